From an optimization exercise on the open Yosys and OpenROAD flow, aimed at small area and a short achievable clock period; shortcuts taken in it are not production practice. RTL that was checked went through simulation tests only; none was proved equivalent to the original. Order is by start time. A run may have started before the one above it ended, and the first run may already hold edits. The series may have gaps, and a smaller design here may also do less where the tests do not look. Only the layout flow was run in runs 6, 7 and 9; the RTL was not checked for function there. The clock cells of runs 9 to 15 come from the design's own scripts or RTL, not from TritonCTS. No driver is modelled on the clock port, so clock power and skew are understated where the tree is cut down; a real chip needs a root buffer or a tree. Power and IR drop assume default switching activity.

**flow/run.sh**
```bash
#!/bin/bash
# synth_recipe.tcl (not shown) runs the flow's synth.tcl, then flattens the netlist and writes it again
# the make line also repeats each setting of config.mk as NAME=value (left out here)
make -C /OpenROAD-flow-scripts/flow DESIGN_CONFIG=/design/flow/config.mk WORK_HOME=/design/flow/orfs CLKGATE_MAP_FILE= SYNTH_SCRIPT=/design/flow/synth_recipe.tcl finish
```
**flow/config.mk**
```make
export PLATFORM = sky130hd
export DESIGN_NAME = mips_exu
export DESIGN_NICKNAME = mips_exu
export VERILOG_FILES = /design/flow/design.v
export SDC_FILE = /design/flow/constraint.sdc
export NUM_CORES = 4
export LEC_CHECK = 0
export CAP_MARGIN = 20
export CORE_MARGIN = 2
export CORE_UTILIZATION = 40
export SLEW_MARGIN = 20
```
**flow/constraint.sdc**
```tcl
create_clock -name core_clock -period 14.0 [get_ports {clk}]
set_input_delay 2.8000 -clock core_clock [delete_from_list [all_inputs] [get_ports {clk}]]
set_output_delay 2.8000 -clock core_clock [all_outputs]
set_load 0.01 [all_outputs]
```
**flow/design.v**
```verilog
module mips_exu (
    input  logic        clk,
    input  logic [31:0] a,
    input  logic [31:0] b,
    input  logic [4:0]  sa,
    input  logic [3:0]  af,
    input  logic        i,
    input  logic [1:0]  sf,
    input  logic [3:0]  bf,
    output logic [31:0] alures,
    output logic        ovfalu,
    output logic [31:0] sures,
    output logic        bcres
);
logic [31:0] a_q, b_q;
logic [4:0]  sa_q;
logic [3:0]  af_q, bf_q;
logic        i_q;
logic [1:0]  sf_q;
always_ff @(posedge clk) begin
    a_q  <= a;
    b_q  <= b;
    sa_q <= sa;
    af_q <= af;
    i_q  <= i;
    sf_q <= sf;
    bf_q <= bf;
end
logic [31:0] alures_d, sures_d;
logic        ovfalu_d, bcres_d;
exu_core #(.N(32)) core (
    .alures(alures_d),
    .ovfalu(ovfalu_d),
    .sures(sures_d),
    .bcres(bcres_d),
    .a(a_q),
    .b(b_q),
    .sa(sa_q),
    .af(af_q),
    .i(i_q),
    .sf(sf_q),
    .bf(bf_q)
);
always_ff @(posedge clk) begin
    alures <= alures_d;
    ovfalu <= ovfalu_d;
    sures  <= sures_d;
    bcres  <= bcres_d;
end
endmodule

module full_adder(
    output logic cout,s,
    input logic a,b,cin
);
assign s = ((a ^ b) ^ cin);
assign cout = (a & b) | (a & cin) | (b & cin);
endmodule
module mux21(
    output logic z,
    input logic a,b,s
);
assign z = (a & ~s) | (b & s);
endmodule
module nmux21 #(parameter N = 32)(
    output logic [N-1:0] z,
    input logic [N-1:0] a,b,
    input logic s
);
genvar i;
generate
  for (i = 0; i < N; i++) begin
    mux21 mux_i(
      .a(a[i]),
      .b(b[i]),
      .s(s),
      .z(z[i])
    );
  end
endgenerate
endmodule
module zero_check #(parameter N = 32)(
    output logic zero, nzero,
    input logic [N-1:0] a
);
assign nzero = |a;
assign zero = ~nzero;
endmodule
module equality_check #(parameter N = 32)(
    output logic eq, neq,
    input logic [N-1:0] a,b
);
logic [N-1:0] tmp;
assign tmp = (a ^ b);
zero_check #(
    .N(N)
)check_xor(
    .a(tmp),
    .zero(eq),
    .nzero(neq)
);
endmodule
module nadder #(parameter N = 32)(
    output logic [N-1:0] s,
    output logic cout,
    input logic [N-1:0] a,b,
    input logic cin
);
logic [N-1:0] carry_internal;
full_adder base_case(
    .a(a[0]),
    .b(b[0]),
    .cin(cin),
    .s(s[0]),
    .cout(carry_internal[0])
);
genvar i;
generate
    for (i = 1; i < N; i++) begin
        full_adder inductive_step(
            .a(a[i]),
            .b(b[i]),
            .cin(carry_internal[i-1]),
            .s(s[i]),
            .cout(carry_internal[i])
        );
    end
endgenerate
assign cout = carry_internal[N-1];
endmodule
module nincrementer #(parameter N=32) (
    output logic [N-1:0] s,
    output logic cout,
    input logic [N-1:0] a,
    input logic cin
);
nadder #(
    .N(N)
) add_inc (
    .a(a),
    .b('0),
    .cin(cin),
    .s(s),
    .cout(cout)
);
endmodule
module au #(parameter N=32) (
    output logic [N-1:0] s,
    output logic ovf, neg,
    input logic [N-1:0] a,b,
    input logic u, sub
);
logic [N-1:0] b_checked;
logic cout;
assign b_checked = (b ^ {N{sub}});
nadder #(
    .N(N)
) add_sub (
    .a(a),
    .b(b_checked),
    .cin(sub),
    .s(s),
    .cout(cout)
);
assign neg = (~u & (a[N-1] ^ b_checked[N-1] ^ cout)) | (u & sub & ~cout);
assign ovf = (~u & ((s[N-1] ^ a[N-1]) & ~(a[N-1] ^ b_checked[N-1])));
endmodule
module logical_unit #(parameter N=32) (
    output logic [N-1:0] res,
    input logic [N-1:0] a,b,
    input logic [1:0] af,
    input logic i
);
logic [N-1:0] a_and_b, a_or_b, a_xor_b, a_nor_b, b_lsbs;
assign a_and_b = (a & b);
assign a_or_b = (a | b);
assign a_xor_b = (a ^ b);
assign a_nor_b = ~a_or_b;
assign b_lsbs = { b[N/2-1:0], { (N/2){1'b0} } };
logic [N-1:0] sel_and_or, sel_nor_lsbs, sel_nor_lsbs_xor;
nmux21 #(.N(N)) g1 (
    .z(sel_and_or),
    .a(a_and_b),
    .b(a_or_b),
    .s(af[0])
);
nmux21 #(.N(N)) g2 (
    .z(sel_nor_lsbs),
    .a(a_nor_b),
    .b(b_lsbs),
    .s(i)
);
nmux21 #(.N(N)) g3 (
    .z(sel_nor_lsbs_xor),
    .a(a_xor_b),
    .b(sel_nor_lsbs),
    .s(af[0])
);
nmux21 #(.N(N)) g4 (
    .z(res),
    .a(sel_and_or),
    .b(sel_nor_lsbs_xor),
    .s(af[1])
);
endmodule
module alu #(parameter N=32) (
    output logic [N-1:0] alures,
    output logic ovfalu,
    input logic [N-1:0] a,b,
    input logic[3:0] af,
    input logic i
);
logic [N-1:0] arith_out;
logic ovf,neg,u,sub;
assign u = af[0];
assign sub = af[1];
au #(.N(N)) arith_ops(
    .s(arith_out),
    .ovf(ovf),
    .neg(neg),
    .a(a),
    .b(b),
    .u(u),
    .sub(sub)
);
logic [N-1:0] logic_out;
logical_unit #(.N(N)) logic_ops(
    .res(logic_out),
    .a(a),
    .b(b),
    .af(af[1:0]),
    .i(i)
);
logic [N-1:0] sel_arith_logic;
nmux21 #(.N(N)) g1 (
    .z(sel_arith_logic),
    .a(arith_out),
    .b(logic_out),
    .s(af[2])
);
logic cmp;
logic [N-1:0] cmp_res;
assign cmp = neg;
assign cmp_res = { {(N-1){1'b0}}, cmp };
nmux21 #(.N(N)) g2 (
    .z(alures),
    .a(sel_arith_logic),
    .b(cmp_res),
    .s(af[3])
);
assign ovfalu = (ovf & (~af[3]) & (~af[2]));
endmodule
module bslc #(
    parameter N=32,
    parameter b=1
    ) (
    output logic [N-1:0] z,
    input logic [N-1:0] a,
    input logic s
);
logic [N-1:0] with_shift;
logic [b-1: 0] a_suf;
logic [N-b-1:0] a_pref;
assign a_pref =  a[N-b-1:0];
assign a_suf = a[N-1:N-b];
assign with_shift = {a_pref, a_suf};
nmux21 #(.N(N)) g1 (
    .z(z),
    .a(a),  
    .b(with_shift),
    .s(s)
);
endmodule
module slc #(parameter N=32) (
    output logic [N-1:0] r,
    input logic [N-1:0] a,
    input logic [$clog2(N)-1:0] b
);
localparam int K = $clog2(N);
logic [N-1:0] shift_res [0:K-1];
bslc #(
    .N(N),
    .b(1)
) shift_0 (
    .z(shift_res[0]),
    .a(a),
    .s(b[0])
);
genvar i;
generate
    for(i=1; i<K; i++) begin
        bslc #(
            .N(N),
            .b(2**i)
        ) shift_i (
            .z(shift_res[i]),
            .a(shift_res[i-1]),
            .s(b[i])
        );
    end
endgenerate
assign r = shift_res[K-1];
endmodule
module srlc #(parameter N=32) (
    output logic [N-1:0] r,
    input logic [N-1:0] a,
    input logic[$clog2(N)-1:0] b,
    input logic f
);
localparam K = $clog2(N);
logic [K-1:0] not_b, neg_b, shift_dist;
assign not_b = ~b;
nincrementer #(
    .N(K)
) convert_to_neg (
    .s(neg_b),
    .cout(),
    .a(not_b),
    .cin('1)
);
nmux21 #(
    .N(K)
) select_b(
    .z(shift_dist),
    .a(b),
    .b(neg_b),
    .s(f)
);
slc #(
    .N(N)
) perform_shift (
    .r(r),
    .a(a),
    .b(shift_dist)
);
endmodule
module su #(parameter N=32) (
    output logic [N-1:0] sures,
    input logic [N-1:0] a,
    input logic [$clog2(N)-1:0] b,
    input logic [1:0] sf
);
localparam K = $clog2(N);
logic [N-1:0] srlc_out;
srlc #(
    .N(N)
) logic_shifts (
    .r(srlc_out),
    .a(a),
    .b(b),
    .f(sf[1])
);
logic [N-1:0] sra_out;
assign sra_out = $signed(a) >>> b;
nmux21 #(
    .N(N)
) select_srlc_sra(
    .z(sures),
    .a(srlc_out),
    .b(sra_out),
    .s(sf[1]&sf[0])
);
endmodule
module bce #(parameter N=32) (
    output logic bcres,
    input logic [N-1:0] a,b,
    input logic [3:0] bf
);
logic [N-1:0] b_or_zero;
logic eq,neq,a_lt_zero,a_lte_zero;
assign a_lt_zero = a[N-1];
assign a_lte_zero = (eq | a_lt_zero);
assign b_or_zero = b & {N{bf[3] & (~bf[2])}};
equality_check #(.N(N)) compare_ab (
    .eq(eq),
    .neq(neq),
    .a(a),
    .b(b_or_zero)
);
assign bcres = (~bf[3] & ~bf[2] & bf[1] & ~bf[0] & a_lt_zero) | (~bf[3] & ~bf[2] & bf[1] & bf[0] & ~a_lt_zero)
    | (bf[3] & ~bf[2] & ~bf[1] & eq) | (bf[3] & ~bf[2] & bf[1] & neq) | (bf[3] & bf[2] & ~bf[1] & a_lte_zero) | (bf[3] & bf[2] & bf[1] & ~a_lte_zero);
endmodule
module exu_core #(parameter N=32) (
    output logic [N-1:0] alures,
    output logic ovfalu,
    output logic [N-1:0] sures,
    output logic bcres,
    input logic [N-1:0] a, b,
    input logic [$clog2(N)-1:0] sa,
    input logic [3:0] af,
    input logic i,
    input logic [1:0] sf,
    input logic [3:0] bf
);
alu #(.N(N)) alu_i (
    .alures(alures),
    .ovfalu(ovfalu),
    .a(a),
    .b(b),
    .af(af),
    .i(i)
);
su #(.N(N)) su_i (
    .sures(sures),
    .a(a),
    .b(sa),
    .sf(sf)
);
bce #(.N(N)) bce_i (
    .bcres(bcres),
    .a(a),
    .b(b),
    .bf(bf)
);
endmodule
```
==> notes.md, run 1 <==
Critical path:
- The capturing element type of the critical path is a register.
- The critical path launch point type is a register.
- The sum of buffers and inverters on the critical path is 2.
- The cell seen most often among critical-path stages is fa_1.
- The critical setup path kind is reg2reg.
- Along the worst path, the maximum fanout reaches 5.
- The category of cells accounting for the largest share of critical-path delay is adder cells.
- The peak per-stage delay on the critical path is 470 ps.
- The endpoint required time on the critical path is 14370 ps.
- For the worst setup path, the data arrival time is 13860 ps.
- The largest individual stage delay along the critical path comes from the cell fa_1.

Route:
- After detailed routing, the number of remaining DRC violations is 0.
- Before antenna repair, the detailed router went through 5 iterations.
- The via count normalized by instance count is 5.55.
- In this run the remaining antenna-violating nets after routing total 0.
- The routed layout has 9194 vias.
- The detailed router's first-iteration violation count is 803.
- For this block, wires on met1 add up to 14300 um.
- The routed length per instance is 21.0 um.
- The routed design has 34800 um of wire.
- The highest metal layer carrying signal wires in the routed design is met4.
- In the detailed route, the total length drawn on met3 is 2160 um.
- The routed design uses 16900 um of met2 wire.

GRT:
- The total overflow left after global routing is 0.
- The pin count of the biggest net entering global routing is 66.
- The number of global-route vias before repair is 9046.
- The number of antenna violations at the first check in global routing was 0.
- The global-route wire length before repair is 52900 um.
- The global routing usage summed across all routing layers is 24.1%.

Die:
- After floorplanning, the core was sized to cover 27700 um^2.
- For this configuration, the core starts out at a cell density of 40.4%.
- The number of I/O pins is 147.
- The number of placement rows is 61.
- Measured along the x axis, the die boundary spans 171 um.
- The die boundary height is 171 um.
- The area of the die is 29400 um^2.

Yosys:
- The number of nets in the synthesized netlist is 1377.
- Summing the sequential cell areas from Yosys gives 26.1% of the chip area.
- Summing every instance area after synthesis gives 11200 um^2.
- The synthesized netlist cell count is 1196.
- The most used flip-flop cell after synthesis is dfxtp_1.
- In the post-synthesis netlist, the biggest area contributors are dfxtp_1, mux2i_1, mux4_2.
- In the synthesized netlist the async set-or-reset flop fraction comes to 0%.
- The count of flip-flops with a built-in enable after synthesis is 0.
- Counting distinct cell types in the post-synthesis netlist gives 58.
- The mean cell area of the mapped netlist is 9.37 um^2.
- The top cell type by area accounts for 26.1% of the synthesized area.
- Yosys printed 3 warnings.
- Of all cell types, the one taking the most synthesized area is dfxtp_1.
- Counting flops and latches in the post-synthesis netlist gives 146.

Placed design:
- Including well taps, the total number of placed cells is 1624.
- Input and output buffers added on the ports amount to 146.
- The instance area at placement is 12800 um^2.
- The placed wire-length estimate after detailed placement is 25800 um.
- The routability-driven placement congestion ratio is 0.887.

Flow run:
- The number of maximum-capacitance violations is 0.

CTS:
- CTS placed an instance of clkbuf_16 at the clock tree root.
- The maximum level of the CTS H-tree is 4.
- The maximum number of buffers from clock root to sink is 2.
- For this design, the sink count on the clock tree is 146.
- Clock-pin slew was measured on the worst setup and hold paths at 70 ps.
- The clock latency on the worst-skew pair is 440 ps.
- The number of setup buffers added after CTS is 0.
- TritonCTS built the clock tree.
- The number of buffers inserted during clock tree synthesis is 17.

Timing:
- For the final routed database, the setup TNS stands at 0 ps.
- Clock skew on the completed layout was measured at 16.9 ps.
- Setup repair after global routing left no endpoint under its margin.
- The share of the cycle needed by the critical path after routing is 96.4%.
- At the pin with the least slew margin, the transition time is 1080 ps.
- The number of pins with negative max-slew slack in the final report is 0.
- The maximum clock rate is 74.1 MHz.
- The final period demand of the worst path is 13490 ps.
- Hold timing on the final database bottoms out at a slack of 707 ps.
- Setup violations remaining at the end of the flow were counted as 0.
- The number of endpoints with negative hold slack in the final report is 0.
- The worst pin sits at a relative slew slack of 28.0%.

Power and ir drop:
- The static power due to leakage is 5.81 nW.
- The part of the total power dissipated in combinational logic is 30.7%.
- The switching power total is 477 uW.
- The clock network burns 34.5% of the power.
- The internal power contribution is 986 uW.
- The peak supply drop is 63.9 uV.
- The design draws 1.46 mW.
- In this run the power density over the cells is 108 nW/um^2.
- Of the total power, registers draw 34.8%.
- The net switching fraction of the power is 32.6%.

Finish:
- From synthesis to final layout, the design area changed by 20.5%.
- Cells with a size suffix above 1 make up 10.9% of the layout.
- Once layout is complete, the cells apart from fillers number 1657.
- Once layout is done, the placed cells without fillers occupy 13500 um^2.
- The diode insertion count for antenna repair is 0.
- For this run, the post-layout net count is 1447.

Worst hold path:
- The kind of path behind the tightest hold check is reg2reg.

Outcome:
- The run finished with no timing, DRC or antenna violations.
## placed cells by master, fill, tap and decap left out, drive strengths merged, types with 4 or more instances in the layout
| master | count |
|---|---|
| mux2i | 166 |
| clkdlybuf4s50 | 146 |
| dfxtp | 146 |
| nand2 | 121 |
| inv | 95 |
| nor2 | 86 |
| ha | 68 |
| mux4 | 53 |
| a21oi | 43 |
| xor2 | 39 |
| fa | 32 |
| o21ai | 32 |
| a211oi | 27 |
| a31oi | 25 |
| buf | 20 |
| clkbuf | 19 |
| nor2b | 17 |
| o211ai | 16 |
| nand4 | 12 |
| mux2 | 12 |
| o21a | 10 |
| xnor2 | 10 |
| a32oi | 9 |
| nand2b | 8 |
| or4b | 7 |
| and3 | 6 |
| o32a | 5 |
| nor3 | 4 |
| clkinv | 4 |
## kinds of logic after synthesis
| logic type | synth area share (%) |
|---|---|
| AND/OR/NAND/NOR | 11.0 |
| multiplexers | 26.7 |
| flip-flops | 26.1 |
| buffers and inverters | 7.67 |
| adder cells (fa/ha/maj) | 13.3 |
| AO/OA/AOI/OAI | 11.4 |
| XOR/XNOR | 3.83 |
## area by class of cell
cell class | instances | area (um^2)
tap | 378 | 473
timing repair buffer | 166 | 1630
clock inverter | 13 | 169
clock buffer | 19 | 464
fill | 2629 | 14200
multi-input combinational | 845 | 7490
inverter | 90 | 338
sequential | 146 | 2940
## flip-flops by register name, indices dropped and copies added (netlist names)
signal	flops
a_q	32
alures	32
b_q	32
sures	32
sa_q	5
af_q	4
bf_q	4
sf_q	2
bcres	1
i_q	1
ovfalu	1
## worst register-to-register path, delay by kind of cell, from the launching register on
kind | cells | cell delay [ps]
xor+xnor | 1 | 180
fa+ha+maj | 31 | 12400
buf+inv | 2 | 140
flops | 1 | 380
mux | 1 | 230
simple gates | 1 | 120
## cells in the mapped netlist (5+ instances only)
cell,n
o21a_1,10
a31oi_1,25
buf_1,12
mux2_2,10
nand2_1,121
o211ai_1,16
nand2b_1,8
dfxtp_1,146
buf_4,5
inv_1,86
and3_1,6
buf_2,17
a21oi_1,43
clkbuf_1,73
nor2b_1,17
a211oi_1,27
xor2_1,39
o21ai_1,9
o21ai_0,22
xnor2_1,10
or4b_1,7
mux4_2,53
a32oi_1,9
fa_1,32
nand4_1,12
ha_1,68
o32a_1,5
nor2_1,86
mux2i_1,166
buf_6,6
## power groups by stage
| stage | Clock, mW | Combinational (mW) | Sequential (mW) |
|---|---|---|---|
| 3_3_place_gp | 0 | 0.438 | 0.520 |
| 2_1_floorplan | 0 | 0.272 | 0.512 |
| 6_report | 0.504 | 0.449 | 0.509 |
| 3_5_place_dp | 0 | 0.442 | 0.521 |
| 4_1_cts | 0.513 | 0.445 | 0.512 |
| 5_1_grt | 0.530 | 0.493 | 0.514 |
## path summary, 6_finish.rpt
path,start,endpoint,depth (start not counted),slack [ps]
worst min register to register,af_q[3],alures[27],2,710
worst min-delay path,af_q[3],alures[27],2,710
worst max register to register,b_q[0],ovfalu,36,510
worst max-delay path,b_q[0],ovfalu,36,510
## through the flow
| stage | utilization [%] | setup WS, ps |
|---|---|---|
| 2_1_floorplan | - | 36.8 |
| 3_3_place_gp | 46.2 | 188 |
| 3_5_place_dp | 46.2 | 29.0 |
| 4_1_cts | 48.5 | 13.4 |
| 5_1_grt | 48.7 | 58.3 |
| 6_report | 48.7 | 507 |
## metal layers
metal | vias up | GRT usage (%)
li1 | 4318 | -
met1 | 4448 | 29.3
met2 | 354 | 41.2
met3 | 74 | 4.46
met4 | 0 | 11.2
met5 | - | 0
## repair_timing
item,4_1_cts,5_1_grt
resized for setup,1,11
hold buffers,0,0
pin swaps,0,1
setup endpoints to repair,2,3
==> run 2, diff against run 1 <==
--- a/flow/design.v
+++ b/flow/design.v
@@ -380,6 +380,148 @@
 assign bcres = (~bf[3] & ~bf[2] & bf[1] & ~bf[0] & a_lt_zero) | (~bf[3] & ~bf[2] & bf[1] & bf[0] & ~a_lt_zero)
     | (bf[3] & ~bf[2] & ~bf[1] & eq) | (bf[3] & ~bf[2] & bf[1] & neq) | (bf[3] & bf[2] & ~bf[1] & a_lte_zero) | (bf[3] & bf[2] & bf[1] & ~a_lte_zero);
 endmodule
+module exu_g_a21o (output logic y, input logic a1, a2, b1);
+assign y = (a1 & a2) | b1;
+endmodule
+module exu_g_a21oi (output logic y, input logic a1, a2, b1);
+assign y = ~((a1 & a2) | b1);
+endmodule
+module exu_g_a222oi (output logic y, input logic a1, a2, b1, b2, c1, c2);
+assign y = ~((a1 & a2) | (b1 & b2) | (c1 & c2));
+endmodule
+module exu_g_a22o (output logic y, input logic a1, a2, b1, b2);
+assign y = (a1 & a2) | (b1 & b2);
+endmodule
+module exu_g_inv (output logic y, input logic a);
+assign y = ~a;
+endmodule
+module exu_g_mux2i (output logic y, input logic a0, a1, s);
+assign y = ~(s ? a1 : a0);
+endmodule
+module exu_g_nand2 (output logic y, input logic a, b);
+assign y = ~(a & b);
+endmodule
+module exu_g_nand3 (output logic y, input logic a, b, c);
+assign y = ~(a & b & c);
+endmodule
+module exu_g_nor2 (output logic y, input logic a, b);
+assign y = ~(a | b);
+endmodule
+module exu_g_o21a (output logic y, input logic a1, a2, b1);
+assign y = (a1 | a2) & b1;
+endmodule
+module exu_g_o21ai (output logic y, input logic a1, a2, b1);
+assign y = ~((a1 | a2) & b1);
+endmodule
+module exu_g_o22ai (output logic y, input logic a1, a2, b1, b2);
+assign y = ~((a1 | a2) & (b1 | b2));
+endmodule
+module exu_g_or4 (output logic y, input logic a, b, c, d);
+assign y = a | b | c | d;
+endmodule
+module exu_g_xnor2 (output logic y, input logic a, b);
+assign y = ~(a ^ b);
+endmodule
+module exu_g_xor2 (output logic y, input logic a, b);
+assign y = a ^ b;
+endmodule
+module exu_alu_ctl (
+    input  logic [3:0] af,
+    input  logic i,
+    output logic T0, T3, U1n, lm, cin, cinn, enn, en, lui
+);
+logic sub, U1;
+assign sub = af[1];
+assign lm  = af[2] & ~af[3];
+always_comb begin
+    if (!lm) begin
+        T0 = sub; T3 = sub; U1 = ~sub;
+    end else begin
+        case (af[1:0])
+            2'b00:   begin T0 = 1'b0; T3 = 1'b1; U1 = 1'b0; end
+            2'b01:   begin T0 = 1'b0; T3 = 1'b1; U1 = 1'b1; end
+            2'b10:   begin T0 = 1'b0; T3 = 1'b0; U1 = 1'b1; end
+            default: begin T0 = ~i;   T3 = 1'b0; U1 = 1'b0; end
+        endcase
+    end
+end
+assign U1n  = ~U1;
+assign cin  = sub & ~lm;
+assign cinn = ~cin;
+assign en   = ~af[3];
+assign enn  = af[3];
+assign lui  = lm & af[1] & af[0] & i;
+endmodule
+module exu_alu_flags (
+    input  logic [3:0] af,
+    input  logic coutn, zn31, a31, c31n,
+    output logic negn, sltn, ovfalu
+);
+logic cout, p31, s31, neg, ovf;
+assign cout = ~coutn;
+assign p31  = ~zn31;
+assign s31  = p31 ^ ~c31n;
+assign neg  = af[0] ? (af[1] & ~cout) : (p31 ^ cout);
+assign ovf  = ~af[0] & (s31 ^ a31) & ~p31;
+assign negn = ~neg;
+assign sltn = ~af[3];
+assign ovfalu = ovf & ~af[3] & ~af[2];
+endmodule
+module exu_bce (
+    input  logic [3:0] bf,
+    input  logic eq, az, a31,
+    output logic bcres
+);
+logic a_lez;
+assign a_lez = az | a31;
+always_comb begin
+    casez (bf)
+        4'b0010: bcres = a31;
+        4'b0011: bcres = ~a31;
+        4'b100?: bcres = eq;
+        4'b101?: bcres = ~eq;
+        4'b110?: bcres = a_lez;
+        4'b111?: bcres = ~a_lez;
+        default: bcres = 1'b0;
+    endcase
+end
+endmodule
+module exu_sh_ctl (
+    input  logic [4:0] sa,
+    input  logic [1:0] sf,
+    input  logic sign,
+    output logic sA0, sA1, sA2, sA3, sAr1, sAr2, sAr3, Fn1, Fn2, Fn3,
+    output logic sB0, sB1, sB2, sC0, sC1, sC2, nar, fs, fsn
+);
+logic arith;
+logic [4:0] r;
+logic [3:0] qa;
+assign arith = sf[1] & sf[0];
+assign r = sf[1] ? sa : (5'd0 - sa);
+assign qa = 4'b0001 << r[4:3];
+assign {sA3, sA2, sA1, sA0} = qa;
+always_comb begin
+    case (r[2:0])
+        3'd0: {sB2, sB1, sB0, sC2, sC1, sC0} = 6'b001_001;
+        3'd1: {sB2, sB1, sB0, sC2, sC1, sC0} = 6'b001_010;
+        3'd2: {sB2, sB1, sB0, sC2, sC1, sC0} = 6'b001_100;
+        3'd3: {sB2, sB1, sB0, sC2, sC1, sC0} = 6'b010_001;
+        3'd4: {sB2, sB1, sB0, sC2, sC1, sC0} = 6'b010_010;
+        3'd5: {sB2, sB1, sB0, sC2, sC1, sC0} = 6'b010_100;
+        3'd6: {sB2, sB1, sB0, sC2, sC1, sC0} = 6'b100_001;
+        default: {sB2, sB1, sB0, sC2, sC1, sC0} = 6'b100_010;
+    endcase
+end
+assign sAr1 = qa[1] & ~arith;
+assign sAr2 = qa[2] & ~arith;
+assign sAr3 = qa[3] & ~arith;
+assign Fn1 = ~(arith & sign & (qa[1] | qa[2] | qa[3]));
+assign Fn2 = ~(arith & sign & (qa[2] | qa[3]));
+assign Fn3 = ~(arith & sign & qa[3]);
+assign nar = ~arith;
+assign fs  = arith & sign;
+assign fsn = arith & ~sign;
+endmodule
 module exu_core #(parameter N=32) (
     output logic [N-1:0] alures,
     output logic ovfalu,
@@ -392,24 +534,941 @@
     input logic [1:0] sf,
     input logic [3:0] bf
 );
-alu #(.N(N)) alu_i (
-    .alures(alures),
-    .ovfalu(ovfalu),
-    .a(a),
-    .b(b),
-    .af(af),
-    .i(i)
-);
-su #(.N(N)) su_i (
-    .sures(sures),
-    .a(a),
-    .b(sa),
-    .sf(sf)
-);
-bce #(.N(N)) bce_i (
-    .bcres(bcres),
-    .a(a),
-    .b(b),
-    .bf(bf)
-);
+logic [31:0] x;
+logic T01;
+logic T32;
+logic U1n3;
+logic lm4;
+logic cin5;
+logic cinn6;
+logic enn7;
+logic en8;
+logic lui9;
+logic n11;
+logic n13;
+logic n15;
+logic n17;
+logic n19;
+logic n21;
+logic n23;
+logic n25;
+logic n27;
+logic n29;
+logic n31;
+logic n33;
+logic n35;
+logic n37;
+logic n39;
+logic n41;
+logic n44;
+logic n46;
+logic n48;
+logic n50;
+logic n53;
+logic n55;
+logic n57;
+logic n60;
+logic n62;
+logic n64;
+logic n67;
+logic n69;
+logic n71;
+logic n74;
+logic n76;
+logic n78;
+logic n81;
+logic n83;
+logic n85;
+logic n88;
+logic n90;
+logic n92;
+logic n95;
+logic n97;
+logic n99;
+logic n102;
+logic n104;
+logic n106;
+logic n109;
+logic n111;
+logic n113;
+logic n116;
+logic n118;
+logic n120;
+logic n123;
+logic n125;
+logic n127;
+logic n130;
+logic n132;
+logic n134;
+logic n137;
+logic n139;
+logic n141;
+logic n144;
+logic n146;
+logic n148;
+logic n151;
+logic n153;
+logic n155;
+logic n158;
+logic n160;
+logic n162;
+logic n165;
+logic n167;
+logic n169;
+logic n172;
+logic n174;
+logic n176;
+logic n179;
+logic n181;
+logic n183;
+logic n186;
+logic n188;
+logic n190;
+logic n193;
+logic n195;
+logic n197;
+logic n200;
+logic n202;
+logic n204;
+logic n207;
+logic n209;
+logic n211;
+logic n214;
+logic n216;
+logic n218;
+logic n221;
+logic n223;
+logic n225;
+logic n228;
+logic n230;
+logic n232;
+logic n235;
+logic n237;
+logic n239;
+logic n242;
+logic n244;
+logic n246;
+logic n249;
+logic n251;
+logic n253;
+logic n256;
+logic n258;
+logic n260;
+logic n263;
+logic n265;
+logic n267;
+logic n269;
+logic n271;
+logic n273;
+logic n275;
+logic n277;
+logic n279;
+logic n281;
+logic n283;
+logic n285;
+logic n287;
+logic n289;
+logic n291;
+logic n293;
+logic n295;
+logic n297;
+logic n299;
+logic n301;
+logic n303;
+logic n305;
+logic n307;
+logic n309;
+logic n311;
+logic n313;
+logic n315;
+logic n317;
+logic n319;
+logic n321;
+logic n323;
+logic n325;
+logic n327;
+logic n329;
+logic n331;
+logic n333;
+logic n335;
+logic n337;
+logic n339;
+logic n341;
+logic n343;
+logic n345;
+logic n347;
+logic n349;
+logic n351;
+logic n353;
+logic n355;
+logic n357;
+logic n359;
+logic n361;
+logic n363;
+logic n365;
+logic n367;
+logic n369;
+logic n371;
+logic n373;
+logic n375;
+logic n377;
+logic n379;
+logic n381;
+logic n383;
+logic n385;
+logic n387;
+logic n389;
+logic n391;
+logic n393;
+logic n395;
+logic n397;
+logic n399;
+logic n401;
+logic n403;
+logic n405;
+logic n407;
+logic n409;
+logic n411;
+logic n413;
+logic n415;
+logic n417;
+logic n419;
+logic n421;
+logic n423;
+logic n425;
+logic n427;
+logic n429;
+logic n431;
+logic n433;
+logic n435;
+logic n437;
+logic n439;
+logic n441;
+logic n443;
+logic n445;
+logic n447;
+logic n449;
+logic n451;
+logic n453;
+logic n455;
+logic n457;
+logic lui_n459;
+logic n461;
+logic n463;
+logic n465;
+logic n467;
+logic n470;
+logic n473;
+logic n476;
+logic n479;
+logic n482;
+logic n485;
+logic n488;
+logic n491;
+logic n494;
+logic n497;
+logic n500;
+logic n503;
+logic n506;
+logic n509;
+logic n512;
+logic n515;
+logic n518;
+logic n521;
+logic n524;
+logic n527;
+logic n530;
+logic n533;
+logic n536;
+logic n539;
+logic n542;
+logic n545;
+logic n548;
+logic n551;
+logic n554;
+logic n557;
+logic negn560;
+logic sltn561;
+logic n562;
+logic n564;
+logic n568;
+logic n570;
+logic n572;
+logic n574;
+logic n576;
+logic n578;
+logic n580;
+logic n582;
+logic n584;
+logic n586;
+logic n588;
+logic n590;
+logic n592;
+logic n594;
+logic n596;
+logic n598;
+logic n600;
+logic n602;
+logic n604;
+logic n606;
+logic n608;
+logic n610;
+logic sA0613;
+logic sA1614;
+logic sA2615;
+logic sA3616;
+logic sAr1617;
+logic sAr2618;
+logic sAr3619;
+logic Fn1620;
+logic Fn2621;
+logic Fn3622;
+logic sB0623;
+logic sB1624;
+logic sB2625;
+logic sC0626;
+logic sC1627;
+logic sC2628;
+logic nar629;
+logic fs630;
+logic fsn631;
+logic n633;
+logic n635;
+logic n637;
+logic n639;
+logic n641;
+logic n643;
+logic n645;
+logic n647;
+logic n649;
+logic n651;
+logic n653;
+logic n655;
+logic n657;
+logic n659;
+logic n661;
+logic n663;
+logic n665;
+logic n667;
+logic n669;
+logic n671;
+logic n673;
+logic n675;
+logic n677;
+logic n679;
+logic n681;
+logic n683;
+logic n685;
+logic n687;
+logic n689;
+logic n691;
+logic n693;
+logic n695;
+logic n697;
+logic n699;
+logic n701;
+logic n703;
+logic n705;
+logic n707;
+logic n709;
+logic n711;
+logic n713;
+logic n715;
+logic n717;
+logic n719;
+logic n721;
+logic n723;
+logic n725;
+logic n727;
+logic n729;
+logic n731;
+logic n733;
+logic n735;
+logic n737;
+logic n739;
+logic n741;
+logic n743;
+logic n745;
+logic n747;
+logic n749;
+logic n751;
+logic n753;
+logic n755;
+logic n757;
+logic n759;
+logic n761;
+logic n763;
+logic n765;
+logic n767;
+logic n769;
+logic n771;
+logic n773;
+logic n775;
+logic n777;
+logic n779;
+logic n781;
+logic n783;
+logic n785;
+logic n787;
+logic n789;
+logic n791;
+logic n793;
+logic n795;
+logic n797;
+logic n799;
+logic n801;
+logic n803;
+logic n805;
+logic n807;
+logic n809;
+logic n811;
+logic n813;
+logic n815;
+logic n817;
+logic n819;
+logic n821;
+logic n823;
+logic n825;
+logic n827;
+logic n829;
+logic n831;
+logic n833;
+logic n835;
+logic n837;
+logic n839;
+logic n841;
+logic n843;
+logic n845;
+logic n847;
+logic n849;
+logic n851;
+logic n853;
+logic n855;
+logic n857;
+logic n859;
+logic n861;
+logic n863;
+logic n865;
+logic n867;
+logic n869;
+logic n871;
+logic n873;
+logic n875;
+logic n877;
+logic n879;
+logic n881;
+logic n883;
+logic n885;
+logic n887;
+logic n889;
+logic n891;
+logic n893;
+logic n895;
+logic n897;
+logic n899;
+logic n901;
+logic n903;
+exu_alu_ctl u10 (.af(af), .i(i), .T0(T01), .T3(T32), .U1n(U1n3), .lm(lm4), .cin(cin5), .cinn(cinn6), .enn(enn7), .en(en8), .lui(lui9));
+exu_g_inv u12 (.y(n11), .a(T01));
+exu_g_inv u14 (.y(n13), .a(T01));
+exu_g_inv u16 (.y(n15), .a(T01));
+exu_g_inv u18 (.y(n17), .a(T01));
+exu_g_inv u20 (.y(n19), .a(T32));
+exu_g_inv u22 (.y(n21), .a(T32));
+exu_g_inv u24 (.y(n23), .a(T32));
+exu_g_inv u26 (.y(n25), .a(T32));
+exu_g_inv u28 (.y(n27), .a(U1n3));
+exu_g_inv u30 (.y(n29), .a(U1n3));
+exu_g_inv u32 (.y(n31), .a(U1n3));
+exu_g_inv u34 (.y(n33), .a(U1n3));
+exu_g_inv u36 (.y(n35), .a(lm4));
+exu_g_inv u38 (.y(n37), .a(lm4));
+exu_g_inv u40 (.y(n39), .a(lm4));
+exu_g_inv u42 (.y(n41), .a(lm4));
+exu_g_xor2 u43 (.y(x[0]), .a(a[0]), .b(b[0]));
+exu_g_mux2i u45 (.y(n44), .a0(n11), .a1(n19), .s(a[0]));
+exu_g_mux2i u47 (.y(n46), .a0(n44), .a1(n27), .s(x[0]));
+exu_g_nand3 u49 (.y(n48), .a(a[0]), .b(n46), .c(n35));
+exu_g_o21a u51 (.y(n50), .a1(n46), .a2(cinn6), .b1(n48));
+exu_g_xor2 u52 (.y(x[1]), .a(a[1]), .b(b[1]));
+exu_g_mux2i u54 (.y(n53), .a0(n11), .a1(n19), .s(a[1]));
+exu_g_mux2i u56 (.y(n55), .a0(n53), .a1(n27), .s(x[1]));
+exu_g_nand3 u58 (.y(n57), .a(a[1]), .b(n55), .c(n35));
+exu_g_xor2 u59 (.y(x[2]), .a(a[2]), .b(b[2]));
+exu_g_mux2i u61 (.y(n60), .a0(n11), .a1(n19), .s(a[2]));
+exu_g_mux2i u63 (.y(n62), .a0(n60), .a1(n27), .s(x[2]));
+exu_g_nand3 u65 (.y(n64), .a(a[2]), .b(n62), .c(n35));
+exu_g_xor2 u66 (.y(x[3]), .a(a[3]), .b(b[3]));
+exu_g_mux2i u68 (.y(n67), .a0(n11), .a1(n19), .s(a[3]));
+exu_g_mux2i u70 (.y(n69), .a0(n67), .a1(n27), .s(x[3]));
+exu_g_nand3 u72 (.y(n71), .a(a[3]), .b(n69), .c(n35));
+exu_g_xor2 u73 (.y(x[4]), .a(a[4]), .b(b[4]));
+exu_g_mux2i u75 (.y(n74), .a0(n11), .a1(n19), .s(a[4]));
+exu_g_mux2i u77 (.y(n76), .a0(n74), .a1(n27), .s(x[4]));
+exu_g_nand3 u79 (.y(n78), .a(a[4]), .b(n76), .c(n35));
+exu_g_xor2 u80 (.y(x[5]), .a(a[5]), .b(b[5]));
+exu_g_mux2i u82 (.y(n81), .a0(n11), .a1(n19), .s(a[5]));
+exu_g_mux2i u84 (.y(n83), .a0(n81), .a1(n27), .s(x[5]));
+exu_g_nand3 u86 (.y(n85), .a(a[5]), .b(n83), .c(n35));
+exu_g_xor2 u87 (.y(x[6]), .a(a[6]), .b(b[6]));
+exu_g_mux2i u89 (.y(n88), .a0(n11), .a1(n19), .s(a[6]));
+exu_g_mux2i u91 (.y(n90), .a0(n88), .a1(n27), .s(x[6]));
+exu_g_nand3 u93 (.y(n92), .a(a[6]), .b(n90), .c(n35));
+exu_g_xor2 u94 (.y(x[7]), .a(a[7]), .b(b[7]));
+exu_g_mux2i u96 (.y(n95), .a0(n11), .a1(n19), .s(a[7]));
+exu_g_mux2i u98 (.y(n97), .a0(n95), .a1(n27), .s(x[7]));
+exu_g_nand3 u100 (.y(n99), .a(a[7]), .b(n97), .c(n35));
+exu_g_xor2 u101 (.y(x[8]), .a(a[8]), .b(b[8]));
+exu_g_mux2i u103 (.y(n102), .a0(n13), .a1(n21), .s(a[8]));
+exu_g_mux2i u105 (.y(n104), .a0(n102), .a1(n29), .s(x[8]));
+exu_g_nand3 u107 (.y(n106), .a(a[8]), .b(n104), .c(n37));
+exu_g_xor2 u108 (.y(x[9]), .a(a[9]), .b(b[9]));
+exu_g_mux2i u110 (.y(n109), .a0(n13), .a1(n21), .s(a[9]));
+exu_g_mux2i u112 (.y(n111), .a0(n109), .a1(n29), .s(x[9]));
+exu_g_nand3 u114 (.y(n113), .a(a[9]), .b(n111), .c(n37));
+exu_g_xor2 u115 (.y(x[10]), .a(a[10]), .b(b[10]));
+exu_g_mux2i u117 (.y(n116), .a0(n13), .a1(n21), .s(a[10]));
+exu_g_mux2i u119 (.y(n118), .a0(n116), .a1(n29), .s(x[10]));
+exu_g_nand3 u121 (.y(n120), .a(a[10]), .b(n118), .c(n37));
+exu_g_xor2 u122 (.y(x[11]), .a(a[11]), .b(b[11]));
+exu_g_mux2i u124 (.y(n123), .a0(n13), .a1(n21), .s(a[11]));
+exu_g_mux2i u126 (.y(n125), .a0(n123), .a1(n29), .s(x[11]));
+exu_g_nand3 u128 (.y(n127), .a(a[11]), .b(n125), .c(n37));
+exu_g_xor2 u129 (.y(x[12]), .a(a[12]), .b(b[12]));
+exu_g_mux2i u131 (.y(n130), .a0(n13), .a1(n21), .s(a[12]));
+exu_g_mux2i u133 (.y(n132), .a0(n130), .a1(n29), .s(x[12]));
+exu_g_nand3 u135 (.y(n134), .a(a[12]), .b(n132), .c(n37));
+exu_g_xor2 u136 (.y(x[13]), .a(a[13]), .b(b[13]));
+exu_g_mux2i u138 (.y(n137), .a0(n13), .a1(n21), .s(a[13]));
+exu_g_mux2i u140 (.y(n139), .a0(n137), .a1(n29), .s(x[13]));
+exu_g_nand3 u142 (.y(n141), .a(a[13]), .b(n139), .c(n37));
+exu_g_xor2 u143 (.y(x[14]), .a(a[14]), .b(b[14]));
+exu_g_mux2i u145 (.y(n144), .a0(n13), .a1(n21), .s(a[14]));
+exu_g_mux2i u147 (.y(n146), .a0(n144), .a1(n29), .s(x[14]));
+exu_g_nand3 u149 (.y(n148), .a(a[14]), .b(n146), .c(n37));
+exu_g_xor2 u150 (.y(x[15]), .a(a[15]), .b(b[15]));
+exu_g_mux2i u152 (.y(n151), .a0(n13), .a1(n21), .s(a[15]));
+exu_g_mux2i u154 (.y(n153), .a0(n151), .a1(n29), .s(x[15]));
+exu_g_nand3 u156 (.y(n155), .a(a[15]), .b(n153), .c(n37));
+exu_g_xor2 u157 (.y(x[16]), .a(a[16]), .b(b[16]));
+exu_g_mux2i u159 (.y(n158), .a0(n15), .a1(n23), .s(a[16]));
+exu_g_mux2i u161 (.y(n160), .a0(n158), .a1(n31), .s(x[16]));
+exu_g_nand3 u163 (.y(n162), .a(a[16]), .b(n160), .c(n39));
+exu_g_xor2 u164 (.y(x[17]), .a(a[17]), .b(b[17]));
+exu_g_mux2i u166 (.y(n165), .a0(n15), .a1(n23), .s(a[17]));
+exu_g_mux2i u168 (.y(n167), .a0(n165), .a1(n31), .s(x[17]));
+exu_g_nand3 u170 (.y(n169), .a(a[17]), .b(n167), .c(n39));
+exu_g_xor2 u171 (.y(x[18]), .a(a[18]), .b(b[18]));
+exu_g_mux2i u173 (.y(n172), .a0(n15), .a1(n23), .s(a[18]));
+exu_g_mux2i u175 (.y(n174), .a0(n172), .a1(n31), .s(x[18]));
+exu_g_nand3 u177 (.y(n176), .a(a[18]), .b(n174), .c(n39));
+exu_g_xor2 u178 (.y(x[19]), .a(a[19]), .b(b[19]));
+exu_g_mux2i u180 (.y(n179), .a0(n15), .a1(n23), .s(a[19]));
+exu_g_mux2i u182 (.y(n181), .a0(n179), .a1(n31), .s(x[19]));
+exu_g_nand3 u184 (.y(n183), .a(a[19]), .b(n181), .c(n39));
+exu_g_xor2 u185 (.y(x[20]), .a(a[20]), .b(b[20]));
+exu_g_mux2i u187 (.y(n186), .a0(n15), .a1(n23), .s(a[20]));
+exu_g_mux2i u189 (.y(n188), .a0(n186), .a1(n31), .s(x[20]));
+exu_g_nand3 u191 (.y(n190), .a(a[20]), .b(n188), .c(n39));
+exu_g_xor2 u192 (.y(x[21]), .a(a[21]), .b(b[21]));
+exu_g_mux2i u194 (.y(n193), .a0(n15), .a1(n23), .s(a[21]));
+exu_g_mux2i u196 (.y(n195), .a0(n193), .a1(n31), .s(x[21]));
+exu_g_nand3 u198 (.y(n197), .a(a[21]), .b(n195), .c(n39));
+exu_g_xor2 u199 (.y(x[22]), .a(a[22]), .b(b[22]));
+exu_g_mux2i u201 (.y(n200), .a0(n15), .a1(n23), .s(a[22]));
+exu_g_mux2i u203 (.y(n202), .a0(n200), .a1(n31), .s(x[22]));
+exu_g_nand3 u205 (.y(n204), .a(a[22]), .b(n202), .c(n39));
+exu_g_xor2 u206 (.y(x[23]), .a(a[23]), .b(b[23]));
+exu_g_mux2i u208 (.y(n207), .a0(n15), .a1(n23), .s(a[23]));
+exu_g_mux2i u210 (.y(n209), .a0(n207), .a1(n31), .s(x[23]));
+exu_g_nand3 u212 (.y(n211), .a(a[23]), .b(n209), .c(n39));
+exu_g_xor2 u213 (.y(x[24]), .a(a[24]), .b(b[24]));
+exu_g_mux2i u215 (.y(n214), .a0(n17), .a1(n25), .s(a[24]));
+exu_g_mux2i u217 (.y(n216), .a0(n214), .a1(n33), .s(x[24]));
+exu_g_nand3 u219 (.y(n218), .a(a[24]), .b(n216), .c(n41));
+exu_g_xor2 u220 (.y(x[25]), .a(a[25]), .b(b[25]));
+exu_g_mux2i u222 (.y(n221), .a0(n17), .a1(n25), .s(a[25]));
+exu_g_mux2i u224 (.y(n223), .a0(n221), .a1(n33), .s(x[25]));
+exu_g_nand3 u226 (.y(n225), .a(a[25]), .b(n223), .c(n41));
+exu_g_xor2 u227 (.y(x[26]), .a(a[26]), .b(b[26]));
+exu_g_mux2i u229 (.y(n228), .a0(n17), .a1(n25), .s(a[26]));
+exu_g_mux2i u231 (.y(n230), .a0(n228), .a1(n33), .s(x[26]));
+exu_g_nand3 u233 (.y(n232), .a(a[26]), .b(n230), .c(n41));
+exu_g_xor2 u234 (.y(x[27]), .a(a[27]), .b(b[27]));
+exu_g_mux2i u236 (.y(n235), .a0(n17), .a1(n25), .s(a[27]));
+exu_g_mux2i u238 (.y(n237), .a0(n235), .a1(n33), .s(x[27]));
+exu_g_nand3 u240 (.y(n239), .a(a[27]), .b(n237), .c(n41));
+exu_g_xor2 u241 (.y(x[28]), .a(a[28]), .b(b[28]));
+exu_g_mux2i u243 (.y(n242), .a0(n17), .a1(n25), .s(a[28]));
+exu_g_mux2i u245 (.y(n244), .a0(n242), .a1(n33), .s(x[28]));
+exu_g_nand3 u247 (.y(n246), .a(a[28]), .b(n244), .c(n41));
+exu_g_xor2 u248 (.y(x[29]), .a(a[29]), .b(b[29]));
+exu_g_mux2i u250 (.y(n249), .a0(n17), .a1(n25), .s(a[29]));
+exu_g_mux2i u252 (.y(n251), .a0(n249), .a1(n33), .s(x[29]));
+exu_g_nand3 u254 (.y(n253), .a(a[29]), .b(n251), .c(n41));
+exu_g_xor2 u255 (.y(x[30]), .a(a[30]), .b(b[30]));
+exu_g_mux2i u257 (.y(n256), .a0(n17), .a1(n25), .s(a[30]));
+exu_g_mux2i u259 (.y(n258), .a0(n256), .a1(n33), .s(x[30]));
+exu_g_nand3 u261 (.y(n260), .a(a[30]), .b(n258), .c(n41));
+exu_g_xor2 u262 (.y(x[31]), .a(a[31]), .b(b[31]));
+exu_g_mux2i u264 (.y(n263), .a0(n17), .a1(n25), .s(a[31]));
+exu_g_mux2i u266 (.y(n265), .a0(n263), .a1(n33), .s(x[31]));
+exu_g_nand3 u268 (.y(n267), .a(a[31]), .b(n265), .c(n41));
+exu_g_o21ai u270 (.y(n269), .a1(n55), .a2(n50), .b1(n57));
+exu_g_o21ai u272 (.y(n271), .a1(n69), .a2(n64), .b1(n71));
+exu_g_nor2 u274 (.y(n273), .a(n69), .b(n62));
+exu_g_o21ai u276 (.y(n275), .a1(n83), .a2(n78), .b1(n85));
+exu_g_nor2 u278 (.y(n277), .a(n83), .b(n76));
+exu_g_o21ai u280 (.y(n279), .a1(n97), .a2(n92), .b1(n99));
+exu_g_nor2 u282 (.y(n281), .a(n97), .b(n90));
+exu_g_o21ai u284 (.y(n283), .a1(n111), .a2(n106), .b1(n113));
+exu_g_nor2 u286 (.y(n285), .a(n111), .b(n104));
+exu_g_o21ai u288 (.y(n287), .a1(n125), .a2(n120), .b1(n127));
+exu_g_nor2 u290 (.y(n289), .a(n125), .b(n118));
+exu_g_o21ai u292 (.y(n291), .a1(n139), .a2(n134), .b1(n141));
+exu_g_nor2 u294 (.y(n293), .a(n139), .b(n132));
+exu_g_o21ai u296 (.y(n295), .a1(n153), .a2(n148), .b1(n155));
+exu_g_nor2 u298 (.y(n297), .a(n153), .b(n146));
+exu_g_o21ai u300 (.y(n299), .a1(n167), .a2(n162), .b1(n169));
+exu_g_nor2 u302 (.y(n301), .a(n167), .b(n160));
+exu_g_o21ai u304 (.y(n303), .a1(n181), .a2(n176), .b1(n183));
+exu_g_nor2 u306 (.y(n305), .a(n181), .b(n174));
+exu_g_o21ai u308 (.y(n307), .a1(n195), .a2(n190), .b1(n197));
+exu_g_nor2 u310 (.y(n309), .a(n195), .b(n188));
+exu_g_o21ai u312 (.y(n311), .a1(n209), .a2(n204), .b1(n211));
+exu_g_nor2 u314 (.y(n313), .a(n209), .b(n202));
+exu_g_o21ai u316 (.y(n315), .a1(n223), .a2(n218), .b1(n225));
+exu_g_nor2 u318 (.y(n317), .a(n223), .b(n216));
+exu_g_o21ai u320 (.y(n319), .a1(n237), .a2(n232), .b1(n239));
+exu_g_nor2 u322 (.y(n321), .a(n237), .b(n230));
+exu_g_o21ai u324 (.y(n323), .a1(n251), .a2(n246), .b1(n253));
+exu_g_nor2 u326 (.y(n325), .a(n251), .b(n244));
+exu_g_o21ai u328 (.y(n327), .a1(n265), .a2(n260), .b1(n267));
+exu_g_nor2 u330 (.y(n329), .a(n265), .b(n258));
+exu_g_a21oi u332 (.y(n331), .a1(n273), .a2(n269), .b1(n271));
+exu_g_a21oi u334 (.y(n333), .a1(n281), .a2(n275), .b1(n279));
+exu_g_nand2 u336 (.y(n335), .a(n281), .b(n277));
+exu_g_a21oi u338 (.y(n337), .a1(n289), .a2(n283), .b1(n287));
+exu_g_nand2 u340 (.y(n339), .a(n289), .b(n285));
+exu_g_a21oi u342 (.y(n341), .a1(n297), .a2(n291), .b1(n295));
+exu_g_nand2 u344 (.y(n343), .a(n297), .b(n293));
+exu_g_a21oi u346 (.y(n345), .a1(n305), .a2(n299), .b1(n303));
+exu_g_nand2 u348 (.y(n347), .a(n305), .b(n301));
+exu_g_a21oi u350 (.y(n349), .a1(n313), .a2(n307), .b1(n311));
+exu_g_nand2 u352 (.y(n351), .a(n313), .b(n309));
+exu_g_a21oi u354 (.y(n353), .a1(n321), .a2(n315), .b1(n319));
+exu_g_nand2 u356 (.y(n355), .a(n321), .b(n317));
+exu_g_a21oi u358 (.y(n357), .a1(n329), .a2(n323), .b1(n327));
+exu_g_nand2 u360 (.y(n359), .a(n329), .b(n325));
+exu_g_o21ai u362 (.y(n361), .a1(n335), .a2(n331), .b1(n333));
+exu_g_o21ai u364 (.y(n363), .a1(n343), .a2(n337), .b1(n341));
+exu_g_nor2 u366 (.y(n365), .a(n343), .b(n339));
+exu_g_o21ai u368 (.y(n367), .a1(n351), .a2(n345), .b1(n349));
+exu_g_nor2 u370 (.y(n369), .a(n351), .b(n347));
+exu_g_o21ai u372 (.y(n371), .a1(n359), .a2(n353), .b1(n357));
+exu_g_nor2 u374 (.y(n373), .a(n359), .b(n355));
+exu_g_a21oi u376 (.y(n375), .a1(n365), .a2(n361), .b1(n363));
+exu_g_a21oi u378 (.y(n377), .a1(n373), .a2(n367), .b1(n371));
+exu_g_nand2 u380 (.y(n379), .a(n373), .b(n369));
+exu_g_o21ai u382 (.y(n381), .a1(n379), .a2(n375), .b1(n377));
+exu_g_inv u384 (.y(n383), .a(n375));
+exu_g_a21oi u386 (.y(n385), .a1(n369), .a2(n383), .b1(n367));
+exu_g_inv u388 (.y(n387), .a(n361));
+exu_g_o21ai u390 (.y(n389), .a1(n339), .a2(n387), .b1(n337));
+exu_g_o21ai u392 (.y(n391), .a1(n347), .a2(n375), .b1(n345));
+exu_g_o21ai u394 (.y(n393), .a1(n355), .a2(n385), .b1(n353));
+exu_g_inv u396 (.y(n395), .a(n331));
+exu_g_a21oi u398 (.y(n397), .a1(n277), .a2(n395), .b1(n275));
+exu_g_a21oi u400 (.y(n399), .a1(n285), .a2(n361), .b1(n283));
+exu_g_a21oi u402 (.y(n401), .a1(n293), .a2(n389), .b1(n291));
+exu_g_a21oi u404 (.y(n403), .a1(n301), .a2(n383), .b1(n299));
+exu_g_a21oi u406 (.y(n405), .a1(n309), .a2(n391), .b1(n307));
+exu_g_inv u408 (.y(n407), .a(n385));
+exu_g_a21oi u410 (.y(n409), .a1(n317), .a2(n407), .b1(n315));
+exu_g_a21oi u412 (.y(n411), .a1(n325), .a2(n393), .b1(n323));
+exu_g_inv u414 (.y(n413), .a(n269));
+exu_g_o21ai u416 (.y(n415), .a1(n62), .a2(n413), .b1(n64));
+exu_g_o21ai u418 (.y(n417), .a1(n76), .a2(n331), .b1(n78));
+exu_g_o21ai u420 (.y(n419), .a1(n90), .a2(n397), .b1(n92));
+exu_g_o21ai u422 (.y(n421), .a1(n104), .a2(n387), .b1(n106));
+exu_g_o21ai u424 (.y(n423), .a1(n118), .a2(n399), .b1(n120));
+exu_g_inv u426 (.y(n425), .a(n389));
+exu_g_o21ai u428 (.y(n427), .a1(n132), .a2(n425), .b1(n134));
+exu_g_o21ai u430 (.y(n429), .a1(n146), .a2(n401), .b1(n148));
+exu_g_o21ai u432 (.y(n431), .a1(n160), .a2(n375), .b1(n162));
+exu_g_o21ai u434 (.y(n433), .a1(n174), .a2(n403), .b1(n176));
+exu_g_inv u436 (.y(n435), .a(n391));
+exu_g_o21ai u438 (.y(n437), .a1(n188), .a2(n435), .b1(n190));
+exu_g_o21ai u440 (.y(n439), .a1(n202), .a2(n405), .b1(n204));
+exu_g_o21ai u442 (.y(n441), .a1(n216), .a2(n385), .b1(n218));
+exu_g_o21ai u444 (.y(n443), .a1(n230), .a2(n409), .b1(n232));
+exu_g_inv u446 (.y(n445), .a(n393));
+exu_g_o21ai u448 (.y(n447), .a1(n244), .a2(n445), .b1(n246));
+exu_g_o21ai u450 (.y(n449), .a1(n258), .a2(n411), .b1(n260));
+exu_g_inv u452 (.y(n451), .a(enn7));
+exu_g_inv u454 (.y(n453), .a(enn7));
+exu_g_inv u456 (.y(n455), .a(en8));
+exu_g_inv u458 (.y(n457), .a(en8));
+exu_g_inv u460 (.y(lui_n459), .a(lui9));
+exu_g_inv u462 (.y(n461), .a(lui_n459));
+exu_g_inv u464 (.y(n463), .a(lui_n459));
+exu_g_xor2 u466 (.y(n465), .a(n46), .b(cin5));
+exu_g_xnor2 u468 (.y(n467), .a(n55), .b(n50));
+exu_g_nor2 u469 (.y(alures[1]), .a(n467), .b(n455));
+exu_g_xor2 u471 (.y(n470), .a(n62), .b(n269));
+exu_g_nor2 u472 (.y(alures[2]), .a(n470), .b(n455));
+exu_g_xor2 u474 (.y(n473), .a(n69), .b(n415));
+exu_g_nor2 u475 (.y(alures[3]), .a(n473), .b(n455));
+exu_g_xnor2 u477 (.y(n476), .a(n76), .b(n331));
+exu_g_nor2 u478 (.y(alures[4]), .a(n476), .b(n455));
+exu_g_xor2 u480 (.y(n479), .a(n83), .b(n417));
+exu_g_nor2 u481 (.y(alures[5]), .a(n479), .b(n455));
+exu_g_xnor2 u483 (.y(n482), .a(n90), .b(n397));
+exu_g_nor2 u484 (.y(alures[6]), .a(n482), .b(n455));
+exu_g_xor2 u486 (.y(n485), .a(n97), .b(n419));
+exu_g_nor2 u487 (.y(alures[7]), .a(n485), .b(n455));
+exu_g_xor2 u489 (.y(n488), .a(n104), .b(n361));
+exu_g_nor2 u490 (.y(alures[8]), .a(n488), .b(n457));
+exu_g_xor2 u492 (.y(n491), .a(n111), .b(n421));
+exu_g_nor2 u493 (.y(alures[9]), .a(n491), .b(n457));
+exu_g_xnor2 u495 (.y(n494), .a(n118), .b(n399));
+exu_g_nor2 u496 (.y(alures[10]), .a(n494), .b(n457));
+exu_g_xor2 u498 (.y(n497), .a(n125), .b(n423));
+exu_g_nor2 u499 (.y(alures[11]), .a(n497), .b(n457));
+exu_g_xor2 u501 (.y(n500), .a(n132), .b(n389));
+exu_g_nor2 u502 (.y(alures[12]), .a(n500), .b(n457));
+exu_g_xor2 u504 (.y(n503), .a(n139), .b(n427));
+exu_g_nor2 u505 (.y(alures[13]), .a(n503), .b(n457));
+exu_g_xnor2 u507 (.y(n506), .a(n146), .b(n401));
+exu_g_nor2 u508 (.y(alures[14]), .a(n506), .b(n457));
+exu_g_xor2 u510 (.y(n509), .a(n153), .b(n429));
+exu_g_nor2 u511 (.y(alures[15]), .a(n509), .b(n457));
+exu_g_xor2 u513 (.y(n512), .a(n160), .b(n375));
+exu_g_a22o u514 (.y(alures[16]), .a1(n512), .a2(n451), .b1(n461), .b2(b[0]));
+exu_g_xnor2 u516 (.y(n515), .a(n167), .b(n431));
+exu_g_a22o u517 (.y(alures[17]), .a1(n515), .a2(n451), .b1(n461), .b2(b[1]));
+exu_g_xor2 u519 (.y(n518), .a(n174), .b(n403));
+exu_g_a22o u520 (.y(alures[18]), .a1(n518), .a2(n451), .b1(n461), .b2(b[2]));
+exu_g_xnor2 u522 (.y(n521), .a(n181), .b(n433));
+exu_g_a22o u523 (.y(alures[19]), .a1(n521), .a2(n451), .b1(n461), .b2(b[3]));
+exu_g_xnor2 u525 (.y(n524), .a(n188), .b(n391));
+exu_g_a22o u526 (.y(alures[20]), .a1(n524), .a2(n451), .b1(n461), .b2(b[4]));
+exu_g_xnor2 u528 (.y(n527), .a(n195), .b(n437));
+exu_g_a22o u529 (.y(alures[21]), .a1(n527), .a2(n451), .b1(n461), .b2(b[5]));
+exu_g_xor2 u531 (.y(n530), .a(n202), .b(n405));
+exu_g_a22o u532 (.y(alures[22]), .a1(n530), .a2(n451), .b1(n461), .b2(b[6]));
+exu_g_xnor2 u534 (.y(n533), .a(n209), .b(n439));
+exu_g_a22o u535 (.y(alures[23]), .a1(n533), .a2(n451), .b1(n461), .b2(b[7]));
+exu_g_xor2 u537 (.y(n536), .a(n216), .b(n385));
+exu_g_a22o u538 (.y(alures[24]), .a1(n536), .a2(n453), .b1(n463), .b2(b[8]));
+exu_g_xnor2 u540 (.y(n539), .a(n223), .b(n441));
+exu_g_a22o u541 (.y(alures[25]), .a1(n539), .a2(n453), .b1(n463), .b2(b[9]));
+exu_g_xor2 u543 (.y(n542), .a(n230), .b(n409));
+exu_g_a22o u544 (.y(alures[26]), .a1(n542), .a2(n453), .b1(n463), .b2(b[10]));
+exu_g_xnor2 u546 (.y(n545), .a(n237), .b(n443));
+exu_g_a22o u547 (.y(alures[27]), .a1(n545), .a2(n453), .b1(n463), .b2(b[11]));
+exu_g_xnor2 u549 (.y(n548), .a(n244), .b(n393));
+exu_g_a22o u550 (.y(alures[28]), .a1(n548), .a2(n453), .b1(n463), .b2(b[12]));
+exu_g_xnor2 u552 (.y(n551), .a(n251), .b(n447));
+exu_g_a22o u553 (.y(alures[29]), .a1(n551), .a2(n453), .b1(n463), .b2(b[13]));
+exu_g_xor2 u555 (.y(n554), .a(n258), .b(n411));
+exu_g_a22o u556 (.y(alures[30]), .a1(n554), .a2(n453), .b1(n463), .b2(b[14]));
+exu_g_xnor2 u558 (.y(n557), .a(n265), .b(n449));
+exu_g_a22o u559 (.y(alures[31]), .a1(n557), .a2(n453), .b1(n463), .b2(b[15]));
+exu_g_inv u563 (.y(n562), .a(n381));
+exu_g_inv u565 (.y(n564), .a(n449));
+exu_alu_flags u566 (.af(af), .coutn(n562), .zn31(n265), .a31(a[31]), .c31n(n564), .negn(negn560), .sltn(sltn561), .ovfalu(ovfalu));
+exu_g_o22ai u567 (.y(alures[0]), .a1(n465), .a2(n455), .b1(negn560), .b2(sltn561));
+exu_g_or4 u569 (.y(n568), .a(x[0]), .b(x[1]), .c(x[2]), .d(x[3]));
+exu_g_or4 u571 (.y(n570), .a(x[4]), .b(x[5]), .c(x[6]), .d(x[7]));
+exu_g_or4 u573 (.y(n572), .a(x[8]), .b(x[9]), .c(x[10]), .d(x[11]));
+exu_g_or4 u575 (.y(n574), .a(x[12]), .b(x[13]), .c(x[14]), .d(x[15]));
+exu_g_or4 u577 (.y(n576), .a(x[16]), .b(x[17]), .c(x[18]), .d(x[19]));
+exu_g_or4 u579 (.y(n578), .a(x[20]), .b(x[21]), .c(x[22]), .d(x[23]));
+exu_g_or4 u581 (.y(n580), .a(x[24]), .b(x[25]), .c(x[26]), .d(x[27]));
+exu_g_or4 u583 (.y(n582), .a(x[28]), .b(x[29]), .c(x[30]), .d(x[31]));
+exu_g_or4 u585 (.y(n584), .a(n568), .b(n570), .c(n572), .d(n574));
+exu_g_or4 u587 (.y(n586), .a(n576), .b(n578), .c(n580), .d(n582));
+exu_g_nor2 u589 (.y(n588), .a(n584), .b(n586));
+exu_g_or4 u591 (.y(n590), .a(a[0]), .b(a[1]), .c(a[2]), .d(a[3]));
+exu_g_or4 u593 (.y(n592), .a(a[4]), .b(a[5]), .c(a[6]), .d(a[7]));
+exu_g_or4 u595 (.y(n594), .a(a[8]), .b(a[9]), .c(a[10]), .d(a[11]));
+exu_g_or4 u597 (.y(n596), .a(a[12]), .b(a[13]), .c(a[14]), .d(a[15]));
+exu_g_or4 u599 (.y(n598), .a(a[16]), .b(a[17]), .c(a[18]), .d(a[19]));
+exu_g_or4 u601 (.y(n600), .a(a[20]), .b(a[21]), .c(a[22]), .d(a[23]));
+exu_g_or4 u603 (.y(n602), .a(a[24]), .b(a[25]), .c(a[26]), .d(a[27]));
+exu_g_or4 u605 (.y(n604), .a(a[28]), .b(a[29]), .c(a[30]), .d(a[31]));
+exu_g_or4 u607 (.y(n606), .a(n590), .b(n592), .c(n594), .d(n596));
+exu_g_or4 u609 (.y(n608), .a(n598), .b(n600), .c(n602), .d(n604));
+exu_g_nor2 u611 (.y(n610), .a(n606), .b(n608));
+exu_bce u612 (.bf(bf), .eq(n588), .az(n610), .a31(a[31]), .bcres(bcres));
+exu_sh_ctl u632 (.sa(sa), .sf(sf), .sign(a[31]), .sA0(sA0613), .sA1(sA1614), .sA2(sA2615), .sA3(sA3616), .sAr1(sAr1617), .sAr2(sAr2618), .sAr3(sAr3619), .Fn1(Fn1620), .Fn2(Fn2621), .Fn3(Fn3622), .sB0(sB0623), .sB1(sB1624), .sB2(sB2625), .sC0(sC0626), .sC1(sC1627), .sC2(sC2628), .nar(nar629), .fs(fs630), .fsn(fsn631));
+exu_g_a222oi u634 (.y(n633), .a1(sA0613), .a2(a[0]), .b1(sA1614), .b2(a[8]), .c1(sA2615), .c2(a[16]));
+exu_g_nand2 u636 (.y(n635), .a(sA3616), .b(a[24]));
+exu_g_nand2 u638 (.y(n637), .a(n633), .b(n635));
+exu_g_a222oi u640 (.y(n639), .a1(sA0613), .a2(a[1]), .b1(sA1614), .b2(a[9]), .c1(sA2615), .c2(a[17]));
+exu_g_nand2 u642 (.y(n641), .a(sA3616), .b(a[25]));
+exu_g_nand2 u644 (.y(n643), .a(n639), .b(n641));
+exu_g_a222oi u646 (.y(n645), .a1(sA0613), .a2(a[2]), .b1(sA1614), .b2(a[10]), .c1(sA2615), .c2(a[18]));
+exu_g_nand2 u648 (.y(n647), .a(sA3616), .b(a[26]));
+exu_g_nand2 u650 (.y(n649), .a(n645), .b(n647));
+exu_g_a222oi u652 (.y(n651), .a1(sA0613), .a2(a[3]), .b1(sA1614), .b2(a[11]), .c1(sA2615), .c2(a[19]));
+exu_g_nand2 u654 (.y(n653), .a(sA3616), .b(a[27]));
+exu_g_nand2 u656 (.y(n655), .a(n651), .b(n653));
+exu_g_a222oi u658 (.y(n657), .a1(sA0613), .a2(a[4]), .b1(sA1614), .b2(a[12]), .c1(sA2615), .c2(a[20]));
+exu_g_nand2 u660 (.y(n659), .a(sA3616), .b(a[28]));
+exu_g_nand2 u662 (.y(n661), .a(n657), .b(n659));
+exu_g_a222oi u664 (.y(n663), .a1(sA0613), .a2(a[5]), .b1(sA1614), .b2(a[13]), .c1(sA2615), .c2(a[21]));
+exu_g_nand2 u666 (.y(n665), .a(sA3616), .b(a[29]));
+exu_g_nand2 u668 (.y(n667), .a(n663), .b(n665));
+exu_g_a222oi u670 (.y(n669), .a1(sA0613), .a2(a[6]), .b1(sA1614), .b2(a[14]), .c1(sA2615), .c2(a[22]));
+exu_g_nand2 u672 (.y(n671), .a(sA3616), .b(a[30]));
+exu_g_nand2 u674 (.y(n673), .a(n669), .b(n671));
+exu_g_a222oi u676 (.y(n675), .a1(sA0613), .a2(a[7]), .b1(sA1614), .b2(a[15]), .c1(sA2615), .c2(a[23]));
+exu_g_nand2 u678 (.y(n677), .a(sA3616), .b(a[31]));
+exu_g_nand2 u680 (.y(n679), .a(n675), .b(n677));
+exu_g_a222oi u682 (.y(n681), .a1(sA0613), .a2(a[8]), .b1(sA1614), .b2(a[16]), .c1(sA2615), .c2(a[24]));
+exu_g_nand2 u684 (.y(n683), .a(sAr3619), .b(a[0]));
+exu_g_nand3 u686 (.y(n685), .a(n681), .b(n683), .c(Fn3622));
+exu_g_a222oi u688 (.y(n687), .a1(sA0613), .a2(a[9]), .b1(sA1614), .b2(a[17]), .c1(sA2615), .c2(a[25]));
+exu_g_nand2 u690 (.y(n689), .a(sAr3619), .b(a[1]));
+exu_g_nand3 u692 (.y(n691), .a(n687), .b(n689), .c(Fn3622));
+exu_g_a222oi u694 (.y(n693), .a1(sA0613), .a2(a[10]), .b1(sA1614), .b2(a[18]), .c1(sA2615), .c2(a[26]));
+exu_g_nand2 u696 (.y(n695), .a(sAr3619), .b(a[2]));
+exu_g_nand3 u698 (.y(n697), .a(n693), .b(n695), .c(Fn3622));
+exu_g_a222oi u700 (.y(n699), .a1(sA0613), .a2(a[11]), .b1(sA1614), .b2(a[19]), .c1(sA2615), .c2(a[27]));
+exu_g_nand2 u702 (.y(n701), .a(sAr3619), .b(a[3]));
+exu_g_nand3 u704 (.y(n703), .a(n699), .b(n701), .c(Fn3622));
+exu_g_a222oi u706 (.y(n705), .a1(sA0613), .a2(a[12]), .b1(sA1614), .b2(a[20]), .c1(sA2615), .c2(a[28]));
+exu_g_nand2 u708 (.y(n707), .a(sAr3619), .b(a[4]));
+exu_g_nand3 u710 (.y(n709), .a(n705), .b(n707), .c(Fn3622));
+exu_g_a222oi u712 (.y(n711), .a1(sA0613), .a2(a[13]), .b1(sA1614), .b2(a[21]), .c1(sA2615), .c2(a[29]));
+exu_g_nand2 u714 (.y(n713), .a(sAr3619), .b(a[5]));
+exu_g_nand3 u716 (.y(n715), .a(n711), .b(n713), .c(Fn3622));
+exu_g_a222oi u718 (.y(n717), .a1(sA0613), .a2(a[14]), .b1(sA1614), .b2(a[22]), .c1(sA2615), .c2(a[30]));
+exu_g_nand2 u720 (.y(n719), .a(sAr3619), .b(a[6]));
+exu_g_nand3 u722 (.y(n721), .a(n717), .b(n719), .c(Fn3622));
+exu_g_a222oi u724 (.y(n723), .a1(sA0613), .a2(a[15]), .b1(sA1614), .b2(a[23]), .c1(sA2615), .c2(a[31]));
+exu_g_nand2 u726 (.y(n725), .a(sAr3619), .b(a[7]));
+exu_g_nand3 u728 (.y(n727), .a(n723), .b(n725), .c(Fn3622));
+exu_g_a222oi u730 (.y(n729), .a1(sA0613), .a2(a[16]), .b1(sA1614), .b2(a[24]), .c1(sAr2618), .c2(a[0]));
+exu_g_nand2 u732 (.y(n731), .a(sAr3619), .b(a[8]));
+exu_g_nand3 u734 (.y(n733), .a(n729), .b(n731), .c(Fn2621));
+exu_g_a222oi u736 (.y(n735), .a1(sA0613), .a2(a[17]), .b1(sA1614), .b2(a[25]), .c1(sAr2618), .c2(a[1]));
+exu_g_nand2 u738 (.y(n737), .a(sAr3619), .b(a[9]));
+exu_g_nand3 u740 (.y(n739), .a(n735), .b(n737), .c(Fn2621));
+exu_g_a222oi u742 (.y(n741), .a1(sA0613), .a2(a[18]), .b1(sA1614), .b2(a[26]), .c1(sAr2618), .c2(a[2]));
+exu_g_nand2 u744 (.y(n743), .a(sAr3619), .b(a[10]));
+exu_g_nand3 u746 (.y(n745), .a(n741), .b(n743), .c(Fn2621));
+exu_g_a222oi u748 (.y(n747), .a1(sA0613), .a2(a[19]), .b1(sA1614), .b2(a[27]), .c1(sAr2618), .c2(a[3]));
+exu_g_nand2 u750 (.y(n749), .a(sAr3619), .b(a[11]));
+exu_g_nand3 u752 (.y(n751), .a(n747), .b(n749), .c(Fn2621));
+exu_g_a222oi u754 (.y(n753), .a1(sA0613), .a2(a[20]), .b1(sA1614), .b2(a[28]), .c1(sAr2618), .c2(a[4]));
+exu_g_nand2 u756 (.y(n755), .a(sAr3619), .b(a[12]));
+exu_g_nand3 u758 (.y(n757), .a(n753), .b(n755), .c(Fn2621));
+exu_g_a222oi u760 (.y(n759), .a1(sA0613), .a2(a[21]), .b1(sA1614), .b2(a[29]), .c1(sAr2618), .c2(a[5]));
+exu_g_nand2 u762 (.y(n761), .a(sAr3619), .b(a[13]));
+exu_g_nand3 u764 (.y(n763), .a(n759), .b(n761), .c(Fn2621));
+exu_g_a222oi u766 (.y(n765), .a1(sA0613), .a2(a[22]), .b1(sA1614), .b2(a[30]), .c1(sAr2618), .c2(a[6]));
+exu_g_nand2 u768 (.y(n767), .a(sAr3619), .b(a[14]));
+exu_g_nand3 u770 (.y(n769), .a(n765), .b(n767), .c(Fn2621));
+exu_g_a222oi u772 (.y(n771), .a1(sA0613), .a2(a[23]), .b1(sA1614), .b2(a[31]), .c1(sAr2618), .c2(a[7]));
+exu_g_nand2 u774 (.y(n773), .a(sAr3619), .b(a[15]));
+exu_g_nand3 u776 (.y(n775), .a(n771), .b(n773), .c(Fn2621));
+exu_g_a222oi u778 (.y(n777), .a1(sA0613), .a2(a[24]), .b1(sAr1617), .b2(a[0]), .c1(sAr2618), .c2(a[8]));
+exu_g_nand2 u780 (.y(n779), .a(sAr3619), .b(a[16]));
+exu_g_nand3 u782 (.y(n781), .a(n777), .b(n779), .c(Fn1620));
+exu_g_a222oi u784 (.y(n783), .a1(sA0613), .a2(a[25]), .b1(sAr1617), .b2(a[1]), .c1(sAr2618), .c2(a[9]));
+exu_g_nand2 u786 (.y(n785), .a(sAr3619), .b(a[17]));
+exu_g_nand3 u788 (.y(n787), .a(n783), .b(n785), .c(Fn1620));
+exu_g_a222oi u790 (.y(n789), .a1(sA0613), .a2(a[26]), .b1(sAr1617), .b2(a[2]), .c1(sAr2618), .c2(a[10]));
+exu_g_nand2 u792 (.y(n791), .a(sAr3619), .b(a[18]));
+exu_g_nand3 u794 (.y(n793), .a(n789), .b(n791), .c(Fn1620));
+exu_g_a222oi u796 (.y(n795), .a1(sA0613), .a2(a[27]), .b1(sAr1617), .b2(a[3]), .c1(sAr2618), .c2(a[11]));
+exu_g_nand2 u798 (.y(n797), .a(sAr3619), .b(a[19]));
+exu_g_nand3 u800 (.y(n799), .a(n795), .b(n797), .c(Fn1620));
+exu_g_a222oi u802 (.y(n801), .a1(sA0613), .a2(a[28]), .b1(sAr1617), .b2(a[4]), .c1(sAr2618), .c2(a[12]));
+exu_g_nand2 u804 (.y(n803), .a(sAr3619), .b(a[20]));
+exu_g_nand3 u806 (.y(n805), .a(n801), .b(n803), .c(Fn1620));
+exu_g_a222oi u808 (.y(n807), .a1(sA0613), .a2(a[29]), .b1(sAr1617), .b2(a[5]), .c1(sAr2618), .c2(a[13]));
+exu_g_nand2 u810 (.y(n809), .a(sAr3619), .b(a[21]));
+exu_g_nand3 u812 (.y(n811), .a(n807), .b(n809), .c(Fn1620));
+exu_g_a222oi u814 (.y(n813), .a1(sA0613), .a2(a[30]), .b1(sAr1617), .b2(a[6]), .c1(sAr2618), .c2(a[14]));
+exu_g_nand2 u816 (.y(n815), .a(sAr3619), .b(a[22]));
+exu_g_nand3 u818 (.y(n817), .a(n813), .b(n815), .c(Fn1620));
+exu_g_a222oi u820 (.y(n819), .a1(sA0613), .a2(a[31]), .b1(sAr1617), .b2(a[7]), .c1(sAr2618), .c2(a[15]));
+exu_g_nand2 u822 (.y(n821), .a(sAr3619), .b(a[23]));
+exu_g_nand3 u824 (.y(n823), .a(n819), .b(n821), .c(Fn1620));
+exu_g_a21o u826 (.y(n825), .a1(n637), .a2(nar629), .b1(fs630));
+exu_g_a21o u828 (.y(n827), .a1(n643), .a2(nar629), .b1(fs630));
+exu_g_a21o u830 (.y(n829), .a1(n649), .a2(nar629), .b1(fs630));
+exu_g_a21o u832 (.y(n831), .a1(n655), .a2(nar629), .b1(fs630));
+exu_g_a21o u834 (.y(n833), .a1(n661), .a2(nar629), .b1(fs630));
+exu_g_a21o u836 (.y(n835), .a1(n667), .a2(nar629), .b1(fs630));
+exu_g_a222oi u838 (.y(n837), .a1(sB0623), .a2(n637), .b1(sB1624), .b2(n655), .c1(sB2625), .c2(n673));
+exu_g_a222oi u840 (.y(n839), .a1(sB0623), .a2(n643), .b1(sB1624), .b2(n661), .c1(sB2625), .c2(n679));
+exu_g_a222oi u842 (.y(n841), .a1(sB0623), .a2(n649), .b1(sB1624), .b2(n667), .c1(sB2625), .c2(n685));
+exu_g_a222oi u844 (.y(n843), .a1(sB0623), .a2(n655), .b1(sB1624), .b2(n673), .c1(sB2625), .c2(n691));
+exu_g_a222oi u846 (.y(n845), .a1(sB0623), .a2(n661), .b1(sB1624), .b2(n679), .c1(sB2625), .c2(n697));
+exu_g_a222oi u848 (.y(n847), .a1(sB0623), .a2(n667), .b1(sB1624), .b2(n685), .c1(sB2625), .c2(n703));
+exu_g_a222oi u850 (.y(n849), .a1(sB0623), .a2(n673), .b1(sB1624), .b2(n691), .c1(sB2625), .c2(n709));
+exu_g_a222oi u852 (.y(n851), .a1(sB0623), .a2(n679), .b1(sB1624), .b2(n697), .c1(sB2625), .c2(n715));
+exu_g_a222oi u854 (.y(n853), .a1(sB0623), .a2(n685), .b1(sB1624), .b2(n703), .c1(sB2625), .c2(n721));
+exu_g_a222oi u856 (.y(n855), .a1(sB0623), .a2(n691), .b1(sB1624), .b2(n709), .c1(sB2625), .c2(n727));
+exu_g_a222oi u858 (.y(n857), .a1(sB0623), .a2(n697), .b1(sB1624), .b2(n715), .c1(sB2625), .c2(n733));
+exu_g_a222oi u860 (.y(n859), .a1(sB0623), .a2(n703), .b1(sB1624), .b2(n721), .c1(sB2625), .c2(n739));
+exu_g_a222oi u862 (.y(n861), .a1(sB0623), .a2(n709), .b1(sB1624), .b2(n727), .c1(sB2625), .c2(n745));
+exu_g_a222oi u864 (.y(n863), .a1(sB0623), .a2(n715), .b1(sB1624), .b2(n733), .c1(sB2625), .c2(n751));
+exu_g_a222oi u866 (.y(n865), .a1(sB0623), .a2(n721), .b1(sB1624), .b2(n739), .c1(sB2625), .c2(n757));
+exu_g_a222oi u868 (.y(n867), .a1(sB0623), .a2(n727), .b1(sB1624), .b2(n745), .c1(sB2625), .c2(n763));
+exu_g_a222oi u870 (.y(n869), .a1(sB0623), .a2(n733), .b1(sB1624), .b2(n751), .c1(sB2625), .c2(n769));
+exu_g_a222oi u872 (.y(n871), .a1(sB0623), .a2(n739), .b1(sB1624), .b2(n757), .c1(sB2625), .c2(n775));
+exu_g_a222oi u874 (.y(n873), .a1(sB0623), .a2(n745), .b1(sB1624), .b2(n763), .c1(sB2625), .c2(n781));
+exu_g_a222oi u876 (.y(n875), .a1(sB0623), .a2(n751), .b1(sB1624), .b2(n769), .c1(sB2625), .c2(n787));
+exu_g_a222oi u878 (.y(n877), .a1(sB0623), .a2(n757), .b1(sB1624), .b2(n775), .c1(sB2625), .c2(n793));
+exu_g_a222oi u880 (.y(n879), .a1(sB0623), .a2(n763), .b1(sB1624), .b2(n781), .c1(sB2625), .c2(n799));
+exu_g_a222oi u882 (.y(n881), .a1(sB0623), .a2(n769), .b1(sB1624), .b2(n787), .c1(sB2625), .c2(n805));
+exu_g_a222oi u884 (.y(n883), .a1(sB0623), .a2(n775), .b1(sB1624), .b2(n793), .c1(sB2625), .c2(n811));
+exu_g_a222oi u886 (.y(n885), .a1(sB0623), .a2(n781), .b1(sB1624), .b2(n799), .c1(sB2625), .c2(n817));
+exu_g_a222oi u888 (.y(n887), .a1(sB0623), .a2(n787), .b1(sB1624), .b2(n805), .c1(sB2625), .c2(n823));
+exu_g_a222oi u890 (.y(n889), .a1(sB0623), .a2(n793), .b1(sB1624), .b2(n811), .c1(sB2625), .c2(n825));
+exu_g_a222oi u892 (.y(n891), .a1(sB0623), .a2(n799), .b1(sB1624), .b2(n817), .c1(sB2625), .c2(n827));
+exu_g_a222oi u894 (.y(n893), .a1(sB0623), .a2(n805), .b1(sB1624), .b2(n823), .c1(sB2625), .c2(n829));
+exu_g_a222oi u896 (.y(n895), .a1(sB0623), .a2(n811), .b1(sB1624), .b2(n825), .c1(sB2625), .c2(n831));
+exu_g_a222oi u898 (.y(n897), .a1(sB0623), .a2(n817), .b1(sB1624), .b2(n827), .c1(sB2625), .c2(n833));
+exu_g_a222oi u900 (.y(n899), .a1(sB0623), .a2(n823), .b1(sB1624), .b2(n829), .c1(sB2625), .c2(n835));
+exu_g_a21o u902 (.y(n901), .a1(n837), .a2(nar629), .b1(fsn631));
+exu_g_a21o u904 (.y(n903), .a1(n839), .a2(nar629), .b1(fsn631));
+exu_g_a222oi u905 (.y(sures[0]), .a1(sC0626), .a2(n837), .b1(sC1627), .b2(n839), .c1(sC2628), .c2(n841));
+exu_g_a222oi u906 (.y(sures[1]), .a1(sC0626), .a2(n839), .b1(sC1627), .b2(n841), .c1(sC2628), .c2(n843));
+exu_g_a222oi u907 (.y(sures[2]), .a1(sC0626), .a2(n841), .b1(sC1627), .b2(n843), .c1(sC2628), .c2(n845));
+exu_g_a222oi u908 (.y(sures[3]), .a1(sC0626), .a2(n843), .b1(sC1627), .b2(n845), .c1(sC2628), .c2(n847));
+exu_g_a222oi u909 (.y(sures[4]), .a1(sC0626), .a2(n845), .b1(sC1627), .b2(n847), .c1(sC2628), .c2(n849));
+exu_g_a222oi u910 (.y(sures[5]), .a1(sC0626), .a2(n847), .b1(sC1627), .b2(n849), .c1(sC2628), .c2(n851));
+exu_g_a222oi u911 (.y(sures[6]), .a1(sC0626), .a2(n849), .b1(sC1627), .b2(n851), .c1(sC2628), .c2(n853));
+exu_g_a222oi u912 (.y(sures[7]), .a1(sC0626), .a2(n851), .b1(sC1627), .b2(n853), .c1(sC2628), .c2(n855));
+exu_g_a222oi u913 (.y(sures[8]), .a1(sC0626), .a2(n853), .b1(sC1627), .b2(n855), .c1(sC2628), .c2(n857));
+exu_g_a222oi u914 (.y(sures[9]), .a1(sC0626), .a2(n855), .b1(sC1627), .b2(n857), .c1(sC2628), .c2(n859));
+exu_g_a222oi u915 (.y(sures[10]), .a1(sC0626), .a2(n857), .b1(sC1627), .b2(n859), .c1(sC2628), .c2(n861));
+exu_g_a222oi u916 (.y(sures[11]), .a1(sC0626), .a2(n859), .b1(sC1627), .b2(n861), .c1(sC2628), .c2(n863));
+exu_g_a222oi u917 (.y(sures[12]), .a1(sC0626), .a2(n861), .b1(sC1627), .b2(n863), .c1(sC2628), .c2(n865));
+exu_g_a222oi u918 (.y(sures[13]), .a1(sC0626), .a2(n863), .b1(sC1627), .b2(n865), .c1(sC2628), .c2(n867));
+exu_g_a222oi u919 (.y(sures[14]), .a1(sC0626), .a2(n865), .b1(sC1627), .b2(n867), .c1(sC2628), .c2(n869));
+exu_g_a222oi u920 (.y(sures[15]), .a1(sC0626), .a2(n867), .b1(sC1627), .b2(n869), .c1(sC2628), .c2(n871));
+exu_g_a222oi u921 (.y(sures[16]), .a1(sC0626), .a2(n869), .b1(sC1627), .b2(n871), .c1(sC2628), .c2(n873));
+exu_g_a222oi u922 (.y(sures[17]), .a1(sC0626), .a2(n871), .b1(sC1627), .b2(n873), .c1(sC2628), .c2(n875));
+exu_g_a222oi u923 (.y(sures[18]), .a1(sC0626), .a2(n873), .b1(sC1627), .b2(n875), .c1(sC2628), .c2(n877));
+exu_g_a222oi u924 (.y(sures[19]), .a1(sC0626), .a2(n875), .b1(sC1627), .b2(n877), .c1(sC2628), .c2(n879));
+exu_g_a222oi u925 (.y(sures[20]), .a1(sC0626), .a2(n877), .b1(sC1627), .b2(n879), .c1(sC2628), .c2(n881));
+exu_g_a222oi u926 (.y(sures[21]), .a1(sC0626), .a2(n879), .b1(sC1627), .b2(n881), .c1(sC2628), .c2(n883));
+exu_g_a222oi u927 (.y(sures[22]), .a1(sC0626), .a2(n881), .b1(sC1627), .b2(n883), .c1(sC2628), .c2(n885));
+exu_g_a222oi u928 (.y(sures[23]), .a1(sC0626), .a2(n883), .b1(sC1627), .b2(n885), .c1(sC2628), .c2(n887));
+exu_g_a222oi u929 (.y(sures[24]), .a1(sC0626), .a2(n885), .b1(sC1627), .b2(n887), .c1(sC2628), .c2(n889));
+exu_g_a222oi u930 (.y(sures[25]), .a1(sC0626), .a2(n887), .b1(sC1627), .b2(n889), .c1(sC2628), .c2(n891));
+exu_g_a222oi u931 (.y(sures[26]), .a1(sC0626), .a2(n889), .b1(sC1627), .b2(n891), .c1(sC2628), .c2(n893));
+exu_g_a222oi u932 (.y(sures[27]), .a1(sC0626), .a2(n891), .b1(sC1627), .b2(n893), .c1(sC2628), .c2(n895));
+exu_g_a222oi u933 (.y(sures[28]), .a1(sC0626), .a2(n893), .b1(sC1627), .b2(n895), .c1(sC2628), .c2(n897));
+exu_g_a222oi u934 (.y(sures[29]), .a1(sC0626), .a2(n895), .b1(sC1627), .b2(n897), .c1(sC2628), .c2(n899));
+exu_g_a222oi u935 (.y(sures[30]), .a1(sC0626), .a2(n897), .b1(sC1627), .b2(n899), .c1(sC2628), .c2(n901));
+exu_g_a222oi u936 (.y(sures[31]), .a1(sC0626), .a2(n899), .b1(sC1627), .b2(n901), .c1(sC2628), .c2(n903));
 endmodule
--- a/flow/config.mk
+++ b/flow/config.mk
@@ -9,3 +9,4 @@
 export CORE_MARGIN = 2
 export CORE_UTILIZATION = 40
 export SLEW_MARGIN = 20
+export SYNTH_HIERARCHICAL = 1
==> notes.md, run 2 <==
Die:
- The area of the die is 18800 um^2 (-36%).
- The initial standard-cell utilization of the core is 41.0% (+0.53 points).
- The placeable core region is 17300 um^2 (-38%).
- The number of placement rows was 48 (-21%).
- The number of I/O pins came to 147 (unchanged).
- The die width is 137 um (-20%).
- The die boundary height came to 137 um (-20%).

Critical path:
- The arrival time of the worst setup path is 4890 ps (-8970 ps).
- The capturing element type of the critical path is a register.
- The endpoint required time on the critical path was 14340 ps (-30 ps).
- The source of the critical timing path is af_q[2].
- The endpoint identified for the worst register-to-register timing path is ovfalu.
- The reg2reg setup slack is 9450 ps (+8950 ps).
- Walking the worst path, the cells encountered are nor2b_2 > mux2i_1 > inv_1 > mux2i_1 > nand3_1 > o21a_1 > o21ai_1 > a21oi_2 > o21ai_1 > a21oi_2 > inv_1 > a21oi_2 > o21ai_1 > a21oi_2 > o21ai_1 > inv_1 > xor2_1 > nor4_2.
- The path length in cells of the critical path was 18 (-50%).
- The critical setup path kind is reg2reg.
- The reg-to-reg startpoint is af_q[2].
- The category of cells accounting for the largest share of critical-path delay is compound AO/OA/AOI/OAI gates.
- The largest driver fanout on the critical path was 10 (+5).
- The cell count of the worst reg-to-reg path is 18 (-50%).
- Among all stages on the critical path, the largest delay is contributed by mux2i_1.
- The sum of buffers and inverters on the critical path was 3 (+1).
- The peak per-stage delay on the critical path is 430 ps (-40 ps).
- In this run the worst setup path terminates at ovfalu.
- The critical path launch point type is a register.

Yosys:
- The warning count from the yosys run is 10 (+7).
- The synthesized netlist cell count is 723 (-40%).
- The count of flip-flops with a built-in enable after synthesis was 0 (unchanged).
- The number of storage elements in the synthesis netlist is 146 (unchanged).
- The number of distinct library cell variants in the gate-level netlist after synthesis is 42 (-28%).
- The number of nets produced by synthesis is 808 (-41%).
- The mapped cell area is 7090 um^2 (-37%).
- The most common cell in the synthesized netlist is dfxtp_1.
- The mean cell area of the mapped netlist was 9.80 um^2 (+4.6%).
- By area the synthesized netlist is led by dfxtp_1, a222oi_1, mux2i_1.
- dfxtp_1 takes more of the synthesized area than any other cell.
- The part of the Yosys area used for sequential elements is 41.3% (+15 points).
- Among all flip-flop cells after synthesis, the most frequent one is dfxtp_1.
- The share of Yosys cell area claimed by the top area cell type is 41.3% (+15 points).
- The proportion of synthesized flip-flops having asynchronous set or reset is 0% (unchanged).
- Ranked by instance count, the synthesized netlist is headed by dfxtp_1, a222oi_1, mux2i_1, nand3_1, nand2_1.

Worst hold path:
- The hold path startpoint is bf_q[1].
- The path class of the tightest hold or removal check is reg2reg.

CTS:
- The number of resized instances in the post-cts repair step is 0 (-1).
- The clock tree root driver cell is clkbuf_16.
- The number of hold buffers added after cts was 0 (unchanged).
- The clock latency on the worst-skew pair is 420 ps (-20 ps).
- The number of buffers inserted during clock tree synthesis is 17 (unchanged).
- The number of setup buffers added after CTS was 0 (unchanged).
- The maximum number of buffers from clock root to sink came to 2 (unchanged).
- The clock-pin slew on the worst setup and hold paths is 60 ps (about the same).
- The clock sink count was 146 (unchanged).
- The maximum level of the CTS H-tree is 4 (unchanged).
- TritonCTS built the clock tree.

GRT:
- The global-route met1 utilization came to 38.1% (+8.7 points).
- The number of global-route vias before repair came to 6369 (-30%).
- The global-route wire length before repair is 36600 um (-31%).
- The layer carrying the most global-route usage is met1.
- The number of antenna violations at the first check in global routing is 0 (unchanged).
- The global routing met3 resource utilization is 5.37% (+0.91 points).
- The met2 usage was 37.6% (-3.6 points).
- The global routing usage summed across all routing layers is 25.7% (+1.6 points).
- The pin count of the biggest net entering global routing is 33 (-50%).
- The overall overflow remaining after global route was 0 (unchanged).

Timing:
- The share of the cycle needed by the critical path after routing is 32.5% (-64 points).
- The number of pins with negative max-slew slack in the final report was 0 (unchanged).
- The relative max-transition margin is 30.2% (+2.2 points).
- The maximum clock rate is 220 MHz (+200%).
- The final period demand of the worst path is 4550 ps (-8950 ps).
- The worst clock skew is 9.39 ps (-7.54 ps).
- The worst hold slack after final layout was 477 ps (-230 ps).
- Setup repair after global routing left no endpoint under its margin.
- The final setup violation count was 0 (unchanged).
- The final setup TNS is 0 ps (unchanged).
- The slew at the pin with the worst max-slew slack is 1050 ps (-30.5 ps).
- The number of endpoints with negative hold slack in the final report is 0 (unchanged).

Finish:
- Relative to the synthesized area, the layout overhead comes to 33.1%.
- The net count of the finished layout is 973 (-33%).
- The diode insertion count for antenna repair is 0 (unchanged).
- The top cell types in the final layout, fill and taps aside, are dfxtp_1, clkdlybuf4s50_1, a222oi_1, mux2i_1, nand3_1.
- The fraction of layout cells with a size suffix above 1 was 7.89% (-3.0 points).

Placed design:
- The number of input and output port buffers inserted came to 146 (unchanged).
- The routability-driven placement congestion ratio is 0.934 (+5.3%).
- The placed wire-length estimate after detailed placement is 17700 um (-31%).

Route:
- The via count came to 6842 (-26%).
- The routed length per instance is 21.4 um (+1.9%).
- The detailed router's first-iteration violation count was 1379 (+72%).
- The post-detailed-route count of antenna-violating nets is 0 (unchanged).
- The iteration count of the initial detailed-routing pass is 14 (+9).
- The count of unresolved DRC violations after routing was 0 (unchanged).
- The sum of routed wire length over all layers is 24100 um (-31%).
- The via count normalized by instance count is 6.08 (+9.6%).

Power and ir drop:
- The internal power contribution is 944 uW (-4.2%).
- The net switching fraction of the power is 32.0% (-0.57 points).
- The part of the total power dissipated in combinational logic is 31.7% (+1.0 points).
- The peak supply drop is 109 uV (+71%).
- The static power due to leakage is 3.82 nW (-34%).
- The power density over the cells is 147 nW/um^2 (+36%).
- The switching power total came to 445 uW (-6.7%).
- The relative contribution of sequential cells to total power is 37.1% (+2.3 points).
- The clock power share is 31.1% (-3.4 points).

Outcome:
- The flow ran to the end and the layout has no timing, DRC or antenna violations.

Flow run:
- The number of maximum-capacitance violations is 0 (unchanged).
run 2: cell count changes after synthesis, moves of 31 or more:
cell	change
inv_1	-45
nor2_1	-45
ha_1	-64
fa_1	-32
nand2_1	-68
a222oi_1	+94
mux4_2	-53
a21oi_1	-40
o21ai_1	+31
nand3_1	+57
mux2i_1	-98
clkbuf_1	-73
run 2: how the worst min path moves through the flow:
stage | endpoint | slack (ps) | depth (start not counted)
floorplan | ovfalu | 430 | 1
global placement | ovfalu | 440 | 1
detailed placement | ovfalu | 470 | 1
CTS | ovfalu | 480 | 1
global route | ovfalu | 500 | 1
finish | bcres | 480 | 2
run 2: Yosys stat by module (local to each module, per instance), a selection:
module         area (um^2)  times used
exu_g_nand3           5.00          56
exu_g_or4             7.51          20
exu_g_a21oi           8.76          18
exu_g_a222oi          10.0          96
exu_g_a22o            8.76          16
exu_g_xor2            8.76          49
exu_alu_ctl            135           1
exu_g_o21ai           5.00          39
exu_g_o21a            7.51           1
exu_g_nor2            3.75          35
exu_alu_flags         56.3           1
exu_g_inv             3.75          33
exu_sh_ctl             324           1
run 2: layout make-up:
| cell class | count | area (um^2) |
|---|---|---|
| Sequential cell | 146 | 2920 |
| Multi-Input combinational cell | 532 | 4020 |
| Inverter | 41 | 154 |
| Clock buffer | 20 | 457 |
| Fill cell | 1502 | 7870 |
| Clock inverter | 11 | 105 |
| Tap cell | 225 | 282 |
| Timing Repair Buffer | 150 | 1490 |
run 2: metrics by stage:
stage	worst slack (ps)	util, %	cells	area (um^2)	total power [mW]
after floorplan	10190	-	723	7090	0.760
after global placement	9830	51.1	1094	8840	0.953
after detailed placement	9570	51.1	1094	8850	0.955
after CTS	9520	54.4	1125	9410	1.39
after global routing	9040	54.5	1125	9430	1.45
final	9450	54.5	1125	9430	1.39
run 2: per-layer routing:
metal,vias up,part of all wire (%)
met1,3227,46
li1,3181,-
met3,27,9.2
met2,407,43
met4,0,1.4
met5,-,0
run 2: tightest hold or removal path: cells and delay by family (launching register included):
kind | cells | cell delay (ps)
AO/OA/AOI/OAI | 2 | 120
flip-flops | 1 | 310
run 2: cell families after synthesis:
| logic type | Yosys count | synth area share (%) |
|---|---|---|
| flops | 146 | 41.3 |
| xor+xnor | 67 | 8.48 |
| fa+ha+maj | 4 | 0.706 |
| simple gates | 197 | 14.1 |
| buf+inv | 45 | 2.67 |
| compound gates | 195 | 23.0 |
| mux | 69 | 9.77 |
run 2: power by group through the flow:
stage | registers, mW | clock network (mW) | logic [mW]
4_1_cts | 0.516 | 0.442 | 0.433
5_1_grt | 0.522 | 0.456 | 0.474
6_report | 0.516 | 0.432 | 0.441
2_1_floorplan | 0.538 | 0 | 0.222
3_3_place_gp | 0.523 | 0 | 0.430
3_5_place_dp | 0.524 | 0 | 0.431
## Run 3: large edit since run 2, in outline
flow/design.v: 1474 -> 1650 lines; modules unchanged: 34
  exu_bit0: new, 11 lines
  exu_core: edited, 950 -> 1118 lines, shown in part
  removed: exu_g_o21a
==> module exu_bit0 as of run 3 <==
module exu_bit0 (
    input  logic a0, b0,
    input  logic [3:0] af,
    output logic G0n
);
logic sub, lm, bx0;
assign sub = af[1];
assign lm  = af[2] & ~af[3];
assign bx0 = b0 ^ sub;
assign G0n = ~(~lm & ((a0 & bx0) | ((a0 ^ bx0) & sub)));
endmodule
==> module exu_core, changes in run 3, first 140 of 1586 lines <==
@@ -36,134 +36,134 @@
 logic n37;
 logic n39;
 logic n41;
-logic n44;
-logic n46;
-logic n48;
-logic n50;
-logic n53;
-logic n55;
-logic n57;
-logic n60;
-logic n62;
-logic n64;
+logic n43;
+logic n45;
+logic n47;
+logic n49;
+logic n51;
+logic n54;
+logic n56;
+logic G0n58;
+logic n61;
+logic n63;
+logic n65;
 logic n67;
-logic n69;
-logic n71;
+logic n70;
+logic n72;
 logic n74;
 logic n76;
-logic n78;
+logic n79;
 logic n81;
 logic n83;
 logic n85;
 logic n88;
 logic n90;
 logic n92;
-logic n95;
+logic n94;
 logic n97;
 logic n99;
-logic n102;
-logic n104;
+logic n101;
+logic n103;
 logic n106;
-logic n109;
-logic n111;
-logic n113;
-logic n116;
-logic n118;
-logic n120;
-logic n123;
-logic n125;
-logic n127;
+logic n108;
+logic n110;
+logic n112;
+logic n115;
+logic n117;
+logic n119;
+logic n121;
+logic n124;
+logic n126;
+logic n128;
 logic n130;
-logic n132;
-logic n134;
+logic n133;
+logic n135;
 logic n137;
 logic n139;
-logic n141;
+logic n142;
 logic n144;
 logic n146;
 logic n148;
 logic n151;
 logic n153;
 logic n155;
-logic n158;
+logic n157;
 logic n160;
 logic n162;
-logic n165;
-logic n167;
+logic n164;
+logic n166;
 logic n169;
-logic n172;
-logic n174;
-logic n176;
-logic n179;
-logic n181;
-logic n183;
-logic n186;
-logic n188;
-logic n190;
+logic n171;
+logic n173;
+logic n175;
+logic n178;
+logic n180;
+logic n182;
+logic n184;
+logic n187;
+logic n189;
+logic n191;
 logic n193;
-logic n195;
-logic n197;
+logic n196;
+logic n198;
 logic n200;
 logic n202;
-logic n204;
+logic n205;
 logic n207;
 logic n209;
 logic n211;
 logic n214;
 logic n216;
 logic n218;
-logic n221;
+logic n220;
 logic n223;
 logic n225;
-logic n228;
-logic n230;
+logic n227;
+logic n229;
 logic n232;
-logic n235;
-logic n237;
-logic n239;
-logic n242;
-logic n244;
--- a/flow/config.mk
+++ b/flow/config.mk
@@ -7,6 +7,6 @@
 export LEC_CHECK = 0
 export CAP_MARGIN = 20
 export CORE_MARGIN = 2
-export CORE_UTILIZATION = 40
+export CORE_UTILIZATION = 35
 export SLEW_MARGIN = 20
 export SYNTH_HIERARCHICAL = 1
==> notes.md, run 3 <==
Outcome:
- The flow ran to the end and the layout has no timing, DRC or antenna violations.

Critical path:
- The sum of buffers and inverters on the critical path came to 1 (-2).
- The capturing element type of the critical path is an output pin.
- The worst setup path is of the reg2out kind.
- The arrival time of the worst setup path was 1330 ps (-3560 ps).
- Among all stages on the critical path, the largest delay is contributed by clkdlybuf4s50_1.
- Walking the worst path, the cells encountered are clkdlybuf4s50_1.
- The critical path launch point type is a register.
- The largest driver fanout on the critical path was 1 (-9).
- The category of cells accounting for the largest share of critical-path delay is buffers and inverters.
- The endpoint required time on the critical path is 11200 ps (-3140 ps).
- The peak per-stage delay on the critical path is 550 ps (+120 ps).

Finish:
- The net count of the finished layout is 1055 (+8.4%).
- The synthesis-to-finish area growth is 31.4%.
- The area used by sequential logic in the layout is 2920 um^2 (unchanged).
- In the layout the commonest cells are dfxtp_1, clkdlybuf4s50_1, a222oi_1, inv_1, xor2_1.
- The combined area of the multi-input logic cells is 4260 um^2 (+6.1%).
- The number of filler instances in the final layout is 2055 (+37%).
- The final design area excluding fillers is 9940 um^2 (+5.4%).
- The fraction of layout cells with a size suffix above 1 is 6.31% (-1.6 points).
- The diode insertion count for antenna repair is 0 (unchanged).

Placed design:
- The number of input and output port buffers inserted is 146 (unchanged).
- The routability-driven placement congestion ratio was 0.914 (-2.2%).
- The placed wire-length estimate after detailed placement is 18000 um (+1.6%).
- The instance area at placement is 9340 um^2 (+5.6%).

GRT:
- The global-route wire length before repair is 37300 um (+1.8%).
- The pin count of the biggest net entering global routing is 17 (-48%).
- The number of global-route vias before repair came to 6753 (+6.0%).
- The global routing usage summed across all routing layers is 21.3% (-4.4 points).
- The overall overflow remaining after global route came to 0 (unchanged).
- The number of antenna violations at the first check in global routing is 0 (unchanged).

Timing:
- The maximum clock rate came to 242 MHz (+10%).
- The number of pins with negative max-slew slack in the final report is 0 (unchanged).
- The final period demand of the worst path is 4130 ps (-419 ps).
- The final setup violation count came to 0 (unchanged).
- The worst clock skew is 9.85 ps (+0.457 ps).
- The number of endpoints with negative hold slack in the final report is 0 (unchanged).
- The share of the cycle needed by the critical path after routing is 29.5% (-3.0 points).
- Setup repair after global routing left no endpoint under its margin.
- The final setup TNS is 0 ps (unchanged).
- The relative max-transition margin was 46.3% (+16 points).
- The slew at the pin with the worst max-slew slack is 797 ps (-250 ps).

Power and ir drop:
- The power density over the cells is 144 nW/um^2 (-2.3%).
- The static power due to leakage is 4.30 nW (+13%).
- The peak supply drop was 69.2 uV (-37%).
- The total power of the final layout is 1.43 mW (+3.0%).

Worst hold path:
- The kind of path behind the tightest hold check is reg2reg.

CTS:
- The maximum level of the CTS H-tree is 4 (unchanged).
- The TritonCTS clock tree is yes.
- The number of setup buffers added after CTS is 0 (unchanged).
- The clock-pin slew on the worst setup and hold paths is 60 ps (about the same).
- The number of hold buffers added after cts is 0 (unchanged).
- The clock latency on the worst-skew pair came to 420 ps (about the same).
- The tree is rooted in a clkbuf_16.
- The number of resized instances in the post-cts repair step is 0 (unchanged).
- The number of buffers inserted during clock tree synthesis came to 17 (unchanged).
- The maximum number of buffers from clock root to sink was 2 (unchanged).
- The clock sink count was 146 (unchanged).

Die:
- The placeable core region is 21100 um^2 (+22%).
- The area of the die is 22800 um^2 (+21%).
- The number of placement rows is 53 (+10%).
- The die width is 151 um (+10%).
- The die boundary height is 151 um (+10%).
- The number of I/O pins is 147 (unchanged).
- The initial standard-cell utilization of the core is 35.9% (-5.1 points).

Route:
- The post-detailed-route count of antenna-violating nets came to 0 (unchanged).
- The via count is 7120 (+4.1%).
- The iteration count of the initial detailed-routing pass is 12 (-2).
- The via count normalized by instance count came to 5.66 (-6.9%).
- The routed length per instance is 19.3 um (-9.7%).
- The sum of routed wire length over all layers is 24300 um (+0.85%).
- The count of unresolved DRC violations after routing is 0 (unchanged).
- The detailed router's first-iteration violation count was 1237 (-10%).

Yosys:
- The mapped cell area is 7570 um^2 (+6.8%).
- The number of nets produced by synthesis is 893 (+11%).
- The mean cell area of the mapped netlist came to 9.36 um^2 (-4.5%).
- The warning count from the yosys run is 10 (unchanged).
- The synthesized netlist cell count came to 808 (+12%).

Flow run:
- The number of maximum-capacitance violations came to 0 (unchanged).
-- run 3: cell count changes in the layout (fill, tap and decap cells not counted), sizes merged, moves of 2 or more --
cell      previous run  this run
clkinvlp             4         2
nand2               53        57
xor2                51        82
buf                  4         1
clkinv               3         5
inv                 44        92
bufinv               1         3
-- run 3: layout make-up --
class / count / share of cell area (%)
tap: 275 / 3.46
clock buffer: 21 / 4.63
multi-input combinational: 566 / 42.9
sequential: 146 / 29.4
inverter: 92 / 3.47
clock inverter: 10 / 1.35
timing repair buffer: 147 / 14.8
-- run 3: layer usage --
metal	share of wire [%]	vias up	global-route usage, %
met2	44	389	32.4
met1	44	3318	29.3
met4	2.3	0	8.13
li1	-	3376	-
met5	0	-	0
met3	9.3	37	5.09
-- run 3: report_power, final --
| part | total [mW] | internal [mW] | switching (mW) | leakage, nW |
|---|---|---|---|---|
| combinational | 0.454 | 0.219 | 0.235 | 2.78 |
| sequential | 0.516 | 0.478 | 0.0381 | 1.23 |
| clock | 0.460 | 0.287 | 0.172 | 0.289 |
-- run 3: through the flow --
| stage | hold slack, ps | setup WS [ps] | utilization (%) | cells |
|---|---|---|---|---|
| 5_1_grt | 507 | 9820 | 47.1 | 1257 |
| 3_3_place_gp | 479 | 10300 | 44.3 | 1226 |
| 4_1_cts | 489 | 9850 | 47.1 | 1257 |
| 2_1_floorplan | 450 | 10870 | - | 808 |
| 3_5_place_dp | 477 | 10300 | 44.3 | 1226 |
| 6_report | 492 | 9870 | 47.1 | 1257 |
-- run 3: worst paths after layout --
path	startpoint	slack, ps	depth (start not counted)	endpoint
min reg2reg	b_q[15]	490	1	alures[31]
min	b_q[15]	490	1	alures[31]
max reg2reg	sa_q[0]	10450	12	sures[31]
max	ovfalu	9870	1	ovfalu
==> run 4, diff against run 3 <==
==> flow/flow/run.sh (new file) <==
#!/bin/bash
# The standard layout, except that the port buffers are plain buffers
# (sky130_fd_sc_hd__buf_1) instead of the delay cells buffer_ports picks
# by default. Every port still gets its own buffer.
set -euo pipefail
cd "$(dirname "$0")/.."
export BUFFER_PORTS_ARGS="-buffer_cell sky130_fd_sc_hd__buf_1"
bash standard.sh BUFFER_PORTS_ARGS="$BUFFER_PORTS_ARGS" finish > standard_flow.log 2>&1
==> flow/standard.sh (new file) <==
#!/bin/bash
# synth_recipe.tcl (not shown) runs the flow's synth.tcl, then flattens the netlist and writes it again
# the make line also repeats each setting of config.mk as NAME=value (left out here)
make -C /OpenROAD-flow-scripts/flow DESIGN_CONFIG=/design/flow/config.mk WORK_HOME=/design/flow/orfs CLKGATE_MAP_FILE= SYNTH_SCRIPT=/design/flow/synth_recipe.tcl "${@:-finish}"
removed: flow/run.sh
==> notes.md, run 4 <==
Outcome:
- The run finished with no timing, DRC or antenna violations.

Critical path:
- The worst setup path is captured at an output pin.
- The critical path goes through buf_1.
- The category of cells accounting for the largest share of critical-path delay is flip-flops.
- The largest driver fanout on the critical path was 1 (unchanged).
- The peak per-stage delay on the critical path is 310 ps (-240 ps).
- The arrival time of the worst setup path is 940 ps (-390 ps).
- The endpoint required time on the critical path is 11200 ps (about the same).
- On the critical path, the stage with the largest delay is an instance of dfxtp_1.
- The sum of buffers and inverters on the critical path was 1 (unchanged).
- The critical setup path kind is reg2out.
- The critical path launch point type is a register.

Die:
- The die boundary height is 151 um (unchanged).
- The initial standard-cell utilization of the core is 35.9% (unchanged).
- The area of the die is 22800 um^2 (unchanged).
- The number of placement rows was 53 (unchanged).
- The die width came to 151 um (unchanged).
- The placeable core region is 21100 um^2 (unchanged).
- The number of I/O pins is 147 (unchanged).

Finish:
- The net count of the finished layout came to 1055 (unchanged).
- Leaving out fill and tap cells, the most frequent cells in the layout are dfxtp_1, buf_1, a222oi_1, inv_1, xor2_1.
- The fraction of layout cells with a size suffix above 1 is 6.31% (unchanged).
- Compared with the post-synthesis result, the final layout area differs by 19.6%.
- The final design area excluding fillers is 9050 um^2 (-9.0%).
- The diode insertion count for antenna repair came to 0 (unchanged).

Yosys:
- The synthesized netlist cell count is 808 (unchanged).
- The mapped cell area was 7570 um^2 (unchanged).
- The mean cell area of the mapped netlist was 9.36 um^2 (unchanged).
- The number of nets produced by synthesis is 893 (unchanged).
- The warning count from the yosys run was 10 (unchanged).

Route:
- The routed length per instance is 19.2 um (-0.48%).
- The iteration count of the initial detailed-routing pass is 13 (+1).
- The detailed router's first-iteration violation count is 1574 (+27%).
- The count of unresolved DRC violations after routing is 0 (unchanged).
- The post-detailed-route count of antenna-violating nets is 0 (unchanged).
- The via count normalized by instance count is 5.66 (-0.15%).
- The via count is 7109 (-0.15%).
- The sum of routed wire length over all layers is 24200 um (-0.48%).

CTS:
- The TritonCTS clock tree is yes.
- The number of buffers inserted during clock tree synthesis is 17 (unchanged).
- The clock-pin slew on the worst setup and hold paths is 60 ps (about the same).
- The clock latency on the worst-skew pair is 420 ps (about the same).
- The number of resized instances in the post-cts repair step is 0 (unchanged).
- The maximum level of the CTS H-tree is 4 (unchanged).
- In this run the clock root is driven by a clkbuf_16.
- The clock sink count is 146 (unchanged).
- The number of setup buffers added after CTS is 0 (unchanged).
- The number of hold buffers added after cts is 0 (unchanged).
- The maximum number of buffers from clock root to sink is 2 (unchanged).

Timing:
- The share of the cycle needed by the critical path after routing came to 26.7% (-2.8 points).
- The maximum clock rate is 268 MHz (+10%).
- The worst clock skew is 10.4 ps (+0.518 ps).
- The slew at the pin with the worst max-slew slack was 813 ps (+16.3 ps).
- The final setup TNS is 0 ps (unchanged).
- The number of endpoints with negative hold slack in the final report is 0 (unchanged).
- Setup repair after global routing left no endpoint under its margin.
- The number of pins with negative max-slew slack in the final report came to 0 (unchanged).
- The final setup violation count was 0 (unchanged).
- The final period demand of the worst path is 3740 ps (-391 ps).
- The relative max-transition margin is 45.2% (-1.1 points).

Worst hold path:
- The tightest min-delay check is of the reg2reg type.

GRT:
- The number of antenna violations at the first check in global routing is 0 (unchanged).
- The pin count of the biggest net entering global routing is 17 (unchanged).
- The global routing usage summed across all routing layers was 21.1% (-0.23 points).
- The number of global-route vias before repair came to 6626 (-1.9%).
- The global-route wire length before repair is 36600 um (-1.8%).
- The overall overflow remaining after global route was 0 (unchanged).

Placed design:
- The routability-driven placement congestion ratio is 0.955 (+4.4%).
- The number of input and output port buffers inserted is 146 (unchanged).
- The instance area at placement is 8430 um^2 (-9.8%).
- The placed wire-length estimate after detailed placement is 17700 um (-1.7%).

Power and ir drop:
- The power density over the cells is 152 nW/um^2 (+5.4%).
- The peak supply drop is 75.7 uV (+9.5%).
- The static power due to leakage came to 3.91 nW (-9.0%).

Flow run:
- The number of maximum-capacitance violations is 0 (unchanged).
run 4: metal layers:
| layer | vias up | routed length [um] | global-route usage, % |
|---|---|---|---|
| li1 | 3379 | - | - |
| met1 | 3258 | 10700 | 29.2 |
| met2 | 420 | 10600 | 32.1 |
| met3 | 52 | 2240 | 5.27 |
| met4 | 0 | 620 | 7.06 |
| met5 | - | 0 | 0 |
run 4: where the power goes:
part           internal, mW  leakage (nW)  switching, mW
Clock                 0.298         0.290          0.179
Sequential            0.478          1.23         0.0379
Combinational         0.144          2.39          0.234
Total                 0.921          3.91          0.451
run 4: area by class of cell:
class / instances / area [um^2]
clock inverters: 12 / 183
well taps: 275 / 344
multi-input cells: 566 / 4260
flip-flops and latches: 146 / 2920
fillers: 2145 / 12000
clock buffers: 19 / 433
repair buffers: 147 / 556
inverters: 92 / 345
run 4: worst paths after layout:
path,startpoint,to,slack (ps),depth (start not counted)
max,ovfalu,ovfalu,10260,1
min,b_q[12],alures[28],500,1
min reg2reg,b_q[12],alures[28],500,1
max reg2reg,a_q[2],ovfalu,10480,15
run 4: metrics by stage:
stage	hold WS, ps	util (%)	instances	worst slack (ps)	power [mW]
global route	524	42.9	1257	10230	1.44
global placement	481	40.0	1226	10580	0.894
floorplan	450	-	808	10870	0.779
finish	502	42.9	1257	10260	1.37
CTS	505	42.9	1257	10250	1.38
detailed placement	486	40.0	1226	10550	0.897
==> run 5, diff against run 4 <==
==> flow/design.v (replaced) <==
module mips_exu (
    input  logic        clk,
    input  logic [31:0] a,
    input  logic [31:0] b,
    input  logic [4:0]  sa,
    input  logic [3:0]  af,
    input  logic        i,
    input  logic [1:0]  sf,
    input  logic [3:0]  bf,
    output logic [31:0] alures,
    output logic        ovfalu,
    output logic [31:0] sures,
    output logic        bcres
);
logic [31:0] a_q, b_q;
logic [4:0]  sa_q;
logic [3:0]  af_q, bf_q;
logic        i_q;
logic [1:0]  sf_q;
always_ff @(posedge clk) begin
    a_q  <= a;
    b_q  <= b;
    sa_q <= sa;
    af_q <= af;
    i_q  <= i;
    sf_q <= sf;
    bf_q <= bf;
end
logic [31:0] alures_d, sures_d;
logic        ovfalu_d, bcres_d;
exu_core #(.N(32)) core (
    .alures(alures_d),
    .ovfalu(ovfalu_d),
    .sures(sures_d),
    .bcres(bcres_d),
    .a(a_q),
    .b(b_q),
    .sa(sa_q),
    .af(af_q),
    .i(i_q),
    .sf(sf_q),
    .bf(bf_q)
);
always_ff @(posedge clk) begin
    alures <= alures_d;
    ovfalu <= ovfalu_d;
    sures  <= sures_d;
    bcres  <= bcres_d;
end
endmodule

module full_adder(
    output logic cout,s,
    input logic a,b,cin
);
assign s = ((a ^ b) ^ cin);
assign cout = (a & b) | (a & cin) | (b & cin);
endmodule
module mux21(
    output logic z,
    input logic a,b,s
);
assign z = (a & ~s) | (b & s);
endmodule
module nmux21 #(parameter N = 32)(
    output logic [N-1:0] z,
    input logic [N-1:0] a,b,
    input logic s
);
genvar i;
generate
  for (i = 0; i < N; i++) begin
    mux21 mux_i(
      .a(a[i]),
      .b(b[i]),
      .s(s),
      .z(z[i])
    );
  end
endgenerate
endmodule
module zero_check #(parameter N = 32)(
    output logic zero, nzero,
    input logic [N-1:0] a
);
assign nzero = |a;
assign zero = ~nzero;
endmodule
module equality_check #(parameter N = 32)(
    output logic eq, neq,
    input logic [N-1:0] a,b
);
logic [N-1:0] tmp;
assign tmp = (a ^ b);
zero_check #(
    .N(N)
)check_xor(
    .a(tmp),
    .zero(eq),
    .nzero(neq)
);
endmodule
module nadder #(parameter N = 32)(
    output logic [N-1:0] s,
    output logic cout,
    input logic [N-1:0] a,b,
    input logic cin
);
logic [N-1:0] carry_internal;
full_adder base_case(
    .a(a[0]),
    .b(b[0]),
    .cin(cin),
    .s(s[0]),
    .cout(carry_internal[0])
);
genvar i;
generate
    for (i = 1; i < N; i++) begin
        full_adder inductive_step(
            .a(a[i]),
            .b(b[i]),
            .cin(carry_internal[i-1]),
            .s(s[i]),
            .cout(carry_internal[i])
        );
    end
endgenerate
assign cout = carry_internal[N-1];
endmodule
module nincrementer #(parameter N=32) (
    output logic [N-1:0] s,
    output logic cout,
    input logic [N-1:0] a,
    input logic cin
);
nadder #(
    .N(N)
) add_inc (
    .a(a),
    .b('0),
    .cin(cin),
    .s(s),
    .cout(cout)
);
endmodule
module au #(parameter N=32) (
    output logic [N-1:0] s,
    output logic ovf, neg,
    input logic [N-1:0] a,b,
    input logic u, sub
);
logic [N-1:0] b_checked;
logic cout;
assign b_checked = (b ^ {N{sub}});
nadder #(
    .N(N)
) add_sub (
    .a(a),
    .b(b_checked),
    .cin(sub),
    .s(s),
    .cout(cout)
);
assign neg = (~u & (a[N-1] ^ b_checked[N-1] ^ cout)) | (u & sub & ~cout);
assign ovf = (~u & ((s[N-1] ^ a[N-1]) & ~(a[N-1] ^ b_checked[N-1])));
endmodule
module logical_unit #(parameter N=32) (
    output logic [N-1:0] res,
    input logic [N-1:0] a,b,
    input logic [1:0] af,
    input logic i
);
logic [N-1:0] a_and_b, a_or_b, a_xor_b, a_nor_b, b_lsbs;
assign a_and_b = (a & b);
assign a_or_b = (a | b);
assign a_xor_b = (a ^ b);
assign a_nor_b = ~a_or_b;
assign b_lsbs = { b[N/2-1:0], { (N/2){1'b0} } };
logic [N-1:0] sel_and_or, sel_nor_lsbs, sel_nor_lsbs_xor;
nmux21 #(.N(N)) g1 (
    .z(sel_and_or),
    .a(a_and_b),
    .b(a_or_b),
    .s(af[0])
);
nmux21 #(.N(N)) g2 (
    .z(sel_nor_lsbs),
    .a(a_nor_b),
    .b(b_lsbs),
    .s(i)
);
nmux21 #(.N(N)) g3 (
    .z(sel_nor_lsbs_xor),
    .a(a_xor_b),
    .b(sel_nor_lsbs),
    .s(af[0])
);
nmux21 #(.N(N)) g4 (
    .z(res),
    .a(sel_and_or),
    .b(sel_nor_lsbs_xor),
    .s(af[1])
);
endmodule
module alu #(parameter N=32) (
    output logic [N-1:0] alures,
    output logic ovfalu,
    input logic [N-1:0] a,b,
    input logic[3:0] af,
    input logic i
);
logic [N-1:0] arith_out;
logic ovf,neg,u,sub;
assign u = af[0];
assign sub = af[1];
au #(.N(N)) arith_ops(
    .s(arith_out),
    .ovf(ovf),
    .neg(neg),
    .a(a),
    .b(b),
    .u(u),
    .sub(sub)
);
logic [N-1:0] logic_out;
logical_unit #(.N(N)) logic_ops(
    .res(logic_out),
    .a(a),
    .b(b),
    .af(af[1:0]),
    .i(i)
);
logic [N-1:0] sel_arith_logic;
nmux21 #(.N(N)) g1 (
    .z(sel_arith_logic),
    .a(arith_out),
    .b(logic_out),
    .s(af[2])
);
logic cmp;
logic [N-1:0] cmp_res;
assign cmp = neg;
assign cmp_res = { {(N-1){1'b0}}, cmp };
nmux21 #(.N(N)) g2 (
    .z(alures),
    .a(sel_arith_logic),
    .b(cmp_res),
    .s(af[3])
);
assign ovfalu = (ovf & (~af[3]) & (~af[2]));
endmodule
module bslc #(
    parameter N=32,
    parameter b=1
    ) (
    output logic [N-1:0] z,
    input logic [N-1:0] a,
    input logic s
);
logic [N-1:0] with_shift;
logic [b-1: 0] a_suf;
logic [N-b-1:0] a_pref;
assign a_pref =  a[N-b-1:0];
assign a_suf = a[N-1:N-b];
assign with_shift = {a_pref, a_suf};
nmux21 #(.N(N)) g1 (
    .z(z),
    .a(a),  
    .b(with_shift),
    .s(s)
);
endmodule
module slc #(parameter N=32) (
    output logic [N-1:0] r,
    input logic [N-1:0] a,
    input logic [$clog2(N)-1:0] b
);
localparam int K = $clog2(N);
logic [N-1:0] shift_res [0:K-1];
bslc #(
    .N(N),
    .b(1)
) shift_0 (
    .z(shift_res[0]),
    .a(a),
    .s(b[0])
);
genvar i;
generate
    for(i=1; i<K; i++) begin
        bslc #(
            .N(N),
            .b(2**i)
        ) shift_i (
            .z(shift_res[i]),
            .a(shift_res[i-1]),
            .s(b[i])
        );
    end
endgenerate
assign r = shift_res[K-1];
endmodule
module srlc #(parameter N=32) (
    output logic [N-1:0] r,
    input logic [N-1:0] a,
    input logic[$clog2(N)-1:0] b,
    input logic f
);
localparam K = $clog2(N);
logic [K-1:0] not_b, neg_b, shift_dist;
assign not_b = ~b;
nincrementer #(
    .N(K)
) convert_to_neg (
    .s(neg_b),
    .cout(),
    .a(not_b),
    .cin('1)
);
nmux21 #(
    .N(K)
) select_b(
    .z(shift_dist),
    .a(b),
    .b(neg_b),
    .s(f)
);
slc #(
    .N(N)
) perform_shift (
    .r(r),
    .a(a),
    .b(shift_dist)
);
endmodule
module su #(parameter N=32) (
    output logic [N-1:0] sures,
    input logic [N-1:0] a,
    input logic [$clog2(N)-1:0] b,
    input logic [1:0] sf
);
localparam K = $clog2(N);
logic [N-1:0] srlc_out;
srlc #(
    .N(N)
) logic_shifts (
    .r(srlc_out),
    .a(a),
    .b(b),
    .f(sf[1])
);
logic [N-1:0] sra_out;
assign sra_out = $signed(a) >>> b;
nmux21 #(
    .N(N)
) select_srlc_sra(
    .z(sures),
    .a(srlc_out),
    .b(sra_out),
    .s(sf[1]&sf[0])
);
endmodule
module bce #(parameter N=32) (
    output logic bcres,
    input logic [N-1:0] a,b,
    input logic [3:0] bf
);
logic [N-1:0] b_or_zero;
logic eq,neq,a_lt_zero,a_lte_zero;
assign a_lt_zero = a[N-1];
assign a_lte_zero = (eq | a_lt_zero);
assign b_or_zero = b & {N{bf[3] & (~bf[2])}};
equality_check #(.N(N)) compare_ab (
    .eq(eq),
    .neq(neq),
    .a(a),
    .b(b_or_zero)
);
assign bcres = (~bf[3] & ~bf[2] & bf[1] & ~bf[0] & a_lt_zero) | (~bf[3] & ~bf[2] & bf[1] & bf[0] & ~a_lt_zero)
    | (bf[3] & ~bf[2] & ~bf[1] & eq) | (bf[3] & ~bf[2] & bf[1] & neq) | (bf[3] & bf[2] & ~bf[1] & a_lte_zero) | (bf[3] & bf[2] & bf[1] & ~a_lte_zero);
endmodule
module exu_g_a21o (output logic y, input logic a1, a2, b1);
assign y = (a1 & a2) | b1;
endmodule
module exu_g_a21oi (output logic y, input logic a1, a2, b1);
assign y = ~((a1 & a2) | b1);
endmodule
module exu_g_a222oi (output logic y, input logic a1, a2, b1, b2, c1, c2);
assign y = ~((a1 & a2) | (b1 & b2) | (c1 & c2));
endmodule
module exu_g_a22o (output logic y, input logic a1, a2, b1, b2);
assign y = (a1 & a2) | (b1 & b2);
endmodule
module exu_g_inv (output logic y, input logic a);
assign y = ~a;
endmodule
module exu_g_mux2i (output logic y, input logic a0, a1, s);
assign y = ~(s ? a1 : a0);
endmodule
module exu_g_nand2 (output logic y, input logic a, b);
assign y = ~(a & b);
endmodule
module exu_g_nand3 (output logic y, input logic a, b, c);
assign y = ~(a & b & c);
endmodule
module exu_g_nor2 (output logic y, input logic a, b);
assign y = ~(a | b);
endmodule
module exu_g_o21ai (output logic y, input logic a1, a2, b1);
assign y = ~((a1 | a2) & b1);
endmodule
module exu_g_o22ai (output logic y, input logic a1, a2, b1, b2);
assign y = ~((a1 | a2) & (b1 | b2));
endmodule
module exu_g_or4 (output logic y, input logic a, b, c, d);
assign y = a | b | c | d;
endmodule
module exu_g_xnor2 (output logic y, input logic a, b);
assign y = ~(a ^ b);
endmodule
module exu_g_xor2 (output logic y, input logic a, b);
assign y = a ^ b;
endmodule
module exu_alu_ctl (
    input  logic [3:0] af,
    input  logic i,
    output logic T0, T3, U1n, lm, cin, cinn, enn, en, lui
);
logic sub, U1;
assign sub = af[1];
assign lm  = af[2] & ~af[3];
always_comb begin
    if (!lm) begin
        T0 = sub; T3 = sub; U1 = ~sub;
    end else begin
        case (af[1:0])
            2'b00:   begin T0 = 1'b0; T3 = 1'b1; U1 = 1'b0; end
            2'b01:   begin T0 = 1'b0; T3 = 1'b1; U1 = 1'b1; end
            2'b10:   begin T0 = 1'b0; T3 = 1'b0; U1 = 1'b1; end
            default: begin T0 = ~i;   T3 = 1'b0; U1 = 1'b0; end
        endcase
    end
end
assign U1n  = ~U1;
assign cin  = sub & ~lm;
assign cinn = ~cin;
assign en   = ~af[3];
assign enn  = af[3];
assign lui  = lm & af[1] & af[0] & i;
endmodule
module exu_bit0 (
    input  logic a0, b0,
    input  logic [3:0] af,
    output logic G0n
);
logic sub, lm, bx0;
assign sub = af[1];
assign lm  = af[2] & ~af[3];
assign bx0 = b0 ^ sub;
assign G0n = ~(~lm & ((a0 & bx0) | ((a0 ^ bx0) & sub)));
endmodule
module exu_alu_flags (
    input  logic [3:0] af,
    input  logic coutn, zn31, a31, c31n,
    output logic negn, sltn, ovfalu
);
logic cout, p31, s31, neg, ovf;
assign cout = ~coutn;
assign p31  = ~zn31;
assign s31  = p31 ^ ~c31n;
assign neg  = af[0] ? (af[1] & ~cout) : (p31 ^ cout);
assign ovf  = ~af[0] & (s31 ^ a31) & ~p31;
assign negn = ~neg;
assign sltn = ~af[3];
assign ovfalu = ovf & ~af[3] & ~af[2];
endmodule
module exu_bce (
    input  logic [3:0] bf,
    input  logic eq, az, a31,
    output logic bcres
);
logic a_lez;
assign a_lez = az | a31;
always_comb begin
    casez (bf)
        4'b0010: bcres = a31;
        4'b0011: bcres = ~a31;
        4'b100?: bcres = eq;
        4'b101?: bcres = ~eq;
        4'b110?: bcres = a_lez;
        4'b111?: bcres = ~a_lez;
        default: bcres = 1'b0;
    endcase
end
endmodule
module exu_sh_ctl (
    input  logic [4:0] sa,
    input  logic [1:0] sf,
    input  logic sign,
    output logic sA0, sA1, sA2, sA3, sAr1, sAr2, sAr3, Fn1, Fn2, Fn3,
    output logic sB0, sB1, sB2, sC0, sC1, sC2, nar, fs, fsn
);
logic arith;
logic [4:0] r;
logic [3:0] qa;
assign arith = sf[1] & sf[0];
assign r = sf[1] ? sa : (5'd0 - sa);
assign qa = 4'b0001 << r[4:3];
assign {sA3, sA2, sA1, sA0} = qa;
always_comb begin
    case (r[2:0])
        3'd0: {sB2, sB1, sB0, sC2, sC1, sC0} = 6'b001_001;
        3'd1: {sB2, sB1, sB0, sC2, sC1, sC0} = 6'b001_010;
        3'd2: {sB2, sB1, sB0, sC2, sC1, sC0} = 6'b001_100;
        3'd3: {sB2, sB1, sB0, sC2, sC1, sC0} = 6'b010_001;
        3'd4: {sB2, sB1, sB0, sC2, sC1, sC0} = 6'b010_010;
        3'd5: {sB2, sB1, sB0, sC2, sC1, sC0} = 6'b010_100;
        3'd6: {sB2, sB1, sB0, sC2, sC1, sC0} = 6'b100_001;
        default: {sB2, sB1, sB0, sC2, sC1, sC0} = 6'b100_010;
    endcase
end
assign sAr1 = qa[1] & ~arith;
assign sAr2 = qa[2] & ~arith;
assign sAr3 = qa[3] & ~arith;
assign Fn1 = ~(arith & sign & (qa[1] | qa[2] | qa[3]));
assign Fn2 = ~(arith & sign & (qa[2] | qa[3]));
assign Fn3 = ~(arith & sign & qa[3]);
assign nar = ~arith;
assign fs  = arith & sign;
assign fsn = arith & ~sign;
endmodule
module exu_core #(parameter N=32) (
    output logic [N-1:0] alures,
    output logic ovfalu,
    output logic [N-1:0] sures,
    output logic bcres,
    input logic [N-1:0] a, b,
    input logic [$clog2(N)-1:0] sa,
    input logic [3:0] af,
    input logic i,
    input logic [1:0] sf,
    input logic [3:0] bf
);
logic [31:0] x;
logic T01;
logic T32;
logic U1n3;
logic lm4;
logic cin5;
logic cinn6;
logic enn7;
logic en8;
logic lui9;
logic n11;
logic n13;
logic n15;
logic n17;
logic n19;
logic n21;
logic n23;
logic n25;
logic n27;
logic n29;
logic n31;
logic n33;
logic n35;
logic n37;
logic n39;
logic n42;
logic n44;
logic G0n46;
logic n49;
logic n51;
logic n53;
logic n55;
logic n58;
logic n60;
logic n62;
logic n64;
logic n67;
logic n69;
logic n71;
logic n73;
logic n76;
logic n78;
logic n80;
logic n82;
logic n85;
logic n87;
logic n89;
logic n91;
logic n94;
logic n96;
logic n98;
logic n100;
logic n103;
logic n105;
logic n107;
logic n109;
logic n112;
logic n114;
logic n116;
logic n118;
logic n121;
logic n123;
logic n125;
logic n127;
logic n130;
logic n132;
logic n134;
logic n136;
logic n139;
logic n141;
logic n143;
logic n145;
logic n148;
logic n150;
logic n152;
logic n154;
logic n157;
logic n159;
logic n161;
logic n163;
logic n166;
logic n168;
logic n170;
logic n172;
logic n175;
logic n177;
logic n179;
logic n181;
logic n184;
logic n186;
logic n188;
logic n190;
logic n193;
logic n195;
logic n197;
logic n199;
logic n202;
logic n204;
logic n206;
logic n208;
logic n211;
logic n213;
logic n215;
logic n217;
logic n220;
logic n222;
logic n224;
logic n226;
logic n229;
logic n231;
logic n233;
logic n235;
logic n238;
logic n240;
logic n242;
logic n244;
logic n247;
logic n249;
logic n251;
logic n253;
logic n256;
logic n258;
logic n260;
logic n262;
logic n265;
logic n267;
logic n269;
logic n271;
logic n274;
logic n276;
logic n278;
logic n280;
logic n283;
logic n285;
logic n287;
logic n289;
logic n292;
logic n294;
logic n296;
logic n298;
logic n301;
logic n303;
logic n305;
logic n307;
logic n310;
logic n312;
logic n314;
logic n316;
logic n319;
logic n321;
logic n323;
logic n325;
logic n327;
logic n329;
logic n331;
logic n333;
logic n335;
logic n337;
logic n339;
logic n341;
logic n343;
logic n345;
logic n347;
logic n349;
logic n351;
logic n353;
logic n355;
logic n357;
logic n359;
logic n361;
logic n363;
logic n365;
logic n367;
logic n369;
logic n371;
logic n373;
logic n375;
logic n377;
logic n379;
logic n381;
logic n383;
logic n385;
logic n387;
logic n389;
logic n391;
logic n393;
logic n395;
logic n397;
logic n399;
logic n401;
logic n403;
logic n405;
logic n407;
logic n409;
logic n411;
logic n413;
logic n415;
logic n417;
logic n419;
logic n421;
logic n423;
logic n425;
logic n427;
logic n429;
logic n431;
logic n433;
logic n435;
logic n437;
logic n439;
logic n441;
logic n443;
logic n445;
logic n447;
logic n449;
logic n451;
logic n453;
logic n455;
logic n457;
logic n459;
logic n461;
logic n463;
logic n465;
logic n467;
logic n469;
logic n471;
logic n473;
logic n475;
logic n477;
logic n479;
logic n481;
logic n483;
logic n485;
logic n487;
logic n489;
logic n491;
logic n493;
logic n495;
logic n497;
logic n499;
logic n501;
logic n503;
logic n505;
logic n507;
logic n509;
logic n511;
logic n514;
logic n517;
logic n520;
logic n523;
logic n526;
logic n529;
logic n532;
logic n535;
logic n538;
logic n541;
logic n544;
logic n547;
logic n550;
logic n553;
logic n556;
logic n559;
logic n562;
logic n565;
logic n568;
logic n571;
logic n574;
logic n577;
logic n580;
logic n583;
logic n586;
logic n589;
logic n592;
logic n595;
logic n598;
logic n601;
logic negn604;
logic sltn605;
logic n606;
logic n608;
logic n612;
logic n614;
logic n616;
logic n618;
logic n620;
logic n622;
logic n624;
logic n626;
logic n628;
logic n630;
logic n632;
logic n634;
logic n636;
logic n638;
logic n640;
logic n642;
logic n644;
logic n646;
logic n648;
logic n650;
logic n652;
logic n654;
logic sA0657;
logic sA1658;
logic sA2659;
logic sA3660;
logic sAr1661;
logic sAr2662;
logic sAr3663;
logic Fn1664;
logic Fn2665;
logic Fn3666;
logic sB0667;
logic sB1668;
logic sB2669;
logic sC0670;
logic sC1671;
logic sC2672;
logic nar673;
logic fs674;
logic fsn675;
logic n677;
logic n679;
logic n681;
logic n683;
logic n685;
logic n687;
logic n689;
logic n691;
logic n693;
logic n695;
logic n697;
logic n699;
logic n701;
logic n703;
logic n705;
logic n707;
logic n709;
logic n711;
logic n713;
logic n715;
logic n717;
logic n719;
logic n721;
logic n723;
logic n725;
logic n727;
logic n729;
logic n731;
logic n733;
logic n735;
logic n737;
logic n739;
logic n741;
logic n743;
logic n745;
logic n747;
logic n749;
logic n751;
logic n753;
logic n755;
logic n757;
logic n759;
logic n761;
logic n763;
logic n765;
logic n767;
logic n769;
logic n771;
logic n773;
logic n775;
logic n777;
logic n779;
logic n781;
logic n783;
logic n785;
logic n787;
logic n789;
logic n791;
logic n793;
logic n795;
logic n797;
logic n799;
logic n801;
logic n803;
logic n805;
logic n807;
logic n809;
logic n811;
logic n813;
logic n815;
logic n817;
logic n819;
logic n821;
logic n823;
logic n825;
logic n827;
logic n829;
logic n831;
logic n833;
logic n835;
logic n837;
logic n839;
logic n841;
logic n843;
logic n845;
logic n847;
logic n849;
logic n851;
logic n853;
logic n855;
logic n857;
logic n859;
logic n861;
logic n863;
logic n865;
logic n867;
logic n869;
logic n871;
logic n873;
logic n875;
logic n877;
logic n879;
logic n881;
logic n883;
logic n885;
logic n887;
logic n889;
logic n891;
logic n893;
logic n895;
logic n897;
logic n899;
logic n901;
logic n903;
logic n905;
logic n907;
logic n909;
logic n911;
logic n913;
logic n915;
logic n917;
logic n919;
logic n921;
logic n923;
logic n925;
logic n927;
logic n929;
logic n931;
logic n933;
logic n935;
logic n937;
logic n939;
logic n941;
logic n943;
logic n945;
logic n947;
logic n949;
logic n951;
logic n953;
logic n955;
logic n957;
logic n959;
logic n961;
logic n963;
logic n965;
logic n967;
logic n969;
logic n971;
logic n973;
logic n975;
logic n977;
logic n979;
logic n981;
logic n983;
logic n985;
logic n987;
logic n989;
logic n991;
logic n993;
logic n995;
logic n997;
logic n999;
logic n1001;
logic n1003;
logic n1005;
logic n1007;
logic n1009;
exu_alu_ctl u10 (.af(af), .i(i), .T0(T01), .T3(T32), .U1n(U1n3), .lm(lm4), .cin(cin5), .cinn(cinn6), .enn(enn7), .en(en8), .lui(lui9));
exu_g_inv u12 (.y(n11), .a(T01));
exu_g_inv u14 (.y(n13), .a(T01));
exu_g_inv u16 (.y(n15), .a(T32));
exu_g_inv u18 (.y(n17), .a(T32));
exu_g_inv u20 (.y(n19), .a(U1n3));
exu_g_inv u22 (.y(n21), .a(U1n3));
exu_g_inv u24 (.y(n23), .a(af[1]));
exu_g_inv u26 (.y(n25), .a(af[1]));
exu_g_inv u28 (.y(n27), .a(af[1]));
exu_g_inv u30 (.y(n29), .a(af[1]));
exu_g_inv u32 (.y(n31), .a(af[3]));
exu_g_nand2 u34 (.y(n33), .a(af[2]), .b(n31));
exu_g_nand2 u36 (.y(n35), .a(af[2]), .b(n31));
exu_g_nand2 u38 (.y(n37), .a(af[2]), .b(n31));
exu_g_nand2 u40 (.y(n39), .a(af[2]), .b(n31));
exu_g_xor2 u41 (.y(x[0]), .a(a[0]), .b(b[0]));
exu_g_mux2i u43 (.y(n42), .a0(n11), .a1(n15), .s(a[0]));
exu_g_mux2i u45 (.y(n44), .a0(n42), .a1(n19), .s(x[0]));
exu_bit0 u47 (.a0(a[0]), .b0(b[0]), .af(af), .G0n(G0n46));
exu_g_xor2 u48 (.y(x[1]), .a(a[1]), .b(b[1]));
exu_g_mux2i u50 (.y(n49), .a0(n11), .a1(n15), .s(a[1]));
exu_g_mux2i u52 (.y(n51), .a0(n49), .a1(n19), .s(x[1]));
exu_g_xor2 u54 (.y(n53), .a(x[1]), .b(n23));
exu_g_nand3 u56 (.y(n55), .a(a[1]), .b(n53), .c(n33));
exu_g_xor2 u57 (.y(x[2]), .a(a[2]), .b(b[2]));
exu_g_mux2i u59 (.y(n58), .a0(n11), .a1(n15), .s(a[2]));
exu_g_mux2i u61 (.y(n60), .a0(n58), .a1(n19), .s(x[2]));
exu_g_xor2 u63 (.y(n62), .a(x[2]), .b(n23));
exu_g_nand3 u65 (.y(n64), .a(a[2]), .b(n62), .c(n33));
exu_g_xor2 u66 (.y(x[3]), .a(a[3]), .b(b[3]));
exu_g_mux2i u68 (.y(n67), .a0(n11), .a1(n15), .s(a[3]));
exu_g_mux2i u70 (.y(n69), .a0(n67), .a1(n19), .s(x[3]));
exu_g_xor2 u72 (.y(n71), .a(x[3]), .b(n23));
exu_g_nand3 u74 (.y(n73), .a(a[3]), .b(n71), .c(n33));
exu_g_xor2 u75 (.y(x[4]), .a(a[4]), .b(b[4]));
exu_g_mux2i u77 (.y(n76), .a0(n11), .a1(n15), .s(a[4]));
exu_g_mux2i u79 (.y(n78), .a0(n76), .a1(n19), .s(x[4]));
exu_g_xor2 u81 (.y(n80), .a(x[4]), .b(n23));
exu_g_nand3 u83 (.y(n82), .a(a[4]), .b(n80), .c(n33));
exu_g_xor2 u84 (.y(x[5]), .a(a[5]), .b(b[5]));
exu_g_mux2i u86 (.y(n85), .a0(n11), .a1(n15), .s(a[5]));
exu_g_mux2i u88 (.y(n87), .a0(n85), .a1(n19), .s(x[5]));
exu_g_xor2 u90 (.y(n89), .a(x[5]), .b(n23));
exu_g_nand3 u92 (.y(n91), .a(a[5]), .b(n89), .c(n33));
exu_g_xor2 u93 (.y(x[6]), .a(a[6]), .b(b[6]));
exu_g_mux2i u95 (.y(n94), .a0(n11), .a1(n15), .s(a[6]));
exu_g_mux2i u97 (.y(n96), .a0(n94), .a1(n19), .s(x[6]));
exu_g_xor2 u99 (.y(n98), .a(x[6]), .b(n23));
exu_g_nand3 u101 (.y(n100), .a(a[6]), .b(n98), .c(n33));
exu_g_xor2 u102 (.y(x[7]), .a(a[7]), .b(b[7]));
exu_g_mux2i u104 (.y(n103), .a0(n11), .a1(n15), .s(a[7]));
exu_g_mux2i u106 (.y(n105), .a0(n103), .a1(n19), .s(x[7]));
exu_g_xor2 u108 (.y(n107), .a(x[7]), .b(n23));
exu_g_nand3 u110 (.y(n109), .a(a[7]), .b(n107), .c(n33));
exu_g_xor2 u111 (.y(x[8]), .a(a[8]), .b(b[8]));
exu_g_mux2i u113 (.y(n112), .a0(n11), .a1(n15), .s(a[8]));
exu_g_mux2i u115 (.y(n114), .a0(n112), .a1(n19), .s(x[8]));
exu_g_xor2 u117 (.y(n116), .a(x[8]), .b(n23));
exu_g_nand3 u119 (.y(n118), .a(a[8]), .b(n116), .c(n33));
exu_g_xor2 u120 (.y(x[9]), .a(a[9]), .b(b[9]));
exu_g_mux2i u122 (.y(n121), .a0(n11), .a1(n15), .s(a[9]));
exu_g_mux2i u124 (.y(n123), .a0(n121), .a1(n19), .s(x[9]));
exu_g_xor2 u126 (.y(n125), .a(x[9]), .b(n25));
exu_g_nand3 u128 (.y(n127), .a(a[9]), .b(n125), .c(n35));
exu_g_xor2 u129 (.y(x[10]), .a(a[10]), .b(b[10]));
exu_g_mux2i u131 (.y(n130), .a0(n11), .a1(n15), .s(a[10]));
exu_g_mux2i u133 (.y(n132), .a0(n130), .a1(n19), .s(x[10]));
exu_g_xor2 u135 (.y(n134), .a(x[10]), .b(n25));
exu_g_nand3 u137 (.y(n136), .a(a[10]), .b(n134), .c(n35));
exu_g_xor2 u138 (.y(x[11]), .a(a[11]), .b(b[11]));
exu_g_mux2i u140 (.y(n139), .a0(n11), .a1(n15), .s(a[11]));
exu_g_mux2i u142 (.y(n141), .a0(n139), .a1(n19), .s(x[11]));
exu_g_xor2 u144 (.y(n143), .a(x[11]), .b(n25));
exu_g_nand3 u146 (.y(n145), .a(a[11]), .b(n143), .c(n35));
exu_g_xor2 u147 (.y(x[12]), .a(a[12]), .b(b[12]));
exu_g_mux2i u149 (.y(n148), .a0(n11), .a1(n15), .s(a[12]));
exu_g_mux2i u151 (.y(n150), .a0(n148), .a1(n19), .s(x[12]));
exu_g_xor2 u153 (.y(n152), .a(x[12]), .b(n25));
exu_g_nand3 u155 (.y(n154), .a(a[12]), .b(n152), .c(n35));
exu_g_xor2 u156 (.y(x[13]), .a(a[13]), .b(b[13]));
exu_g_mux2i u158 (.y(n157), .a0(n11), .a1(n15), .s(a[13]));
exu_g_mux2i u160 (.y(n159), .a0(n157), .a1(n19), .s(x[13]));
exu_g_xor2 u162 (.y(n161), .a(x[13]), .b(n25));
exu_g_nand3 u164 (.y(n163), .a(a[13]), .b(n161), .c(n35));
exu_g_xor2 u165 (.y(x[14]), .a(a[14]), .b(b[14]));
exu_g_mux2i u167 (.y(n166), .a0(n11), .a1(n15), .s(a[14]));
exu_g_mux2i u169 (.y(n168), .a0(n166), .a1(n19), .s(x[14]));
exu_g_xor2 u171 (.y(n170), .a(x[14]), .b(n25));
exu_g_nand3 u173 (.y(n172), .a(a[14]), .b(n170), .c(n35));
exu_g_xor2 u174 (.y(x[15]), .a(a[15]), .b(b[15]));
exu_g_mux2i u176 (.y(n175), .a0(n11), .a1(n15), .s(a[15]));
exu_g_mux2i u178 (.y(n177), .a0(n175), .a1(n19), .s(x[15]));
exu_g_xor2 u180 (.y(n179), .a(x[15]), .b(n25));
exu_g_nand3 u182 (.y(n181), .a(a[15]), .b(n179), .c(n35));
exu_g_xor2 u183 (.y(x[16]), .a(a[16]), .b(b[16]));
exu_g_mux2i u185 (.y(n184), .a0(n13), .a1(n17), .s(a[16]));
exu_g_mux2i u187 (.y(n186), .a0(n184), .a1(n21), .s(x[16]));
exu_g_xor2 u189 (.y(n188), .a(x[16]), .b(n25));
exu_g_nand3 u191 (.y(n190), .a(a[16]), .b(n188), .c(n35));
exu_g_xor2 u192 (.y(x[17]), .a(a[17]), .b(b[17]));
exu_g_mux2i u194 (.y(n193), .a0(n13), .a1(n17), .s(a[17]));
exu_g_mux2i u196 (.y(n195), .a0(n193), .a1(n21), .s(x[17]));
exu_g_xor2 u198 (.y(n197), .a(x[17]), .b(n27));
exu_g_nand3 u200 (.y(n199), .a(a[17]), .b(n197), .c(n37));
exu_g_xor2 u201 (.y(x[18]), .a(a[18]), .b(b[18]));
exu_g_mux2i u203 (.y(n202), .a0(n13), .a1(n17), .s(a[18]));
exu_g_mux2i u205 (.y(n204), .a0(n202), .a1(n21), .s(x[18]));
exu_g_xor2 u207 (.y(n206), .a(x[18]), .b(n27));
exu_g_nand3 u209 (.y(n208), .a(a[18]), .b(n206), .c(n37));
exu_g_xor2 u210 (.y(x[19]), .a(a[19]), .b(b[19]));
exu_g_mux2i u212 (.y(n211), .a0(n13), .a1(n17), .s(a[19]));
exu_g_mux2i u214 (.y(n213), .a0(n211), .a1(n21), .s(x[19]));
exu_g_xor2 u216 (.y(n215), .a(x[19]), .b(n27));
exu_g_nand3 u218 (.y(n217), .a(a[19]), .b(n215), .c(n37));
exu_g_xor2 u219 (.y(x[20]), .a(a[20]), .b(b[20]));
exu_g_mux2i u221 (.y(n220), .a0(n13), .a1(n17), .s(a[20]));
exu_g_mux2i u223 (.y(n222), .a0(n220), .a1(n21), .s(x[20]));
exu_g_xor2 u225 (.y(n224), .a(x[20]), .b(n27));
exu_g_nand3 u227 (.y(n226), .a(a[20]), .b(n224), .c(n37));
exu_g_xor2 u228 (.y(x[21]), .a(a[21]), .b(b[21]));
exu_g_mux2i u230 (.y(n229), .a0(n13), .a1(n17), .s(a[21]));
exu_g_mux2i u232 (.y(n231), .a0(n229), .a1(n21), .s(x[21]));
exu_g_xor2 u234 (.y(n233), .a(x[21]), .b(n27));
exu_g_nand3 u236 (.y(n235), .a(a[21]), .b(n233), .c(n37));
exu_g_xor2 u237 (.y(x[22]), .a(a[22]), .b(b[22]));
exu_g_mux2i u239 (.y(n238), .a0(n13), .a1(n17), .s(a[22]));
exu_g_mux2i u241 (.y(n240), .a0(n238), .a1(n21), .s(x[22]));
exu_g_xor2 u243 (.y(n242), .a(x[22]), .b(n27));
exu_g_nand3 u245 (.y(n244), .a(a[22]), .b(n242), .c(n37));
exu_g_xor2 u246 (.y(x[23]), .a(a[23]), .b(b[23]));
exu_g_mux2i u248 (.y(n247), .a0(n13), .a1(n17), .s(a[23]));
exu_g_mux2i u250 (.y(n249), .a0(n247), .a1(n21), .s(x[23]));
exu_g_xor2 u252 (.y(n251), .a(x[23]), .b(n27));
exu_g_nand3 u254 (.y(n253), .a(a[23]), .b(n251), .c(n37));
exu_g_xor2 u255 (.y(x[24]), .a(a[24]), .b(b[24]));
exu_g_mux2i u257 (.y(n256), .a0(n13), .a1(n17), .s(a[24]));
exu_g_mux2i u259 (.y(n258), .a0(n256), .a1(n21), .s(x[24]));
exu_g_xor2 u261 (.y(n260), .a(x[24]), .b(n27));
exu_g_nand3 u263 (.y(n262), .a(a[24]), .b(n260), .c(n37));
exu_g_xor2 u264 (.y(x[25]), .a(a[25]), .b(b[25]));
exu_g_mux2i u266 (.y(n265), .a0(n13), .a1(n17), .s(a[25]));
exu_g_mux2i u268 (.y(n267), .a0(n265), .a1(n21), .s(x[25]));
exu_g_xor2 u270 (.y(n269), .a(x[25]), .b(n29));
exu_g_nand3 u272 (.y(n271), .a(a[25]), .b(n269), .c(n39));
exu_g_xor2 u273 (.y(x[26]), .a(a[26]), .b(b[26]));
exu_g_mux2i u275 (.y(n274), .a0(n13), .a1(n17), .s(a[26]));
exu_g_mux2i u277 (.y(n276), .a0(n274), .a1(n21), .s(x[26]));
exu_g_xor2 u279 (.y(n278), .a(x[26]), .b(n29));
exu_g_nand3 u281 (.y(n280), .a(a[26]), .b(n278), .c(n39));
exu_g_xor2 u282 (.y(x[27]), .a(a[27]), .b(b[27]));
exu_g_mux2i u284 (.y(n283), .a0(n13), .a1(n17), .s(a[27]));
exu_g_mux2i u286 (.y(n285), .a0(n283), .a1(n21), .s(x[27]));
exu_g_xor2 u288 (.y(n287), .a(x[27]), .b(n29));
exu_g_nand3 u290 (.y(n289), .a(a[27]), .b(n287), .c(n39));
exu_g_xor2 u291 (.y(x[28]), .a(a[28]), .b(b[28]));
exu_g_mux2i u293 (.y(n292), .a0(n13), .a1(n17), .s(a[28]));
exu_g_mux2i u295 (.y(n294), .a0(n292), .a1(n21), .s(x[28]));
exu_g_xor2 u297 (.y(n296), .a(x[28]), .b(n29));
exu_g_nand3 u299 (.y(n298), .a(a[28]), .b(n296), .c(n39));
exu_g_xor2 u300 (.y(x[29]), .a(a[29]), .b(b[29]));
exu_g_mux2i u302 (.y(n301), .a0(n13), .a1(n17), .s(a[29]));
exu_g_mux2i u304 (.y(n303), .a0(n301), .a1(n21), .s(x[29]));
exu_g_xor2 u306 (.y(n305), .a(x[29]), .b(n29));
exu_g_nand3 u308 (.y(n307), .a(a[29]), .b(n305), .c(n39));
exu_g_xor2 u309 (.y(x[30]), .a(a[30]), .b(b[30]));
exu_g_mux2i u311 (.y(n310), .a0(n13), .a1(n17), .s(a[30]));
exu_g_mux2i u313 (.y(n312), .a0(n310), .a1(n21), .s(x[30]));
exu_g_xor2 u315 (.y(n314), .a(x[30]), .b(n29));
exu_g_nand3 u317 (.y(n316), .a(a[30]), .b(n314), .c(n39));
exu_g_xor2 u318 (.y(x[31]), .a(a[31]), .b(b[31]));
exu_g_mux2i u320 (.y(n319), .a0(n13), .a1(n17), .s(a[31]));
exu_g_mux2i u322 (.y(n321), .a0(n319), .a1(n21), .s(x[31]));
exu_g_xor2 u324 (.y(n323), .a(x[31]), .b(n29));
exu_g_nand3 u326 (.y(n325), .a(a[31]), .b(n323), .c(n39));
exu_g_o21ai u328 (.y(n327), .a1(n53), .a2(G0n46), .b1(n55));
exu_g_o21ai u330 (.y(n329), .a1(n71), .a2(n64), .b1(n73));
exu_g_nor2 u332 (.y(n331), .a(n71), .b(n62));
exu_g_o21ai u334 (.y(n333), .a1(n89), .a2(n82), .b1(n91));
exu_g_nor2 u336 (.y(n335), .a(n89), .b(n80));
exu_g_o21ai u338 (.y(n337), .a1(n107), .a2(n100), .b1(n109));
exu_g_nor2 u340 (.y(n339), .a(n107), .b(n98));
exu_g_o21ai u342 (.y(n341), .a1(n125), .a2(n118), .b1(n127));
exu_g_nor2 u344 (.y(n343), .a(n125), .b(n116));
exu_g_o21ai u346 (.y(n345), .a1(n143), .a2(n136), .b1(n145));
exu_g_nor2 u348 (.y(n347), .a(n143), .b(n134));
exu_g_o21ai u350 (.y(n349), .a1(n161), .a2(n154), .b1(n163));
exu_g_nor2 u352 (.y(n351), .a(n161), .b(n152));
exu_g_o21ai u354 (.y(n353), .a1(n179), .a2(n172), .b1(n181));
exu_g_nor2 u356 (.y(n355), .a(n179), .b(n170));
exu_g_o21ai u358 (.y(n357), .a1(n197), .a2(n190), .b1(n199));
exu_g_nor2 u360 (.y(n359), .a(n197), .b(n188));
exu_g_o21ai u362 (.y(n361), .a1(n215), .a2(n208), .b1(n217));
exu_g_nor2 u364 (.y(n363), .a(n215), .b(n206));
exu_g_o21ai u366 (.y(n365), .a1(n233), .a2(n226), .b1(n235));
exu_g_nor2 u368 (.y(n367), .a(n233), .b(n224));
exu_g_o21ai u370 (.y(n369), .a1(n251), .a2(n244), .b1(n253));
exu_g_nor2 u372 (.y(n371), .a(n251), .b(n242));
exu_g_o21ai u374 (.y(n373), .a1(n269), .a2(n262), .b1(n271));
exu_g_nor2 u376 (.y(n375), .a(n269), .b(n260));
exu_g_o21ai u378 (.y(n377), .a1(n287), .a2(n280), .b1(n289));
exu_g_nor2 u380 (.y(n379), .a(n287), .b(n278));
exu_g_o21ai u382 (.y(n381), .a1(n305), .a2(n298), .b1(n307));
exu_g_nor2 u384 (.y(n383), .a(n305), .b(n296));
exu_g_o21ai u386 (.y(n385), .a1(n323), .a2(n316), .b1(n325));
exu_g_nor2 u388 (.y(n387), .a(n323), .b(n314));
exu_g_a21oi u390 (.y(n389), .a1(n331), .a2(n327), .b1(n329));
exu_g_a21oi u392 (.y(n391), .a1(n339), .a2(n333), .b1(n337));
exu_g_nand2 u394 (.y(n393), .a(n339), .b(n335));
exu_g_a21oi u396 (.y(n395), .a1(n347), .a2(n341), .b1(n345));
exu_g_nand2 u398 (.y(n397), .a(n347), .b(n343));
exu_g_a21oi u400 (.y(n399), .a1(n355), .a2(n349), .b1(n353));
exu_g_nand2 u402 (.y(n401), .a(n355), .b(n351));
exu_g_a21oi u404 (.y(n403), .a1(n363), .a2(n357), .b1(n361));
exu_g_nand2 u406 (.y(n405), .a(n363), .b(n359));
exu_g_a21oi u408 (.y(n407), .a1(n371), .a2(n365), .b1(n369));
exu_g_nand2 u410 (.y(n409), .a(n371), .b(n367));
exu_g_a21oi u412 (.y(n411), .a1(n379), .a2(n373), .b1(n377));
exu_g_nand2 u414 (.y(n413), .a(n379), .b(n375));
exu_g_a21oi u416 (.y(n415), .a1(n387), .a2(n381), .b1(n385));
exu_g_nand2 u418 (.y(n417), .a(n387), .b(n383));
exu_g_o21ai u420 (.y(n419), .a1(n393), .a2(n389), .b1(n391));
exu_g_o21ai u422 (.y(n421), .a1(n401), .a2(n395), .b1(n399));
exu_g_nor2 u424 (.y(n423), .a(n401), .b(n397));
exu_g_o21ai u426 (.y(n425), .a1(n409), .a2(n403), .b1(n407));
exu_g_nor2 u428 (.y(n427), .a(n409), .b(n405));
exu_g_o21ai u430 (.y(n429), .a1(n417), .a2(n411), .b1(n415));
exu_g_nor2 u432 (.y(n431), .a(n417), .b(n413));
exu_g_a21oi u434 (.y(n433), .a1(n423), .a2(n419), .b1(n421));
exu_g_a21oi u436 (.y(n435), .a1(n431), .a2(n425), .b1(n429));
exu_g_nand2 u438 (.y(n437), .a(n431), .b(n427));
exu_g_o21ai u440 (.y(n439), .a1(n437), .a2(n433), .b1(n435));
exu_g_inv u442 (.y(n441), .a(n433));
exu_g_a21oi u444 (.y(n443), .a1(n427), .a2(n441), .b1(n425));
exu_g_inv u446 (.y(n445), .a(n419));
exu_g_o21ai u448 (.y(n447), .a1(n397), .a2(n445), .b1(n395));
exu_g_o21ai u450 (.y(n449), .a1(n405), .a2(n433), .b1(n403));
exu_g_o21ai u452 (.y(n451), .a1(n413), .a2(n443), .b1(n411));
exu_g_inv u454 (.y(n453), .a(n389));
exu_g_a21oi u456 (.y(n455), .a1(n335), .a2(n453), .b1(n333));
exu_g_a21oi u458 (.y(n457), .a1(n343), .a2(n419), .b1(n341));
exu_g_a21oi u460 (.y(n459), .a1(n351), .a2(n447), .b1(n349));
exu_g_a21oi u462 (.y(n461), .a1(n359), .a2(n441), .b1(n357));
exu_g_a21oi u464 (.y(n463), .a1(n367), .a2(n449), .b1(n365));
exu_g_inv u466 (.y(n465), .a(n443));
exu_g_a21oi u468 (.y(n467), .a1(n375), .a2(n465), .b1(n373));
exu_g_a21oi u470 (.y(n469), .a1(n383), .a2(n451), .b1(n381));
exu_g_inv u472 (.y(n471), .a(n327));
exu_g_o21ai u474 (.y(n473), .a1(n62), .a2(n471), .b1(n64));
exu_g_o21ai u476 (.y(n475), .a1(n80), .a2(n389), .b1(n82));
exu_g_o21ai u478 (.y(n477), .a1(n98), .a2(n455), .b1(n100));
exu_g_o21ai u480 (.y(n479), .a1(n116), .a2(n445), .b1(n118));
exu_g_o21ai u482 (.y(n481), .a1(n134), .a2(n457), .b1(n136));
exu_g_inv u484 (.y(n483), .a(n447));
exu_g_o21ai u486 (.y(n485), .a1(n152), .a2(n483), .b1(n154));
exu_g_o21ai u488 (.y(n487), .a1(n170), .a2(n459), .b1(n172));
exu_g_o21ai u490 (.y(n489), .a1(n188), .a2(n433), .b1(n190));
exu_g_o21ai u492 (.y(n491), .a1(n206), .a2(n461), .b1(n208));
exu_g_inv u494 (.y(n493), .a(n449));
exu_g_o21ai u496 (.y(n495), .a1(n224), .a2(n493), .b1(n226));
exu_g_o21ai u498 (.y(n497), .a1(n242), .a2(n463), .b1(n244));
exu_g_o21ai u500 (.y(n499), .a1(n260), .a2(n443), .b1(n262));
exu_g_o21ai u502 (.y(n501), .a1(n278), .a2(n467), .b1(n280));
exu_g_inv u504 (.y(n503), .a(n451));
exu_g_o21ai u506 (.y(n505), .a1(n296), .a2(n503), .b1(n298));
exu_g_o21ai u508 (.y(n507), .a1(n314), .a2(n469), .b1(n316));
exu_g_xor2 u510 (.y(n509), .a(n44), .b(cin5));
exu_g_xnor2 u512 (.y(n511), .a(n51), .b(G0n46));
exu_g_nor2 u513 (.y(alures[1]), .a(n511), .b(enn7));
exu_g_xor2 u515 (.y(n514), .a(n60), .b(n327));
exu_g_nor2 u516 (.y(alures[2]), .a(n514), .b(enn7));
exu_g_xor2 u518 (.y(n517), .a(n69), .b(n473));
exu_g_nor2 u519 (.y(alures[3]), .a(n517), .b(enn7));
exu_g_xnor2 u521 (.y(n520), .a(n78), .b(n389));
exu_g_nor2 u522 (.y(alures[4]), .a(n520), .b(enn7));
exu_g_xor2 u524 (.y(n523), .a(n87), .b(n475));
exu_g_nor2 u525 (.y(alures[5]), .a(n523), .b(enn7));
exu_g_xnor2 u527 (.y(n526), .a(n96), .b(n455));
exu_g_nor2 u528 (.y(alures[6]), .a(n526), .b(enn7));
exu_g_xor2 u530 (.y(n529), .a(n105), .b(n477));
exu_g_nor2 u531 (.y(alures[7]), .a(n529), .b(enn7));
exu_g_xor2 u533 (.y(n532), .a(n114), .b(n419));
exu_g_nor2 u534 (.y(alures[8]), .a(n532), .b(enn7));
exu_g_xor2 u536 (.y(n535), .a(n123), .b(n479));
exu_g_nor2 u537 (.y(alures[9]), .a(n535), .b(enn7));
exu_g_xnor2 u539 (.y(n538), .a(n132), .b(n457));
exu_g_nor2 u540 (.y(alures[10]), .a(n538), .b(enn7));
exu_g_xor2 u542 (.y(n541), .a(n141), .b(n481));
exu_g_nor2 u543 (.y(alures[11]), .a(n541), .b(enn7));
exu_g_xor2 u545 (.y(n544), .a(n150), .b(n447));
exu_g_nor2 u546 (.y(alures[12]), .a(n544), .b(enn7));
exu_g_xor2 u548 (.y(n547), .a(n159), .b(n485));
exu_g_nor2 u549 (.y(alures[13]), .a(n547), .b(enn7));
exu_g_xnor2 u551 (.y(n550), .a(n168), .b(n459));
exu_g_nor2 u552 (.y(alures[14]), .a(n550), .b(enn7));
exu_g_xor2 u554 (.y(n553), .a(n177), .b(n487));
exu_g_nor2 u555 (.y(alures[15]), .a(n553), .b(enn7));
exu_g_xor2 u557 (.y(n556), .a(n186), .b(n433));
exu_g_a22o u558 (.y(alures[16]), .a1(n556), .a2(en8), .b1(lui9), .b2(b[0]));
exu_g_xnor2 u560 (.y(n559), .a(n195), .b(n489));
exu_g_a22o u561 (.y(alures[17]), .a1(n559), .a2(en8), .b1(lui9), .b2(b[1]));
exu_g_xor2 u563 (.y(n562), .a(n204), .b(n461));
exu_g_a22o u564 (.y(alures[18]), .a1(n562), .a2(en8), .b1(lui9), .b2(b[2]));
exu_g_xnor2 u566 (.y(n565), .a(n213), .b(n491));
exu_g_a22o u567 (.y(alures[19]), .a1(n565), .a2(en8), .b1(lui9), .b2(b[3]));
exu_g_xnor2 u569 (.y(n568), .a(n222), .b(n449));
exu_g_a22o u570 (.y(alures[20]), .a1(n568), .a2(en8), .b1(lui9), .b2(b[4]));
exu_g_xnor2 u572 (.y(n571), .a(n231), .b(n495));
exu_g_a22o u573 (.y(alures[21]), .a1(n571), .a2(en8), .b1(lui9), .b2(b[5]));
exu_g_xor2 u575 (.y(n574), .a(n240), .b(n463));
exu_g_a22o u576 (.y(alures[22]), .a1(n574), .a2(en8), .b1(lui9), .b2(b[6]));
exu_g_xnor2 u578 (.y(n577), .a(n249), .b(n497));
exu_g_a22o u579 (.y(alures[23]), .a1(n577), .a2(en8), .b1(lui9), .b2(b[7]));
exu_g_xor2 u581 (.y(n580), .a(n258), .b(n443));
exu_g_a22o u582 (.y(alures[24]), .a1(n580), .a2(en8), .b1(lui9), .b2(b[8]));
exu_g_xnor2 u584 (.y(n583), .a(n267), .b(n499));
exu_g_a22o u585 (.y(alures[25]), .a1(n583), .a2(en8), .b1(lui9), .b2(b[9]));
exu_g_xor2 u587 (.y(n586), .a(n276), .b(n467));
exu_g_a22o u588 (.y(alures[26]), .a1(n586), .a2(en8), .b1(lui9), .b2(b[10]));
exu_g_xnor2 u590 (.y(n589), .a(n285), .b(n501));
exu_g_a22o u591 (.y(alures[27]), .a1(n589), .a2(en8), .b1(lui9), .b2(b[11]));
exu_g_xnor2 u593 (.y(n592), .a(n294), .b(n451));
exu_g_a22o u594 (.y(alures[28]), .a1(n592), .a2(en8), .b1(lui9), .b2(b[12]));
exu_g_xnor2 u596 (.y(n595), .a(n303), .b(n505));
exu_g_a22o u597 (.y(alures[29]), .a1(n595), .a2(en8), .b1(lui9), .b2(b[13]));
exu_g_xor2 u599 (.y(n598), .a(n312), .b(n469));
exu_g_a22o u600 (.y(alures[30]), .a1(n598), .a2(en8), .b1(lui9), .b2(b[14]));
exu_g_xnor2 u602 (.y(n601), .a(n321), .b(n507));
exu_g_a22o u603 (.y(alures[31]), .a1(n601), .a2(en8), .b1(lui9), .b2(b[15]));
exu_g_inv u607 (.y(n606), .a(n439));
exu_g_inv u609 (.y(n608), .a(n507));
exu_alu_flags u610 (.af(af), .coutn(n606), .zn31(n323), .a31(a[31]), .c31n(n608), .negn(negn604), .sltn(sltn605), .ovfalu(ovfalu));
exu_g_o22ai u611 (.y(alures[0]), .a1(n509), .a2(enn7), .b1(negn604), .b2(sltn605));
exu_g_or4 u613 (.y(n612), .a(x[0]), .b(x[1]), .c(x[2]), .d(x[3]));
exu_g_or4 u615 (.y(n614), .a(x[4]), .b(x[5]), .c(x[6]), .d(x[7]));
exu_g_or4 u617 (.y(n616), .a(x[8]), .b(x[9]), .c(x[10]), .d(x[11]));
exu_g_or4 u619 (.y(n618), .a(x[12]), .b(x[13]), .c(x[14]), .d(x[15]));
exu_g_or4 u621 (.y(n620), .a(x[16]), .b(x[17]), .c(x[18]), .d(x[19]));
exu_g_or4 u623 (.y(n622), .a(x[20]), .b(x[21]), .c(x[22]), .d(x[23]));
exu_g_or4 u625 (.y(n624), .a(x[24]), .b(x[25]), .c(x[26]), .d(x[27]));
exu_g_or4 u627 (.y(n626), .a(x[28]), .b(x[29]), .c(x[30]), .d(x[31]));
exu_g_or4 u629 (.y(n628), .a(n612), .b(n614), .c(n616), .d(n618));
exu_g_or4 u631 (.y(n630), .a(n620), .b(n622), .c(n624), .d(n626));
exu_g_nor2 u633 (.y(n632), .a(n628), .b(n630));
exu_g_or4 u635 (.y(n634), .a(a[0]), .b(a[1]), .c(a[2]), .d(a[3]));
exu_g_or4 u637 (.y(n636), .a(a[4]), .b(a[5]), .c(a[6]), .d(a[7]));
exu_g_or4 u639 (.y(n638), .a(a[8]), .b(a[9]), .c(a[10]), .d(a[11]));
exu_g_or4 u641 (.y(n640), .a(a[12]), .b(a[13]), .c(a[14]), .d(a[15]));
exu_g_or4 u643 (.y(n642), .a(a[16]), .b(a[17]), .c(a[18]), .d(a[19]));
exu_g_or4 u645 (.y(n644), .a(a[20]), .b(a[21]), .c(a[22]), .d(a[23]));
exu_g_or4 u647 (.y(n646), .a(a[24]), .b(a[25]), .c(a[26]), .d(a[27]));
exu_g_or4 u649 (.y(n648), .a(a[28]), .b(a[29]), .c(a[30]), .d(a[31]));
exu_g_or4 u651 (.y(n650), .a(n634), .b(n636), .c(n638), .d(n640));
exu_g_or4 u653 (.y(n652), .a(n642), .b(n644), .c(n646), .d(n648));
exu_g_nor2 u655 (.y(n654), .a(n650), .b(n652));
exu_bce u656 (.bf(bf), .eq(n632), .az(n654), .a31(a[31]), .bcres(bcres));
exu_sh_ctl u676 (.sa(sa), .sf(sf), .sign(a[31]), .sA0(sA0657), .sA1(sA1658), .sA2(sA2659), .sA3(sA3660), .sAr1(sAr1661), .sAr2(sAr2662), .sAr3(sAr3663), .Fn1(Fn1664), .Fn2(Fn2665), .Fn3(Fn3666), .sB0(sB0667), .sB1(sB1668), .sB2(sB2669), .sC0(sC0670), .sC1(sC1671), .sC2(sC2672), .nar(nar673), .fs(fs674), .fsn(fsn675));
exu_g_inv u678 (.y(n677), .a(sA0657));
exu_g_inv u680 (.y(n679), .a(n677));
exu_g_inv u682 (.y(n681), .a(n677));
exu_g_inv u684 (.y(n683), .a(sA1658));
exu_g_inv u686 (.y(n685), .a(n683));
exu_g_inv u688 (.y(n687), .a(n683));
exu_g_inv u690 (.y(n689), .a(sA2659));
exu_g_inv u692 (.y(n691), .a(n689));
exu_g_inv u694 (.y(n693), .a(sB0667));
exu_g_inv u696 (.y(n695), .a(n693));
exu_g_inv u698 (.y(n697), .a(n693));
exu_g_inv u700 (.y(n699), .a(sC0670));
exu_g_inv u702 (.y(n701), .a(n699));
exu_g_inv u704 (.y(n703), .a(n699));
exu_g_inv u706 (.y(n705), .a(sB1668));
exu_g_inv u708 (.y(n707), .a(n705));
exu_g_inv u710 (.y(n709), .a(n705));
exu_g_inv u712 (.y(n711), .a(sC1671));
exu_g_inv u714 (.y(n713), .a(n711));
exu_g_inv u716 (.y(n715), .a(n711));
exu_g_inv u718 (.y(n717), .a(sB2669));
exu_g_inv u720 (.y(n719), .a(n717));
exu_g_inv u722 (.y(n721), .a(n717));
exu_g_inv u724 (.y(n723), .a(sC2672));
exu_g_inv u726 (.y(n725), .a(n723));
exu_g_inv u728 (.y(n727), .a(n723));
exu_g_inv u730 (.y(n729), .a(sAr3663));
exu_g_inv u732 (.y(n731), .a(n729));
exu_g_inv u734 (.y(n733), .a(n729));
exu_g_inv u736 (.y(n735), .a(sAr2662));
exu_g_inv u738 (.y(n737), .a(n735));
exu_g_a222oi u740 (.y(n739), .a1(n679), .a2(a[0]), .b1(n685), .b2(a[8]), .c1(n691), .c2(a[16]));
exu_g_nand2 u742 (.y(n741), .a(sA3660), .b(a[24]));
exu_g_nand2 u744 (.y(n743), .a(n739), .b(n741));
exu_g_a222oi u746 (.y(n745), .a1(n679), .a2(a[1]), .b1(n685), .b2(a[9]), .c1(n691), .c2(a[17]));
exu_g_nand2 u748 (.y(n747), .a(sA3660), .b(a[25]));
exu_g_nand2 u750 (.y(n749), .a(n745), .b(n747));
exu_g_a222oi u752 (.y(n751), .a1(n679), .a2(a[2]), .b1(n685), .b2(a[10]), .c1(n691), .c2(a[18]));
exu_g_nand2 u754 (.y(n753), .a(sA3660), .b(a[26]));
exu_g_nand2 u756 (.y(n755), .a(n751), .b(n753));
exu_g_a222oi u758 (.y(n757), .a1(n679), .a2(a[3]), .b1(n685), .b2(a[11]), .c1(n691), .c2(a[19]));
exu_g_nand2 u760 (.y(n759), .a(sA3660), .b(a[27]));
exu_g_nand2 u762 (.y(n761), .a(n757), .b(n759));
exu_g_a222oi u764 (.y(n763), .a1(n679), .a2(a[4]), .b1(n685), .b2(a[12]), .c1(n691), .c2(a[20]));
exu_g_nand2 u766 (.y(n765), .a(sA3660), .b(a[28]));
exu_g_nand2 u768 (.y(n767), .a(n763), .b(n765));
exu_g_a222oi u770 (.y(n769), .a1(n679), .a2(a[5]), .b1(n685), .b2(a[13]), .c1(n691), .c2(a[21]));
exu_g_nand2 u772 (.y(n771), .a(sA3660), .b(a[29]));
exu_g_nand2 u774 (.y(n773), .a(n769), .b(n771));
exu_g_a222oi u776 (.y(n775), .a1(n679), .a2(a[6]), .b1(n685), .b2(a[14]), .c1(n691), .c2(a[22]));
exu_g_nand2 u778 (.y(n777), .a(sA3660), .b(a[30]));
exu_g_nand2 u780 (.y(n779), .a(n775), .b(n777));
exu_g_a222oi u782 (.y(n781), .a1(n679), .a2(a[7]), .b1(n685), .b2(a[15]), .c1(n691), .c2(a[23]));
exu_g_nand2 u784 (.y(n783), .a(sA3660), .b(a[31]));
exu_g_nand2 u786 (.y(n785), .a(n781), .b(n783));
exu_g_a222oi u788 (.y(n787), .a1(n679), .a2(a[8]), .b1(n685), .b2(a[16]), .c1(n691), .c2(a[24]));
exu_g_nand2 u790 (.y(n789), .a(n731), .b(a[0]));
exu_g_nand3 u792 (.y(n791), .a(n787), .b(n789), .c(Fn3666));
exu_g_a222oi u794 (.y(n793), .a1(n679), .a2(a[9]), .b1(n685), .b2(a[17]), .c1(n691), .c2(a[25]));
exu_g_nand2 u796 (.y(n795), .a(n731), .b(a[1]));
exu_g_nand3 u798 (.y(n797), .a(n793), .b(n795), .c(Fn3666));
exu_g_a222oi u800 (.y(n799), .a1(n679), .a2(a[10]), .b1(n685), .b2(a[18]), .c1(n691), .c2(a[26]));
exu_g_nand2 u802 (.y(n801), .a(n731), .b(a[2]));
exu_g_nand3 u804 (.y(n803), .a(n799), .b(n801), .c(Fn3666));
exu_g_a222oi u806 (.y(n805), .a1(n679), .a2(a[11]), .b1(n685), .b2(a[19]), .c1(n691), .c2(a[27]));
exu_g_nand2 u808 (.y(n807), .a(n731), .b(a[3]));
exu_g_nand3 u810 (.y(n809), .a(n805), .b(n807), .c(Fn3666));
exu_g_a222oi u812 (.y(n811), .a1(n679), .a2(a[12]), .b1(n687), .b2(a[20]), .c1(n691), .c2(a[28]));
exu_g_nand2 u814 (.y(n813), .a(n731), .b(a[4]));
exu_g_nand3 u816 (.y(n815), .a(n811), .b(n813), .c(Fn3666));
exu_g_a222oi u818 (.y(n817), .a1(n679), .a2(a[13]), .b1(n687), .b2(a[21]), .c1(n691), .c2(a[29]));
exu_g_nand2 u820 (.y(n819), .a(n731), .b(a[5]));
exu_g_nand3 u822 (.y(n821), .a(n817), .b(n819), .c(Fn3666));
exu_g_a222oi u824 (.y(n823), .a1(n679), .a2(a[14]), .b1(n687), .b2(a[22]), .c1(n691), .c2(a[30]));
exu_g_nand2 u826 (.y(n825), .a(n731), .b(a[6]));
exu_g_nand3 u828 (.y(n827), .a(n823), .b(n825), .c(Fn3666));
exu_g_a222oi u830 (.y(n829), .a1(n679), .a2(a[15]), .b1(n687), .b2(a[23]), .c1(n691), .c2(a[31]));
exu_g_nand2 u832 (.y(n831), .a(n731), .b(a[7]));
exu_g_nand3 u834 (.y(n833), .a(n829), .b(n831), .c(Fn3666));
exu_g_a222oi u836 (.y(n835), .a1(n681), .a2(a[16]), .b1(n687), .b2(a[24]), .c1(n737), .c2(a[0]));
exu_g_nand2 u838 (.y(n837), .a(n731), .b(a[8]));
exu_g_nand3 u840 (.y(n839), .a(n835), .b(n837), .c(Fn2665));
exu_g_a222oi u842 (.y(n841), .a1(n681), .a2(a[17]), .b1(n687), .b2(a[25]), .c1(n737), .c2(a[1]));
exu_g_nand2 u844 (.y(n843), .a(n731), .b(a[9]));
exu_g_nand3 u846 (.y(n845), .a(n841), .b(n843), .c(Fn2665));
exu_g_a222oi u848 (.y(n847), .a1(n681), .a2(a[18]), .b1(n687), .b2(a[26]), .c1(n737), .c2(a[2]));
exu_g_nand2 u850 (.y(n849), .a(n731), .b(a[10]));
exu_g_nand3 u852 (.y(n851), .a(n847), .b(n849), .c(Fn2665));
exu_g_a222oi u854 (.y(n853), .a1(n681), .a2(a[19]), .b1(n687), .b2(a[27]), .c1(n737), .c2(a[3]));
exu_g_nand2 u856 (.y(n855), .a(n731), .b(a[11]));
exu_g_nand3 u858 (.y(n857), .a(n853), .b(n855), .c(Fn2665));
exu_g_a222oi u860 (.y(n859), .a1(n681), .a2(a[20]), .b1(n687), .b2(a[28]), .c1(n737), .c2(a[4]));
exu_g_nand2 u862 (.y(n861), .a(n733), .b(a[12]));
exu_g_nand3 u864 (.y(n863), .a(n859), .b(n861), .c(Fn2665));
exu_g_a222oi u866 (.y(n865), .a1(n681), .a2(a[21]), .b1(n687), .b2(a[29]), .c1(n737), .c2(a[5]));
exu_g_nand2 u868 (.y(n867), .a(n733), .b(a[13]));
exu_g_nand3 u870 (.y(n869), .a(n865), .b(n867), .c(Fn2665));
exu_g_a222oi u872 (.y(n871), .a1(n681), .a2(a[22]), .b1(n687), .b2(a[30]), .c1(n737), .c2(a[6]));
exu_g_nand2 u874 (.y(n873), .a(n733), .b(a[14]));
exu_g_nand3 u876 (.y(n875), .a(n871), .b(n873), .c(Fn2665));
exu_g_a222oi u878 (.y(n877), .a1(n681), .a2(a[23]), .b1(n687), .b2(a[31]), .c1(n737), .c2(a[7]));
exu_g_nand2 u880 (.y(n879), .a(n733), .b(a[15]));
exu_g_nand3 u882 (.y(n881), .a(n877), .b(n879), .c(Fn2665));
exu_g_a222oi u884 (.y(n883), .a1(n681), .a2(a[24]), .b1(sAr1661), .b2(a[0]), .c1(n737), .c2(a[8]));
exu_g_nand2 u886 (.y(n885), .a(n733), .b(a[16]));
exu_g_nand3 u888 (.y(n887), .a(n883), .b(n885), .c(Fn1664));
exu_g_a222oi u890 (.y(n889), .a1(n681), .a2(a[25]), .b1(sAr1661), .b2(a[1]), .c1(n737), .c2(a[9]));
exu_g_nand2 u892 (.y(n891), .a(n733), .b(a[17]));
exu_g_nand3 u894 (.y(n893), .a(n889), .b(n891), .c(Fn1664));
exu_g_a222oi u896 (.y(n895), .a1(n681), .a2(a[26]), .b1(sAr1661), .b2(a[2]), .c1(n737), .c2(a[10]));
exu_g_nand2 u898 (.y(n897), .a(n733), .b(a[18]));
exu_g_nand3 u900 (.y(n899), .a(n895), .b(n897), .c(Fn1664));
exu_g_a222oi u902 (.y(n901), .a1(n681), .a2(a[27]), .b1(sAr1661), .b2(a[3]), .c1(n737), .c2(a[11]));
exu_g_nand2 u904 (.y(n903), .a(n733), .b(a[19]));
exu_g_nand3 u906 (.y(n905), .a(n901), .b(n903), .c(Fn1664));
exu_g_a222oi u908 (.y(n907), .a1(n681), .a2(a[28]), .b1(sAr1661), .b2(a[4]), .c1(n737), .c2(a[12]));
exu_g_nand2 u910 (.y(n909), .a(n733), .b(a[20]));
exu_g_nand3 u912 (.y(n911), .a(n907), .b(n909), .c(Fn1664));
exu_g_a222oi u914 (.y(n913), .a1(n681), .a2(a[29]), .b1(sAr1661), .b2(a[5]), .c1(n737), .c2(a[13]));
exu_g_nand2 u916 (.y(n915), .a(n733), .b(a[21]));
exu_g_nand3 u918 (.y(n917), .a(n913), .b(n915), .c(Fn1664));
exu_g_a222oi u920 (.y(n919), .a1(n681), .a2(a[30]), .b1(sAr1661), .b2(a[6]), .c1(n737), .c2(a[14]));
exu_g_nand2 u922 (.y(n921), .a(n733), .b(a[22]));
exu_g_nand3 u924 (.y(n923), .a(n919), .b(n921), .c(Fn1664));
exu_g_a222oi u926 (.y(n925), .a1(n681), .a2(a[31]), .b1(sAr1661), .b2(a[7]), .c1(n737), .c2(a[15]));
exu_g_nand2 u928 (.y(n927), .a(n733), .b(a[23]));
exu_g_nand3 u930 (.y(n929), .a(n925), .b(n927), .c(Fn1664));
exu_g_a21o u932 (.y(n931), .a1(n743), .a2(nar673), .b1(fs674));
exu_g_a21o u934 (.y(n933), .a1(n749), .a2(nar673), .b1(fs674));
exu_g_a21o u936 (.y(n935), .a1(n755), .a2(nar673), .b1(fs674));
exu_g_a21o u938 (.y(n937), .a1(n761), .a2(nar673), .b1(fs674));
exu_g_a21o u940 (.y(n939), .a1(n767), .a2(nar673), .b1(fs674));
exu_g_a21o u942 (.y(n941), .a1(n773), .a2(nar673), .b1(fs674));
exu_g_a222oi u944 (.y(n943), .a1(n695), .a2(n743), .b1(n707), .b2(n761), .c1(n719), .c2(n779));
exu_g_a222oi u946 (.y(n945), .a1(n695), .a2(n749), .b1(n707), .b2(n767), .c1(n719), .c2(n785));
exu_g_a222oi u948 (.y(n947), .a1(n695), .a2(n755), .b1(n707), .b2(n773), .c1(n719), .c2(n791));
exu_g_a222oi u950 (.y(n949), .a1(n695), .a2(n761), .b1(n707), .b2(n779), .c1(n719), .c2(n797));
exu_g_a222oi u952 (.y(n951), .a1(n695), .a2(n767), .b1(n707), .b2(n785), .c1(n719), .c2(n803));
exu_g_a222oi u954 (.y(n953), .a1(n695), .a2(n773), .b1(n707), .b2(n791), .c1(n719), .c2(n809));
exu_g_a222oi u956 (.y(n955), .a1(n695), .a2(n779), .b1(n707), .b2(n797), .c1(n719), .c2(n815));
exu_g_a222oi u958 (.y(n957), .a1(n695), .a2(n785), .b1(n707), .b2(n803), .c1(n719), .c2(n821));
exu_g_a222oi u960 (.y(n959), .a1(n695), .a2(n791), .b1(n707), .b2(n809), .c1(n719), .c2(n827));
exu_g_a222oi u962 (.y(n961), .a1(n695), .a2(n797), .b1(n707), .b2(n815), .c1(n719), .c2(n833));
exu_g_a222oi u964 (.y(n963), .a1(n695), .a2(n803), .b1(n707), .b2(n821), .c1(n719), .c2(n839));
exu_g_a222oi u966 (.y(n965), .a1(n695), .a2(n809), .b1(n707), .b2(n827), .c1(n719), .c2(n845));
exu_g_a222oi u968 (.y(n967), .a1(n695), .a2(n815), .b1(n707), .b2(n833), .c1(n719), .c2(n851));
exu_g_a222oi u970 (.y(n969), .a1(n695), .a2(n821), .b1(n707), .b2(n839), .c1(n719), .c2(n857));
exu_g_a222oi u972 (.y(n971), .a1(n695), .a2(n827), .b1(n707), .b2(n845), .c1(n719), .c2(n863));
exu_g_a222oi u974 (.y(n973), .a1(n695), .a2(n833), .b1(n707), .b2(n851), .c1(n719), .c2(n869));
exu_g_a222oi u976 (.y(n975), .a1(n697), .a2(n839), .b1(n709), .b2(n857), .c1(n721), .c2(n875));
exu_g_a222oi u978 (.y(n977), .a1(n697), .a2(n845), .b1(n709), .b2(n863), .c1(n721), .c2(n881));
exu_g_a222oi u980 (.y(n979), .a1(n697), .a2(n851), .b1(n709), .b2(n869), .c1(n721), .c2(n887));
exu_g_a222oi u982 (.y(n981), .a1(n697), .a2(n857), .b1(n709), .b2(n875), .c1(n721), .c2(n893));
exu_g_a222oi u984 (.y(n983), .a1(n697), .a2(n863), .b1(n709), .b2(n881), .c1(n721), .c2(n899));
exu_g_a222oi u986 (.y(n985), .a1(n697), .a2(n869), .b1(n709), .b2(n887), .c1(n721), .c2(n905));
exu_g_a222oi u988 (.y(n987), .a1(n697), .a2(n875), .b1(n709), .b2(n893), .c1(n721), .c2(n911));
exu_g_a222oi u990 (.y(n989), .a1(n697), .a2(n881), .b1(n709), .b2(n899), .c1(n721), .c2(n917));
exu_g_a222oi u992 (.y(n991), .a1(n697), .a2(n887), .b1(n709), .b2(n905), .c1(n721), .c2(n923));
exu_g_a222oi u994 (.y(n993), .a1(n697), .a2(n893), .b1(n709), .b2(n911), .c1(n721), .c2(n929));
exu_g_a222oi u996 (.y(n995), .a1(n697), .a2(n899), .b1(n709), .b2(n917), .c1(n721), .c2(n931));
exu_g_a222oi u998 (.y(n997), .a1(n697), .a2(n905), .b1(n709), .b2(n923), .c1(n721), .c2(n933));
exu_g_a222oi u1000 (.y(n999), .a1(n697), .a2(n911), .b1(n709), .b2(n929), .c1(n721), .c2(n935));
exu_g_a222oi u1002 (.y(n1001), .a1(n697), .a2(n917), .b1(n709), .b2(n931), .c1(n721), .c2(n937));
exu_g_a222oi u1004 (.y(n1003), .a1(n697), .a2(n923), .b1(n709), .b2(n933), .c1(n721), .c2(n939));
exu_g_a222oi u1006 (.y(n1005), .a1(n697), .a2(n929), .b1(n709), .b2(n935), .c1(n721), .c2(n941));
exu_g_a21o u1008 (.y(n1007), .a1(n943), .a2(nar673), .b1(fsn675));
exu_g_a21o u1010 (.y(n1009), .a1(n945), .a2(nar673), .b1(fsn675));
exu_g_a222oi u1011 (.y(sures[0]), .a1(n701), .a2(n943), .b1(n713), .b2(n945), .c1(n725), .c2(n947));
exu_g_a222oi u1012 (.y(sures[1]), .a1(n701), .a2(n945), .b1(n713), .b2(n947), .c1(n725), .c2(n949));
exu_g_a222oi u1013 (.y(sures[2]), .a1(n701), .a2(n947), .b1(n713), .b2(n949), .c1(n725), .c2(n951));
exu_g_a222oi u1014 (.y(sures[3]), .a1(n701), .a2(n949), .b1(n713), .b2(n951), .c1(n725), .c2(n953));
exu_g_a222oi u1015 (.y(sures[4]), .a1(n701), .a2(n951), .b1(n713), .b2(n953), .c1(n725), .c2(n955));
exu_g_a222oi u1016 (.y(sures[5]), .a1(n701), .a2(n953), .b1(n713), .b2(n955), .c1(n725), .c2(n957));
exu_g_a222oi u1017 (.y(sures[6]), .a1(n701), .a2(n955), .b1(n713), .b2(n957), .c1(n725), .c2(n959));
exu_g_a222oi u1018 (.y(sures[7]), .a1(n701), .a2(n957), .b1(n713), .b2(n959), .c1(n725), .c2(n961));
exu_g_a222oi u1019 (.y(sures[8]), .a1(n701), .a2(n959), .b1(n713), .b2(n961), .c1(n725), .c2(n963));
exu_g_a222oi u1020 (.y(sures[9]), .a1(n701), .a2(n961), .b1(n713), .b2(n963), .c1(n725), .c2(n965));
exu_g_a222oi u1021 (.y(sures[10]), .a1(n701), .a2(n963), .b1(n713), .b2(n965), .c1(n725), .c2(n967));
exu_g_a222oi u1022 (.y(sures[11]), .a1(n701), .a2(n965), .b1(n713), .b2(n967), .c1(n725), .c2(n969));
exu_g_a222oi u1023 (.y(sures[12]), .a1(n701), .a2(n967), .b1(n713), .b2(n969), .c1(n725), .c2(n971));
exu_g_a222oi u1024 (.y(sures[13]), .a1(n701), .a2(n969), .b1(n713), .b2(n971), .c1(n725), .c2(n973));
exu_g_a222oi u1025 (.y(sures[14]), .a1(n701), .a2(n971), .b1(n713), .b2(n973), .c1(n725), .c2(n975));
exu_g_a222oi u1026 (.y(sures[15]), .a1(n701), .a2(n973), .b1(n713), .b2(n975), .c1(n725), .c2(n977));
exu_g_a222oi u1027 (.y(sures[16]), .a1(n703), .a2(n975), .b1(n715), .b2(n977), .c1(n727), .c2(n979));
exu_g_a222oi u1028 (.y(sures[17]), .a1(n703), .a2(n977), .b1(n715), .b2(n979), .c1(n727), .c2(n981));
exu_g_a222oi u1029 (.y(sures[18]), .a1(n703), .a2(n979), .b1(n715), .b2(n981), .c1(n727), .c2(n983));
exu_g_a222oi u1030 (.y(sures[19]), .a1(n703), .a2(n981), .b1(n715), .b2(n983), .c1(n727), .c2(n985));
exu_g_a222oi u1031 (.y(sures[20]), .a1(n703), .a2(n983), .b1(n715), .b2(n985), .c1(n727), .c2(n987));
exu_g_a222oi u1032 (.y(sures[21]), .a1(n703), .a2(n985), .b1(n715), .b2(n987), .c1(n727), .c2(n989));
exu_g_a222oi u1033 (.y(sures[22]), .a1(n703), .a2(n987), .b1(n715), .b2(n989), .c1(n727), .c2(n991));
exu_g_a222oi u1034 (.y(sures[23]), .a1(n703), .a2(n989), .b1(n715), .b2(n991), .c1(n727), .c2(n993));
exu_g_a222oi u1035 (.y(sures[24]), .a1(n703), .a2(n991), .b1(n715), .b2(n993), .c1(n727), .c2(n995));
exu_g_a222oi u1036 (.y(sures[25]), .a1(n703), .a2(n993), .b1(n715), .b2(n995), .c1(n727), .c2(n997));
exu_g_a222oi u1037 (.y(sures[26]), .a1(n703), .a2(n995), .b1(n715), .b2(n997), .c1(n727), .c2(n999));
exu_g_a222oi u1038 (.y(sures[27]), .a1(n703), .a2(n997), .b1(n715), .b2(n999), .c1(n727), .c2(n1001));
exu_g_a222oi u1039 (.y(sures[28]), .a1(n703), .a2(n999), .b1(n715), .b2(n1001), .c1(n727), .c2(n1003));
exu_g_a222oi u1040 (.y(sures[29]), .a1(n703), .a2(n1001), .b1(n715), .b2(n1003), .c1(n727), .c2(n1005));
exu_g_a222oi u1041 (.y(sures[30]), .a1(n703), .a2(n1003), .b1(n715), .b2(n1005), .c1(n727), .c2(n1007));
exu_g_a222oi u1042 (.y(sures[31]), .a1(n703), .a2(n1005), .b1(n715), .b2(n1007), .c1(n727), .c2(n1009));
endmodule
==> notes.md, run 5 <==
Worst hold path:
- In this run the most critical hold path is launched from bf_q[1].
- The path class of the tightest hold or removal check is reg2reg.
- The worst hold path terminates at bcres.
- The number of instances on the worst hold path is 2 (+1).

GRT:
- The number of antenna violations at the first check in global routing is 0 (unchanged).
- The global-route wire length before repair came to 35200 um (-3.8%).
- The overall overflow remaining after global route is 0 (unchanged).
- The global routing usage summed across all routing layers is 20.6% (-0.55 points).
- The number of global-route vias before repair is 6235 (-5.9%).
- The pin count of the biggest net entering global routing is 24 (+7).

Finish:
- The fraction of layout cells with a size suffix above 1 is 6.62% (+0.31 points).
- The net count of the finished layout is 1023 (-3.0%).
- The library cells used most frequently in the layout, excluding fill and tap cells, are dfxtp_1, buf_1, a222oi_1, xor2_1, mux2i_1.
- The synthesis-to-finish area growth is 19.5% (about the same).
- The final cell utilization of the core was 42.5% (-0.43 points).
- The diode insertion count for antenna repair came to 0 (unchanged).

Die:
- The area of the die is 22500 um^2 (-1.5%).
- The placeable core region is 21000 um^2 (-0.63%).
- The number of I/O pins came to 147 (unchanged).
- The number of placement rows is 53 (unchanged).
- The initial standard-cell utilization of the core was 35.6% (-0.33 points).
- The die width is 150 um (-0.75%).
- The die boundary height is 150 um (-0.75%).

CTS:
- The maximum number of buffers from clock root to sink is 2 (unchanged).
- The TritonCTS clock tree is yes.
- The number of buffers inserted during clock tree synthesis came to 17 (unchanged).
- The clock latency on the worst-skew pair is 420 ps (about the same).
- The clock sink count is 146 (unchanged).
- The number of setup buffers added after CTS is 0 (unchanged).
- The clock tree root driver cell is clkbuf_16.
- The number of resized instances in the post-cts repair step was 0 (unchanged).
- The maximum level of the CTS H-tree is 4 (unchanged).
- The number of hold buffers added after cts came to 0 (unchanged).
- The clock-pin slew on the worst setup and hold paths is 60 ps (about the same).

Critical path:
- The reg2reg setup slack was 10230 ps (-250 ps).
- The cell count of the worst reg-to-reg path is 15 (unchanged).
- The capturing element type of the critical path is a register.
- The endpoint required time on the critical path was 14340 ps (+3140 ps).
- The worst setup path is launched from a register.
- The largest driver fanout on the critical path came to 23 (+22).
- The arrival time of the worst setup path is 4110 ps (+3170 ps).
- The startpoint identified for the worst register-to-register timing path is af_q[3].
- The critical path in this run is classified as reg2reg.
- The endpoint of the lowest-slack register-to-register path is ovfalu.

Timing:
- The final setup violation count is 0 (unchanged).
- The number of endpoints with negative hold slack in the final report is 0 (unchanged).
- Setup repair after global routing left no endpoint under its margin.
- The number of pins with negative max-slew slack in the final report is 0 (unchanged).
- The slew at the pin with the worst max-slew slack is 876 ps (+63.4 ps).
- The relative max-transition margin came to 41.5% (-3.7 points).
- The worst clock skew came to 11.1 ps (+0.733 ps).
- The final setup TNS is 0 ps (unchanged).
- The final period demand of the worst path is 3770 ps (+31.1 ps).
- The share of the cycle needed by the critical path after routing is 26.9% (+0.22 points).
- The maximum clock rate came to 265 MHz (-0.82%).

Power and ir drop:
- The total power of the final layout is 1.35 mW (-1.9%).
- The power density over the cells is 151 nW/um^2 (-0.26%).
- The peak supply drop is 76.4 uV (+0.88%).
- The static power due to leakage was 3.70 nW (-5.4%).

Yosys:
- The mapped cell area came to 7450 um^2 (-1.5%).
- The warning count from the yosys run came to 10 (unchanged).
- The number of nets produced by synthesis is 862 (-3.5%).
- The synthesized netlist cell count is 777 (-3.8%).
- The mean cell area of the mapped netlist was 9.59 um^2 (+2.4%).

Route:
- The routed length per instance is 19.0 um (-0.90%).
- The via count came to 6923 (-2.6%).
- The detailed router's first-iteration violation count is 1307 (-17%).
- The iteration count of the initial detailed-routing pass came to 12 (-1).
- The via count normalized by instance count is 5.65 (-0.15%).
- The count of unresolved DRC violations after routing came to 0 (unchanged).
- The sum of routed wire length over all layers came to 23400 um (-3.3%).
- The post-detailed-route count of antenna-violating nets is 0 (unchanged).

Placed design:
- The number of input and output port buffers inserted is 146 (unchanged).
- The placed wire-length estimate after detailed placement is 17200 um (-2.4%).
- The routability-driven placement congestion ratio was 0.955 (unchanged).

Outcome:
- The run finished with no timing, DRC or antenna violations.

Flow run:
- The number of maximum-capacitance violations is 0 (unchanged).
run 5: cell types whose count changed in the layout (fill, tap and decap cells not counted), moves of 2 or more:
| cell | previous run | this run |
|---|---|---|
| clkinvlp_4 | 3 | 1 |
| clkinv_4 | 2 | 4 |
| inv_1 | 92 | 61 |
| bufinv_16 | 4 | 2 |
run 5: metal layers:
metal  track usage [%]  routed length, um  vias up
met1              28.9              10500     3175
met3              4.21               2070       36
li1                  -                  -     3323
met2              31.2              10400      389
met5                 0                  0        -
met4              7.41                438        0
run 5: cell type report:
cell class                 instances  area (um^2)
clock buffer                      19          443
clock inverter                    13          150
fill                            2115        12100
inverter                          61          229
multi-input combinational        566         4260
sequential                       146         2920
tap                              275          344
timing repair buffer             146          548
run 5: metrics by stage:
stage / instances / area (um^2) / worst slack [ps] / hold WS (ps)
after floorplan: 777 / 7450 / 10870 / 450
after global placement: 1194 / 8310 / 10450 / 475
after detailed placement: 1194 / 8310 / 10340 / 477
after CTS: 1226 / 8900 / 10250 / 485
after global routing: 1226 / 8900 / 9890 / 499
final: 1226 / 8900 / 10230 / 484
run 5: worst max-delay path by stage:
stage	from	endpoint	slack, ps	depth (start not counted)
floorplan	alures[0]	alures[0]	10870	0
global placement	af_q[3]	ovfalu	10450	15
detailed placement	af_q[3]	ovfalu	10340	15
CTS	ovfalu	ovfalu	10250	1
global route	af_q[3]	ovfalu	9890	15
finish	af_q[3]	ovfalu	10230	15
run 5: critical path, cell delays in order (launching register included):
cell and delay (ps):
dfxtp_1 890, inv_1 200, nand2_1 270, nand3_1 110, o21ai_1 180, a21oi_2 140
o21ai_1 410, a21oi_2 180, inv_1 140, a21oi_2 90, o21ai_1 310, a21oi_2 110
o21ai_1 230, inv_1 80, xor2_1 170, nor4_2 160
run 5: power breakdown:
| group | switching [mW] | internal, mW |
|---|---|---|
| Clock | 0.185 | 0.270 |
| Sequential | 0.0385 | 0.478 |
| Combinational | 0.231 | 0.143 |
| Total | 0.455 | 0.891 |
## Run 6: large edit since run 5, in outline
flow/design.v: 1588 -> 1602 lines; modules unchanged: 33
  exu_g_or3: new, 3 lines
  exu_alu_t0: new, 3 lines
  exu_alu_u1n: new, 3 lines
  exu_alu_lui: new, 3 lines
  exu_sh_dec3: new, 17 lines
  exu_sh_deca: new, 21 lines
  exu_core: edited, 1056 -> 1083 lines, shown in part
  removed: exu_alu_ctl, exu_sh_ctl
==> module exu_g_or3 as of run 6 <==
module exu_g_or3 (output logic y, input logic a, b, c);
assign y = a | b | c;
endmodule
==> module exu_alu_t0 as of run 6 <==
module exu_alu_t0 (input logic lm, input logic [1:0] af, input logic i, output logic y);
assign y = lm ? (af[1] & af[0] & ~i) : af[1];
endmodule
==> module exu_alu_u1n as of run 6 <==
module exu_alu_u1n (input logic lm, input logic [1:0] af, output logic y);
assign y = lm ? ~(af[1] ^ af[0]) : af[1];
endmodule
==> module exu_alu_lui as of run 6 <==
module exu_alu_lui (input logic lm, input logic [1:0] af, input logic i, output logic y);
assign y = lm & af[1] & af[0] & i;
endmodule
==> module exu_sh_dec3 as of run 6 <==
module exu_sh_dec3 (
    input  logic [2:0] r,
    output logic sB0, sB1, sB2, sC0, sC1, sC2
);
always_comb begin
    case (r)
        3'd0: {sB2, sB1, sB0, sC2, sC1, sC0} = 6'b001_001;
        3'd1: {sB2, sB1, sB0, sC2, sC1, sC0} = 6'b001_010;
        3'd2: {sB2, sB1, sB0, sC2, sC1, sC0} = 6'b001_100;
        3'd3: {sB2, sB1, sB0, sC2, sC1, sC0} = 6'b010_001;
        3'd4: {sB2, sB1, sB0, sC2, sC1, sC0} = 6'b010_010;
        3'd5: {sB2, sB1, sB0, sC2, sC1, sC0} = 6'b010_100;
        3'd6: {sB2, sB1, sB0, sC2, sC1, sC0} = 6'b100_001;
        default: {sB2, sB1, sB0, sC2, sC1, sC0} = 6'b100_010;
    endcase
end
endmodule
==> module exu_sh_deca as of run 6 <==
module exu_sh_deca (
    input  logic [1:0] r43,
    input  logic [1:0] sf,
    input  logic sign,
    output logic sA0, sA1, sA2, sA3, sAr1, sAr2, sAr3, Fn1, Fn2, Fn3, nar, fs, fsn
);
logic arith;
logic [3:0] qa;
assign arith = sf[1] & sf[0];
assign qa = 4'b0001 << r43;
assign {sA3, sA2, sA1, sA0} = qa;
assign sAr1 = qa[1] & ~arith;
assign sAr2 = qa[2] & ~arith;
assign sAr3 = qa[3] & ~arith;
assign Fn1 = ~(arith & sign & (qa[1] | qa[2] | qa[3]));
assign Fn2 = ~(arith & sign & (qa[2] | qa[3]));
assign Fn3 = ~(arith & sign & qa[3]);
assign nar = ~arith;
assign fs  = arith & sign;
assign fsn = arith & ~sign;
endmodule
==> module exu_core, changes in run 6, first 142 of 1503 lines <==
@@ -11,156 +11,152 @@
     input logic [3:0] bf
 );
 logic [31:0] x;
-logic T01;
-logic T32;
-logic U1n3;
-logic lm4;
-logic cin5;
-logic cinn6;
-logic enn7;
-logic en8;
-logic lui9;
+logic n1;
+logic n3;
+logic n5;
+logic n7;
+logic n9;
 logic n11;
 logic n13;
 logic n15;
 logic n17;
 logic n19;
 logic n21;
-logic n23;
-logic n25;
-logic n27;
+logic T023;
+logic U1n24;
+logic lui25;
 logic n29;
 logic n31;
 logic n33;
 logic n35;
 logic n37;
 logic n39;
-logic n42;
-logic n44;
-logic G0n46;
-logic n49;
-logic n51;
-logic n53;
+logic n41;
+logic n43;
+logic n45;
+logic n48;
+logic n50;
+logic G0n52;
 logic n55;
-logic n58;
-logic n60;
-logic n62;
+logic n57;
+logic n59;
+logic n61;
 logic n64;
-logic n67;
-logic n69;
-logic n71;
+logic n66;
+logic n68;
+logic n70;
 logic n73;
-logic n76;
-logic n78;
-logic n80;
+logic n75;
+logic n77;
+logic n79;
 logic n82;
-logic n85;
-logic n87;
-logic n89;
+logic n84;
+logic n86;
+logic n88;
 logic n91;
-logic n94;
-logic n96;
-logic n98;
+logic n93;
+logic n95;
+logic n97;
 logic n100;
-logic n103;
-logic n105;
-logic n107;
+logic n102;
+logic n104;
+logic n106;
 logic n109;
-logic n112;
-logic n114;
-logic n116;
+logic n111;
+logic n113;
+logic n115;
 logic n118;
-logic n121;
-logic n123;
-logic n125;
+logic n120;
+logic n122;
+logic n124;
 logic n127;
-logic n130;
-logic n132;
-logic n134;
+logic n129;
+logic n131;
+logic n133;
 logic n136;
-logic n139;
-logic n141;
-logic n143;
+logic n138;
+logic n140;
+logic n142;
 logic n145;
-logic n148;
-logic n150;
-logic n152;
+logic n147;
+logic n149;
+logic n151;
 logic n154;
-logic n157;
-logic n159;
-logic n161;
+logic n156;
+logic n158;
+logic n160;
 logic n163;
-logic n166;
-logic n168;
-logic n170;
+logic n165;
+logic n167;
+logic n169;
 logic n172;
-logic n175;
-logic n177;
--- a/flow/config.mk
+++ b/flow/config.mk
@@ -8,5 +8,6 @@
 export CAP_MARGIN = 20
 export CORE_MARGIN = 2
 export CORE_UTILIZATION = 35
+export PLACE_DENSITY = 0.5
 export SLEW_MARGIN = 20
 export SYNTH_HIERARCHICAL = 1
==> notes.md, run 6 <==
Critical path:
- The largest driver fanout on the critical path is 1 (-96%).
- The library cell contributing the largest single delay on the critical path is dfxtp_1.
- The critical path goes through buf_1.
- The peak per-stage delay on the critical path was 330 ps (-560 ps).
- The capturing element type of the critical path is an output pin.
- The sum of buffers and inverters on the critical path is 1 (-2).
- The critical setup path kind is reg2out.
- The arrival time of the worst setup path was 900 ps (-3210 ps).
- The endpoint required time on the critical path is 11200 ps (-3140 ps).
- Grouping stages by cell kind, the critical path spends the most delay in flip-flops.
- The critical path launch point type is a register.

CTS:
- The clock latency on the worst-skew pair is 420 ps (about the same).
- The number of setup buffers added after CTS is 0 (unchanged).
- The number of hold buffers added after cts is 0 (unchanged).
- The clock tree root driver cell is clkbuf_16.
- The clock-pin slew on the worst setup and hold paths is 60 ps (about the same).
- The number of buffers inserted during clock tree synthesis is 17 (unchanged).
- The clock sink count is 146 (unchanged).
- The number of resized instances in the post-cts repair step is 0 (unchanged).
- The maximum level of the CTS H-tree came to 4 (unchanged).
- The maximum number of buffers from clock root to sink was 2 (unchanged).
- TritonCTS built the clock tree.

Timing:
- The worst clock skew came to 7.20 ps (-3.90 ps).
- Setup repair after global routing left no endpoint under its margin.
- The final setup TNS is 0 ps (unchanged).
- The worst hold slack after final layout is 492 ps (+7.23 ps).
- The final worst slack is 10300 ps (+63.7 ps).
- The final period demand of the worst path is 3700 ps (-63.7 ps).
- The slew at the pin with the worst max-slew slack is 807 ps (-69.6 ps).
- The number of pins with negative max-slew slack in the final report was 0 (unchanged).
- The final setup violation count is 0 (unchanged).
- The relative max-transition margin came to 45.7% (+4.2 points).
- The maximum clock rate was 270 MHz (+1.7%).
- The number of endpoints with negative hold slack in the final report came to 0 (unchanged).
- The share of the cycle needed by the critical path after routing came to 26.5% (-0.45 points).

Die:
- The die width is 148 um (-0.98%).
- The number of I/O pins came to 147 (unchanged).
- The number of placement rows came to 52 (-1.9%).
- The placeable core region is 20400 um^2 (-2.8%).
- The die boundary height is 148 um (-0.98%).
- The initial standard-cell utilization of the core is 35.9% (+0.30 points).
- The area of the die is 22000 um^2 (-1.9%).

Route:
- The iteration count of the initial detailed-routing pass came to 10 (-2).
- The via count normalized by instance count came to 5.67 (+0.49%).
- The detailed router's first-iteration violation count was 1160 (-11%).
- The via count is 6855 (-0.98%).
- The count of unresolved DRC violations after routing came to 0 (unchanged).
- The routed length per instance came to 20.3 um (+6.5%).
- The sum of routed wire length over all layers is 24500 um (+4.9%).
- The post-detailed-route count of antenna-violating nets came to 0 (unchanged).

Finish:
- The area growth from synthesis to layout is 20.9%.
- The diode insertion count for antenna repair is 0 (unchanged).
- The number of standard cells in the layout, taps in and fillers out is 1208 (-1.5%).
- The final cell utilization of the core was 43.3% (+0.86 points).
- The fraction of layout cells with a size suffix above 1 is 6.08% (-0.55 points).
- The final design area excluding fillers is 8820 um^2 (-0.86%).
- The library cells used most frequently in the layout, excluding fill and tap cells, are dfxtp_1, buf_1, a222oi_1, xor2_1, mux2i_1.
- The net count of the finished layout came to 1008 (-1.5%).

Yosys:
- The number of distinct library cell variants in the gate-level netlist after synthesis is 38.
- The mean cell area of the mapped netlist was 9.58 um^2 (about the same).
- The warning count from the yosys run is 9 (-1).
- The commonest register cell after synthesis is dfxtp_1.
- Yosys attributes the largest share of cell area to dfxtp_1, a222oi_1, xor2_1.
- The number of nets produced by synthesis is 843 (-2.2%).
- Ranked by instance count, the synthesized netlist is headed by dfxtp_1, a222oi_1, xor2_1, mux2i_1, inv_1.
- The synthesized design devotes to its leading area cell type 40.0% of total area.
- In the synthesized netlist the async set-or-reset flop fraction comes to 0%.
- The most instantiated library cell after synthesis is dfxtp_1.
- The mapped cell area is 7300 um^2 (-2.0%).
- The synthesized netlist cell count is 762 (-1.9%).
- The count of flip-flops with a built-in enable after synthesis is 0.
- The number of storage elements in the synthesis netlist is 146.
- dfxtp_1 takes more of the synthesized area than any other cell.
- The part of the Yosys area used for sequential elements is 40.0%.

GRT:
- The pin count of the biggest net entering global routing was 18 (-25%).
- The global-route wire length before repair is 36700 um (+4.2%).
- The number of global-route vias before repair was 6423 (+3.0%).
- The global routing usage summed across all routing layers came to 21.8% (+1.2 points).
- The number of antenna violations at the first check in global routing came to 0 (unchanged).
- The overall overflow remaining after global route is 0 (unchanged).

Power and ir drop:
- The static power due to leakage is 3.68 nW (-0.43%).
- The peak supply drop is 77.4 uV (+1.3%).
- The total power of the final layout came to 1.41 mW (+5.1%).
- The power density over the cells is 160 nW/um^2 (+6.0%).

Placed design:
- The routability-driven placement congestion ratio is 0.882 (-7.7%).
- The instance area at placement came to 8190 um^2 (-1.4%).
- The placed instance count is 1178 (-1.3%).
- The worst slack at placement came to 10460 ps (+123 ps).
- The placed wire-length estimate after detailed placement is 17800 um (+3.2%).
- The number of input and output port buffers inserted is 146 (unchanged).

Outcome:
- The run finished with no timing, DRC or antenna violations.

Worst hold path:
- The worst hold path belongs to the class reg2reg.

Flow run:
- The number of maximum-capacitance violations came to 0 (unchanged).
## run 6: report_power, final
group / total [mW] / switching (mW) / internal (mW)
clock network: 0.488 / 0.172 / 0.316
registers: 0.519 / 0.0378 / 0.482
logic: 0.407 / 0.256 / 0.151
total: 1.41 / 0.466 / 0.949
## run 6: kinds of logic (layout without fill, tap and decap cells)
group | after synthesis | count (layout) | share of synthesized area (%)
compound gates | 190 | 190 | 21.9
mux | 67 | 67 | 9.19
xor+xnor | 104 | 104 | 12.6
simple gates | 194 | 194 | 13.2
buf+inv | 61 | 237 | 3.15
flops | 146 | 146 | 40.0
## run 6: Yosys stat by module (local to each module, per instance), excerpt
| module | flops+latches | area (um^2) | cells inside |
|---|---|---|---|
| mips_exu | 146 | 2920 | 146 |
| exu_alu_flags | 0 | 56.3 | 8 |
| exu_bit0 | 0 | 25.0 | 3 |
| exu_alu_t0 | 0 | 13.8 | 2 |
| exu_g_a22o | 0 | 8.76 | 1 |
| exu_g_o22ai | 0 | 6.26 | 1 |
| exu_g_nor2 | 0 | 3.75 | 1 |
| exu_g_nand2 | 0 | 3.75 | 1 |
## run 6: per-layer routing
| layer | track usage [%] | vias to the layer above | part of all wire (%) |
|---|---|---|---|
| met2 | 33.5 | 341 | 44 |
| met3 | 3.99 | 49 | 7.5 |
| met1 | 30.6 | 3212 | 46 |
| met4 | 8.00 | 0 | 2.5 |
| met5 | 0 | - | 0 |
| li1 | - | 3253 | - |
## run 6: final timing paths
kind	slack [ps]	cells past startpoint	startpoint	endpoint
worst max-delay path	10300	1	alures[29]	alures[29]
worst min-delay path	490	2	bf_q[1]	bcres
worst max register to register	10460	14	af_q[1]	alures[31]
worst min register to register	490	2	bf_q[1]	bcres
## run 6: layout make-up
cell class / instances / area [um^2]
Timing Repair Buffer: 147 / 556
Sequential cell: 146 / 2920
Multi-Input combinational cell: 555 / 4150
Inverter: 60 / 225
Clock inverter: 8 / 150
Tap cell: 270 / 338
Clock buffer: 22 / 484
Fill cell: 2062 / 11500
## run 6: tightest hold or removal path, stage by stage, from the launching register on
cell	delay, ps
dfxtp_1	310
o21ai_0	70
o21bai_1	70
==> run 7, diff against run 6 <==
--- a/flow/config.mk
+++ b/flow/config.mk
@@ -8,6 +8,6 @@
 export CAP_MARGIN = 20
 export CORE_MARGIN = 2
 export CORE_UTILIZATION = 35
-export PLACE_DENSITY = 0.5
+export CTS_BUF_LIST = sky130_fd_sc_hd__clkbuf_8
 export SLEW_MARGIN = 20
 export SYNTH_HIERARCHICAL = 1
==> notes.md, run 7 <==
Power and ir drop:
- The peak supply drop is 62.5 uV (-19%).
- The power density over the cells is 144 nW/um^2 (-10%).
- The static power due to leakage is 3.55 nW (-3.5%).

Worst hold path:
- The kind of path behind the tightest hold check is reg2reg.

Yosys:
- The most instantiated library cell after synthesis is dfxtp_1.
- The proportion of synthesized flip-flops having asynchronous set or reset was 0% (unchanged).
- The number of nets produced by synthesis is 843 (unchanged).
- The mapped cell area is 7300 um^2 (unchanged).
- The mean cell area of the mapped netlist is 9.58 um^2 (unchanged).
- The share of Yosys cell area claimed by the top area cell type is 40.0% (unchanged).
- The synthesized netlist cell count came to 762 (unchanged).
- The warning count from the yosys run was 9 (unchanged).
- The synthesized design spends more area on one cell type than any other, namely dfxtp_1.
- The number of distinct library cell variants in the gate-level netlist after synthesis is 38 (unchanged).
- The count of flip-flops with a built-in enable after synthesis is 0 (unchanged).
- The commonest register cell after synthesis is dfxtp_1.
- The part of the Yosys area used for sequential elements is 40.0% (unchanged).
- Sorting the synthesized cells by how often they occur yields dfxtp_1, a222oi_1, xor2_1, mux2i_1, inv_1.
- By area the synthesized netlist is led by dfxtp_1, a222oi_1, xor2_1.
- The number of storage elements in the synthesis netlist was 146 (unchanged).

Placed design:
- The placed instance count is 1178 (unchanged).
- The instance area at placement is 8190 um^2 (unchanged).
- The number of input and output port buffers inserted is 146 (unchanged).
- The placed wire-length estimate after detailed placement is 16900 um (-4.8%).
- The routability-driven placement congestion ratio was 0.929 (+5.4%).
- The worst slack at placement is 10540 ps (+79.9 ps).

Route:
- The sum of routed wire length over all layers is 23000 um (-6.0%).
- The routed length per instance is 19.0 um (-6.2%).
- The via count normalized by instance count was 5.68 (about the same).
- The count of unresolved DRC violations after routing is 0 (unchanged).
- The iteration count of the initial detailed-routing pass came to 14 (+4).
- The via count came to 6872 (+0.25%).
- The detailed router's first-iteration violation count is 1391 (+20%).
- The post-detailed-route count of antenna-violating nets is 0 (unchanged).

Finish:
- The fraction of layout cells with a size suffix above 1 is 6.06% (-0.013 points).
- The number of standard cells in the layout, taps in and fillers out is 1210 (+0.17%).
- The diode insertion count for antenna repair is 0 (unchanged).
- The synthesis-to-finish area growth is 17.3%.
- The final design area excluding fillers is 8560 um^2 (-2.9%).
- The library cells used most frequently in the layout, excluding fill and tap cells, are dfxtp_1, buf_1, a222oi_1, xor2_1, mux2i_1.
- The net count of the finished layout was 1008 (unchanged).

Critical path:
- The critical setup path kind is reg2out.
- The endpoint required time on the critical path is 11200 ps (about the same).
- The peak per-stage delay on the critical path is 360 ps (+30 ps).
- The arrival time of the worst setup path is 960 ps (+60 ps).
- The sum of buffers and inverters on the critical path is 1 (unchanged).
- The capturing element type of the critical path is an output pin.
- The critical path launch point type is a register.
- The library cell contributing the largest single delay on the critical path is dfxtp_1.
- The largest driver fanout on the critical path is 1 (unchanged).
- The critical path goes through buf_1.
- Among cell families on the critical path, the largest total delay comes from flip-flops.

CTS:
- The number of buffers inserted during clock tree synthesis came to 17 (unchanged).
- The maximum number of buffers from clock root to sink is 2 (unchanged).
- TritonCTS built the clock tree.
- The maximum level of the CTS H-tree was 4 (unchanged).
- The cell sitting at the root of the clock tree is a clkbuf_8.
- The number of hold buffers added after cts came to 0 (unchanged).
- The clock sink count is 146 (unchanged).
- The clock latency on the worst-skew pair is 450 ps (+30 ps).
- The number of setup buffers added after CTS came to 0 (unchanged).
- The number of resized instances in the post-cts repair step is 0 (unchanged).
- The clock-pin slew on the worst setup and hold paths is 90 ps (+30 ps).

Timing:
- The worst hold slack after final layout is 500 ps (+7.82 ps).
- The final setup violation count is 0 (unchanged).
- The worst clock skew is 16.7 ps (+9.52 ps).
- The slew at the pin with the worst max-slew slack came to 848 ps (+40.9 ps).
- The relative max-transition margin came to 42.9% (-2.8 points).
- The share of the cycle needed by the critical path after routing was 26.9% (+0.42 points).
- The final worst slack came to 10240 ps (-59.0 ps).
- The number of pins with negative max-slew slack in the final report is 0 (unchanged).
- The final setup TNS is 0 ps (unchanged).
- The final period demand of the worst path is 3760 ps (+59.0 ps).
- Setup repair after global routing left no endpoint under its margin.
- The number of endpoints with negative hold slack in the final report was 0 (unchanged).
- The maximum clock rate came to 266 MHz (-1.6%).

GRT:
- The overall overflow remaining after global route is 0 (unchanged).
- The number of global-route vias before repair is 6359 (-1.0%).
- The global routing usage summed across all routing layers is 20.4% (-1.4 points).
- The pin count of the biggest net entering global routing is 18 (unchanged).
- The number of antenna violations at the first check in global routing is 0 (unchanged).
- The global-route wire length before repair came to 35000 um (-4.6%).

Die:
- The die width came to 148 um (unchanged).
- The die boundary height is 148 um (unchanged).
- The area of the die is 22000 um^2 (unchanged).
- The initial standard-cell utilization of the core is 35.9% (unchanged).
- The number of I/O pins was 147 (unchanged).
- The number of placement rows is 52 (unchanged).
- The placeable core region came to 20400 um^2 (unchanged).

Outcome:
- The run finished with no timing, DRC or antenna violations.

Flow run:
- The number of maximum-capacitance violations came to 0 (unchanged).
[run 7: cell counts after synthesis]
Identical to the previous run, type by type.
[run 7: power by group]
part           leakage, nW  internal (mW)  switching [mW]
clock network        0.181          0.149           0.166
registers             1.23          0.481          0.0374
logic                 2.15          0.151           0.252
total                 3.55          0.781           0.455
[run 7: cells by family (layout without fill, tap and decap cells)]
family	after synthesis	after routing	share of synthesized area, %
compound gates	190	190	21.9
xor+xnor	104	104	12.6
flops	146	146	40.0
simple gates	194	194	13.2
mux	67	67	9.19
buf+inv	61	239	3.15
[run 7: path summary, 6_finish.rpt]
kind | start | endpoint | slack, ps | cells after the start
worst max-delay path | alures[29] | alures[29] | 10240 | 1
worst min-delay path | b_q[14] | alures[30] | 500 | 1
worst max register to register | af_q[1] | ovfalu | 10480 | 15
worst min register to register | b_q[14] | alures[30] | 500 | 1
[run 7: worst reg2reg max path, stage by stage (launching register included)]
cell     delay [ps]
dfxtp_1         590
inv_1           330
xor2_1          330
nand3_1         150
o21ai_1         180
a21oi_2          80
o21ai_1         370
a21oi_2         180
inv_1           140
a21oi_2          90
o21ai_1         280
a21oi_2         110
o21ai_1         210
inv_1            80
xor2_1          170
nor4_2          150
[run 7: metal layers]
layer	vias up	wire length, um	global-route usage [%]
met2	411	9980	30.6
li1	3258	-	-
met1	3166	10300	28.8
met5	-	0	0
met3	37	2220	4.79
met4	0	494	7.14
[run 7: cell type report]
class	instances	area, um^2
inverters	60	225
repair buffers	147	556
clock buffers	19	262
flip-flops and latches	146	2920
fillers	2036	11800
well taps	270	338
multi-input cells	555	4150
clock inverters	13	113
[run 7: stage by stage]
| step | power (mW) | utilization, % |
|---|---|---|
| 5_1_grt | 1.30 | 42.0 |
| 3_5_place_dp | 0.920 | 40.2 |
| 2_1_floorplan | 0.797 | - |
| 6_report | 1.24 | 42.0 |
| 4_1_cts | 1.24 | 42.0 |
| 3_3_place_gp | 0.920 | 40.2 |
[run 7: Yosys stat by module, one instance, submodules excluded, excerpt]
module / area [um^2] / flops+latches / times used
exu_g_a21oi: 8.76 / 0 / 18
exu_g_mux2i: 10.0 / 0 / 64
exu_g_o22ai: 6.26 / 0 / 1
exu_alu_lui: 8.76 / 0 / 1
exu_bce: 52.6 / 0 / 1
exu_g_or3: 6.26 / 0 / 1
exu_g_nand3: 5.00 / 0 / 55
exu_g_a21o: 7.51 / 0 / 8
exu_bit0: 25.0 / 0 / 1
==> run 8, diff against run 7 <==
--- a/flow/design.v
+++ b/flow/design.v
@@ -1047,161 +1047,161 @@
 exu_g_inv u44 (.y(n43), .a(U1n24));
 exu_g_inv u46 (.y(n45), .a(U1n24));
 exu_g_xor2 u47 (.y(x[0]), .a(a[0]), .b(b[0]));
-exu_g_mux2i u49 (.y(n48), .a0(n35), .a1(n39), .s(a[0]));
+exu_g_mux2i u49 (.y(n48), .a0(n35), .a1(n39), .s(b[0]));
 exu_g_mux2i u51 (.y(n50), .a0(n48), .a1(n43), .s(x[0]));
 exu_bit0 u53 (.a0(a[0]), .b0(b[0]), .af(af), .G0n(G0n52));
 exu_g_xor2 u54 (.y(x[1]), .a(a[1]), .b(b[1]));
-exu_g_mux2i u56 (.y(n55), .a0(n35), .a1(n39), .s(a[1]));
+exu_g_mux2i u56 (.y(n55), .a0(n35), .a1(n39), .s(b[1]));
 exu_g_mux2i u58 (.y(n57), .a0(n55), .a1(n43), .s(x[1]));
 exu_g_xor2 u60 (.y(n59), .a(x[1]), .b(n1));
 exu_g_nand3 u62 (.y(n61), .a(a[1]), .b(n59), .c(n11));
 exu_g_xor2 u63 (.y(x[2]), .a(a[2]), .b(b[2]));
-exu_g_mux2i u65 (.y(n64), .a0(n35), .a1(n39), .s(a[2]));
+exu_g_mux2i u65 (.y(n64), .a0(n35), .a1(n39), .s(b[2]));
 exu_g_mux2i u67 (.y(n66), .a0(n64), .a1(n43), .s(x[2]));
 exu_g_xor2 u69 (.y(n68), .a(x[2]), .b(n1));
 exu_g_nand3 u71 (.y(n70), .a(a[2]), .b(n68), .c(n11));
 exu_g_xor2 u72 (.y(x[3]), .a(a[3]), .b(b[3]));
-exu_g_mux2i u74 (.y(n73), .a0(n35), .a1(n39), .s(a[3]));
+exu_g_mux2i u74 (.y(n73), .a0(n35), .a1(n39), .s(b[3]));
 exu_g_mux2i u76 (.y(n75), .a0(n73), .a1(n43), .s(x[3]));
 exu_g_xor2 u78 (.y(n77), .a(x[3]), .b(n1));
 exu_g_nand3 u80 (.y(n79), .a(a[3]), .b(n77), .c(n11));
 exu_g_xor2 u81 (.y(x[4]), .a(a[4]), .b(b[4]));
-exu_g_mux2i u83 (.y(n82), .a0(n35), .a1(n39), .s(a[4]));
+exu_g_mux2i u83 (.y(n82), .a0(n35), .a1(n39), .s(b[4]));
 exu_g_mux2i u85 (.y(n84), .a0(n82), .a1(n43), .s(x[4]));
 exu_g_xor2 u87 (.y(n86), .a(x[4]), .b(n1));
 exu_g_nand3 u89 (.y(n88), .a(a[4]), .b(n86), .c(n11));
 exu_g_xor2 u90 (.y(x[5]), .a(a[5]), .b(b[5]));
-exu_g_mux2i u92 (.y(n91), .a0(n35), .a1(n39), .s(a[5]));
+exu_g_mux2i u92 (.y(n91), .a0(n35), .a1(n39), .s(b[5]));
 exu_g_mux2i u94 (.y(n93), .a0(n91), .a1(n43), .s(x[5]));
 exu_g_xor2 u96 (.y(n95), .a(x[5]), .b(n1));
 exu_g_nand3 u98 (.y(n97), .a(a[5]), .b(n95), .c(n11));
 exu_g_xor2 u99 (.y(x[6]), .a(a[6]), .b(b[6]));
-exu_g_mux2i u101 (.y(n100), .a0(n35), .a1(n39), .s(a[6]));
+exu_g_mux2i u101 (.y(n100), .a0(n35), .a1(n39), .s(b[6]));
 exu_g_mux2i u103 (.y(n102), .a0(n100), .a1(n43), .s(x[6]));
 exu_g_xor2 u105 (.y(n104), .a(x[6]), .b(n1));
 exu_g_nand3 u107 (.y(n106), .a(a[6]), .b(n104), .c(n11));
 exu_g_xor2 u108 (.y(x[7]), .a(a[7]), .b(b[7]));
-exu_g_mux2i u110 (.y(n109), .a0(n35), .a1(n39), .s(a[7]));
+exu_g_mux2i u110 (.y(n109), .a0(n35), .a1(n39), .s(b[7]));
 exu_g_mux2i u112 (.y(n111), .a0(n109), .a1(n43), .s(x[7]));
 exu_g_xor2 u114 (.y(n113), .a(x[7]), .b(n1));
 exu_g_nand3 u116 (.y(n115), .a(a[7]), .b(n113), .c(n11));
 exu_g_xor2 u117 (.y(x[8]), .a(a[8]), .b(b[8]));
-exu_g_mux2i u119 (.y(n118), .a0(n35), .a1(n39), .s(a[8]));
+exu_g_mux2i u119 (.y(n118), .a0(n35), .a1(n39), .s(b[8]));
 exu_g_mux2i u121 (.y(n120), .a0(n118), .a1(n43), .s(x[8]));
 exu_g_xor2 u123 (.y(n122), .a(x[8]), .b(n1));
 exu_g_nand3 u125 (.y(n124), .a(a[8]), .b(n122), .c(n11));
 exu_g_xor2 u126 (.y(x[9]), .a(a[9]), .b(b[9]));
-exu_g_mux2i u128 (.y(n127), .a0(n35), .a1(n39), .s(a[9]));
+exu_g_mux2i u128 (.y(n127), .a0(n35), .a1(n39), .s(b[9]));
 exu_g_mux2i u130 (.y(n129), .a0(n127), .a1(n43), .s(x[9]));
 exu_g_xor2 u132 (.y(n131), .a(x[9]), .b(n3));
 exu_g_nand3 u134 (.y(n133), .a(a[9]), .b(n131), .c(n13));
 exu_g_xor2 u135 (.y(x[10]), .a(a[10]), .b(b[10]));
-exu_g_mux2i u137 (.y(n136), .a0(n35), .a1(n39), .s(a[10]));
+exu_g_mux2i u137 (.y(n136), .a0(n35), .a1(n39), .s(b[10]));
 exu_g_mux2i u139 (.y(n138), .a0(n136), .a1(n43), .s(x[10]));
 exu_g_xor2 u141 (.y(n140), .a(x[10]), .b(n3));
 exu_g_nand3 u143 (.y(n142), .a(a[10]), .b(n140), .c(n13));
 exu_g_xor2 u144 (.y(x[11]), .a(a[11]), .b(b[11]));
-exu_g_mux2i u146 (.y(n145), .a0(n35), .a1(n39), .s(a[11]));
+exu_g_mux2i u146 (.y(n145), .a0(n35), .a1(n39), .s(b[11]));
 exu_g_mux2i u148 (.y(n147), .a0(n145), .a1(n43), .s(x[11]));
 exu_g_xor2 u150 (.y(n149), .a(x[11]), .b(n3));
 exu_g_nand3 u152 (.y(n151), .a(a[11]), .b(n149), .c(n13));
 exu_g_xor2 u153 (.y(x[12]), .a(a[12]), .b(b[12]));
-exu_g_mux2i u155 (.y(n154), .a0(n35), .a1(n39), .s(a[12]));
+exu_g_mux2i u155 (.y(n154), .a0(n35), .a1(n39), .s(b[12]));
 exu_g_mux2i u157 (.y(n156), .a0(n154), .a1(n43), .s(x[12]));
 exu_g_xor2 u159 (.y(n158), .a(x[12]), .b(n3));
 exu_g_nand3 u161 (.y(n160), .a(a[12]), .b(n158), .c(n13));
 exu_g_xor2 u162 (.y(x[13]), .a(a[13]), .b(b[13]));
-exu_g_mux2i u164 (.y(n163), .a0(n35), .a1(n39), .s(a[13]));
+exu_g_mux2i u164 (.y(n163), .a0(n35), .a1(n39), .s(b[13]));
 exu_g_mux2i u166 (.y(n165), .a0(n163), .a1(n43), .s(x[13]));
 exu_g_xor2 u168 (.y(n167), .a(x[13]), .b(n3));
 exu_g_nand3 u170 (.y(n169), .a(a[13]), .b(n167), .c(n13));
 exu_g_xor2 u171 (.y(x[14]), .a(a[14]), .b(b[14]));
-exu_g_mux2i u173 (.y(n172), .a0(n35), .a1(n39), .s(a[14]));
+exu_g_mux2i u173 (.y(n172), .a0(n35), .a1(n39), .s(b[14]));
 exu_g_mux2i u175 (.y(n174), .a0(n172), .a1(n43), .s(x[14]));
 exu_g_xor2 u177 (.y(n176), .a(x[14]), .b(n3));
 exu_g_nand3 u179 (.y(n178), .a(a[14]), .b(n176), .c(n13));
 exu_g_xor2 u180 (.y(x[15]), .a(a[15]), .b(b[15]));
-exu_g_mux2i u182 (.y(n181), .a0(n35), .a1(n39), .s(a[15]));
+exu_g_mux2i u182 (.y(n181), .a0(n35), .a1(n39), .s(b[15]));
 exu_g_mux2i u184 (.y(n183), .a0(n181), .a1(n43), .s(x[15]));
 exu_g_xor2 u186 (.y(n185), .a(x[15]), .b(n3));
 exu_g_nand3 u188 (.y(n187), .a(a[15]), .b(n185), .c(n13));
 exu_g_xor2 u189 (.y(x[16]), .a(a[16]), .b(b[16]));
-exu_g_mux2i u191 (.y(n190), .a0(n37), .a1(n41), .s(a[16]));
+exu_g_mux2i u191 (.y(n190), .a0(n37), .a1(n41), .s(b[16]));
 exu_g_mux2i u193 (.y(n192), .a0(n190), .a1(n45), .s(x[16]));
 exu_g_xor2 u195 (.y(n194), .a(x[16]), .b(n3));
 exu_g_nand3 u197 (.y(n196), .a(a[16]), .b(n194), .c(n13));
 exu_g_xor2 u198 (.y(x[17]), .a(a[17]), .b(b[17]));
-exu_g_mux2i u200 (.y(n199), .a0(n37), .a1(n41), .s(a[17]));
+exu_g_mux2i u200 (.y(n199), .a0(n37), .a1(n41), .s(b[17]));
 exu_g_mux2i u202 (.y(n201), .a0(n199), .a1(n45), .s(x[17]));
 exu_g_xor2 u204 (.y(n203), .a(x[17]), .b(n5));
 exu_g_nand3 u206 (.y(n205), .a(a[17]), .b(n203), .c(n15));
 exu_g_xor2 u207 (.y(x[18]), .a(a[18]), .b(b[18]));
-exu_g_mux2i u209 (.y(n208), .a0(n37), .a1(n41), .s(a[18]));
+exu_g_mux2i u209 (.y(n208), .a0(n37), .a1(n41), .s(b[18]));
 exu_g_mux2i u211 (.y(n210), .a0(n208), .a1(n45), .s(x[18]));
 exu_g_xor2 u213 (.y(n212), .a(x[18]), .b(n5));
 exu_g_nand3 u215 (.y(n214), .a(a[18]), .b(n212), .c(n15));
 exu_g_xor2 u216 (.y(x[19]), .a(a[19]), .b(b[19]));
-exu_g_mux2i u218 (.y(n217), .a0(n37), .a1(n41), .s(a[19]));
+exu_g_mux2i u218 (.y(n217), .a0(n37), .a1(n41), .s(b[19]));
 exu_g_mux2i u220 (.y(n219), .a0(n217), .a1(n45), .s(x[19]));
 exu_g_xor2 u222 (.y(n221), .a(x[19]), .b(n5));
 exu_g_nand3 u224 (.y(n223), .a(a[19]), .b(n221), .c(n15));
 exu_g_xor2 u225 (.y(x[20]), .a(a[20]), .b(b[20]));
-exu_g_mux2i u227 (.y(n226), .a0(n37), .a1(n41), .s(a[20]));
+exu_g_mux2i u227 (.y(n226), .a0(n37), .a1(n41), .s(b[20]));
 exu_g_mux2i u229 (.y(n228), .a0(n226), .a1(n45), .s(x[20]));
 exu_g_xor2 u231 (.y(n230), .a(x[20]), .b(n5));
 exu_g_nand3 u233 (.y(n232), .a(a[20]), .b(n230), .c(n15));
 exu_g_xor2 u234 (.y(x[21]), .a(a[21]), .b(b[21]));
-exu_g_mux2i u236 (.y(n235), .a0(n37), .a1(n41), .s(a[21]));
+exu_g_mux2i u236 (.y(n235), .a0(n37), .a1(n41), .s(b[21]));
 exu_g_mux2i u238 (.y(n237), .a0(n235), .a1(n45), .s(x[21]));
 exu_g_xor2 u240 (.y(n239), .a(x[21]), .b(n5));
 exu_g_nand3 u242 (.y(n241), .a(a[21]), .b(n239), .c(n15));
 exu_g_xor2 u243 (.y(x[22]), .a(a[22]), .b(b[22]));
-exu_g_mux2i u245 (.y(n244), .a0(n37), .a1(n41), .s(a[22]));
+exu_g_mux2i u245 (.y(n244), .a0(n37), .a1(n41), .s(b[22]));
 exu_g_mux2i u247 (.y(n246), .a0(n244), .a1(n45), .s(x[22]));
 exu_g_xor2 u249 (.y(n248), .a(x[22]), .b(n5));
 exu_g_nand3 u251 (.y(n250), .a(a[22]), .b(n248), .c(n15));
 exu_g_xor2 u252 (.y(x[23]), .a(a[23]), .b(b[23]));
-exu_g_mux2i u254 (.y(n253), .a0(n37), .a1(n41), .s(a[23]));
+exu_g_mux2i u254 (.y(n253), .a0(n37), .a1(n41), .s(b[23]));
 exu_g_mux2i u256 (.y(n255), .a0(n253), .a1(n45), .s(x[23]));
 exu_g_xor2 u258 (.y(n257), .a(x[23]), .b(n5));
 exu_g_nand3 u260 (.y(n259), .a(a[23]), .b(n257), .c(n15));
 exu_g_xor2 u261 (.y(x[24]), .a(a[24]), .b(b[24]));
-exu_g_mux2i u263 (.y(n262), .a0(n37), .a1(n41), .s(a[24]));
+exu_g_mux2i u263 (.y(n262), .a0(n37), .a1(n41), .s(b[24]));
 exu_g_mux2i u265 (.y(n264), .a0(n262), .a1(n45), .s(x[24]));
 exu_g_xor2 u267 (.y(n266), .a(x[24]), .b(n5));
 exu_g_nand3 u269 (.y(n268), .a(a[24]), .b(n266), .c(n15));
 exu_g_xor2 u270 (.y(x[25]), .a(a[25]), .b(b[25]));
-exu_g_mux2i u272 (.y(n271), .a0(n37), .a1(n41), .s(a[25]));
+exu_g_mux2i u272 (.y(n271), .a0(n37), .a1(n41), .s(b[25]));
 exu_g_mux2i u274 (.y(n273), .a0(n271), .a1(n45), .s(x[25]));
 exu_g_xor2 u276 (.y(n275), .a(x[25]), .b(n7));
 exu_g_nand3 u278 (.y(n277), .a(a[25]), .b(n275), .c(n17));
 exu_g_xor2 u279 (.y(x[26]), .a(a[26]), .b(b[26]));
-exu_g_mux2i u281 (.y(n280), .a0(n37), .a1(n41), .s(a[26]));
+exu_g_mux2i u281 (.y(n280), .a0(n37), .a1(n41), .s(b[26]));
 exu_g_mux2i u283 (.y(n282), .a0(n280), .a1(n45), .s(x[26]));
 exu_g_xor2 u285 (.y(n284), .a(x[26]), .b(n7));
 exu_g_nand3 u287 (.y(n286), .a(a[26]), .b(n284), .c(n17));
 exu_g_xor2 u288 (.y(x[27]), .a(a[27]), .b(b[27]));
-exu_g_mux2i u290 (.y(n289), .a0(n37), .a1(n41), .s(a[27]));
+exu_g_mux2i u290 (.y(n289), .a0(n37), .a1(n41), .s(b[27]));
 exu_g_mux2i u292 (.y(n291), .a0(n289), .a1(n45), .s(x[27]));
 exu_g_xor2 u294 (.y(n293), .a(x[27]), .b(n7));
 exu_g_nand3 u296 (.y(n295), .a(a[27]), .b(n293), .c(n17));
 exu_g_xor2 u297 (.y(x[28]), .a(a[28]), .b(b[28]));
-exu_g_mux2i u299 (.y(n298), .a0(n37), .a1(n41), .s(a[28]));
+exu_g_mux2i u299 (.y(n298), .a0(n37), .a1(n41), .s(b[28]));
 exu_g_mux2i u301 (.y(n300), .a0(n298), .a1(n45), .s(x[28]));
 exu_g_xor2 u303 (.y(n302), .a(x[28]), .b(n7));
 exu_g_nand3 u305 (.y(n304), .a(a[28]), .b(n302), .c(n17));
 exu_g_xor2 u306 (.y(x[29]), .a(a[29]), .b(b[29]));
-exu_g_mux2i u308 (.y(n307), .a0(n37), .a1(n41), .s(a[29]));
+exu_g_mux2i u308 (.y(n307), .a0(n37), .a1(n41), .s(b[29]));
 exu_g_mux2i u310 (.y(n309), .a0(n307), .a1(n45), .s(x[29]));
 exu_g_xor2 u312 (.y(n311), .a(x[29]), .b(n7));
 exu_g_nand3 u314 (.y(n313), .a(a[29]), .b(n311), .c(n17));
 exu_g_xor2 u315 (.y(x[30]), .a(a[30]), .b(b[30]));
-exu_g_mux2i u317 (.y(n316), .a0(n37), .a1(n41), .s(a[30]));
+exu_g_mux2i u317 (.y(n316), .a0(n37), .a1(n41), .s(b[30]));
 exu_g_mux2i u319 (.y(n318), .a0(n316), .a1(n45), .s(x[30]));
 exu_g_xor2 u321 (.y(n320), .a(x[30]), .b(n7));
 exu_g_nand3 u323 (.y(n322), .a(a[30]), .b(n320), .c(n17));
 exu_g_xor2 u324 (.y(x[31]), .a(a[31]), .b(b[31]));
-exu_g_mux2i u326 (.y(n325), .a0(n37), .a1(n41), .s(a[31]));
+exu_g_mux2i u326 (.y(n325), .a0(n37), .a1(n41), .s(b[31]));
 exu_g_mux2i u328 (.y(n327), .a0(n325), .a1(n45), .s(x[31]));
 exu_g_xor2 u330 (.y(n329), .a(x[31]), .b(n7));
 exu_g_nand3 u332 (.y(n331), .a(a[31]), .b(n329), .c(n17));
==> flow/flow/run.sh (replaced) <==
#!/bin/bash
# The standard layout (standard.sh), except that
# - the port buffers are plain buffers (sky130_fd_sc_hd__buf_1) instead of the
#   delay cells buffer_ports picks by default; every port still gets its own
#   buffer;
# - the clock tree uses clkbuf_8 below a clkbuf_16 root, without dummy loads.
# Its output goes to standard_flow.log here, and ORFS's per-step logs to
# orfs/logs/.
set -euo pipefail
cd "$(dirname "$0")/.."
BUF="-buffer_cell sky130_fd_sc_hd__buf_1"
CTS="-sink_clustering_enable -repair_clock_nets -buf_list sky130_fd_sc_hd__clkbuf_8 -root_buf sky130_fd_sc_hd__clkbuf_16 -dont_use_dummy_load"
export BUFFER_PORTS_ARGS="$BUF" CTS_ARGS="$CTS"
bash standard.sh BUFFER_PORTS_ARGS="$BUF" CTS_ARGS="$CTS" finish > standard_flow.log 2>&1
--- a/flow/config.mk
+++ b/flow/config.mk
@@ -6,8 +6,8 @@
 export NUM_CORES = 4
 export LEC_CHECK = 0
 export CAP_MARGIN = 20
+export CELL_PAD_IN_SITES_DETAIL_PLACEMENT = 1
 export CORE_MARGIN = 2
 export CORE_UTILIZATION = 35
-export CTS_BUF_LIST = sky130_fd_sc_hd__clkbuf_8
 export SLEW_MARGIN = 20
 export SYNTH_HIERARCHICAL = 1
==> notes.md, run 8 <==
Route:
- The routed length per instance came to 20.4 um (+7.3%).
- The post-detailed-route count of antenna-violating nets is 0 (unchanged).
- The count of unresolved DRC violations after routing is 0 (unchanged).
- The iteration count of the initial detailed-routing pass is 11 (-3).
- The sum of routed wire length over all layers is 24400 um (+5.9%).
- The via count came to 6934 (+0.90%).
- The via count normalized by instance count is 5.80 (+2.2%).
- The detailed router's first-iteration violation count came to 1104 (-21%).

Flow run:
- The number of maximum-capacitance violations came to 0 (unchanged).

Critical path:
- The worst register-to-register path ends at ovfalu.
- Following the worst setup path forward leads to its endpoint at alures[27].
- The critical path launch point type is a register.
- The reg2reg setup slack is 10450 ps (-30 ps).
- The cell count of the worst reg-to-reg path is 15 (unchanged).
- The largest driver fanout on the critical path was 1 (unchanged).
- The source of the critical timing path is alures[27].
- The arrival time of the worst setup path was 880 ps (-80 ps).
- Among all stages on the critical path, the largest delay is contributed by dfxtp_1.
- The reg-to-reg startpoint is af_q[1].
- The path length in cells of the critical path is 1 (unchanged).
- Walking the worst path, the cells encountered are buf_1.
- By startpoint and endpoint, the worst setup path is classified as reg2out.
- In this design, the largest share of critical-path delay is due to flip-flops.
- The sum of buffers and inverters on the critical path is 1 (unchanged).
- The peak per-stage delay on the critical path is 340 ps (-20 ps).
- The endpoint required time on the critical path is 11200 ps (about the same).
- STA classifies the critical path endpoint as an output pin.

Timing:
- The slew at the pin with the worst max-slew slack is 785 ps (-62.0 ps).
- The relative max-transition margin is 47.1% (+4.2 points).
- The final setup violation count is 0 (unchanged).
- The final worst slack is 10320 ps (+84.4 ps).
- The share of the cycle needed by the critical path after routing is 26.3% (-0.60 points).
- The final setup TNS is 0 ps (unchanged).
- The number of endpoints with negative hold slack in the final report came to 0 (unchanged).
- The worst clock skew is 27.5 ps (+10.8 ps).
- The maximum clock rate is 272 MHz (+2.3%).
- The final period demand of the worst path is 3680 ps (-84.4 ps).
- Setup repair after global routing left no endpoint under its margin.
- The number of pins with negative max-slew slack in the final report is 0 (unchanged).

Yosys:
- In the post-synthesis netlist, the biggest area contributors are dfxtp_1, a222oi_1, xor2_1.
- The share of Yosys cell area claimed by the top area cell type is 40.0% (unchanged).
- Among all flip-flop cells after synthesis, the most frequent one is dfxtp_1.
- The synthesized netlist cell count is 762 (unchanged).
- The warning count from the yosys run is 9 (unchanged).
- The mapped cell area came to 7300 um^2 (unchanged).
- The most area-hungry cell type in the Yosys netlist is dfxtp_1.
- The number of distinct library cell variants in the gate-level netlist after synthesis is 38 (unchanged).
- The count of flip-flops with a built-in enable after synthesis is 0 (unchanged).
- The mean cell area of the mapped netlist is 9.58 um^2 (unchanged).
- The part of the Yosys area used for sequential elements is 40.0% (unchanged).
- After synthesis, the most frequently instantiated cells are dfxtp_1, a222oi_1, xor2_1, mux2i_1, inv_1.
- The number of nets produced by synthesis came to 843 (unchanged).
- The most instantiated library cell after synthesis is dfxtp_1.
- The proportion of synthesized flip-flops having asynchronous set or reset is 0% (unchanged).
- The number of storage elements in the synthesis netlist is 146 (unchanged).

CTS:
- The number of hold buffers added after cts came to 0 (unchanged).
- The clock sink count is 146 (unchanged).
- The maximum level of the CTS H-tree was 4 (unchanged).
- TritonCTS built the clock tree.
- The maximum number of buffers from clock root to sink is 2 (unchanged).
- The number of buffers inserted during clock tree synthesis was 17 (unchanged).
- The clock-pin slew on the worst setup and hold paths is 80 ps (about the same).
- The tree is rooted in a clkbuf_16.
- The number of setup buffers added after CTS is 0 (unchanged).
- The clock latency on the worst-skew pair was 380 ps (-70 ps).
- The number of resized instances in the post-cts repair step was 0 (unchanged).

Power and ir drop:
- The peak supply drop is 67.2 uV (+7.6%).
- The power density over the cells is 140 nW/um^2 (-3.3%).
- The static power due to leakage came to 3.50 nW (-1.5%).

GRT:
- The number of antenna violations at the first check in global routing was 0 (unchanged).
- The global-route wire length before repair came to 37600 um (+7.3%).
- The number of global-route vias before repair came to 6865 (+8.0%).
- The global routing usage summed across all routing layers is 21.9% (+1.5 points).
- The overall overflow remaining after global route is 0 (unchanged).
- The pin count of the biggest net entering global routing came to 18 (unchanged).

Worst hold path:
- The kind of path behind the tightest hold check is reg2reg.

Die:
- The die width is 148 um (unchanged).
- The initial standard-cell utilization of the core is 35.9% (unchanged).
- The die boundary height was 148 um (unchanged).
- The number of placement rows is 52 (unchanged).
- The area of the die is 22000 um^2 (unchanged).
- The placeable core region is 20400 um^2 (unchanged).
- The number of I/O pins is 147 (unchanged).

Finish:
- The synthesis-to-finish area growth is 15.5%.
- The final design area excluding fillers is 8430 um^2 (-1.5%).
- The diode insertion count for antenna repair is 0 (unchanged).
- The fraction of layout cells with a size suffix above 1 was 4.86% (-1.2 points).
- The net count of the finished layout is 1008 (unchanged).
- In the layout the commonest cells are dfxtp_1, buf_1, a222oi_1, xor2_1, mux2i_1.

Placed design:
- The placed wire-length estimate after detailed placement was 18400 um (+8.7%).
- The routability-driven placement congestion ratio is 0.936 (+0.76%).
- The worst slack at placement came to 10510 ps (-31.4 ps).
- The instance area at placement was 8190 um^2 (unchanged).
- The number of input and output port buffers inserted came to 146 (unchanged).

Outcome:
- The flow ran to the end and the layout has no timing, DRC or antenna violations.
-- run 8: cell counts after synthesis --
Identical to the previous run, type by type.
-- run 8: worst min path at each step --
stage	startpoint	end	slack, ps	depth (start not counted)
final	bf_q[1]	bcres	520	2
after global routing	bf_q[1]	bcres	560	2
after CTS	bf_q[1]	bcres	520	2
after detailed placement	bf_q[1]	bcres	480	2
after global placement	bf_q[1]	bcres	480	2
after floorplan	bf_q[1]	bcres	450	2
-- run 8: stage by stage --
stage | power [mW] | instances | hold WS [ps] | util [%]
after floorplan | 0.797 | 762 | 450 | -
after global placement | 0.919 | 1178 | 477 | 40.2
after detailed placement | 0.927 | 1178 | 484 | 40.2
after CTS | 1.18 | 1195 | 521 | 41.4
after global routing | 1.24 | 1195 | 560 | 41.4
final | 1.18 | 1195 | 522 | 41.4
-- run 8: layout make-up --
cell class,count,area [um^2]
Multi-Input combinational cell,555,4150
Fill cell,2427,11900
Clock buffer,17,245
Sequential cell,146,2920
Inverter,60,225
Timing Repair Buffer,147,556
Tap cell,270,338
-- run 8: per-layer routing --
metal	part of all wire, %	track usage, %	wire [um]
met4	2.6	7.76	640
met1	44	29.7	10900
met2	46	34.6	11100
met3	7.3	4.66	1790
met5	0	0	0
-- run 8: worst min-delay path: stages (launching register included) --
cell and delay (ps):
dfxtp_1 320, o21ai_0 70, o21bai_1 60
-- run 8: modules after synthesis, one instance, submodules excluded, a selection --
module,cells inside,flip-flops and latches,copies in the design,cell area (um^2)
exu_sh_deca,13,0,1,76.3
exu_g_xor2,1,0,81,8.76
mips_exu,146,146,1,2920
exu_g_a21o,1,0,8,7.51
exu_g_xnor2,1,0,19,8.76
exu_g_a222oi,1,0,96,10.0
exu_g_nor2,1,0,36,3.75
exu_alu_flags,8,0,1,56.3
exu_alu_lui,1,0,1,8.76
exu_alu_u1n,2,0,1,30.0
exu_alu_t0,2,0,1,13.8
-- run 8: kinds of logic (layout without fill, tap and decap cells) --
group	after synthesis	count (layout)	share of synthesized area (%)
AO/OA/AOI/OAI	190	190	21.9
XOR/XNOR	104	104	12.6
buffers and inverters	61	224	3.15
flip-flops	146	146	40.0
multiplexers	67	67	9.19
AND/OR/NAND/NOR	194	194	13.2
-- run 8: power by group --
group          switching (mW)  total, mW  leakage [nW]  internal (mW)
clock                   0.136      0.250         0.127          0.114
combinational           0.257      0.408          2.15          0.151
sequential             0.0370      0.518          1.23          0.481
## Run 9: large edit since run 8, in outline
flow/design.v: 1602 -> 1609 lines; modules unchanged: 38
  exu_alu_flags: edited, 15 -> 15 lines
  exu_core: edited, 1083 -> 1090 lines, shown in part
==> module exu_alu_flags as of run 9 <==
module exu_alu_flags (
    input  logic [3:0] af,
    input  logic coutn, zn31, a31,
    output logic negn, sltn, k0n, k1n
);
logic cout, p31, neg, ok;
assign cout = ~coutn;
assign p31  = ~zn31;
assign neg  = af[0] ? (af[1] & ~cout) : (p31 ^ cout);
assign negn = ~neg;
assign sltn = ~af[3];
assign ok   = ~af[0] & ~p31 & ~af[3] & ~af[2];
assign k0n  = ~(ok & a31);
assign k1n  = ~(ok & ~a31);
endmodule
==> module exu_core, changes in run 9, first 139 of 1875 lines <==
@@ -11,6 +11,7 @@
     input logic [3:0] bf
 );
 logic [31:0] x;
+logic [3:0] afs;
 logic n1;
 logic n3;
 logic n5;
@@ -22,11 +23,11 @@
 logic n17;
 logic n19;
 logic n21;
-logic T023;
-logic U1n24;
-logic lui25;
-logic n29;
-logic n31;
+logic n23;
+logic n25;
+logic T027;
+logic U1n28;
+logic lui29;
 logic n33;
 logic n35;
 logic n37;
@@ -34,131 +35,131 @@
 logic n41;
 logic n43;
 logic n45;
-logic n48;
-logic n50;
-logic G0n52;
-logic n55;
-logic n57;
+logic n47;
+logic n49;
+logic n52;
+logic n54;
+logic G0n56;
 logic n59;
 logic n61;
-logic n64;
-logic n66;
+logic n63;
+logic n65;
 logic n68;
 logic n70;
-logic n73;
-logic n75;
+logic n72;
+logic n74;
 logic n77;
 logic n79;
-logic n82;
-logic n84;
+logic n81;
+logic n83;
 logic n86;
 logic n88;
-logic n91;
-logic n93;
+logic n90;
+logic n92;
 logic n95;
 logic n97;
-logic n100;
-logic n102;
+logic n99;
+logic n101;
 logic n104;
 logic n106;
-logic n109;
-logic n111;
+logic n108;
+logic n110;
 logic n113;
 logic n115;
-logic n118;
-logic n120;
+logic n117;
+logic n119;
 logic n122;
 logic n124;
-logic n127;
-logic n129;
+logic n126;
+logic n128;
 logic n131;
 logic n133;
-logic n136;
-logic n138;
+logic n135;
+logic n137;
 logic n140;
 logic n142;
-logic n145;
-logic n147;
+logic n144;
+logic n146;
 logic n149;
 logic n151;
-logic n154;
-logic n156;
+logic n153;
+logic n155;
 logic n158;
 logic n160;
-logic n163;
-logic n165;
+logic n162;
+logic n164;
 logic n167;
 logic n169;
-logic n172;
-logic n174;
+logic n171;
+logic n173;
 logic n176;
 logic n178;
-logic n181;
-logic n183;
+logic n180;
+logic n182;
 logic n185;
 logic n187;
-logic n190;
-logic n192;
+logic n189;
+logic n191;
 logic n194;
 logic n196;
-logic n199;
-logic n201;
+logic n198;
+logic n200;
 logic n203;
 logic n205;
-logic n208;
-logic n210;
==> flow/flow/run.sh (replaced) <==
#!/bin/bash
# The standard layout (standard.sh), except:
# - the port buffers are plain buffers (sky130_fd_sc_hd__buf_1) instead of the
#   delay cells buffer_ports picks by default; every port still gets its own
#   buffer;
# - the clock tree is built by flow/clock_tree.tcl instead of ORFS's CTS: two
#   balanced levels of clkbuf_8 (4 roots on the clock port, 12 leaves), every
#   flip-flop behind the same two stages.
# Each tool's output goes to a log file here: standard_place.log,
# clock_tree.log, standard_finish.log (and ORFS's own logs under orfs/logs/).
set -euo pipefail
cd "$(dirname "$0")/.."
BUF="-buffer_cell sky130_fd_sc_hd__buf_1"
export BUFFER_PORTS_ARGS="$BUF"
bash standard.sh BUFFER_PORTS_ARGS="$BUF" place > standard_place.log 2>&1
RES=orfs/results/$FLOW_PLATFORM/mips_exu/base
LOGD=orfs/logs/$FLOW_PLATFORM/mips_exu/base
RESULTS=$PWD/$RES NLEAF=12 LEAFBUF=sky130_fd_sc_hd__clkbuf_8 NROOT=4 ROOTBUF=sky130_fd_sc_hd__clkbuf_8 \
  LIB=$FLOW_HOME/platforms/$FLOW_PLATFORM/lib/sky130_fd_sc_hd__tt_025C_1v80.lib \
  PLATFORM_DIR=$FLOW_HOME/platforms/$FLOW_PLATFORM \
  openroad -exit flow/clock_tree.tcl > clock_tree.log 2>&1
cp clock_tree.log $LOGD/4_1_cts.log
cp $RES/4_1_cts.odb $RES/4_cts.odb
bash standard.sh BUFFER_PORTS_ARGS="$BUF" finish > standard_finish.log 2>&1
==> flow/flow/clock_tree.tcl (new file) <==
# Clock tree in place of ORFS's CTS step (reads 3_place.odb, writes
# 4_1_cts.odb and 4_cts.sdc): the flip-flops are split into NLEAF clusters
# (balanced k-means on their placed locations), each driven by a LEAFBUF
# buffer at its centre; the leaf buffers are split the same way into NROOT
# groups, each driven by a ROOTBUF buffer that the clock port drives.
# Every flip-flop sees the same two buffer stages.
set R $::env(RESULTS)
read_db $R/3_place.odb
read_liberty $::env(LIB)
read_sdc $R/3_place.sdc
source $::env(PLATFORM_DIR)/setRC.tcl
set block [ord::get_db_block]
set dbu [$block getDbUnitsPerMicron]

# balanced k-means: returns the cluster of each point
proc kmeans {xs ys k} {
  set n [llength $xs]
  set cap [expr {int(ceil(double($n) / $k))}]
  set xmin [tcl::mathfunc::min {*}$xs]; set xmax [tcl::mathfunc::max {*}$xs]
  set ymin [tcl::mathfunc::min {*}$ys]; set ymax [tcl::mathfunc::max {*}$ys]
  set cx {}; set cy {}
  for {set c 0} {$c < $k} {incr c} {
    set a [expr {2.0 * 3.14159265 * ($c + 0.5) / $k}]
    lappend cx [expr {($xmin + $xmax) / 2.0 + cos($a) * ($xmax - $xmin) / 3.0}]
    lappend cy [expr {($ymin + $ymax) / 2.0 + sin($a) * ($ymax - $ymin) / 3.0}]
  }
  set asg [lrepeat $n 0]
  for {set it 0} {$it < 40} {incr it} {
    set order {}
    for {set i 0} {$i < $n} {incr i} {
      set ds {}
      for {set c 0} {$c < $k} {incr c} {
        lappend ds [expr {hypot([lindex $xs $i] - [lindex $cx $c], [lindex $ys $i] - [lindex $cy $c])}]
      }
      set s [lsort -real $ds]
      # points with the most to lose go first
      lappend order [list $i [expr {[lindex $s 1] - [lindex $s 0]}] $ds]
    }
    set order [lsort -real -decreasing -index 1 $order]
    set cnt [lrepeat $k 0]
    foreach e $order {
      lassign $e i regret ds
      set best 1e30; set bc 0
      for {set c 0} {$c < $k} {incr c} {
        if {[lindex $cnt $c] >= $cap} { continue }
        if {[lindex $ds $c] < $best} { set best [lindex $ds $c]; set bc $c }
      }
      lset asg $i $bc
      lset cnt $bc [expr {[lindex $cnt $bc] + 1}]
    }
    set sx [lrepeat $k 0.0]; set sy [lrepeat $k 0.0]
    for {set i 0} {$i < $n} {incr i} {
      set c [lindex $asg $i]
      lset sx $c [expr {[lindex $sx $c] + [lindex $xs $i]}]
      lset sy $c [expr {[lindex $sy $c] + [lindex $ys $i]}]
    }
    for {set c 0} {$c < $k} {incr c} {
      if {[lindex $cnt $c] > 0} {
        lset cx $c [expr {[lindex $sx $c] / [lindex $cnt $c]}]
        lset cy $c [expr {[lindex $sy $c] / [lindex $cnt $c]}]
      }
    }
  }
  return [list $asg $cx $cy]
}

proc pin_xy {pin} {
  set box [[sta::sta_to_db_inst [$pin instance]] getBBox]
  return [list [expr {([$box xMin] + [$box xMax]) / 2.0}] [expr {([$box yMin] + [$box yMax]) / 2.0}]]
}

# insert one buffer per cluster of the given load pins on net clk
proc buffer_clusters {pins xs ys k cell prefix} {
  global dbu
  lassign [kmeans $xs $ys $k] asg cx cy
  set bufs {}
  for {set c 0} {$c < $k} {incr c} {
    set load {}
    for {set i 0} {$i < [llength $pins]} {incr i} {
      if {[lindex $asg $i] == $c} { lappend load [lindex $pins $i] }
    }
    if {![llength $load]} { continue }
    set x [expr {[lindex $cx $c] / $dbu}]
    set y [expr {[lindex $cy $c] / $dbu}]
    puts "$prefix$c: [llength $load] loads at ($x, $y)"
    set before [llength [$::block getInsts]]
    set r [insert_buffer -buffer_cell $cell -net clk -load_pins $load -location [list $x $y] \
      -buffer_name ${prefix}$c -net_name ${prefix}net_$c]
    puts "inserted: $r"
    lappend bufs $r
  }
  return $bufs
}

set sinks {}
foreach pin [get_pins -of_objects [get_nets clk]] {
  if {[get_property $pin direction] eq "input"} { lappend sinks $pin }
}
puts "clock sinks: [llength $sinks]"
set xs {}; set ys {}
foreach p $sinks { lassign [pin_xy $p] x y; lappend xs $x; lappend ys $y }
set leaves [buffer_clusters $sinks $xs $ys $::env(NLEAF) $::env(LEAFBUF) clkleaf_]
set leafpins {}; set xs {}; set ys {}
foreach b $leaves {
  lappend leafpins [get_pins -of_objects $b -filter "direction == input"]
  set box [[sta::sta_to_db_inst $b] getBBox]
  lappend xs [expr {([$box xMin] + [$box xMax]) / 2.0}]
  lappend ys [expr {([$box yMin] + [$box yMax]) / 2.0}]
}
if {$::env(NROOT) > 0} {
  buffer_clusters $leafpins $xs $ys $::env(NROOT) $::env(ROOTBUF) clkroot_
}
foreach net [$block getNets] {
  if {[string match clkleaf_net_* [$net getName]] || [string match clkroot_net_* [$net getName]] || [$net getName] eq "clk"} {
    $net setSigType CLOCK
  }
}
detailed_placement
check_placement -verbose
set_propagated_clock [all_clocks]
estimate_parasitics -placement
report_clock_latency
set worst 0
foreach pin [all_registers -clock_pins] {
  foreach rf {rise fall} {
    set s [get_property $pin slew_max_$rf]
    if {$s > $worst} { set worst $s }
  }
}
puts "worst flip-flop clock pin slew: $worst"
report_checks -path_delay max -to [all_outputs] -format end -group_path_count 1
write_db $R/4_1_cts.odb
write_sdc $R/4_cts.sdc
==> notes.md, run 9 <==
Outcome:
- The run finished with no timing, DRC or antenna violations.

Critical path:
- The critical path is of the reg2out type.
- The reg-to-reg startpoint is sa_q[0].
- The capturing element type of the critical path is an output pin.
- The largest driver fanout on the critical path is 1 (unchanged).
- The library cell contributing the largest single delay on the critical path is dfxtp_1.
- The endpoint of the lowest-slack register-to-register path is sures[28].
- The critical path launch point type is a register.
- The arrival time of the worst setup path is 800 ps (-80 ps).
- The endpoint required time on the critical path was 11200 ps (about the same).
- The cell family contributing the most delay on the critical path is flip-flops.
- The signal on the critical path passes through buf_1.
- The cell count of the worst reg-to-reg path was 11 (-4).
- The reg2reg setup slack was 10490 ps (+40 ps).
- The peak per-stage delay on the critical path came to 350 ps (about the same).
- The sum of buffers and inverters on the critical path is 1 (unchanged).

Power and ir drop:
- The part of the total power dissipated in combinational logic is 35.6% (+0.9 points).
- The switching power total is 426 uW (-0.83%).
- The static power due to leakage is 3.49 nW (-0.35%).
- The clock power share is 19.8% (-1.5 points).
- The peak supply drop came to 57.3 uV (-15%).
- The relative contribution of sequential cells to total power is 44.6% (+0.6 points).
- The net switching fraction of the power was 36.7% (+0.17 points).
- The power density over the cells is 138 nW/um^2 (-0.97%).
- The internal power contribution is 735 uW (-1.6%).

Die:
- The die boundary height was 148 um (about the same).
- The die width came to 148 um (about the same).
- The placeable core region is 20400 um^2 (unchanged).
- The number of I/O pins is 147 (unchanged).
- The number of placement rows is 52 (unchanged).
- The area of the die is 22000 um^2 (about the same).
- The initial standard-cell utilization of the core came to 35.9% (about the same).

Route:
- The sum of routed wire length over all layers was 25200 um (+3.4%).
- The count of unresolved DRC violations after routing is 0 (unchanged).
- The detailed router's first-iteration violation count was 1169 (+5.9%).
- The iteration count of the initial detailed-routing pass is 10 (-1).
- The via count is 7095 (+2.3%).
- The post-detailed-route count of antenna-violating nets is 0 (unchanged).
- The via count normalized by instance count is 5.94 (+2.3%).
- The routed length per instance is 21.1 um (+3.4%).

Yosys:
- In the post-synthesis netlist, the biggest area contributors are dfxtp_1, a222oi_1, xor2_1.
- The number of storage elements in the synthesis netlist is 146 (unchanged).
- The proportion of synthesized flip-flops having asynchronous set or reset was 0% (unchanged).
- The number of nets produced by synthesis is 845 (+0.24%).
- The most instantiated library cell after synthesis is dfxtp_1.
- The mean cell area of the mapped netlist is 9.56 um^2 (-0.19%).
- The mapped cell area is 7310 um^2 (about the same).
- The count of flip-flops with a built-in enable after synthesis is 0 (unchanged).
- For this run, the leading register cell type out of synthesis is dfxtp_1.
- The share of Yosys cell area claimed by the top area cell type is 40.0% (about the same).
- The number of distinct library cell variants in the gate-level netlist after synthesis is 39 (+2.6%).
- The most area-hungry cell type in the Yosys netlist is dfxtp_1.
- The warning count from the yosys run was 9 (unchanged).
- The synthesized netlist cell count is 764 (+0.26%).
- By count the netlist is led by dfxtp_1, a222oi_1, xor2_1, mux2i_1, inv_1.
- The part of the Yosys area used for sequential elements is 40.0% (about the same).

Worst hold path:
- The number of instances on the worst hold path is 2 (unchanged).
- For hold timing, the worst endpoint is bcres.
- The min-delay analysis places its worst path in the category reg2reg.
- In this run the most critical hold path is launched from bf_q[1].

Placed design:
- The placed wire-length estimate after detailed placement came to 18900 um (+2.6%).
- The instance area at placement is 8190 um^2 (about the same).
- The number of input and output port buffers inserted was 146 (unchanged).
- The routability-driven placement congestion ratio came to 0.936 (about the same).

Timing:
- The final period demand of the worst path is 3600 ps (-74.8 ps).
- The slew at the pin with the worst max-slew slack is 967 ps (+181 ps).
- The worst clock skew is 23.2 ps (-4.28 ps).
- The final setup violation count is 0 (unchanged).
- The number of pins with negative max-slew slack in the final report is 0 (unchanged).
- The share of the cycle needed by the critical path after routing is 25.7% (-0.53 points).
- The maximum clock rate is 277 MHz (+2.1%).
- The relative max-transition margin is 34.9% (-12 points).
- The final setup TNS is 0 ps (unchanged).
- The number of endpoints with negative hold slack in the final report came to 0 (unchanged).
- Setup repair after global routing left no endpoint under its margin.

GRT:
- The pin count of the biggest net entering global routing was 18 (unchanged).
- The overall overflow remaining after global route is 0 (unchanged).
- The number of antenna violations at the first check in global routing is 0 (unchanged).
- The global-route wire length before repair is 38600 um (+2.7%).
- The global routing usage summed across all routing layers is 21.7% (-0.24 points).
- The number of global-route vias before repair is 6992 (+1.8%).

Flow run:
- The number of maximum-capacitance violations is 0 (unchanged).

Finish:
- The net count of the finished layout was 1008 (unchanged).
- The final design area excluding fillers came to 8410 um^2 (-0.33%).
- Relative to the synthesized area, the layout overhead comes to 15.1%.
- The top cell types in the final layout, fill and taps aside, are dfxtp_1, buf_1, a222oi_1, xor2_1, mux2i_1.
- The diode insertion count for antenna repair is 0 (unchanged).
- The fraction of layout cells with a size suffix above 1 is 4.43% (-0.43 points).

CTS:
- The clock latency on the worst-skew pair is 300 ps (-80 ps).
- The clock-pin slew on the worst setup and hold paths is 80 ps (about the same).
run 9: per-module statistics from Yosys, one instance, submodules excluded, excerpt:
module	copies in the design	cells inside	cell area (um^2)	flops+latches
mips_exu	1	146	2920	146
exu_sh_dec3	1	12	82.6	0
exu_bce	1	8	52.6	0
exu_alu_flags	1	8	47.5	0
exu_alu_u1n	1	2	30.0	0
exu_g_a22o	16	1	8.76	0
exu_g_xnor2	19	1	8.76	0
exu_g_a21oi	18	1	8.76	0
exu_g_xor2	81	1	8.76	0
exu_g_a21o	8	1	7.51	0
exu_g_or4	21	1	7.51	0
exu_g_o22ai	1	1	6.26	0
exu_g_or3	1	1	6.26	0
exu_g_nand2	55	1	3.75	0
exu_g_inv	57	1	3.75	0
run 9: through the flow:
stage,hold WS (ps),setup WS (ps),std cells,util (%),total power [mW]
final,493,10400,1195,41.3,1.16
after global routing,558,10320,1195,41.3,1.23
after global placement,470,10660,1179,40.2,0.923
after detailed placement,476,10600,1179,40.2,0.932
after floorplan,450,10870,764,-,0.796
run 9: layout make-up:
type,instances,area [um^2]
fill,2440,12000
multi-input combinational,556,4150
sequential,146,2920
timing repair buffer,146,548
tap,270,338
inverter,61,229
clock buffer,16,220
run 9: kinds of logic after synthesis:
kind of cell | count (synthesis) | share of synthesized area, %
flops | 146 | 40.0
compound gates | 189 | 21.8
buf+inv | 62 | 3.20
simple gates | 196 | 13.2
mux | 68 | 9.32
xor+xnor | 103 | 12.5
run 9: worst max path at each step:
| stage | startpoint | endpoint | slack (ps) | cells after the start |
|---|---|---|---|---|
| 2_1_floorplan | alures[0] | alures[0] | 10870 | 0 |
| 3_3_place_gp | sa_q[0] | sures[31] | 10660 | 11 |
| 3_5_place_dp | sa_q[0] | sures[30] | 10600 | 11 |
| 5_1_grt | a_q[3] | alures[31] | 10320 | 13 |
| 6_report | alures[31] | alures[31] | 10400 | 1 |
run 9: power groups by stage:
stage	logic, mW	registers (mW)	clock network [mW]
final	0.413	0.519	0.230
after floorplan	0.251	0.545	0
after global routing	0.448	0.526	0.256
after global placement	0.395	0.528	0
after detailed placement	0.404	0.528	0
run 9: tightest hold or removal path: cells and delay by family, from the launching register on:
kind / cells / cell delay [ps]
AOI/OAI and AO/OA: 2 / 130
DFF: 1 / 320
run 9: metal layers:
metal	share of wire, %	GRT usage [%]	vias up	wire length, um
met4	3.3	6.62	0	837
met1	44	30.5	3451	11100
met5	0	0	-	0
li1	-	-	3249	-
met2	45	34.6	344	11300
met3	7.8	2.85	51	1970
--- run 10: outline of the changes from run 9 ---
flow/design.v: 1609 -> 1604 lines; modules unchanged: 38
  exu_core: edited, 1090 -> 1088 lines, shown in part
  removed: exu_g_or3
==> module exu_core, changes in run 10, first 141 of 1554 lines <==
@@ -34,132 +34,132 @@
 logic n39;
 logic n41;
 logic n43;
-logic n45;
-logic n47;
-logic n49;
-logic n52;
-logic n54;
-logic G0n56;
+logic n46;
+logic n48;
+logic G0n50;
+logic n53;
+logic n55;
+logic n57;
 logic n59;
-logic n61;
-logic n63;
-logic n65;
+logic n62;
+logic n64;
+logic n66;
 logic n68;
-logic n70;
-logic n72;
-logic n74;
+logic n71;
+logic n73;
+logic n75;
 logic n77;
-logic n79;
-logic n81;
-logic n83;
+logic n80;
+logic n82;
+logic n84;
 logic n86;
-logic n88;
-logic n90;
-logic n92;
+logic n89;
+logic n91;
+logic n93;
 logic n95;
-logic n97;
-logic n99;
-logic n101;
+logic n98;
+logic n100;
+logic n102;
 logic n104;
-logic n106;
-logic n108;
-logic n110;
+logic n107;
+logic n109;
+logic n111;
 logic n113;
-logic n115;
-logic n117;
-logic n119;
+logic n116;
+logic n118;
+logic n120;
 logic n122;
-logic n124;
-logic n126;
-logic n128;
+logic n125;
+logic n127;
+logic n129;
 logic n131;
-logic n133;
-logic n135;
-logic n137;
+logic n134;
+logic n136;
+logic n138;
 logic n140;
-logic n142;
-logic n144;
-logic n146;
+logic n143;
+logic n145;
+logic n147;
 logic n149;
-logic n151;
-logic n153;
-logic n155;
+logic n152;
+logic n154;
+logic n156;
 logic n158;
-logic n160;
-logic n162;
-logic n164;
+logic n161;
+logic n163;
+logic n165;
 logic n167;
-logic n169;
-logic n171;
-logic n173;
+logic n170;
+logic n172;
+logic n174;
 logic n176;
-logic n178;
-logic n180;
-logic n182;
+logic n179;
+logic n181;
+logic n183;
 logic n185;
-logic n187;
-logic n189;
-logic n191;
+logic n188;
+logic n190;
+logic n192;
 logic n194;
-logic n196;
-logic n198;
-logic n200;
+logic n197;
+logic n199;
+logic n201;
 logic n203;
-logic n205;
-logic n207;
-logic n209;
+logic n206;
+logic n208;
+logic n210;
 logic n212;
-logic n214;
-logic n216;
-logic n218;
+logic n215;
+logic n217;
==> notes.md, run 10 <==
Outcome:
- The run finished with no timing, DRC or antenna violations.

Timing:
- The slew at the pin with the worst max-slew slack is 1110 ps (+140 ps).
- The number of pins with negative max-slew slack in the final report is 0 (unchanged).
- The share of the cycle needed by the critical path after routing is 25.6% (-0.15 points).
- The worst clock skew is 27.7 ps (+4.47 ps).
- Setup repair after global routing left no endpoint under its margin.
- The final worst slack is 10420 ps (+21.3 ps).
- The number of endpoints with negative hold slack in the final report is 0 (unchanged).
- The relative max-transition margin was 26.2% (-8.7 points).
- The final period demand of the worst path was 3580 ps (-21.3 ps).
- The final setup violation count was 0 (unchanged).
- The final setup TNS came to 0 ps (unchanged).
- The maximum clock rate is 279 MHz (+0.60%).

Critical path:
- On the critical path the largest part of the delay comes from flip-flops.
- The critical setup path kind is reg2out.
- The peak per-stage delay on the critical path was 320 ps (-30 ps).
- The reg2reg setup slack is 10530 ps (+40 ps).
- The largest driver fanout on the critical path came to 1 (unchanged).
- The reg-to-reg startpoint is sa_q[0].
- The endpoint required time on the critical path came to 11200 ps (about the same).
- The cell count of the worst reg-to-reg path came to 10 (-1).
- The endpoint of the lowest-slack register-to-register path is sures[14].
- The library cell contributing the largest single delay on the critical path is dfxtp_1.
- The critical path launch point type is a register.
- The capturing element type of the critical path is an output pin.
- The sum of buffers and inverters on the critical path is 1 (unchanged).
- Traced cell by cell, the critical path runs through buf_1.
- The arrival time of the worst setup path is 780 ps (-20 ps).
- In this run the worst setup path begins at sures[25].

Finish:
- The fraction of layout cells with a size suffix above 1 was 4.54% (+0.11 points).
- The number of filler instances in the final layout was 2435 (-0.20%).
- The net count of the finished layout is 1008 (unchanged).
- The top cell types in the final layout, fill and taps aside, are dfxtp_1, buf_1, a222oi_1, xor2_1, mux2i_1.
- The diode insertion count for antenna repair is 0 (unchanged).
- Compared with the post-synthesis result, the final layout area differs by 15.5%.

Placed design:
- The placed wire-length estimate after detailed placement is 18500 um (-2.0%).
- The number of input and output port buffers inserted is 146 (unchanged).
- The worst slack at placement is 10630 ps (+28.8 ps).
- The routability-driven placement congestion ratio is 0.917 (-1.9%).

Die:
- The initial standard-cell utilization of the core is 35.8% (-0.043 points).
- The placeable core region is 20400 um^2 (unchanged).
- The area of the die is 22000 um^2 (-0.11%).
- The die width is 148 um (about the same).
- The number of I/O pins is 147 (unchanged).
- The number of placement rows is 52 (unchanged).
- The die boundary height is 148 um (about the same).

Route:
- The routed length per instance was 20.6 um (-2.5%).
- The routed metal-1 wirelength is 11000 um (-0.94%).
- The wire length on met2 is 11000 um (-3.0%).
- The count of unresolved DRC violations after routing came to 0 (unchanged).
- The via count normalized by instance count is 5.83 (-1.8%).
- The top metal layer carrying routed signals is met4.
- The iteration count of the initial detailed-routing pass is 13 (+3).
- The detailed router's first-iteration violation count was 1312 (+12%).
- The sum of routed wire length over all layers is 24600 um (-2.5%).
- The routed length on met3 is 1970 um (about the same).
- The post-detailed-route count of antenna-violating nets was 0 (unchanged).
- The via count is 6968 (-1.8%).

Yosys:
- The warning count from the yosys run is 9 (unchanged).
- The area share of fa/ha/maj cells after synthesis is 0% (unchanged).
- The synthesized netlist cell count came to 763 (-0.13%).
- The share of Yosys cell area claimed by the top area cell type is 40.1% (+0.048 points).
- The xor/xnor cell area share of the yosys netlist is 12.5% (+0.015 points).
- Ranked by total cell area, the synthesized netlist is headed by dfxtp_1, a222oi_1, xor2_1.
- The proportion of synthesized flip-flops having asynchronous set or reset is 0% (unchanged).
- The number of nets produced by synthesis is 844 (-0.12%).
- The part of the Yosys area used for sequential elements is 40.1% (+0.048 points).
- The compound-cell area share of the yosys netlist is 21.9% (+0.095 points).
- Sorting the synthesized cells by how often they occur yields dfxtp_1, a222oi_1, xor2_1, mux2i_1.
- The simple-gate share of the synthesized area is 13.2% (-0.070 points).
- The biggest area contributor in the post-synthesis netlist is dfxtp_1.
- By instance count, the leading cell after synthesis is dfxtp_1.
- The mean cell area of the mapped netlist came to 9.56 um^2 (about the same).
- The proportion of synthesized area in mux cells is 9.33% (+0.011 points).
- The mapped cell area is 7300 um^2 (-0.12%).
- The number of distinct library cell variants in the gate-level netlist after synthesis is 38 (-2.6%).
- By area, the combinational part of the netlist is dominated by compound AO/OA/AOI/OAI gates.
- The count of flip-flops with a built-in enable after synthesis came to 0 (unchanged).
- The commonest register cell after synthesis is dfxtp_1.
- The number of storage elements in the synthesis netlist is 146 (unchanged).

CTS:
- The clock-pin slew on the worst setup and hold paths is 80 ps (about the same).
- The clock latency on the worst-skew pair is 290 ps (about the same).

GRT:
- The overall overflow remaining after global route is 0 (unchanged).
- The global-route wire length before repair is 37700 um (-2.1%).
- The global routing usage summed across all routing layers is 21.3% (-0.41 points).
- The number of antenna violations at the first check in global routing is 0 (unchanged).
- The pin count of the biggest net entering global routing came to 33 (+15).
- The number of global-route vias before repair is 6715 (-4.0%).

Flow run:
- The number of maximum-capacitance violations came to 0 (unchanged).

Worst hold path:
- The path class of the tightest hold or removal check is reg2reg.
- The path with the worst hold slack has its endpoint at bcres.
- The hold path startpoint is bf_q[3].
- The number of instances on the worst hold path came to 2 (unchanged).

Power and ir drop:
- The power density over the cells came to 140 nW/um^2 (+1.0%).
- The static power due to leakage is 3.48 nW (-0.29%).
- The peak supply drop is 43.3 uV (-24%).
run 10: cell types whose count changed after synthesis:
cell	change
or3_1	-1
inv_1	-2
o21ai_1	+1
nor2_1	+2
or4_1	-1
run 10: metal layers:
| metal | global-route usage [%] | up-vias |
|---|---|---|
| met4 | 5.05 | 0 |
| met1 | 30.6 | 3321 |
| met3 | 2.58 | 45 |
| met2 | 34.1 | 360 |
| li1 | - | 3242 |
| met5 | 0 | - |
run 10: cell type report:
class / instances / area (um^2) / area share (%)
Sequential cell: 146 / 2920 / 34.7
Tap cell: 270 / 338 / 4.01
Inverter: 59 / 221 / 2.63
Multi-Input combinational cell: 557 / 4150 / 49.2
Clock buffer: 16 / 220 / 2.61
Timing Repair Buffer: 147 / 576 / 6.83
run 10: cells by family after synthesis:
group,after synthesis
simple gates,196
buf+inv,60
flops,146
xor+xnor,103
mux,68
compound gates,190
run 10: worst max-delay path by stage:
| stage | slack, ps | cells past startpoint | endpoint |
|---|---|---|---|
| finish | 10420 | 1 | sures[25] |
| global route | 10290 | 10 | sures[27] |
| detailed placement | 10630 | 14 | alures[31] |
| global placement | 10730 | 1 | sures[17] |
| floorplan | 10870 | 0 | alures[0] |
run 10: power breakdown:
group / internal (mW) / total, mW / switching, mW
clock: 0.103 / 0.228 / 0.125
combinational: 0.156 / 0.436 / 0.280
sequential: 0.479 / 0.512 / 0.0337
run 10: Yosys stat by module (local to each module, per instance), excerpt:
module / area [um^2] / cells / flops+latches
exu_alu_t0: 13.8 / 2 / 0
exu_g_a222oi: 10.0 / 1 / 0
exu_g_a22o: 8.76 / 1 / 0
exu_g_mux2i: 10.0 / 1 / 0
exu_g_nand3: 5.00 / 1 / 0
mips_exu: 2920 / 146 / 146
run 10: through the flow:
stage	util, %	power [mW]	instance area [um^2]	instances	hold slack, ps
floorplan	-	0.804	7300	763	450
global placement	40.2	0.936	8180	1178	470
detailed placement	40.2	0.947	8180	1178	516
global route	41.4	1.24	8430	1195	556
finish	41.4	1.18	8430	1195	529
==> run 11, diff against run 10 <==
--- a/flow/config.mk
+++ b/flow/config.mk
@@ -8,6 +8,6 @@
 export CAP_MARGIN = 20
 export CELL_PAD_IN_SITES_DETAIL_PLACEMENT = 1
 export CORE_MARGIN = 2
-export CORE_UTILIZATION = 35
+export CORE_UTILIZATION = 45
 export SLEW_MARGIN = 20
 export SYNTH_HIERARCHICAL = 1
==> notes.md, run 11 <==
Timing:
- The final setup violation count is 0 (unchanged).
- The share of the cycle needed by the critical path after routing was 25.8% (+0.24 points).
- The worst hold slack after final layout is 487 ps (-42.2 ps).
- The slew at the pin with the worst max-slew slack came to 1050 ps (-56.3 ps).
- The worst clock skew is 26.8 ps (-0.934 ps).
- The maximum clock rate is 277 MHz (-0.91%).
- Setup repair after global routing left no endpoint under its margin.
- The final period demand of the worst path is 3620 ps (+32.9 ps).
- The final setup TNS is 0 ps (unchanged).
- The relative max-transition margin came to 30.0% (+3.8 points).
- The number of pins with negative max-slew slack in the final report is 0 (unchanged).
- The number of endpoints with negative hold slack in the final report is 0 (unchanged).
- The final worst slack was 10380 ps (-32.9 ps).

GRT:
- The overall overflow remaining after global route is 0 (unchanged).
- The number of antenna violations at the first check in global routing was 0 (unchanged).
- The global routing usage summed across all routing layers is 28.1% (+6.8 points).
- The pin count of the biggest net entering global routing is 33 (unchanged).
- The global-route wire length before repair is 39500 um (+4.7%).
- The number of global-route vias before repair is 6976 (+3.9%).

Worst hold path:
- The worst hold path endpoint is bcres.
- The number of instances on the worst hold path came to 2 (unchanged).
- The worst hold path belongs to the class reg2reg.
- In this run the most critical hold path is launched from bf_q[1].

Die:
- The die width is 131 um (-11%).
- The initial standard-cell utilization of the core is 45.9% (+10 points).
- The die boundary height came to 131 um (-11%).
- The area of the die is 17300 um^2 (-22%).
- The number of placement rows is 46 (-12%).
- The placeable core region is 15900 um^2 (-22%).
- The number of I/O pins is 147 (unchanged).

Power and ir drop:
- The peak supply drop is 72.7 uV (+68%).
- The total power of the final layout is 1.19 mW (+0.88%).
- The power density over the cells is 142 nW/um^2 (+1.7%).
- The static power due to leakage came to 3.48 nW (about the same).

Critical path:
- The reg-to-reg startpoint is sa_q[0].
- The arrival time of the worst setup path is 820 ps (+40 ps).
- The category of cells accounting for the largest share of critical-path delay is flip-flops.
- The cell count of the worst reg-to-reg path is 10 (unchanged).
- The critical path goes through buf_1.
- The slowest stage of the critical path belongs to the cell dfxtp_1.
- The largest driver fanout on the critical path is 1 (unchanged).
- The sum of buffers and inverters on the critical path came to 1 (unchanged).
- The peak per-stage delay on the critical path is 360 ps (+40 ps).
- The worst setup path is of the reg2out kind.
- The worst register-to-register path ends at sures[27].
- The worst setup path is captured at an output pin.
- The critical path launch point type is a register.
- The reg2reg setup slack is 10410 ps (-120 ps).
- The endpoint required time on the critical path is 11200 ps (about the same).

Finish:
- The top cell types in the final layout, fill and taps aside, are dfxtp_1, buf_1, a222oi_1, xor2_1, mux2i_1.
- The fraction of layout cells with a size suffix above 1 is 4.54% (unchanged).
- The diode insertion count for antenna repair is 0 (unchanged).
- The synthesis-to-finish area growth is 14.5%.
- The final cell utilization of the core is 52.6% (+11 points).
- The net count of the finished layout is 1008 (unchanged).

Route:
- The sum of routed wire length over all layers is 25700 um (+4.6%).
- The detailed router's first-iteration violation count is 1280 (-2.4%).
- The count of unresolved DRC violations after routing was 0 (unchanged).
- The via count is 7122 (+2.2%).
- The post-detailed-route count of antenna-violating nets is 0 (unchanged).
- The via count normalized by instance count is 6.24 (+7.0%).
- The routed length per instance is 22.6 um (+9.6%).
- The iteration count of the initial detailed-routing pass is 15 (+2).

Placed design:
- The routability-driven placement congestion ratio is 0.927 (+1.0%).
- The number of input and output port buffers inserted is 146 (unchanged).
- The placed wire-length estimate after detailed placement is 19400 um (+4.7%).
- The worst slack at placement was 10570 ps (-55.2 ps).

Yosys:
- The share of Yosys cell area claimed by the top area cell type came to 40.1% (unchanged).
- The proportion of synthesized area in mux cells is 9.33% (unchanged).
- The number of storage elements in the synthesis netlist is 146 (unchanged).
- The combinational family with the most area after synthesis is compound AO/OA/AOI/OAI gates.
- For this run, the leading register cell type out of synthesis is dfxtp_1.
- In the post-synthesis netlist, the biggest area contributors are dfxtp_1, a222oi_1, xor2_1.
- The count of flip-flops with a built-in enable after synthesis came to 0 (unchanged).
- The mean cell area of the mapped netlist is 9.56 um^2 (unchanged).
- The number of distinct library cell variants in the gate-level netlist after synthesis is 38 (unchanged).
- The largest total area in the synthesized netlist belongs to dfxtp_1.
- The number of nets produced by synthesis is 844 (unchanged).
- The synthesized netlist cell count was 763 (unchanged).
- The part of the Yosys area used for sequential elements is 40.1% (unchanged).
- The warning count from the yosys run is 9 (unchanged).
- The proportion of synthesized flip-flops having asynchronous set or reset is 0% (unchanged).
- The commonest cells after synthesis are dfxtp_1, a222oi_1, xor2_1, mux2i_1.
- The simple-gate share of the synthesized area was 13.2% (unchanged).
- The mapped cell area came to 7300 um^2 (unchanged).
- The area share of fa/ha/maj cells after synthesis is 0% (unchanged).
- The compound-cell area share of the yosys netlist is 21.9% (unchanged).
- The xor/xnor cell area share of the yosys netlist is 12.5% (unchanged).
- dfxtp_1 is the most common cell in the netlist.

CTS:
- The clock latency on the worst-skew pair came to 300 ps (about the same).
- The clock-pin slew on the worst setup and hold paths came to 80 ps (about the same).

Flow run:
- The number of maximum-capacitance violations is 0 (unchanged).

Outcome:
- The flow ran to the end and the layout has no timing, DRC or antenna violations.
==> run 11: cell counts after synthesis <==
No cell type changed its count.
==> run 11: per-layer routing <==
| metal | track usage (%) | vias to the layer above | wire length [um] |
|---|---|---|---|
| met3 | 4.13 | 43 | 2010 |
| met1 | 40.5 | 3476 | 11400 |
| met4 | 7.73 | 0 | 612 |
| met5 | 0 | - | 0 |
| li1 | - | 3243 | - |
| met2 | 43.9 | 360 | 11700 |
==> run 11: layout make-up <==
class,count,area (um^2)
Clock buffer,16,220
Fill cell,1926,7530
Inverter,59,221
Multi-Input combinational cell,557,4150
Sequential cell,146,2920
Tap cell,216,270
Timing Repair Buffer,147,576
==> run 11: how the worst max path moves through the flow <==
stage / startpoint / end / slack, ps / depth (start not counted)
after floorplan: alures[0] / alures[0] / 10870 / 0
after global placement: sa_q[0] / sures[27] / 10680 / 10
after detailed placement: sa_q[0] / sures[31] / 10570 / 10
after global routing: sa_q[0] / sures[27] / 10150 / 10
final: alures[27] / alures[27] / 10380 / 1
==> run 11: kinds of logic after synthesis <==
logic type	count (synthesis)
simple gates	196
compound gates	190
flops	146
xor+xnor	103
mux	68
buf+inv	60
==> run 11: per-stage QoR <==
stage	std cells	area (um^2)
floorplan	763	7300
global placement	1124	8110
detailed placement	1124	8110
global route	1141	8360
finish	1141	8360
==> run 11: worst register-to-register path: stages (launching register included) <==
cell      delay (ps)
dfxtp_1          470
nand2_1          110
xnor2_1          540
mux2i_1          300
inv_1             80
inv_1            360
a222oi_1         250
a21o_1           240
a222oi_1         790
a222oi_1         250
nand3_1          130
==> run 11: modules after synthesis, one instance, submodules excluded, excerpt <==
module,cells,area (um^2)
exu_g_o22ai,1,6.26
exu_bit0,3,25.0
exu_alu_u1n,2,30.0
exu_bce,8,52.6
exu_g_nand2,1,3.75
exu_g_or4,1,7.51
exu_g_a22o,1,8.76
exu_g_mux2i,1,10.0
mips_exu,146,2920
exu_g_nand3,1,5.00
exu_alu_t0,2,13.8
exu_alu_lui,1,8.76
==> run 11: power breakdown <==
group	total, mW	internal (mW)	switching (mW)
clock network	0.231	0.103	0.128
logic	0.444	0.156	0.288
registers	0.512	0.479	0.0333
==> run 12, diff against run 11 <==
--- a/flow/config.mk
+++ b/flow/config.mk
@@ -8,6 +8,6 @@
 export CAP_MARGIN = 20
 export CELL_PAD_IN_SITES_DETAIL_PLACEMENT = 1
 export CORE_MARGIN = 2
-export CORE_UTILIZATION = 45
+export CORE_UTILIZATION = 28
 export SLEW_MARGIN = 20
 export SYNTH_HIERARCHICAL = 1
==> notes.md, run 12 <==
GRT:
- The global-route wire length before repair is 39000 um (-1.4%).
- The overall overflow remaining after global route is 0 (unchanged).
- The pin count of the biggest net entering global routing came to 33 (unchanged).
- The number of antenna violations at the first check in global routing is 0 (unchanged).
- The global routing usage summed across all routing layers is 18.1% (-10 points).
- The number of global-route vias before repair is 6999 (+0.33%).

Yosys:
- The number of nets produced by synthesis is 844 (unchanged).
- By count the netlist is led by dfxtp_1, a222oi_1, xor2_1, mux2i_1.
- The number of storage elements in the synthesis netlist is 146 (unchanged).
- The synthesized netlist cell count is 763 (unchanged).
- The commonest register cell after synthesis is dfxtp_1.
- The count of flip-flops with a built-in enable after synthesis is 0 (unchanged).
- The most area-hungry cell type in the Yosys netlist is dfxtp_1.
- The number of distinct library cell variants in the gate-level netlist after synthesis is 38 (unchanged).
- The part of the Yosys area used for sequential elements came to 40.1% (unchanged).
- The mean cell area of the mapped netlist is 9.56 um^2 (unchanged).
- The mapped cell area is 7300 um^2 (unchanged).
- In the post-synthesis netlist, the cell with the most instances is dfxtp_1.
- In the post-synthesis netlist, the biggest area contributors are dfxtp_1, a222oi_1, xor2_1.
- The share of Yosys cell area claimed by the top area cell type was 40.1% (unchanged).
- The proportion of synthesized flip-flops having asynchronous set or reset came to 0% (unchanged).
- The warning count from the yosys run is 9 (unchanged).

Finish:
- The diode insertion count for antenna repair came to 0 (unchanged).
- The number of filler instances in the final layout is 3078 (+60%).
- The net count of the finished layout is 1009 (+0.099%).
- In the layout the commonest cells are dfxtp_1, buf_1, a222oi_1, xor2_1, mux2i_1.
- From synthesis to final layout, the design area changed by 16.5%.
- The fraction of layout cells with a size suffix above 1 is 4.64% (+0.10 points).

Outcome:
- The run finished with no timing, DRC or antenna violations.

Die:
- The die width is 165 um (+26%).
- The die boundary height is 165 um (+26%).
- The area of the die came to 27400 um^2 (+59%).
- The initial standard-cell utilization of the core is 28.2% (-18 points).
- The number of I/O pins is 147 (unchanged).
- The placeable core region is 25800 um^2 (+63%).
- The number of placement rows came to 59 (+28%).

Timing:
- Setup repair after global routing left no endpoint under its margin.
- The maximum clock rate is 278 MHz (+0.56%).
- The final setup TNS is 0 ps (unchanged).
- The final setup violation count is 0 (unchanged).
- The final period demand of the worst path is 3600 ps (-20.0 ps).
- The slew at the pin with the worst max-slew slack is 1060 ps (+5.38 ps).
- The number of pins with negative max-slew slack in the final report is 0 (unchanged).
- The worst clock skew is 26.0 ps (-0.783 ps).
- The share of the cycle needed by the critical path after routing is 25.7% (-0.14 points).
- The relative max-transition margin is 28.9% (-1.1 points).
- The number of endpoints with negative hold slack in the final report is 0 (unchanged).
- The final worst slack is 10400 ps (+20.0 ps).

Route:
- The routed length per instance is 20.6 um (-8.6%).
- The iteration count of the initial detailed-routing pass is 13 (-2).
- The via count is 6982 (-2.0%).
- The post-detailed-route count of antenna-violating nets is 0 (unchanged).
- The sum of routed wire length over all layers is 26000 um (+1.0%).
- The via count normalized by instance count is 5.54 (-11%).
- The count of unresolved DRC violations after routing was 0 (unchanged).
- The detailed router's first-iteration violation count is 982 (-23%).

Placed design:
- The placed wire-length estimate after detailed placement was 19700 um (+1.4%).
- The number of input and output port buffers inserted came to 146 (unchanged).
- The worst slack at placement is 10640 ps (+69.3 ps).
- The routability-driven placement congestion ratio was 0.921 (-0.68%).

Critical path:
- The largest driver fanout on the critical path is 1 (unchanged).
- The capturing element type of the critical path is an output pin.
- The endpoint required time on the critical path is 11200 ps (about the same).
- The critical path launch point type is a register.
- The arrival time of the worst setup path was 800 ps (-20 ps).
- The worst register-to-register path ends at sures[27].
- The sum of buffers and inverters on the critical path is 1 (unchanged).
- The reg-to-reg startpoint is sa_q[0].
- The slowest stage of the critical path belongs to the cell dfxtp_1.
- Among cell families on the critical path, the largest total delay comes from flip-flops.
- The peak per-stage delay on the critical path is 340 ps (-20 ps).
- The critical path in this run is classified as reg2out.
- The cell count of the worst reg-to-reg path is 10 (unchanged).
- Traced cell by cell, the critical path runs through buf_1.
- The reg2reg setup slack is 10540 ps (+130 ps).

Worst hold path:
- The tightest min-delay check is of the reg2reg type.
- The number of instances on the worst hold path was 2 (unchanged).
- The worst hold path endpoint is bcres.
- The hold path startpoint is bf_q[1].

Power and ir drop:
- The power density over the cells is 139 nW/um^2 (-2.1%).
- The peak supply drop came to 63.2 uV (-13%).
- The static power due to leakage is 3.48 nW (about the same).

Flow run:
- The number of maximum-capacitance violations is 0 (unchanged).

CTS:
- The clock latency on the worst-skew pair came to 310 ps (about the same).
- The clock-pin slew on the worst setup and hold paths was 80 ps (about the same).
[run 12: final cells by class]
cell class	count	area (um^2)	area share, %
Tap cell	335	419	4.93
Inverter	59	221	2.60
Timing Repair Buffer	148	571	6.71
Clock buffer	16	220	2.59
Multi-Input combinational cell	557	4150	48.8
Sequential cell	146	2920	34.4
[run 12: worst max-delay path by stage]
stage	slack (ps)	from	to	cells after the start
3_5_place_dp	10640	af_q[1]	alures[31]	14
3_3_place_gp	10720	alures[29]	alures[29]	1
2_1_floorplan	10870	alures[0]	alures[0]	0
5_1_grt	10180	sa_q[0]	sures[27]	11
6_report	10400	alures[29]	alures[29]	1
[run 12: metrics by stage]
stage / util (%) / power [mW] / cells / hold slack, ps / area (um^2)
final: 32.9 / 1.18 / 1261 / 512 / 8500
after detailed placement: 32.0 / 0.947 / 1244 / 493 / 8270
after global routing: 32.9 / 1.25 / 1261 / 525 / 8500
after global placement: 32.0 / 0.938 / 1244 / 480 / 8270
after floorplan: - / 0.804 / 763 / 450 / 7300
[run 12: cell families (layout without fill, tap and decap cells)]
group	after synthesis	count (layout)	share of synthesized area, %
and+or+nand+nor	196	196	13.2
DFF	146	146	40.1
buffers and inverters	60	223	3.10
xor gates and xnor gates	103	103	12.5
AOI/OAI and AO/OA	190	190	21.9
muxes	68	68	9.33
[run 12: Yosys stat by module (local to each module, per instance), excerpt]
module | cells | area [um^2] | times used
exu_g_mux2i | 1 | 10.0 | 65
exu_sh_dec3 | 12 | 82.6 | 1
exu_alu_flags | 8 | 47.5 | 1
exu_bit0 | 3 | 25.0 | 1
exu_g_inv | 1 | 3.75 | 55
exu_g_xnor2 | 1 | 8.76 | 19
exu_bce | 8 | 52.6 | 1
exu_alu_u1n | 2 | 30.0 | 1
exu_g_o22ai | 1 | 6.26 | 1
exu_alu_t0 | 2 | 13.8 | 1
mips_exu | 146 | 2920 | 1
exu_g_a21oi | 1 | 8.76 | 18
exu_g_nand3 | 1 | 5.00 | 55
[run 12: worst reg2reg max path, delay by kind of cell (launching register included)]
family                    cells  cell delay (ps)
DFF                           1              480
AOI/OAI and AO/OA             4             1440
xor gates and xnor gates      1              510
and+or+nand+nor               2              240
buffers and inverters         2              460
muxes                         1              250
[run 12: power by group]
part           leakage, nW  switching [mW]  internal, mW  total, mW
clock network        0.115           0.131         0.103      0.235
registers             1.23          0.0341         0.479      0.513
logic                 2.14           0.279         0.156      0.435
total                 3.48           0.444         0.738       1.18
[run 12: routing by layer]
metal  track usage (%)  wire, um  vias up
met1              23.8     11200     3331
met5                 0         0        -
li1                  -         -     3247
met3              3.00      2070       69
met2              29.2     11600      335
met4              8.19      1210        0
==> run 13: too many edits to list; what changed since run 12 <==
flow/design.v: 1604 -> 1635 lines; modules unchanged: 35
  exu_sh_dec3: edited, 17 -> 17 lines
  exu_sh_deca: edited, 21 -> 21 lines
  exu_core: edited, 1088 -> 1122 lines, shown in part
  removed: exu_g_a22o
==> module exu_sh_dec3 as of run 13 <==
module exu_sh_dec3 (
    input  logic [2:0] r,
    output logic sB0, sB1, sB2, sC0, sC1, sC2
);
always_comb begin
    case (r)
        3'd0: {sB2, sB1, sB0, sC2, sC1, sC0} = 6'b110110;
        3'd1: {sB2, sB1, sB0, sC2, sC1, sC0} = 6'b110101;
        3'd2: {sB2, sB1, sB0, sC2, sC1, sC0} = 6'b110011;
        3'd3: {sB2, sB1, sB0, sC2, sC1, sC0} = 6'b101110;
        3'd4: {sB2, sB1, sB0, sC2, sC1, sC0} = 6'b101101;
        3'd5: {sB2, sB1, sB0, sC2, sC1, sC0} = 6'b101011;
        3'd6: {sB2, sB1, sB0, sC2, sC1, sC0} = 6'b011110;
        default: {sB2, sB1, sB0, sC2, sC1, sC0} = 6'b011101;
    endcase
end
endmodule
==> module exu_sh_deca as of run 13 <==
module exu_sh_deca (
    input  logic [1:0] r43,
    input  logic [1:0] sf,
    input  logic sign,
    output logic sA0, sA1, sA2, sA3, sAr1, sAr2, sAr3, Fn1, Fn2, Fn3, nar, fs, fsn
);
logic arith;
logic [3:0] qa;
assign arith = sf[1] & sf[0];
assign qa = 4'b0001 << r43;
assign {sA3, sA2, sA1, sA0} = ~qa;           
assign sAr1 = ~(qa[1] & ~arith);
assign sAr2 = ~(qa[2] & ~arith);
assign sAr3 = ~(qa[3] & ~arith);
assign Fn1 = ~(arith & sign & (qa[1] | qa[2] | qa[3]));
assign Fn2 = ~(arith & sign & (qa[2] | qa[3]));
assign Fn3 = ~(arith & sign & qa[3]);
assign nar = ~arith;
assign fs  = arith & sign;
assign fsn = arith & ~sign;
endmodule
==> module exu_core, changes in run 13, first 140 of 1662 lines <==
@@ -34,137 +34,137 @@
 logic n39;
 logic n41;
 logic n43;
-logic n46;
-logic n48;
-logic G0n50;
+logic n45;
+logic n47;
+logic n49;
+logic n51;
 logic n53;
 logic n55;
 logic n57;
 logic n59;
 logic n62;
 logic n64;
-logic n66;
-logic n68;
+logic G0n66;
+logic n69;
 logic n71;
 logic n73;
 logic n75;
-logic n77;
+logic n78;
 logic n80;
 logic n82;
 logic n84;
-logic n86;
+logic n87;
 logic n89;
 logic n91;
 logic n93;
-logic n95;
+logic n96;
 logic n98;
 logic n100;
 logic n102;
-logic n104;
+logic n105;
 logic n107;
 logic n109;
 logic n111;
-logic n113;
+logic n114;
 logic n116;
 logic n118;
 logic n120;
-logic n122;
+logic n123;
 logic n125;
 logic n127;
 logic n129;
-logic n131;
+logic n132;
 logic n134;
 logic n136;
 logic n138;
-logic n140;
+logic n141;
 logic n143;
 logic n145;
 logic n147;
-logic n149;
+logic n150;
 logic n152;
 logic n154;
 logic n156;
-logic n158;
+logic n159;
 logic n161;
 logic n163;
 logic n165;
-logic n167;
+logic n168;
 logic n170;
 logic n172;
 logic n174;
-logic n176;
+logic n177;
 logic n179;
 logic n181;
 logic n183;
-logic n185;
+logic n186;
 logic n188;
 logic n190;
 logic n192;
-logic n194;
+logic n195;
 logic n197;
 logic n199;
 logic n201;
-logic n203;
+logic n204;
 logic n206;
 logic n208;
 logic n210;
-logic n212;
+logic n213;
 logic n215;
 logic n217;
 logic n219;
-logic n221;
+logic n222;
 logic n224;
 logic n226;
 logic n228;
-logic n230;
+logic n231;
 logic n233;
 logic n235;
 logic n237;
-logic n239;
+logic n240;
 logic n242;
 logic n244;
 logic n246;
-logic n248;
+logic n249;
 logic n251;
 logic n253;
 logic n255;
-logic n257;
+logic n258;
 logic n260;
 logic n262;
 logic n264;
-logic n266;
+logic n267;
 logic n269;
 logic n271;
 logic n273;
-logic n275;
+logic n276;
 logic n278;
 logic n280;
 logic n282;
-logic n284;
--- a/flow/flow/run.sh
+++ b/flow/flow/run.sh
@@ -4,7 +4,8 @@
 #   delay cells buffer_ports picks by default; every port still gets its own
 #   buffer;
 # - the clock tree is built by flow/clock_tree.tcl instead of ORFS's CTS: two
-#   balanced levels of clkbuf_8 (4 roots on the clock port, 12 leaves), every
+#   balanced levels of clock inverters (4 clkinv_8 roots on the clock port,
+#   12 clkinv_4 leaves, so the flip-flops see the clock uninverted), every
 #   flip-flop behind the same two stages.
 # Each tool's output goes to a log file here: standard_place.log,
 # clock_tree.log, standard_finish.log (and ORFS's own logs under orfs/logs/).
@@ -15,7 +16,7 @@
 bash standard.sh BUFFER_PORTS_ARGS="$BUF" place > standard_place.log 2>&1
 RES=orfs/results/$FLOW_PLATFORM/mips_exu/base
 LOGD=orfs/logs/$FLOW_PLATFORM/mips_exu/base
-RESULTS=$PWD/$RES NLEAF=12 LEAFBUF=sky130_fd_sc_hd__clkbuf_8 NROOT=4 ROOTBUF=sky130_fd_sc_hd__clkbuf_8 \
+RESULTS=$PWD/$RES NLEAF=12 LEAFBUF=sky130_fd_sc_hd__clkinv_4 NROOT=4 ROOTBUF=sky130_fd_sc_hd__clkinv_8 \
   LIB=$FLOW_HOME/platforms/$FLOW_PLATFORM/lib/sky130_fd_sc_hd__tt_025C_1v80.lib \
   PLATFORM_DIR=$FLOW_HOME/platforms/$FLOW_PLATFORM \
   openroad -exit flow/clock_tree.tcl > clock_tree.log 2>&1
--- a/flow/flow/clock_tree.tcl
+++ b/flow/flow/clock_tree.tcl
@@ -1,4 +1,4 @@
-# Clock tree in place of ORFS's CTS step (reads 3_place.odb, writes
+# Clock tree (buffers or inverters) in place of ORFS's CTS step (reads 3_place.odb, writes
 # 4_1_cts.odb and 4_cts.sdc): the flip-flops are split into NLEAF clusters
 # (balanced k-means on their placed locations), each driven by a LEAFBUF
 # buffer at its centre; the leaf buffers are split the same way into NROOT
@@ -69,6 +69,30 @@
   return [list [expr {([$box xMin] + [$box xMax]) / 2.0}] [expr {([$box yMin] + [$box yMax]) / 2.0}]]
 }
 
+# a clock buffer or inverter (master cell) at (x, y) um, driving the given
+# load pins (STA pins on net clk) through a new net; returns its STA instance
+proc insert_driver {cell loads x y name netname} {
+  global block dbu
+  set master [[ord::get_db] findMaster $cell]
+  set inst [odb::dbInst_create $block $master $name]
+  set net [odb::dbNet_create $block $netname]
+  $net setSigType CLOCK
+  set clk [$block findNet clk]
+  foreach p $loads {
+    set it [sta::sta_to_db_pin $p]
+    $it disconnect
+    $it connect $net
+  }
+  foreach mt [$master getMTerms] {
+    set it [$inst findITerm [$mt getName]]
+    if {[$mt getSigType] eq "POWER" || [$mt getSigType] eq "GROUND"} { continue }
+    if {[$mt getIoType] eq "INPUT"} { $it connect $clk } else { $it connect $net }
+  }
+  $inst setLocation [expr {int($x * $dbu)}] [expr {int($y * $dbu)}]
+  $inst setPlacementStatus PLACED
+  return [sta::find_instance $name]
+}
+
 # insert one buffer per cluster of the given load pins on net clk
 proc buffer_clusters {pins xs ys k cell prefix} {
   global dbu
@@ -83,10 +107,7 @@
     set x [expr {[lindex $cx $c] / $dbu}]
     set y [expr {[lindex $cy $c] / $dbu}]
     puts "$prefix$c: [llength $load] loads at ($x, $y)"
-    set before [llength [$::block getInsts]]
-    set r [insert_buffer -buffer_cell $cell -net clk -load_pins $load -location [list $x $y] \
-      -buffer_name ${prefix}$c -net_name ${prefix}net_$c]
-    puts "inserted: $r"
+    set r [insert_driver $cell $load $x $y ${prefix}$c ${prefix}net_$c]
     lappend bufs $r
   }
   return $bufs
--- a/flow/config.mk
+++ b/flow/config.mk
@@ -8,6 +8,6 @@
 export CAP_MARGIN = 20
 export CELL_PAD_IN_SITES_DETAIL_PLACEMENT = 1
 export CORE_MARGIN = 2
-export CORE_UTILIZATION = 28
+export CORE_UTILIZATION = 35
 export SLEW_MARGIN = 20
 export SYNTH_HIERARCHICAL = 1
==> notes.md, run 13 <==
Outcome:
- The run finished with no timing, DRC or antenna violations.

Power and ir drop:
- The static power due to leakage is 3.46 nW (-0.49%).
- The total power of the final layout is 1.11 mW (-6.3%).
- The power density over the cells is 133 nW/um^2 (-4.6%).
- The peak supply drop is 45.4 uV (-28%).

Critical path:
- The arrival time of the worst setup path came to 650 ps (-150 ps).
- The cell family contributing the most delay on the critical path is flip-flops.
- The cell count of the worst reg-to-reg path is 8 (-2).
- The sum of buffers and inverters on the critical path came to 1 (unchanged).
- The reg2reg setup slack is 10590 ps (+50 ps).
- The critical path launch point type is a register.
- The endpoint of the lowest-slack register-to-register path is sures[17].
- The critical setup path kind is reg2out.
- The signal on the critical path passes through buf_1.
- The endpoint required time on the critical path came to 11200 ps (about the same).
- The worst register-to-register path begins at sa_q[0].
- The peak per-stage delay on the critical path is 320 ps (-20 ps).
- STA classifies the critical path endpoint as an output pin.
- The largest individual stage delay along the critical path comes from the cell dfxtp_1.
- The largest driver fanout on the critical path is 1 (unchanged).

Yosys:
- The number of storage elements in the synthesis netlist is 146 (unchanged).
- By count the netlist is led by dfxtp_1, a222oi_1, xor2_1, nand2_1, mux2i_1.
- The mapped cell area came to 7290 um^2 (about the same).
- The area share of fa/ha/maj cells after synthesis is 0% (unchanged).
- The mean cell area of the mapped netlist is 9.36 um^2 (-2.1%).
- The number of nets produced by synthesis is 860 (+1.9%).
- The most area-hungry cell type in the Yosys netlist is dfxtp_1.
- By area, the combinational part of the netlist is dominated by compound AO/OA/AOI/OAI gates.
- The number of distinct library cell variants in the gate-level netlist after synthesis is 33 (-13%).
- The warning count from the yosys run is 9 (unchanged).
- The compound-cell area share of the yosys netlist came to 20.9% (-1.0 points).
- The proportion of synthesized flip-flops having asynchronous set or reset is 0% (unchanged).
- The synthesized netlist cell count was 779 (+2.1%).
- The xor/xnor cell area share of the yosys netlist is 12.5% (about the same).
- The part of the Yosys area used for sequential elements came to 40.1% (about the same).
- The count of flip-flops with a built-in enable after synthesis is 0 (unchanged).
- The proportion of synthesized area in mux cells came to 9.49% (+0.16 points).
- The most instantiated library cell after synthesis is dfxtp_1.
- By area the synthesized netlist is led by dfxtp_1, a222oi_1, xor2_1.
- The share of Yosys cell area claimed by the top area cell type came to 40.1% (about the same).
- The commonest register cell after synthesis is dfxtp_1.
- The simple-gate share of the synthesized area is 14.0% (+0.82 points).

GRT:
- The number of global-route vias before repair is 6826 (-2.5%).
- The pin count of the biggest net entering global routing was 17 (-48%).
- The number of antenna violations at the first check in global routing is 0 (unchanged).
- The global-route wire length before repair is 37400 um (-3.9%).
- The overall overflow remaining after global route is 0 (unchanged).
- The global routing usage summed across all routing layers is 21.0% (+2.9 points).

Placed design:
- The placed wire-length estimate after detailed placement is 18700 um (-4.7%).
- The number of input and output port buffers inserted is 146 (unchanged).
- The instance area at placement is 8170 um^2 (-1.1%).
- The routability-driven placement congestion ratio came to 0.934 (+1.5%).
- The worst slack at placement was 10660 ps (+16.2 ps).
- The placed instance count was 1194 (-4.0%).

Worst hold path:
- The kind of path behind the tightest hold check is reg2reg.
- The worst hold path endpoint is bcres.
- The number of instances on the worst hold path is 2 (unchanged).
- The startpoint identified for the worst hold timing path is bf_q[1].

Die:
- The placeable core region is 20400 um^2 (-21%).
- The die width came to 148 um (-10%).
- The area of the die is 22000 um^2 (-20%).
- The initial standard-cell utilization of the core is 35.8% (+7.6 points).
- The die boundary height is 148 um (-10%).
- The number of I/O pins is 147 (unchanged).
- The number of placement rows is 52 (-12%).

Timing:
- The share of the cycle needed by the critical path after routing is 24.6% (-1.1 points).
- The slew at the pin with the worst max-slew slack is 898 ps (-157 ps).
- The maximum clock rate is 290 MHz (+4.3%).
- The worst hold slack after final layout is 508 ps (-4.50 ps).
- The final period demand of the worst path was 3450 ps (-150 ps).
- The worst clock skew is 22.2 ps (-3.75 ps).
- The number of endpoints with negative hold slack in the final report is 0 (unchanged).
- The final setup TNS is 0 ps (unchanged).
- Setup repair after global routing left no endpoint under its margin.
- The relative max-transition margin came to 40.1% (+11 points).
- The final setup violation count is 0 (unchanged).
- The final worst slack is 10550 ps (+150 ps).
- The number of pins with negative max-slew slack in the final report is 0 (unchanged).

Finish:
- The diode insertion count for antenna repair was 0 (unchanged).
- The number of standard cells in the layout, taps in and fillers out is 1210 (-4.0%).
- The final design area excluding fillers came to 8340 um^2 (-1.9%).
- The number of filler instances in the final layout came to 2446 (-21%).
- The net count of the finished layout was 1023 (+1.4%).
- The fraction of layout cells with a size suffix above 1 is 4.15% (-0.49 points).
- The synthesis-to-finish area growth is 14.4%.
- The top cell types in the final layout, fill and taps aside, are dfxtp_1, buf_1, a222oi_1, xor2_1, nand2_1.
- The final cell utilization of the core was 41.0% (+8.1 points).

Route:
- The count of unresolved DRC violations after routing is 0 (unchanged).
- The routed length per instance is 20.2 um (-2.1%).
- The via count is 6933 (-0.70%).
- The sum of routed wire length over all layers is 24400 um (-6.1%).
- The post-detailed-route count of antenna-violating nets is 0 (unchanged).
- The iteration count of the initial detailed-routing pass is 10 (-3).
- The via count normalized by instance count is 5.73 (+3.5%).
- The detailed router's first-iteration violation count is 1087 (+11%).

CTS:
- The clock latency on the worst-skew pair came to 150 ps (-160 ps).
- The clock-pin slew on the worst setup and hold paths is 90 ps (about the same).

Flow run:
- The number of maximum-capacitance violations is 0 (unchanged).
## run 13: cell types whose count changed after synthesis, sizes merged, moves of 2 or more
cell    before  now
nand2       59   77
xnor2       21   17
nand2b       6   11
o21ai       45   59
nand3       56   58
and2         5    0
a22o        16    0
xor2        82   86
## run 13: cell families after synthesis
family,Yosys count
AOI/OAI and AO/OA,187
xor gates and xnor gates,103
buffers and inverters,60
DFF,146
muxes,69
and+or+nand+nor,214
## run 13: where the power goes
group	switching (mW)	total (mW)	leakage (nW)	internal [mW]
clock	0.144	0.178	0.0770	0.0335
combinational	0.269	0.417	2.16	0.148
sequential	0.0339	0.512	1.23	0.478
## run 13: cell type report
| type | count | area [um^2] | area share (%) |
|---|---|---|---|
| Sequential cell | 146 | 2920 | 35.0 |
| Multi-Input combinational cell | 573 | 4140 | 49.7 |
| Tap cell | 270 | 338 | 4.05 |
| Inverter | 75 | 392 | 4.69 |
| Timing Repair Buffer | 146 | 548 | 6.57 |
## run 13: worst max path at each step
stage	start	to	slack, ps	cells after the start
after floorplan	alures[0]	alures[0]	10870	0
after detailed placement	sf_q[1]	sures[22]	10660	9
final	alures[22]	alures[22]	10550	1
after global placement	sures[16]	sures[16]	10720	1
after global routing	sf_q[1]	sures[25]	10240	9
## run 13: modules after synthesis, one instance, submodules excluded, excerpt
module        cells inside  area, um^2  times used  flops+latches
exu_g_a222oi             1        10.0          96              0
exu_alu_t0               2        13.8           1              0
exu_alu_lui              1        8.76           1              0
exu_g_or4                1        7.51          20              0
exu_alu_u1n              2        30.0           1              0
exu_g_a21o               1        7.51           8              0
exu_g_xor2               1        8.76          85              0
exu_g_o21ai              1        5.00          57              0
exu_g_nor2               1        3.75          38              0
exu_g_inv                1        3.75          56              0
exu_bce                  8        52.6           1              0
exu_sh_dec3             11        81.3           1              0
exu_g_a21oi              1        8.76          18              0
exu_g_nand3              1        5.00          55              0
mips_exu               146        2920           1            146
exu_sh_deca             13        68.8           1              0
## run 13: routing by layer
layer,up-vias,share of wire [%],GRT usage (%)
met5,-,0,0
met4,0,2.9,5.29
met3,47,8.3,3.44
met2,328,44,33.1
met1,3271,45,30.1
li1,3287,-,-
==> run 14, diff against run 13 <==
--- a/flow/design.v
+++ b/flow/design.v
@@ -473,22 +473,17 @@
     endcase
 end
 endmodule
-module exu_sh_dec3 (
-    input  logic [2:0] r,
-    output logic sB0, sB1, sB2, sC0, sC1, sC2
-);
-always_comb begin
-    case (r)
-        3'd0: {sB2, sB1, sB0, sC2, sC1, sC0} = 6'b110110;
-        3'd1: {sB2, sB1, sB0, sC2, sC1, sC0} = 6'b110101;
-        3'd2: {sB2, sB1, sB0, sC2, sC1, sC0} = 6'b110011;
-        3'd3: {sB2, sB1, sB0, sC2, sC1, sC0} = 6'b101110;
-        3'd4: {sB2, sB1, sB0, sC2, sC1, sC0} = 6'b101101;
-        3'd5: {sB2, sB1, sB0, sC2, sC1, sC0} = 6'b101011;
-        3'd6: {sB2, sB1, sB0, sC2, sC1, sC0} = 6'b011110;
-        default: {sB2, sB1, sB0, sC2, sC1, sC0} = 6'b011101;
-    endcase
-end
+module exu_sh_dB0 (input logic [2:0] s, input logic sf1, output logic y);
+assign y = ~(({sf1, s} == 4'b0000) | ({sf1, s} == 4'b0110) | ({sf1, s} == 4'b0111) | ({sf1, s} == 4'b1000) | ({sf1, s} == 4'b1001) | ({sf1, s} == 4'b1010));
+endmodule
+module exu_sh_dB1 (input logic [2:0] s, input logic sf1, output logic y);
+assign y = ~(({sf1, s} == 4'b0011) | ({sf1, s} == 4'b0100) | ({sf1, s} == 4'b0101) | ({sf1, s} == 4'b1011) | ({sf1, s} == 4'b1100) | ({sf1, s} == 4'b1101));
+endmodule
+module exu_sh_dC0 (input logic [2:0] s, input logic sf1, output logic y);
+assign y = ~(({sf1, s} == 4'b0000) | ({sf1, s} == 4'b0010) | ({sf1, s} == 4'b0101) | ({sf1, s} == 4'b1000) | ({sf1, s} == 4'b1011) | ({sf1, s} == 4'b1110));
+endmodule
+module exu_sh_dC1 (input logic [2:0] s, input logic sf1, output logic y);
+assign y = ~(({sf1, s} == 4'b0001) | ({sf1, s} == 4'b0100) | ({sf1, s} == 4'b0111) | ({sf1, s} == 4'b1001) | ({sf1, s} == 4'b1100) | ({sf1, s} == 4'b1111));
 endmodule
 module exu_sh_deca (
     input  logic [1:0] r43,
@@ -872,171 +867,169 @@
 logic [4:0] rsh733;
 logic n734;
 logic n736;
-logic n739;
-logic n742;
-logic n744;
-logic n746;
-logic n749;
-logic n751;
-logic n753;
-logic n758;
-logic n760;
-logic n762;
-logic n764;
-logic n766;
-logic n768;
-logic n770;
-logic n772;
-logic n774;
-logic n776;
-logic n778;
-logic n780;
-logic n782;
-logic n784;
-logic n786;
-logic n788;
-logic n790;
-logic n792;
-logic n794;
-logic n796;
-logic n798;
-logic n800;
-logic n802;
-logic n804;
-logic n806;
-logic n808;
-logic n810;
-logic n812;
-logic n814;
-logic n816;
-logic n818;
-logic n820;
-logic n822;
-logic n824;
-logic n826;
-logic n828;
-logic n830;
-logic n832;
-logic n834;
-logic n836;
-logic n838;
-logic n840;
-logic n842;
-logic n844;
-logic n846;
-logic n848;
-logic n850;
-logic n852;
-logic n854;
-logic n856;
-logic n858;
-logic n860;
-logic n862;
-logic n864;
-logic n866;
-logic n868;
-logic n870;
-logic n872;
-logic n874;
-logic n876;
-logic n878;
-logic n880;
-logic n882;
-logic n884;
-logic n886;
-logic n888;
-logic n890;
-logic n892;
-logic n894;
-logic n896;
-logic n898;
-logic n900;
-logic n902;
-logic n904;
-logic n906;
-logic n908;
-logic n910;
-logic n912;
-logic n914;
-logic n916;
-logic n918;
-logic n920;
-logic n922;
-logic n924;
-logic n926;
-logic n928;
-logic n930;
-logic n932;
-logic n934;
-logic n936;
-logic n938;
-logic n940;
-logic n942;
-logic n944;
-logic n946;
-logic n948;
-logic n951;
-logic n953;
-logic n956;
-logic n958;
-logic n961;
-logic n963;
-logic n966;
-logic n968;
-logic n971;
-logic n973;
-logic n976;
-logic n978;
-logic n981;
-logic n983;
-logic n986;
-logic n988;
-logic n991;
-logic n993;
-logic n996;
-logic n998;
-logic n1001;
-logic n1003;
-logic n1006;
-logic n1008;
-logic n1011;
-logic n1013;
-logic n1016;
-logic n1018;
-logic n1021;
-logic n1023;
-logic n1026;
-logic n1028;
-logic n1031;
-logic n1033;
-logic n1036;
-logic n1038;
-logic n1041;
-logic n1043;
-logic n1046;
-logic n1048;
-logic n1051;
-logic n1053;
-logic n1056;
-logic n1058;
-logic n1061;
-logic n1063;
-logic n1066;
-logic n1068;
-logic n1071;
-logic n1073;
-logic n1076;
-logic n1078;
-logic n1081;
-logic n1083;
-logic n1086;
-logic n1088;
-logic n1091;
-logic n1093;
-logic n1096;
-logic n1098;
-logic n1101;
-logic n1103;
+logic n738;
+logic n740;
+logic n743;
+logic n745;
+logic n747;
+logic n757;
+logic n759;
+logic n761;
+logic n763;
+logic n765;
+logic n767;
+logic n769;
+logic n771;
+logic n773;
+logic n775;
+logic n777;
+logic n779;
+logic n781;
+logic n783;
+logic n785;
+logic n787;
+logic n789;
+logic n791;
+logic n793;
+logic n795;
+logic n797;
+logic n799;
+logic n801;
+logic n803;
+logic n805;
+logic n807;
+logic n809;
+logic n811;
+logic n813;
+logic n815;
+logic n817;
+logic n819;
+logic n821;
+logic n823;
+logic n825;
+logic n827;
+logic n829;
+logic n831;
+logic n833;
+logic n835;
+logic n837;
+logic n839;
+logic n841;
+logic n843;
+logic n845;
+logic n847;
+logic n849;
+logic n851;
+logic n853;
+logic n855;
+logic n857;
+logic n859;
+logic n861;
+logic n863;
+logic n865;
+logic n867;
+logic n869;
+logic n871;
+logic n873;
+logic n875;
+logic n877;
+logic n879;
+logic n881;
+logic n883;
+logic n885;
+logic n887;
+logic n889;
+logic n891;
+logic n893;
+logic n895;
+logic n897;
+logic n899;
+logic n901;
+logic n903;
+logic n905;
+logic n907;
+logic n909;
+logic n911;
+logic n913;
+logic n915;
+logic n917;
+logic n919;
+logic n921;
+logic n923;
+logic n925;
+logic n927;
+logic n929;
+logic n931;
+logic n933;
+logic n935;
+logic n937;
+logic n939;
+logic n941;
+logic n943;
+logic n945;
+logic n947;
+logic n950;
+logic n952;
+logic n955;
+logic n957;
+logic n960;
+logic n962;
+logic n965;
+logic n967;
+logic n970;
+logic n972;
+logic n975;
+logic n977;
+logic n980;
+logic n982;
+logic n985;
+logic n987;
+logic n990;
+logic n992;
+logic n995;
+logic n997;
+logic n1000;
+logic n1002;
+logic n1005;
+logic n1007;
+logic n1010;
+logic n1012;
+logic n1015;
+logic n1017;
+logic n1020;
+logic n1022;
+logic n1025;
+logic n1027;
+logic n1030;
+logic n1032;
+logic n1035;
+logic n1037;
+logic n1040;
+logic n1042;
+logic n1045;
+logic n1047;
+logic n1050;
+logic n1052;
+logic n1055;
+logic n1057;
+logic n1060;
+logic n1062;
+logic n1065;
+logic n1067;
+logic n1070;
+logic n1072;
+logic n1075;
+logic n1077;
+logic n1080;
+logic n1082;
+logic n1085;
+logic n1087;
+logic n1090;
+logic n1092;
+logic n1095;
+logic n1097;
+logic n1100;
+logic n1102;
 exu_g_inv u2 (.y(n1), .a(af[1]));
 exu_g_inv u4 (.y(n3), .a(af[1]));
 exu_g_inv u6 (.y(n5), .a(af[1]));
@@ -1427,209 +1420,210 @@
 exu_g_nor2 u712 (.y(n711), .a(n707), .b(n709));
 exu_bce u713 (.bf(bf), .eq(n689), .az(n711), .a31(a[31]), .bcres(bcres));
 exu_g_inv u735 (.y(n734), .a(sf[1]));
-assign rsh733[0] = sa[0];
-exu_g_nand2 u737 (.y(n736), .a(sa[0]), .b(n734));
-exu_g_xnor2 u738 (.y(rsh733[1]), .a(sa[1]), .b(n736));
-exu_g_o21ai u740 (.y(n739), .a1(sa[0]), .a2(sa[1]), .b1(n734));
-exu_g_xnor2 u741 (.y(rsh733[2]), .a(sa[2]), .b(n739));
-exu_g_nor2 u743 (.y(n742), .a(sa[0]), .b(sa[1]));
-exu_g_inv u745 (.y(n744), .a(n742));
-exu_g_o21ai u747 (.y(n746), .a1(n744), .a2(sa[2]), .b1(n734));
-exu_g_xnor2 u748 (.y(rsh733[3]), .a(sa[3]), .b(n746));
-exu_g_nor2 u750 (.y(n749), .a(sa[2]), .b(sa[3]));
-exu_g_nand2 u752 (.y(n751), .a(n742), .b(n749));
-exu_g_nand2 u754 (.y(n753), .a(n734), .b(n751));
-exu_g_xnor2 u755 (.y(rsh733[4]), .a(sa[4]), .b(n753));
-exu_sh_dec3 u756 (.r(rsh733[2:0]), .sB0(sB0724), .sB1(sB1725), .sB2(sB2726), .sC0(sC0727), .sC1(sC1728), .sC2(sC2729));
-exu_sh_deca u757 (.r43(rsh733[4:3]), .sf(sf), .sign(a[31]), .sA0(sA0714), .sA1(sA1715), .sA2(sA2716), .sA3(sA3717), .sAr1(sAr1718), .sAr2(sAr2719), .sAr3(sAr3720), .Fn1(Fn1721), .Fn2(Fn2722), .Fn3(Fn3723), .nar(nar730), .fs(fs731), .fsn(fsn732));
-exu_g_inv u759 (.y(n758), .a(sA0714));
-exu_g_inv u761 (.y(n760), .a(sA0714));
-exu_g_inv u763 (.y(n762), .a(sA1715));
-exu_g_inv u765 (.y(n764), .a(sA1715));
-exu_g_inv u767 (.y(n766), .a(sA2716));
-exu_g_inv u769 (.y(n768), .a(sA3717));
-exu_g_inv u771 (.y(n770), .a(sB0724));
-exu_g_inv u773 (.y(n772), .a(sB0724));
-exu_g_inv u775 (.y(n774), .a(sC0727));
-exu_g_inv u777 (.y(n776), .a(sC0727));
-exu_g_inv u779 (.y(n778), .a(sB1725));
-exu_g_inv u781 (.y(n780), .a(sB1725));
-exu_g_inv u783 (.y(n782), .a(sC1728));
-exu_g_inv u785 (.y(n784), .a(sC1728));
-exu_g_inv u787 (.y(n786), .a(sB2726));
-exu_g_inv u789 (.y(n788), .a(sB2726));
-exu_g_inv u791 (.y(n790), .a(sC2729));
-exu_g_inv u793 (.y(n792), .a(sC2729));
-exu_g_inv u795 (.y(n794), .a(sAr3720));
-exu_g_inv u797 (.y(n796), .a(sAr3720));
-exu_g_inv u799 (.y(n798), .a(sAr2719));
-exu_g_inv u801 (.y(n800), .a(sAr1718));
-exu_g_a21o u803 (.y(n802), .a1(a[0]), .a2(nar730), .b1(fs731));
-exu_g_a21o u805 (.y(n804), .a1(a[1]), .a2(nar730), .b1(fs731));
-exu_g_a222oi u807 (.y(n806), .a1(n774), .a2(a[0]), .b1(n782), .b2(a[1]), .c1(n790), .c2(a[2]));
-exu_g_a222oi u809 (.y(n808), .a1(n774), .a2(a[1]), .b1(n782), .b2(a[2]), .c1(n790), .c2(a[3]));
-exu_g_a222oi u811 (.y(n810), .a1(n774), .a2(a[2]), .b1(n782), .b2(a[3]), .c1(n790), .c2(a[4]));
-exu_g_a222oi u813 (.y(n812), .a1(n774), .a2(a[3]), .b1(n782), .b2(a[4]), .c1(n790), .c2(a[5]));
-exu_g_a222oi u815 (.y(n814), .a1(n774), .a2(a[4]), .b1(n782), .b2(a[5]), .c1(n790), .c2(a[6]));
-exu_g_a222oi u817 (.y(n816), .a1(n774), .a2(a[5]), .b1(n782), .b2(a[6]), .c1(n790), .c2(a[7]));
-exu_g_a222oi u819 (.y(n818), .a1(n774), .a2(a[6]), .b1(n782), .b2(a[7]), .c1(n790), .c2(a[8]));
-exu_g_a222oi u821 (.y(n820), .a1(n774), .a2(a[7]), .b1(n782), .b2(a[8]), .c1(n790), .c2(a[9]));
-exu_g_a222oi u823 (.y(n822), .a1(n774), .a2(a[8]), .b1(n782), .b2(a[9]), .c1(n790), .c2(a[10]));
-exu_g_a222oi u825 (.y(n824), .a1(n774), .a2(a[9]), .b1(n782), .b2(a[10]), .c1(n790), .c2(a[11]));
-exu_g_a222oi u827 (.y(n826), .a1(n774), .a2(a[10]), .b1(n782), .b2(a[11]), .c1(n790), .c2(a[12]));
-exu_g_a222oi u829 (.y(n828), .a1(n774), .a2(a[11]), .b1(n782), .b2(a[12]), .c1(n790), .c2(a[13]));
-exu_g_a222oi u831 (.y(n830), .a1(n774), .a2(a[12]), .b1(n782), .b2(a[13]), .c1(n790), .c2(a[14]));
-exu_g_a222oi u833 (.y(n832), .a1(n774), .a2(a[13]), .b1(n782), .b2(a[14]), .c1(n790), .c2(a[15]));
-exu_g_a222oi u835 (.y(n834), .a1(n774), .a2(a[14]), .b1(n782), .b2(a[15]), .c1(n790), .c2(a[16]));
-exu_g_a222oi u837 (.y(n836), .a1(n774), .a2(a[15]), .b1(n782), .b2(a[16]), .c1(n790), .c2(a[17]));
-exu_g_a222oi u839 (.y(n838), .a1(n776), .a2(a[16]), .b1(n784), .b2(a[17]), .c1(n792), .c2(a[18]));
-exu_g_a222oi u841 (.y(n840), .a1(n776), .a2(a[17]), .b1(n784), .b2(a[18]), .c1(n792), .c2(a[19]));
-exu_g_a222oi u843 (.y(n842), .a1(n776), .a2(a[18]), .b1(n784), .b2(a[19]), .c1(n792), .c2(a[20]));
-exu_g_a222oi u845 (.y(n844), .a1(n776), .a2(a[19]), .b1(n784), .b2(a[20]), .c1(n792), .c2(a[21]));
-exu_g_a222oi u847 (.y(n846), .a1(n776), .a2(a[20]), .b1(n784), .b2(a[21]), .c1(n792), .c2(a[22]));
-exu_g_a222oi u849 (.y(n848), .a1(n776), .a2(a[21]), .b1(n784), .b2(a[22]), .c1(n792), .c2(a[23]));
-exu_g_a222oi u851 (.y(n850), .a1(n776), .a2(a[22]), .b1(n784), .b2(a[23]), .c1(n792), .c2(a[24]));
-exu_g_a222oi u853 (.y(n852), .a1(n776), .a2(a[23]), .b1(n784), .b2(a[24]), .c1(n792), .c2(a[25]));
-exu_g_a222oi u855 (.y(n854), .a1(n776), .a2(a[24]), .b1(n784), .b2(a[25]), .c1(n792), .c2(a[26]));
-exu_g_a222oi u857 (.y(n856), .a1(n776), .a2(a[25]), .b1(n784), .b2(a[26]), .c1(n792), .c2(a[27]));
-exu_g_a222oi u859 (.y(n858), .a1(n776), .a2(a[26]), .b1(n784), .b2(a[27]), .c1(n792), .c2(a[28]));
-exu_g_a222oi u861 (.y(n860), .a1(n776), .a2(a[27]), .b1(n784), .b2(a[28]), .c1(n792), .c2(a[29]));
-exu_g_a222oi u863 (.y(n862), .a1(n776), .a2(a[28]), .b1(n784), .b2(a[29]), .c1(n792), .c2(a[30]));
-exu_g_a222oi u865 (.y(n864), .a1(n776), .a2(a[29]), .b1(n784), .b2(a[30]), .c1(n792), .c2(a[31]));
-exu_g_a222oi u867 (.y(n866), .a1(n776), .a2(a[30]), .b1(n784), .b2(a[31]), .c1(n792), .c2(n802));
-exu_g_a222oi u869 (.y(n868), .a1(n776), .a2(a[31]), .b1(n784), .b2(n802), .c1(n792), .c2(n804));
-exu_g_a21o u871 (.y(n870), .a1(n806), .a2(nar730), .b1(fsn732));
-exu_g_a21o u873 (.y(n872), .a1(n808), .a2(nar730), .b1(fsn732));
-exu_g_a21o u875 (.y(n874), .a1(n810), .a2(nar730), .b1(fsn732));
-exu_g_a21o u877 (.y(n876), .a1(n812), .a2(nar730), .b1(fsn732));
-exu_g_a21o u879 (.y(n878), .a1(n814), .a2(nar730), .b1(fsn732));
-exu_g_a21o u881 (.y(n880), .a1(n816), .a2(nar730), .b1(fsn732));
-exu_g_a222oi u883 (.y(n882), .a1(n770), .a2(n806), .b1(n778), .b2(n812), .c1(n786), .c2(n818));
-exu_g_a222oi u885 (.y(n884), .a1(n770), .a2(n808), .b1(n778), .b2(n814), .c1(n786), .c2(n820));
-exu_g_a222oi u887 (.y(n886), .a1(n770), .a2(n810), .b1(n778), .b2(n816), .c1(n786), .c2(n822));
-exu_g_a222oi u889 (.y(n888), .a1(n770), .a2(n812), .b1(n778), .b2(n818), .c1(n786), .c2(n824));
-exu_g_a222oi u891 (.y(n890), .a1(n770), .a2(n814), .b1(n778), .b2(n820), .c1(n786), .c2(n826));
-exu_g_a222oi u893 (.y(n892), .a1(n770), .a2(n816), .b1(n778), .b2(n822), .c1(n786), .c2(n828));
-exu_g_a222oi u895 (.y(n894), .a1(n770), .a2(n818), .b1(n778), .b2(n824), .c1(n786), .c2(n830));
-exu_g_a222oi u897 (.y(n896), .a1(n770), .a2(n820), .b1(n778), .b2(n826), .c1(n786), .c2(n832));
-exu_g_a222oi u899 (.y(n898), .a1(n770), .a2(n822), .b1(n778), .b2(n828), .c1(n786), .c2(n834));
-exu_g_a222oi u901 (.y(n900), .a1(n770), .a2(n824), .b1(n778), .b2(n830), .c1(n786), .c2(n836));
-exu_g_a222oi u903 (.y(n902), .a1(n770), .a2(n826), .b1(n778), .b2(n832), .c1(n786), .c2(n838));
-exu_g_a222oi u905 (.y(n904), .a1(n770), .a2(n828), .b1(n778), .b2(n834), .c1(n786), .c2(n840));
-exu_g_a222oi u907 (.y(n906), .a1(n770), .a2(n830), .b1(n778), .b2(n836), .c1(n786), .c2(n842));
-exu_g_a222oi u909 (.y(n908), .a1(n770), .a2(n832), .b1(n778), .b2(n838), .c1(n786), .c2(n844));
-exu_g_a222oi u911 (.y(n910), .a1(n770), .a2(n834), .b1(n778), .b2(n840), .c1(n786), .c2(n846));
-exu_g_a222oi u913 (.y(n912), .a1(n770), .a2(n836), .b1(n778), .b2(n842), .c1(n786), .c2(n848));
-exu_g_a222oi u915 (.y(n914), .a1(n772), .a2(n838), .b1(n780), .b2(n844), .c1(n788), .c2(n850));
-exu_g_a222oi u917 (.y(n916), .a1(n772), .a2(n840), .b1(n780), .b2(n846), .c1(n788), .c2(n852));
-exu_g_a222oi u919 (.y(n918), .a1(n772), .a2(n842), .b1(n780), .b2(n848), .c1(n788), .c2(n854));
-exu_g_a222oi u921 (.y(n920), .a1(n772), .a2(n844), .b1(n780), .b2(n850), .c1(n788), .c2(n856));
-exu_g_a222oi u923 (.y(n922), .a1(n772), .a2(n846), .b1(n780), .b2(n852), .c1(n788), .c2(n858));
-exu_g_a222oi u925 (.y(n924), .a1(n772), .a2(n848), .b1(n780), .b2(n854), .c1(n788), .c2(n860));
-exu_g_a222oi u927 (.y(n926), .a1(n772), .a2(n850), .b1(n780), .b2(n856), .c1(n788), .c2(n862));
-exu_g_a222oi u929 (.y(n928), .a1(n772), .a2(n852), .b1(n780), .b2(n858), .c1(n788), .c2(n864));
-exu_g_a222oi u931 (.y(n930), .a1(n772), .a2(n854), .b1(n780), .b2(n860), .c1(n788), .c2(n866));
-exu_g_a222oi u933 (.y(n932), .a1(n772), .a2(n856), .b1(n780), .b2(n862), .c1(n788), .c2(n868));
-exu_g_a222oi u935 (.y(n934), .a1(n772), .a2(n858), .b1(n780), .b2(n864), .c1(n788), .c2(n870));
-exu_g_a222oi u937 (.y(n936), .a1(n772), .a2(n860), .b1(n780), .b2(n866), .c1(n788), .c2(n872));
-exu_g_a222oi u939 (.y(n938), .a1(n772), .a2(n862), .b1(n780), .b2(n868), .c1(n788), .c2(n874));
-exu_g_a222oi u941 (.y(n940), .a1(n772), .a2(n864), .b1(n780), .b2(n870), .c1(n788), .c2(n876));
-exu_g_a222oi u943 (.y(n942), .a1(n772), .a2(n866), .b1(n780), .b2(n872), .c1(n788), .c2(n878));
-exu_g_a222oi u945 (.y(n944), .a1(n772), .a2(n868), .b1(n780), .b2(n874), .c1(n788), .c2(n880));
-exu_g_a222oi u947 (.y(n946), .a1(n758), .a2(n882), .b1(n762), .b2(n898), .c1(n766), .c2(n914));
-exu_g_nand2 u949 (.y(n948), .a(n768), .b(n930));
-exu_g_nand2 u950 (.y(sures[0]), .a(n946), .b(n948));
-exu_g_a222oi u952 (.y(n951), .a1(n758), .a2(n884), .b1(n762), .b2(n900), .c1(n766), .c2(n916));
-exu_g_nand2 u954 (.y(n953), .a(n768), .b(n932));
-exu_g_nand2 u955 (.y(sures[1]), .a(n951), .b(n953));
-exu_g_a222oi u957 (.y(n956), .a1(n758), .a2(n886), .b1(n762), .b2(n902), .c1(n766), .c2(n918));
-exu_g_nand2 u959 (.y(n958), .a(n768), .b(n934));
-exu_g_nand2 u960 (.y(sures[2]), .a(n956), .b(n958));
-exu_g_a222oi u962 (.y(n961), .a1(n758), .a2(n888), .b1(n762), .b2(n904), .c1(n766), .c2(n920));
-exu_g_nand2 u964 (.y(n963), .a(n768), .b(n936));
-exu_g_nand2 u965 (.y(sures[3]), .a(n961), .b(n963));
-exu_g_a222oi u967 (.y(n966), .a1(n758), .a2(n890), .b1(n762), .b2(n906), .c1(n766), .c2(n922));
-exu_g_nand2 u969 (.y(n968), .a(n768), .b(n938));
-exu_g_nand2 u970 (.y(sures[4]), .a(n966), .b(n968));
-exu_g_a222oi u972 (.y(n971), .a1(n758), .a2(n892), .b1(n762), .b2(n908), .c1(n766), .c2(n924));
-exu_g_nand2 u974 (.y(n973), .a(n768), .b(n940));
-exu_g_nand2 u975 (.y(sures[5]), .a(n971), .b(n973));
-exu_g_a222oi u977 (.y(n976), .a1(n758), .a2(n894), .b1(n762), .b2(n910), .c1(n766), .c2(n926));
-exu_g_nand2 u979 (.y(n978), .a(n768), .b(n942));
-exu_g_nand2 u980 (.y(sures[6]), .a(n976), .b(n978));
-exu_g_a222oi u982 (.y(n981), .a1(n758), .a2(n896), .b1(n762), .b2(n912), .c1(n766), .c2(n928));
-exu_g_nand2 u984 (.y(n983), .a(n768), .b(n944));
-exu_g_nand2 u985 (.y(sures[7]), .a(n981), .b(n983));
-exu_g_a222oi u987 (.y(n986), .a1(n758), .a2(n898), .b1(n762), .b2(n914), .c1(n766), .c2(n930));
-exu_g_nand2 u989 (.y(n988), .a(n794), .b(n882));
-exu_g_nand3 u990 (.y(sures[8]), .a(n986), .b(n988), .c(Fn3723));
-exu_g_a222oi u992 (.y(n991), .a1(n758), .a2(n900), .b1(n762), .b2(n916), .c1(n766), .c2(n932));
-exu_g_nand2 u994 (.y(n993), .a(n794), .b(n884));
-exu_g_nand3 u995 (.y(sures[9]), .a(n991), .b(n993), .c(Fn3723));
-exu_g_a222oi u997 (.y(n996), .a1(n758), .a2(n902), .b1(n762), .b2(n918), .c1(n766), .c2(n934));
-exu_g_nand2 u999 (.y(n998), .a(n794), .b(n886));
-exu_g_nand3 u1000 (.y(sures[10]), .a(n996), .b(n998), .c(Fn3723));
-exu_g_a222oi u1002 (.y(n1001), .a1(n758), .a2(n904), .b1(n762), .b2(n920), .c1(n766), .c2(n936));
-exu_g_nand2 u1004 (.y(n1003), .a(n794), .b(n888));
-exu_g_nand3 u1005 (.y(sures[11]), .a(n1001), .b(n1003), .c(Fn3723));
-exu_g_a222oi u1007 (.y(n1006), .a1(n758), .a2(n906), .b1(n764), .b2(n922), .c1(n766), .c2(n938));
-exu_g_nand2 u1009 (.y(n1008), .a(n794), .b(n890));
-exu_g_nand3 u1010 (.y(sures[12]), .a(n1006), .b(n1008), .c(Fn3723));
-exu_g_a222oi u1012 (.y(n1011), .a1(n758), .a2(n908), .b1(n764), .b2(n924), .c1(n766), .c2(n940));
-exu_g_nand2 u1014 (.y(n1013), .a(n794), .b(n892));
-exu_g_nand3 u1015 (.y(sures[13]), .a(n1011), .b(n1013), .c(Fn3723));
-exu_g_a222oi u1017 (.y(n1016), .a1(n758), .a2(n910), .b1(n764), .b2(n926), .c1(n766), .c2(n942));
-exu_g_nand2 u1019 (.y(n1018), .a(n794), .b(n894));
-exu_g_nand3 u1020 (.y(sures[14]), .a(n1016), .b(n1018), .c(Fn3723));
-exu_g_a222oi u1022 (.y(n1021), .a1(n758), .a2(n912), .b1(n764), .b2(n928), .c1(n766), .c2(n944));
-exu_g_nand2 u1024 (.y(n1023), .a(n794), .b(n896));
-exu_g_nand3 u1025 (.y(sures[15]), .a(n1021), .b(n1023), .c(Fn3723));
-exu_g_a222oi u1027 (.y(n1026), .a1(n760), .a2(n914), .b1(n764), .b2(n930), .c1(n798), .c2(n882));
-exu_g_nand2 u1029 (.y(n1028), .a(n794), .b(n898));
-exu_g_nand3 u1030 (.y(sures[16]), .a(n1026), .b(n1028), .c(Fn2722));
-exu_g_a222oi u1032 (.y(n1031), .a1(n760), .a2(n916), .b1(n764), .b2(n932), .c1(n798), .c2(n884));
-exu_g_nand2 u1034 (.y(n1033), .a(n794), .b(n900));
-exu_g_nand3 u1035 (.y(sures[17]), .a(n1031), .b(n1033), .c(Fn2722));
-exu_g_a222oi u1037 (.y(n1036), .a1(n760), .a2(n918), .b1(n764), .b2(n934), .c1(n798), .c2(n886));
-exu_g_nand2 u1039 (.y(n1038), .a(n794), .b(n902));
-exu_g_nand3 u1040 (.y(sures[18]), .a(n1036), .b(n1038), .c(Fn2722));
-exu_g_a222oi u1042 (.y(n1041), .a1(n760), .a2(n920), .b1(n764), .b2(n936), .c1(n798), .c2(n888));
-exu_g_nand2 u1044 (.y(n1043), .a(n794), .b(n904));
-exu_g_nand3 u1045 (.y(sures[19]), .a(n1041), .b(n1043), .c(Fn2722));
-exu_g_a222oi u1047 (.y(n1046), .a1(n760), .a2(n922), .b1(n764), .b2(n938), .c1(n798), .c2(n890));
-exu_g_nand2 u1049 (.y(n1048), .a(n796), .b(n906));
-exu_g_nand3 u1050 (.y(sures[20]), .a(n1046), .b(n1048), .c(Fn2722));
-exu_g_a222oi u1052 (.y(n1051), .a1(n760), .a2(n924), .b1(n764), .b2(n940), .c1(n798), .c2(n892));
-exu_g_nand2 u1054 (.y(n1053), .a(n796), .b(n908));
-exu_g_nand3 u1055 (.y(sures[21]), .a(n1051), .b(n1053), .c(Fn2722));
-exu_g_a222oi u1057 (.y(n1056), .a1(n760), .a2(n926), .b1(n764), .b2(n942), .c1(n798), .c2(n894));
-exu_g_nand2 u1059 (.y(n1058), .a(n796), .b(n910));
-exu_g_nand3 u1060 (.y(sures[22]), .a(n1056), .b(n1058), .c(Fn2722));
-exu_g_a222oi u1062 (.y(n1061), .a1(n760), .a2(n928), .b1(n764), .b2(n944), .c1(n798), .c2(n896));
-exu_g_nand2 u1064 (.y(n1063), .a(n796), .b(n912));
-exu_g_nand3 u1065 (.y(sures[23]), .a(n1061), .b(n1063), .c(Fn2722));
-exu_g_a222oi u1067 (.y(n1066), .a1(n760), .a2(n930), .b1(n800), .b2(n882), .c1(n798), .c2(n898));
-exu_g_nand2 u1069 (.y(n1068), .a(n796), .b(n914));
-exu_g_nand3 u1070 (.y(sures[24]), .a(n1066), .b(n1068), .c(Fn1721));
-exu_g_a222oi u1072 (.y(n1071), .a1(n760), .a2(n932), .b1(n800), .b2(n884), .c1(n798), .c2(n900));
-exu_g_nand2 u1074 (.y(n1073), .a(n796), .b(n916));
-exu_g_nand3 u1075 (.y(sures[25]), .a(n1071), .b(n1073), .c(Fn1721));
-exu_g_a222oi u1077 (.y(n1076), .a1(n760), .a2(n934), .b1(n800), .b2(n886), .c1(n798), .c2(n902));
-exu_g_nand2 u1079 (.y(n1078), .a(n796), .b(n918));
-exu_g_nand3 u1080 (.y(sures[26]), .a(n1076), .b(n1078), .c(Fn1721));
-exu_g_a222oi u1082 (.y(n1081), .a1(n760), .a2(n936), .b1(n800), .b2(n888), .c1(n798), .c2(n904));
-exu_g_nand2 u1084 (.y(n1083), .a(n796), .b(n920));
-exu_g_nand3 u1085 (.y(sures[27]), .a(n1081), .b(n1083), .c(Fn1721));
-exu_g_a222oi u1087 (.y(n1086), .a1(n760), .a2(n938), .b1(n800), .b2(n890), .c1(n798), .c2(n906));
-exu_g_nand2 u1089 (.y(n1088), .a(n796), .b(n922));
-exu_g_nand3 u1090 (.y(sures[28]), .a(n1086), .b(n1088), .c(Fn1721));
-exu_g_a222oi u1092 (.y(n1091), .a1(n760), .a2(n940), .b1(n800), .b2(n892), .c1(n798), .c2(n908));
-exu_g_nand2 u1094 (.y(n1093), .a(n796), .b(n924));
-exu_g_nand3 u1095 (.y(sures[29]), .a(n1091), .b(n1093), .c(Fn1721));
-exu_g_a222oi u1097 (.y(n1096), .a1(n760), .a2(n942), .b1(n800), .b2(n894), .c1(n798), .c2(n910));
-exu_g_nand2 u1099 (.y(n1098), .a(n796), .b(n926));
-exu_g_nand3 u1100 (.y(sures[30]), .a(n1096), .b(n1098), .c(Fn1721));
-exu_g_a222oi u1102 (.y(n1101), .a1(n760), .a2(n944), .b1(n800), .b2(n896), .c1(n798), .c2(n912));
-exu_g_nand2 u1104 (.y(n1103), .a(n796), .b(n928));
-exu_g_nand3 u1105 (.y(sures[31]), .a(n1101), .b(n1103), .c(Fn1721));
+assign rsh733[2:0] = 3'b000;   
+exu_g_nor2 u737 (.y(n736), .a(sa[0]), .b(sa[1]));
+exu_g_inv u739 (.y(n738), .a(n736));
+exu_g_o21ai u741 (.y(n740), .a1(n738), .a2(sa[2]), .b1(n734));
+exu_g_xnor2 u742 (.y(rsh733[3]), .a(sa[3]), .b(n740));
+exu_g_nor2 u744 (.y(n743), .a(sa[2]), .b(sa[3]));
+exu_g_nand2 u746 (.y(n745), .a(n736), .b(n743));
+exu_g_nand2 u748 (.y(n747), .a(n734), .b(n745));
+exu_g_xnor2 u749 (.y(rsh733[4]), .a(sa[4]), .b(n747));
+exu_sh_dB0 u750 (.s(sa[2:0]), .sf1(sf[1]), .y(sB0724));
+exu_sh_dB1 u751 (.s(sa[2:0]), .sf1(sf[1]), .y(sB1725));
+exu_sh_dC0 u752 (.s(sa[2:0]), .sf1(sf[1]), .y(sC0727));
+exu_sh_dC1 u753 (.s(sa[2:0]), .sf1(sf[1]), .y(sC1728));
+exu_g_nand2 u754 (.y(sB2726), .a(sB0724), .b(sB1725));
+exu_g_nand2 u755 (.y(sC2729), .a(sC0727), .b(sC1728));
+exu_sh_deca u756 (.r43(rsh733[4:3]), .sf(sf), .sign(a[31]), .sA0(sA0714), .sA1(sA1715), .sA2(sA2716), .sA3(sA3717), .sAr1(sAr1718), .sAr2(sAr2719), .sAr3(sAr3720), .Fn1(Fn1721), .Fn2(Fn2722), .Fn3(Fn3723), .nar(nar730), .fs(fs731), .fsn(fsn732));
+exu_g_inv u758 (.y(n757), .a(sA0714));
+exu_g_inv u760 (.y(n759), .a(sA0714));
+exu_g_inv u762 (.y(n761), .a(sA1715));
+exu_g_inv u764 (.y(n763), .a(sA1715));
+exu_g_inv u766 (.y(n765), .a(sA2716));
+exu_g_inv u768 (.y(n767), .a(sA3717));
+exu_g_inv u770 (.y(n769), .a(sB0724));
+exu_g_inv u772 (.y(n771), .a(sB0724));
+exu_g_inv u774 (.y(n773), .a(sC0727));
+exu_g_inv u776 (.y(n775), .a(sC0727));
+exu_g_inv u778 (.y(n777), .a(sB1725));
+exu_g_inv u780 (.y(n779), .a(sB1725));
+exu_g_inv u782 (.y(n781), .a(sC1728));
+exu_g_inv u784 (.y(n783), .a(sC1728));
+exu_g_inv u786 (.y(n785), .a(sB2726));
+exu_g_inv u788 (.y(n787), .a(sB2726));
+exu_g_inv u790 (.y(n789), .a(sC2729));
+exu_g_inv u792 (.y(n791), .a(sC2729));
+exu_g_inv u794 (.y(n793), .a(sAr3720));
+exu_g_inv u796 (.y(n795), .a(sAr3720));
+exu_g_inv u798 (.y(n797), .a(sAr2719));
+exu_g_inv u800 (.y(n799), .a(sAr1718));
+exu_g_a21o u802 (.y(n801), .a1(a[0]), .a2(nar730), .b1(fs731));
+exu_g_a21o u804 (.y(n803), .a1(a[1]), .a2(nar730), .b1(fs731));
+exu_g_a222oi u806 (.y(n805), .a1(n773), .a2(a[0]), .b1(n781), .b2(a[1]), .c1(n789), .c2(a[2]));
+exu_g_a222oi u808 (.y(n807), .a1(n773), .a2(a[1]), .b1(n781), .b2(a[2]), .c1(n789), .c2(a[3]));
+exu_g_a222oi u810 (.y(n809), .a1(n773), .a2(a[2]), .b1(n781), .b2(a[3]), .c1(n789), .c2(a[4]));
+exu_g_a222oi u812 (.y(n811), .a1(n773), .a2(a[3]), .b1(n781), .b2(a[4]), .c1(n789), .c2(a[5]));
+exu_g_a222oi u814 (.y(n813), .a1(n773), .a2(a[4]), .b1(n781), .b2(a[5]), .c1(n789), .c2(a[6]));
+exu_g_a222oi u816 (.y(n815), .a1(n773), .a2(a[5]), .b1(n781), .b2(a[6]), .c1(n789), .c2(a[7]));
+exu_g_a222oi u818 (.y(n817), .a1(n773), .a2(a[6]), .b1(n781), .b2(a[7]), .c1(n789), .c2(a[8]));
+exu_g_a222oi u820 (.y(n819), .a1(n773), .a2(a[7]), .b1(n781), .b2(a[8]), .c1(n789), .c2(a[9]));
+exu_g_a222oi u822 (.y(n821), .a1(n773), .a2(a[8]), .b1(n781), .b2(a[9]), .c1(n789), .c2(a[10]));
+exu_g_a222oi u824 (.y(n823), .a1(n773), .a2(a[9]), .b1(n781), .b2(a[10]), .c1(n789), .c2(a[11]));
+exu_g_a222oi u826 (.y(n825), .a1(n773), .a2(a[10]), .b1(n781), .b2(a[11]), .c1(n789), .c2(a[12]));
+exu_g_a222oi u828 (.y(n827), .a1(n773), .a2(a[11]), .b1(n781), .b2(a[12]), .c1(n789), .c2(a[13]));
+exu_g_a222oi u830 (.y(n829), .a1(n773), .a2(a[12]), .b1(n781), .b2(a[13]), .c1(n789), .c2(a[14]));
+exu_g_a222oi u832 (.y(n831), .a1(n773), .a2(a[13]), .b1(n781), .b2(a[14]), .c1(n789), .c2(a[15]));
+exu_g_a222oi u834 (.y(n833), .a1(n773), .a2(a[14]), .b1(n781), .b2(a[15]), .c1(n789), .c2(a[16]));
+exu_g_a222oi u836 (.y(n835), .a1(n773), .a2(a[15]), .b1(n781), .b2(a[16]), .c1(n789), .c2(a[17]));
+exu_g_a222oi u838 (.y(n837), .a1(n775), .a2(a[16]), .b1(n783), .b2(a[17]), .c1(n791), .c2(a[18]));
+exu_g_a222oi u840 (.y(n839), .a1(n775), .a2(a[17]), .b1(n783), .b2(a[18]), .c1(n791), .c2(a[19]));
+exu_g_a222oi u842 (.y(n841), .a1(n775), .a2(a[18]), .b1(n783), .b2(a[19]), .c1(n791), .c2(a[20]));
+exu_g_a222oi u844 (.y(n843), .a1(n775), .a2(a[19]), .b1(n783), .b2(a[20]), .c1(n791), .c2(a[21]));
+exu_g_a222oi u846 (.y(n845), .a1(n775), .a2(a[20]), .b1(n783), .b2(a[21]), .c1(n791), .c2(a[22]));
+exu_g_a222oi u848 (.y(n847), .a1(n775), .a2(a[21]), .b1(n783), .b2(a[22]), .c1(n791), .c2(a[23]));
+exu_g_a222oi u850 (.y(n849), .a1(n775), .a2(a[22]), .b1(n783), .b2(a[23]), .c1(n791), .c2(a[24]));
+exu_g_a222oi u852 (.y(n851), .a1(n775), .a2(a[23]), .b1(n783), .b2(a[24]), .c1(n791), .c2(a[25]));
+exu_g_a222oi u854 (.y(n853), .a1(n775), .a2(a[24]), .b1(n783), .b2(a[25]), .c1(n791), .c2(a[26]));
+exu_g_a222oi u856 (.y(n855), .a1(n775), .a2(a[25]), .b1(n783), .b2(a[26]), .c1(n791), .c2(a[27]));
+exu_g_a222oi u858 (.y(n857), .a1(n775), .a2(a[26]), .b1(n783), .b2(a[27]), .c1(n791), .c2(a[28]));
+exu_g_a222oi u860 (.y(n859), .a1(n775), .a2(a[27]), .b1(n783), .b2(a[28]), .c1(n791), .c2(a[29]));
+exu_g_a222oi u862 (.y(n861), .a1(n775), .a2(a[28]), .b1(n783), .b2(a[29]), .c1(n791), .c2(a[30]));
+exu_g_a222oi u864 (.y(n863), .a1(n775), .a2(a[29]), .b1(n783), .b2(a[30]), .c1(n791), .c2(a[31]));
+exu_g_a222oi u866 (.y(n865), .a1(n775), .a2(a[30]), .b1(n783), .b2(a[31]), .c1(n791), .c2(n801));
+exu_g_a222oi u868 (.y(n867), .a1(n775), .a2(a[31]), .b1(n783), .b2(n801), .c1(n791), .c2(n803));
+exu_g_a21o u870 (.y(n869), .a1(n805), .a2(nar730), .b1(fsn732));
+exu_g_a21o u872 (.y(n871), .a1(n807), .a2(nar730), .b1(fsn732));
+exu_g_a21o u874 (.y(n873), .a1(n809), .a2(nar730), .b1(fsn732));
+exu_g_a21o u876 (.y(n875), .a1(n811), .a2(nar730), .b1(fsn732));
+exu_g_a21o u878 (.y(n877), .a1(n813), .a2(nar730), .b1(fsn732));
+exu_g_a21o u880 (.y(n879), .a1(n815), .a2(nar730), .b1(fsn732));
+exu_g_a222oi u882 (.y(n881), .a1(n769), .a2(n805), .b1(n777), .b2(n811), .c1(n785), .c2(n817));
+exu_g_a222oi u884 (.y(n883), .a1(n769), .a2(n807), .b1(n777), .b2(n813), .c1(n785), .c2(n819));
+exu_g_a222oi u886 (.y(n885), .a1(n769), .a2(n809), .b1(n777), .b2(n815), .c1(n785), .c2(n821));
+exu_g_a222oi u888 (.y(n887), .a1(n769), .a2(n811), .b1(n777), .b2(n817), .c1(n785), .c2(n823));
+exu_g_a222oi u890 (.y(n889), .a1(n769), .a2(n813), .b1(n777), .b2(n819), .c1(n785), .c2(n825));
+exu_g_a222oi u892 (.y(n891), .a1(n769), .a2(n815), .b1(n777), .b2(n821), .c1(n785), .c2(n827));
+exu_g_a222oi u894 (.y(n893), .a1(n769), .a2(n817), .b1(n777), .b2(n823), .c1(n785), .c2(n829));
+exu_g_a222oi u896 (.y(n895), .a1(n769), .a2(n819), .b1(n777), .b2(n825), .c1(n785), .c2(n831));
+exu_g_a222oi u898 (.y(n897), .a1(n769), .a2(n821), .b1(n777), .b2(n827), .c1(n785), .c2(n833));
+exu_g_a222oi u900 (.y(n899), .a1(n769), .a2(n823), .b1(n777), .b2(n829), .c1(n785), .c2(n835));
+exu_g_a222oi u902 (.y(n901), .a1(n769), .a2(n825), .b1(n777), .b2(n831), .c1(n785), .c2(n837));
+exu_g_a222oi u904 (.y(n903), .a1(n769), .a2(n827), .b1(n777), .b2(n833), .c1(n785), .c2(n839));
+exu_g_a222oi u906 (.y(n905), .a1(n769), .a2(n829), .b1(n777), .b2(n835), .c1(n785), .c2(n841));
+exu_g_a222oi u908 (.y(n907), .a1(n769), .a2(n831), .b1(n777), .b2(n837), .c1(n785), .c2(n843));
+exu_g_a222oi u910 (.y(n909), .a1(n769), .a2(n833), .b1(n777), .b2(n839), .c1(n785), .c2(n845));
+exu_g_a222oi u912 (.y(n911), .a1(n769), .a2(n835), .b1(n777), .b2(n841), .c1(n785), .c2(n847));
+exu_g_a222oi u914 (.y(n913), .a1(n771), .a2(n837), .b1(n779), .b2(n843), .c1(n787), .c2(n849));
+exu_g_a222oi u916 (.y(n915), .a1(n771), .a2(n839), .b1(n779), .b2(n845), .c1(n787), .c2(n851));
+exu_g_a222oi u918 (.y(n917), .a1(n771), .a2(n841), .b1(n779), .b2(n847), .c1(n787), .c2(n853));
+exu_g_a222oi u920 (.y(n919), .a1(n771), .a2(n843), .b1(n779), .b2(n849), .c1(n787), .c2(n855));
+exu_g_a222oi u922 (.y(n921), .a1(n771), .a2(n845), .b1(n779), .b2(n851), .c1(n787), .c2(n857));
+exu_g_a222oi u924 (.y(n923), .a1(n771), .a2(n847), .b1(n779), .b2(n853), .c1(n787), .c2(n859));
+exu_g_a222oi u926 (.y(n925), .a1(n771), .a2(n849), .b1(n779), .b2(n855), .c1(n787), .c2(n861));
+exu_g_a222oi u928 (.y(n927), .a1(n771), .a2(n851), .b1(n779), .b2(n857), .c1(n787), .c2(n863));
+exu_g_a222oi u930 (.y(n929), .a1(n771), .a2(n853), .b1(n779), .b2(n859), .c1(n787), .c2(n865));
+exu_g_a222oi u932 (.y(n931), .a1(n771), .a2(n855), .b1(n779), .b2(n861), .c1(n787), .c2(n867));
+exu_g_a222oi u934 (.y(n933), .a1(n771), .a2(n857), .b1(n779), .b2(n863), .c1(n787), .c2(n869));
+exu_g_a222oi u936 (.y(n935), .a1(n771), .a2(n859), .b1(n779), .b2(n865), .c1(n787), .c2(n871));
+exu_g_a222oi u938 (.y(n937), .a1(n771), .a2(n861), .b1(n779), .b2(n867), .c1(n787), .c2(n873));
+exu_g_a222oi u940 (.y(n939), .a1(n771), .a2(n863), .b1(n779), .b2(n869), .c1(n787), .c2(n875));
+exu_g_a222oi u942 (.y(n941), .a1(n771), .a2(n865), .b1(n779), .b2(n871), .c1(n787), .c2(n877));
+exu_g_a222oi u944 (.y(n943), .a1(n771), .a2(n867), .b1(n779), .b2(n873), .c1(n787), .c2(n879));
+exu_g_a222oi u946 (.y(n945), .a1(n757), .a2(n881), .b1(n761), .b2(n897), .c1(n765), .c2(n913));
+exu_g_nand2 u948 (.y(n947), .a(n767), .b(n929));
+exu_g_nand2 u949 (.y(sures[0]), .a(n945), .b(n947));
+exu_g_a222oi u951 (.y(n950), .a1(n757), .a2(n883), .b1(n761), .b2(n899), .c1(n765), .c2(n915));
+exu_g_nand2 u953 (.y(n952), .a(n767), .b(n931));
+exu_g_nand2 u954 (.y(sures[1]), .a(n950), .b(n952));
+exu_g_a222oi u956 (.y(n955), .a1(n757), .a2(n885), .b1(n761), .b2(n901), .c1(n765), .c2(n917));
+exu_g_nand2 u958 (.y(n957), .a(n767), .b(n933));
+exu_g_nand2 u959 (.y(sures[2]), .a(n955), .b(n957));
+exu_g_a222oi u961 (.y(n960), .a1(n757), .a2(n887), .b1(n761), .b2(n903), .c1(n765), .c2(n919));
+exu_g_nand2 u963 (.y(n962), .a(n767), .b(n935));
+exu_g_nand2 u964 (.y(sures[3]), .a(n960), .b(n962));
+exu_g_a222oi u966 (.y(n965), .a1(n757), .a2(n889), .b1(n761), .b2(n905), .c1(n765), .c2(n921));
+exu_g_nand2 u968 (.y(n967), .a(n767), .b(n937));
+exu_g_nand2 u969 (.y(sures[4]), .a(n965), .b(n967));
+exu_g_a222oi u971 (.y(n970), .a1(n757), .a2(n891), .b1(n761), .b2(n907), .c1(n765), .c2(n923));
+exu_g_nand2 u973 (.y(n972), .a(n767), .b(n939));
+exu_g_nand2 u974 (.y(sures[5]), .a(n970), .b(n972));
+exu_g_a222oi u976 (.y(n975), .a1(n757), .a2(n893), .b1(n761), .b2(n909), .c1(n765), .c2(n925));
+exu_g_nand2 u978 (.y(n977), .a(n767), .b(n941));
+exu_g_nand2 u979 (.y(sures[6]), .a(n975), .b(n977));
+exu_g_a222oi u981 (.y(n980), .a1(n757), .a2(n895), .b1(n761), .b2(n911), .c1(n765), .c2(n927));
+exu_g_nand2 u983 (.y(n982), .a(n767), .b(n943));
+exu_g_nand2 u984 (.y(sures[7]), .a(n980), .b(n982));
+exu_g_a222oi u986 (.y(n985), .a1(n757), .a2(n897), .b1(n761), .b2(n913), .c1(n765), .c2(n929));
+exu_g_nand2 u988 (.y(n987), .a(n793), .b(n881));
+exu_g_nand3 u989 (.y(sures[8]), .a(n985), .b(n987), .c(Fn3723));
+exu_g_a222oi u991 (.y(n990), .a1(n757), .a2(n899), .b1(n761), .b2(n915), .c1(n765), .c2(n931));
+exu_g_nand2 u993 (.y(n992), .a(n793), .b(n883));
+exu_g_nand3 u994 (.y(sures[9]), .a(n990), .b(n992), .c(Fn3723));
+exu_g_a222oi u996 (.y(n995), .a1(n757), .a2(n901), .b1(n761), .b2(n917), .c1(n765), .c2(n933));
+exu_g_nand2 u998 (.y(n997), .a(n793), .b(n885));
+exu_g_nand3 u999 (.y(sures[10]), .a(n995), .b(n997), .c(Fn3723));
+exu_g_a222oi u1001 (.y(n1000), .a1(n757), .a2(n903), .b1(n761), .b2(n919), .c1(n765), .c2(n935));
+exu_g_nand2 u1003 (.y(n1002), .a(n793), .b(n887));
+exu_g_nand3 u1004 (.y(sures[11]), .a(n1000), .b(n1002), .c(Fn3723));
+exu_g_a222oi u1006 (.y(n1005), .a1(n757), .a2(n905), .b1(n763), .b2(n921), .c1(n765), .c2(n937));
+exu_g_nand2 u1008 (.y(n1007), .a(n793), .b(n889));
+exu_g_nand3 u1009 (.y(sures[12]), .a(n1005), .b(n1007), .c(Fn3723));
+exu_g_a222oi u1011 (.y(n1010), .a1(n757), .a2(n907), .b1(n763), .b2(n923), .c1(n765), .c2(n939));
+exu_g_nand2 u1013 (.y(n1012), .a(n793), .b(n891));
+exu_g_nand3 u1014 (.y(sures[13]), .a(n1010), .b(n1012), .c(Fn3723));
+exu_g_a222oi u1016 (.y(n1015), .a1(n757), .a2(n909), .b1(n763), .b2(n925), .c1(n765), .c2(n941));
+exu_g_nand2 u1018 (.y(n1017), .a(n793), .b(n893));
+exu_g_nand3 u1019 (.y(sures[14]), .a(n1015), .b(n1017), .c(Fn3723));
+exu_g_a222oi u1021 (.y(n1020), .a1(n757), .a2(n911), .b1(n763), .b2(n927), .c1(n765), .c2(n943));
+exu_g_nand2 u1023 (.y(n1022), .a(n793), .b(n895));
+exu_g_nand3 u1024 (.y(sures[15]), .a(n1020), .b(n1022), .c(Fn3723));
+exu_g_a222oi u1026 (.y(n1025), .a1(n759), .a2(n913), .b1(n763), .b2(n929), .c1(n797), .c2(n881));
+exu_g_nand2 u1028 (.y(n1027), .a(n793), .b(n897));
+exu_g_nand3 u1029 (.y(sures[16]), .a(n1025), .b(n1027), .c(Fn2722));
+exu_g_a222oi u1031 (.y(n1030), .a1(n759), .a2(n915), .b1(n763), .b2(n931), .c1(n797), .c2(n883));
+exu_g_nand2 u1033 (.y(n1032), .a(n793), .b(n899));
+exu_g_nand3 u1034 (.y(sures[17]), .a(n1030), .b(n1032), .c(Fn2722));
+exu_g_a222oi u1036 (.y(n1035), .a1(n759), .a2(n917), .b1(n763), .b2(n933), .c1(n797), .c2(n885));
+exu_g_nand2 u1038 (.y(n1037), .a(n793), .b(n901));
+exu_g_nand3 u1039 (.y(sures[18]), .a(n1035), .b(n1037), .c(Fn2722));
+exu_g_a222oi u1041 (.y(n1040), .a1(n759), .a2(n919), .b1(n763), .b2(n935), .c1(n797), .c2(n887));
+exu_g_nand2 u1043 (.y(n1042), .a(n793), .b(n903));
+exu_g_nand3 u1044 (.y(sures[19]), .a(n1040), .b(n1042), .c(Fn2722));
+exu_g_a222oi u1046 (.y(n1045), .a1(n759), .a2(n921), .b1(n763), .b2(n937), .c1(n797), .c2(n889));
+exu_g_nand2 u1048 (.y(n1047), .a(n795), .b(n905));
+exu_g_nand3 u1049 (.y(sures[20]), .a(n1045), .b(n1047), .c(Fn2722));
+exu_g_a222oi u1051 (.y(n1050), .a1(n759), .a2(n923), .b1(n763), .b2(n939), .c1(n797), .c2(n891));
+exu_g_nand2 u1053 (.y(n1052), .a(n795), .b(n907));
+exu_g_nand3 u1054 (.y(sures[21]), .a(n1050), .b(n1052), .c(Fn2722));
+exu_g_a222oi u1056 (.y(n1055), .a1(n759), .a2(n925), .b1(n763), .b2(n941), .c1(n797), .c2(n893));
+exu_g_nand2 u1058 (.y(n1057), .a(n795), .b(n909));
+exu_g_nand3 u1059 (.y(sures[22]), .a(n1055), .b(n1057), .c(Fn2722));
+exu_g_a222oi u1061 (.y(n1060), .a1(n759), .a2(n927), .b1(n763), .b2(n943), .c1(n797), .c2(n895));
+exu_g_nand2 u1063 (.y(n1062), .a(n795), .b(n911));
+exu_g_nand3 u1064 (.y(sures[23]), .a(n1060), .b(n1062), .c(Fn2722));
+exu_g_a222oi u1066 (.y(n1065), .a1(n759), .a2(n929), .b1(n799), .b2(n881), .c1(n797), .c2(n897));
+exu_g_nand2 u1068 (.y(n1067), .a(n795), .b(n913));
+exu_g_nand3 u1069 (.y(sures[24]), .a(n1065), .b(n1067), .c(Fn1721));
+exu_g_a222oi u1071 (.y(n1070), .a1(n759), .a2(n931), .b1(n799), .b2(n883), .c1(n797), .c2(n899));
+exu_g_nand2 u1073 (.y(n1072), .a(n795), .b(n915));
+exu_g_nand3 u1074 (.y(sures[25]), .a(n1070), .b(n1072), .c(Fn1721));
+exu_g_a222oi u1076 (.y(n1075), .a1(n759), .a2(n933), .b1(n799), .b2(n885), .c1(n797), .c2(n901));
+exu_g_nand2 u1078 (.y(n1077), .a(n795), .b(n917));
+exu_g_nand3 u1079 (.y(sures[26]), .a(n1075), .b(n1077), .c(Fn1721));
+exu_g_a222oi u1081 (.y(n1080), .a1(n759), .a2(n935), .b1(n799), .b2(n887), .c1(n797), .c2(n903));
+exu_g_nand2 u1083 (.y(n1082), .a(n795), .b(n919));
+exu_g_nand3 u1084 (.y(sures[27]), .a(n1080), .b(n1082), .c(Fn1721));
+exu_g_a222oi u1086 (.y(n1085), .a1(n759), .a2(n937), .b1(n799), .b2(n889), .c1(n797), .c2(n905));
+exu_g_nand2 u1088 (.y(n1087), .a(n795), .b(n921));
+exu_g_nand3 u1089 (.y(sures[28]), .a(n1085), .b(n1087), .c(Fn1721));
+exu_g_a222oi u1091 (.y(n1090), .a1(n759), .a2(n939), .b1(n799), .b2(n891), .c1(n797), .c2(n907));
+exu_g_nand2 u1093 (.y(n1092), .a(n795), .b(n923));
+exu_g_nand3 u1094 (.y(sures[29]), .a(n1090), .b(n1092), .c(Fn1721));
+exu_g_a222oi u1096 (.y(n1095), .a1(n759), .a2(n941), .b1(n799), .b2(n893), .c1(n797), .c2(n909));
+exu_g_nand2 u1098 (.y(n1097), .a(n795), .b(n925));
+exu_g_nand3 u1099 (.y(sures[30]), .a(n1095), .b(n1097), .c(Fn1721));
+exu_g_a222oi u1101 (.y(n1100), .a1(n759), .a2(n943), .b1(n799), .b2(n895), .c1(n797), .c2(n911));
+exu_g_nand2 u1103 (.y(n1102), .a(n795), .b(n927));
+exu_g_nand3 u1104 (.y(sures[31]), .a(n1100), .b(n1102), .c(Fn1721));
 endmodule
==> notes.md, run 14 <==
Timing:
- The maximum clock rate is 291 MHz (+0.30%).
- The number of endpoints with negative hold slack in the final report is 0 (unchanged).
- The worst clock skew is 40.8 ps (+18.6 ps).
- The final period demand of the worst path was 3440 ps (-10.2 ps).
- The relative max-transition margin came to 43.5% (+3.4 points).
- The share of the cycle needed by the critical path after routing is 24.5% (-0.073 points).
- The worst hold slack after final layout was 511 ps (+3.32 ps).
- The slew at the pin with the worst max-slew slack is 847 ps (-51.0 ps).
- The final setup violation count came to 0 (unchanged).
- The number of pins with negative max-slew slack in the final report was 0 (unchanged).
- Setup repair after global routing left no endpoint under its margin.
- The final setup TNS is 0 ps (unchanged).

Finish:
- The diode insertion count for antenna repair is 0 (unchanged).
- The final cell utilization of the core came to 41.0% (about the same).
- Leaving out fill and tap cells, the most frequent cells in the layout are dfxtp_1, buf_1, a222oi_1, xor2_1, nand2_1.
- The net count of the finished layout was 1025 (+0.20%).
- The synthesis-to-finish area growth was 14.5% (about the same).
- The fraction of layout cells with a size suffix above 1 was 4.25% (+0.097 points).
- The number of filler instances in the final layout is 2450 (+0.16%).
- The final design area excluding fillers is 8340 um^2 (about the same).

Critical path:
- The arrival time of the worst setup path is 640 ps (about the same).
- The critical setup path kind is reg2out.
- Walking the worst path, the cells encountered are buf_1.
- The cell count of the worst reg-to-reg path came to 14 (+6).
- The endpoint required time on the critical path is 11200 ps (about the same).
- The reg2reg setup slack is 10650 ps (+60 ps).
- The category of cells accounting for the largest share of critical-path delay is flip-flops.
- The largest driver fanout on the critical path is 1 (unchanged).
- The library cell contributing the largest single delay on the critical path is dfxtp_1.
- The peak per-stage delay on the critical path is 320 ps (about the same).
- The critical path launch point type is a register.
- The reg-to-reg startpoint is a_q[2].
- The capturing element type of the critical path is an output pin.
- The endpoint identified for the worst register-to-register timing path is alures[31].
- The sum of buffers and inverters on the critical path came to 1 (unchanged).

Route:
- The via count normalized by instance count is 5.73 (about the same).
- The via count is 6942 (+0.13%).
- The sum of routed wire length over all layers is 24100 um (-1.3%).
- The count of unresolved DRC violations after routing is 0 (unchanged).
- The detailed router's first-iteration violation count is 1237 (+14%).
- The routed length per instance was 19.9 um (-1.4%).
- The iteration count of the initial detailed-routing pass is 11 (+1).
- The post-detailed-route count of antenna-violating nets is 0 (unchanged).

Worst hold path:
- For hold timing, the worst endpoint is bcres.
- The number of instances on the worst hold path is 2 (unchanged).
- The worst hold path begins at bf_q[1].
- The kind of path behind the tightest hold check is reg2reg.

Placed design:
- The number of input and output port buffers inserted is 146 (unchanged).
- The instance area at placement is 8170 um^2 (about the same).
- The placed wire-length estimate after detailed placement came to 18600 um (-0.65%).
- The routability-driven placement congestion ratio is 0.910 (-2.6%).

Yosys:
- The number of distinct library cell variants in the gate-level netlist after synthesis is 35 (+6.1%).
- The number of storage elements in the synthesis netlist is 146 (unchanged).
- The mean cell area of the mapped netlist is 9.34 um^2 (-0.18%).
- In the synthesized netlist the dominant register cell turns out to be dfxtp_1.
- The warning count from the yosys run was 8 (-1).
- The share of Yosys cell area claimed by the top area cell type came to 40.1% (about the same).
- In the post-synthesis netlist, the biggest area contributors are dfxtp_1, a222oi_1, xor2_1.
- The proportion of synthesized flip-flops having asynchronous set or reset is 0% (unchanged).
- The part of the Yosys area used for sequential elements is 40.1% (about the same).
- The mapped cell area is 7290 um^2 (about the same).
- The biggest area contributor in the post-synthesis netlist is dfxtp_1.
- By count the netlist is led by dfxtp_1, a222oi_1, xor2_1, nand2_1, mux2i_1.
- The number of nets produced by synthesis is 861 (+0.12%).
- The synthesized netlist cell count is 780 (+0.13%).
- dfxtp_1 is the most common cell in the netlist.
- The count of flip-flops with a built-in enable after synthesis was 0 (unchanged).

Power and ir drop:
- The peak supply drop is 45.5 uV (+0.26%).
- The power density over the cells is 126 nW/um^2 (-4.8%).
- The static power due to leakage is 3.45 nW (-0.35%).

CTS:
- The clock latency on the worst-skew pair is 160 ps (about the same).
- The clock-pin slew on the worst setup and hold paths was 80 ps (about the same).

Die:
- The number of I/O pins came to 147 (unchanged).
- The initial standard-cell utilization of the core is 35.8% (about the same).
- The die width came to 148 um (about the same).
- The number of placement rows is 52 (unchanged).
- The placeable core region came to 20400 um^2 (unchanged).
- The area of the die came to 22000 um^2 (about the same).
- The die boundary height is 148 um (about the same).

Outcome:
- The run finished with no timing, DRC or antenna violations.

GRT:
- The number of global-route vias before repair came to 6733 (-1.4%).
- The global-route wire length before repair is 37000 um (-1.3%).
- The overall overflow remaining after global route is 0 (unchanged).
- The pin count of the biggest net entering global routing is 17 (unchanged).
- The global routing usage summed across all routing layers was 20.7% (-0.30 points).
- The number of antenna violations at the first check in global routing came to 0 (unchanged).

Flow run:
- The number of maximum-capacitance violations is 0 (unchanged).
[run 14: cell types whose count changed after synthesis, sizes merged]
cell / before / now
mux2i: 68 / 65
xor2: 86 / 87
o22a: 0 / 1
inv: 59 / 60
buf: 1 / 0
nor2b: 2 / 0
maj3: 0 / 1
o221ai: 1 / 2
nor3b: 1 / 2
nand2: 77 / 79
a21oi: 19 / 20
xnor2: 17 / 15
[run 14: metrics by stage]
stage | worst slack, ps | cells | power (mW)
final | 10560 | 1212 | 1.05
after global routing | 10280 | 1212 | 1.12
after detailed placement | 10710 | 1196 | 0.879
after floorplan | 10870 | 780 | 0.759
after global placement | 10740 | 1196 | 0.871
[run 14: layout make-up]
cell class / instances / area, um^2 / area share, %
tap: 270 / 338 / 4.05
timing repair buffer: 146 / 548 / 6.57
inverter: 76 / 395 / 4.74
multi-input combinational: 574 / 4140 / 49.6
sequential: 146 / 2920 / 35.0
[run 14: modules after synthesis, one instance, submodules excluded, excerpt]
module	flops+latches	times used	area, um^2
exu_g_or4	0	20	7.51
mips_exu	146	1	2920
exu_g_o21ai	0	56	5.00
exu_alu_u1n	0	1	30.0
exu_g_o22ai	0	1	6.26
exu_g_nand2	0	72	3.75
exu_bit0	0	1	25.0
exu_sh_dB0	0	1	27.5
exu_sh_deca	0	1	68.8
exu_g_a222oi	0	96	10.0
exu_g_a21o	0	8	7.51
exu_alu_t0	0	1	13.8
[run 14: worst max-delay path by stage]
stage / start / cells after the start / slack, ps / end
after floorplan: alures[0] / 0 / 10870 / alures[0]
after global placement: sures[25] / 1 / 10740 / sures[25]
after detailed placement: a_q[4] / 14 / 10710 / alures[31]
after global routing: a_q[2] / 14 / 10280 / alures[31]
final: alures[20] / 1 / 10560 / alures[20]
[run 14: metal layers]
metal / vias up / global-route usage [%] / share of wire [%]
met5: - / 0 / 0
met4: 0 / 4.81 / 2.4
met3: 43 / 3.10 / 7.9
met2: 331 / 32.9 / 44
met1: 3276 / 29.8 / 46
li1: 3292 / - / -
[run 14: kinds of logic after synthesis]
group           synth area share (%)
fa+ha+maj                      0.154
simple gates                    14.0
mux                             9.08
buf+inv                         3.09
xor+xnor                        12.4
flops                           40.1
compound gates                  21.2
[run 14: report_power, final]
group	internal, mW	total, mW	switching [mW]
Combinational	0.132	0.368	0.236
Clock	0.0336	0.179	0.145
Sequential	0.474	0.507	0.0332
Total	0.640	1.05	0.414
--- run 15: outline of the changes from run 14 ---
flow/design.v: 1629 -> 1620 lines; modules unchanged: 40
  exu_g_nand4: new, 3 lines
  exu_core: edited, 1121 -> 1109 lines, shown in part
==> module exu_g_nand4 as of run 15 <==
module exu_g_nand4 (output logic y, input logic a, b, c, d);
assign y = ~(a & b & c & d);
endmodule
==> module exu_core, changes in run 15, first 140 of 1647 lines <==
@@ -36,135 +36,135 @@
 logic n43;
 logic n45;
 logic n47;
-logic n49;
-logic n51;
-logic n53;
-logic n55;
+logic n50;
+logic n52;
+logic G0n54;
 logic n57;
 logic n59;
-logic n62;
-logic n64;
-logic G0n66;
-logic n69;
-logic n71;
-logic n73;
+logic n61;
+logic n63;
+logic n66;
+logic n68;
+logic n70;
+logic n72;
 logic n75;
-logic n78;
-logic n80;
-logic n82;
+logic n77;
+logic n79;
+logic n81;
 logic n84;
-logic n87;
-logic n89;
-logic n91;
+logic n86;
+logic n88;
+logic n90;
 logic n93;
-logic n96;
-logic n98;
-logic n100;
+logic n95;
+logic n97;
+logic n99;
 logic n102;
-logic n105;
-logic n107;
-logic n109;
+logic n104;
+logic n106;
+logic n108;
 logic n111;
-logic n114;
-logic n116;
-logic n118;
+logic n113;
+logic n115;
+logic n117;
 logic n120;
-logic n123;
-logic n125;
-logic n127;
+logic n122;
+logic n124;
+logic n126;
 logic n129;
-logic n132;
-logic n134;
-logic n136;
+logic n131;
+logic n133;
+logic n135;
 logic n138;
-logic n141;
-logic n143;
-logic n145;
+logic n140;
+logic n142;
+logic n144;
 logic n147;
-logic n150;
-logic n152;
-logic n154;
+logic n149;
+logic n151;
+logic n153;
 logic n156;
-logic n159;
-logic n161;
-logic n163;
+logic n158;
+logic n160;
+logic n162;
 logic n165;
-logic n168;
-logic n170;
-logic n172;
+logic n167;
+logic n169;
+logic n171;
 logic n174;
-logic n177;
-logic n179;
-logic n181;
+logic n176;
+logic n178;
+logic n180;
 logic n183;
-logic n186;
-logic n188;
-logic n190;
+logic n185;
+logic n187;
+logic n189;
 logic n192;
-logic n195;
-logic n197;
-logic n199;
+logic n194;
+logic n196;
+logic n198;
 logic n201;
-logic n204;
-logic n206;
-logic n208;
+logic n203;
+logic n205;
+logic n207;
 logic n210;
-logic n213;
-logic n215;
-logic n217;
+logic n212;
+logic n214;
+logic n216;
 logic n219;
-logic n222;
-logic n224;
==> notes.md, run 15 <==
Placed design:
- The number of input and output port buffers inserted is 146 (unchanged).
- The placed wire-length estimate after detailed placement is 18600 um (+0.17%).
- The routability-driven placement congestion ratio is 0.928 (+1.9%).

Route:
- The routed length per instance is 20.4 um (+2.4%).
- The via count normalized by instance count is 5.80 (+1.2%).
- The via count is 6991 (+0.71%).
- The count of unresolved DRC violations after routing is 0 (unchanged).
- The iteration count of the initial detailed-routing pass is 11 (unchanged).
- The routed metal-1 wirelength was 10800 um (-1.7%).
- The detailed router's first-iteration violation count is 1239 (+0.16%).
- The wire length on met2 is 11100 um (+4.3%).
- The routed length on met3 is 1960 um (+2.9%).
- The sum of routed wire length over all layers is 24600 um (+1.9%).
- The post-detailed-route count of antenna-violating nets is 0 (unchanged).
- The top metal layer carrying routed signals is met4.

Power and ir drop:
- The power density over the cells is 128 nW/um^2 (+1.8%).
- The switching power total came to 423 uW (+2.2%).
- The static power due to leakage is 3.28 nW (-5.0%).
- The relative contribution of sequential cells to total power is 47.5% (-0.6 points).
- The internal power contribution is 645 uW (+0.83%).
- The net switching fraction of the power is 39.6% (+0.31 points).
- The peak supply drop is 52.2 uV (+15%).
- The part of the total power dissipated in combinational logic is 35.2% (+0.3 points).
- The clock power share is 17.3% (+0.3 points).
- The total power of the final layout was 1.07 mW (+1.4%).

Critical path:
- The peak per-stage delay on the critical path is 350 ps (+30 ps).
- The library cell contributing the largest single delay on the critical path is dfxtp_1.
- The source of the critical timing path is sures[17].
- The cell count of the worst reg-to-reg path came to 14 (unchanged).
- The critical path goes through buf_1.
- The worst setup path is captured at an output pin.
- The largest driver fanout on the critical path is 1 (unchanged).
- The path length in cells of the critical path is 1 (unchanged).
- The worst register-to-register path begins at a_q[1].
- The sum of buffers and inverters on the critical path is 1 (unchanged).
- The critical path in this run is classified as reg2out.
- The reg2reg setup slack came to 10670 ps (+20 ps).
- The arrival time of the worst setup path came to 670 ps (+30 ps).
- The endpoint required time on the critical path was 11200 ps (about the same).
- The critical path launch point type is a register.
- The category of cells accounting for the largest share of critical-path delay is flip-flops.

Die:
- The die width is 148 um (-0.22%).
- The number of placement rows came to 52 (unchanged).
- The area of the die came to 21900 um^2 (-0.44%).
- The number of I/O pins came to 147 (unchanged).
- The placeable core region was 20300 um^2 (-0.32%).
- The initial standard-cell utilization of the core is 35.7% (-0.046 points).
- The die boundary height came to 148 um (-0.22%).

Timing:
- The worst clock skew is 37.2 ps (-3.57 ps).
- The relative max-transition margin is 38.8% (-4.7 points).
- The final period demand of the worst path is 3470 ps (+29.2 ps).
- The slew at the pin with the worst max-slew slack is 918 ps (+70.7 ps).
- The number of pins with negative max-slew slack in the final report is 0 (unchanged).
- The final setup TNS is 0 ps (unchanged).
- The final setup violation count is 0 (unchanged).
- The maximum clock rate is 289 MHz (-0.84%).
- The number of endpoints with negative hold slack in the final report came to 0 (unchanged).
- Setup repair after global routing left no endpoint under its margin.
- The share of the cycle needed by the critical path after routing is 24.8% (+0.21 points).

Yosys:
- The count of flip-flops with a built-in enable after synthesis is 0 (unchanged).
- The part of the Yosys area used for sequential elements is 40.3% (+0.18 points).
- The share of Yosys cell area claimed by the top area cell type is 40.3% (+0.18 points).
- The number of distinct library cell variants in the gate-level netlist after synthesis is 35 (unchanged).
- The most instantiated library cell after synthesis is dfxtp_1.
- The most area-hungry cell type in the Yosys netlist is dfxtp_1.
- The number of nets produced by synthesis is 855 (-0.70%).
- The mapped cell area is 7260 um^2 (-0.45%).
- The most used flip-flop cell after synthesis is dfxtp_1.
- The warning count from the yosys run is 8 (unchanged).
- The mean cell area of the mapped netlist was 9.37 um^2 (+0.33%).
- The number of storage elements in the synthesis netlist is 146 (unchanged).
- Sorting the synthesized cells by how often they occur yields dfxtp_1, a222oi_1, nand2_1, xnor2_1, mux2i_1.
- The synthesized netlist cell count is 774 (-0.77%).
- After synthesis, the cell types taking the most area are dfxtp_1, a222oi_1, xnor2_1.
- The proportion of synthesized flip-flops having asynchronous set or reset is 0% (unchanged).

Finish:
- The area used by sequential logic in the layout was 2920 um^2 (unchanged).
- The diode insertion count for antenna repair is 0 (unchanged).
- The number of filler instances in the final layout is 2471 (+0.86%).
- The fraction of layout cells with a size suffix above 1 is 4.27% (+0.027 points).
- Leaving out fill and tap cells, the most frequent cells in the layout are dfxtp_1, buf_1, a222oi_1, nand2_1, xnor2_1.
- The combined area of the multi-input logic cells came to 4130 um^2 (-0.24%).
- The synthesis-to-finish area growth came to 14.6% (about the same).
- The final cell utilization of the core is 40.9% (about the same).
- The net count of the finished layout was 1019 (-0.59%).

GRT:
- The number of global-route vias before repair was 6711 (-0.33%).
- The overall overflow remaining after global route is 0 (unchanged).
- The pin count of the biggest net entering global routing came to 17 (unchanged).
- The global routing usage summed across all routing layers is 21.1% (+0.37 points).
- The number of antenna violations at the first check in global routing came to 0 (unchanged).
- The global-route wire length before repair was 37400 um (+1.1%).

Outcome:
- The run finished with no timing, DRC or antenna violations.

Flow run:
- The number of maximum-capacitance violations is 0 (unchanged).

Worst hold path:
- The number of instances on the worst hold path is 2 (unchanged).
- The kind of path behind the tightest hold check is reg2reg.
- The hold path startpoint is b_q[14].

CTS:
- The clock latency on the worst-skew pair is 170 ps (about the same).
- The clock-pin slew on the worst setup and hold paths is 120 ps (+40 ps).
-- run 15: cell count changes after synthesis, sizes merged --
cell / previous run / this run
xnor2: 15 / 78
xor2: 87 / 24
nand4: 1 / 9
or4: 20 / 12
inv: 60 / 54
-- run 15: layout make-up --
| type | instances | share of cell area (%) |
|---|---|---|
| Timing Repair Buffer | 146 | 6.59 |
| Tap cell | 270 | 4.06 |
| Sequential cell | 146 | 35.2 |
| Multi-Input combinational cell | 574 | 49.7 |
| Inverter | 70 | 4.49 |
-- run 15: power groups by stage --
stage          Combinational [mW]  Sequential (mW)  Clock (mW)
2_1_floorplan               0.233            0.532           0
3_3_place_gp                0.362            0.517           0
3_5_place_dp                0.370            0.518           0
5_1_grt                     0.409            0.514       0.209
6_report                    0.376            0.507       0.184
-- run 15: path summary, 6_finish.rpt --
path           endpoint
max           sures[17]
min          alures[30]
max reg2reg  alures[31]
min reg2reg  alures[30]
-- run 15: Yosys stat by module, one instance, submodules excluded, excerpt --
module / copies in the design / area (um^2) / flip-flops and latches
exu_g_a21o: 8 / 7.51 / 0
exu_g_mux2i: 65 / 10.0 / 0
exu_sh_dB0: 1 / 27.5 / 0
exu_g_inv: 50 / 3.75 / 0
exu_g_nand3: 55 / 5.00 / 0
exu_g_xnor2: 76 / 8.76 / 0
exu_g_a222oi: 96 / 10.0 / 0
exu_g_xor2: 22 / 8.76 / 0
-- run 15: through the flow --
step                instance area (um^2)  worst slack [ps]  hold WS [ps]  instances
floorplan                           7260             10870           450        774
global placement                    8140             10710           469       1190
detailed placement                  8140             10720           497       1190
global route                        8310             10380           564       1206
finish                              8310             10530           534       1206
-- run 15: per-layer routing --
metal	vias up	global-route usage (%)
li1	3279	-
met1	3322	30.0
met2	341	33.4
met3	49	3.46
met4	0	5.19
met5	-	0
-- run 15: worst min-delay path, cell delays in order (launching register included) --
cell,delay (ps)
dfxtp_1,350
nand2_1,80
o21ai_1,60
-- run 15: kinds of logic after synthesis --
logic type | after synthesis | synth area share [%]
AOI/OAI and AO/OA | 190 | 21.3
xor gates and xnor gates | 102 | 12.4
adders and majority gates | 1 | 0.155
buffers and inverters | 54 | 2.79
DFF | 146 | 40.3
muxes | 66 | 9.12
and+or+nand+nor | 215 | 13.9

==> re-timing with driven ports <==
The results above use ideal ports. As a check the final layouts listed here were re-extracted and re-timed, cells and wires unchanged.
Step 1: set_driving_cell puts a clkbuf_16 on clk and a buf_2 on each other input, an assumption about the parent block.
Step 2 adds t to the input delays and takes it off the output delays; t is the mean of the earliest and latest rising clock arrival at the registers after step 1. Input paths then give back, and output paths get back, about the clock's delay inside the block.
Slacks: ideal / step 1 / step 2; pairs: ideal / step 1.
run | t, ns | setup WS [ns] | worst setup path at the end
run 1 | 0.483 | 0.507 / 0.507 / 0.507 | register to register
run 2 | 0.465 | 9.452 / 9.452 / 9.452 | register to register
run 3 | 0.468 | 9.871 / 9.822 / 10.290 | register to output
run 4 | 0.465 | 10.262 / 10.214 / 10.478 | register to register
run 5 | 0.467 | 10.231 / 10.231 / 10.231 | register to register
run 6 | 0.465 | 10.295 / 10.249 / 10.461 | register to register
run 7 | 0.481 | 10.236 / 10.196 / 10.479 | register to register
run 8 | 0.412 | 10.321 / 10.277 / 10.447 | register to register
run 9 | 0.380 | 10.395 / 10.304 / 10.490 | register to register
run 10 | 0.366 | 10.417 / 10.330 / 10.525 | register to register
run 11 | 0.378 | 10.384 / 10.293 / 10.412 | register to register
run 12 | 0.379 | 10.404 / 10.322 / 10.545 | register to register
run 13 | 0.295 | 10.553 / 10.397 / 10.589 | register to register
run 14 | 0.297 | 10.563 / 10.405 / 10.646 | register to register
run 15 | 0.308 | 10.534 / 10.376 / 10.666 | register to register
After both steps setup and hold are still met in every run listed.
